From an optimization exercise on the open Yosys and OpenROAD flow, aimed at small area and a short achievable clock period; shortcuts taken in it are not production practice.
At most, simulation tests tie the RTL to the original design; equivalence was not proved.
Order is by start time. A run may have started before the one above it ended, and the first run may already hold edits.
Not every run is shown, and edits may drop behaviour that the tests do not exercise.
Function not checked in runs 2 to 4, 9 to 14, 17, 18, 21 and 23: the RTL went through the layout flow alone.

==> flow/design.v <==
module DOUBLY_PIPELINE(clk,xi,yi,r,ang,xf,yf);
input signed[15:0] xi,yi;
input clk;
output reg signed [15:0] r,ang;
output reg signed [15:0] xf,yf;
 wire signed [15:0] ri,angi;
 wire  signed [15:0] xfi,yfi;
wire  signed [15:0] g1,g2,g3,g4,g5,g6,g7,g8;
ROTATING x1(clk,xi,yi,g1,g2,g3,g4,g5,g6,g7,g8,xfi,yfi);     
VECTORING x2(clk,xi,yi,g1,g2,g3,g4,g5,g6,g7,g8,ri,angi);  
always @(*)
begin 
xf<=xfi;
yf<=yfi;  
r<=ri;
ang<=angi;
end
endmodule
module ROTATING(clk,xi,yi,a1,a2,a3,a4,a5,a6,a7,a8,xf,yf);
input signed[15:0] xi,yi;
input   signed [15:0] a1,a2,a3,a4,a5,a6,a7,a8;
input clk;
output reg  signed [15:0] xf,yf;
reg  signed [15:0] x1,x2,x3,x4,x5,x6,x7,x8;
reg  signed [15:0] y1,y2,y3,y4,y5,y6,y7,y8;
wire signed [15:0] angle45,angle26,angle14,angle7,angle3_5,angle1_79,angle0_89,angle0_44;
reg  signed [15:0] angle_i [8:0];  
wire signed [15:0] s = 16'd607;
assign angle45 = 16'd4500;
assign angle26 = 16'd2657;
assign angle14 = 16'd1404;
assign angle7 = 16'd713;
assign angle3_5 = 16'd358;
assign angle1_79 = 16'd179;
assign angle0_89 = 16'd89;
assign angle0_44 = 16'd44;
always @(posedge clk)
begin  
    angle_i[0] <= angle45 ;
	    x1<= xi + yi;   
		y1<= yi - xi;
	   if (angle_i[0] > a2)
		begin 
		x2<= x1 - (y1>>>1);  
		y2<= y1 + (x1>>>1); 
		angle_i[1] <= angle_i[0] - angle26 ; 
		end 
	   else
		begin 
		x2<= x1+(y1>>>1); 
		y2<= y1-(x1>>>1);
	    angle_i[1] <= angle_i[0] + angle26 ;  
	   end
	 if (angle_i[1] > a3)
	    begin 
		 angle_i[2] <= angle_i[1] - angle14 ;  
		  x3<= x2 - (y2>>>2); 
		  y3<= y2 +(x2>>>2);
		end 
		else 
		begin 
	      angle_i[2] <= angle_i[1] + angle14 ;  
		  x3<= x2+(y2>>>2); 
		  y3<= y2-(x2>>>2);
		end 
	if (angle_i[2] > a4)
	    begin 
		  angle_i[3] <= angle_i[2] - angle7 ;  
		  x4<= x3 - (y3>>>3); 
		  y4<= y3 +(x3>>>3);
		 end 
		else 
		begin 
	     angle_i[3] <= angle_i[2] + angle7 ;  
		  x4<= x3+(y3>>>3); 
		  y4<= y3-(x3>>>3);
		end 
		if (angle_i[3] > a5)
	    begin 
			angle_i[4] <= angle_i[3] - angle3_5 ;  
			x5<= x4 - (y4>>>4); 
			y5<= y4 + (x4>>>4);
		 end 
		else 
		begin
			angle_i[4] <= angle_i[3] + angle3_5 ;  
			x5<= x4+(y4>>>4); 
			y5<= y4-(x4>>>4);
		end 
	   if (angle_i[4] > a6)
	    begin 
			angle_i[5] <= angle_i[4] - angle1_79 ;  
			x6<= x5 - (y5>>>5); 
			y6<= y5 +(x5>>>5);
		end
		else 
		begin 
	       angle_i[5] <= angle_i[4] + angle1_79 ;  
		   x6<= x5+(y5>>>5); 
		   y6<= y5-(x5>>>5);
		end 
		if (angle_i[5] > a7)
	    begin 
			angle_i[6] <= angle_i[5] - angle0_89 ;  
			x7<= x6 - (y6>>>6); 
			y7<= y6 +(x6>>>6);
		end
		else 
		begin 
			angle_i[6] <= angle_i[5] + angle0_89;  
			x7<= x6+(y6>>>6); 
			y7<= y6-(x6>>>6);
		end 
		if (angle_i[6] > a8)
	     begin 
			angle_i[7] <= angle_i[6] - angle0_44 ;  
			x8<= x7 - (y7>>>7); 
			y8<= y7 +(x7>>>7);
		 end 
		 else 
         begin 	     
			angle_i[7] <= angle_i[6] + angle0_44 ;  
			x8<= x7+(y7>>>7); 
			y8<= y7-(x7>>>7);
		 end  
      xf <=  (s*x8)/1000 ;
      yf <=  (s*y8)/1000 ;	  
end 
endmodule
module VECTORING(clk,a0,b0,ang1,ang2,ang3,ang4,ang5,ang6,ang7,ang8,r,ang);
input signed[15:0]a0,b0;
input clk;
  output reg signed [15:0]r,ang;  
  output reg signed[15:0] ang1,ang2,ang3,ang4,ang5,ang6,ang7,ang8;  
  reg signed [15:0] a1,a2,a3,a4,a5,a6,a7,a8;
  reg signed [15:0] b1,b2,b3,b4,b5,b6,b7,b8;
  reg signed[15:0] angle_x1,angle_x2,angle_x3,angle_x4,angle_x5,angle_x6,angle_x7,angle_x8;
wire signed [15:0] v = 16'd0607;
wire [15:0] angle_c0 = 16'd4500;
wire [15:0] angle_c1 = 16'd2657;
wire [15:0] angle_c2 = 16'd1404;
wire [15:0] angle_c3 = 16'd713;
wire [15:0] angle_c4 = 16'd358;
wire [15:0] angle_c5 = 16'd179;
wire [15:0] angle_c6 = 16'd089;
wire [15:0] angle_c7 = 16'd044; 
  always @ (posedge clk)
   begin
      a1<=a0+b0;
      b1<=b0-a0;
      angle_x1 <= angle_c0;
	  ang1 <= angle_x1;
    if(b1 < 0)  
   begin
      a2<= a1 - (b1>>>1);
      b2<= b1 + (a1>>>1);
     angle_x2<=angle_x1-angle_c1;
	   ang2<= angle_x2;
     end
    else
   begin
      a2<=a1+(b1>>>1);
      b2<=b1-(a1>>>1);
      angle_x2<=angle_x1+angle_c1;
	  ang2<= angle_x2;
    end
     if(b2<0)
	begin
     a3<=a2-(b2>>>2);
     b3<=b2+(a2>>>2);
     angle_x3<=angle_x2-angle_c2;
	  ang3<= angle_x3;
     end
  	else
  	begin
      a3<=a2+(b2>>>2);
      b3<=b2-(a2>>>2);
      angle_x3<=angle_x2+angle_c2;
	  ang3<= angle_x3;
	end
     if(b3<0)
	begin
     a4<=a3-(b3>>>3);
     b4<=b3+(a3>>>3);
     angle_x4<=angle_x3-angle_c3;
	 ang4<=angle_x4;
     end
  	else
  	begin
      a4<=a3+(b3>>>3);
      b4<=b3-(a3>>>3);
     angle_x4<=angle_x3+angle_c3;
	 ang4<=angle_x4;
	end
     if(b4<0)
	begin
     a5<=a4-(b4>>>4);
     b5<=b4+(a4>>>4);
      angle_x5<=angle_x4-angle_c4;
	   ang5<=angle_x5;
     end
  	else
  	begin
      a5<=a4+(b4>>>4);
      b5<=b4-(a4>>>4);
      angle_x5<=angle_x4+angle_c4;
	   ang5<=angle_x5;
	end
     if(b5<0)
	begin
     a6<=a5-(b5>>>5);
     b6<=b5+(a5>>>5);
    angle_x6<=angle_x5-angle_c5;
	 ang6<=angle_x6;
     end
  	else
  	begin
      a6<=a5+(b5>>>5);
      b6<=b5-(a5>>>5);
      angle_x6<=angle_x5+angle_c5;
	  ang6<=angle_x6;
	end
     if(b6<0)
	begin
     a7<=a6-(b6>>>6);
     b7<=b6+(a6>>>6);
     angle_x7<=angle_x6-angle_c6;
	 ang7<=angle_x7;
     end
  	else
  	begin
     a7<=a6+(b6>>>6);
     b7<=b6-(a6>>>6);
      angle_x7<=angle_x6+angle_c6;
	  ang7<=angle_x7;
 	 end
     if(b7<0)
	begin
      a8<=a7-(b7>>>7);
      b8<=b7+(a7>>>7);
      angle_x8<=angle_x7-angle_c7;
	  ang8<=angle_x8;
     end
  	else
      begin
      a8<=a7+(b7>>>7);
      b8<=b7-(a7>>>7);
       angle_x8<=angle_x7-angle_c7;
	   ang8<=angle_x8;
     end
r<=v*a8/1000;
ang<=angle_x8;
end
endmodule
==> flow/run.sh <==
#!/bin/bash
# synth_recipe.tcl (not shown) runs the flow's synth.tcl, then flattens the netlist and writes it again
# the make line also repeats each setting of config.mk as NAME=value (left out here)
make -C /OpenROAD-flow-scripts/flow DESIGN_CONFIG=/design/flow/config.mk WORK_HOME=/design/flow/orfs CLKGATE_MAP_FILE= SYNTH_SCRIPT=/design/flow/synth_recipe.tcl finish
==> flow/config.mk <==
export PLATFORM = sky130hd
export DESIGN_NAME = DOUBLY_PIPELINE
export DESIGN_NICKNAME = DOUBLY_PIPELINE
export VERILOG_FILES = /design/flow/design.v
export SDC_FILE = /design/flow/constraint.sdc
export NUM_CORES = 4
export LEC_CHECK = 0
export CAP_MARGIN = 20
export CORE_MARGIN = 2
export CORE_UTILIZATION = 40
export SLEW_MARGIN = 20
==> flow/constraint.sdc <==
create_clock -name core_clock -period 25.0 [get_ports {clk}]
set_input_delay 5.0000 -clock core_clock [delete_from_list [all_inputs] [get_ports {clk}]]
set_output_delay 5.0000 -clock core_clock [all_outputs]
set_load 0.01 [all_outputs]
==> results of run 1 <==
worst max path at each step:
stage / startpoint / endpoint / slack, ns / cells after the start
floorplan: x2.a8[15] / x2.r[14] / 7.63 / 66
global placement: x1.y8[5] / x1.yf[12] / 3.63 / 61
detailed placement: x1.y8[8] / x1.yf[12] / 3.36 / 61
CTS: x1.y8[5] / x1.yf[12] / 3.29 / 61
global route: x1.y8[2] / x1.yf[12] / 1.20 / 60
finish: x1.y8[5] / x1.yf[12] / 3.01 / 61
logic make-up (layout without fill, tap and decap cells):
group,after synthesis,count (layout),synth area share
AO/OA/AOI/OAI,2458,2458,0.224
AND/OR/NAND/NOR,2084,2084,0.138
buffers and inverters,1246,1325,0.0645
adder cells (fa/ha/maj),1181,1181,0.225
XOR/XNOR,1047,1047,0.124
flip-flops,750,750,0.202
multiplexers,155,155,0.0218
other,1,2,0.0000505
final cells by class:
class,instances,area (um^2)
fillers,18300,104000
clock inverters,45,548
clock buffers,117,2500
inverters,1020,3830
repair buffers,143,1310
diodes,1,2.50
flip-flops and latches,750,15000
multi-input cells,6926,54400
well taps,2480,3100
stage by stage:
| stage | hold slack, ns | setup slack, ns | util | area, um^2 | cells |
|---|---|---|---|---|---|
| final | 0.319 | 3.01 | 0.437 | 80800 | 11500 |
| after floorplan | 0.310 | 7.63 | - | 74200 | 8922 |
| after detailed placement | 0.312 | 3.36 | 0.420 | 77700 | 11300 |
| after global routing | 0.327 | 1.20 | 0.437 | 80800 | 11500 |
| after CTS | 0.323 | 3.29 | 0.437 | 80700 | 11500 |
| after global placement | 0.311 | 3.63 | 0.420 | 77700 | 11300 |
layout by cell type, fill, tap and decap left out, drive strengths merged, types with 35 or more instances in the layout:
cell	synthesis	routed
or3	48	48
nand2b	82	82
o21ai	446	446
o31ai	66	66
and3	64	64
a211o	40	40
nand3	172	172
fa	256	256
nand4	65	65
clkbuf	164	117
and2	64	64
o21a	65	65
mux2	35	35
nand2	426	426
o211ai	85	85
nor2	637	637
clkdlybuf4s50	0	95
mux2i	120	120
or2	38	38
a211oi	99	99
a21oi	751	751
ha	909	909
nor2b	55	55
a31oi	89	89
xnor2	665	665
a21o	198	198
nor4	73	73
buf	62	48
o21bai	191	191
xor2	382	382
inv	1018	1029
dfxtp	750	750
nor3	232	232
critical path: cells and delay by family (launching register included):
kind,cells,cell delay (ns)
buffers and inverters,5,0.53
adder cells (fa/ha/maj),7,2.88
multiplexers,7,2.43
flip-flops,1,0.51
XOR/XNOR,2,0.70
AO/OA/AOI/OAI,26,11.07
AND/OR/NAND/NOR,14,3.71
routing by layer:
| metal | wire length [um] | vias up | track usage |
|---|---|---|---|
| met5 | 0 | - | 0 |
| met3 | 6580 | 240 | 0.0196 |
| met1 | 81300 | 28800 | 0.239 |
| li1 | - | 31500 | - |
| met2 | 86400 | 1198 | 0.330 |
| met4 | 4650 | 0 | 0.0546 |
==> impl_metrics.toml, run 1 <==
[detailed_routing]
ant_nets = 0
vias_per_cell = 5.37
wl_per_cell_um = 15.6
drc_errors = 0
vias = 61700
routed_wl_um = 179000
drt_iter0_drc = 3457
drtPass1Iterations = 6

[synth]
synth_common_cells = "inv_1, ha_1, dfxtp_1, a21oi_1, xnor2_1"
yosys_warnings = 4
syn_area_um2 = 74200
ys_top_cells_by_area = "dfxtp_1, ha_1, xnor2_1"
synth_enable_flop_cells = 0
yosysSeqAreaShare = 0.202
synth.most_common_cell = "inv_1"
async_reset_ff_frac = 0
synthCells = 8922
ys_types = 146
synthFlopType = "dfxtp_1"
synth_seq_cells = 750
synth_top_area_cell = "dfxtp_1"
synth_area_per_cell_um2 = 8.32
synth_top_area_frac = 0.202

[sta]
rsz0062_at_grt = "no"
hold_violations = 0
report.final.slew_viol_count = 0
finalSetupTns_ns = 0
maxSlewHeadroom = 0.232
fin_skew_ns = 0.0310
period_minus_slack_ns = 21.99
fmax_ghz = 0.0455
finalSetupViolCount = 0
min_period_over_period = 0.880
worst_pin_slew_ns = 1.14

[clocking]
cts_tree = "done"
clk-insertion-delay-late_ns = 0.71
cts_buffer_depth = 3
cts_inserted_buffers = 89
hold_buffers = 0
cts_setup_buffers = 0
path_clk_slew_ns = 0.07
cts_sinks = 750
h-tree-depth = 3
cts_resized = 0
cts-root-buf = "clkbuf_16"

[die]
die_w_um = 435
fp.coreArea_um2 = 185000
initial_core_util = 0.401
rows = 158
fp.dieH_um = 435
pin_count = 97
die-area_um2 = 189000

[critical_path]
critical_path_required_ns = 25.56
r2r_setup_slack_ns = 3.01
r2r_cells = 61
cp-start-kind = "flip-flop"
worstPathArrival_ns = 22.55
r2r_end = "x1.yf[12]"
slowest_delay_ns = 1.06
cp_max_fo = 16
reg2reg_from = "x1.y8[5]"
crit_type = "flip-flop to flip-flop"
end_kind = "flip-flop"
cpMaxStageDelayCell = "a41oi_1"

[run_status]
status = "timing/DRC/antenna clean"

[min_path]
holdPathEnd = "x2.ang8[2]"
hold_path_class = "flip-flop to flip-flop"
min_from = "x2.angle_x8[2]"
whs_path_depth = 0

[grt]
antenna_found_initial = 2
grt_pass1_wl_um = 299000
grt_max_degree = 42
grtUsageTotal = 0.187
grt_pass1_vias = 60800
overflow = 0

[run]
maxCapViolCount = 0

[layout]
nets = 10100
regMostFlops = "x1.angle_i"
area_growth_pct = 8.86
drive_gt1_frac = 0.0479
largest_register_ffs = 74

[place]
numPortBuffers = 95
dp_hpwl_um = 145000
place.gp.congestion = 0.894
Power of run 1 is not shown: default switching activity piles up to over one toggle a cycle in this logic, so the estimate is an artifact.
==> run 2: changes to the inputs <==
==> flow/design.v (replaced) <==
module DOUBLY_PIPELINE(clk,xi,yi,r,ang,xf,yf);
input signed [15:0] xi,yi;
input clk;
output reg signed [15:0] r,ang;
output reg signed [15:0] xf,yf;
reg signed [15:0] a1,a2,a3,a4,a5,a6,a7,a8;
reg signed [15:0] b1,b2,b3,b4,b5,b6,b7;
reg [1:1] d2;
reg [2:1] d3;
reg [3:1] d4;
reg [4:1] d5;
reg [5:1] d6;
reg [6:1] d7;
reg [6:1] d8;
reg signed [15:0] x2,x3,x4,x5,x6,x7,x8;
reg signed [15:0] y2,y3,y4,y5,y6,y7,y8;
function signed [15:0] scale;
  input signed [15:0] v;
  reg signed [40:0] p;
  begin
    p = v * 41'sd5091885 + (v[15] ? 41'sd8384512 : 41'sd4096);
    scale = p[38:23];
  end
endfunction
function [15:0] angle;
  input [6:1] d;
  begin
    angle = 16'd4456 + (d[1] ? -16'd2657 : 16'd2657) + (d[2] ? -16'd1404 : 16'd1404)
          + (d[3] ? -16'd713 : 16'd713) + (d[4] ? -16'd358 : 16'd358)
          + (d[5] ? -16'd179 : 16'd179) + (d[6] ? -16'd89 : 16'd89);
  end
endfunction
always @(posedge clk) begin
  a1 <= xi + yi;
  b1 <= yi - xi;
  if (b1[15]) begin a2 <= a1 - (b1>>>1); b2 <= b1 + (a1>>>1); end
  else        begin a2 <= a1 + (b1>>>1); b2 <= b1 - (a1>>>1); end
  if (b2[15]) begin a3 <= a2 - (b2>>>2); b3 <= b2 + (a2>>>2); end
  else        begin a3 <= a2 + (b2>>>2); b3 <= b2 - (a2>>>2); end
  if (b3[15]) begin a4 <= a3 - (b3>>>3); b4 <= b3 + (a3>>>3); end
  else        begin a4 <= a3 + (b3>>>3); b4 <= b3 - (a3>>>3); end
  if (b4[15]) begin a5 <= a4 - (b4>>>4); b5 <= b4 + (a4>>>4); end
  else        begin a5 <= a4 + (b4>>>4); b5 <= b4 - (a4>>>4); end
  if (b5[15]) begin a6 <= a5 - (b5>>>5); b6 <= b5 + (a5>>>5); end
  else        begin a6 <= a5 + (b5>>>5); b6 <= b5 - (a5>>>5); end
  if (b6[15]) begin a7 <= a6 - (b6>>>6); b7 <= b6 + (a6>>>6); end
  else        begin a7 <= a6 + (b6>>>6); b7 <= b6 - (a6>>>6); end
  if (b7[15]) a8 <= a7 - (b7>>>7);
  else        a8 <= a7 + (b7>>>7);
  d2 <= b1[15];
  d3 <= {b2[15], d2};
  d4 <= {b3[15], d3};
  d5 <= {b4[15], d4};
  d6 <= {b5[15], d5};
  d7 <= {b6[15], d6};
  d8 <= d7;
  if (d3[1]) begin x2 <= a1 - (b1>>>1); y2 <= b1 + (a1>>>1); end
  else       begin x2 <= a1 + (b1>>>1); y2 <= b1 - (a1>>>1); end
  if (d4[2]) begin x3 <= x2 - (y2>>>2); y3 <= y2 + (x2>>>2); end
  else       begin x3 <= x2 + (y2>>>2); y3 <= y2 - (x2>>>2); end
  if (d5[3]) begin x4 <= x3 - (y3>>>3); y4 <= y3 + (x3>>>3); end
  else       begin x4 <= x3 + (y3>>>3); y4 <= y3 - (x3>>>3); end
  if (d6[4]) begin x5 <= x4 - (y4>>>4); y5 <= y4 + (x4>>>4); end
  else       begin x5 <= x4 + (y4>>>4); y5 <= y4 - (x4>>>4); end
  if (d7[5]) begin x6 <= x5 - (y5>>>5); y6 <= y5 + (x5>>>5); end
  else       begin x6 <= x5 + (y5>>>5); y6 <= y5 - (x5>>>5); end
  if (d8[6]) begin x7 <= x6 - (y6>>>6); y7 <= y6 + (x6>>>6); end
  else       begin x7 <= x6 + (y6>>>6); y7 <= y6 - (x6>>>6); end
  x8 <= x7 - (y7>>>7);
  y8 <= y7 + (x7>>>7);
  xf  <= scale(x8);
  yf  <= scale(y8);
  r   <= scale(a8);
  ang <= angle(d8);
end
endmodule
==> impl_metrics.toml, run 2 <==
[detailed_routing]
vias = 40200
ant_nets = 0
wl_per_cell_um = 15.3
drt_iter0_drc = 1442
vias_per_cell = 5.02
routed_wl_um = 123000
drc_errors = 0
drtPass1Iterations = 5

[critical_path]
critical_path_required_ns = 25.52
worstPathArrival_ns = 8.06
cp_max_fo = 3
cp-start-kind = "primary input"
end_kind = "flip-flop"
crit_type = "primary input to flip-flop"

[clocking]
cts-root-buf = "clkbuf_16"
h-tree-depth = 3
cts_tree = "done"
cts_inserted_buffers = 69
cts_setup_buffers = 0
cts_sinks = 544
clk-insertion-delay-late_ns = 0.67
path_clk_slew_ns = 0.06
hold_buffers = 0
cts_buffer_depth = 3
cts_resized = 0

[sta]
finalSetupViolCount = 0
hold_violations = 0
maxSlewHeadroom = 0.293
worst_pin_slew_ns = 1.06
report.final.slew_viol_count = 0
fin_skew_ns = 0.0340
finalSetupTns_ns = 0
fmax_ghz = 0.133
min_period_over_period = 0.302
period_minus_slack_ns = 7.54
rsz0062_at_grt = "no"

[layout]
nets = 7566
layout_commonest_cell = "inv_1"
mostFrequentLayoutCells = "inv_1, ha_1, dfxtp_1, nor2_1, fa_1"
diodes = 0
area_growth_pct = 9.93
drive_gt1_frac = 0.0315

[synth]
synthFlopType = "dfxtp_1"
synth_seq_cells = 544
synth_area_per_cell_um2 = 8.99
synth_common_cells = "inv_1, ha_1, dfxtp_1, nor2_1, fa_1"
synth.most_common_cell = "inv_1"
synthCells = 6062
yosysSeqAreaShare = 0.200
synth_top_area_cell = "ha_1"
async_reset_ff_frac = 0
syn_area_um2 = 54500
synth_enable_flop_cells = 0
synth_top_area_frac = 0.218
ys_top_cells_by_area = "ha_1, dfxtp_1, fa_1"
yosys_warnings = 1
ys_types = 89

[die]
die_w_um = 373
initial_core_util = 0.403
pin_count = 97
rows = 135
fp.coreArea_um2 = 135000
fp.dieH_um = 373
die-area_um2 = 139000

[grt]
overflow = 0
grt_max_degree = 43
grt_pass1_wl_um = 204000
antenna_found_initial = 1
grtUsageTotal = 0.178
grt_pass1_vias = 41000

[place]
place.gp.congestion = 0.929
dp_hpwl_um = 104000
numPortBuffers = 95

[run_status]
status = "timing/DRC/antenna clean"

[min_path]
hold_path_class = "flip-flop to flip-flop"

[run]
maxCapViolCount = 0
run 2: cells by family after synthesis:
kind of cell,share of synthesized area
compound gates,0.129
buf+inv,0.0712
xor+xnor,0.0975
flops,0.200
simple gates,0.123
mux,0.00838
other cells,0.0000688
fa+ha+maj,0.371
run 2: critical path: stages:
cell	delay (ns)
clkdlybuf4s50_1	0.54
inv_1	0.10
ha_1	0.31
o21bai_1	0.14
a21oi_1	0.12
o21ba_2	0.26
o31ai_1	0.40
a2111oi_0	0.29
o41ai_1	0.69
o211ai_1	0.20
run 2: path summary, 6_finish.rpt:
check | startpoint | to | slack (ns) | depth (start not counted)
worst max-delay path | xi[1] | a1[15] | 17.46 | 10
worst min register to register | d6[1] | d7[1] | 0.32 | 0
worst max register to register | a8[15] | r[13] | 18.81 | 22
worst min-delay path | d6[1] | d7[1] | 0.32 | 0
run 2: routing by layer:
layer / GRT usage / part of all wire / up-vias / wire length, um
met1: 0.213 / 0.45 / 18900 / 54700
met3: 0.0186 / 0.027 / 167 / 3340
met2: 0.330 / 0.50 / 508 / 61700
met4: 0.0522 / 0.025 / 0 / 3010
li1: - / - / 20600 / -
met5: 0 / 0 / - / 0
run 2: layout make-up:
type	instances	area [um^2]
Clock buffer	95	1970
Clock inverter	32	457
Fill cell	13200	75400
Inverter	959	3600
Multi-Input combinational cell	4487	39700
Sequential cell	544	10900
Tap cell	1781	2230
Timing Repair Buffer	105	1030
run 2: stage by stage:
stage,hold slack [ns],util,setup slack [ns],instance area (um^2),instances
global route,0.328,0.443,17.09,59900,8003
finish,0.317,0.443,17.46,59900,8003
CTS,0.317,0.443,17.47,59900,8003
floorplan,0.310,-,17.96,54500,6062
detailed placement,0.312,0.425,16.75,57400,7876
global placement,0.310,0.425,16.77,57400,7876
Power of run 2 is left out for the same reason.
==> run 3: changes to the inputs <==
==> flow/design.v (replaced) <==
module DOUBLY_PIPELINE(clk,xi,yi,r,ang,xf,yf);
input [15:0] xi,yi;
input clk;
output reg [15:0] r,ang;
output reg [15:0] xf,yf;
reg [15:0] a1,a2,a3,a4,a5,a6,a7,a8;
reg [15:0] b1,b2,b3,b4,b5,b6;
reg [15:7] b7;
reg [15:0] x2,x3,x4,x5,x6,x7,x8;
reg [15:0] y2,y3,y4,y5,y6,y7,y8;
reg [1:1] d2; reg [2:1] d3; reg [3:1] d4; reg [4:1] d5; reg [5:1] d6; reg [6:1] d7; reg [6:1] d8;
wire [15:0] s1a, s1b;
add16 u_s1a (.a(xi), .b(yi), .s(s1a));
sub16 u_s1b (.a(yi), .b(xi), .s(s1b));
always @(posedge clk) begin a1 <= s1a; b1 <= s1b; end
wire t_x1 = b1[1] ^ b1[15];
wire t_x2 = b1[2] ^ b1[15];
wire t_x3 = b1[3] ^ b1[15];
wire t_x4 = b1[4] ^ b1[15];
wire t_x5 = b1[5] ^ b1[15];
wire t_x6 = b1[6] ^ b1[15];
wire t_x7 = b1[7] ^ b1[15];
wire t_x8 = b1[8] ^ b1[15];
wire t_x9 = b1[9] ^ b1[15];
wire t_x10 = b1[10] ^ b1[15];
wire t_x11 = b1[11] ^ b1[15];
wire t_x12 = b1[12] ^ b1[15];
wire t_x13 = b1[13] ^ b1[15];
wire t_x14 = b1[14] ^ b1[15];
wire t_x15 = b1[15] ^ b1[15];
wire t_s16, t_c17; fa u_t_s16 (.a(a1[0]), .b(t_x1), .c(b1[15]), .s(t_s16), .co(t_c17));
wire t_s18, t_c19; fa u_t_s18 (.a(a1[1]), .b(t_x2), .c(t_c17), .s(t_s18), .co(t_c19));
wire t_s20, t_c21; fa u_t_s20 (.a(a1[2]), .b(t_x3), .c(t_c19), .s(t_s20), .co(t_c21));
wire t_s22, t_c23; fa u_t_s22 (.a(a1[3]), .b(t_x4), .c(t_c21), .s(t_s22), .co(t_c23));
wire t_s24, t_c25; fa u_t_s24 (.a(a1[4]), .b(t_x5), .c(t_c23), .s(t_s24), .co(t_c25));
wire t_s26, t_c27; fa u_t_s26 (.a(a1[5]), .b(t_x6), .c(t_c25), .s(t_s26), .co(t_c27));
wire t_s28, t_c29; fa u_t_s28 (.a(a1[6]), .b(t_x7), .c(t_c27), .s(t_s28), .co(t_c29));
wire t_s30, t_c31; fa u_t_s30 (.a(a1[7]), .b(t_x8), .c(t_c29), .s(t_s30), .co(t_c31));
wire t_s32, t_c33; fa u_t_s32 (.a(a1[8]), .b(t_x9), .c(t_c31), .s(t_s32), .co(t_c33));
wire t_s34, t_c35; fa u_t_s34 (.a(a1[9]), .b(t_x10), .c(t_c33), .s(t_s34), .co(t_c35));
wire t_s36, t_c37; fa u_t_s36 (.a(a1[10]), .b(t_x11), .c(t_c35), .s(t_s36), .co(t_c37));
wire t_s38, t_c39; fa u_t_s38 (.a(a1[11]), .b(t_x12), .c(t_c37), .s(t_s38), .co(t_c39));
wire t_s40, t_c41; fa u_t_s40 (.a(a1[12]), .b(t_x13), .c(t_c39), .s(t_s40), .co(t_c41));
wire t_s42, t_c43; fa u_t_s42 (.a(a1[13]), .b(t_x14), .c(t_c41), .s(t_s42), .co(t_c43));
wire t_s44, t_c45; fa u_t_s44 (.a(a1[14]), .b(t_x15), .c(t_c43), .s(t_s44), .co(t_c45));
wire t_s46, t_c47; fa u_t_s46 (.a(a1[15]), .b(t_x15), .c(t_c45), .s(t_s46), .co(t_c47));
wire [15:0] va2 = {t_s46, t_s44, t_s42, t_s40, t_s38, t_s36, t_s34, t_s32, t_s30, t_s28, t_s26, t_s24, t_s22, t_s20, t_s18, t_s16};
always @(posedge clk) a2 <= va2;
wire t_n48 = ~b1[15];
wire t_x49 = a1[1] ^ ~b1[15];
wire t_x50 = a1[2] ^ ~b1[15];
wire t_x51 = a1[3] ^ ~b1[15];
wire t_x52 = a1[4] ^ ~b1[15];
wire t_x53 = a1[5] ^ ~b1[15];
wire t_x54 = a1[6] ^ ~b1[15];
wire t_x55 = a1[7] ^ ~b1[15];
wire t_x56 = a1[8] ^ ~b1[15];
wire t_x57 = a1[9] ^ ~b1[15];
wire t_x58 = a1[10] ^ ~b1[15];
wire t_x59 = a1[11] ^ ~b1[15];
wire t_x60 = a1[12] ^ ~b1[15];
wire t_x61 = a1[13] ^ ~b1[15];
wire t_x62 = a1[14] ^ ~b1[15];
wire t_x63 = a1[15] ^ ~b1[15];
wire t_s64, t_c65; fa u_t_s64 (.a(b1[0]), .b(t_x49), .c(t_n48), .s(t_s64), .co(t_c65));
wire t_s66, t_c67; fa u_t_s66 (.a(b1[1]), .b(t_x50), .c(t_c65), .s(t_s66), .co(t_c67));
wire t_s68, t_c69; fa u_t_s68 (.a(b1[2]), .b(t_x51), .c(t_c67), .s(t_s68), .co(t_c69));
wire t_s70, t_c71; fa u_t_s70 (.a(b1[3]), .b(t_x52), .c(t_c69), .s(t_s70), .co(t_c71));
wire t_s72, t_c73; fa u_t_s72 (.a(b1[4]), .b(t_x53), .c(t_c71), .s(t_s72), .co(t_c73));
wire t_s74, t_c75; fa u_t_s74 (.a(b1[5]), .b(t_x54), .c(t_c73), .s(t_s74), .co(t_c75));
wire t_s76, t_c77; fa u_t_s76 (.a(b1[6]), .b(t_x55), .c(t_c75), .s(t_s76), .co(t_c77));
wire t_s78, t_c79; fa u_t_s78 (.a(b1[7]), .b(t_x56), .c(t_c77), .s(t_s78), .co(t_c79));
wire t_s80, t_c81; fa u_t_s80 (.a(b1[8]), .b(t_x57), .c(t_c79), .s(t_s80), .co(t_c81));
wire t_s82, t_c83; fa u_t_s82 (.a(b1[9]), .b(t_x58), .c(t_c81), .s(t_s82), .co(t_c83));
wire t_s84, t_c85; fa u_t_s84 (.a(b1[10]), .b(t_x59), .c(t_c83), .s(t_s84), .co(t_c85));
wire t_s86, t_c87; fa u_t_s86 (.a(b1[11]), .b(t_x60), .c(t_c85), .s(t_s86), .co(t_c87));
wire t_s88, t_c89; fa u_t_s88 (.a(b1[12]), .b(t_x61), .c(t_c87), .s(t_s88), .co(t_c89));
wire t_s90, t_c91; fa u_t_s90 (.a(b1[13]), .b(t_x62), .c(t_c89), .s(t_s90), .co(t_c91));
wire t_s92, t_c93; fa u_t_s92 (.a(b1[14]), .b(t_x63), .c(t_c91), .s(t_s92), .co(t_c93));
wire t_s94, t_c95; fa u_t_s94 (.a(b1[15]), .b(t_x63), .c(t_c93), .s(t_s94), .co(t_c95));
wire [15:0] vb2 = {t_s94, t_s92, t_s90, t_s88, t_s86, t_s84, t_s82, t_s80, t_s78, t_s76, t_s74, t_s72, t_s70, t_s68, t_s66, t_s64};
always @(posedge clk) b2 <= vb2;
wire t_x96 = b2[2] ^ b2[15];
wire t_x97 = b2[3] ^ b2[15];
wire t_x98 = b2[4] ^ b2[15];
wire t_x99 = b2[5] ^ b2[15];
wire t_x100 = b2[6] ^ b2[15];
wire t_x101 = b2[7] ^ b2[15];
wire t_x102 = b2[8] ^ b2[15];
wire t_x103 = b2[9] ^ b2[15];
wire t_x104 = b2[10] ^ b2[15];
wire t_x105 = b2[11] ^ b2[15];
wire t_x106 = b2[12] ^ b2[15];
wire t_x107 = b2[13] ^ b2[15];
wire t_x108 = b2[14] ^ b2[15];
wire t_x109 = b2[15] ^ b2[15];
wire t_s110, t_c111; fa u_t_s110 (.a(a2[0]), .b(t_x96), .c(b2[15]), .s(t_s110), .co(t_c111));
wire t_s112, t_c113; fa u_t_s112 (.a(a2[1]), .b(t_x97), .c(t_c111), .s(t_s112), .co(t_c113));
wire t_s114, t_c115; fa u_t_s114 (.a(a2[2]), .b(t_x98), .c(t_c113), .s(t_s114), .co(t_c115));
wire t_s116, t_c117; fa u_t_s116 (.a(a2[3]), .b(t_x99), .c(t_c115), .s(t_s116), .co(t_c117));
wire t_s118, t_c119; fa u_t_s118 (.a(a2[4]), .b(t_x100), .c(t_c117), .s(t_s118), .co(t_c119));
wire t_s120, t_c121; fa u_t_s120 (.a(a2[5]), .b(t_x101), .c(t_c119), .s(t_s120), .co(t_c121));
wire t_s122, t_c123; fa u_t_s122 (.a(a2[6]), .b(t_x102), .c(t_c121), .s(t_s122), .co(t_c123));
wire t_s124, t_c125; fa u_t_s124 (.a(a2[7]), .b(t_x103), .c(t_c123), .s(t_s124), .co(t_c125));
wire t_s126, t_c127; fa u_t_s126 (.a(a2[8]), .b(t_x104), .c(t_c125), .s(t_s126), .co(t_c127));
wire t_s128, t_c129; fa u_t_s128 (.a(a2[9]), .b(t_x105), .c(t_c127), .s(t_s128), .co(t_c129));
wire t_s130, t_c131; fa u_t_s130 (.a(a2[10]), .b(t_x106), .c(t_c129), .s(t_s130), .co(t_c131));
wire t_s132, t_c133; fa u_t_s132 (.a(a2[11]), .b(t_x107), .c(t_c131), .s(t_s132), .co(t_c133));
wire t_s134, t_c135; fa u_t_s134 (.a(a2[12]), .b(t_x108), .c(t_c133), .s(t_s134), .co(t_c135));
wire t_s136, t_c137; fa u_t_s136 (.a(a2[13]), .b(t_x109), .c(t_c135), .s(t_s136), .co(t_c137));
wire t_s138, t_c139; fa u_t_s138 (.a(a2[14]), .b(t_x109), .c(t_c137), .s(t_s138), .co(t_c139));
wire t_s140, t_c141; fa u_t_s140 (.a(a2[15]), .b(t_x109), .c(t_c139), .s(t_s140), .co(t_c141));
wire [15:0] va3 = {t_s140, t_s138, t_s136, t_s134, t_s132, t_s130, t_s128, t_s126, t_s124, t_s122, t_s120, t_s118, t_s116, t_s114, t_s112, t_s110};
always @(posedge clk) a3 <= va3;
wire t_n142 = ~b2[15];
wire t_x143 = a2[2] ^ ~b2[15];
wire t_x144 = a2[3] ^ ~b2[15];
wire t_x145 = a2[4] ^ ~b2[15];
wire t_x146 = a2[5] ^ ~b2[15];
wire t_x147 = a2[6] ^ ~b2[15];
wire t_x148 = a2[7] ^ ~b2[15];
wire t_x149 = a2[8] ^ ~b2[15];
wire t_x150 = a2[9] ^ ~b2[15];
wire t_x151 = a2[10] ^ ~b2[15];
wire t_x152 = a2[11] ^ ~b2[15];
wire t_x153 = a2[12] ^ ~b2[15];
wire t_x154 = a2[13] ^ ~b2[15];
wire t_x155 = a2[14] ^ ~b2[15];
wire t_x156 = a2[15] ^ ~b2[15];
wire t_s157, t_c158; fa u_t_s157 (.a(b2[0]), .b(t_x143), .c(t_n142), .s(t_s157), .co(t_c158));
wire t_s159, t_c160; fa u_t_s159 (.a(b2[1]), .b(t_x144), .c(t_c158), .s(t_s159), .co(t_c160));
wire t_s161, t_c162; fa u_t_s161 (.a(b2[2]), .b(t_x145), .c(t_c160), .s(t_s161), .co(t_c162));
wire t_s163, t_c164; fa u_t_s163 (.a(b2[3]), .b(t_x146), .c(t_c162), .s(t_s163), .co(t_c164));
wire t_s165, t_c166; fa u_t_s165 (.a(b2[4]), .b(t_x147), .c(t_c164), .s(t_s165), .co(t_c166));
wire t_s167, t_c168; fa u_t_s167 (.a(b2[5]), .b(t_x148), .c(t_c166), .s(t_s167), .co(t_c168));
wire t_s169, t_c170; fa u_t_s169 (.a(b2[6]), .b(t_x149), .c(t_c168), .s(t_s169), .co(t_c170));
wire t_s171, t_c172; fa u_t_s171 (.a(b2[7]), .b(t_x150), .c(t_c170), .s(t_s171), .co(t_c172));
wire t_s173, t_c174; fa u_t_s173 (.a(b2[8]), .b(t_x151), .c(t_c172), .s(t_s173), .co(t_c174));
wire t_s175, t_c176; fa u_t_s175 (.a(b2[9]), .b(t_x152), .c(t_c174), .s(t_s175), .co(t_c176));
wire t_s177, t_c178; fa u_t_s177 (.a(b2[10]), .b(t_x153), .c(t_c176), .s(t_s177), .co(t_c178));
wire t_s179, t_c180; fa u_t_s179 (.a(b2[11]), .b(t_x154), .c(t_c178), .s(t_s179), .co(t_c180));
wire t_s181, t_c182; fa u_t_s181 (.a(b2[12]), .b(t_x155), .c(t_c180), .s(t_s181), .co(t_c182));
wire t_s183, t_c184; fa u_t_s183 (.a(b2[13]), .b(t_x156), .c(t_c182), .s(t_s183), .co(t_c184));
wire t_s185, t_c186; fa u_t_s185 (.a(b2[14]), .b(t_x156), .c(t_c184), .s(t_s185), .co(t_c186));
wire t_s187, t_c188; fa u_t_s187 (.a(b2[15]), .b(t_x156), .c(t_c186), .s(t_s187), .co(t_c188));
wire [15:0] vb3 = {t_s187, t_s185, t_s183, t_s181, t_s179, t_s177, t_s175, t_s173, t_s171, t_s169, t_s167, t_s165, t_s163, t_s161, t_s159, t_s157};
always @(posedge clk) b3 <= vb3;
wire t_x189 = b3[3] ^ b3[15];
wire t_x190 = b3[4] ^ b3[15];
wire t_x191 = b3[5] ^ b3[15];
wire t_x192 = b3[6] ^ b3[15];
wire t_x193 = b3[7] ^ b3[15];
wire t_x194 = b3[8] ^ b3[15];
wire t_x195 = b3[9] ^ b3[15];
wire t_x196 = b3[10] ^ b3[15];
wire t_x197 = b3[11] ^ b3[15];
wire t_x198 = b3[12] ^ b3[15];
wire t_x199 = b3[13] ^ b3[15];
wire t_x200 = b3[14] ^ b3[15];
wire t_x201 = b3[15] ^ b3[15];
wire t_s202, t_c203; fa u_t_s202 (.a(a3[0]), .b(t_x189), .c(b3[15]), .s(t_s202), .co(t_c203));
wire t_s204, t_c205; fa u_t_s204 (.a(a3[1]), .b(t_x190), .c(t_c203), .s(t_s204), .co(t_c205));
wire t_s206, t_c207; fa u_t_s206 (.a(a3[2]), .b(t_x191), .c(t_c205), .s(t_s206), .co(t_c207));
wire t_s208, t_c209; fa u_t_s208 (.a(a3[3]), .b(t_x192), .c(t_c207), .s(t_s208), .co(t_c209));
wire t_s210, t_c211; fa u_t_s210 (.a(a3[4]), .b(t_x193), .c(t_c209), .s(t_s210), .co(t_c211));
wire t_s212, t_c213; fa u_t_s212 (.a(a3[5]), .b(t_x194), .c(t_c211), .s(t_s212), .co(t_c213));
wire t_s214, t_c215; fa u_t_s214 (.a(a3[6]), .b(t_x195), .c(t_c213), .s(t_s214), .co(t_c215));
wire t_s216, t_c217; fa u_t_s216 (.a(a3[7]), .b(t_x196), .c(t_c215), .s(t_s216), .co(t_c217));
wire t_s218, t_c219; fa u_t_s218 (.a(a3[8]), .b(t_x197), .c(t_c217), .s(t_s218), .co(t_c219));
wire t_s220, t_c221; fa u_t_s220 (.a(a3[9]), .b(t_x198), .c(t_c219), .s(t_s220), .co(t_c221));
wire t_s222, t_c223; fa u_t_s222 (.a(a3[10]), .b(t_x199), .c(t_c221), .s(t_s222), .co(t_c223));
wire t_s224, t_c225; fa u_t_s224 (.a(a3[11]), .b(t_x200), .c(t_c223), .s(t_s224), .co(t_c225));
wire t_s226, t_c227; fa u_t_s226 (.a(a3[12]), .b(t_x201), .c(t_c225), .s(t_s226), .co(t_c227));
wire t_s228, t_c229; fa u_t_s228 (.a(a3[13]), .b(t_x201), .c(t_c227), .s(t_s228), .co(t_c229));
wire t_s230, t_c231; fa u_t_s230 (.a(a3[14]), .b(t_x201), .c(t_c229), .s(t_s230), .co(t_c231));
wire t_s232, t_c233; fa u_t_s232 (.a(a3[15]), .b(t_x201), .c(t_c231), .s(t_s232), .co(t_c233));
wire [15:0] va4 = {t_s232, t_s230, t_s228, t_s226, t_s224, t_s222, t_s220, t_s218, t_s216, t_s214, t_s212, t_s210, t_s208, t_s206, t_s204, t_s202};
always @(posedge clk) a4 <= va4;
wire t_n234 = ~b3[15];
wire t_x235 = a3[3] ^ ~b3[15];
wire t_x236 = a3[4] ^ ~b3[15];
wire t_x237 = a3[5] ^ ~b3[15];
wire t_x238 = a3[6] ^ ~b3[15];
wire t_x239 = a3[7] ^ ~b3[15];
wire t_x240 = a3[8] ^ ~b3[15];
wire t_x241 = a3[9] ^ ~b3[15];
wire t_x242 = a3[10] ^ ~b3[15];
wire t_x243 = a3[11] ^ ~b3[15];
wire t_x244 = a3[12] ^ ~b3[15];
wire t_x245 = a3[13] ^ ~b3[15];
wire t_x246 = a3[14] ^ ~b3[15];
wire t_x247 = a3[15] ^ ~b3[15];
wire t_s248, t_c249; fa u_t_s248 (.a(b3[0]), .b(t_x235), .c(t_n234), .s(t_s248), .co(t_c249));
wire t_s250, t_c251; fa u_t_s250 (.a(b3[1]), .b(t_x236), .c(t_c249), .s(t_s250), .co(t_c251));
wire t_s252, t_c253; fa u_t_s252 (.a(b3[2]), .b(t_x237), .c(t_c251), .s(t_s252), .co(t_c253));
wire t_s254, t_c255; fa u_t_s254 (.a(b3[3]), .b(t_x238), .c(t_c253), .s(t_s254), .co(t_c255));
wire t_s256, t_c257; fa u_t_s256 (.a(b3[4]), .b(t_x239), .c(t_c255), .s(t_s256), .co(t_c257));
wire t_s258, t_c259; fa u_t_s258 (.a(b3[5]), .b(t_x240), .c(t_c257), .s(t_s258), .co(t_c259));
wire t_s260, t_c261; fa u_t_s260 (.a(b3[6]), .b(t_x241), .c(t_c259), .s(t_s260), .co(t_c261));
wire t_s262, t_c263; fa u_t_s262 (.a(b3[7]), .b(t_x242), .c(t_c261), .s(t_s262), .co(t_c263));
wire t_s264, t_c265; fa u_t_s264 (.a(b3[8]), .b(t_x243), .c(t_c263), .s(t_s264), .co(t_c265));
wire t_s266, t_c267; fa u_t_s266 (.a(b3[9]), .b(t_x244), .c(t_c265), .s(t_s266), .co(t_c267));
wire t_s268, t_c269; fa u_t_s268 (.a(b3[10]), .b(t_x245), .c(t_c267), .s(t_s268), .co(t_c269));
wire t_s270, t_c271; fa u_t_s270 (.a(b3[11]), .b(t_x246), .c(t_c269), .s(t_s270), .co(t_c271));
wire t_s272, t_c273; fa u_t_s272 (.a(b3[12]), .b(t_x247), .c(t_c271), .s(t_s272), .co(t_c273));
wire t_s274, t_c275; fa u_t_s274 (.a(b3[13]), .b(t_x247), .c(t_c273), .s(t_s274), .co(t_c275));
wire t_s276, t_c277; fa u_t_s276 (.a(b3[14]), .b(t_x247), .c(t_c275), .s(t_s276), .co(t_c277));
wire t_s278, t_c279; fa u_t_s278 (.a(b3[15]), .b(t_x247), .c(t_c277), .s(t_s278), .co(t_c279));
wire [15:0] vb4 = {t_s278, t_s276, t_s274, t_s272, t_s270, t_s268, t_s266, t_s264, t_s262, t_s260, t_s258, t_s256, t_s254, t_s252, t_s250, t_s248};
always @(posedge clk) b4 <= vb4;
wire t_x280 = b4[4] ^ b4[15];
wire t_x281 = b4[5] ^ b4[15];
wire t_x282 = b4[6] ^ b4[15];
wire t_x283 = b4[7] ^ b4[15];
wire t_x284 = b4[8] ^ b4[15];
wire t_x285 = b4[9] ^ b4[15];
wire t_x286 = b4[10] ^ b4[15];
wire t_x287 = b4[11] ^ b4[15];
wire t_x288 = b4[12] ^ b4[15];
wire t_x289 = b4[13] ^ b4[15];
wire t_x290 = b4[14] ^ b4[15];
wire t_x291 = b4[15] ^ b4[15];
wire t_s292, t_c293; fa u_t_s292 (.a(a4[0]), .b(t_x280), .c(b4[15]), .s(t_s292), .co(t_c293));
wire t_s294, t_c295; fa u_t_s294 (.a(a4[1]), .b(t_x281), .c(t_c293), .s(t_s294), .co(t_c295));
wire t_s296, t_c297; fa u_t_s296 (.a(a4[2]), .b(t_x282), .c(t_c295), .s(t_s296), .co(t_c297));
wire t_s298, t_c299; fa u_t_s298 (.a(a4[3]), .b(t_x283), .c(t_c297), .s(t_s298), .co(t_c299));
wire t_s300, t_c301; fa u_t_s300 (.a(a4[4]), .b(t_x284), .c(t_c299), .s(t_s300), .co(t_c301));
wire t_s302, t_c303; fa u_t_s302 (.a(a4[5]), .b(t_x285), .c(t_c301), .s(t_s302), .co(t_c303));
wire t_s304, t_c305; fa u_t_s304 (.a(a4[6]), .b(t_x286), .c(t_c303), .s(t_s304), .co(t_c305));
wire t_s306, t_c307; fa u_t_s306 (.a(a4[7]), .b(t_x287), .c(t_c305), .s(t_s306), .co(t_c307));
wire t_s308, t_c309; fa u_t_s308 (.a(a4[8]), .b(t_x288), .c(t_c307), .s(t_s308), .co(t_c309));
wire t_s310, t_c311; fa u_t_s310 (.a(a4[9]), .b(t_x289), .c(t_c309), .s(t_s310), .co(t_c311));
wire t_s312, t_c313; fa u_t_s312 (.a(a4[10]), .b(t_x290), .c(t_c311), .s(t_s312), .co(t_c313));
wire t_s314, t_c315; fa u_t_s314 (.a(a4[11]), .b(t_x291), .c(t_c313), .s(t_s314), .co(t_c315));
wire t_s316, t_c317; fa u_t_s316 (.a(a4[12]), .b(t_x291), .c(t_c315), .s(t_s316), .co(t_c317));
wire t_s318, t_c319; fa u_t_s318 (.a(a4[13]), .b(t_x291), .c(t_c317), .s(t_s318), .co(t_c319));
wire t_s320, t_c321; fa u_t_s320 (.a(a4[14]), .b(t_x291), .c(t_c319), .s(t_s320), .co(t_c321));
wire t_s322, t_c323; fa u_t_s322 (.a(a4[15]), .b(t_x291), .c(t_c321), .s(t_s322), .co(t_c323));
wire [15:0] va5 = {t_s322, t_s320, t_s318, t_s316, t_s314, t_s312, t_s310, t_s308, t_s306, t_s304, t_s302, t_s300, t_s298, t_s296, t_s294, t_s292};
always @(posedge clk) a5 <= va5;
wire t_n324 = ~b4[15];
wire t_x325 = a4[4] ^ ~b4[15];
wire t_x326 = a4[5] ^ ~b4[15];
wire t_x327 = a4[6] ^ ~b4[15];
wire t_x328 = a4[7] ^ ~b4[15];
wire t_x329 = a4[8] ^ ~b4[15];
wire t_x330 = a4[9] ^ ~b4[15];
wire t_x331 = a4[10] ^ ~b4[15];
wire t_x332 = a4[11] ^ ~b4[15];
wire t_x333 = a4[12] ^ ~b4[15];
wire t_x334 = a4[13] ^ ~b4[15];
wire t_x335 = a4[14] ^ ~b4[15];
wire t_x336 = a4[15] ^ ~b4[15];
wire t_s337, t_c338; fa u_t_s337 (.a(b4[0]), .b(t_x325), .c(t_n324), .s(t_s337), .co(t_c338));
wire t_s339, t_c340; fa u_t_s339 (.a(b4[1]), .b(t_x326), .c(t_c338), .s(t_s339), .co(t_c340));
wire t_s341, t_c342; fa u_t_s341 (.a(b4[2]), .b(t_x327), .c(t_c340), .s(t_s341), .co(t_c342));
wire t_s343, t_c344; fa u_t_s343 (.a(b4[3]), .b(t_x328), .c(t_c342), .s(t_s343), .co(t_c344));
wire t_s345, t_c346; fa u_t_s345 (.a(b4[4]), .b(t_x329), .c(t_c344), .s(t_s345), .co(t_c346));
wire t_s347, t_c348; fa u_t_s347 (.a(b4[5]), .b(t_x330), .c(t_c346), .s(t_s347), .co(t_c348));
wire t_s349, t_c350; fa u_t_s349 (.a(b4[6]), .b(t_x331), .c(t_c348), .s(t_s349), .co(t_c350));
wire t_s351, t_c352; fa u_t_s351 (.a(b4[7]), .b(t_x332), .c(t_c350), .s(t_s351), .co(t_c352));
wire t_s353, t_c354; fa u_t_s353 (.a(b4[8]), .b(t_x333), .c(t_c352), .s(t_s353), .co(t_c354));
wire t_s355, t_c356; fa u_t_s355 (.a(b4[9]), .b(t_x334), .c(t_c354), .s(t_s355), .co(t_c356));
wire t_s357, t_c358; fa u_t_s357 (.a(b4[10]), .b(t_x335), .c(t_c356), .s(t_s357), .co(t_c358));
wire t_s359, t_c360; fa u_t_s359 (.a(b4[11]), .b(t_x336), .c(t_c358), .s(t_s359), .co(t_c360));
wire t_s361, t_c362; fa u_t_s361 (.a(b4[12]), .b(t_x336), .c(t_c360), .s(t_s361), .co(t_c362));
wire t_s363, t_c364; fa u_t_s363 (.a(b4[13]), .b(t_x336), .c(t_c362), .s(t_s363), .co(t_c364));
wire t_s365, t_c366; fa u_t_s365 (.a(b4[14]), .b(t_x336), .c(t_c364), .s(t_s365), .co(t_c366));
wire t_s367, t_c368; fa u_t_s367 (.a(b4[15]), .b(t_x336), .c(t_c366), .s(t_s367), .co(t_c368));
wire [15:0] vb5 = {t_s367, t_s365, t_s363, t_s361, t_s359, t_s357, t_s355, t_s353, t_s351, t_s349, t_s347, t_s345, t_s343, t_s341, t_s339, t_s337};
always @(posedge clk) b5 <= vb5;
wire t_x369 = b5[5] ^ b5[15];
wire t_x370 = b5[6] ^ b5[15];
wire t_x371 = b5[7] ^ b5[15];
wire t_x372 = b5[8] ^ b5[15];
wire t_x373 = b5[9] ^ b5[15];
wire t_x374 = b5[10] ^ b5[15];
wire t_x375 = b5[11] ^ b5[15];
wire t_x376 = b5[12] ^ b5[15];
wire t_x377 = b5[13] ^ b5[15];
wire t_x378 = b5[14] ^ b5[15];
wire t_x379 = b5[15] ^ b5[15];
wire t_s380, t_c381; fa u_t_s380 (.a(a5[0]), .b(t_x369), .c(b5[15]), .s(t_s380), .co(t_c381));
wire t_s382, t_c383; fa u_t_s382 (.a(a5[1]), .b(t_x370), .c(t_c381), .s(t_s382), .co(t_c383));
wire t_s384, t_c385; fa u_t_s384 (.a(a5[2]), .b(t_x371), .c(t_c383), .s(t_s384), .co(t_c385));
wire t_s386, t_c387; fa u_t_s386 (.a(a5[3]), .b(t_x372), .c(t_c385), .s(t_s386), .co(t_c387));
wire t_s388, t_c389; fa u_t_s388 (.a(a5[4]), .b(t_x373), .c(t_c387), .s(t_s388), .co(t_c389));
wire t_s390, t_c391; fa u_t_s390 (.a(a5[5]), .b(t_x374), .c(t_c389), .s(t_s390), .co(t_c391));
wire t_s392, t_c393; fa u_t_s392 (.a(a5[6]), .b(t_x375), .c(t_c391), .s(t_s392), .co(t_c393));
wire t_s394, t_c395; fa u_t_s394 (.a(a5[7]), .b(t_x376), .c(t_c393), .s(t_s394), .co(t_c395));
wire t_s396, t_c397; fa u_t_s396 (.a(a5[8]), .b(t_x377), .c(t_c395), .s(t_s396), .co(t_c397));
wire t_s398, t_c399; fa u_t_s398 (.a(a5[9]), .b(t_x378), .c(t_c397), .s(t_s398), .co(t_c399));
wire t_s400, t_c401; fa u_t_s400 (.a(a5[10]), .b(t_x379), .c(t_c399), .s(t_s400), .co(t_c401));
wire t_s402, t_c403; fa u_t_s402 (.a(a5[11]), .b(t_x379), .c(t_c401), .s(t_s402), .co(t_c403));
wire t_s404, t_c405; fa u_t_s404 (.a(a5[12]), .b(t_x379), .c(t_c403), .s(t_s404), .co(t_c405));
wire t_s406, t_c407; fa u_t_s406 (.a(a5[13]), .b(t_x379), .c(t_c405), .s(t_s406), .co(t_c407));
wire t_s408, t_c409; fa u_t_s408 (.a(a5[14]), .b(t_x379), .c(t_c407), .s(t_s408), .co(t_c409));
wire t_s410, t_c411; fa u_t_s410 (.a(a5[15]), .b(t_x379), .c(t_c409), .s(t_s410), .co(t_c411));
wire [15:0] va6 = {t_s410, t_s408, t_s406, t_s404, t_s402, t_s400, t_s398, t_s396, t_s394, t_s392, t_s390, t_s388, t_s386, t_s384, t_s382, t_s380};
always @(posedge clk) a6 <= va6;
wire t_n412 = ~b5[15];
wire t_x413 = a5[5] ^ ~b5[15];
wire t_x414 = a5[6] ^ ~b5[15];
wire t_x415 = a5[7] ^ ~b5[15];
wire t_x416 = a5[8] ^ ~b5[15];
wire t_x417 = a5[9] ^ ~b5[15];
wire t_x418 = a5[10] ^ ~b5[15];
wire t_x419 = a5[11] ^ ~b5[15];
wire t_x420 = a5[12] ^ ~b5[15];
wire t_x421 = a5[13] ^ ~b5[15];
wire t_x422 = a5[14] ^ ~b5[15];
wire t_x423 = a5[15] ^ ~b5[15];
wire t_s424, t_c425; fa u_t_s424 (.a(b5[0]), .b(t_x413), .c(t_n412), .s(t_s424), .co(t_c425));
wire t_s426, t_c427; fa u_t_s426 (.a(b5[1]), .b(t_x414), .c(t_c425), .s(t_s426), .co(t_c427));
wire t_s428, t_c429; fa u_t_s428 (.a(b5[2]), .b(t_x415), .c(t_c427), .s(t_s428), .co(t_c429));
wire t_s430, t_c431; fa u_t_s430 (.a(b5[3]), .b(t_x416), .c(t_c429), .s(t_s430), .co(t_c431));
wire t_s432, t_c433; fa u_t_s432 (.a(b5[4]), .b(t_x417), .c(t_c431), .s(t_s432), .co(t_c433));
wire t_s434, t_c435; fa u_t_s434 (.a(b5[5]), .b(t_x418), .c(t_c433), .s(t_s434), .co(t_c435));
wire t_s436, t_c437; fa u_t_s436 (.a(b5[6]), .b(t_x419), .c(t_c435), .s(t_s436), .co(t_c437));
wire t_s438, t_c439; fa u_t_s438 (.a(b5[7]), .b(t_x420), .c(t_c437), .s(t_s438), .co(t_c439));
wire t_s440, t_c441; fa u_t_s440 (.a(b5[8]), .b(t_x421), .c(t_c439), .s(t_s440), .co(t_c441));
wire t_s442, t_c443; fa u_t_s442 (.a(b5[9]), .b(t_x422), .c(t_c441), .s(t_s442), .co(t_c443));
wire t_s444, t_c445; fa u_t_s444 (.a(b5[10]), .b(t_x423), .c(t_c443), .s(t_s444), .co(t_c445));
wire t_s446, t_c447; fa u_t_s446 (.a(b5[11]), .b(t_x423), .c(t_c445), .s(t_s446), .co(t_c447));
wire t_s448, t_c449; fa u_t_s448 (.a(b5[12]), .b(t_x423), .c(t_c447), .s(t_s448), .co(t_c449));
wire t_s450, t_c451; fa u_t_s450 (.a(b5[13]), .b(t_x423), .c(t_c449), .s(t_s450), .co(t_c451));
wire t_s452, t_c453; fa u_t_s452 (.a(b5[14]), .b(t_x423), .c(t_c451), .s(t_s452), .co(t_c453));
wire t_s454, t_c455; fa u_t_s454 (.a(b5[15]), .b(t_x423), .c(t_c453), .s(t_s454), .co(t_c455));
wire [15:0] vb6 = {t_s454, t_s452, t_s450, t_s448, t_s446, t_s444, t_s442, t_s440, t_s438, t_s436, t_s434, t_s432, t_s430, t_s428, t_s426, t_s424};
always @(posedge clk) b6 <= vb6;
wire t_x456 = b6[6] ^ b6[15];
wire t_x457 = b6[7] ^ b6[15];
wire t_x458 = b6[8] ^ b6[15];
wire t_x459 = b6[9] ^ b6[15];
wire t_x460 = b6[10] ^ b6[15];
wire t_x461 = b6[11] ^ b6[15];
wire t_x462 = b6[12] ^ b6[15];
wire t_x463 = b6[13] ^ b6[15];
wire t_x464 = b6[14] ^ b6[15];
wire t_x465 = b6[15] ^ b6[15];
wire t_s466, t_c467; fa u_t_s466 (.a(a6[0]), .b(t_x456), .c(b6[15]), .s(t_s466), .co(t_c467));
wire t_s468, t_c469; fa u_t_s468 (.a(a6[1]), .b(t_x457), .c(t_c467), .s(t_s468), .co(t_c469));
wire t_s470, t_c471; fa u_t_s470 (.a(a6[2]), .b(t_x458), .c(t_c469), .s(t_s470), .co(t_c471));
wire t_s472, t_c473; fa u_t_s472 (.a(a6[3]), .b(t_x459), .c(t_c471), .s(t_s472), .co(t_c473));
wire t_s474, t_c475; fa u_t_s474 (.a(a6[4]), .b(t_x460), .c(t_c473), .s(t_s474), .co(t_c475));
wire t_s476, t_c477; fa u_t_s476 (.a(a6[5]), .b(t_x461), .c(t_c475), .s(t_s476), .co(t_c477));
wire t_s478, t_c479; fa u_t_s478 (.a(a6[6]), .b(t_x462), .c(t_c477), .s(t_s478), .co(t_c479));
wire t_s480, t_c481; fa u_t_s480 (.a(a6[7]), .b(t_x463), .c(t_c479), .s(t_s480), .co(t_c481));
wire t_s482, t_c483; fa u_t_s482 (.a(a6[8]), .b(t_x464), .c(t_c481), .s(t_s482), .co(t_c483));
wire t_s484, t_c485; fa u_t_s484 (.a(a6[9]), .b(t_x465), .c(t_c483), .s(t_s484), .co(t_c485));
wire t_s486, t_c487; fa u_t_s486 (.a(a6[10]), .b(t_x465), .c(t_c485), .s(t_s486), .co(t_c487));
wire t_s488, t_c489; fa u_t_s488 (.a(a6[11]), .b(t_x465), .c(t_c487), .s(t_s488), .co(t_c489));
wire t_s490, t_c491; fa u_t_s490 (.a(a6[12]), .b(t_x465), .c(t_c489), .s(t_s490), .co(t_c491));
wire t_s492, t_c493; fa u_t_s492 (.a(a6[13]), .b(t_x465), .c(t_c491), .s(t_s492), .co(t_c493));
wire t_s494, t_c495; fa u_t_s494 (.a(a6[14]), .b(t_x465), .c(t_c493), .s(t_s494), .co(t_c495));
wire t_s496, t_c497; fa u_t_s496 (.a(a6[15]), .b(t_x465), .c(t_c495), .s(t_s496), .co(t_c497));
wire [15:0] va7 = {t_s496, t_s494, t_s492, t_s490, t_s488, t_s486, t_s484, t_s482, t_s480, t_s478, t_s476, t_s474, t_s472, t_s470, t_s468, t_s466};
always @(posedge clk) a7 <= va7;
wire t_n498 = ~b6[15];
wire t_x499 = a6[6] ^ ~b6[15];
wire t_x500 = a6[7] ^ ~b6[15];
wire t_x501 = a6[8] ^ ~b6[15];
wire t_x502 = a6[9] ^ ~b6[15];
wire t_x503 = a6[10] ^ ~b6[15];
wire t_x504 = a6[11] ^ ~b6[15];
wire t_x505 = a6[12] ^ ~b6[15];
wire t_x506 = a6[13] ^ ~b6[15];
wire t_x507 = a6[14] ^ ~b6[15];
wire t_x508 = a6[15] ^ ~b6[15];
wire t_c509; mj u_t_c509 (.a(b6[0]), .b(t_x499), .c(t_n498), .co(t_c509));
wire t_c510; mj u_t_c510 (.a(b6[1]), .b(t_x500), .c(t_c509), .co(t_c510));
wire t_c511; mj u_t_c511 (.a(b6[2]), .b(t_x501), .c(t_c510), .co(t_c511));
wire t_c512; mj u_t_c512 (.a(b6[3]), .b(t_x502), .c(t_c511), .co(t_c512));
wire t_c513; mj u_t_c513 (.a(b6[4]), .b(t_x503), .c(t_c512), .co(t_c513));
wire t_c514; mj u_t_c514 (.a(b6[5]), .b(t_x504), .c(t_c513), .co(t_c514));
wire t_c515; mj u_t_c515 (.a(b6[6]), .b(t_x505), .c(t_c514), .co(t_c515));
wire t_s516, t_c517; fa u_t_s516 (.a(b6[7]), .b(t_x506), .c(t_c515), .s(t_s516), .co(t_c517));
wire t_s518, t_c519; fa u_t_s518 (.a(b6[8]), .b(t_x507), .c(t_c517), .s(t_s518), .co(t_c519));
wire t_s520, t_c521; fa u_t_s520 (.a(b6[9]), .b(t_x508), .c(t_c519), .s(t_s520), .co(t_c521));
wire t_s522, t_c523; fa u_t_s522 (.a(b6[10]), .b(t_x508), .c(t_c521), .s(t_s522), .co(t_c523));
wire t_s524, t_c525; fa u_t_s524 (.a(b6[11]), .b(t_x508), .c(t_c523), .s(t_s524), .co(t_c525));
wire t_s526, t_c527; fa u_t_s526 (.a(b6[12]), .b(t_x508), .c(t_c525), .s(t_s526), .co(t_c527));
wire t_s528, t_c529; fa u_t_s528 (.a(b6[13]), .b(t_x508), .c(t_c527), .s(t_s528), .co(t_c529));
wire t_s530, t_c531; fa u_t_s530 (.a(b6[14]), .b(t_x508), .c(t_c529), .s(t_s530), .co(t_c531));
wire t_s532, t_c533; fa u_t_s532 (.a(b6[15]), .b(t_x508), .c(t_c531), .s(t_s532), .co(t_c533));
always @(posedge clk) b7 <= {t_s532, t_s530, t_s528, t_s526, t_s524, t_s522, t_s520, t_s518, t_s516};
wire t_x534 = b7[7] ^ b7[15];
wire t_x535 = b7[8] ^ b7[15];
wire t_x536 = b7[9] ^ b7[15];
wire t_x537 = b7[10] ^ b7[15];
wire t_x538 = b7[11] ^ b7[15];
wire t_x539 = b7[12] ^ b7[15];
wire t_x540 = b7[13] ^ b7[15];
wire t_x541 = b7[14] ^ b7[15];
wire t_x542 = b7[15] ^ b7[15];
wire t_s543, t_c544; fa u_t_s543 (.a(a7[0]), .b(t_x534), .c(b7[15]), .s(t_s543), .co(t_c544));
wire t_s545, t_c546; fa u_t_s545 (.a(a7[1]), .b(t_x535), .c(t_c544), .s(t_s545), .co(t_c546));
wire t_s547, t_c548; fa u_t_s547 (.a(a7[2]), .b(t_x536), .c(t_c546), .s(t_s547), .co(t_c548));
wire t_s549, t_c550; fa u_t_s549 (.a(a7[3]), .b(t_x537), .c(t_c548), .s(t_s549), .co(t_c550));
wire t_s551, t_c552; fa u_t_s551 (.a(a7[4]), .b(t_x538), .c(t_c550), .s(t_s551), .co(t_c552));
wire t_s553, t_c554; fa u_t_s553 (.a(a7[5]), .b(t_x539), .c(t_c552), .s(t_s553), .co(t_c554));
wire t_s555, t_c556; fa u_t_s555 (.a(a7[6]), .b(t_x540), .c(t_c554), .s(t_s555), .co(t_c556));
wire t_s557, t_c558; fa u_t_s557 (.a(a7[7]), .b(t_x541), .c(t_c556), .s(t_s557), .co(t_c558));
wire t_s559, t_c560; fa u_t_s559 (.a(a7[8]), .b(t_x542), .c(t_c558), .s(t_s559), .co(t_c560));
wire t_s561, t_c562; fa u_t_s561 (.a(a7[9]), .b(t_x542), .c(t_c560), .s(t_s561), .co(t_c562));
wire t_s563, t_c564; fa u_t_s563 (.a(a7[10]), .b(t_x542), .c(t_c562), .s(t_s563), .co(t_c564));
wire t_s565, t_c566; fa u_t_s565 (.a(a7[11]), .b(t_x542), .c(t_c564), .s(t_s565), .co(t_c566));
wire t_s567, t_c568; fa u_t_s567 (.a(a7[12]), .b(t_x542), .c(t_c566), .s(t_s567), .co(t_c568));
wire t_s569, t_c570; fa u_t_s569 (.a(a7[13]), .b(t_x542), .c(t_c568), .s(t_s569), .co(t_c570));
wire t_s571, t_c572; fa u_t_s571 (.a(a7[14]), .b(t_x542), .c(t_c570), .s(t_s571), .co(t_c572));
wire t_s573, t_c574; fa u_t_s573 (.a(a7[15]), .b(t_x542), .c(t_c572), .s(t_s573), .co(t_c574));
wire [15:0] va8 = {t_s573, t_s571, t_s569, t_s567, t_s565, t_s563, t_s561, t_s559, t_s557, t_s555, t_s553, t_s551, t_s549, t_s547, t_s545, t_s543};
always @(posedge clk) a8 <= va8;
always @(posedge clk) begin d2 <= b1[15]; d3 <= {b2[15], d2}; d4 <= {b3[15], d3}; d5 <= {b4[15], d4}; d6 <= {b5[15], d5}; d7 <= {b6[15], d6}; d8 <= d7; end
wire t_n575 = ~d3[1];
wire t_x576 = b1[1] ^ d3[1];
wire t_x577 = b1[2] ^ d3[1];
wire t_x578 = b1[3] ^ d3[1];
wire t_x579 = b1[4] ^ d3[1];
wire t_x580 = b1[5] ^ d3[1];
wire t_x581 = b1[6] ^ d3[1];
wire t_x582 = b1[7] ^ d3[1];
wire t_x583 = b1[8] ^ d3[1];
wire t_x584 = b1[9] ^ d3[1];
wire t_x585 = b1[10] ^ d3[1];
wire t_x586 = b1[11] ^ d3[1];
wire t_x587 = b1[12] ^ d3[1];
wire t_x588 = b1[13] ^ d3[1];
wire t_x589 = b1[14] ^ d3[1];
wire t_x590 = b1[15] ^ d3[1];
wire t_s591, t_c592; fa u_t_s591 (.a(a1[0]), .b(t_x576), .c(d3[1]), .s(t_s591), .co(t_c592));
wire t_s593, t_c594; fa u_t_s593 (.a(a1[1]), .b(t_x577), .c(t_c592), .s(t_s593), .co(t_c594));
wire t_s595, t_c596; fa u_t_s595 (.a(a1[2]), .b(t_x578), .c(t_c594), .s(t_s595), .co(t_c596));
wire t_s597, t_c598; fa u_t_s597 (.a(a1[3]), .b(t_x579), .c(t_c596), .s(t_s597), .co(t_c598));
wire t_s599, t_c600; fa u_t_s599 (.a(a1[4]), .b(t_x580), .c(t_c598), .s(t_s599), .co(t_c600));
wire t_s601, t_c602; fa u_t_s601 (.a(a1[5]), .b(t_x581), .c(t_c600), .s(t_s601), .co(t_c602));
wire t_s603, t_c604; fa u_t_s603 (.a(a1[6]), .b(t_x582), .c(t_c602), .s(t_s603), .co(t_c604));
wire t_s605, t_c606; fa u_t_s605 (.a(a1[7]), .b(t_x583), .c(t_c604), .s(t_s605), .co(t_c606));
wire t_s607, t_c608; fa u_t_s607 (.a(a1[8]), .b(t_x584), .c(t_c606), .s(t_s607), .co(t_c608));
wire t_s609, t_c610; fa u_t_s609 (.a(a1[9]), .b(t_x585), .c(t_c608), .s(t_s609), .co(t_c610));
wire t_s611, t_c612; fa u_t_s611 (.a(a1[10]), .b(t_x586), .c(t_c610), .s(t_s611), .co(t_c612));
wire t_s613, t_c614; fa u_t_s613 (.a(a1[11]), .b(t_x587), .c(t_c612), .s(t_s613), .co(t_c614));
wire t_s615, t_c616; fa u_t_s615 (.a(a1[12]), .b(t_x588), .c(t_c614), .s(t_s615), .co(t_c616));
wire t_s617, t_c618; fa u_t_s617 (.a(a1[13]), .b(t_x589), .c(t_c616), .s(t_s617), .co(t_c618));
wire t_s619, t_c620; fa u_t_s619 (.a(a1[14]), .b(t_x590), .c(t_c618), .s(t_s619), .co(t_c620));
wire t_s621, t_c622; fa u_t_s621 (.a(a1[15]), .b(t_x590), .c(t_c620), .s(t_s621), .co(t_c622));
wire [15:0] rx2 = {t_s621, t_s619, t_s617, t_s615, t_s613, t_s611, t_s609, t_s607, t_s605, t_s603, t_s601, t_s599, t_s597, t_s595, t_s593, t_s591};
wire t_x623 = a1[1] ^ ~d3[1];
wire t_x624 = a1[2] ^ ~d3[1];
wire t_x625 = a1[3] ^ ~d3[1];
wire t_x626 = a1[4] ^ ~d3[1];
wire t_x627 = a1[5] ^ ~d3[1];
wire t_x628 = a1[6] ^ ~d3[1];
wire t_x629 = a1[7] ^ ~d3[1];
wire t_x630 = a1[8] ^ ~d3[1];
wire t_x631 = a1[9] ^ ~d3[1];
wire t_x632 = a1[10] ^ ~d3[1];
wire t_x633 = a1[11] ^ ~d3[1];
wire t_x634 = a1[12] ^ ~d3[1];
wire t_x635 = a1[13] ^ ~d3[1];
wire t_x636 = a1[14] ^ ~d3[1];
wire t_x637 = a1[15] ^ ~d3[1];
wire t_s638, t_c639; fa u_t_s638 (.a(b1[0]), .b(t_x623), .c(t_n575), .s(t_s638), .co(t_c639));
wire t_s640, t_c641; fa u_t_s640 (.a(b1[1]), .b(t_x624), .c(t_c639), .s(t_s640), .co(t_c641));
wire t_s642, t_c643; fa u_t_s642 (.a(b1[2]), .b(t_x625), .c(t_c641), .s(t_s642), .co(t_c643));
wire t_s644, t_c645; fa u_t_s644 (.a(b1[3]), .b(t_x626), .c(t_c643), .s(t_s644), .co(t_c645));
wire t_s646, t_c647; fa u_t_s646 (.a(b1[4]), .b(t_x627), .c(t_c645), .s(t_s646), .co(t_c647));
wire t_s648, t_c649; fa u_t_s648 (.a(b1[5]), .b(t_x628), .c(t_c647), .s(t_s648), .co(t_c649));
wire t_s650, t_c651; fa u_t_s650 (.a(b1[6]), .b(t_x629), .c(t_c649), .s(t_s650), .co(t_c651));
wire t_s652, t_c653; fa u_t_s652 (.a(b1[7]), .b(t_x630), .c(t_c651), .s(t_s652), .co(t_c653));
wire t_s654, t_c655; fa u_t_s654 (.a(b1[8]), .b(t_x631), .c(t_c653), .s(t_s654), .co(t_c655));
wire t_s656, t_c657; fa u_t_s656 (.a(b1[9]), .b(t_x632), .c(t_c655), .s(t_s656), .co(t_c657));
wire t_s658, t_c659; fa u_t_s658 (.a(b1[10]), .b(t_x633), .c(t_c657), .s(t_s658), .co(t_c659));
wire t_s660, t_c661; fa u_t_s660 (.a(b1[11]), .b(t_x634), .c(t_c659), .s(t_s660), .co(t_c661));
wire t_s662, t_c663; fa u_t_s662 (.a(b1[12]), .b(t_x635), .c(t_c661), .s(t_s662), .co(t_c663));
wire t_s664, t_c665; fa u_t_s664 (.a(b1[13]), .b(t_x636), .c(t_c663), .s(t_s664), .co(t_c665));
wire t_s666, t_c667; fa u_t_s666 (.a(b1[14]), .b(t_x637), .c(t_c665), .s(t_s666), .co(t_c667));
wire t_s668, t_c669; fa u_t_s668 (.a(b1[15]), .b(t_x637), .c(t_c667), .s(t_s668), .co(t_c669));
wire [15:0] ry2 = {t_s668, t_s666, t_s664, t_s662, t_s660, t_s658, t_s656, t_s654, t_s652, t_s650, t_s648, t_s646, t_s644, t_s642, t_s640, t_s638};
always @(posedge clk) begin x2 <= rx2; y2 <= ry2; end
wire t_n670 = ~d4[2];
wire t_x671 = y2[2] ^ d4[2];
wire t_x672 = y2[3] ^ d4[2];
wire t_x673 = y2[4] ^ d4[2];
wire t_x674 = y2[5] ^ d4[2];
wire t_x675 = y2[6] ^ d4[2];
wire t_x676 = y2[7] ^ d4[2];
wire t_x677 = y2[8] ^ d4[2];
wire t_x678 = y2[9] ^ d4[2];
wire t_x679 = y2[10] ^ d4[2];
wire t_x680 = y2[11] ^ d4[2];
wire t_x681 = y2[12] ^ d4[2];
wire t_x682 = y2[13] ^ d4[2];
wire t_x683 = y2[14] ^ d4[2];
wire t_x684 = y2[15] ^ d4[2];
wire t_s685, t_c686; fa u_t_s685 (.a(x2[0]), .b(t_x671), .c(d4[2]), .s(t_s685), .co(t_c686));
wire t_s687, t_c688; fa u_t_s687 (.a(x2[1]), .b(t_x672), .c(t_c686), .s(t_s687), .co(t_c688));
wire t_s689, t_c690; fa u_t_s689 (.a(x2[2]), .b(t_x673), .c(t_c688), .s(t_s689), .co(t_c690));
wire t_s691, t_c692; fa u_t_s691 (.a(x2[3]), .b(t_x674), .c(t_c690), .s(t_s691), .co(t_c692));
wire t_s693, t_c694; fa u_t_s693 (.a(x2[4]), .b(t_x675), .c(t_c692), .s(t_s693), .co(t_c694));
wire t_s695, t_c696; fa u_t_s695 (.a(x2[5]), .b(t_x676), .c(t_c694), .s(t_s695), .co(t_c696));
wire t_s697, t_c698; fa u_t_s697 (.a(x2[6]), .b(t_x677), .c(t_c696), .s(t_s697), .co(t_c698));
wire t_s699, t_c700; fa u_t_s699 (.a(x2[7]), .b(t_x678), .c(t_c698), .s(t_s699), .co(t_c700));
wire t_s701, t_c702; fa u_t_s701 (.a(x2[8]), .b(t_x679), .c(t_c700), .s(t_s701), .co(t_c702));
wire t_s703, t_c704; fa u_t_s703 (.a(x2[9]), .b(t_x680), .c(t_c702), .s(t_s703), .co(t_c704));
wire t_s705, t_c706; fa u_t_s705 (.a(x2[10]), .b(t_x681), .c(t_c704), .s(t_s705), .co(t_c706));
wire t_s707, t_c708; fa u_t_s707 (.a(x2[11]), .b(t_x682), .c(t_c706), .s(t_s707), .co(t_c708));
wire t_s709, t_c710; fa u_t_s709 (.a(x2[12]), .b(t_x683), .c(t_c708), .s(t_s709), .co(t_c710));
wire t_s711, t_c712; fa u_t_s711 (.a(x2[13]), .b(t_x684), .c(t_c710), .s(t_s711), .co(t_c712));
wire t_s713, t_c714; fa u_t_s713 (.a(x2[14]), .b(t_x684), .c(t_c712), .s(t_s713), .co(t_c714));
wire t_s715, t_c716; fa u_t_s715 (.a(x2[15]), .b(t_x684), .c(t_c714), .s(t_s715), .co(t_c716));
wire [15:0] rx3 = {t_s715, t_s713, t_s711, t_s709, t_s707, t_s705, t_s703, t_s701, t_s699, t_s697, t_s695, t_s693, t_s691, t_s689, t_s687, t_s685};
wire t_x717 = x2[2] ^ ~d4[2];
wire t_x718 = x2[3] ^ ~d4[2];
wire t_x719 = x2[4] ^ ~d4[2];
wire t_x720 = x2[5] ^ ~d4[2];
wire t_x721 = x2[6] ^ ~d4[2];
wire t_x722 = x2[7] ^ ~d4[2];
wire t_x723 = x2[8] ^ ~d4[2];
wire t_x724 = x2[9] ^ ~d4[2];
wire t_x725 = x2[10] ^ ~d4[2];
wire t_x726 = x2[11] ^ ~d4[2];
wire t_x727 = x2[12] ^ ~d4[2];
wire t_x728 = x2[13] ^ ~d4[2];
wire t_x729 = x2[14] ^ ~d4[2];
wire t_x730 = x2[15] ^ ~d4[2];
wire t_s731, t_c732; fa u_t_s731 (.a(y2[0]), .b(t_x717), .c(t_n670), .s(t_s731), .co(t_c732));
wire t_s733, t_c734; fa u_t_s733 (.a(y2[1]), .b(t_x718), .c(t_c732), .s(t_s733), .co(t_c734));
wire t_s735, t_c736; fa u_t_s735 (.a(y2[2]), .b(t_x719), .c(t_c734), .s(t_s735), .co(t_c736));
wire t_s737, t_c738; fa u_t_s737 (.a(y2[3]), .b(t_x720), .c(t_c736), .s(t_s737), .co(t_c738));
wire t_s739, t_c740; fa u_t_s739 (.a(y2[4]), .b(t_x721), .c(t_c738), .s(t_s739), .co(t_c740));
wire t_s741, t_c742; fa u_t_s741 (.a(y2[5]), .b(t_x722), .c(t_c740), .s(t_s741), .co(t_c742));
wire t_s743, t_c744; fa u_t_s743 (.a(y2[6]), .b(t_x723), .c(t_c742), .s(t_s743), .co(t_c744));
wire t_s745, t_c746; fa u_t_s745 (.a(y2[7]), .b(t_x724), .c(t_c744), .s(t_s745), .co(t_c746));
wire t_s747, t_c748; fa u_t_s747 (.a(y2[8]), .b(t_x725), .c(t_c746), .s(t_s747), .co(t_c748));
wire t_s749, t_c750; fa u_t_s749 (.a(y2[9]), .b(t_x726), .c(t_c748), .s(t_s749), .co(t_c750));
wire t_s751, t_c752; fa u_t_s751 (.a(y2[10]), .b(t_x727), .c(t_c750), .s(t_s751), .co(t_c752));
wire t_s753, t_c754; fa u_t_s753 (.a(y2[11]), .b(t_x728), .c(t_c752), .s(t_s753), .co(t_c754));
wire t_s755, t_c756; fa u_t_s755 (.a(y2[12]), .b(t_x729), .c(t_c754), .s(t_s755), .co(t_c756));
wire t_s757, t_c758; fa u_t_s757 (.a(y2[13]), .b(t_x730), .c(t_c756), .s(t_s757), .co(t_c758));
wire t_s759, t_c760; fa u_t_s759 (.a(y2[14]), .b(t_x730), .c(t_c758), .s(t_s759), .co(t_c760));
wire t_s761, t_c762; fa u_t_s761 (.a(y2[15]), .b(t_x730), .c(t_c760), .s(t_s761), .co(t_c762));
wire [15:0] ry3 = {t_s761, t_s759, t_s757, t_s755, t_s753, t_s751, t_s749, t_s747, t_s745, t_s743, t_s741, t_s739, t_s737, t_s735, t_s733, t_s731};
always @(posedge clk) begin x3 <= rx3; y3 <= ry3; end
wire t_n763 = ~d5[3];
wire t_x764 = y3[3] ^ d5[3];
wire t_x765 = y3[4] ^ d5[3];
wire t_x766 = y3[5] ^ d5[3];
wire t_x767 = y3[6] ^ d5[3];
wire t_x768 = y3[7] ^ d5[3];
wire t_x769 = y3[8] ^ d5[3];
wire t_x770 = y3[9] ^ d5[3];
wire t_x771 = y3[10] ^ d5[3];
wire t_x772 = y3[11] ^ d5[3];
wire t_x773 = y3[12] ^ d5[3];
wire t_x774 = y3[13] ^ d5[3];
wire t_x775 = y3[14] ^ d5[3];
wire t_x776 = y3[15] ^ d5[3];
wire t_s777, t_c778; fa u_t_s777 (.a(x3[0]), .b(t_x764), .c(d5[3]), .s(t_s777), .co(t_c778));
wire t_s779, t_c780; fa u_t_s779 (.a(x3[1]), .b(t_x765), .c(t_c778), .s(t_s779), .co(t_c780));
wire t_s781, t_c782; fa u_t_s781 (.a(x3[2]), .b(t_x766), .c(t_c780), .s(t_s781), .co(t_c782));
wire t_s783, t_c784; fa u_t_s783 (.a(x3[3]), .b(t_x767), .c(t_c782), .s(t_s783), .co(t_c784));
wire t_s785, t_c786; fa u_t_s785 (.a(x3[4]), .b(t_x768), .c(t_c784), .s(t_s785), .co(t_c786));
wire t_s787, t_c788; fa u_t_s787 (.a(x3[5]), .b(t_x769), .c(t_c786), .s(t_s787), .co(t_c788));
wire t_s789, t_c790; fa u_t_s789 (.a(x3[6]), .b(t_x770), .c(t_c788), .s(t_s789), .co(t_c790));
wire t_s791, t_c792; fa u_t_s791 (.a(x3[7]), .b(t_x771), .c(t_c790), .s(t_s791), .co(t_c792));
wire t_s793, t_c794; fa u_t_s793 (.a(x3[8]), .b(t_x772), .c(t_c792), .s(t_s793), .co(t_c794));
wire t_s795, t_c796; fa u_t_s795 (.a(x3[9]), .b(t_x773), .c(t_c794), .s(t_s795), .co(t_c796));
wire t_s797, t_c798; fa u_t_s797 (.a(x3[10]), .b(t_x774), .c(t_c796), .s(t_s797), .co(t_c798));
wire t_s799, t_c800; fa u_t_s799 (.a(x3[11]), .b(t_x775), .c(t_c798), .s(t_s799), .co(t_c800));
wire t_s801, t_c802; fa u_t_s801 (.a(x3[12]), .b(t_x776), .c(t_c800), .s(t_s801), .co(t_c802));
wire t_s803, t_c804; fa u_t_s803 (.a(x3[13]), .b(t_x776), .c(t_c802), .s(t_s803), .co(t_c804));
wire t_s805, t_c806; fa u_t_s805 (.a(x3[14]), .b(t_x776), .c(t_c804), .s(t_s805), .co(t_c806));
wire t_s807, t_c808; fa u_t_s807 (.a(x3[15]), .b(t_x776), .c(t_c806), .s(t_s807), .co(t_c808));
wire [15:0] rx4 = {t_s807, t_s805, t_s803, t_s801, t_s799, t_s797, t_s795, t_s793, t_s791, t_s789, t_s787, t_s785, t_s783, t_s781, t_s779, t_s777};
wire t_x809 = x3[3] ^ ~d5[3];
wire t_x810 = x3[4] ^ ~d5[3];
wire t_x811 = x3[5] ^ ~d5[3];
wire t_x812 = x3[6] ^ ~d5[3];
wire t_x813 = x3[7] ^ ~d5[3];
wire t_x814 = x3[8] ^ ~d5[3];
wire t_x815 = x3[9] ^ ~d5[3];
wire t_x816 = x3[10] ^ ~d5[3];
wire t_x817 = x3[11] ^ ~d5[3];
wire t_x818 = x3[12] ^ ~d5[3];
wire t_x819 = x3[13] ^ ~d5[3];
wire t_x820 = x3[14] ^ ~d5[3];
wire t_x821 = x3[15] ^ ~d5[3];
wire t_s822, t_c823; fa u_t_s822 (.a(y3[0]), .b(t_x809), .c(t_n763), .s(t_s822), .co(t_c823));
wire t_s824, t_c825; fa u_t_s824 (.a(y3[1]), .b(t_x810), .c(t_c823), .s(t_s824), .co(t_c825));
wire t_s826, t_c827; fa u_t_s826 (.a(y3[2]), .b(t_x811), .c(t_c825), .s(t_s826), .co(t_c827));
wire t_s828, t_c829; fa u_t_s828 (.a(y3[3]), .b(t_x812), .c(t_c827), .s(t_s828), .co(t_c829));
wire t_s830, t_c831; fa u_t_s830 (.a(y3[4]), .b(t_x813), .c(t_c829), .s(t_s830), .co(t_c831));
wire t_s832, t_c833; fa u_t_s832 (.a(y3[5]), .b(t_x814), .c(t_c831), .s(t_s832), .co(t_c833));
wire t_s834, t_c835; fa u_t_s834 (.a(y3[6]), .b(t_x815), .c(t_c833), .s(t_s834), .co(t_c835));
wire t_s836, t_c837; fa u_t_s836 (.a(y3[7]), .b(t_x816), .c(t_c835), .s(t_s836), .co(t_c837));
wire t_s838, t_c839; fa u_t_s838 (.a(y3[8]), .b(t_x817), .c(t_c837), .s(t_s838), .co(t_c839));
wire t_s840, t_c841; fa u_t_s840 (.a(y3[9]), .b(t_x818), .c(t_c839), .s(t_s840), .co(t_c841));
wire t_s842, t_c843; fa u_t_s842 (.a(y3[10]), .b(t_x819), .c(t_c841), .s(t_s842), .co(t_c843));
wire t_s844, t_c845; fa u_t_s844 (.a(y3[11]), .b(t_x820), .c(t_c843), .s(t_s844), .co(t_c845));
wire t_s846, t_c847; fa u_t_s846 (.a(y3[12]), .b(t_x821), .c(t_c845), .s(t_s846), .co(t_c847));
wire t_s848, t_c849; fa u_t_s848 (.a(y3[13]), .b(t_x821), .c(t_c847), .s(t_s848), .co(t_c849));
wire t_s850, t_c851; fa u_t_s850 (.a(y3[14]), .b(t_x821), .c(t_c849), .s(t_s850), .co(t_c851));
wire t_s852, t_c853; fa u_t_s852 (.a(y3[15]), .b(t_x821), .c(t_c851), .s(t_s852), .co(t_c853));
wire [15:0] ry4 = {t_s852, t_s850, t_s848, t_s846, t_s844, t_s842, t_s840, t_s838, t_s836, t_s834, t_s832, t_s830, t_s828, t_s826, t_s824, t_s822};
always @(posedge clk) begin x4 <= rx4; y4 <= ry4; end
wire t_n854 = ~d6[4];
wire t_x855 = y4[4] ^ d6[4];
wire t_x856 = y4[5] ^ d6[4];
wire t_x857 = y4[6] ^ d6[4];
wire t_x858 = y4[7] ^ d6[4];
wire t_x859 = y4[8] ^ d6[4];
wire t_x860 = y4[9] ^ d6[4];
wire t_x861 = y4[10] ^ d6[4];
wire t_x862 = y4[11] ^ d6[4];
wire t_x863 = y4[12] ^ d6[4];
wire t_x864 = y4[13] ^ d6[4];
wire t_x865 = y4[14] ^ d6[4];
wire t_x866 = y4[15] ^ d6[4];
wire t_s867, t_c868; fa u_t_s867 (.a(x4[0]), .b(t_x855), .c(d6[4]), .s(t_s867), .co(t_c868));
wire t_s869, t_c870; fa u_t_s869 (.a(x4[1]), .b(t_x856), .c(t_c868), .s(t_s869), .co(t_c870));
wire t_s871, t_c872; fa u_t_s871 (.a(x4[2]), .b(t_x857), .c(t_c870), .s(t_s871), .co(t_c872));
wire t_s873, t_c874; fa u_t_s873 (.a(x4[3]), .b(t_x858), .c(t_c872), .s(t_s873), .co(t_c874));
wire t_s875, t_c876; fa u_t_s875 (.a(x4[4]), .b(t_x859), .c(t_c874), .s(t_s875), .co(t_c876));
wire t_s877, t_c878; fa u_t_s877 (.a(x4[5]), .b(t_x860), .c(t_c876), .s(t_s877), .co(t_c878));
wire t_s879, t_c880; fa u_t_s879 (.a(x4[6]), .b(t_x861), .c(t_c878), .s(t_s879), .co(t_c880));
wire t_s881, t_c882; fa u_t_s881 (.a(x4[7]), .b(t_x862), .c(t_c880), .s(t_s881), .co(t_c882));
wire t_s883, t_c884; fa u_t_s883 (.a(x4[8]), .b(t_x863), .c(t_c882), .s(t_s883), .co(t_c884));
wire t_s885, t_c886; fa u_t_s885 (.a(x4[9]), .b(t_x864), .c(t_c884), .s(t_s885), .co(t_c886));
wire t_s887, t_c888; fa u_t_s887 (.a(x4[10]), .b(t_x865), .c(t_c886), .s(t_s887), .co(t_c888));
wire t_s889, t_c890; fa u_t_s889 (.a(x4[11]), .b(t_x866), .c(t_c888), .s(t_s889), .co(t_c890));
wire t_s891, t_c892; fa u_t_s891 (.a(x4[12]), .b(t_x866), .c(t_c890), .s(t_s891), .co(t_c892));
wire t_s893, t_c894; fa u_t_s893 (.a(x4[13]), .b(t_x866), .c(t_c892), .s(t_s893), .co(t_c894));
wire t_s895, t_c896; fa u_t_s895 (.a(x4[14]), .b(t_x866), .c(t_c894), .s(t_s895), .co(t_c896));
wire t_s897, t_c898; fa u_t_s897 (.a(x4[15]), .b(t_x866), .c(t_c896), .s(t_s897), .co(t_c898));
wire [15:0] rx5 = {t_s897, t_s895, t_s893, t_s891, t_s889, t_s887, t_s885, t_s883, t_s881, t_s879, t_s877, t_s875, t_s873, t_s871, t_s869, t_s867};
wire t_x899 = x4[4] ^ ~d6[4];
wire t_x900 = x4[5] ^ ~d6[4];
wire t_x901 = x4[6] ^ ~d6[4];
wire t_x902 = x4[7] ^ ~d6[4];
wire t_x903 = x4[8] ^ ~d6[4];
wire t_x904 = x4[9] ^ ~d6[4];
wire t_x905 = x4[10] ^ ~d6[4];
wire t_x906 = x4[11] ^ ~d6[4];
wire t_x907 = x4[12] ^ ~d6[4];
wire t_x908 = x4[13] ^ ~d6[4];
wire t_x909 = x4[14] ^ ~d6[4];
wire t_x910 = x4[15] ^ ~d6[4];
wire t_s911, t_c912; fa u_t_s911 (.a(y4[0]), .b(t_x899), .c(t_n854), .s(t_s911), .co(t_c912));
wire t_s913, t_c914; fa u_t_s913 (.a(y4[1]), .b(t_x900), .c(t_c912), .s(t_s913), .co(t_c914));
wire t_s915, t_c916; fa u_t_s915 (.a(y4[2]), .b(t_x901), .c(t_c914), .s(t_s915), .co(t_c916));
wire t_s917, t_c918; fa u_t_s917 (.a(y4[3]), .b(t_x902), .c(t_c916), .s(t_s917), .co(t_c918));
wire t_s919, t_c920; fa u_t_s919 (.a(y4[4]), .b(t_x903), .c(t_c918), .s(t_s919), .co(t_c920));
wire t_s921, t_c922; fa u_t_s921 (.a(y4[5]), .b(t_x904), .c(t_c920), .s(t_s921), .co(t_c922));
wire t_s923, t_c924; fa u_t_s923 (.a(y4[6]), .b(t_x905), .c(t_c922), .s(t_s923), .co(t_c924));
wire t_s925, t_c926; fa u_t_s925 (.a(y4[7]), .b(t_x906), .c(t_c924), .s(t_s925), .co(t_c926));
wire t_s927, t_c928; fa u_t_s927 (.a(y4[8]), .b(t_x907), .c(t_c926), .s(t_s927), .co(t_c928));
wire t_s929, t_c930; fa u_t_s929 (.a(y4[9]), .b(t_x908), .c(t_c928), .s(t_s929), .co(t_c930));
wire t_s931, t_c932; fa u_t_s931 (.a(y4[10]), .b(t_x909), .c(t_c930), .s(t_s931), .co(t_c932));
wire t_s933, t_c934; fa u_t_s933 (.a(y4[11]), .b(t_x910), .c(t_c932), .s(t_s933), .co(t_c934));
wire t_s935, t_c936; fa u_t_s935 (.a(y4[12]), .b(t_x910), .c(t_c934), .s(t_s935), .co(t_c936));
wire t_s937, t_c938; fa u_t_s937 (.a(y4[13]), .b(t_x910), .c(t_c936), .s(t_s937), .co(t_c938));
wire t_s939, t_c940; fa u_t_s939 (.a(y4[14]), .b(t_x910), .c(t_c938), .s(t_s939), .co(t_c940));
wire t_s941, t_c942; fa u_t_s941 (.a(y4[15]), .b(t_x910), .c(t_c940), .s(t_s941), .co(t_c942));
wire [15:0] ry5 = {t_s941, t_s939, t_s937, t_s935, t_s933, t_s931, t_s929, t_s927, t_s925, t_s923, t_s921, t_s919, t_s917, t_s915, t_s913, t_s911};
always @(posedge clk) begin x5 <= rx5; y5 <= ry5; end
wire t_n943 = ~d7[5];
wire t_x944 = y5[5] ^ d7[5];
wire t_x945 = y5[6] ^ d7[5];
wire t_x946 = y5[7] ^ d7[5];
wire t_x947 = y5[8] ^ d7[5];
wire t_x948 = y5[9] ^ d7[5];
wire t_x949 = y5[10] ^ d7[5];
wire t_x950 = y5[11] ^ d7[5];
wire t_x951 = y5[12] ^ d7[5];
wire t_x952 = y5[13] ^ d7[5];
wire t_x953 = y5[14] ^ d7[5];
wire t_x954 = y5[15] ^ d7[5];
wire t_s955, t_c956; fa u_t_s955 (.a(x5[0]), .b(t_x944), .c(d7[5]), .s(t_s955), .co(t_c956));
wire t_s957, t_c958; fa u_t_s957 (.a(x5[1]), .b(t_x945), .c(t_c956), .s(t_s957), .co(t_c958));
wire t_s959, t_c960; fa u_t_s959 (.a(x5[2]), .b(t_x946), .c(t_c958), .s(t_s959), .co(t_c960));
wire t_s961, t_c962; fa u_t_s961 (.a(x5[3]), .b(t_x947), .c(t_c960), .s(t_s961), .co(t_c962));
wire t_s963, t_c964; fa u_t_s963 (.a(x5[4]), .b(t_x948), .c(t_c962), .s(t_s963), .co(t_c964));
wire t_s965, t_c966; fa u_t_s965 (.a(x5[5]), .b(t_x949), .c(t_c964), .s(t_s965), .co(t_c966));
wire t_s967, t_c968; fa u_t_s967 (.a(x5[6]), .b(t_x950), .c(t_c966), .s(t_s967), .co(t_c968));
wire t_s969, t_c970; fa u_t_s969 (.a(x5[7]), .b(t_x951), .c(t_c968), .s(t_s969), .co(t_c970));
wire t_s971, t_c972; fa u_t_s971 (.a(x5[8]), .b(t_x952), .c(t_c970), .s(t_s971), .co(t_c972));
wire t_s973, t_c974; fa u_t_s973 (.a(x5[9]), .b(t_x953), .c(t_c972), .s(t_s973), .co(t_c974));
wire t_s975, t_c976; fa u_t_s975 (.a(x5[10]), .b(t_x954), .c(t_c974), .s(t_s975), .co(t_c976));
wire t_s977, t_c978; fa u_t_s977 (.a(x5[11]), .b(t_x954), .c(t_c976), .s(t_s977), .co(t_c978));
wire t_s979, t_c980; fa u_t_s979 (.a(x5[12]), .b(t_x954), .c(t_c978), .s(t_s979), .co(t_c980));
wire t_s981, t_c982; fa u_t_s981 (.a(x5[13]), .b(t_x954), .c(t_c980), .s(t_s981), .co(t_c982));
wire t_s983, t_c984; fa u_t_s983 (.a(x5[14]), .b(t_x954), .c(t_c982), .s(t_s983), .co(t_c984));
wire t_s985, t_c986; fa u_t_s985 (.a(x5[15]), .b(t_x954), .c(t_c984), .s(t_s985), .co(t_c986));
wire [15:0] rx6 = {t_s985, t_s983, t_s981, t_s979, t_s977, t_s975, t_s973, t_s971, t_s969, t_s967, t_s965, t_s963, t_s961, t_s959, t_s957, t_s955};
wire t_x987 = x5[5] ^ ~d7[5];
wire t_x988 = x5[6] ^ ~d7[5];
wire t_x989 = x5[7] ^ ~d7[5];
wire t_x990 = x5[8] ^ ~d7[5];
wire t_x991 = x5[9] ^ ~d7[5];
wire t_x992 = x5[10] ^ ~d7[5];
wire t_x993 = x5[11] ^ ~d7[5];
wire t_x994 = x5[12] ^ ~d7[5];
wire t_x995 = x5[13] ^ ~d7[5];
wire t_x996 = x5[14] ^ ~d7[5];
wire t_x997 = x5[15] ^ ~d7[5];
wire t_s998, t_c999; fa u_t_s998 (.a(y5[0]), .b(t_x987), .c(t_n943), .s(t_s998), .co(t_c999));
wire t_s1000, t_c1001; fa u_t_s1000 (.a(y5[1]), .b(t_x988), .c(t_c999), .s(t_s1000), .co(t_c1001));
wire t_s1002, t_c1003; fa u_t_s1002 (.a(y5[2]), .b(t_x989), .c(t_c1001), .s(t_s1002), .co(t_c1003));
wire t_s1004, t_c1005; fa u_t_s1004 (.a(y5[3]), .b(t_x990), .c(t_c1003), .s(t_s1004), .co(t_c1005));
wire t_s1006, t_c1007; fa u_t_s1006 (.a(y5[4]), .b(t_x991), .c(t_c1005), .s(t_s1006), .co(t_c1007));
wire t_s1008, t_c1009; fa u_t_s1008 (.a(y5[5]), .b(t_x992), .c(t_c1007), .s(t_s1008), .co(t_c1009));
wire t_s1010, t_c1011; fa u_t_s1010 (.a(y5[6]), .b(t_x993), .c(t_c1009), .s(t_s1010), .co(t_c1011));
wire t_s1012, t_c1013; fa u_t_s1012 (.a(y5[7]), .b(t_x994), .c(t_c1011), .s(t_s1012), .co(t_c1013));
wire t_s1014, t_c1015; fa u_t_s1014 (.a(y5[8]), .b(t_x995), .c(t_c1013), .s(t_s1014), .co(t_c1015));
wire t_s1016, t_c1017; fa u_t_s1016 (.a(y5[9]), .b(t_x996), .c(t_c1015), .s(t_s1016), .co(t_c1017));
wire t_s1018, t_c1019; fa u_t_s1018 (.a(y5[10]), .b(t_x997), .c(t_c1017), .s(t_s1018), .co(t_c1019));
wire t_s1020, t_c1021; fa u_t_s1020 (.a(y5[11]), .b(t_x997), .c(t_c1019), .s(t_s1020), .co(t_c1021));
wire t_s1022, t_c1023; fa u_t_s1022 (.a(y5[12]), .b(t_x997), .c(t_c1021), .s(t_s1022), .co(t_c1023));
wire t_s1024, t_c1025; fa u_t_s1024 (.a(y5[13]), .b(t_x997), .c(t_c1023), .s(t_s1024), .co(t_c1025));
wire t_s1026, t_c1027; fa u_t_s1026 (.a(y5[14]), .b(t_x997), .c(t_c1025), .s(t_s1026), .co(t_c1027));
wire t_s1028, t_c1029; fa u_t_s1028 (.a(y5[15]), .b(t_x997), .c(t_c1027), .s(t_s1028), .co(t_c1029));
wire [15:0] ry6 = {t_s1028, t_s1026, t_s1024, t_s1022, t_s1020, t_s1018, t_s1016, t_s1014, t_s1012, t_s1010, t_s1008, t_s1006, t_s1004, t_s1002, t_s1000, t_s998};
always @(posedge clk) begin x6 <= rx6; y6 <= ry6; end
wire t_n1030 = ~d8[6];
wire t_x1031 = y6[6] ^ d8[6];
wire t_x1032 = y6[7] ^ d8[6];
wire t_x1033 = y6[8] ^ d8[6];
wire t_x1034 = y6[9] ^ d8[6];
wire t_x1035 = y6[10] ^ d8[6];
wire t_x1036 = y6[11] ^ d8[6];
wire t_x1037 = y6[12] ^ d8[6];
wire t_x1038 = y6[13] ^ d8[6];
wire t_x1039 = y6[14] ^ d8[6];
wire t_x1040 = y6[15] ^ d8[6];
wire t_s1041, t_c1042; fa u_t_s1041 (.a(x6[0]), .b(t_x1031), .c(d8[6]), .s(t_s1041), .co(t_c1042));
wire t_s1043, t_c1044; fa u_t_s1043 (.a(x6[1]), .b(t_x1032), .c(t_c1042), .s(t_s1043), .co(t_c1044));
wire t_s1045, t_c1046; fa u_t_s1045 (.a(x6[2]), .b(t_x1033), .c(t_c1044), .s(t_s1045), .co(t_c1046));
wire t_s1047, t_c1048; fa u_t_s1047 (.a(x6[3]), .b(t_x1034), .c(t_c1046), .s(t_s1047), .co(t_c1048));
wire t_s1049, t_c1050; fa u_t_s1049 (.a(x6[4]), .b(t_x1035), .c(t_c1048), .s(t_s1049), .co(t_c1050));
wire t_s1051, t_c1052; fa u_t_s1051 (.a(x6[5]), .b(t_x1036), .c(t_c1050), .s(t_s1051), .co(t_c1052));
wire t_s1053, t_c1054; fa u_t_s1053 (.a(x6[6]), .b(t_x1037), .c(t_c1052), .s(t_s1053), .co(t_c1054));
wire t_s1055, t_c1056; fa u_t_s1055 (.a(x6[7]), .b(t_x1038), .c(t_c1054), .s(t_s1055), .co(t_c1056));
wire t_s1057, t_c1058; fa u_t_s1057 (.a(x6[8]), .b(t_x1039), .c(t_c1056), .s(t_s1057), .co(t_c1058));
wire t_s1059, t_c1060; fa u_t_s1059 (.a(x6[9]), .b(t_x1040), .c(t_c1058), .s(t_s1059), .co(t_c1060));
wire t_s1061, t_c1062; fa u_t_s1061 (.a(x6[10]), .b(t_x1040), .c(t_c1060), .s(t_s1061), .co(t_c1062));
wire t_s1063, t_c1064; fa u_t_s1063 (.a(x6[11]), .b(t_x1040), .c(t_c1062), .s(t_s1063), .co(t_c1064));
wire t_s1065, t_c1066; fa u_t_s1065 (.a(x6[12]), .b(t_x1040), .c(t_c1064), .s(t_s1065), .co(t_c1066));
wire t_s1067, t_c1068; fa u_t_s1067 (.a(x6[13]), .b(t_x1040), .c(t_c1066), .s(t_s1067), .co(t_c1068));
wire t_s1069, t_c1070; fa u_t_s1069 (.a(x6[14]), .b(t_x1040), .c(t_c1068), .s(t_s1069), .co(t_c1070));
wire t_s1071, t_c1072; fa u_t_s1071 (.a(x6[15]), .b(t_x1040), .c(t_c1070), .s(t_s1071), .co(t_c1072));
wire [15:0] rx7 = {t_s1071, t_s1069, t_s1067, t_s1065, t_s1063, t_s1061, t_s1059, t_s1057, t_s1055, t_s1053, t_s1051, t_s1049, t_s1047, t_s1045, t_s1043, t_s1041};
wire t_x1073 = x6[6] ^ ~d8[6];
wire t_x1074 = x6[7] ^ ~d8[6];
wire t_x1075 = x6[8] ^ ~d8[6];
wire t_x1076 = x6[9] ^ ~d8[6];
wire t_x1077 = x6[10] ^ ~d8[6];
wire t_x1078 = x6[11] ^ ~d8[6];
wire t_x1079 = x6[12] ^ ~d8[6];
wire t_x1080 = x6[13] ^ ~d8[6];
wire t_x1081 = x6[14] ^ ~d8[6];
wire t_x1082 = x6[15] ^ ~d8[6];
wire t_s1083, t_c1084; fa u_t_s1083 (.a(y6[0]), .b(t_x1073), .c(t_n1030), .s(t_s1083), .co(t_c1084));
wire t_s1085, t_c1086; fa u_t_s1085 (.a(y6[1]), .b(t_x1074), .c(t_c1084), .s(t_s1085), .co(t_c1086));
wire t_s1087, t_c1088; fa u_t_s1087 (.a(y6[2]), .b(t_x1075), .c(t_c1086), .s(t_s1087), .co(t_c1088));
wire t_s1089, t_c1090; fa u_t_s1089 (.a(y6[3]), .b(t_x1076), .c(t_c1088), .s(t_s1089), .co(t_c1090));
wire t_s1091, t_c1092; fa u_t_s1091 (.a(y6[4]), .b(t_x1077), .c(t_c1090), .s(t_s1091), .co(t_c1092));
wire t_s1093, t_c1094; fa u_t_s1093 (.a(y6[5]), .b(t_x1078), .c(t_c1092), .s(t_s1093), .co(t_c1094));
wire t_s1095, t_c1096; fa u_t_s1095 (.a(y6[6]), .b(t_x1079), .c(t_c1094), .s(t_s1095), .co(t_c1096));
wire t_s1097, t_c1098; fa u_t_s1097 (.a(y6[7]), .b(t_x1080), .c(t_c1096), .s(t_s1097), .co(t_c1098));
wire t_s1099, t_c1100; fa u_t_s1099 (.a(y6[8]), .b(t_x1081), .c(t_c1098), .s(t_s1099), .co(t_c1100));
wire t_s1101, t_c1102; fa u_t_s1101 (.a(y6[9]), .b(t_x1082), .c(t_c1100), .s(t_s1101), .co(t_c1102));
wire t_s1103, t_c1104; fa u_t_s1103 (.a(y6[10]), .b(t_x1082), .c(t_c1102), .s(t_s1103), .co(t_c1104));
wire t_s1105, t_c1106; fa u_t_s1105 (.a(y6[11]), .b(t_x1082), .c(t_c1104), .s(t_s1105), .co(t_c1106));
wire t_s1107, t_c1108; fa u_t_s1107 (.a(y6[12]), .b(t_x1082), .c(t_c1106), .s(t_s1107), .co(t_c1108));
wire t_s1109, t_c1110; fa u_t_s1109 (.a(y6[13]), .b(t_x1082), .c(t_c1108), .s(t_s1109), .co(t_c1110));
wire t_s1111, t_c1112; fa u_t_s1111 (.a(y6[14]), .b(t_x1082), .c(t_c1110), .s(t_s1111), .co(t_c1112));
wire t_s1113, t_c1114; fa u_t_s1113 (.a(y6[15]), .b(t_x1082), .c(t_c1112), .s(t_s1113), .co(t_c1114));
wire [15:0] ry7 = {t_s1113, t_s1111, t_s1109, t_s1107, t_s1105, t_s1103, t_s1101, t_s1099, t_s1097, t_s1095, t_s1093, t_s1091, t_s1089, t_s1087, t_s1085, t_s1083};
always @(posedge clk) begin x7 <= rx7; y7 <= ry7; end
wire t_n1115 = ~y7[7];
wire t_n1116 = ~y7[8];
wire t_n1117 = ~y7[9];
wire t_n1118 = ~y7[10];
wire t_n1119 = ~y7[11];
wire t_n1120 = ~y7[12];
wire t_n1121 = ~y7[13];
wire t_n1122 = ~y7[14];
wire t_n1123 = ~y7[15];
wire t_n1124 = ~(x7[0] ^ t_n1115);
wire t_n1125 = x7[0] | t_n1115;
wire t_s1126, t_c1127; fa u_t_s1126 (.a(x7[1]), .b(t_n1116), .c(t_n1125), .s(t_s1126), .co(t_c1127));
wire t_s1128, t_c1129; fa u_t_s1128 (.a(x7[2]), .b(t_n1117), .c(t_c1127), .s(t_s1128), .co(t_c1129));
wire t_s1130, t_c1131; fa u_t_s1130 (.a(x7[3]), .b(t_n1118), .c(t_c1129), .s(t_s1130), .co(t_c1131));
wire t_s1132, t_c1133; fa u_t_s1132 (.a(x7[4]), .b(t_n1119), .c(t_c1131), .s(t_s1132), .co(t_c1133));
wire t_s1134, t_c1135; fa u_t_s1134 (.a(x7[5]), .b(t_n1120), .c(t_c1133), .s(t_s1134), .co(t_c1135));
wire t_s1136, t_c1137; fa u_t_s1136 (.a(x7[6]), .b(t_n1121), .c(t_c1135), .s(t_s1136), .co(t_c1137));
wire t_s1138, t_c1139; fa u_t_s1138 (.a(x7[7]), .b(t_n1122), .c(t_c1137), .s(t_s1138), .co(t_c1139));
wire t_s1140, t_c1141; fa u_t_s1140 (.a(x7[8]), .b(t_n1123), .c(t_c1139), .s(t_s1140), .co(t_c1141));
wire t_s1142, t_c1143; fa u_t_s1142 (.a(x7[9]), .b(t_n1123), .c(t_c1141), .s(t_s1142), .co(t_c1143));
wire t_s1144, t_c1145; fa u_t_s1144 (.a(x7[10]), .b(t_n1123), .c(t_c1143), .s(t_s1144), .co(t_c1145));
wire t_s1146, t_c1147; fa u_t_s1146 (.a(x7[11]), .b(t_n1123), .c(t_c1145), .s(t_s1146), .co(t_c1147));
wire t_s1148, t_c1149; fa u_t_s1148 (.a(x7[12]), .b(t_n1123), .c(t_c1147), .s(t_s1148), .co(t_c1149));
wire t_s1150, t_c1151; fa u_t_s1150 (.a(x7[13]), .b(t_n1123), .c(t_c1149), .s(t_s1150), .co(t_c1151));
wire t_s1152, t_c1153; fa u_t_s1152 (.a(x7[14]), .b(t_n1123), .c(t_c1151), .s(t_s1152), .co(t_c1153));
wire t_s1154, t_c1155; fa u_t_s1154 (.a(x7[15]), .b(t_n1123), .c(t_c1153), .s(t_s1154), .co(t_c1155));
wire [15:0] rx8 = {t_s1154, t_s1152, t_s1150, t_s1148, t_s1146, t_s1144, t_s1142, t_s1140, t_s1138, t_s1136, t_s1134, t_s1132, t_s1130, t_s1128, t_s1126, t_n1124};
wire t_s1156, t_c1157; ha u_t_s1156 (.a(y7[0]), .b(x7[7]), .s(t_s1156), .co(t_c1157));
wire t_s1158, t_c1159; fa u_t_s1158 (.a(y7[1]), .b(x7[8]), .c(t_c1157), .s(t_s1158), .co(t_c1159));
wire t_s1160, t_c1161; fa u_t_s1160 (.a(y7[2]), .b(x7[9]), .c(t_c1159), .s(t_s1160), .co(t_c1161));
wire t_s1162, t_c1163; fa u_t_s1162 (.a(y7[3]), .b(x7[10]), .c(t_c1161), .s(t_s1162), .co(t_c1163));
wire t_s1164, t_c1165; fa u_t_s1164 (.a(y7[4]), .b(x7[11]), .c(t_c1163), .s(t_s1164), .co(t_c1165));
wire t_s1166, t_c1167; fa u_t_s1166 (.a(y7[5]), .b(x7[12]), .c(t_c1165), .s(t_s1166), .co(t_c1167));
wire t_s1168, t_c1169; fa u_t_s1168 (.a(y7[6]), .b(x7[13]), .c(t_c1167), .s(t_s1168), .co(t_c1169));
wire t_s1170, t_c1171; fa u_t_s1170 (.a(y7[7]), .b(x7[14]), .c(t_c1169), .s(t_s1170), .co(t_c1171));
wire t_s1172, t_c1173; fa u_t_s1172 (.a(y7[8]), .b(x7[15]), .c(t_c1171), .s(t_s1172), .co(t_c1173));
wire t_s1174, t_c1175; fa u_t_s1174 (.a(y7[9]), .b(x7[15]), .c(t_c1173), .s(t_s1174), .co(t_c1175));
wire t_s1176, t_c1177; fa u_t_s1176 (.a(y7[10]), .b(x7[15]), .c(t_c1175), .s(t_s1176), .co(t_c1177));
wire t_s1178, t_c1179; fa u_t_s1178 (.a(y7[11]), .b(x7[15]), .c(t_c1177), .s(t_s1178), .co(t_c1179));
wire t_s1180, t_c1181; fa u_t_s1180 (.a(y7[12]), .b(x7[15]), .c(t_c1179), .s(t_s1180), .co(t_c1181));
wire t_s1182, t_c1183; fa u_t_s1182 (.a(y7[13]), .b(x7[15]), .c(t_c1181), .s(t_s1182), .co(t_c1183));
wire t_s1184, t_c1185; fa u_t_s1184 (.a(y7[14]), .b(x7[15]), .c(t_c1183), .s(t_s1184), .co(t_c1185));
wire t_s1186, t_c1187; fa u_t_s1186 (.a(y7[15]), .b(x7[15]), .c(t_c1185), .s(t_s1186), .co(t_c1187));
wire [15:0] ry8 = {t_s1186, t_s1184, t_s1182, t_s1180, t_s1178, t_s1176, t_s1174, t_s1172, t_s1170, t_s1168, t_s1166, t_s1164, t_s1162, t_s1160, t_s1158, t_s1156};
always @(posedge clk) begin x8 <= rx8; y8 <= ry8; end
function [15:0] angle;
  input [6:1] d;
  begin
    angle = 16'd4456 + (d[1] ? -16'd2657 : 16'd2657) + (d[2] ? -16'd1404 : 16'd1404)
          + (d[3] ? -16'd713 : 16'd713) + (d[4] ? -16'd358 : 16'd358)
          + (d[5] ? -16'd179 : 16'd179) + (d[6] ? -16'd89 : 16'd89);
  end
endfunction
wire [15:0] sx, sy, sr;
scale607 u_sx(.v(x8), .q(sx)); scale607 u_sy(.v(y8), .q(sy)); scale607 u_sr(.v(a8), .q(sr));
always @(posedge clk) begin xf <= sx; yf <= sy; r <= sr; ang <= angle(d8); end
endmodule
module scale607(v, q);
input [15:0] v;
output [15:0] q;
wire [15:0] nv = ~v;
wire t_s1, t_c2; ha u_t_s1 (.a(v[13]), .b(nv[11]), .s(t_s1), .co(t_c2));
wire t_s3, t_c4; fa u_t_s3 (.a(v[14]), .b(nv[12]), .c(nv[10]), .s(t_s3), .co(t_c4));
wire t_s5, t_c6; ha u_t_s5 (.a(v[8]), .b(v[5]), .s(t_s5), .co(t_c6));
wire t_s7, t_c8; fa u_t_s7 (.a(nv[15]), .b(nv[13]), .c(nv[11]), .s(t_s7), .co(t_c8));
wire t_s9, t_c10; fa u_t_s9 (.a(v[9]), .b(v[6]), .c(nv[3]), .s(t_s9), .co(t_c10));
wire t_s11, t_c12; fa u_t_s11 (.a(nv[14]), .b(nv[12]), .c(v[10]), .s(t_s11), .co(t_c12));
wire t_s13, t_c14; ha u_t_s13 (.a(v[7]), .b(nv[4]), .s(t_s13), .co(t_c14));
wire t_s15, t_c16; fa u_t_s15 (.a(v[15]), .b(nv[13]), .c(v[11]), .s(t_s15), .co(t_c16));
wire t_s17, t_c18; fa u_t_s17 (.a(v[8]), .b(nv[5]), .c(nv[3]), .s(t_s17), .co(t_c18));
wire t_s19, t_c20; fa u_t_s19 (.a(nv[14]), .b(v[12]), .c(v[9]), .s(t_s19), .co(t_c20));
wire t_s21, t_c22; ha u_t_s21 (.a(nv[6]), .b(nv[4]), .s(t_s21), .co(t_c22));
wire t_s23, t_c24; fa u_t_s23 (.a(v[15]), .b(v[13]), .c(v[10]), .s(t_s23), .co(t_c24));
wire t_s25, t_c26; fa u_t_s25 (.a(v[14]), .b(v[11]), .c(nv[8]), .s(t_s25), .co(t_c26));
wire t_s27, t_c28; ha u_t_s27 (.a(nv[15]), .b(v[12]), .s(t_s27), .co(t_c28));
wire t_s29, t_c30; fa u_t_s29 (.a(v[13]), .b(nv[10]), .c(nv[8]), .s(t_s29), .co(t_c30));
wire t_s31, t_c32; fa u_t_s31 (.a(v[14]), .b(nv[11]), .c(nv[9]), .s(t_s31), .co(t_c32));
wire t_s33, t_c34; ha u_t_s33 (.a(nv[6]), .b(v[3]), .s(t_s33), .co(t_c34));
wire t_s35, t_c36; fa u_t_s35 (.a(nv[15]), .b(nv[12]), .c(nv[10]), .s(t_s35), .co(t_c36));
wire t_s37, t_c38; ha u_t_s37 (.a(nv[13]), .b(nv[11]), .s(t_s37), .co(t_c38));
wire t_s39, t_c40; ha u_t_s39 (.a(nv[14]), .b(nv[12]), .s(t_s39), .co(t_c40));
wire t_s41, t_c42; fa u_t_s41 (.a(v[11]), .b(nv[9]), .c(nv[7]), .s(t_s41), .co(t_c42));
wire t_s43, t_c44; fa u_t_s43 (.a(v[12]), .b(nv[10]), .c(nv[8]), .s(t_s43), .co(t_c44));
wire t_s45, t_c46; ha u_t_s45 (.a(v[6]), .b(v[3]), .s(t_s45), .co(t_c46));
wire t_s47, t_c48; fa u_t_s47 (.a(t_s1), .b(nv[9]), .c(v[7]), .s(t_s47), .co(t_c48));
wire t_s49, t_c50; fa u_t_s49 (.a(v[4]), .b(nv[1]), .c(nv[15]), .s(t_s49), .co(t_c50));
wire t_s51, t_c52; fa u_t_s51 (.a(t_c2), .b(t_s3), .c(t_s5), .s(t_s51), .co(t_c52));
wire t_s53 = ~(nv[2] ^ nv[0]);
wire t_c54 = nv[2] | nv[0];
wire t_s55, t_c56; fa u_t_s55 (.a(t_c4), .b(t_c6), .c(t_s7), .s(t_s55), .co(t_c56));
wire t_s57 = ~(t_s9 ^ nv[1]);
wire t_c58 = t_s9 | nv[1];
wire t_s59, t_c60; fa u_t_s59 (.a(t_c8), .b(t_c10), .c(t_s11), .s(t_s59), .co(t_c60));
wire t_s61 = ~(t_s13 ^ nv[2]);
wire t_c62 = t_s13 | nv[2];
wire t_s63, t_c64; fa u_t_s63 (.a(t_c12), .b(t_c14), .c(t_s15), .s(t_s63), .co(t_c64));
wire t_s65 = ~(t_s17 ^ nv[0]);
wire t_c66 = t_s17 | nv[0];
wire t_s67, t_c68; fa u_t_s67 (.a(t_c16), .b(t_c18), .c(t_s19), .s(t_s67), .co(t_c68));
wire t_s69 = ~(t_s21 ^ nv[1]);
wire t_c70 = t_s21 | nv[1];
wire t_s71, t_c72; fa u_t_s71 (.a(t_c20), .b(t_c22), .c(t_s23), .s(t_s71), .co(t_c72));
wire t_s73, t_c74; fa u_t_s73 (.a(nv[7]), .b(nv[5]), .c(nv[2]), .s(t_s73), .co(t_c74));
wire t_s75, t_c76; fa u_t_s75 (.a(t_c24), .b(t_s25), .c(nv[6]), .s(t_s75), .co(t_c76));
wire t_s77 = ~(nv[3] ^ v[0]);
wire t_c78 = nv[3] | v[0];
wire t_s79, t_c80; fa u_t_s79 (.a(t_c26), .b(t_s27), .c(nv[9]), .s(t_s79), .co(t_c80));
wire t_s81, t_c82; fa u_t_s81 (.a(nv[7]), .b(nv[4]), .c(v[1]), .s(t_s81), .co(t_c82));
wire t_s83, t_c84; fa u_t_s83 (.a(t_c28), .b(t_s29), .c(nv[5]), .s(t_s83), .co(t_c84));
wire t_s85 = ~(v[2] ^ v[0]);
wire t_c86 = v[2] | v[0];
wire t_s87, t_c88; fa u_t_s87 (.a(t_c30), .b(t_s31), .c(t_s33), .s(t_s87), .co(t_c88));
wire t_s89 = ~(v[1] ^ v[15]);
wire t_c90 = v[1] | v[15];
wire t_s91, t_c92; fa u_t_s91 (.a(t_c32), .b(t_c34), .c(t_s35), .s(t_s91), .co(t_c92));
wire t_s93, t_c94; fa u_t_s93 (.a(nv[7]), .b(v[4]), .c(v[2]), .s(t_s93), .co(t_c94));
wire t_s95, t_c96; fa u_t_s95 (.a(t_c36), .b(t_s37), .c(nv[8]), .s(t_s95), .co(t_c96));
wire t_s97 = ~(v[5] ^ v[3]);
wire t_c98 = v[5] | v[3];
wire t_s99, t_c100; fa u_t_s99 (.a(t_c38), .b(t_s39), .c(nv[9]), .s(t_s99), .co(t_c100));
wire t_s101 = ~(v[6] ^ v[4]);
wire t_c102 = v[6] | v[4];
wire t_s103, t_c104; fa u_t_s103 (.a(t_c40), .b(v[15]), .c(nv[13]), .s(t_s103), .co(t_c104));
wire t_s105, t_c106; fa u_t_s105 (.a(nv[10]), .b(v[7]), .c(v[5]), .s(t_s105), .co(t_c106));
wire t_s107, t_c108; fa u_t_s107 (.a(nv[14]), .b(nv[11]), .c(v[8]), .s(t_s107), .co(t_c108));
wire t_s109 = ~v[6];
wire t_s110, t_c111; fa u_t_s110 (.a(v[15]), .b(nv[12]), .c(v[9]), .s(t_s110), .co(t_c111));
wire t_s112, t_c113; ha u_t_s112 (.a(nv[13]), .b(v[10]), .s(t_s112), .co(t_c113));
wire t_s114, t_c115; ha u_t_s114 (.a(nv[14]), .b(v[11]), .s(t_s114), .co(t_c115));
wire t_s116, t_c117; ha u_t_s116 (.a(t_s41), .b(v[5]), .s(t_s116), .co(t_c117));
wire t_s118, t_c119; fa u_t_s118 (.a(t_c42), .b(t_s43), .c(t_s45), .s(t_s118), .co(t_c119));
wire t_s120, t_c121; fa u_t_s120 (.a(t_c44), .b(t_c46), .c(t_s47), .s(t_s120), .co(t_c121));
wire t_s122, t_c123; fa u_t_s122 (.a(t_c48), .b(t_c50), .c(t_s51), .s(t_s122), .co(t_c123));
wire t_s124, t_c125; fa u_t_s124 (.a(t_c52), .b(t_c54), .c(t_s55), .s(t_s124), .co(t_c125));
wire t_s126, t_c127; fa u_t_s126 (.a(t_c56), .b(t_c58), .c(t_s59), .s(t_s126), .co(t_c127));
wire t_s128, t_c129; fa u_t_s128 (.a(t_c60), .b(t_c62), .c(t_s63), .s(t_s128), .co(t_c129));
wire t_s130, t_c131; fa u_t_s130 (.a(t_c64), .b(t_c66), .c(t_s67), .s(t_s130), .co(t_c131));
wire t_s132, t_c133; fa u_t_s132 (.a(t_c68), .b(t_c70), .c(t_s71), .s(t_s132), .co(t_c133));
wire t_s134, t_c135; fa u_t_s134 (.a(t_c72), .b(t_c74), .c(t_s75), .s(t_s134), .co(t_c135));
wire t_s136, t_c137; fa u_t_s136 (.a(t_c76), .b(t_c78), .c(t_s79), .s(t_s136), .co(t_c137));
wire t_s138, t_c139; fa u_t_s138 (.a(t_c80), .b(t_c82), .c(t_s83), .s(t_s138), .co(t_c139));
wire t_s140, t_c141; fa u_t_s140 (.a(t_c84), .b(t_c86), .c(t_s87), .s(t_s140), .co(t_c141));
wire t_s142, t_c143; fa u_t_s142 (.a(t_c88), .b(t_c90), .c(t_s91), .s(t_s142), .co(t_c143));
wire t_s144, t_c145; fa u_t_s144 (.a(t_c92), .b(t_c94), .c(t_s95), .s(t_s144), .co(t_c145));
wire t_s146, t_c147; fa u_t_s146 (.a(t_c96), .b(t_c98), .c(t_s99), .s(t_s146), .co(t_c147));
wire t_s148, t_c149; fa u_t_s148 (.a(t_c100), .b(t_c102), .c(t_s103), .s(t_s148), .co(t_c149));
wire t_s150, t_c151; fa u_t_s150 (.a(t_c104), .b(t_c106), .c(t_s107), .s(t_s150), .co(t_c151));
wire t_s152, t_c153; fa u_t_s152 (.a(t_c108), .b(v[6]), .c(t_s110), .s(t_s152), .co(t_c153));
wire t_s154, t_c155; fa u_t_s154 (.a(t_c111), .b(t_s112), .c(v[8]), .s(t_s154), .co(t_c155));
wire t_s156, t_c157; fa u_t_s156 (.a(t_c113), .b(t_s114), .c(v[9]), .s(t_s156), .co(t_c157));
wire t_s158, t_c159; fa u_t_s158 (.a(t_c115), .b(v[15]), .c(v[12]), .s(t_s158), .co(t_c159));
wire t_s160, t_c161; ha u_t_s160 (.a(v[13]), .b(v[11]), .s(t_s160), .co(t_c161));
wire t_s162, t_c163; ha u_t_s162 (.a(v[14]), .b(v[12]), .s(t_s162), .co(t_c163));
wire t_s164, t_c165; ha u_t_s164 (.a(t_s116), .b(v[2]), .s(t_s164), .co(t_c165));
wire t_s166, t_c167; fa u_t_s166 (.a(t_c117), .b(t_s118), .c(nv[0]), .s(t_s166), .co(t_c167));
wire t_s168, t_c169; fa u_t_s168 (.a(t_c119), .b(t_s120), .c(t_s49), .s(t_s168), .co(t_c169));
wire t_s170, t_c171; fa u_t_s170 (.a(t_c121), .b(t_s122), .c(t_s53), .s(t_s170), .co(t_c171));
wire t_s172, t_c173; fa u_t_s172 (.a(t_c123), .b(t_s124), .c(t_s57), .s(t_s172), .co(t_c173));
wire t_s174, t_c175; fa u_t_s174 (.a(t_c125), .b(t_s126), .c(t_s61), .s(t_s174), .co(t_c175));
wire t_s176, t_c177; fa u_t_s176 (.a(t_c127), .b(t_s128), .c(t_s65), .s(t_s176), .co(t_c177));
wire t_s178, t_c179; fa u_t_s178 (.a(t_c129), .b(t_s130), .c(t_s69), .s(t_s178), .co(t_c179));
wire t_s180, t_c181; fa u_t_s180 (.a(t_c131), .b(t_s132), .c(t_s73), .s(t_s180), .co(t_c181));
wire t_s182, t_c183; fa u_t_s182 (.a(t_c133), .b(t_s134), .c(t_s77), .s(t_s182), .co(t_c183));
wire t_s184, t_c185; fa u_t_s184 (.a(t_c135), .b(t_s136), .c(t_s81), .s(t_s184), .co(t_c185));
wire t_s186, t_c187; fa u_t_s186 (.a(t_c137), .b(t_s138), .c(t_s85), .s(t_s186), .co(t_c187));
wire t_s188, t_c189; fa u_t_s188 (.a(t_c139), .b(t_s140), .c(t_s89), .s(t_s188), .co(t_c189));
wire t_s190, t_c191; fa u_t_s190 (.a(t_c141), .b(t_s142), .c(t_s93), .s(t_s190), .co(t_c191));
wire t_s192, t_c193; fa u_t_s192 (.a(t_c143), .b(t_s144), .c(t_s97), .s(t_s192), .co(t_c193));
wire t_s194, t_c195; fa u_t_s194 (.a(t_c145), .b(t_s146), .c(t_s101), .s(t_s194), .co(t_c195));
wire t_s196, t_c197; fa u_t_s196 (.a(t_c147), .b(t_s148), .c(t_s105), .s(t_s196), .co(t_c197));
wire t_s198, t_c199; fa u_t_s198 (.a(t_c149), .b(t_s150), .c(t_s109), .s(t_s198), .co(t_c199));
wire t_s200, t_c201; fa u_t_s200 (.a(t_c151), .b(t_s152), .c(v[7]), .s(t_s200), .co(t_c201));
wire t_s202 = ~(t_c153 ^ t_s154);
wire t_c203 = t_c153 | t_s154;
wire t_s204 = ~(t_c155 ^ t_s156);
wire t_c205 = t_c155 | t_s156;
wire t_s206, t_c207; fa u_t_s206 (.a(t_c157), .b(t_s158), .c(v[10]), .s(t_s206), .co(t_c207));
wire t_s208 = ~(t_c159 ^ t_s160);
wire t_c209 = t_c159 | t_s160;
wire t_s210 = ~(t_c161 ^ t_s162);
wire t_c211 = t_c161 | t_s162;
wire t_s212, t_c213; fa u_t_s212 (.a(t_c163), .b(nv[15]), .c(v[13]), .s(t_s212), .co(t_c213));
wire t_s214 = ~v[14];
wire [27:0] ra = {1'b1, v[14], t_c213, t_c211, t_c209, t_c207, t_c205, t_c203, t_c201, t_c199, t_c197, t_c195, t_c193, t_c191, t_c189, t_c187, t_c185, t_c183, t_c181, t_c179, t_c177, t_c175, t_c173, t_c171, t_c169, t_c167, t_c165, t_s164};
wire [27:0] rb = {1'b0, nv[15], t_s214, t_s212, t_s210, t_s208, t_s206, t_s204, t_s202, t_s200, t_s198, t_s196, t_s194, t_s192, t_s190, t_s188, t_s186, t_s184, t_s182, t_s180, t_s178, t_s176, t_s174, t_s172, t_s170, t_s168, t_s166, 1'b1};
wire [27:0] sum;
cpa28 u_cpa (.a(ra), .b(rb), .s(sum));
assign q = sum[27:12];
endmodule
module cpa28(a, b, s);
input [27:0] a, b;
output [27:0] s;
assign s = a + b;
endmodule
module fa(a, b, c, s, co);
input a, b, c;
output s, co;
assign s = a ^ b ^ c;
assign co = (a & b) | (c & (a ^ b));
endmodule
module ha(a, b, s, co);
input a, b;
output s, co;
assign s = a ^ b;
assign co = a & b;
endmodule
module mj(a, b, c, co);
input a, b, c;
output co;
assign co = (a & b) | (c & (a | b));
endmodule
module add16(a, b, s);
input [15:0] a, b;
output [15:0] s;
assign s = a + b;
endmodule
module sub16(a, b, s);
input [15:0] a, b;
output [15:0] s;
assign s = a - b;
endmodule
--- a/flow/config.mk
+++ b/flow/config.mk
@@ -11 +11,3 @@
 export SLEW_MARGIN = 20
+export SYNTH_HIERARCHICAL = 1
+export SYNTH_MINIMUM_KEEP_SIZE = 0
==> impl_metrics.toml, run 3 <==
[run_status]
status = "timing/DRC/antenna clean"

[clocking]
cts_tree = "done"
cts_sinks = 547
cts_buffer_depth = 3
clk-insertion-delay-late_ns = 0.62
cts_resized = 0
path_clk_slew_ns = 0.06
cts-root-buf = "clkbuf_16"
h-tree-depth = 2
cts_setup_buffers = 0
hold_buffers = 0
cts_inserted_buffers = 61

[critical_path]
crit_type = "flip-flop to flip-flop"
crit_chain = "xnor2_1 > fa_1 > fa_1 > fa_1 > fa_1 > fa_1 > fa_1 > fa_1 > fa_1 > fa_1 > fa_1 > fa_1 > fa_1 > fa_1 > fa_1 > fa_1 > fa_1"
reg2reg_from = "d3[1]"
r2r_cells = 17
end_kind = "flip-flop"
slowest_delay_ns = 0.90
cp-start-kind = "flip-flop"
cpMaxStageDelayCell = "dfxtp_2"
cp_max_fo = 33
r2r_end = "y2[15]"
r2r_setup_slack_ns = 17.42
cpMostUsedCell = "fa_1"
crit_path_start = "d3[1]"
critical_path_required_ns = 25.49
worstPathArrival_ns = 8.07

[die]
initial_core_util = 0.403
rows = 110
pin_count = 97
die-area_um2 = 93200
die_w_um = 305
fp.coreArea_um2 = 90000
fp.dieH_um = 305

[layout]
drive_gt1_frac = 0.0601
area_growth_pct = 12.2
diodes = 0
nets = 3880
fill_cells = 8232
mostFrequentLayoutCells = "fa_1, dfxtp_1, inv_1, ha_1, xor2_1"
layout_commonest_cell = "fa_1"

[synth]
syn_area_um2 = 36300
yosys_warnings = 7
synth_area_per_cell_um2 = 13.1
synthCells = 2773

[place]
place.gp.congestion = 0.858
numPortBuffers = 95
dp_hpwl_um = 53300

[min_path]
min_from = "d6[2]"
hold_path_class = "flip-flop to flip-flop"
holdPathEnd = "d7[2]"
whs_path_depth = 0

[sta]
worst_pin_slew_ns = 0.903
hold_violations = 0
min_period_over_period = 0.303
finalSetupViolCount = 0
rsz0062_at_grt = "no"
report.final.slew_viol_count = 0
finalSetupTns_ns = 0
fin_skew_ns = 0.0249
period_minus_slack_ns = 7.58
fmax_ghz = 0.132
maxSlewHeadroom = 0.396

[detailed_routing]
wl_per_cell_um = 15.3
drc_errors = 0
drt_iter0_drc = 700
ant_nets = 0
vias_per_cell = 4.58
wl_met3_um = 1820
vias = 18900
dr_wl_met2_um = 30800
drtPass1Iterations = 4
highest_layer = "met4"
routed_wl_um = 63300
wl_met1_um = 29200

[run]
maxCapViolCount = 0

[grt]
grt_max_degree = 36
grtUsageTotal = 0.143
antenna_found_initial = 0
grt_pass1_wl_um = 108000
overflow = 0
grt_pass1_vias = 21200
## run 3: per-layer routing
metal  GRT usage  vias up
met5           0        -
met4      0.0393        0
met3      0.0173       98
met2       0.241      258
met1       0.194     9457
li1            -     9136
## run 3: worst max-delay path: cells and delay by family, from the launching register on
kind       cells  cell delay [ns]
fa+ha+maj     16             6.36
xor+xnor       1             0.20
flops          1             0.90
## run 3: cell type report
cell class	count	area, um^2	area share
clock buffers	86	1740	0.0427
clock inverters	24	338	0.00829
inverters	270	1010	0.0249
multi-input cells	1930	24200	0.594
flip-flops and latches	547	11000	0.269
well taps	1176	1470	0.0361
repair buffers	106	1030	0.0254
## run 3: how the worst max path moves through the flow
stage / end / slack [ns] / cells past startpoint
after floorplan: y7[15] / 17.61 / 19
after global placement: y2[15] / 17.51 / 17
after detailed placement: y2[15] / 17.42 / 17
after CTS: y2[15] / 17.41 / 17
after global routing: y2[15] / 17.12 / 17
final: y2[15] / 17.42 / 17
## run 3: through the flow
| stage | area (um^2) | hold slack (ns) | utilization | instances | worst slack [ns] |
|---|---|---|---|---|---|
| CTS | 40700 | 0.316 | 0.452 | 4139 | 17.41 |
| global placement | 38600 | 0.311 | 0.429 | 4029 | 17.51 |
| floorplan | 36400 | 0.310 | - | 2811 | 17.61 |
| finish | 40800 | 0.316 | 0.453 | 4139 | 17.42 |
| global route | 40800 | 0.323 | 0.453 | 4139 | 17.12 |
| detailed placement | 38600 | 0.313 | 0.429 | 4029 | 17.42 |
Power of run 3 is left out for the same reason.
==> run 4: changes to the inputs <==
==> flow/flow/run.sh (new file) <==
#!/bin/bash
# Standard layout, but buffer the ports with buf_4 instead of the default delay-cell buffer.
export BUFFER_PORTS_ARGS="-buffer_cell sky130_fd_sc_hd__buf_4"
bash standard.sh > standard.log 2>&1
==> flow/standard.sh (new file) <==
#!/bin/bash
# synth_recipe.tcl (not shown) runs the flow's synth.tcl, then flattens the netlist and writes it again
# the make line also repeats each setting of config.mk as NAME=value (left out here)
make -C /OpenROAD-flow-scripts/flow DESIGN_CONFIG=/design/flow/config.mk WORK_HOME=/design/flow/orfs CLKGATE_MAP_FILE= SYNTH_SCRIPT=/design/flow/synth_recipe.tcl "${@:-finish}"
removed: flow/run.sh
==> impl_metrics.toml, run 4 <==
[run_status]
status = "timing/DRC/antenna clean"

[critical_path]
r2r_setup_slack_ns = 17.37
cpMaxStageDelayCell = "dfxtp_2"
critical_path_buf_inv_count = 0
crit_chain = "xor2_1 > fa_1 > fa_1 > fa_1 > fa_1 > fa_1 > fa_1 > fa_1 > fa_1 > fa_1 > fa_1 > fa_1 > fa_1 > fa_1 > fa_1 > fa_1 > fa_1"
critical_path.top_delay_family = "adder cells"
crit_type = "flip-flop to flip-flop"
critical_path_required_ns = 25.51
r2r_end = "x2[15]"
cp_max_fo = 33
slowest_delay_ns = 0.93
reg2reg_from = "d3[1]"
end_kind = "flip-flop"
cp-start-kind = "flip-flop"
r2r_cells = 17
cpMostUsedCell = "fa_1"
worstPathArrival_ns = 8.13

[clocking]
cts_tree = "done"
cts-root-buf = "clkbuf_16"
cts_resized = 0
hold_buffers = 0
cts_buffer_depth = 3
cts_inserted_buffers = 59
clk-insertion-delay-late_ns = 0.63
path_clk_slew_ns = 0.06
cts_sinks = 547
cts_setup_buffers = 0
h-tree-depth = 2

[place]
dp_hpwl_um = 53400
pre_cts_slack_ns = 17.41
place.gp.congestion = 0.860
numPortBuffers = 95

[layout]
layout_commonest_cell = "fa_1"
drive_gt1_frac = 0.0934
layout.area.seq_um2 = 11000
mostFrequentLayoutCells = "fa_1, dfxtp_1, inv_1, ha_1, xor2_1"
multi_input_area_um2 = 24200
fill_cells = 8231
area_growth_pct = 11.4
diodes = 0
nets = 3879

[die]
pin_count = 97
die_w_um = 305
initial_core_util = 0.403
die-area_um2 = 93200
rows = 110
fp.dieH_um = 305
fp.coreArea_um2 = 90000

[grt]
antenna_found_initial = 0
grtUsageTotal = 0.142
grt_pass1_vias = 20900
grt_pass1_wl_um = 108000
grt_max_degree = 36
overflow = 0

[synth]
synthCells = 2773
syn_area_um2 = 36300
yosys_warnings = 7
synth_area_per_cell_um2 = 13.1

[detailed_routing]
vias_per_cell = 4.57
routed_wl_um = 63700
drtPass1Iterations = 5
ant_nets = 0
drc_errors = 0
vias = 18900
wl_per_cell_um = 15.4
drt_iter0_drc = 726

[sta]
finalSetupTns_ns = 0
period_minus_slack_ns = 7.63
finalSetupViolCount = 0
fin_ws_ns = 17.37
min_period_over_period = 0.305
maxSlewHeadroom = 0.321
rsz0062_at_grt = "no"
fmax_ghz = 0.131
worst_pin_slew_ns = 1.01
fin_skew_ns = 0.0312
hold_violations = 0
report.final.slew_viol_count = 0

[min_path]
whs_path_depth = 0
min_from = "d4[3]"
hold_path_class = "flip-flop to flip-flop"
holdPathEnd = "d5[3]"

[run]
maxCapViolCount = 0
[run 4: layout make-up]
cell class / instances / area share
clock buffers: 81 / 0.0410
clock inverters: 31 / 0.00863
inverters: 270 / 0.0251
multi-input cells: 1930 / 0.598
flip-flops and latches: 547 / 0.271
well taps: 1176 / 0.0364
repair buffers: 107 / 0.0199
[run 4: how the worst max path moves through the flow]
stage,from,end,cells after the start
final,d3[1],x2[15],17
after global routing,d3[1],y2[15],17
after CTS,d8[6],y7[15],18
after detailed placement,d3[1],x2[15],17
after global placement,d3[1],y2[15],17
after floorplan,d8[6],y7[15],19
[run 4: through the flow]
| step | instances | utilization | hold slack [ns] | area (um^2) |
|---|---|---|---|---|
| after CTS | 4141 | 0.449 | 0.326 | 40400 |
| after detailed placement | 4029 | 0.427 | 0.312 | 38400 |
| after global placement | 4029 | 0.427 | 0.311 | 38400 |
| after floorplan | 2811 | - | 0.310 | 36400 |
| after global routing | 4142 | 0.449 | 0.332 | 40400 |
| final | 4142 | 0.449 | 0.326 | 40400 |
[run 4: worst reg2reg max path: stages, from the launching register on]
cell and delay (ns):
dfxtp_2 0.93, xor2_1 0.22, fa_1 0.45, fa_1 0.39, fa_1 0.39, fa_1 0.39, fa_1 0.40, fa_1 0.39
fa_1 0.39, fa_1 0.39, fa_1 0.39, fa_1 0.41, fa_1 0.39, fa_1 0.39, fa_1 0.39, fa_1 0.39
fa_1 0.39, fa_1 0.43
[run 4: per-layer routing]
layer / vias to the layer above / track usage / wire length (um)
li1: 9120 / - / -
met1: 9481 / 0.191 / 29300
met2: 254 / 0.241 / 31000
met3: 89 / 0.0198 / 1980
met4: 0 / 0.0362 / 1360
met5: - / 0 / 0
Power of run 4 is left out for the same reason.
==> run 5: too many edits to list; what changed since run 4 <==
flow/design.v: 1001 -> 1422 lines; modules unchanged: 5
  DOUBLY_PIPELINE: edited, 837 -> 1185 lines, shown in part
  scale607: edited, 132 -> 210 lines, not shown
  removed: cpa28
==> module DOUBLY_PIPELINE, changes in run 5, first 41 of 1899 lines <==
@@ -11,2 +11,4 @@
 reg [1:1] d2; reg [2:1] d3; reg [3:1] d4; reg [4:1] d5; reg [5:1] d6; reg [6:1] d7; reg [6:1] d8;
+reg nb1, nb2, nb3, nb4, nb5, nb6;
+reg ne1, ne2, ne3, ne4, ne5, ne6;
 wire [15:0] s1a, s1b;
@@ -15,2 +17,3 @@
 always @(posedge clk) begin a1 <= s1a; b1 <= s1b; end
+always @(posedge clk) nb1 <= ~s1b[15];
 wire t_x1 = b1[1] ^ b1[15];
@@ -41,3 +44,3 @@
 wire t_s36, t_c37; fa u_t_s36 (.a(a1[10]), .b(t_x11), .c(t_c35), .s(t_s36), .co(t_c37));
-wire t_s38, t_c39; fa u_t_s38 (.a(a1[11]), .b(t_x12), .c(t_c37), .s(t_s38), .co(t_c39));
+wire t_s38, t_c39; ha u_t_s38 (.a(a1[11]), .b(t_x12), .s(t_s38), .co(t_c39));
 wire t_s40, t_c41; fa u_t_s40 (.a(a1[12]), .b(t_x13), .c(t_c39), .s(t_s40), .co(t_c41));
@@ -46,780 +49,1125 @@
 wire t_s46, t_c47; fa u_t_s46 (.a(a1[15]), .b(t_x15), .c(t_c45), .s(t_s46), .co(t_c47));
-wire [15:0] va2 = {t_s46, t_s44, t_s42, t_s40, t_s38, t_s36, t_s34, t_s32, t_s30, t_s28, t_s26, t_s24, t_s22, t_s20, t_s18, t_s16};
+wire t_n48 = t_s38 & t_s40;
+wire t_n49 = t_n48 & t_s42;
+wire t_n50 = t_n49 & t_s44;
+wire t_n51 = t_n50 & t_s46;
+wire t_n52 = t_s38 ^ t_c37;
+wire t_n53 = t_c37 & t_s38;
+wire t_n54 = t_s40 ^ t_n53;
+wire t_n55 = t_c37 & t_n48;
+wire t_n56 = t_s42 ^ t_n55;
+wire t_n57 = t_c37 & t_n49;
+wire t_n58 = t_s44 ^ t_n57;
+wire t_n59 = t_c37 & t_n50;
+wire t_n60 = t_s46 ^ t_n59;
+wire [15:0] va2 = {t_n60, t_n58, t_n56, t_n54, t_n52, t_s36, t_s34, t_s32, t_s30, t_s28, t_s26, t_s24, t_s22, t_s20, t_s18, t_s16};
 always @(posedge clk) a2 <= va2;
-wire t_n48 = ~b1[15];
-wire t_x49 = a1[1] ^ ~b1[15];
-wire t_x50 = a1[2] ^ ~b1[15];
-wire t_x51 = a1[3] ^ ~b1[15];
-wire t_x52 = a1[4] ^ ~b1[15];
-wire t_x53 = a1[5] ^ ~b1[15];
-wire t_x54 = a1[6] ^ ~b1[15];
-wire t_x55 = a1[7] ^ ~b1[15];
-wire t_x56 = a1[8] ^ ~b1[15];
--- a/flow/config.mk
+++ b/flow/config.mk
@@ -9,3 +9,5 @@
 export CORE_MARGIN = 2
-export CORE_UTILIZATION = 40
+export CORE_UTILIZATION = 60
+export CTS_BUF_LIST = sky130_fd_sc_hd__clkbuf_4
+export CTS_CLUSTER_SIZE = 20
 export SLEW_MARGIN = 20
==> impl_metrics.toml, run 5 <==
[run_status]
status = "timing/DRC/antenna clean"

[sta]
report.final.slew_viol_count = 0
rsz0062_at_grt = "no"
maxSlewHeadroom = 0.359
fin_skew_ns = 0.0442
finalSetupTns_ns = 0
finalSetupViolCount = 0
period_minus_slack_ns = 6.49
hold-worst-slack_ns = 0.305
hold_violations = 0
worst_pin_slew_ns = 0.958
min_period_over_period = 0.259
fmax_ghz = 0.154

[clocking]
path_clk_slew_ns = 0.07
cts_inserted_buffers = 147
cts_resized = 0
clk-insertion-delay-late_ns = 0.94
h-tree-depth = 4
hold_buffers = 0
cts_tree = "done"
cts_buffer_depth = 3
cts-root-buf = "clkbuf_4"
cts_setup_buffers = 0
cts_sinks = 559

[detailed_routing]
vias_per_cell = 4.97
wl_per_cell_um = 16.7
drc_errors = 0
routed_wl_um = 64700
drt_iter0_drc = 593
drtPass1Iterations = 4
ant_nets = 0
vias = 19200

[critical_path]
cpMaxStageDelayCell = "dfxtp_1"
critical_path_buf_inv_count = 1
worstPathArrival_ns = 1.49
crit_chain = "buf_4"
critical_path.top_delay_family = "flip-flops"
slowest_delay_ns = 0.40
cp_max_fo = 1
crit_type = "flip-flop to output port"
cp-start-kind = "flip-flop"
cp.depth = 1
critical_path_required_ns = 20.00
end_kind = "output port"
r2r_cells = 16

[layout]
finalInstanceArea_um2 = 40100
area_growth_pct = 8.51
nets = 3967
final_cells = 3870
multi_input_area_um2 = 24200
layout.area.seq_um2 = 11200
layout_commonest_cell = "fa_1"
drive_gt1_frac = 0.121
fill_cells = 4608
mostFrequentLayoutCells = "fa_1, dfxtp_1, xor2_1, inv_1, ha_1"

[grt]
antenna_found_initial = 3
grt_pass1_vias = 22200
grtUsageTotal = 0.219
grt_max_degree = 20
overflow = 0
grt_pass1_wl_um = 109000

[synth]
synth_enable_flop_cells = 0
ys_top_cells_by_area = "fa_1, dfxtp_1, xor2_1"
synth_area_per_cell_um2 = 13.2
async_reset_ff_frac = 0
synthCells = 2794
ys_types = 63
synth.most_common_cell = "fa_1"
synth_top_area_frac = 0.392
synthFlopType = "dfxtp_1"
yosys_warnings = 7
synth_top_area_cell = "fa_1"
syn_area_um2 = 37000
synth_seq_cells = 559
synth_common_cells = "fa_1, dfxtp_1, xor2_1, inv_1, ha_1"
yosysSeqAreaShare = 0.303

[place]
dpl.cell_count = 3617
numPortBuffers = 95
dpl_cell_area_um2 = 38200
dp_hpwl_um = 54400
place.gp.congestion = 0.926

[die]
pin_count = 97
initial_core_util = 0.610
fp.dieH_um = 252
die_w_um = 252
rows = 90
fp.coreArea_um2 = 60600
die-area_um2 = 63600

[run]
maxCapViolCount = 0

[min_path]
whs_path_depth = 0
hold_path_class = "flip-flop to flip-flop"
[run 5: changes by cell type in the layout (fill, tap and decap cells not counted), moves of 33 or more]
cell / delta
clkbuf_4: +193
xor2_1: +190
xnor2_1: -92
clkbuf_16: -59
a21oi_1: -45
nand4_1: +34
clkinv_1: +33
[run 5: cells by family (layout without fill, tap and decap cells)]
kind of cell / count (synthesis) / after routing / synth area share
AO/OA/AOI/OAI: 135 / 135 / 0.0249
adder cells (fa/ha/maj): 969 / 969 / 0.474
other: 1 / 37 / 0.000101
multiplexers: 4 / 4 / 0.00112
XOR/XNOR: 479 / 479 / 0.114
flip-flops: 559 / 559 / 0.303
AND/OR/NAND/NOR: 256 / 256 / 0.0370
buffers and inverters: 391 / 649 / 0.0461
[run 5: final cells by class]
cell class	count	share of cell area
Antenna cell	1	0.0000624
Sequential cell	559	0.279
Tap cell	782	0.0244
Multi-Input combinational cell	1879	0.603
Clock buffer	193	0.0361
Clock inverter	59	0.0103
Inverter	295	0.0276
Timing Repair Buffer	102	0.0191
[run 5: modules after synthesis, one instance, submodules excluded]
module           times used  cell area (um^2)
DOUBLY_PIPELINE           1             17800
scale607                  3               896
fa                      678              20.0
mj                       19              11.3
sub16                     1               793
ha                       88              12.5
add16                     1               810
[run 5: worst paths after layout]
check / startpoint / endpoint / slack, ns
max: xf[12] / xf[12] / 18.51
min: d7[2] / d8[2] / 0.31
max reg2reg: x8[15] / xf[9] / 18.65
min reg2reg: d7[2] / d8[2] / 0.31
[run 5: per-layer routing]
| layer | wire (um) | GRT usage | up-vias |
|---|---|---|---|
| met5 | 0 | 0 | - |
| met4 | 1740 | 0.0784 | 0 |
| met3 | 2320 | 0.0517 | 101 |
| met2 | 34400 | 0.395 | 338 |
| met1 | 26300 | 0.256 | 9636 |
| li1 | - | - | 9146 |
[run 5: metrics by stage]
| stage | worst slack, ns | utilization |
|---|---|---|
| after floorplan | 18.39 | - |
| after global placement | 18.03 | 0.631 |
| after detailed placement | 18.00 | 0.631 |
| after CTS | 18.33 | 0.662 |
| after global routing | 18.35 | 0.662 |
| final | 18.51 | 0.662 |
Power of run 5 is left out for the same reason.
==> run 6: changes to the inputs <==
--- a/flow/config.mk
+++ b/flow/config.mk
@@ -10,4 +10,2 @@
 export CORE_UTILIZATION = 60
-export CTS_BUF_LIST = sky130_fd_sc_hd__clkbuf_4
-export CTS_CLUSTER_SIZE = 20
 export SLEW_MARGIN = 20
==> impl_metrics.toml, run 6 <==
[die]
die-area_um2 = 63600
fp.coreArea_um2 = 60600
pin_count = 97
initial_core_util = 0.610
fp.dieH_um = 252
rows = 90
die_w_um = 252

[critical_path]
cp_max_fo = 3
r2r_cells = 16
reg2reg_from = "x8[15]"
worstPathArrival_ns = 6.88
critical_path.endpoint = "a1[12]"
crit_chain = "buf_4 > ha_1 > fa_1 > a21o_1 > a31oi_1 > o21ba_2 > o21ai_1 > xor2_1"
crit_type = "primary input to flip-flop"
critical_path_required_ns = 25.51
cp-start-kind = "primary input"
r2r_setup_slack_ns = 18.66
slowest_delay_ns = 0.41
cpMaxStageDelayCell = "fa_1"
r2r_end = "xf[9]"
end_kind = "flip-flop"
crit_path_start = "xi[0]"

[synth]
synth_top_area_cell = "fa_1"
synth_enable_flop_cells = 0
yosys_warnings = 7
synth.most_common_cell = "fa_1"
synthFlopType = "dfxtp_1"
yosysSeqAreaShare = 0.303
synth_seq_cells = 559
async_reset_ff_frac = 0
synthCells = 2794
syn_area_um2 = 37000
synth_common_cells = "fa_1, dfxtp_1, xor2_1, inv_1, ha_1"
synth_top_area_frac = 0.392
ys_types = 63
ys_top_cells_by_area = "fa_1, dfxtp_1, xor2_1"
synth_area_per_cell_um2 = 13.2

[detailed_routing]
ant_nets = 0
drt_iter0_drc = 629
vias = 18800
vias_per_cell = 5.04
drtPass1Iterations = 5
routed_wl_um = 64300
drc_errors = 0
wl_per_cell_um = 17.3

[layout]
diodes = 0
mostFrequentLayoutCells = "fa_1, dfxtp_1, xor2_1, inv_1, ha_1"
nets = 3879
area_growth_pct = 8.88
drive_gt1_frac = 0.0863
layout_commonest_cell = "fa_1"

[sta]
finalSetupViolCount = 0
fmax_ghz = 0.157
report.final.slew_viol_count = 0
period_minus_slack_ns = 6.37
hold_violations = 0
min_period_over_period = 0.255
finalSetupTns_ns = 0
rsz0062_at_grt = "no"
fin_skew_ns = 0.0225
maxSlewHeadroom = 0.348
worst_pin_slew_ns = 0.975

[clocking]
cts-root-buf = "clkbuf_16"
hold_buffers = 0
path_clk_slew_ns = 0.06
cts_buffer_depth = 3
cts_inserted_buffers = 59
cts_setup_buffers = 0
h-tree-depth = 2
cts_sinks = 559
cts_resized = 0
clk-insertion-delay-late_ns = 0.63
cts_tree = "done"

[grt]
grt_pass1_vias = 21500
grt_max_degree = 20
grt_pass1_wl_um = 108000
overflow = 0
grtUsageTotal = 0.214
antenna_found_initial = 2

[run]
maxCapViolCount = 0

[min_path]
whs_path_depth = 0
hold_path_class = "flip-flop to flip-flop"

[place]
dp_hpwl_um = 54400
place.gp.congestion = 0.926
numPortBuffers = 95

[run_status]
status = "timing/DRC/antenna clean"
==> run 6: changes by cell type in the layout (fill, tap and decap cells not counted), sizes merged <==
cell / delta
clkbuf: -109
diode: -1
inv: -2
clkinv: -30
bufinv: -3
==> run 6: how the worst min path moves through the flow <==
stage	from	endpoint	slack [ns]
6_report	d7[2]	d8[2]	0.32
4_1_cts	d7[2]	d8[2]	0.32
3_3_place_gp	d5[1]	d6[1]	0.31
5_1_grt	d7[2]	d8[2]	0.33
2_1_floorplan	d4[1]	d5[1]	0.31
3_5_place_dp	d6[2]	d7[2]	0.31
==> run 6: cells by family (layout without fill, tap and decap cells) <==
kind of cell    Yosys count  count (layout)  synth area share
fa+ha+maj               969             969             0.474
flops                   559             559             0.303
xor+xnor                479             479             0.114
buf+inv                 391             505            0.0461
simple gates            256             256            0.0370
compound gates          135             135            0.0249
mux                       4               4           0.00112
other cells               1              36          0.000101
==> run 6: routing by layer <==
metal / up-vias / part of all wire / global-route usage / wire length [um]
met5: - / 0 / 0 / 0
met4: 0 / 0.029 / 0.0661 / 1880
met3: 108 / 0.032 / 0.0281 / 2050
met2: 302 / 0.53 / 0.394 / 33900
met1: 9463 / 0.41 / 0.263 / 26500
li1: 8883 / - / - / -
==> run 6: per-module statistics from Yosys, one instance, submodules excluded <==
| module | flip-flops and latches | cells |
|---|---|---|
| mj | 0 | 1 |
| sub16 | 0 | 115 |
| fa | 0 | 1 |
| ha | 0 | 1 |
| scale607 | 0 | 144 |
| DOUBLY_PIPELINE | 559 | 1358 |
| add16 | 0 | 104 |
==> run 6: area by class of cell <==
| cell class | count | area (um^2) |
|---|---|---|
| Clock buffer | 84 | 1720 |
| Clock inverter | 24 | 283 |
| Fill cell | 4553 | 20300 |
| Inverter | 295 | 1110 |
| Multi-Input combinational cell | 1879 | 24200 |
| Sequential cell | 559 | 11200 |
| Tap cell | 782 | 978 |
| Timing Repair Buffer | 102 | 766 |
==> run 6: metrics by stage <==
step	hold WS [ns]	util	cells	worst slack, ns	instance area [um^2]
after floorplan	0.310	-	2829	18.39	37100
after global placement	0.312	0.631	3617	18.03	38200
after detailed placement	0.312	0.631	3617	18.00	38200
after CTS	0.318	0.664	3725	18.61	40200
after global routing	0.329	0.664	3725	18.33	40200
final	0.316	0.664	3725	18.63	40200
==> run 6: worst max-delay path, delay by kind of cell <==
kind,cells,cell delay [ns]
AOI/OAI and AO/OA,4,0.97
adders and majority gates,2,0.65
xor gates and xnor gates,1,0.14
buffers and inverters,1,0.12
Power of run 6 is left out for the same reason.
==> run 7: changes to the inputs <==
--- a/flow/config.mk
+++ b/flow/config.mk
@@ -9,3 +9,6 @@
 export CORE_MARGIN = 2
-export CORE_UTILIZATION = 60
+export CORE_UTILIZATION = 55
+export CTS_BUF_LIST = sky130_fd_sc_hd__clkbuf_16 sky130_fd_sc_hd__clkbuf_8
+export CTS_CLUSTER_DIAMETER = 80
+export CTS_CLUSTER_SIZE = 16
 export SLEW_MARGIN = 20
==> impl_metrics.toml, run 7 <==
[sta]
fmax_ghz = 0.155
worst_pin_slew_ns = 0.954
rsz0062_at_grt = "no"
finalSetupViolCount = 0
hold_violations = 0
maxSlewHeadroom = 0.362
min_period_over_period = 0.258
fin_skew_ns = 0.0173
period_minus_slack_ns = 6.45
report.final.slew_viol_count = 0
finalSetupTns_ns = 0

[synth]
synth_top_area_cell = "fa_1"
syn_area_um2 = 37000
synth_common_cells = "fa_1, dfxtp_1, xor2_1, inv_1, ha_1"
synthFlopType = "dfxtp_1"
synth_seq_cells = 559
synth_enable_flop_cells = 0
ys_types = 63
synth_top_area_frac = 0.392
async_reset_ff_frac = 0
synthCells = 2794
yosysSeqAreaShare = 0.303
synth.most_common_cell = "fa_1"
ys_top_cells_by_area = "fa_1, dfxtp_1, xor2_1"
yosys_warnings = 7
synth_area_per_cell_um2 = 13.2

[critical_path]
crit_type = "primary input to flip-flop"
end_kind = "flip-flop"
crit_chain = "buf_4 > ha_1 > fa_1 > a21o_1 > a31oi_1 > o21ba_2 > o21ai_1 > xor2_1"
r2r_setup_slack_ns = 18.74
cp-start-kind = "primary input"
critical_path_required_ns = 25.47
worstPathArrival_ns = 6.92
cpMaxStageDelayCell = "fa_1"
critical_path.top_delay_family = "compound AO/OA/AOI/OAI gates"
critical_path_buf_inv_count = 1
slowest_delay_ns = 0.43
cp_max_fo = 3

[detailed_routing]
drc_errors = 0
ant_nets = 0
vias_per_cell = 4.96
drt_iter0_drc = 579
drtPass1Iterations = 5
vias = 18700
routed_wl_um = 64300
wl_per_cell_um = 17.1

[clocking]
clk-insertion-delay-late_ns = 0.60
cts_inserted_buffers = 45
cts_tree = "done"
cts-root-buf = "clkbuf_16"
hold_buffers = 0
cts_resized = 0
cts_sinks = 559
cts_setup_buffers = 0
h-tree-depth = 2
cts_buffer_depth = 3
path_clk_slew_ns = 0.07

[grt]
grt_use_met1 = 0.233
grtUsageTotal = 0.196
gr-usage-met3 = 0.0250
antenna_found_initial = 0
grtUsageMet2 = 0.370
overflow = 0
busiest_layer = "met2"
grt_max_degree = 20
grt_pass1_vias = 21400
grt_pass1_wl_um = 108000

[layout]
layout_commonest_cell = "fa_1"
nets = 3867
area_growth_pct = 7.37
diodes = 0
mostFrequentLayoutCells = "fa_1, dfxtp_1, xor2_1, inv_1, ha_1"
drive_gt1_frac = 0.0749

[die]
die_w_um = 263
initial_core_util = 0.553
rows = 95
fp.coreArea_um2 = 66800
die-area_um2 = 69300
pin_count = 97
fp.dieH_um = 263

[place]
numPortBuffers = 95
place.gp.congestion = 0.921
dp_hpwl_um = 55000

[min_path]
hold_path_class = "flip-flop to flip-flop"

[run]
maxCapViolCount = 0

[run_status]
status = "timing/DRC/antenna clean"
## run 7: layout make-up
class	count	area [um^2]
well taps	873	1090
multi-input cells	1879	24200
flip-flops and latches	559	11200
clock inverters	15	189
fillers	5401	27100
inverters	295	1110
repair buffers	104	781
clock buffers	45	1130
## run 7: kinds of logic after synthesis
family | share of synthesized area
DFF | 0.303
buffers and inverters | 0.0461
other | 0.000101
adders and majority gates | 0.474
xor gates and xnor gates | 0.114
muxes | 0.00112
and+or+nand+nor | 0.0370
AOI/OAI and AO/OA | 0.0249
## run 7: worst reg2reg max path: stages (launching register included)
cell      delay, ns
dfxtp_1        0.60
inv_1          0.36
fa_1           0.53
fa_1           0.56
fa_1           0.44
fa_1           0.47
ha_1           0.20
fa_1           0.38
fa_1           0.42
fa_1           0.41
fa_1           0.49
nand4_1        0.13
nor3_2         0.37
o21bai_2       0.22
o31ai_1        0.27
ha_1           0.20
xor2_1         0.14
## run 7: modules after synthesis, one instance, submodules excluded
module           cells  flops+latches  times used
mj                   1              0          19
scale607           144              0           3
DOUBLY_PIPELINE   1358            559           1
add16              104              0           1
fa                   1              0         678
sub16              115              0           1
ha                   1              0          88
## run 7: through the flow
step           hold slack (ns)  utilization  std cells  setup WS, ns  instance area [um^2]
2_1_floorplan            0.310            -       2829         18.39                 37100
3_3_place_gp             0.312        0.574       3710         17.99                 38400
3_5_place_dp             0.314        0.574       3710         17.94                 38400
4_1_cts                  0.331        0.594       3770         18.59                 39700
5_1_grt                  0.333        0.594       3770         18.32                 39700
6_report                 0.327        0.594       3770         18.55                 39700
## run 7: layer usage
| layer | up-vias | routed length [um] |
|---|---|---|
| met5 | - | 0 |
| met4 | 0 | 1680 |
| met3 | 99 | 1870 |
| met2 | 261 | 34700 |
| met1 | 9496 | 26000 |
| li1 | 8828 | - |
## run 7: path summary, 6_finish.rpt
kind / cells past startpoint / startpoint / endpoint
worst min-delay path: 0 / d7[1] / d8[1]
worst min register to register: 0 / d7[1] / d8[1]
worst max-delay path: 8 / xi[0] / a1[10]
worst max register to register: 16 / y8[15] / yf[13]
Power of run 7 is left out for the same reason.
==> run 8: changes to the inputs <==
--- a/flow/config.mk
+++ b/flow/config.mk
@@ -9,6 +9,3 @@
 export CORE_MARGIN = 2
-export CORE_UTILIZATION = 55
-export CTS_BUF_LIST = sky130_fd_sc_hd__clkbuf_16 sky130_fd_sc_hd__clkbuf_8
-export CTS_CLUSTER_DIAMETER = 80
-export CTS_CLUSTER_SIZE = 16
+export CORE_UTILIZATION = 40
 export SLEW_MARGIN = 20
==> impl_metrics.toml, run 8 <==
[run_status]
status = "timing/DRC/antenna clean"

[clocking]
h-tree-depth = 2
cts_inserted_buffers = 61
cts_buffer_depth = 3
cts_resized = 0
path_clk_slew_ns = 0.06
clk-insertion-delay-late_ns = 0.65
hold_buffers = 0
cts-root-buf = "clkbuf_16"
cts_tree = "done"
cts_sinks = 559
cts_setup_buffers = 0

[critical_path]
worstPathArrival_ns = 6.83
end_kind = "flip-flop"
r2r_setup_slack_ns = 18.78
cp_max_fo = 4
r2r_end = "r[13]"
critical_path_required_ns = 25.55
reg2reg_from = "a8[15]"
cp-start-kind = "primary input"
r2r_cells = 16
crit_type = "primary input to flip-flop"

[layout]
nets = 3883
multi_input_area_um2 = 24200
fill_cells = 8396
drive_gt1_frac = 0.0918
diodes = 0
mostFrequentLayoutCells = "fa_1, dfxtp_1, xor2_1, inv_1, ha_1"
layout.area.seq_um2 = 11200
layout_commonest_cell = "fa_1"
area_growth_pct = 11.2

[die]
initial_core_util = 0.403
die_w_um = 308
die-area_um2 = 94800
rows = 111
pin_count = 97
fp.dieH_um = 308
fp.coreArea_um2 = 91700

[grt]
grt_max_degree = 20
antenna_found_initial = 0
grt_pass1_wl_um = 106000
grt_pass1_vias = 20700
grtUsageTotal = 0.137
overflow = 0

[sta]
min_period_over_period = 0.251
maxSlewHeadroom = 0.412
worst_pin_slew_ns = 0.879
hold_violations = 0
period_minus_slack_ns = 6.28
finalSetupViolCount = 0
fin_skew_ns = 0.0676
fmax_ghz = 0.159
finalSetupTns_ns = 0
rsz0062_at_grt = "no"
report.final.slew_viol_count = 0

[detailed_routing]
routed_wl_um = 61700
vias_per_cell = 4.45
drtPass1Iterations = 5
drt_iter0_drc = 612
drc_errors = 0
wl_per_cell_um = 14.9
ant_nets = 0
vias = 18400

[min_path]
holdPathEnd = "d8[2]"
whs_path_depth = 0
hold_path_class = "flip-flop to flip-flop"
min_from = "d7[2]"

[synth]
syn_area_um2 = 37000
synth_top_family_by_area = "adder cells"
yosys_warnings = 7
yosys.area_share.simple = 0.0370
synth_enable_flop_cells = 0
async_reset_ff_frac = 0
synthCells = 2794
synthXorXnorAreaFrac = 0.114
yosysSeqAreaShare = 0.303
synth.area.mux_share = 0.00112
synth_adder_area_share = 0.474
synthFlopType = "dfxtp_1"
synth_top_area_frac = 0.392
synth_top_area_cell = "fa_1"
synth.most_common_cell = "fa_1"
synth_area_per_cell_um2 = 13.2
synth_common_cells = "fa_1, dfxtp_1, xor2_1, inv_1, ha_1"
ys_types = 63
synth-compound-area-share = 0.0249
synth_seq_cells = 559
ys_top_cells_by_area = "fa_1, dfxtp_1, xor2_1"

[place]
numPortBuffers = 95
place.gp.congestion = 0.864
dp_hpwl_um = 52200

[run]
maxCapViolCount = 0
-- run 8: Yosys stat by module (local to each module, per instance) --
module | cells inside | flip-flops and latches | copies in the design | cell area (um^2)
DOUBLY_PIPELINE | 1358 | 559 | 1 | 17800
add16 | 104 | 0 | 1 | 810
fa | 1 | 0 | 678 | 20.0
ha | 1 | 0 | 88 | 12.5
mj | 1 | 0 | 19 | 11.3
scale607 | 144 | 0 | 3 | 896
sub16 | 115 | 0 | 1 | 793
-- run 8: metrics by stage --
step           cell area, um^2  setup slack [ns]  hold WS, ns   util  cells
3_5_place_dp             38800             18.08        0.312  0.423   4023
6_report                 41100             18.72        0.326  0.448   4139
2_1_floorplan            37100             18.39        0.310      -   2829
3_3_place_gp             38800             18.09        0.311  0.423   4023
4_1_cts                  41100             18.71        0.326  0.448   4139
5_1_grt                  41100             18.41        0.332  0.448   4139
-- run 8: routing by layer --
| layer | vias up | GRT usage | wire length [um] |
|---|---|---|---|
| met5 | - | 0 | 0 |
| met4 | 0 | 0.0425 | 1810 |
| met3 | 88 | 0.0177 | 1900 |
| met2 | 263 | 0.241 | 30800 |
| met1 | 9180 | 0.177 | 27200 |
| li1 | 8875 | - | - |
-- run 8: critical path: stages --
cell and delay, ns:
buf_4 0.08, inv_1 0.03, ha_1 0.22, fa_1 0.40
and2b_1 0.24, o211ai_1 0.15, a31oi_1 0.38, o22ai_1 0.17
xnor2_1 0.15
-- run 8: worst max-delay path by stage --
stage | end | cells after the start | start | slack [ns]
global placement | b1[8] | 9 | yi[0] | 18.09
CTS | yf[13] | 16 | y8[14] | 18.71
global route | xf[13] | 16 | x8[15] | 18.41
detailed placement | b1[8] | 9 | yi[0] | 18.08
finish | b1[8] | 9 | yi[0] | 18.72
floorplan | b1[8] | 8 | yi[0] | 18.39
-- run 8: logic make-up after synthesis --
kind of cell | Yosys count
AND/OR/NAND/NOR | 256
XOR/XNOR | 479
flip-flops | 559
AO/OA/AOI/OAI | 135
adder cells (fa/ha/maj) | 969
other | 1
buffers and inverters | 391
multiplexers | 4
-- run 8: layout make-up --
| cell class | count | area share |
|---|---|---|
| multi-input cells | 1879 | 0.589 |
| flip-flops and latches | 559 | 0.272 |
| clock buffers | 76 | 0.0414 |
| well taps | 1186 | 0.0361 |
| inverters | 295 | 0.0269 |
| repair buffers | 104 | 0.0190 |
| clock inverters | 40 | 0.0156 |
Power of run 8 is left out for the same reason.
## Run 9: large edit since run 8, in outline
flow/design.v: 1422 -> 1433 lines; modules unchanged: 5
  DOUBLY_PIPELINE: edited, 1185 -> 1168 lines, shown in part
  scale607: edited, 210 -> 196 lines, not shown
  angtab_a: new, 16 lines
  angtab_b: new, 16 lines
  xn2: new, 5 lines
  or2: new, 5 lines
==> module DOUBLY_PIPELINE as of run 9, first 40 of 1168 lines <==
module DOUBLY_PIPELINE(clk,xi,yi,r,ang,xf,yf);
input [15:0] xi,yi;
input clk;
output reg [15:0] r,ang;
output reg [15:0] xf,yf;
reg [15:0] a1,a2,a3,a4,a5,a6,a7,a8;
reg [15:0] b1,b2,b3,b4,b5,b6;
reg [15:7] b7;
reg [15:0] x2,x3,x4,x5,x6,x7,x8;
reg [15:0] y2,y3,y4,y5,y6,y7,y8;
reg [1:1] d2; reg [2:1] d3; reg [3:1] d4; reg [4:1] d5; reg [5:1] d6; reg [6:1] d7; reg [6:1] d8;
reg nb1, nb2, nb3, nb4, nb5, nb6;
reg ne1, ne2, ne3, ne4, ne5, ne6;
wire [15:0] s1a, s1b;
add16 u_s1a (.a(xi), .b(yi), .s(s1a));
sub16 u_s1b (.a(yi), .b(xi), .s(s1b));
always @(posedge clk) begin a1 <= s1a; b1 <= s1b; end
always @(posedge clk) nb1 <= ~s1b[15];
wire t_x1 = b1[1] ^ b1[15];
wire t_x2 = b1[2] ^ b1[15];
wire t_x3 = b1[3] ^ b1[15];
wire t_x4 = b1[4] ^ b1[15];
wire t_x5 = b1[5] ^ b1[15];
wire t_x6 = b1[6] ^ b1[15];
wire t_x7 = b1[7] ^ b1[15];
wire t_x8 = b1[8] ^ b1[15];
wire t_x9 = b1[9] ^ b1[15];
wire t_x10 = b1[10] ^ b1[15];
wire t_x11 = b1[11] ^ b1[15];
wire t_x12 = b1[12] ^ b1[15];
wire t_x13 = b1[13] ^ b1[15];
wire t_x14 = b1[14] ^ b1[15];
wire t_s15, t_c16; fa u_t_s15 (.a(a1[0]), .b(t_x1), .c(b1[15]), .s(t_s15), .co(t_c16));
wire t_s17, t_c18; fa u_t_s17 (.a(a1[1]), .b(t_x2), .c(t_c16), .s(t_s17), .co(t_c18));
wire t_s19, t_c20; fa u_t_s19 (.a(a1[2]), .b(t_x3), .c(t_c18), .s(t_s19), .co(t_c20));
wire t_s21, t_c22; fa u_t_s21 (.a(a1[3]), .b(t_x4), .c(t_c20), .s(t_s21), .co(t_c22));
wire t_s23, t_c24; fa u_t_s23 (.a(a1[4]), .b(t_x5), .c(t_c22), .s(t_s23), .co(t_c24));
wire t_s25, t_c26; fa u_t_s25 (.a(a1[5]), .b(t_x6), .c(t_c24), .s(t_s25), .co(t_c26));
wire t_s27, t_c28; fa u_t_s27 (.a(a1[6]), .b(t_x7), .c(t_c26), .s(t_s27), .co(t_c28));
wire t_s29, t_c30; fa u_t_s29 (.a(a1[7]), .b(t_x8), .c(t_c28), .s(t_s29), .co(t_c30));
==> module angtab_a as of run 9 <==
module angtab_a(d, q);
input [2:0] d;
output reg [14:0] q;
always @(*)
  case (d)
    3'd0: q = 15'd4302;
    3'd1: q = 15'd1645;
    3'd2: q = 15'd2898;
    3'd3: q = 15'd241;
    3'd4: q = 15'd3589;
    3'd5: q = 15'd932;
    3'd6: q = 15'd2185;
    3'd7: q = 15'd32296;
    default: q = 0;
  endcase
endmodule
==> module angtab_b as of run 9 <==
module angtab_b(d, q);
input [2:0] d;
output reg [9:0] q;
always @(*)
  case (d)
    3'd0: q = 10'd626;
    3'd1: q = 10'd268;
    3'd2: q = 10'd447;
    3'd3: q = 10'd89;
    3'd4: q = 10'd537;
    3'd5: q = 10'd179;
    3'd6: q = 10'd358;
    3'd7: q = 10'd0;
    default: q = 0;
  endcase
endmodule
==> module xn2 as of run 9 <==
module xn2(a, b, y);
input a, b;
output y;
assign y = ~(a ^ b);
endmodule
==> module or2 as of run 9 <==
module or2(a, b, y);
input a, b;
output y;
assign y = a | b;
endmodule
--- a/flow/config.mk
+++ b/flow/config.mk
@@ -9,3 +9,6 @@
 export CORE_MARGIN = 2
-export CORE_UTILIZATION = 40
+export CORE_UTILIZATION = 55
+export CTS_BUF_LIST = sky130_fd_sc_hd__clkbuf_16 sky130_fd_sc_hd__clkbuf_8
+export CTS_CLUSTER_DIAMETER = 80
+export CTS_CLUSTER_SIZE = 16
 export SLEW_MARGIN = 20
==> impl_metrics.toml, run 9 <==
[synth]
syn_area_um2 = 35100
synth_seq_cells = 559
yosys_warnings = 9
yosysSeqAreaShare = 0.319
ys_top_cells_by_area = "fa_1, dfxtp_1, xor2_1"
synthFlopType = "dfxtp_1"
synth_top_area_cell = "fa_1"
synth_area_per_cell_um2 = 13.7
synth_enable_flop_cells = 0
synth.most_common_cell = "fa_1"
synth_top_area_frac = 0.376
ys_types = 63
async_reset_ff_frac = 0
synthCells = 2567
synth_common_cells = "fa_1, dfxtp_1, xor2_1, ha_1, xnor2_1"

[clocking]
cts_inserted_buffers = 43
cts_sinks = 559
clk-insertion-delay-late_ns = 0.58
h-tree-depth = 2
cts-root-buf = "clkbuf_16"
hold_buffers = 0
path_clk_slew_ns = 0.07
cts_setup_buffers = 0
cts_buffer_depth = 3
cts_tree = "done"
cts_resized = 0

[critical_path]
cp_max_fo = 4
crit_type = "primary input to flip-flop"
worstPathArrival_ns = 6.87
cp-start-kind = "primary input"
end_kind = "flip-flop"
critical_path_required_ns = 25.48
r2r_setup_slack_ns = 18.73

[layout]
area_growth_pct = 6.80
finalInstanceArea_um2 = 37400
layout_commonest_cell = "fa_1"
drive_gt1_frac = 0.0830
nets = 3493
mostFrequentLayoutCells = "fa_1, dfxtp_1, xor2_1, ha_1, xnor2_1"
final_cells = 3473

[place]
dp_hpwl_um = 53100
place.gp.congestion = 0.935
dpl_cell_area_um2 = 36200
numPortBuffers = 95
dpl.cell_count = 3417
pre_cts_slack_ns = 18.04

[detailed_routing]
drtPass1Iterations = 4
ant_nets = 0
routed_wl_um = 62100
wl_per_cell_um = 17.9
vias = 17300
drt_iter0_drc = 484
drc_errors = 0
vias_per_cell = 4.99

[grt]
grtUsageTotal = 0.201
grt_use_met1 = 0.244
grt_pass1_vias = 20200
grt_pass1_wl_um = 105000
antenna_found_initial = 0
busiest_layer = "met2"
gr-usage-met3 = 0.0398
grt_max_degree = 22
grtUsageMet2 = 0.365
overflow = 0

[sta]
fin_ws_ns = 18.60
finalSetupViolCount = 0
worst_pin_slew_ns = 0.989
period_minus_slack_ns = 6.40
min_period_over_period = 0.256
hold_violations = 0
fin_skew_ns = 0.0164
finalSetupTns_ns = 0
rsz0062_at_grt = "no"
maxSlewHeadroom = 0.340
fmax_ghz = 0.156
report.final.slew_viol_count = 0

[die]
initial_core_util = 0.556
die_w_um = 256
rows = 92
die-area_um2 = 65800
fp.dieH_um = 256
fp.coreArea_um2 = 63100
pin_count = 97

[min_path]
hold_path_class = "flip-flop to flip-flop"

[run_status]
status = "timing/DRC/antenna clean"

[run]
maxCapViolCount = 0
[run 9: cell count changes in the layout (fill, tap and decap cells not counted), moves of 35 or more]
| cell | delta |
|---|---|
| or2_1 | +43 |
| fa_1 | -65 |
| inv_1 | -174 |
| ha_1 | -41 |
| xnor2_1 | +36 |
| conb_1 | -35 |
[run 9: kinds of logic after synthesis]
group	count (synthesis)	share of synthesized area
AOI/OAI and AO/OA	119	0.0229
xor gates and xnor gates	518	0.130
adders and majority gates	863	0.448
buffers and inverters	221	0.0333
DFF	559	0.319
muxes	6	0.00203
other	1	0.000107
and+or+nand+nor	280	0.0443
[run 9: path summary, 6_finish.rpt]
path          start      to  cells past startpoint
max           yi[0]   b1[8]                      9
min           d6[1]   d7[1]                      0
max reg2reg  x8[15]  xf[13]                     16
min reg2reg   d6[1]   d7[1]                      0
[run 9: stage by stage]
stage / hold slack (ns) / util
4_1_cts: 0.326 / 0.593
6_report: 0.323 / 0.594
3_3_place_gp: 0.311 / 0.574
2_1_floorplan: 0.310 / -
5_1_grt: 0.333 / 0.593
3_5_place_dp: 0.313 / 0.574
[run 9: area by class of cell]
class                   instances  area [um^2]
clock buffers                  45         1110
repair buffers                105          788
fillers                      5132        25600
diodes                          1         2.50
multi-input cells            1787        22700
inverters                     120          450
well taps                     846         1060
clock inverters                10          139
flip-flops and latches        559        11200
[run 9: critical path, stage by stage]
cell      delay [ns]
buf_4           0.09
inv_1           0.04
ha_1            0.21
fa_1            0.41
and2b_1         0.24
o211ai_1        0.15
a31oi_1         0.41
o22ai_1         0.17
xnor2_1         0.15
[run 9: routing by layer]
metal	vias up	wire (um)
li1	8190	-
met1	8765	25300
met2	284	32400
met3	102	2660
met4	0	1750
met5	-	0
[run 9: per-module statistics from Yosys (local to each module, per instance)]
module	cell area, um^2	times used	cells
xn2	8.76	43	1
sub16	793	1	115
mj	11.3	19	1
add16	810	1	104
angtab_a	241	1	28
DOUBLY_PIPELINE	16000	1	1160
or2	6.26	43	1
angtab_b	165	1	21
scale607	574	3	91
ha	12.5	105	1
fa	20.0	656	1
Power of run 9 is left out for the same reason.
==> run 10: changes to the inputs <==
--- a/flow/config.mk
+++ b/flow/config.mk
@@ -9,6 +9,3 @@
 export CORE_MARGIN = 2
-export CORE_UTILIZATION = 55
-export CTS_BUF_LIST = sky130_fd_sc_hd__clkbuf_16 sky130_fd_sc_hd__clkbuf_8
-export CTS_CLUSTER_DIAMETER = 80
-export CTS_CLUSTER_SIZE = 16
+export CORE_UTILIZATION = 40
 export SLEW_MARGIN = 20
==> impl_metrics.toml, run 10 <==
[layout]
nets = 3510
fill_cells = 7801
multi_input_area_um2 = 22700
layout_commonest_cell = "fa_1"
mostFrequentLayoutCells = "fa_1, dfxtp_1, xor2_1, ha_1, xnor2_1"
drive_gt1_frac = 0.0967
layout.area.seq_um2 = 11200
area_growth_pct = 10.1

[critical_path]
critical_path_buf_inv_count = 1
cp-start-kind = "flip-flop"
end_kind = "flip-flop"
crit_chain = "inv_1 > fa_1 > fa_1 > fa_1 > fa_1 > ha_1 > fa_1 > fa_1 > fa_1 > fa_1 > nand4_1 > nor3_2 > o21bai_2 > o31ai_1 > ha_1 > xor2_1"
cpMaxStageDelayCell = "dfxtp_1"
cpMostUsedCell = "fa_1"
crit_type = "flip-flop to flip-flop"
critical_path_required_ns = 25.56
worstPathArrival_ns = 6.93
slowest_delay_ns = 0.65
critical_path.top_delay_family = "adder cells"
cp_max_fo = 8

[detailed_routing]
routed_wl_um = 62300
ant_nets = 0
drc_errors = 0
drtPass1Iterations = 4
drt_iter0_drc = 540
vias_per_cell = 4.52
wl_per_cell_um = 16.2
vias = 17300

[synth]
synth_common_cells = "fa_1, dfxtp_1, xor2_1, ha_1, xnor2_1"
ys_types = 63
synthCells = 2567
async_reset_ff_frac = 0
synth.most_common_cell = "fa_1"
synth_top_area_frac = 0.376
yosysSeqAreaShare = 0.319
synth_enable_flop_cells = 0
yosys_warnings = 9
synth_top_area_cell = "fa_1"
synth_seq_cells = 559
synthFlopType = "dfxtp_1"
syn_area_um2 = 35100
ys_top_cells_by_area = "fa_1, dfxtp_1, xor2_1"
synth_area_per_cell_um2 = 13.7

[clocking]
cts_tree = "done"
cts_inserted_buffers = 61
h-tree-depth = 2
cts_buffer_depth = 3
path_clk_slew_ns = 0.06
clk-insertion-delay-late_ns = 0.63
cts_resized = 0
cts_sinks = 559
cts-root-buf = "clkbuf_16"
cts_setup_buffers = 0
hold_buffers = 0

[die]
die_w_um = 300
die-area_um2 = 90000
fp.dieH_um = 300
pin_count = 97
initial_core_util = 0.404
rows = 108
fp.coreArea_um2 = 86800

[sta]
period_minus_slack_ns = 6.37
maxSlewHeadroom = 0.280
finalSetupViolCount = 0
report.final.slew_viol_count = 0
min_period_over_period = 0.255
fmax_ghz = 0.157
finalSetupTns_ns = 0
rsz0062_at_grt = "no"
hold_violations = 0
fin_skew_ns = 0.0318
hold-worst-slack_ns = 0.325
worst_pin_slew_ns = 1.08

[grt]
grt_pass1_wl_um = 105000
grt_pass1_vias = 20300
grt_max_degree = 22
antenna_found_initial = 1
overflow = 0
grtUsageTotal = 0.144

[place]
place.gp.congestion = 0.874
numPortBuffers = 95
dp_hpwl_um = 52800

[run]
maxCapViolCount = 0

[min_path]
hold_path_class = "flip-flop to flip-flop"

[run_status]
status = "timing/DRC/antenna clean"
run 10: cell counts after synthesis:
Identical to the previous run, type by type.
run 10: layer usage:
layer	wire length, um	up-vias	part of all wire	track usage
li1	-	8248	-	-
met1	26600	8700	0.43	0.180
met2	32100	288	0.52	0.261
met3	1920	101	0.031	0.0175
met4	1640	0	0.026	0.0436
met5	0	-	0	0
run 10: final timing paths:
check	start	endpoint	slack [ns]	cells after the start
setup / recovery	x8[15]	xf[13]	18.63	16
hold / removal	d6[1]	d7[1]	0.33	0
setup reg to reg	x8[15]	xf[13]	18.63	16
hold reg to reg	d6[1]	d7[1]	0.33	0
run 10: final cells by class:
type | instances | share of cell area
clock inverters | 23 | 0.00726
multi-input cells | 1787 | 0.588
repair buffers | 104 | 0.0202
inverters | 120 | 0.0117
diodes | 1 | 0.0000649
flip-flops and latches | 559 | 0.290
clock buffers | 86 | 0.0451
well taps | 1155 | 0.0375
run 10: Yosys stat by module, one instance, submodules excluded:
module,cell area (um^2),flip-flops and latches,cells,copies in the design
sub16,793,0,115,1
or2,6.26,0,1,43
angtab_b,165,0,21,1
xn2,8.76,0,1,43
fa,20.0,0,1,656
mj,11.3,0,1,19
ha,12.5,0,1,105
DOUBLY_PIPELINE,16000,559,1160,1
angtab_a,241,0,28,1
add16,810,0,104,1
scale607,574,0,91,3
run 10: kinds of logic after synthesis:
family,after synthesis,synth area share
adder cells (fa/ha/maj),863,0.448
flip-flops,559,0.319
XOR/XNOR,518,0.130
AND/OR/NAND/NOR,280,0.0443
buffers and inverters,221,0.0333
AO/OA/AOI/OAI,119,0.0229
multiplexers,6,0.00203
other,1,0.000107
run 10: stage by stage:
stage                     setup WS [ns]  std cells  cell area, um^2  utilization
after floorplan                   18.39       2567            35100            -
after CTS                         18.56       3834            38600        0.445
after global placement            18.10       3725            36600        0.421
after global routing              18.29       3834            38600        0.445
after detailed placement          18.06       3725            36600        0.421
final                             18.63       3835            38600        0.445
Power of run 10 is left out for the same reason.
==> run 11: changes to the inputs <==
--- a/flow/design.v
+++ b/flow/design.v
@@ -1156,3 +1156,3 @@
 wire t_s1494, t_c1495; fa u_t_s1494 (.a(angA[7]), .b(angB[7]), .c(t_c1493), .s(t_s1494), .co(t_c1495));
-wire t_s1496, t_c1497; fa u_t_s1496 (.a(angA[8]), .b(angB[8]), .c(t_c1495), .s(t_s1496), .co(t_c1497));
+wire t_s1496, t_c1497; ha u_t_s1496 (.a(angA[8]), .b(angB[8]), .s(t_s1496), .co(t_c1497));
 wire t_s1498, t_c1499; fa u_t_s1498 (.a(angA[9]), .b(angB[9]), .c(t_c1497), .s(t_s1498), .co(t_c1499));
@@ -1163,3 +1163,22 @@
 wire t_s1508, t_c1509; ha u_t_s1508 (.a(angA[14]), .b(t_c1507), .s(t_s1508), .co(t_c1509));
-wire [15:0] angv = {t_s1508, t_s1506, t_s1504, t_s1502, t_s1500, t_s1498, t_s1496, t_s1494, t_s1492, t_s1490, t_s1488, t_s1486, t_s1484, t_s1482, t_s1480, 1'b0};
+wire t_n1510 = t_s1496 & t_s1498;
+wire t_n1511 = t_n1510 & t_s1500;
+wire t_n1512 = t_n1511 & t_s1502;
+wire t_n1513 = t_n1512 & t_s1504;
+wire t_n1514 = t_n1513 & t_s1506;
+wire t_n1515 = t_n1514 & t_s1508;
+wire t_n1516 = t_s1496 ^ t_c1495;
+wire t_n1517 = t_c1495 & t_s1496;
+wire t_n1518 = t_s1498 ^ t_n1517;
+wire t_n1519 = t_c1495 & t_n1510;
+wire t_n1520 = t_s1500 ^ t_n1519;
+wire t_n1521 = t_c1495 & t_n1511;
+wire t_n1522 = t_s1502 ^ t_n1521;
+wire t_n1523 = t_c1495 & t_n1512;
+wire t_n1524 = t_s1504 ^ t_n1523;
+wire t_n1525 = t_c1495 & t_n1513;
+wire t_n1526 = t_s1506 ^ t_n1525;
+wire t_n1527 = t_c1495 & t_n1514;
+wire t_n1528 = t_s1508 ^ t_n1527;
+wire [15:0] angv = {t_n1528, t_n1526, t_n1524, t_n1522, t_n1520, t_n1518, t_n1516, t_s1494, t_s1492, t_s1490, t_s1488, t_s1486, t_s1484, t_s1482, t_s1480, 1'b0};
 wire [15:0] sx, sy, sr;
--- a/flow/config.mk
+++ b/flow/config.mk
@@ -9,3 +9,6 @@
 export CORE_MARGIN = 2
-export CORE_UTILIZATION = 40
+export CORE_UTILIZATION = 55
+export CTS_BUF_LIST = sky130_fd_sc_hd__clkbuf_16 sky130_fd_sc_hd__clkbuf_8
+export CTS_CLUSTER_DIAMETER = 80
+export CTS_CLUSTER_SIZE = 16
 export SLEW_MARGIN = 20
==> impl_metrics.toml, run 11 <==
[synth]
synth_top_area_cell = "fa_1"
ys_top_cells_by_area = "fa_1, dfxtp_1, xor2_1"
async_reset_ff_frac = 0
synth_top_area_frac = 0.374
synth_area_per_cell_um2 = 13.6
ys_types = 62
synth.most_common_cell = "fa_1"
syn_area_um2 = 35100
synth.area.mux_share = 0.00203
synth_common_cells = "fa_1, dfxtp_1, xor2_1, ha_1, xnor2_1"
synth_enable_flop_cells = 0
synth_adder_area_share = 0.447
synth_top_family_by_area = "adder cells"
synth-compound-area-share = 0.0228
synthCells = 2582
synthXorXnorAreaFrac = 0.131
yosys_warnings = 9
synth_seq_cells = 559
yosys.area_share.simple = 0.0448
yosysSeqAreaShare = 0.318
synthFlopType = "dfxtp_1"

[grt]
antenna_found_initial = 1
grt_pass1_wl_um = 105000
grt_use_met1 = 0.242
grt_pass1_vias = 20200
grtUsageTotal = 0.201
overflow = 0
busiest_layer = "met2"
gr-usage-met3 = 0.0369
grtUsageMet2 = 0.364
grt_max_degree = 22

[clocking]
cts_sinks = 559
clk-insertion-delay-late_ns = 0.58
cts_inserted_buffers = 45
cts_setup_buffers = 0
cts_buffer_depth = 3
hold_buffers = 0
path_clk_slew_ns = 0.07
cts_tree = "done"
h-tree-depth = 2
cts-root-buf = "clkbuf_16"
cts_resized = 0

[detailed_routing]
routed_wl_um = 62300
drc_errors = 0
drt_iter0_drc = 560
drtPass1Iterations = 4
ant_nets = 0
vias_per_cell = 4.99
vias = 17400
wl_per_cell_um = 17.8

[critical_path]
crit_chain = "buf_4 > inv_1 > ha_1 > fa_1 > and2b_1 > o211ai_1 > a31oi_1 > o22ai_1 > xnor2_1"
cp_max_fo = 4
worstPathArrival_ns = 6.86
crit_type = "primary input to flip-flop"
slowest_delay_ns = 0.42
critical_path_required_ns = 25.48
cp-start-kind = "primary input"
cpMaxStageDelayCell = "fa_1"
end_kind = "flip-flop"

[place]
dp_hpwl_um = 53500
place.gp.congestion = 0.928
numPortBuffers = 95
pre_cts_slack_ns = 18.02

[sta]
maxSlewHeadroom = 0.353
finalSetupViolCount = 0
worst_pin_slew_ns = 0.970
report.final.slew_viol_count = 0
fin_skew_ns = 0.0152
min_period_over_period = 0.256
fmax_ghz = 0.157
hold_violations = 0
finalSetupTns_ns = 0
period_minus_slack_ns = 6.39
rsz0062_at_grt = "no"
fin_ws_ns = 18.61

[layout]
layout_commonest_cell = "fa_1"
drive_gt1_frac = 0.0838
mostFrequentLayoutCells = "fa_1, dfxtp_1, xor2_1, ha_1, xnor2_1"
diodes = 0
fill_cells = 5137
nets = 3511
area_growth_pct = 7.06

[die]
initial_core_util = 0.557
die_w_um = 257
pin_count = 97
fp.dieH_um = 257
die-area_um2 = 65900
rows = 92
fp.coreArea_um2 = 63100

[run]
maxCapViolCount = 0

[min_path]
hold_path_class = "flip-flop to flip-flop"

[run_status]
status = "timing/DRC/antenna clean"
run 11: changes by cell type in the layout (fill, tap and decap cells not counted), sizes merged, moves of 2 or more:
cell,before,now
xor2,385,389
nor2,33,36
clkinvlp,4,1
clkinv,13,1
nand3,54,57
clkbuf,86,51
ha,186,188
bufinv,5,1
inv,121,129
xnor2,133,135
run 11: layer usage:
| layer | share of wire | wire [um] | vias up |
|---|---|---|---|
| met2 | 0.52 | 32400 | 283 |
| met4 | 0.032 | 2020 | 0 |
| met5 | 0 | 0 | - |
| li1 | - | - | 8252 |
| met1 | 0.40 | 25200 | 8812 |
| met3 | 0.044 | 2720 | 98 |
run 11: cell type report:
type                       instances  area (um^2)  area share
clock inverter                    11          129     0.00343
tap                              846         1060      0.0281
inverter                         121          454      0.0121
timing repair buffer             105          788      0.0210
clock buffer                      51         1230      0.0327
multi-input combinational       1801        22800       0.605
sequential                       559        11200       0.297
run 11: cells by family after synthesis:
family          Yosys count
compound gates          119
simple gates            287
fa+ha+maj               864
other cells               1
xor+xnor                524
buf+inv                 222
flops                   559
mux                       6
run 11: path summary, 6_finish.rpt:
| path | startpoint | slack (ns) | end | cells past startpoint |
|---|---|---|---|---|
| setup / recovery | yi[0] | 18.61 | b1[8] | 9 |
| hold / removal | d7[3] | 0.33 | d8[3] | 0 |
| setup reg to reg | a8[15] | 18.76 | r[13] | 16 |
| hold reg to reg | d7[3] | 0.33 | d8[3] | 0 |
run 11: modules after synthesis, one instance, submodules excluded:
module	area [um^2]	flip-flops and latches
sub16	793	0
scale607	574	0
add16	810	0
mj	11.3	0
angtab_b	165	0
angtab_a	241	0
or2	6.26	0
xn2	8.76	0
fa	20.0	0
DOUBLY_PIPELINE	16100	559
ha	12.5	0
run 11: critical path: cells and delay by family:
| family | cells | cell delay (ns) |
|---|---|---|
| fa+ha+maj | 2 | 0.63 |
| compound gates | 3 | 0.71 |
| buf+inv | 2 | 0.12 |
| simple gates | 1 | 0.24 |
| xor+xnor | 1 | 0.15 |
run 11: metrics by stage:
stage	instances	utilization	instance area, um^2	hold slack, ns
2_1_floorplan	2582	-	35100	0.310
3_3_place_gp	3432	0.575	36300	0.311
3_5_place_dp	3432	0.575	36300	0.313
4_1_cts	3494	0.596	37600	0.329
5_1_grt	3494	0.596	37600	0.333
6_report	3494	0.596	37600	0.327
Power of run 11 is left out for the same reason.
==> run 12: changes to the inputs <==
--- a/flow/config.mk
+++ b/flow/config.mk
@@ -10,5 +10,5 @@
 export CORE_UTILIZATION = 55
-export CTS_BUF_LIST = sky130_fd_sc_hd__clkbuf_16 sky130_fd_sc_hd__clkbuf_8
-export CTS_CLUSTER_DIAMETER = 80
-export CTS_CLUSTER_SIZE = 16
+export CTS_BUF_LIST = sky130_fd_sc_hd__clkbuf_16
+export CTS_CLUSTER_DIAMETER = 120
+export CTS_CLUSTER_SIZE = 30
 export SLEW_MARGIN = 20
==> impl_metrics.toml, run 12 <==
[run_status]
status = "timing/DRC/antenna clean"

[sta]
fmax_ghz = 0.157
finalSetupViolCount = 0
maxSlewHeadroom = 0.343
period_minus_slack_ns = 6.38
hold_violations = 0
fin_skew_ns = 0.0157
report.final.slew_viol_count = 0
worst_pin_slew_ns = 0.985
finalSetupTns_ns = 0
min_period_over_period = 0.255
fin_ws_ns = 18.62
rsz0062_at_grt = "no"

[min_path]
whs_path_depth = 0
min_from = "d7[2]"
hold_path_class = "flip-flop to flip-flop"
holdPathEnd = "d8[2]"

[synth]
synthCells = 2582
yosys.area_share.simple = 0.0448
synthFlopType = "dfxtp_1"
synth-compound-area-share = 0.0228
synth_common_cells = "fa_1, dfxtp_1, xor2_1, ha_1, xnor2_1"
synth.most_common_cell = "fa_1"
syn_area_um2 = 35100
synth_top_area_frac = 0.374
synth_seq_cells = 559
async_reset_ff_frac = 0
yosys_warnings = 9
synth_top_area_cell = "fa_1"
synth_top_family_by_area = "adder cells"
synthXorXnorAreaFrac = 0.131
synth.area.mux_share = 0.00203
ys_top_cells_by_area = "fa_1, dfxtp_1, xor2_1"
synth_adder_area_share = 0.447
synth_enable_flop_cells = 0
ys_types = 62
yosysSeqAreaShare = 0.318
synth_area_per_cell_um2 = 13.6

[detailed_routing]
ant_nets = 0
drtPass1Iterations = 5
vias_per_cell = 4.99
routed_wl_um = 61800
drc_errors = 0
wl_per_cell_um = 17.9
drt_iter0_drc = 617
vias = 17300

[critical_path]
slowest_delay_ns = 0.42
worstPathArrival_ns = 6.86
r2r_end = "xf[13]"
cp-start-kind = "primary input"
r2r_setup_slack_ns = 18.74
critical_path_required_ns = 25.48
cpMaxStageDelayCell = "fa_1"
crit_type = "primary input to flip-flop"
cp_max_fo = 4
reg2reg_from = "x8[15]"
crit_chain = "buf_4 > inv_1 > ha_1 > fa_1 > and2b_1 > o211ai_1 > a31oi_1 > o22ai_1 > xnor2_1"
r2r_cells = 16
end_kind = "flip-flop"

[grt]
grt_pass1_vias = 20000
grt_max_degree = 31
antenna_found_initial = 1
overflow = 0
grtUsageTotal = 0.198
grt_pass1_wl_um = 104000

[clocking]
cts_tree = "done"
cts_inserted_buffers = 23
cts_sinks = 559
clk-insertion-delay-late_ns = 0.60
hold_buffers = 0
cts_resized = 0
cts-root-buf = "clkbuf_16"
cts_buffer_depth = 3
cts_setup_buffers = 0
h-tree-depth = 1
path_clk_slew_ns = 0.10

[die]
fp.dieH_um = 257
die_w_um = 257
fp.coreArea_um2 = 63100
rows = 92
pin_count = 97
die-area_um2 = 65900
initial_core_util = 0.557

[layout]
drive_gt1_frac = 0.0730
nets = 3489
final_core_util = 0.585
diodes = 0
layout_commonest_cell = "fa_1"
mostFrequentLayoutCells = "fa_1, dfxtp_1, xor2_1, ha_1, xnor2_1"
fill_cells = 5196
finalInstanceArea_um2 = 36900
area_growth_pct = 5.03

[place]
numPortBuffers = 95
place.gp.congestion = 0.928
pre_cts_slack_ns = 18.02
dpl_cell_area_um2 = 36300
dp_hpwl_um = 53500

[run]
maxCapViolCount = 0
run 12: cell count changes in the layout (fill, tap and decap cells not counted):
cell        previous run  this run
inv_8                  3         1
clkbuf_8               4         0
bufinv_16              1         0
clkinv_4               0         1
inv_6                  2         0
inv_1                123       121
clkinv_8               1         0
clkinvlp_4             1         2
clkbuf_16             47        23
inv_16                 0         1
run 12: worst max path at each step:
stage	startpoint	end	slack (ns)	cells past startpoint
global route	a8[15]	r[13]	18.35	16
finish	yi[0]	b1[8]	18.62	9
global placement	xi[0]	a1[12]	18.04	8
detailed placement	xi[0]	a1[12]	18.02	8
CTS	xi[0]	a1[12]	18.67	8
floorplan	yi[0]	b1[8]	18.39	8
run 12: final cells by class:
| cell class | instances | area, um^2 | share of cell area |
|---|---|---|---|
| repair buffers | 105 | 788 | 0.0214 |
| multi-input cells | 1801 | 22800 | 0.617 |
| flip-flops and latches | 559 | 11200 | 0.303 |
| well taps | 846 | 1060 | 0.0287 |
| inverters | 121 | 454 | 0.0123 |
| clock inverters | 6 | 71.3 | 0.00193 |
| clock buffers | 23 | 576 | 0.0156 |
run 12: Yosys stat by module, one instance, submodules excluded, a selection:
module,copies in the design,cells,cell area [um^2]
sub16,1,115,793
scale607,3,91,574
angtab_b,1,21,165
mj,19,1,11.3
xn2,43,1,8.76
or2,43,1,6.26
run 12: through the flow:
| stage | hold slack, ns | std cells |
|---|---|---|
| 6_report | 0.336 | 3461 |
| 4_1_cts | 0.337 | 3461 |
| 3_3_place_gp | 0.311 | 3432 |
| 5_1_grt | 0.343 | 3461 |
| 2_1_floorplan | 0.310 | 2582 |
| 3_5_place_dp | 0.313 | 3432 |
run 12: kinds of logic after synthesis:
group	after synthesis
simple gates	287
xor+xnor	524
flops	559
buf+inv	222
compound gates	119
fa+ha+maj	864
other cells	1
mux	6
run 12: per-layer routing:
layer / track usage / wire, um / up-vias
li1: - / - / 8189
met1: 0.242 / 25200 / 8792
met2: 0.365 / 32500 / 227
met3: 0.0317 / 2310 / 71
met4: 0.0510 / 1830 / 0
met5: 0 / 0 / -
run 12: critical path, delay by kind of cell:
family / cells / cell delay, ns
AO/OA/AOI/OAI: 3 / 0.70
AND/OR/NAND/NOR: 1 / 0.24
buffers and inverters: 2 / 0.12
XOR/XNOR: 1 / 0.15
adder cells (fa/ha/maj): 2 / 0.63
Power of run 12 is left out for the same reason.
--- run 13: outline of the changes from run 12 ---
flow/design.v: 1452 -> 1357 lines; modules unchanged: 10
  DOUBLY_PIPELINE: edited, 1187 -> 1092 lines, shown in part
==> module DOUBLY_PIPELINE, changes in run 13, first 42 of 2155 lines <==
@@ -43,4 +43,4 @@
 wire t_s35, t_c36; fa u_t_s35 (.a(a1[10]), .b(t_x11), .c(t_c34), .s(t_s35), .co(t_c36));
-wire t_s37, t_c38; ha u_t_s37 (.a(a1[11]), .b(t_x12), .s(t_s37), .co(t_c38));
-wire t_s39, t_c40; fa u_t_s39 (.a(a1[12]), .b(t_x13), .c(t_c38), .s(t_s39), .co(t_c40));
+wire t_s37, t_c38; fa u_t_s37 (.a(a1[11]), .b(t_x12), .c(t_c36), .s(t_s37), .co(t_c38));
+wire t_s39, t_c40; ha u_t_s39 (.a(a1[12]), .b(t_x13), .s(t_s39), .co(t_c40));
 wire t_s41, t_c42; fa u_t_s41 (.a(a1[13]), .b(t_x14), .c(t_c40), .s(t_s41), .co(t_c42));
@@ -48,510 +48,457 @@
 wire t_s45, t_c46; ha u_t_s45 (.a(a1[15]), .b(t_c44), .s(t_s45), .co(t_c46));
-wire t_n47 = t_s37 & t_s39;
-wire t_n48 = t_n47 & t_s41;
-wire t_n49 = t_n48 & t_s43;
-wire t_n50 = t_n49 & t_s45;
-wire t_n51 = t_s37 ^ t_c36;
-wire t_n52 = t_c36 & t_s37;
-wire t_n53 = t_s39 ^ t_n52;
-wire t_n54 = t_c36 & t_n47;
-wire t_n55 = t_s41 ^ t_n54;
-wire t_n56 = t_c36 & t_n48;
-wire t_n57 = t_s43 ^ t_n56;
-wire t_n58 = t_c36 & t_n49;
-wire t_n59 = t_s45 ^ t_n58;
-wire [15:0] va2 = {t_n59, t_n57, t_n55, t_n53, t_n51, t_s35, t_s33, t_s31, t_s29, t_s27, t_s25, t_s23, t_s21, t_s19, t_s17, t_s15};
+wire t_n47 = t_s39 & t_s41;
+wire t_n48 = t_n47 & t_s43;
+wire t_n49 = t_n48 & t_s45;
+wire t_n50 = t_s39 ^ t_c38;
+wire t_n51 = t_c38 & t_s39;
+wire t_n52 = t_s41 ^ t_n51;
+wire t_n53 = t_c38 & t_n47;
+wire t_n54 = t_s43 ^ t_n53;
+wire t_n55 = t_c38 & t_n48;
+wire t_n56 = t_s45 ^ t_n55;
+wire [15:0] va2 = {t_n56, t_n54, t_n52, t_n50, t_s37, t_s35, t_s33, t_s31, t_s29, t_s27, t_s25, t_s23, t_s21, t_s19, t_s17, t_s15};
 always @(posedge clk) a2 <= va2;
-wire t_x60 = a1[1] ^ nb1;
-wire t_x61 = a1[2] ^ nb1;
-wire t_x62 = a1[3] ^ nb1;
-wire t_x63 = a1[4] ^ nb1;
-wire t_x64 = a1[5] ^ nb1;
-wire t_x65 = a1[6] ^ nb1;
-wire t_x66 = a1[7] ^ nb1;
==> impl_metrics.toml, run 13 <==
[clocking]
hold_buffers = 0
clk-insertion-delay-late_ns = 0.60
cts_resized = 0
h-tree-depth = 1
path_clk_slew_ns = 0.12
cts_tree = "done"
cts_inserted_buffers = 23
cts-root-buf = "clkbuf_16"
cts_sinks = 559
cts_setup_buffers = 0
cts_buffer_depth = 3

[layout]
layout.area.seq_um2 = 11200
diodes = 0
fill_cells = 5160
layout_commonest_cell = "fa_1"
area_growth_pct = 4.81
finalInstanceArea_um2 = 36500
drive_gt1_frac = 0.0733
multi_input_area_um2 = 22500
mostFrequentLayoutCells = "fa_1, dfxtp_1, xor2_1, ha_1, xnor2_1"
nets = 3422

[die]
die-area_um2 = 65400
fp.dieH_um = 256
die_w_um = 256
pin_count = 97
fp.coreArea_um2 = 62900
rows = 92
initial_core_util = 0.555

[detailed_routing]
drtPass1Iterations = 6
vias = 17100
vias_per_cell = 5.04
ant_nets = 0
drt_iter0_drc = 585
drc_errors = 0
wl_per_cell_um = 18.2
routed_wl_um = 61500

[critical_path]
worstPathArrival_ns = 6.99
crit_chain = "xor2_1 > fa_1 > fa_1 > fa_1 > fa_1 > fa_1 > fa_1 > fa_1 > fa_1 > fa_1 > fa_1 > fa_1 > fa_1 > ha_1 > xor2_1"
cp_max_fo = 16
cp-start-kind = "flip-flop"
critical_path_required_ns = 25.50
cpMostUsedCell = "fa_1"
slowest_delay_ns = 0.93
crit_path_start = "ne1"
crit_type = "flip-flop to flip-flop"
cpMaxStageDelayCell = "dfxtp_1"
end_kind = "flip-flop"
reg2reg_from = "ne1"

[synth]
synth_top_area_frac = 0.378
yosys_warnings = 9
async_reset_ff_frac = 0
synth.most_common_cell = "fa_1"
synthFlopType = "dfxtp_1"
synth_area_per_cell_um2 = 13.9
synth_top_family_by_area = "adder cells"
synth_adder_area_share = 0.454
yosysSeqAreaShare = 0.321
synth_common_cells = "fa_1, dfxtp_1, xor2_1, ha_1, xnor2_1"
synth_seq_cells = 559
synth.area.mux_share = 0.00201
syn_area_um2 = 34900
synthCells = 2513
yosys.area_share.simple = 0.0423
synthXorXnorAreaFrac = 0.122
synth_top_area_cell = "fa_1"
ys_top_cells_by_area = "fa_1, dfxtp_1, xor2_1"
synth_enable_flop_cells = 0
synth-compound-area-share = 0.0250
ys_types = 63

[grt]
busiest_layer = "met2"
grt_pass1_vias = 19600
grt_max_degree = 31
grtUsageTotal = 0.197
overflow = 0
grt_use_met1 = 0.243
antenna_found_initial = 0
grt_pass1_wl_um = 103000
grtUsageMet2 = 0.367
gr-usage-met3 = 0.0215

[sta]
worst_pin_slew_ns = 0.954
finalSetupTns_ns = 0
finalSetupViolCount = 0
rsz0062_at_grt = "no"
period_minus_slack_ns = 6.49
fmax_ghz = 0.154
fin_skew_ns = 0.0268
maxSlewHeadroom = 0.363
report.final.slew_viol_count = 0
hold_violations = 0
min_period_over_period = 0.260

[min_path]
min_from = "d5[2]"
hold_path_class = "flip-flop to flip-flop"

[place]
place.gp.congestion = 0.882
dp_hpwl_um = 53100
numPortBuffers = 95
dpl_cell_area_um2 = 35900

[run]
maxCapViolCount = 0

[run_status]
status = "timing/DRC/antenna clean"
[run 13: cell types whose count changed after synthesis, moves of 4 or more]
cell     before  now
a21o_1        7   11
buf_4        83   75
buf_6         2   14
nor2_1       36   19
xor2_1      389  359
and3_1        9    3
inv_1       121  103
a21oi_1      36   29
xnor2_1     133  126
ha_1        188  194
[run 13: kinds of logic (layout without fill, tap and decap cells)]
logic type / after synthesis / in the layout
adders and majority gates: 871 / 871
and+or+nand+nor: 261 / 261
DFF: 559 / 559
other: 1 / 1
AOI/OAI and AO/OA: 123 / 123
muxes: 6 / 6
xor gates and xnor gates: 485 / 485
buffers and inverters: 207 / 233
[run 13: per-layer routing]
layer,share of wire,up-vias
li1,-,7972
met5,0,-
met1,0.41,8775
met4,0.030,0
met2,0.53,231
met3,0.027,78
[run 13: final cells by class]
| class | instances | share of cell area |
|---|---|---|
| clock buffer | 23 | 0.0158 |
| clock inverter | 4 | 0.00178 |
| inverter | 103 | 0.0106 |
| multi-input combinational | 1747 | 0.615 |
| sequential | 559 | 0.306 |
| tap | 846 | 0.0290 |
| timing repair buffer | 103 | 0.0212 |
[run 13: path summary, 6_finish.rpt]
check,endpoint,slack [ns],cells past startpoint
worst max register to register,y2[13],18.51,15
worst min-delay path,d6[2],0.33,0
worst min register to register,d6[2],0.33,0
worst max-delay path,y2[13],18.51,15
[run 13: per-module statistics from Yosys, one instance, submodules excluded]
module / cell area (um^2) / flops+latches
mj: 11.3 / 0
add16: 810 / 0
fa: 20.0 / 0
scale607: 574 / 0
ha: 12.5 / 0
DOUBLY_PIPELINE: 15600 / 559
angtab_b: 165 / 0
sub16: 933 / 0
angtab_a: 241 / 0
xn2: 8.76 / 0
or2: 6.26 / 0
[run 13: worst max-delay path: cells and delay by family (launching register included)]
kind / cells / cell delay (ns)
adders and majority gates: 13 / 5.11
DFF: 1 / 0.93
xor gates and xnor gates: 2 / 0.34
[run 13: per-stage QoR]
stage | worst slack (ns) | hold slack (ns) | utilization | instances
floorplan | 18.46 | 0.310 | - | 2513
global placement | 18.01 | 0.311 | 0.571 | 3358
detailed placement | 18.00 | 0.313 | 0.571 | 3358
CTS | 18.48 | 0.332 | 0.581 | 3385
global route | 18.26 | 0.335 | 0.581 | 3385
finish | 18.51 | 0.330 | 0.581 | 3385
Power of run 13 is left out for the same reason.
==> run 14: changes to the inputs <==
--- a/flow/design.v
+++ b/flow/design.v
@@ -1350,3 +1350,118 @@
 output [15:0] s;
-assign s = a + b;
+wire [15:0] g0, p0;
+kg u_g0 (.a(a[0]), .b(b[0]), .y(g0[0])); kp u_p0 (.a(a[0]), .b(b[0]), .y(p0[0]));
+kg u_g1 (.a(a[1]), .b(b[1]), .y(g0[1])); kp u_p1 (.a(a[1]), .b(b[1]), .y(p0[1]));
+kg u_g2 (.a(a[2]), .b(b[2]), .y(g0[2])); kp u_p2 (.a(a[2]), .b(b[2]), .y(p0[2]));
+kg u_g3 (.a(a[3]), .b(b[3]), .y(g0[3])); kp u_p3 (.a(a[3]), .b(b[3]), .y(p0[3]));
+kg u_g4 (.a(a[4]), .b(b[4]), .y(g0[4])); kp u_p4 (.a(a[4]), .b(b[4]), .y(p0[4]));
+kg u_g5 (.a(a[5]), .b(b[5]), .y(g0[5])); kp u_p5 (.a(a[5]), .b(b[5]), .y(p0[5]));
+kg u_g6 (.a(a[6]), .b(b[6]), .y(g0[6])); kp u_p6 (.a(a[6]), .b(b[6]), .y(p0[6]));
+kg u_g7 (.a(a[7]), .b(b[7]), .y(g0[7])); kp u_p7 (.a(a[7]), .b(b[7]), .y(p0[7]));
+kg u_g8 (.a(a[8]), .b(b[8]), .y(g0[8])); kp u_p8 (.a(a[8]), .b(b[8]), .y(p0[8]));
+kg u_g9 (.a(a[9]), .b(b[9]), .y(g0[9])); kp u_p9 (.a(a[9]), .b(b[9]), .y(p0[9]));
+kg u_g10 (.a(a[10]), .b(b[10]), .y(g0[10])); kp u_p10 (.a(a[10]), .b(b[10]), .y(p0[10]));
+kg u_g11 (.a(a[11]), .b(b[11]), .y(g0[11])); kp u_p11 (.a(a[11]), .b(b[11]), .y(p0[11]));
+kg u_g12 (.a(a[12]), .b(b[12]), .y(g0[12])); kp u_p12 (.a(a[12]), .b(b[12]), .y(p0[12]));
+kg u_g13 (.a(a[13]), .b(b[13]), .y(g0[13])); kp u_p13 (.a(a[13]), .b(b[13]), .y(p0[13]));
+kg u_g14 (.a(a[14]), .b(b[14]), .y(g0[14])); kp u_p14 (.a(a[14]), .b(b[14]), .y(p0[14]));
+kg u_g15 (.a(a[15]), .b(b[15]), .y(g0[15])); kp u_p15 (.a(a[15]), .b(b[15]), .y(p0[15]));
+wire G1_1; kao u_G1_1 (.g1(g0[1]), .p1(p0[1]), .g0(g0[0]), .y(G1_1));
+wire G1_2; kao u_G1_2 (.g1(g0[2]), .p1(p0[2]), .g0(g0[1]), .y(G1_2));
+wire P1_2; kan u_P1_2 (.a(p0[2]), .b(p0[1]), .y(P1_2));
+wire G1_3; kao u_G1_3 (.g1(g0[3]), .p1(p0[3]), .g0(g0[2]), .y(G1_3));
+wire P1_3; kan u_P1_3 (.a(p0[3]), .b(p0[2]), .y(P1_3));
+wire G1_4; kao u_G1_4 (.g1(g0[4]), .p1(p0[4]), .g0(g0[3]), .y(G1_4));
+wire P1_4; kan u_P1_4 (.a(p0[4]), .b(p0[3]), .y(P1_4));
+wire G1_5; kao u_G1_5 (.g1(g0[5]), .p1(p0[5]), .g0(g0[4]), .y(G1_5));
+wire P1_5; kan u_P1_5 (.a(p0[5]), .b(p0[4]), .y(P1_5));
+wire G1_6; kao u_G1_6 (.g1(g0[6]), .p1(p0[6]), .g0(g0[5]), .y(G1_6));
+wire P1_6; kan u_P1_6 (.a(p0[6]), .b(p0[5]), .y(P1_6));
+wire G1_7; kao u_G1_7 (.g1(g0[7]), .p1(p0[7]), .g0(g0[6]), .y(G1_7));
+wire P1_7; kan u_P1_7 (.a(p0[7]), .b(p0[6]), .y(P1_7));
+wire G1_8; kao u_G1_8 (.g1(g0[8]), .p1(p0[8]), .g0(g0[7]), .y(G1_8));
+wire P1_8; kan u_P1_8 (.a(p0[8]), .b(p0[7]), .y(P1_8));
+wire G1_9; kao u_G1_9 (.g1(g0[9]), .p1(p0[9]), .g0(g0[8]), .y(G1_9));
+wire P1_9; kan u_P1_9 (.a(p0[9]), .b(p0[8]), .y(P1_9));
+wire G1_10; kao u_G1_10 (.g1(g0[10]), .p1(p0[10]), .g0(g0[9]), .y(G1_10));
+wire P1_10; kan u_P1_10 (.a(p0[10]), .b(p0[9]), .y(P1_10));
+wire G1_11; kao u_G1_11 (.g1(g0[11]), .p1(p0[11]), .g0(g0[10]), .y(G1_11));
+wire P1_11; kan u_P1_11 (.a(p0[11]), .b(p0[10]), .y(P1_11));
+wire G1_12; kao u_G1_12 (.g1(g0[12]), .p1(p0[12]), .g0(g0[11]), .y(G1_12));
+wire P1_12; kan u_P1_12 (.a(p0[12]), .b(p0[11]), .y(P1_12));
+wire G1_13; kao u_G1_13 (.g1(g0[13]), .p1(p0[13]), .g0(g0[12]), .y(G1_13));
+wire P1_13; kan u_P1_13 (.a(p0[13]), .b(p0[12]), .y(P1_13));
+wire G1_14; kao u_G1_14 (.g1(g0[14]), .p1(p0[14]), .g0(g0[13]), .y(G1_14));
+wire P1_14; kan u_P1_14 (.a(p0[14]), .b(p0[13]), .y(P1_14));
+wire G1_15; kao u_G1_15 (.g1(g0[15]), .p1(p0[15]), .g0(g0[14]), .y(G1_15));
+wire P1_15; kan u_P1_15 (.a(p0[15]), .b(p0[14]), .y(P1_15));
+wire G2_2; kao u_G2_2 (.g1(G1_2), .p1(P1_2), .g0(g0[0]), .y(G2_2));
+wire G2_3; kao u_G2_3 (.g1(G1_3), .p1(P1_3), .g0(G1_1), .y(G2_3));
+wire G2_4; kao u_G2_4 (.g1(G1_4), .p1(P1_4), .g0(G1_2), .y(G2_4));
+wire P2_4; kan u_P2_4 (.a(P1_4), .b(P1_2), .y(P2_4));
+wire G2_5; kao u_G2_5 (.g1(G1_5), .p1(P1_5), .g0(G1_3), .y(G2_5));
+wire P2_5; kan u_P2_5 (.a(P1_5), .b(P1_3), .y(P2_5));
+wire G2_6; kao u_G2_6 (.g1(G1_6), .p1(P1_6), .g0(G1_4), .y(G2_6));
+wire P2_6; kan u_P2_6 (.a(P1_6), .b(P1_4), .y(P2_6));
+wire G2_7; kao u_G2_7 (.g1(G1_7), .p1(P1_7), .g0(G1_5), .y(G2_7));
+wire P2_7; kan u_P2_7 (.a(P1_7), .b(P1_5), .y(P2_7));
+wire G2_8; kao u_G2_8 (.g1(G1_8), .p1(P1_8), .g0(G1_6), .y(G2_8));
+wire P2_8; kan u_P2_8 (.a(P1_8), .b(P1_6), .y(P2_8));
+wire G2_9; kao u_G2_9 (.g1(G1_9), .p1(P1_9), .g0(G1_7), .y(G2_9));
+wire P2_9; kan u_P2_9 (.a(P1_9), .b(P1_7), .y(P2_9));
+wire G2_10; kao u_G2_10 (.g1(G1_10), .p1(P1_10), .g0(G1_8), .y(G2_10));
+wire P2_10; kan u_P2_10 (.a(P1_10), .b(P1_8), .y(P2_10));
+wire G2_11; kao u_G2_11 (.g1(G1_11), .p1(P1_11), .g0(G1_9), .y(G2_11));
+wire P2_11; kan u_P2_11 (.a(P1_11), .b(P1_9), .y(P2_11));
+wire G2_12; kao u_G2_12 (.g1(G1_12), .p1(P1_12), .g0(G1_10), .y(G2_12));
+wire P2_12; kan u_P2_12 (.a(P1_12), .b(P1_10), .y(P2_12));
+wire G2_13; kao u_G2_13 (.g1(G1_13), .p1(P1_13), .g0(G1_11), .y(G2_13));
+wire P2_13; kan u_P2_13 (.a(P1_13), .b(P1_11), .y(P2_13));
+wire G2_14; kao u_G2_14 (.g1(G1_14), .p1(P1_14), .g0(G1_12), .y(G2_14));
+wire P2_14; kan u_P2_14 (.a(P1_14), .b(P1_12), .y(P2_14));
+wire G2_15; kao u_G2_15 (.g1(G1_15), .p1(P1_15), .g0(G1_13), .y(G2_15));
+wire P2_15; kan u_P2_15 (.a(P1_15), .b(P1_13), .y(P2_15));
+wire G4_4; kao u_G4_4 (.g1(G2_4), .p1(P2_4), .g0(g0[0]), .y(G4_4));
+wire G4_5; kao u_G4_5 (.g1(G2_5), .p1(P2_5), .g0(G1_1), .y(G4_5));
+wire G4_6; kao u_G4_6 (.g1(G2_6), .p1(P2_6), .g0(G2_2), .y(G4_6));
+wire G4_7; kao u_G4_7 (.g1(G2_7), .p1(P2_7), .g0(G2_3), .y(G4_7));
+wire G4_8; kao u_G4_8 (.g1(G2_8), .p1(P2_8), .g0(G2_4), .y(G4_8));
+wire P4_8; kan u_P4_8 (.a(P2_8), .b(P2_4), .y(P4_8));
+wire G4_9; kao u_G4_9 (.g1(G2_9), .p1(P2_9), .g0(G2_5), .y(G4_9));
+wire P4_9; kan u_P4_9 (.a(P2_9), .b(P2_5), .y(P4_9));
+wire G4_10; kao u_G4_10 (.g1(G2_10), .p1(P2_10), .g0(G2_6), .y(G4_10));
+wire P4_10; kan u_P4_10 (.a(P2_10), .b(P2_6), .y(P4_10));
+wire G4_11; kao u_G4_11 (.g1(G2_11), .p1(P2_11), .g0(G2_7), .y(G4_11));
+wire P4_11; kan u_P4_11 (.a(P2_11), .b(P2_7), .y(P4_11));
+wire G4_12; kao u_G4_12 (.g1(G2_12), .p1(P2_12), .g0(G2_8), .y(G4_12));
+wire P4_12; kan u_P4_12 (.a(P2_12), .b(P2_8), .y(P4_12));
+wire G4_13; kao u_G4_13 (.g1(G2_13), .p1(P2_13), .g0(G2_9), .y(G4_13));
+wire P4_13; kan u_P4_13 (.a(P2_13), .b(P2_9), .y(P4_13));
+wire G4_14; kao u_G4_14 (.g1(G2_14), .p1(P2_14), .g0(G2_10), .y(G4_14));
+wire P4_14; kan u_P4_14 (.a(P2_14), .b(P2_10), .y(P4_14));
+wire G4_15; kao u_G4_15 (.g1(G2_15), .p1(P2_15), .g0(G2_11), .y(G4_15));
+wire P4_15; kan u_P4_15 (.a(P2_15), .b(P2_11), .y(P4_15));
+wire G8_8; kao u_G8_8 (.g1(G4_8), .p1(P4_8), .g0(g0[0]), .y(G8_8));
+wire G8_9; kao u_G8_9 (.g1(G4_9), .p1(P4_9), .g0(G1_1), .y(G8_9));
+wire G8_10; kao u_G8_10 (.g1(G4_10), .p1(P4_10), .g0(G2_2), .y(G8_10));
+wire G8_11; kao u_G8_11 (.g1(G4_11), .p1(P4_11), .g0(G2_3), .y(G8_11));
+wire G8_12; kao u_G8_12 (.g1(G4_12), .p1(P4_12), .g0(G4_4), .y(G8_12));
+wire G8_13; kao u_G8_13 (.g1(G4_13), .p1(P4_13), .g0(G4_5), .y(G8_13));
+wire G8_14; kao u_G8_14 (.g1(G4_14), .p1(P4_14), .g0(G4_6), .y(G8_14));
+wire G8_15; kao u_G8_15 (.g1(G4_15), .p1(P4_15), .g0(G4_7), .y(G8_15));
+assign s[0] = p0[0];
+kx u_s1 (.a(p0[1]), .b(g0[0]), .y(s[1]));
+kx u_s2 (.a(p0[2]), .b(G1_1), .y(s[2]));
+kx u_s3 (.a(p0[3]), .b(G2_2), .y(s[3]));
+kx u_s4 (.a(p0[4]), .b(G2_3), .y(s[4]));
+kx u_s5 (.a(p0[5]), .b(G4_4), .y(s[5]));
+kx u_s6 (.a(p0[6]), .b(G4_5), .y(s[6]));
+kx u_s7 (.a(p0[7]), .b(G4_6), .y(s[7]));
+kx u_s8 (.a(p0[8]), .b(G4_7), .y(s[8]));
+kx u_s9 (.a(p0[9]), .b(G8_8), .y(s[9]));
+kx u_s10 (.a(p0[10]), .b(G8_9), .y(s[10]));
+kx u_s11 (.a(p0[11]), .b(G8_10), .y(s[11]));
+kx u_s12 (.a(p0[12]), .b(G8_11), .y(s[12]));
+kx u_s13 (.a(p0[13]), .b(G8_12), .y(s[13]));
+kx u_s14 (.a(p0[14]), .b(G8_13), .y(s[14]));
+kx u_s15 (.a(p0[15]), .b(G8_14), .y(s[15]));
 endmodule
@@ -1355,3 +1470,127 @@
 output [15:0] s;
-assign s = a - b;
+wire [15:0] g0, p0;
+kgn u_g0 (.a(a[0]), .b(b[0]), .y(g0[0])); kpn u_p0 (.a(a[0]), .b(b[0]), .y(p0[0]));
+kgn u_g1 (.a(a[1]), .b(b[1]), .y(g0[1])); kpn u_p1 (.a(a[1]), .b(b[1]), .y(p0[1]));
+kgn u_g2 (.a(a[2]), .b(b[2]), .y(g0[2])); kpn u_p2 (.a(a[2]), .b(b[2]), .y(p0[2]));
+kgn u_g3 (.a(a[3]), .b(b[3]), .y(g0[3])); kpn u_p3 (.a(a[3]), .b(b[3]), .y(p0[3]));
+kgn u_g4 (.a(a[4]), .b(b[4]), .y(g0[4])); kpn u_p4 (.a(a[4]), .b(b[4]), .y(p0[4]));
+kgn u_g5 (.a(a[5]), .b(b[5]), .y(g0[5])); kpn u_p5 (.a(a[5]), .b(b[5]), .y(p0[5]));
+kgn u_g6 (.a(a[6]), .b(b[6]), .y(g0[6])); kpn u_p6 (.a(a[6]), .b(b[6]), .y(p0[6]));
+kgn u_g7 (.a(a[7]), .b(b[7]), .y(g0[7])); kpn u_p7 (.a(a[7]), .b(b[7]), .y(p0[7]));
+kgn u_g8 (.a(a[8]), .b(b[8]), .y(g0[8])); kpn u_p8 (.a(a[8]), .b(b[8]), .y(p0[8]));
+kgn u_g9 (.a(a[9]), .b(b[9]), .y(g0[9])); kpn u_p9 (.a(a[9]), .b(b[9]), .y(p0[9]));
+kgn u_g10 (.a(a[10]), .b(b[10]), .y(g0[10])); kpn u_p10 (.a(a[10]), .b(b[10]), .y(p0[10]));
+kgn u_g11 (.a(a[11]), .b(b[11]), .y(g0[11])); kpn u_p11 (.a(a[11]), .b(b[11]), .y(p0[11]));
+kgn u_g12 (.a(a[12]), .b(b[12]), .y(g0[12])); kpn u_p12 (.a(a[12]), .b(b[12]), .y(p0[12]));
+kgn u_g13 (.a(a[13]), .b(b[13]), .y(g0[13])); kpn u_p13 (.a(a[13]), .b(b[13]), .y(p0[13]));
+kgn u_g14 (.a(a[14]), .b(b[14]), .y(g0[14])); kpn u_p14 (.a(a[14]), .b(b[14]), .y(p0[14]));
+kgn u_g15 (.a(a[15]), .b(b[15]), .y(g0[15])); kpn u_p15 (.a(a[15]), .b(b[15]), .y(p0[15]));
+wire c0g; kor u_c0 (.a(g0[0]), .b(p0[0]), .y(c0g));
+wire G1_1; kao u_G1_1 (.g1(g0[1]), .p1(p0[1]), .g0(c0g), .y(G1_1));
+wire G1_2; kao u_G1_2 (.g1(g0[2]), .p1(p0[2]), .g0(g0[1]), .y(G1_2));
+wire P1_2; kan u_P1_2 (.a(p0[2]), .b(p0[1]), .y(P1_2));
+wire G1_3; kao u_G1_3 (.g1(g0[3]), .p1(p0[3]), .g0(g0[2]), .y(G1_3));
+wire P1_3; kan u_P1_3 (.a(p0[3]), .b(p0[2]), .y(P1_3));
+wire G1_4; kao u_G1_4 (.g1(g0[4]), .p1(p0[4]), .g0(g0[3]), .y(G1_4));
+wire P1_4; kan u_P1_4 (.a(p0[4]), .b(p0[3]), .y(P1_4));
+wire G1_5; kao u_G1_5 (.g1(g0[5]), .p1(p0[5]), .g0(g0[4]), .y(G1_5));
+wire P1_5; kan u_P1_5 (.a(p0[5]), .b(p0[4]), .y(P1_5));
+wire G1_6; kao u_G1_6 (.g1(g0[6]), .p1(p0[6]), .g0(g0[5]), .y(G1_6));
+wire P1_6; kan u_P1_6 (.a(p0[6]), .b(p0[5]), .y(P1_6));
+wire G1_7; kao u_G1_7 (.g1(g0[7]), .p1(p0[7]), .g0(g0[6]), .y(G1_7));
+wire P1_7; kan u_P1_7 (.a(p0[7]), .b(p0[6]), .y(P1_7));
+wire G1_8; kao u_G1_8 (.g1(g0[8]), .p1(p0[8]), .g0(g0[7]), .y(G1_8));
+wire P1_8; kan u_P1_8 (.a(p0[8]), .b(p0[7]), .y(P1_8));
+wire G1_9; kao u_G1_9 (.g1(g0[9]), .p1(p0[9]), .g0(g0[8]), .y(G1_9));
+wire P1_9; kan u_P1_9 (.a(p0[9]), .b(p0[8]), .y(P1_9));
+wire G1_10; kao u_G1_10 (.g1(g0[10]), .p1(p0[10]), .g0(g0[9]), .y(G1_10));
+wire P1_10; kan u_P1_10 (.a(p0[10]), .b(p0[9]), .y(P1_10));
+wire G1_11; kao u_G1_11 (.g1(g0[11]), .p1(p0[11]), .g0(g0[10]), .y(G1_11));
+wire P1_11; kan u_P1_11 (.a(p0[11]), .b(p0[10]), .y(P1_11));
+wire G1_12; kao u_G1_12 (.g1(g0[12]), .p1(p0[12]), .g0(g0[11]), .y(G1_12));
+wire P1_12; kan u_P1_12 (.a(p0[12]), .b(p0[11]), .y(P1_12));
+wire G1_13; kao u_G1_13 (.g1(g0[13]), .p1(p0[13]), .g0(g0[12]), .y(G1_13));
+wire P1_13; kan u_P1_13 (.a(p0[13]), .b(p0[12]), .y(P1_13));
+wire G1_14; kao u_G1_14 (.g1(g0[14]), .p1(p0[14]), .g0(g0[13]), .y(G1_14));
+wire P1_14; kan u_P1_14 (.a(p0[14]), .b(p0[13]), .y(P1_14));
+wire G1_15; kao u_G1_15 (.g1(g0[15]), .p1(p0[15]), .g0(g0[14]), .y(G1_15));
+wire P1_15; kan u_P1_15 (.a(p0[15]), .b(p0[14]), .y(P1_15));
+wire G2_2; kao u_G2_2 (.g1(G1_2), .p1(P1_2), .g0(c0g), .y(G2_2));
+wire G2_3; kao u_G2_3 (.g1(G1_3), .p1(P1_3), .g0(G1_1), .y(G2_3));
+wire G2_4; kao u_G2_4 (.g1(G1_4), .p1(P1_4), .g0(G1_2), .y(G2_4));
+wire P2_4; kan u_P2_4 (.a(P1_4), .b(P1_2), .y(P2_4));
+wire G2_5; kao u_G2_5 (.g1(G1_5), .p1(P1_5), .g0(G1_3), .y(G2_5));
+wire P2_5; kan u_P2_5 (.a(P1_5), .b(P1_3), .y(P2_5));
+wire G2_6; kao u_G2_6 (.g1(G1_6), .p1(P1_6), .g0(G1_4), .y(G2_6));
+wire P2_6; kan u_P2_6 (.a(P1_6), .b(P1_4), .y(P2_6));
+wire G2_7; kao u_G2_7 (.g1(G1_7), .p1(P1_7), .g0(G1_5), .y(G2_7));
+wire P2_7; kan u_P2_7 (.a(P1_7), .b(P1_5), .y(P2_7));
+wire G2_8; kao u_G2_8 (.g1(G1_8), .p1(P1_8), .g0(G1_6), .y(G2_8));
+wire P2_8; kan u_P2_8 (.a(P1_8), .b(P1_6), .y(P2_8));
+wire G2_9; kao u_G2_9 (.g1(G1_9), .p1(P1_9), .g0(G1_7), .y(G2_9));
+wire P2_9; kan u_P2_9 (.a(P1_9), .b(P1_7), .y(P2_9));
+wire G2_10; kao u_G2_10 (.g1(G1_10), .p1(P1_10), .g0(G1_8), .y(G2_10));
+wire P2_10; kan u_P2_10 (.a(P1_10), .b(P1_8), .y(P2_10));
+wire G2_11; kao u_G2_11 (.g1(G1_11), .p1(P1_11), .g0(G1_9), .y(G2_11));
+wire P2_11; kan u_P2_11 (.a(P1_11), .b(P1_9), .y(P2_11));
+wire G2_12; kao u_G2_12 (.g1(G1_12), .p1(P1_12), .g0(G1_10), .y(G2_12));
+wire P2_12; kan u_P2_12 (.a(P1_12), .b(P1_10), .y(P2_12));
+wire G2_13; kao u_G2_13 (.g1(G1_13), .p1(P1_13), .g0(G1_11), .y(G2_13));
+wire P2_13; kan u_P2_13 (.a(P1_13), .b(P1_11), .y(P2_13));
+wire G2_14; kao u_G2_14 (.g1(G1_14), .p1(P1_14), .g0(G1_12), .y(G2_14));
+wire P2_14; kan u_P2_14 (.a(P1_14), .b(P1_12), .y(P2_14));
+wire G2_15; kao u_G2_15 (.g1(G1_15), .p1(P1_15), .g0(G1_13), .y(G2_15));
+wire P2_15; kan u_P2_15 (.a(P1_15), .b(P1_13), .y(P2_15));
+wire G4_4; kao u_G4_4 (.g1(G2_4), .p1(P2_4), .g0(c0g), .y(G4_4));
+wire G4_5; kao u_G4_5 (.g1(G2_5), .p1(P2_5), .g0(G1_1), .y(G4_5));
+wire G4_6; kao u_G4_6 (.g1(G2_6), .p1(P2_6), .g0(G2_2), .y(G4_6));
+wire G4_7; kao u_G4_7 (.g1(G2_7), .p1(P2_7), .g0(G2_3), .y(G4_7));
+wire G4_8; kao u_G4_8 (.g1(G2_8), .p1(P2_8), .g0(G2_4), .y(G4_8));
+wire P4_8; kan u_P4_8 (.a(P2_8), .b(P2_4), .y(P4_8));
+wire G4_9; kao u_G4_9 (.g1(G2_9), .p1(P2_9), .g0(G2_5), .y(G4_9));
+wire P4_9; kan u_P4_9 (.a(P2_9), .b(P2_5), .y(P4_9));
+wire G4_10; kao u_G4_10 (.g1(G2_10), .p1(P2_10), .g0(G2_6), .y(G4_10));
+wire P4_10; kan u_P4_10 (.a(P2_10), .b(P2_6), .y(P4_10));
+wire G4_11; kao u_G4_11 (.g1(G2_11), .p1(P2_11), .g0(G2_7), .y(G4_11));
+wire P4_11; kan u_P4_11 (.a(P2_11), .b(P2_7), .y(P4_11));
+wire G4_12; kao u_G4_12 (.g1(G2_12), .p1(P2_12), .g0(G2_8), .y(G4_12));
+wire P4_12; kan u_P4_12 (.a(P2_12), .b(P2_8), .y(P4_12));
+wire G4_13; kao u_G4_13 (.g1(G2_13), .p1(P2_13), .g0(G2_9), .y(G4_13));
+wire P4_13; kan u_P4_13 (.a(P2_13), .b(P2_9), .y(P4_13));
+wire G4_14; kao u_G4_14 (.g1(G2_14), .p1(P2_14), .g0(G2_10), .y(G4_14));
+wire P4_14; kan u_P4_14 (.a(P2_14), .b(P2_10), .y(P4_14));
+wire G4_15; kao u_G4_15 (.g1(G2_15), .p1(P2_15), .g0(G2_11), .y(G4_15));
+wire P4_15; kan u_P4_15 (.a(P2_15), .b(P2_11), .y(P4_15));
+wire G8_8; kao u_G8_8 (.g1(G4_8), .p1(P4_8), .g0(c0g), .y(G8_8));
+wire G8_9; kao u_G8_9 (.g1(G4_9), .p1(P4_9), .g0(G1_1), .y(G8_9));
+wire G8_10; kao u_G8_10 (.g1(G4_10), .p1(P4_10), .g0(G2_2), .y(G8_10));
+wire G8_11; kao u_G8_11 (.g1(G4_11), .p1(P4_11), .g0(G2_3), .y(G8_11));
+wire G8_12; kao u_G8_12 (.g1(G4_12), .p1(P4_12), .g0(G4_4), .y(G8_12));
+wire G8_13; kao u_G8_13 (.g1(G4_13), .p1(P4_13), .g0(G4_5), .y(G8_13));
+wire G8_14; kao u_G8_14 (.g1(G4_14), .p1(P4_14), .g0(G4_6), .y(G8_14));
+wire G8_15; kao u_G8_15 (.g1(G4_15), .p1(P4_15), .g0(G4_7), .y(G8_15));
+assign s[0] = ~p0[0];
+kx u_s1 (.a(p0[1]), .b(c0g), .y(s[1]));
+kx u_s2 (.a(p0[2]), .b(G1_1), .y(s[2]));
+kx u_s3 (.a(p0[3]), .b(G2_2), .y(s[3]));
+kx u_s4 (.a(p0[4]), .b(G2_3), .y(s[4]));
+kx u_s5 (.a(p0[5]), .b(G4_4), .y(s[5]));
+kx u_s6 (.a(p0[6]), .b(G4_5), .y(s[6]));
+kx u_s7 (.a(p0[7]), .b(G4_6), .y(s[7]));
+kx u_s8 (.a(p0[8]), .b(G4_7), .y(s[8]));
+kx u_s9 (.a(p0[9]), .b(G8_8), .y(s[9]));
+kx u_s10 (.a(p0[10]), .b(G8_9), .y(s[10]));
+kx u_s11 (.a(p0[11]), .b(G8_10), .y(s[11]));
+kx u_s12 (.a(p0[12]), .b(G8_11), .y(s[12]));
+kx u_s13 (.a(p0[13]), .b(G8_12), .y(s[13]));
+kx u_s14 (.a(p0[14]), .b(G8_13), .y(s[14]));
+kx u_s15 (.a(p0[15]), .b(G8_14), .y(s[15]));
 endmodule
+module kg(a, b, y); input a, b; output y; assign y = a & b; endmodule
+module kp(a, b, y); input a, b; output y; assign y = a ^ b; endmodule
+module kgn(a, b, y); input a, b; output y; assign y = a & ~b; endmodule
+module kpn(a, b, y); input a, b; output y; assign y = ~(a ^ b); endmodule
+module kor(a, b, y); input a, b; output y; assign y = a | b; endmodule
+module kao(g1, p1, g0, y); input g1, p1, g0; output y; assign y = g1 | (p1 & g0); endmodule
+module kan(a, b, y); input a, b; output y; assign y = a & b; endmodule
+module kx(a, b, y); input a, b; output y; assign y = a ^ b; endmodule
==> impl_metrics.toml, run 14 <==
[layout]
finalInstanceArea_um2 = 36700
nets = 3416
fill_cells = 5181
drive_gt1_frac = 0.0706
area_growth_pct = 4.85
final_core_util = 0.582
mostFrequentLayoutCells = "fa_1, dfxtp_1, xor2_1, ha_1, xnor2_1"
layout_commonest_cell = "fa_1"
diodes = 0

[synth]
synth.most_common_cell = "fa_1"
synthFlopType = "dfxtp_1"
syn_area_um2 = 35000
synth_top_area_frac = 0.375
async_reset_ff_frac = 0
synth_seq_cells = 559
yosys_warnings = 9
yosysSeqAreaShare = 0.319
ys_top_cells_by_area = "fa_1, dfxtp_1, xor2_1"
synth_enable_flop_cells = 0
synthCells = 2528
synth_common_cells = "fa_1, dfxtp_1, xor2_1, ha_1, xnor2_1"
synth_top_area_cell = "fa_1"
synth_area_per_cell_um2 = 13.9
ys_types = 39

[detailed_routing]
drc_errors = 0
vias_per_cell = 4.96
wl_per_cell_um = 18.5
vias = 16900
drtPass1Iterations = 4
drt_iter0_drc = 668
ant_nets = 0
routed_wl_um = 62900

[die]
fp.dieH_um = 256
pin_count = 97
die-area_um2 = 65700
initial_core_util = 0.555
fp.coreArea_um2 = 63100
rows = 92
die_w_um = 256

[grt]
antenna_found_initial = 0
grt_max_degree = 31
grtUsageTotal = 0.203
grt_pass1_vias = 19400
overflow = 0
grt_pass1_wl_um = 105000

[sta]
fin_skew_ns = 0.0302
worst_pin_slew_ns = 0.983
fmax_ghz = 0.156
fin_ws_ns = 18.59
finalSetupViolCount = 0
finalSetupTns_ns = 0
report.final.slew_viol_count = 0
hold_violations = 0
period_minus_slack_ns = 6.41
rsz0062_at_grt = "no"
maxSlewHeadroom = 0.342
min_period_over_period = 0.256

[clocking]
cts_setup_buffers = 0
cts-root-buf = "clkbuf_16"
cts_inserted_buffers = 22
cts_buffer_depth = 3
cts_sinks = 559
cts_resized = 0
clk-insertion-delay-late_ns = 0.59
path_clk_slew_ns = 0.11
hold_buffers = 0
h-tree-depth = 1
cts_tree = "done"

[critical_path]
cpMostUsedCell = "fa_1"
cpMaxStageDelayCell = "dfxtp_1"
crit_chain = "xor2_1 > fa_1 > fa_1 > fa_1 > fa_1 > fa_1 > fa_1 > fa_1 > fa_1 > fa_1 > fa_1 > fa_1 > fa_1 > ha_1 > xor2_1"
cp-start-kind = "flip-flop"
crit_type = "flip-flop to flip-flop"
end_kind = "flip-flop"
slowest_delay_ns = 0.82
worstPathArrival_ns = 6.87
critical_path_required_ns = 25.46
cp_max_fo = 14

[place]
pre_cts_slack_ns = 18.42
place.gp.congestion = 0.837
dpl_cell_area_um2 = 36100
dp_hpwl_um = 55200
numPortBuffers = 95

[run]
maxCapViolCount = 0

[run_status]
status = "timing/DRC/antenna clean"

[min_path]
hold_path_class = "flip-flop to flip-flop"
## run 14: cell count changes after synthesis, moves of 10 or more
cell	delta
nor2_1	-12
inv_1	-19
xor2_1	+34
nor2b_4	+14
nand3_1	-10
a21o_1	+80
and2_1	+77
ha_1	-30
a21oi_1	-22
nand2_1	-17
## run 14: per-stage QoR
stage,hold WS [ns],std cells
6_report,0.332,3411
5_1_grt,0.340,3411
4_1_cts,0.339,3411
3_5_place_dp,0.315,3385
3_3_place_gp,0.310,3385
2_1_floorplan,0.310,2528
## run 14: cell families after synthesis
family | synth area share
other | 0.000107
DFF | 0.319
AOI/OAI and AO/OA | 0.0281
muxes | 0.000714
and+or+nand+nor | 0.0515
buffers and inverters | 0.0301
xor gates and xnor gates | 0.130
adders and majority gates | 0.440
## run 14: layout make-up
cell class	count	area (um^2)	area share
Clock buffer	22	551	0.0150
Clock inverter	4	32.5	0.000886
Timing Repair Buffer	106	796	0.0217
Inverter	84	315	0.00858
Multi-Input combinational cell	1790	22800	0.620
Sequential cell	559	11200	0.305
Tap cell	846	1060	0.0288
## run 14: path summary, 6_finish.rpt
| path | to | cells past startpoint | start | slack (ns) |
|---|---|---|---|---|
| min | d8[3] | 0 | d7[3] | 0.33 |
| max | x5[13] | 15 | d6[4] | 18.59 |
| max reg2reg | x5[13] | 15 | d6[4] | 18.59 |
| min reg2reg | d8[3] | 0 | d7[3] | 0.33 |
## run 14: worst max-delay path: cells and delay by family, from the launching register on
family                   cells  cell delay, ns
XOR/XNOR                     2            0.36
flip-flops                   1            0.82
adder cells (fa/ha/maj)     13            5.11
## run 14: per-module statistics from Yosys (local to each module, per instance), excerpt
module | area [um^2] | times used | cells
kor | 6.26 | 1 | 1
kx | 8.76 | 30 | 1
kgn | 13.8 | 15 | 1
ha | 12.5 | 114 | 1
kp | 8.76 | 16 | 1
kan | 6.26 | 62 | 1
kpn | 8.76 | 16 | 1
scale607 | 574 | 3 | 91
angtab_a | 239 | 1 | 29
kao | 7.51 | 90 | 1
## run 14: metal layers
layer  global-route usage  up-vias  routed length (um)  part of all wire
li1                     -     7986                   -                 -
met1                0.271     8709               27700              0.44
met2                0.365      178               32800              0.52
met3               0.0192       49                1610             0.025
met4               0.0344        0                 854             0.014
met5                    0        -                   0                 0
Power of run 14 is left out for the same reason.
==> run 15: too many edits to list; what changed since run 14 <==
flow/design.v: 1596 -> 1686 lines; modules unchanged: 17
  DOUBLY_PIPELINE: edited, 1092 -> 1181 lines, shown in part
  scale607: edited, 196 -> 197 lines, not shown
==> module DOUBLY_PIPELINE, changes in run 15, first 42 of 2148 lines <==
@@ -43,4 +43,4 @@
 wire t_s35, t_c36; fa u_t_s35 (.a(a1[10]), .b(t_x11), .c(t_c34), .s(t_s35), .co(t_c36));
-wire t_s37, t_c38; fa u_t_s37 (.a(a1[11]), .b(t_x12), .c(t_c36), .s(t_s37), .co(t_c38));
-wire t_s39, t_c40; ha u_t_s39 (.a(a1[12]), .b(t_x13), .s(t_s39), .co(t_c40));
+wire t_s37, t_c38; ha u_t_s37 (.a(a1[11]), .b(t_x12), .s(t_s37), .co(t_c38));
+wire t_s39, t_c40; fa u_t_s39 (.a(a1[12]), .b(t_x13), .c(t_c38), .s(t_s39), .co(t_c40));
 wire t_s41, t_c42; fa u_t_s41 (.a(a1[13]), .b(t_x14), .c(t_c40), .s(t_s41), .co(t_c42));
@@ -48,457 +48,504 @@
 wire t_s45, t_c46; ha u_t_s45 (.a(a1[15]), .b(t_c44), .s(t_s45), .co(t_c46));
-wire t_n47 = t_s39 & t_s41;
-wire t_n48 = t_n47 & t_s43;
-wire t_n49 = t_n48 & t_s45;
-wire t_n50 = t_s39 ^ t_c38;
-wire t_n51 = t_c38 & t_s39;
-wire t_n52 = t_s41 ^ t_n51;
-wire t_n53 = t_c38 & t_n47;
-wire t_n54 = t_s43 ^ t_n53;
-wire t_n55 = t_c38 & t_n48;
-wire t_n56 = t_s45 ^ t_n55;
-wire [15:0] va2 = {t_n56, t_n54, t_n52, t_n50, t_s37, t_s35, t_s33, t_s31, t_s29, t_s27, t_s25, t_s23, t_s21, t_s19, t_s17, t_s15};
+wire t_n47 = t_s37 & t_s39;
+wire t_n48 = t_n47 & t_s41;
+wire t_n49 = t_n48 & t_s43;
+wire t_n50 = t_n49 & t_s45;
+wire t_n51 = t_s37 ^ t_c36;
+wire t_n52 = t_c36 & t_s37;
+wire t_n53 = t_s39 ^ t_n52;
+wire t_n54 = t_c36 & t_n47;
+wire t_n55 = t_s41 ^ t_n54;
+wire t_n56 = t_c36 & t_n48;
+wire t_n57 = t_s43 ^ t_n56;
+wire t_n58 = t_c36 & t_n49;
+wire t_n59 = t_s45 ^ t_n58;
+wire [15:0] va2 = {t_n59, t_n57, t_n55, t_n53, t_n51, t_s35, t_s33, t_s31, t_s29, t_s27, t_s25, t_s23, t_s21, t_s19, t_s17, t_s15};
 always @(posedge clk) a2 <= va2;
-wire t_x57 = a1[1] ^ nb1;
-wire t_x58 = a1[2] ^ nb1;
-wire t_x59 = a1[3] ^ nb1;
-wire t_x60 = a1[4] ^ nb1;
-wire t_x61 = a1[5] ^ nb1;
-wire t_x62 = a1[6] ^ nb1;
-wire t_x63 = a1[7] ^ nb1;
==> impl_metrics.toml, run 15 <==
[clocking]
cts_tree = "done"
cts_setup_buffers = 0
clk-insertion-delay-late_ns = 0.61
cts-root-buf = "clkbuf_16"
cts_inserted_buffers = 23
cts_sinks = 559
cts_resized = 0
path_clk_slew_ns = 0.11
h-tree-depth = 1
hold_buffers = 0
cts_buffer_depth = 3

[detailed_routing]
wl_per_cell_um = 18.2
drc_errors = 0
routed_wl_um = 63300
vias = 17000
drtPass1Iterations = 4
drt_iter0_drc = 602
ant_nets = 0
vias_per_cell = 4.91

[critical_path]
end_kind = "output port"
crit_path_start = "ang[1]"
cp_max_fo = 1
r2r_setup_slack_ns = 18.97
reg2reg_from = "nb5"
critical_path.endpoint = "ang[1]"
critical_path_required_ns = 20.00
cpMaxStageDelayCell = "dfxtp_1"
cp.depth = 1
r2r_end = "b6[15]"
cp-start-kind = "flip-flop"
crit_chain = "buf_4"
r2r_cells = 15
slowest_delay_ns = 0.43
worstPathArrival_ns = 1.18
critical_path_buf_inv_count = 1
critical_path.top_delay_family = "flip-flops"
crit_type = "flip-flop to output port"

[place]
dpl.cell_count = 3445
numPortBuffers = 95
dpl_cell_area_um2 = 36500
place.gp.congestion = 0.872
dp_hpwl_um = 55400

[synth]
synthFlopType = "dfxtp_1"
yosys_warnings = 9
synth_area_per_cell_um2 = 13.7
synth_adder_area_share = 0.435
synthCells = 2585
synth_top_area_frac = 0.371
synthXorXnorAreaFrac = 0.139
syn_area_um2 = 35300
synth.area.mux_share = 0.000708
synth_top_area_cell = "fa_1"
synth-compound-area-share = 0.0270
synth_enable_flop_cells = 0
ys_types = 37
synth.most_common_cell = "fa_1"
yosys.area_share.simple = 0.0502
yosysSeqAreaShare = 0.317
synth_seq_cells = 559
synth_top_family_by_area = "adder cells"
synth_common_cells = "fa_1, dfxtp_1, xor2_1, ha_1, xnor2_1"
async_reset_ff_frac = 0
ys_top_cells_by_area = "fa_1, dfxtp_1, xor2_1"

[die]
fp.dieH_um = 257
initial_core_util = 0.558
rows = 92
die-area_um2 = 66300
pin_count = 97
fp.coreArea_um2 = 63300
die_w_um = 257

[sta]
finalSetupTns_ns = 0
worst_pin_slew_ns = 0.955
finalSetupViolCount = 0
fin_skew_ns = 0.0231
fmax_ghz = 0.162
maxSlewHeadroom = 0.361
rsz0062_at_grt = "no"
min_period_over_period = 0.247
period_minus_slack_ns = 6.18
hold_violations = 0
report.final.slew_viol_count = 0

[layout]
diodes = 0
finalInstanceArea_um2 = 37200
nets = 3479
final_core_util = 0.587
layout_commonest_cell = "fa_1"
area_growth_pct = 5.18
final_cells = 3474
mostFrequentLayoutCells = "fa_1, dfxtp_1, xor2_1, ha_1, xnor2_1"
drive_gt1_frac = 0.0700

[grt]
overflow = 0
antenna_found_initial = 0
grt_pass1_wl_um = 105000
grt_pass1_vias = 19800
grtUsageTotal = 0.201
grt_max_degree = 31

[run]
maxCapViolCount = 0

[min_path]
hold_path_class = "flip-flop to flip-flop"

[run_status]
status = "timing/DRC/antenna clean"
==> run 15: changes by cell type in the layout (fill, tap and decap cells not counted), moves of 9 or more <==
cell and change:
inv_1 +22, nand4_1 -11, nor2_1 +23, xor2_1 +39, a21oi_1 +9
==> run 15: logic make-up after synthesis <==
kind of cell / count (synthesis)
mux: 2
flops: 559
other cells: 1
compound gates: 131
buf+inv: 199
xor+xnor: 561
fa+ha+maj: 838
simple gates: 294
==> run 15: per-layer routing <==
layer / share of wire / GRT usage / routed length (um)
met5: 0 / 0 / 0
met4: 0.016 / 0.0326 / 981
met3: 0.024 / 0.0184 / 1540
met2: 0.53 / 0.376 / 33700
met1: 0.43 / 0.258 / 27000
==> run 15: how the worst min path moves through the flow <==
| stage | depth (start not counted) | to | slack (ns) | from |
|---|---|---|---|---|
| after floorplan | 0 | d5[1] | 0.31 | d4[1] |
| after global placement | 0 | d6[1] | 0.31 | d5[1] |
| after detailed placement | 0 | d6[2] | 0.31 | d5[2] |
| after CTS | 0 | d6[1] | 0.34 | d5[1] |
| after global routing | 0 | d6[2] | 0.34 | d5[2] |
| final | 0 | d8[3] | 0.33 | d7[3] |
==> run 15: metrics by stage <==
| stage | setup slack, ns | hold slack [ns] |
|---|---|---|
| 3_5_place_dp | 18.41 | 0.313 |
| 6_report | 18.82 | 0.334 |
| 5_1_grt | 18.73 | 0.345 |
| 4_1_cts | 18.80 | 0.338 |
| 2_1_floorplan | 18.76 | 0.310 |
| 3_3_place_gp | 18.34 | 0.311 |
==> run 15: per-module statistics from Yosys (local to each module, per instance), a selection <==
| module | cells inside | flops+latches | copies in the design | cell area, um^2 |
|---|---|---|---|---|
| angtab_b | 21 | 0 | 1 | 165 |
| fa | 1 | 0 | 655 | 20.0 |
| kao | 1 | 0 | 90 | 7.51 |
| kg | 1 | 0 | 15 | 6.26 |
| kor | 1 | 0 | 1 | 6.26 |
| kpn | 1 | 0 | 16 | 8.76 |
| mj | 1 | 0 | 16 | 11.3 |
| scale607 | 84 | 0 | 3 | 533 |
| sub16 | 1 | 0 | 1 | 3.75 |
| xn2 | 1 | 0 | 43 | 8.76 |
==> run 15: worst register-to-register path, stage by stage (launching register included) <==
cell and delay (ns):
dfxtp_1 0.76, xor2_1 0.19, fa_1 0.44, fa_1 0.40, fa_1 0.39, fa_1 0.41
fa_1 0.46, fa_1 0.42, fa_1 0.40, fa_1 0.39, fa_1 0.39, fa_1 0.39
fa_1 0.42, and3_1 0.24, nand3_1 0.14, xnor2_1 0.13
==> run 15: cell type report <==
class | count | area, um^2
fillers | 5136 | 26100
inverters | 107 | 402
multi-input cells | 1827 | 23100
clock inverters | 6 | 73.8
clock buffers | 23 | 576
flip-flops and latches | 559 | 11200
well taps | 846 | 1060
repair buffers | 106 | 796
Power of run 15 is left out for the same reason.
==> run 16: changes to the inputs <==
==> flow/flow/run.sh (replaced) <==
#!/bin/bash
# The standard layout, with two changes: the ports are buffered with buf_4
# instead of the default delay-cell buffer, and after placement the flip-flops
# that drive an output port or many loads get a stronger drive (same cell type).
set -euo pipefail
export BUFFER_PORTS_ARGS="-buffer_cell sky130_fd_sc_hd__buf_4"
bash standard.sh synth floorplan place > standard_place.log 2>&1
openroad -no_init -exit flow/upsize.tcl > upsize.log 2>&1
bash standard.sh > standard.log 2>&1
==> flow/flow/upsize.tcl (new file) <==
# Give a stronger drive to flip-flops that drive an output port buffer or a
# high-fanout net, then legalize the placement again.
set res $::env(FLOW_OUT)/../orfs/results/$::env(FLOW_PLATFORM)/DOUBLY_PIPELINE/base
read_db $res/3_place.odb
read_liberty $::env(FLOW_HOME)/platforms/$::env(FLOW_PLATFORM)/lib/sky130_fd_sc_hd__tt_025C_1v80.lib
set n 0
foreach inst [get_cells *] {
  set master [get_property $inst ref_name]
  if {$master ne "sky130_fd_sc_hd__dfxtp_1"} { continue }
  set q [get_pins -of_objects $inst -filter "direction == output"]
  set net [get_nets -of_objects $q]
  set loads [get_pins -of_objects $net -filter "direction == input"]
  set nl [llength $loads]
  set to_port 0
  foreach l $loads {
    set lc [get_cells -of_objects $l]
    set onet [get_nets -of_objects [get_pins -of_objects $lc -filter "direction == output"]]
    if {[llength [get_ports -quiet -of_objects $onet]] > 0} { set to_port 1 }
  }
  if {$to_port || $nl >= 8} {
    set new [expr {$nl >= 12 ? "sky130_fd_sc_hd__dfxtp_4" : "sky130_fd_sc_hd__dfxtp_2"}]
    if {$to_port} { set new "sky130_fd_sc_hd__dfxtp_2" }
    replace_cell $inst $new
    incr n
  }
}
puts "upsized $n flip-flops"
detailed_placement
check_placement -verbose
write_db $res/3_place.odb
==> impl_metrics.toml, run 16 <==
[detailed_routing]
vias = 17100
routed_wl_um = 63500
drtPass1Iterations = 6
drt_iter0_drc = 571
drc_errors = 0
ant_nets = 0
wl_per_cell_um = 18.2
vias_per_cell = 4.92

[synth]
syn_area_um2 = 35300
synth_top_area_frac = 0.371
synth_enable_flop_cells = 0
synth_seq_cells = 559
ys_top_cells_by_area = "fa_1, dfxtp_1, xor2_1"
synth.most_common_cell = "fa_1"
yosysSeqAreaShare = 0.317
synthXorXnorAreaFrac = 0.139
synthFlopType = "dfxtp_1"
synth_top_family_by_area = "adder cells"
synth_area_per_cell_um2 = 13.7
synthCells = 2585
synth.area.mux_share = 0.000708
synth-compound-area-share = 0.0270
async_reset_ff_frac = 0
ys_types = 37
synth_adder_area_share = 0.435
yosys_warnings = 9
yosys.area_share.simple = 0.0502
synth_top_area_cell = "fa_1"
synth_common_cells = "fa_1, dfxtp_1, xor2_1, ha_1, xnor2_1"

[grt]
gr-usage-met3 = 0.0184
antenna_found_initial = 0
overflow = 0
grt_pass1_wl_um = 105000
grt_pass1_vias = 19800
busiest_layer = "met2"
grtUsageTotal = 0.202
grtUsageMet2 = 0.377
grt_use_met1 = 0.257
grt_max_degree = 32

[die]
pin_count = 97
die-area_um2 = 66300
initial_core_util = 0.558
fp.dieH_um = 257
fp.coreArea_um2 = 63300
rows = 92
die_w_um = 257

[min_path]
min_from = "d7[1]"
hold_path_class = "flip-flop to flip-flop"
holdPathEnd = "d8[1]"
whs_path_depth = 0

[critical_path]
cp-start-kind = "flip-flop"
crit_chain = "buf_4"
slowest_delay_ns = 0.39
r2r_end = "xf[13]"
r2r_cells = 15
critical_path.top_delay_family = "flip-flops"
crit_type = "flip-flop to output port"
reg2reg_from = "x8[14]"
r2r_setup_slack_ns = 19.26
cpMaxStageDelayCell = "dfxtp_2"
worstPathArrival_ns = 1.12
cp_max_fo = 1
critical_path_required_ns = 20.00
critical_path_buf_inv_count = 1
end_kind = "output port"

[clocking]
cts_inserted_buffers = 23
cts-root-buf = "clkbuf_16"
clk-insertion-delay-late_ns = 0.61
path_clk_slew_ns = 0.11
cts_sinks = 559
cts_tree = "done"
hold_buffers = 0
cts_setup_buffers = 0
cts_buffer_depth = 3
cts_resized = 0
h-tree-depth = 1

[place]
dpl_cell_area_um2 = 36500
place.gp.congestion = 0.872
dpl.cell_count = 3445
numPortBuffers = 95
dp_hpwl_um = 55400

[sta]
finalSetupTns_ns = 0
hold_violations = 0
fmax_ghz = 0.163
min_period_over_period = 0.245
maxSlewHeadroom = 0.365
finalSetupViolCount = 0
rsz0062_at_grt = "no"
fin_skew_ns = 0.0207
worst_pin_slew_ns = 0.950
period_minus_slack_ns = 6.12
report.final.slew_viol_count = 0

[layout]
finalInstanceArea_um2 = 37300
area_growth_pct = 5.59
drive_gt1_frac = 0.101
mostFrequentLayoutCells = "fa_1, dfxtp_1, xor2_1, ha_1, xnor2_1"
final_cells = 3478
nets = 3479
diodes = 0
layout_commonest_cell = "fa_1"
fill_cells = 5138

[run_status]
status = "timing/DRC/antenna clean"

[run]
maxCapViolCount = 0
## run 16: how the worst max path moves through the flow
stage	from	to	slack, ns	cells after the start
3_5_place_dp	xi[3]	nb1	18.41	8
4_1_cts	ang[9]	ang[9]	18.86	1
2_1_floorplan	yi[0]	nb1	18.76	7
3_3_place_gp	xi[3]	nb1	18.34	8
6_report	ang[1]	ang[1]	18.88	1
5_1_grt	ang[1]	ang[1]	18.85	1
## run 16: cell families after synthesis
logic type,after synthesis
AOI/OAI and AO/OA,131
xor gates and xnor gates,561
adders and majority gates,838
buffers and inverters,199
DFF,559
muxes,2
other,1
and+or+nand+nor,294
## run 16: per-module statistics from Yosys (local to each module, per instance), excerpt
| module | flops+latches | cells inside |
|---|---|---|
| kao | 0 | 1 |
| kpn | 0 | 1 |
| DOUBLY_PIPELINE | 559 | 1167 |
| angtab_a | 0 | 29 |
| kor | 0 | 1 |
| kp | 0 | 1 |
| kan | 0 | 1 |
| ha | 0 | 1 |
| add16 | 0 | 1 |
| scale607 | 0 | 84 |
## run 16: worst reg2reg max path, stage by stage (launching register included)
cell and delay (ns):
dfxtp_1 0.61, inv_1 0.32, fa_1 0.53, fa_1 0.57
fa_1 0.43, fa_1 0.49, ha_1 0.22, fa_1 0.39
fa_1 0.40, fa_1 0.50, nand4_1 0.12, a21oi_1 0.46
nand4_1 0.25, nand2_1 0.13, ha_1 0.16, xor2_1 0.12
## run 16: layout make-up
class                   count  area, um^2  share of cell area
flip-flops and latches    559       11300               0.303
repair buffers            106         796              0.0213
clock inverters            10        88.8             0.00238
well taps                 846        1060              0.0284
inverters                 107         402              0.0108
multi-input cells        1827       23100               0.618
clock buffers              23         576              0.0154
## run 16: through the flow
stage | worst slack (ns) | hold WS, ns | util
global placement | 18.34 | 0.311 | 0.577
global route | 18.85 | 0.341 | 0.589
finish | 18.88 | 0.335 | 0.589
detailed placement | 18.41 | 0.313 | 0.577
floorplan | 18.76 | 0.310 | -
CTS | 18.86 | 0.337 | 0.589
## run 16: metal layers
| layer | up-vias | part of all wire |
|---|---|---|
| li1 | 8126 | - |
| met1 | 8760 | 0.43 |
| met2 | 164 | 0.53 |
| met3 | 49 | 0.022 |
| met4 | 0 | 0.016 |
| met5 | - | 0 |
Power of run 16 is left out for the same reason.
==> run 17: too many edits to list; what changed since run 16 <==
flow/design.v: 1686 -> 1689 lines; modules unchanged: 18
  DOUBLY_PIPELINE: edited, 1181 -> 1184 lines, shown in part
==> module DOUBLY_PIPELINE as of run 17, first 39 of 1184 lines <==
module DOUBLY_PIPELINE(clk,xi,yi,r,ang,xf,yf);
input [15:0] xi,yi;
input clk;
output reg [15:0] r,ang;
output reg [15:0] xf,yf;
reg [15:0] a1,a2,a3,a4,a5,a6,a7,a8;
reg [15:0] b1,b2,b3,b4,b5,b6;
reg [15:7] b7;
reg [15:0] x2,x3,x4,x5,x6,x7,x8;
reg [15:0] y2,y3,y4,y5,y6,y7,y8;
reg [1:1] d2; reg [2:1] d3; reg [3:1] d4; reg [4:1] d5; reg [5:1] d6; reg [6:1] d7; reg [6:1] d8;
wire [15:0] s1a, s1b;
add16 u_s1a (.a(xi), .b(yi), .s(s1a));
sub16 u_s1b (.a(yi), .b(xi), .s(s1b));
always @(posedge clk) begin a1 <= s1a; b1 <= s1b; end
wire t_n1 = ~b1[15];
wire t_x2 = b1[1] ^ b1[15];
wire t_x3 = b1[2] ^ b1[15];
wire t_x4 = b1[3] ^ b1[15];
wire t_x5 = b1[4] ^ b1[15];
wire t_x6 = b1[5] ^ b1[15];
wire t_x7 = b1[6] ^ b1[15];
wire t_x8 = b1[7] ^ b1[15];
wire t_x9 = b1[8] ^ b1[15];
wire t_x10 = b1[9] ^ b1[15];
wire t_x11 = b1[10] ^ b1[15];
wire t_x12 = b1[11] ^ b1[15];
wire t_x13 = b1[12] ^ b1[15];
wire t_x14 = b1[13] ^ b1[15];
wire t_x15 = b1[14] ^ b1[15];
wire t_s16, t_c17; fa u_t_s16 (.a(a1[0]), .b(t_x2), .c(b1[15]), .s(t_s16), .co(t_c17));
wire t_s18, t_c19; fa u_t_s18 (.a(a1[1]), .b(t_x3), .c(t_c17), .s(t_s18), .co(t_c19));
wire t_s20, t_c21; fa u_t_s20 (.a(a1[2]), .b(t_x4), .c(t_c19), .s(t_s20), .co(t_c21));
wire t_s22, t_c23; fa u_t_s22 (.a(a1[3]), .b(t_x5), .c(t_c21), .s(t_s22), .co(t_c23));
wire t_s24, t_c25; fa u_t_s24 (.a(a1[4]), .b(t_x6), .c(t_c23), .s(t_s24), .co(t_c25));
wire t_s26, t_c27; fa u_t_s26 (.a(a1[5]), .b(t_x7), .c(t_c25), .s(t_s26), .co(t_c27));
wire t_s28, t_c29; fa u_t_s28 (.a(a1[6]), .b(t_x8), .c(t_c27), .s(t_s28), .co(t_c29));
wire t_s30, t_c31; fa u_t_s30 (.a(a1[7]), .b(t_x9), .c(t_c29), .s(t_s30), .co(t_c31));
wire t_s32, t_c33; fa u_t_s32 (.a(a1[8]), .b(t_x10), .c(t_c31), .s(t_s32), .co(t_c33));
==> impl_metrics.toml, run 17 <==
[run_status]
status = "timing/DRC/antenna clean"

[critical_path]
slowest_delay_ns = 0.97
cp-start-kind = "flip-flop"
critical_path_required_ns = 25.47
end_kind = "flip-flop"
crit_type = "flip-flop to flip-flop"
r2r_end = "y7[12]"
reg2reg_from = "d8[6]"
crit_chain = "xnor2_1 > fa_1 > fa_1 > fa_1 > fa_1 > fa_1 > fa_1 > fa_1 > fa_1 > fa_1 > fa_1 > fa_1 > ha_1 > xor2_1"
cpMostUsedCell = "fa_1"
worstPathArrival_ns = 6.65
r2r_setup_slack_ns = 18.82
cp_max_fo = 32
cpMaxStageDelayCell = "dfxtp_2"
r2r_cells = 14

[sta]
fin_skew_ns = 0.0243
hold_violations = 0
finalSetupTns_ns = 0
report.final.slew_viol_count = 0
worst_pin_slew_ns = 1.03
fmax_ghz = 0.162
rsz0062_at_grt = "no"
maxSlewHeadroom = 0.314
min_period_over_period = 0.247
period_minus_slack_ns = 6.18
finalSetupViolCount = 0

[clocking]
path_clk_slew_ns = 0.11
cts_sinks = 547
cts_buffer_depth = 3
h-tree-depth = 1
cts_resized = 0
cts_inserted_buffers = 23
hold_buffers = 0
cts_tree = "done"
cts_setup_buffers = 0
clk-insertion-delay-late_ns = 0.59
cts-root-buf = "clkbuf_16"

[grt]
grt_pass1_vias = 19700
grt_max_degree = 34
overflow = 0
antenna_found_initial = 3
grtUsageTotal = 0.200
grt_pass1_wl_um = 104000

[detailed_routing]
wl_per_cell_um = 18.0
vias = 17000
drt_iter0_drc = 657
ant_nets = 0
routed_wl_um = 62300
vias_per_cell = 4.90
drc_errors = 0
drtPass1Iterations = 4

[synth]
syn_area_um2 = 35200
yosys_warnings = 9
synth_top_area_cell = "fa_1"
async_reset_ff_frac = 0
synthCells = 2577
synth_common_cells = "fa_1, dfxtp_1, xor2_1, xnor2_1, ha_1"
ys_types = 37
synth_enable_flop_cells = 0
yosysSeqAreaShare = 0.311
synthFlopType = "dfxtp_1"
synth.most_common_cell = "fa_1"
synth_top_area_frac = 0.373
ys_top_cells_by_area = "fa_1, dfxtp_1, xor2_1"
synth_seq_cells = 547
synth_area_per_cell_um2 = 13.6

[place]
place.gp.congestion = 0.904
numPortBuffers = 95
dp_hpwl_um = 54100
dpl_cell_area_um2 = 36200

[layout]
area_growth_pct = 5.17
finalInstanceArea_um2 = 37000
diodes = 0
layout_commonest_cell = "fa_1"
mostFrequentLayoutCells = "fa_1, dfxtp_1, xor2_1, xnor2_1, ha_1"
drive_gt1_frac = 0.0977
nets = 3468

[min_path]
min_from = "d7[6]"
holdPathEnd = "d8[6]"
hold_path_class = "flip-flop to flip-flop"
whs_path_depth = 0

[die]
rows = 92
fp.dieH_um = 257
initial_core_util = 0.557
die-area_um2 = 66000
fp.coreArea_um2 = 63100
die_w_um = 257
pin_count = 97

[run]
maxCapViolCount = 0
[run 17: cell count changes in the layout (fill, tap and decap cells not counted), moves of 2 or more]
| cell | before | now |
|---|---|---|
| dfxtp_1 | 477 | 474 |
| xnor2_2 | 2 | 0 |
| dfxtp_4 | 11 | 0 |
| dfxtp_2 | 71 | 73 |
| inv_6 | 0 | 4 |
| xor2_1 | 432 | 279 |
| xnor2_1 | 127 | 277 |
| and3_1 | 6 | 4 |
| nand2_1 | 33 | 31 |
| inv_16 | 2 | 0 |
| nor2_1 | 30 | 34 |
| or2_4 | 2 | 0 |
| inv_1 | 111 | 114 |
[run 17: cell type report]
class	instances	area, um^2
clock buffer	23	576
clock inverter	8	81.3
fill	5137	26100
inverter	114	428
multi-input combinational	1822	23000
sequential	547	11000
tap	846	1060
timing repair buffer	105	788
[run 17: logic make-up after synthesis]
| kind of cell | after synthesis | share of synthesized area |
|---|---|---|
| simple gates | 294 | 0.0503 |
| mux | 2 | 0.000712 |
| other cells | 1 | 0.000107 |
| fa+ha+maj | 838 | 0.438 |
| xor+xnor | 556 | 0.139 |
| buf+inv | 208 | 0.0342 |
| flops | 547 | 0.311 |
| compound gates | 131 | 0.0272 |
[run 17: per-stage QoR]
| stage | setup WS, ns | util | hold WS (ns) | std cells |
|---|---|---|---|---|
| finish | 18.82 | 0.586 | 0.333 | 3465 |
| global route | 18.54 | 0.586 | 0.342 | 3465 |
| CTS | 18.77 | 0.586 | 0.335 | 3465 |
| detailed placement | 18.47 | 0.574 | 0.313 | 3434 |
| global placement | 18.49 | 0.574 | 0.312 | 3434 |
| floorplan | 18.78 | - | 0.310 | 2577 |
[run 17: critical path: cells and delay by family, from the launching register on]
family                   cells  cell delay [ns]
XOR/XNOR                     2             0.34
adder cells (fa/ha/maj)     12             4.76
flip-flops                   1             0.97
[run 17: worst max-delay path by stage]
stage | startpoint | endpoint | slack [ns] | cells past startpoint
4_1_cts | d4[2] | y3[12] | 18.77 | 14
3_3_place_gp | xi[10] | b1[11] | 18.49 | 7
3_5_place_dp | xi[0] | b1[12] | 18.47 | 7
5_1_grt | d3[1] | y2[15] | 18.54 | 15
6_report | d8[6] | y7[12] | 18.82 | 14
2_1_floorplan | yi[0] | b1[12] | 18.78 | 6
[run 17: per-module statistics from Yosys, one instance, submodules excluded, a selection]
module / flops+latches / area [um^2]
scale607: 0 / 533
kp: 0 / 8.76
kg: 0 / 6.26
DOUBLY_PIPELINE: 547 / 15900
angtab_b: 0 / 165
ha: 0 / 12.5
kao: 0 / 7.51
[run 17: layer usage]
metal | GRT usage | wire length [um] | up-vias
li1 | - | - | 8083
met1 | 0.245 | 25500 | 8607
met4 | 0.0473 | 1660 | 0
met2 | 0.372 | 33000 | 221
met5 | 0 | 0 | -
met3 | 0.0260 | 2140 | 64
Power of run 17 is left out for the same reason.
## Run 18: large edit since run 17, in outline
flow/design.v: 1689 -> 1597 lines; modules unchanged: 18
  DOUBLY_PIPELINE: edited, 1184 -> 1092 lines, shown in part
==> module DOUBLY_PIPELINE as of run 18, first 40 of 1092 lines <==
module DOUBLY_PIPELINE(clk,xi,yi,r,ang,xf,yf);
input [15:0] xi,yi;
input clk;
output reg [15:0] r,ang;
output reg [15:0] xf,yf;
reg [15:0] a1,a2,a3,a4,a5,a6,a7,a8;
reg [15:0] b1,b2,b3,b4,b5,b6;
reg [15:7] b7;
reg [15:0] x2,x3,x4,x5,x6,x7,x8;
reg [15:0] y2,y3,y4,y5,y6,y7,y8;
reg [1:1] d2; reg [2:1] d3; reg [3:1] d4; reg [4:1] d5; reg [5:1] d6; reg [6:1] d7; reg [6:1] d8;
reg nb1, nb2, nb3, nb4, nb5, nb6;
reg ne1, ne2, ne3, ne4, ne5, ne6;
wire [15:0] s1a, s1b;
add16 u_s1a (.a(xi), .b(yi), .s(s1a));
sub16 u_s1b (.a(yi), .b(xi), .s(s1b));
always @(posedge clk) begin a1 <= s1a; b1 <= s1b; end
always @(posedge clk) nb1 <= ~s1b[15];
wire t_x1 = b1[1] ^ b1[15];
wire t_x2 = b1[2] ^ b1[15];
wire t_x3 = b1[3] ^ b1[15];
wire t_x4 = b1[4] ^ b1[15];
wire t_x5 = b1[5] ^ b1[15];
wire t_x6 = b1[6] ^ b1[15];
wire t_x7 = b1[7] ^ b1[15];
wire t_x8 = b1[8] ^ b1[15];
wire t_x9 = b1[9] ^ b1[15];
wire t_x10 = b1[10] ^ b1[15];
wire t_x11 = b1[11] ^ b1[15];
wire t_x12 = b1[12] ^ b1[15];
wire t_x13 = b1[13] ^ b1[15];
wire t_x14 = b1[14] ^ b1[15];
wire t_s15, t_c16; fa u_t_s15 (.a(a1[0]), .b(t_x1), .c(b1[15]), .s(t_s15), .co(t_c16));
wire t_s17, t_c18; fa u_t_s17 (.a(a1[1]), .b(t_x2), .c(t_c16), .s(t_s17), .co(t_c18));
wire t_s19, t_c20; fa u_t_s19 (.a(a1[2]), .b(t_x3), .c(t_c18), .s(t_s19), .co(t_c20));
wire t_s21, t_c22; fa u_t_s21 (.a(a1[3]), .b(t_x4), .c(t_c20), .s(t_s21), .co(t_c22));
wire t_s23, t_c24; fa u_t_s23 (.a(a1[4]), .b(t_x5), .c(t_c22), .s(t_s23), .co(t_c24));
wire t_s25, t_c26; fa u_t_s25 (.a(a1[5]), .b(t_x6), .c(t_c24), .s(t_s25), .co(t_c26));
wire t_s27, t_c28; fa u_t_s27 (.a(a1[6]), .b(t_x7), .c(t_c26), .s(t_s27), .co(t_c28));
wire t_s29, t_c30; fa u_t_s29 (.a(a1[7]), .b(t_x8), .c(t_c28), .s(t_s29), .co(t_c30));
==> impl_metrics.toml, run 18 <==
[synth]
synth_common_cells = "fa_1, dfxtp_1, xor2_1, ha_1, xnor2_1"
yosys_warnings = 9
synth_area_per_cell_um2 = 13.9
synth_top_area_cell = "fa_1"
ys_types = 35
synth_top_area_frac = 0.376
synth_enable_flop_cells = 0
ys_top_cells_by_area = "fa_1, dfxtp_1, xor2_1"
synth_seq_cells = 559
synthFlopType = "dfxtp_1"
syn_area_um2 = 34900
synth.most_common_cell = "fa_1"
synthCells = 2507
yosysSeqAreaShare = 0.321
async_reset_ff_frac = 0

[sta]
fmax_ghz = 0.162
hold_violations = 0
fin_ws_ns = 18.83
period_minus_slack_ns = 6.17
maxSlewHeadroom = 0.341
fin_skew_ns = 0.0222
finalSetupViolCount = 0
worst_pin_slew_ns = 0.985
min_period_over_period = 0.247
finalSetupTns_ns = 0
report.final.slew_viol_count = 0
rsz0062_at_grt = "no"

[layout]
drive_gt1_frac = 0.102
diodes = 0
fill_cells = 5125
mostFrequentLayoutCells = "fa_1, dfxtp_1, xor2_1, ha_1, xnor2_1"
area_growth_pct = 5.53
layout_commonest_cell = "fa_1"
nets = 3405
final_cells = 3402

[die]
fp.coreArea_um2 = 63000
die-area_um2 = 65500
pin_count = 97
die_w_um = 256
rows = 92
initial_core_util = 0.555
fp.dieH_um = 256

[place]
dp_hpwl_um = 55200
numPortBuffers = 95
dpl.cell_count = 3367
place.gp.congestion = 0.879
pre_cts_slack_ns = 18.43

[detailed_routing]
wl_per_cell_um = 18.6
vias_per_cell = 4.92
vias = 16700
drtPass1Iterations = 5
ant_nets = 0
drt_iter0_drc = 630
drc_errors = 0
routed_wl_um = 63200

[critical_path]
cpMostUsedCell = "fa_1"
worstPathArrival_ns = 6.67
crit_type = "flip-flop to flip-flop"
critical_path_buf_inv_count = 1
critical_path.top_delay_family = "adder cells"
cpMaxStageDelayCell = "fa_1"
crit_chain = "buf_4 > xor2_1 > fa_1 > fa_1 > fa_1 > fa_1 > fa_1 > fa_1 > fa_1 > fa_1 > fa_1 > fa_1 > fa_1 > fa_1 > ha_1 > xor2_1"
critical_path_required_ns = 25.50
cp_max_fo = 21
cp-start-kind = "flip-flop"
end_kind = "flip-flop"
slowest_delay_ns = 0.46

[min_path]
hold_path_class = "flip-flop to flip-flop"

[clocking]
cts_sinks = 559
cts_setup_buffers = 0
clk-insertion-delay-late_ns = 0.60
hold_buffers = 0
cts-root-buf = "clkbuf_16"
cts_inserted_buffers = 23
cts_tree = "done"
path_clk_slew_ns = 0.11
h-tree-depth = 1
cts_resized = 0
cts_buffer_depth = 3

[grt]
grtUsageTotal = 0.204
grt_pass1_vias = 19400
overflow = 0
antenna_found_initial = 0
grt_max_degree = 32
grt_pass1_wl_um = 105000

[run_status]
status = "timing/DRC/antenna clean"

[run]
maxCapViolCount = 0
## run 18: cell type report
type | count | area, um^2 | area share
sequential | 559 | 11300 | 0.307
timing repair buffer | 106 | 796 | 0.0216
clock inverter | 12 | 93.8 | 0.00255
inverter | 90 | 338 | 0.00917
clock buffer | 23 | 576 | 0.0156
multi-input combinational | 1766 | 22700 | 0.615
tap | 846 | 1060 | 0.0287
## run 18: logic make-up (layout without fill, tap and decap cells)
kind of cell | Yosys count | count (layout) | synth area share
compound gates | 131 | 131 | 0.0273
xor+xnor | 525 | 525 | 0.132
fa+ha+maj | 842 | 842 | 0.442
buf+inv | 182 | 231 | 0.0304
flops | 559 | 559 | 0.321
mux | 2 | 2 | 0.000717
other cells | 1 | 1 | 0.000107
simple gates | 265 | 265 | 0.0470
## run 18: final timing paths
| kind | startpoint | end | slack, ns | cells after the start |
|---|---|---|---|---|
| setup reg to reg | d8[6] | x7[13] | 18.83 | 16 |
| setup / recovery | d8[6] | x7[13] | 18.83 | 16 |
| hold reg to reg | d7[3] | d8[3] | 0.33 | 0 |
| hold / removal | d7[3] | d8[3] | 0.33 | 0 |
## run 18: metrics by stage
| step | hold slack, ns | area [um^2] | util |
|---|---|---|---|
| global placement | 0.310 | 36000 | 0.572 |
| floorplan | 0.310 | 34900 | - |
| detailed placement | 0.312 | 36000 | 0.572 |
| global route | 0.339 | 36800 | 0.585 |
| finish | 0.332 | 36800 | 0.585 |
| CTS | 0.334 | 36800 | 0.585 |
## run 18: layer usage
metal	track usage	up-vias	wire length [um]	part of all wire
met5	0	-	0	0
met4	0.0365	0	1160	0.018
met3	0.0194	67	1490	0.024
met2	0.368	164	32900	0.52
met1	0.270	8618	27600	0.44
li1	-	7898	-	-
## run 18: per-module statistics from Yosys (local to each module, per instance), excerpt
| module | area, um^2 | times used |
|---|---|---|
| DOUBLY_PIPELINE | 15600 | 1 |
| add16 | 7.51 | 1 |
| angtab_a | 239 | 1 |
| ha | 12.5 | 117 |
| kan | 6.26 | 62 |
| kao | 7.51 | 90 |
| kor | 6.26 | 1 |
| kp | 8.76 | 16 |
| kpn | 8.76 | 16 |
| kx | 8.76 | 30 |
| mj | 11.3 | 16 |
| or2 | 6.26 | 43 |
| sub16 | 3.75 | 1 |
| xn2 | 8.76 | 43 |
Power of run 18 is left out for the same reason.
==> run 19: changes to the inputs <==
==> flow/design.v: back to that of run 15 <==
--- a/flow/flow/upsize.tcl
+++ b/flow/flow/upsize.tcl
@@ -27,2 +27,23 @@
 puts "upsized $n flip-flops"
+# cells fed straight from an input port buffer that drive several loads
+set m 0
+foreach port [all_inputs] {
+  if {[get_name $port] eq "clk"} { continue }
+  set pnet [get_nets -quiet [get_name $port]]
+  foreach bpin [get_pins -of_objects $pnet -filter "direction == input"] {
+    set buf [get_cells -of_objects $bpin]
+    set bnet [get_nets -of_objects [get_pins -of_objects $buf -filter "direction == output"]]
+    foreach lpin [get_pins -of_objects $bnet -filter "direction == input"] {
+      set lc [get_cells -of_objects $lpin]
+      set ref [get_property $lc ref_name]
+      if {![regexp {^(sky130_fd_sc_hd__\w+)_1$} $ref -> base]} { continue }
+      set onet [get_nets -of_objects [get_pins -of_objects $lc -filter "direction == output"]]
+      if {[llength [get_pins -of_objects $onet -filter "direction == input"]] < 3} { continue }
+      if {[llength [get_lib_cells -quiet */${base}_2]] == 0} { continue }
+      replace_cell $lc ${base}_2
+      incr m
+    }
+  }
+}
+puts "upsized $m input-side cells"
 detailed_placement
==> impl_metrics.toml, run 19 <==
[run_status]
status = "timing/DRC/antenna clean"

[synth]
yosysSeqAreaShare = 0.317
synth_area_per_cell_um2 = 13.7
synth.area.mux_share = 0.000708
synth_enable_flop_cells = 0
synth_top_family_by_area = "adder cells"
synth_top_area_frac = 0.371
syn_area_um2 = 35300
yosys.area_share.simple = 0.0502
synthCells = 2585
synth_common_cells = "fa_1, dfxtp_1, xor2_1, ha_1, xnor2_1"
async_reset_ff_frac = 0
synth_seq_cells = 559
ys_types = 37
synth-compound-area-share = 0.0270
ys_top_cells_by_area = "fa_1, dfxtp_1, xor2_1"
synthXorXnorAreaFrac = 0.139
synth_top_area_cell = "fa_1"
synth_adder_area_share = 0.435
yosys_warnings = 9
synthFlopType = "dfxtp_1"
synth.most_common_cell = "fa_1"

[grt]
grt_pass1_vias = 19900
grt_max_degree = 32
overflow = 0
antenna_found_initial = 0
grt_pass1_wl_um = 106000
grtUsageTotal = 0.202

[clocking]
path_clk_slew_ns = 0.11
cts_tree = "done"
cts_sinks = 559
clk-insertion-delay-late_ns = 0.60
hold_buffers = 0
cts_setup_buffers = 0
cts_inserted_buffers = 23
cts_resized = 0
cts-root-buf = "clkbuf_16"
h-tree-depth = 1
cts_buffer_depth = 3

[critical_path]
crit_type = "flip-flop to output port"
slowest_delay_ns = 0.39
critical_path_buf_inv_count = 1
end_kind = "output port"
cp_max_fo = 1
cpMaxStageDelayCell = "dfxtp_2"
critical_path.top_delay_family = "flip-flops"
crit_chain = "buf_4"
critical_path_required_ns = 20.00
worstPathArrival_ns = 1.12
cp-start-kind = "flip-flop"

[place]
dp_hpwl_um = 55400
dpl_cell_area_um2 = 36500
dpl.cell_count = 3445
place.gp.congestion = 0.872
numPortBuffers = 95

[sta]
finalSetupViolCount = 0
fmax_ghz = 0.163
period_minus_slack_ns = 6.12
fin_skew_ns = 0.0184
rsz0062_at_grt = "no"
hold-worst-slack_ns = 0.335
min_period_over_period = 0.245
hold_violations = 0
worst_pin_slew_ns = 0.964
maxSlewHeadroom = 0.355
finalSetupTns_ns = 0
report.final.slew_viol_count = 0

[die]
fp.dieH_um = 257
die_w_um = 257
rows = 92
die-area_um2 = 66300
initial_core_util = 0.558
fp.coreArea_um2 = 63300
pin_count = 97

[layout]
finalInstanceArea_um2 = 37500
drive_gt1_frac = 0.112
area_growth_pct = 6.19
nets = 3479
final_cells = 3478
diodes = 0
layout_commonest_cell = "fa_1"
mostFrequentLayoutCells = "fa_1, dfxtp_1, xor2_1, ha_1, xnor2_1"

[detailed_routing]
ant_nets = 0
wl_per_cell_um = 18.2
vias = 17100
vias_per_cell = 4.91
routed_wl_um = 63400
drtPass1Iterations = 4
drc_errors = 0
drt_iter0_drc = 530

[run]
maxCapViolCount = 0

[min_path]
hold_path_class = "flip-flop to flip-flop"
[run 19: per-module statistics from Yosys, one instance, submodules excluded, a selection]
module / cells inside / flops+latches / area (um^2) / copies in the design
fa: 1 / 0 / 20.0 / 655
kpn: 1 / 0 / 8.76 / 16
ha: 1 / 0 / 12.5 / 112
add16: 1 / 0 / 7.51 / 1
DOUBLY_PIPELINE: 1167 / 559 / 16100 / 1
kg: 1 / 0 / 6.26 / 15
mj: 1 / 0 / 11.3 / 16
kor: 1 / 0 / 6.26 / 1
angtab_a: 29 / 0 / 239 / 1
kp: 1 / 0 / 8.76 / 16
scale607: 84 / 0 / 533 / 3
[run 19: area by class of cell]
class,instances,area [um^2]
Clock buffer,23,576
Clock inverter,10,88.8
Fill cell,5120,25800
Inverter,107,402
Multi-Input combinational cell,1827,23300
Sequential cell,559,11300
Tap cell,846,1060
Timing Repair Buffer,106,796
[run 19: logic make-up after synthesis]
family,after synthesis
xor+xnor,561
simple gates,294
fa+ha+maj,838
other cells,1
mux,2
flops,559
compound gates,131
buf+inv,199
[run 19: metrics by stage]
step | worst slack (ns) | util
after detailed placement | 18.41 | 0.577
final | 18.88 | 0.593
after CTS | 18.86 | 0.593
after floorplan | 18.76 | -
after global placement | 18.34 | 0.577
after global routing | 18.85 | 0.593
[run 19: worst paths after layout]
path,slack (ns),end,startpoint,depth (start not counted)
worst min-delay path,0.34,d8[1],d7[1],0
worst max-delay path,18.88,ang[1],ang[1],1
worst max register to register,19.26,xf[13],x8[14],15
worst min register to register,0.34,d8[1],d7[1],0
[run 19: metal layers]
| layer | share of wire | vias up | GRT usage | wire length [um] |
|---|---|---|---|---|
| li1 | - | 8117 | - | - |
| met1 | 0.43 | 8741 | 0.258 | 27000 |
| met2 | 0.53 | 167 | 0.378 | 33900 |
| met3 | 0.025 | 47 | 0.0184 | 1580 |
| met4 | 0.015 | 0 | 0.0323 | 941 |
| met5 | 0 | - | 0 | 0 |
Power of run 19 is left out for the same reason.
==> run 20: changes to the inputs <==
--- a/flow/flow/upsize.tcl
+++ b/flow/flow/upsize.tcl
@@ -27,23 +27,3 @@
 puts "upsized $n flip-flops"
-# cells fed straight from an input port buffer that drive several loads
-set m 0
-foreach port [all_inputs] {
-  if {[get_name $port] eq "clk"} { continue }
-  set pnet [get_nets -quiet [get_name $port]]
-  foreach bpin [get_pins -of_objects $pnet -filter "direction == input"] {
-    set buf [get_cells -of_objects $bpin]
-    set bnet [get_nets -of_objects [get_pins -of_objects $buf -filter "direction == output"]]
-    foreach lpin [get_pins -of_objects $bnet -filter "direction == input"] {
-      set lc [get_cells -of_objects $lpin]
-      set ref [get_property $lc ref_name]
-      if {![regexp {^(sky130_fd_sc_hd__\w+)_1$} $ref -> base]} { continue }
-      set onet [get_nets -of_objects [get_pins -of_objects $lc -filter "direction == output"]]
-      if {[llength [get_pins -of_objects $onet -filter "direction == input"]] < 3} { continue }
-      if {[llength [get_lib_cells -quiet */${base}_2]] == 0} { continue }
-      replace_cell $lc ${base}_2
-      incr m
-    }
-  }
-}
-puts "upsized $m input-side cells"
+
 detailed_placement
==> impl_metrics.toml, run 20 <==
[detailed_routing]
ant_nets = 0
wl_per_cell_um = 18.2
routed_wl_um = 63500
vias = 17100
drtPass1Iterations = 6
drt_iter0_drc = 571
drc_errors = 0
vias_per_cell = 4.92

[die]
fp.dieH_um = 257
fp.coreArea_um2 = 63300
pin_count = 97
die-area_um2 = 66300
rows = 92
initial_core_util = 0.558
die_w_um = 257

[clocking]
cts_setup_buffers = 0
cts_buffer_depth = 3
cts_inserted_buffers = 23
cts_resized = 0
clk-insertion-delay-late_ns = 0.61
cts_sinks = 559
cts_tree = "done"
cts-root-buf = "clkbuf_16"
hold_buffers = 0
path_clk_slew_ns = 0.11
h-tree-depth = 1

[critical_path]
reg2reg_from = "x8[14]"
r2r_cells = 15
cpMaxStageDelayCell = "dfxtp_2"
r2r_setup_slack_ns = 19.26
critical_path.top_delay_family = "flip-flops"
crit_type = "flip-flop to output port"
cp.depth = 1
critical_path_buf_inv_count = 1
end_kind = "output port"
critical_path.endpoint = "ang[1]"
crit_chain = "buf_4"
r2r_end = "xf[13]"
cp_max_fo = 1
cp-start-kind = "flip-flop"
critical_path_required_ns = 20.00
crit_path_start = "ang[1]"
slowest_delay_ns = 0.39
worstPathArrival_ns = 1.12

[layout]
mostFrequentLayoutCells = "fa_1, dfxtp_1, xor2_1, ha_1, xnor2_1"
finalInstanceArea_um2 = 37300
nets = 3479
area_growth_pct = 5.59
drive_gt1_frac = 0.101
diodes = 0
layout_commonest_cell = "fa_1"
final_cells = 3478

[sta]
fmax_ghz = 0.163
hold-worst-slack_ns = 0.335
fin_skew_ns = 0.0207
report.final.slew_viol_count = 0
period_minus_slack_ns = 6.12
rsz0062_at_grt = "no"
hold_violations = 0
worst_pin_slew_ns = 0.950
finalSetupViolCount = 0
min_period_over_period = 0.245
maxSlewHeadroom = 0.365
finalSetupTns_ns = 0

[grt]
antenna_found_initial = 0
grt_max_degree = 32
grt_pass1_vias = 19800
overflow = 0
grt_pass1_wl_um = 105000
grtUsageTotal = 0.202

[place]
place.gp.congestion = 0.872
dp_hpwl_um = 55400
numPortBuffers = 95
dpl_cell_area_um2 = 36500
dpl.cell_count = 3445

[synth]
synth_common_cells = "fa_1, dfxtp_1, xor2_1, ha_1, xnor2_1"
ys_top_cells_by_area = "fa_1, dfxtp_1, xor2_1"
synth_top_area_frac = 0.371
synth_area_per_cell_um2 = 13.7
async_reset_ff_frac = 0
yosys_warnings = 9
yosysSeqAreaShare = 0.317
syn_area_um2 = 35300
synth.most_common_cell = "fa_1"
synthFlopType = "dfxtp_1"
ys_types = 37
synth_seq_cells = 559
synth_enable_flop_cells = 0
synth_top_area_cell = "fa_1"
synthCells = 2585

[run]
maxCapViolCount = 0

[run_status]
status = "timing/DRC/antenna clean"

[min_path]
hold_path_class = "flip-flop to flip-flop"
run 20: worst min-delay path by stage:
stage | from | to | slack (ns) | cells past startpoint
after floorplan | d4[1] | d5[1] | 0.31 | 0
after global placement | d5[1] | d6[1] | 0.31 | 0
after detailed placement | d5[2] | d6[2] | 0.31 | 0
after CTS | d5[1] | d6[1] | 0.34 | 0
after global routing | d7[3] | d8[3] | 0.34 | 0
final | d7[1] | d8[1] | 0.34 | 0
run 20: cells by family (layout without fill, tap and decap cells):
family,after synthesis,after routing,synth area share
compound gates,131,131,0.0270
fa+ha+maj,838,838,0.435
other cells,1,1,0.000106
buf+inv,199,246,0.0304
xor+xnor,561,561,0.139
mux,2,2,0.000708
simple gates,294,294,0.0502
flops,559,559,0.317
run 20: stage by stage:
step	util	setup slack [ns]
2_1_floorplan	-	18.76
3_3_place_gp	0.577	18.34
3_5_place_dp	0.577	18.41
4_1_cts	0.589	18.86
5_1_grt	0.589	18.85
6_report	0.589	18.88
run 20: Yosys stat by module (local to each module, per instance), a selection:
module / cells / copies in the design / area (um^2)
DOUBLY_PIPELINE: 1167 / 1 / 16100
scale607: 84 / 3 / 533
angtab_b: 21 / 1 / 165
fa: 1 / 655 / 20.0
kgn: 1 / 15 / 13.8
ha: 1 / 112 / 12.5
mj: 1 / 16 / 11.3
kx: 1 / 30 / 8.76
xn2: 1 / 43 / 8.76
kpn: 1 / 16 / 8.76
kp: 1 / 16 / 8.76
add16: 1 / 1 / 7.51
kan: 1 / 62 / 6.26
kg: 1 / 15 / 6.26
or2: 1 / 43 / 6.26
sub16: 1 / 1 / 3.75
run 20: cell type report:
class / instances / area [um^2]
Fill cell: 5138 / 26000
Clock buffer: 23 / 576
Timing Repair Buffer: 106 / 796
Multi-Input combinational cell: 1827 / 23100
Clock inverter: 10 / 88.8
Sequential cell: 559 / 11300
Inverter: 107 / 402
Tap cell: 846 / 1060
run 20: layer usage:
metal | vias up | track usage | share of wire
met1 | 8760 | 0.257 | 0.43
met2 | 164 | 0.377 | 0.53
met4 | 0 | 0.0328 | 0.016
li1 | 8126 | - | -
met5 | - | 0 | 0
met3 | 49 | 0.0184 | 0.022
Power of run 20 is left out for the same reason.
--- run 21: outline of the changes from run 20 ---
flow/design.v: 1686 -> 1666 lines; modules unchanged: 18
  DOUBLY_PIPELINE: edited, 1181 -> 1161 lines, shown in part
==> module DOUBLY_PIPELINE as of run 21, first 41 of 1161 lines <==
module DOUBLY_PIPELINE(clk,xi,yi,r,ang,xf,yf);
input [15:0] xi,yi;
input clk;
output reg [15:0] r,ang;
output reg [15:0] xf,yf;
reg [15:0] a1,a2,a3,a4,a5,a6,a7,a8;
reg [15:0] b1,b2,b3,b4,b5,b6;
reg [15:7] b7;
reg [15:0] x2,x3,x4,x5,x6,x7,x8;
reg [15:0] y2,y3,y4,y5,y6,y7,y8;
reg [1:1] d2; reg [2:1] d3; reg [3:1] d4; reg [4:1] d5; reg [5:1] d6; reg [6:1] d7; reg [6:1] d8;
reg nb1, nb2, nb3, nb4, nb5, nb6;
reg ne1;
wire [15:0] s1a, s1b;
add16 u_s1a (.a(xi), .b(yi), .s(s1a));
sub16 u_s1b (.a(yi), .b(xi), .s(s1b));
always @(posedge clk) begin a1 <= s1a; b1 <= s1b; end
always @(posedge clk) nb1 <= ~s1b[15];
wire t_x1 = b1[1] ^ b1[15];
wire t_x2 = b1[2] ^ b1[15];
wire t_x3 = b1[3] ^ b1[15];
wire t_x4 = b1[4] ^ b1[15];
wire t_x5 = b1[5] ^ b1[15];
wire t_x6 = b1[6] ^ b1[15];
wire t_x7 = b1[7] ^ b1[15];
wire t_x8 = b1[8] ^ b1[15];
wire t_x9 = b1[9] ^ b1[15];
wire t_x10 = b1[10] ^ b1[15];
wire t_x11 = b1[11] ^ b1[15];
wire t_x12 = b1[12] ^ b1[15];
wire t_x13 = b1[13] ^ b1[15];
wire t_x14 = b1[14] ^ b1[15];
wire t_s15, t_c16; fa u_t_s15 (.a(a1[0]), .b(t_x1), .c(b1[15]), .s(t_s15), .co(t_c16));
wire t_s17, t_c18; fa u_t_s17 (.a(a1[1]), .b(t_x2), .c(t_c16), .s(t_s17), .co(t_c18));
wire t_s19, t_c20; fa u_t_s19 (.a(a1[2]), .b(t_x3), .c(t_c18), .s(t_s19), .co(t_c20));
wire t_s21, t_c22; fa u_t_s21 (.a(a1[3]), .b(t_x4), .c(t_c20), .s(t_s21), .co(t_c22));
wire t_s23, t_c24; fa u_t_s23 (.a(a1[4]), .b(t_x5), .c(t_c22), .s(t_s23), .co(t_c24));
wire t_s25, t_c26; fa u_t_s25 (.a(a1[5]), .b(t_x6), .c(t_c24), .s(t_s25), .co(t_c26));
wire t_s27, t_c28; fa u_t_s27 (.a(a1[6]), .b(t_x7), .c(t_c26), .s(t_s27), .co(t_c28));
wire t_s29, t_c30; fa u_t_s29 (.a(a1[7]), .b(t_x8), .c(t_c28), .s(t_s29), .co(t_c30));
wire t_s31, t_c32; fa u_t_s31 (.a(a1[8]), .b(t_x9), .c(t_c30), .s(t_s31), .co(t_c32));
==> impl_metrics.toml, run 21 <==
[run_status]
status = "timing/DRC/antenna clean"

[min_path]
min_from = "d7[3]"
holdPathEnd = "d8[3]"
whs_path_depth = 0
hold_path_class = "flip-flop to flip-flop"

[die]
initial_core_util = 0.555
die_w_um = 256
fp.dieH_um = 256
fp.coreArea_um2 = 62900
rows = 92
die-area_um2 = 65500
pin_count = 97

[synth]
async_reset_ff_frac = 0
syn_area_um2 = 34900
yosys_warnings = 9
synth_area_per_cell_um2 = 13.6
synth_top_area_frac = 0.373
synth_seq_cells = 554
synth_top_area_cell = "fa_1"
ys_top_cells_by_area = "fa_1, dfxtp_1, xor2_1"
ys_types = 36
synth_common_cells = "fa_1, dfxtp_1, xor2_1, xnor2_1, ha_1"
synth_enable_flop_cells = 0
synth.most_common_cell = "fa_1"
yosysSeqAreaShare = 0.318
synthFlopType = "dfxtp_1"
synthCells = 2569

[place]
dp_hpwl_um = 55100
pre_cts_slack_ns = 18.40
numPortBuffers = 95
place.gp.congestion = 0.859

[grt]
grt_max_degree = 32
busiest_layer = "met2"
grt_use_met1 = 0.257
grtUsageTotal = 0.202
gr-usage-met3 = 0.0289
grt_pass1_vias = 19600
grtUsageMet2 = 0.367
overflow = 0
grt_pass1_wl_um = 105000
antenna_found_initial = 0

[sta]
fin_skew_ns = 0.0220
fmax_ghz = 0.158
fin_ws_ns = 18.69
worst_pin_slew_ns = 0.898
min_period_over_period = 0.253
report.final.slew_viol_count = 0
finalSetupTns_ns = 0
maxSlewHeadroom = 0.399
hold_violations = 0
rsz0062_at_grt = "no"
finalSetupViolCount = 0
period_minus_slack_ns = 6.31

[clocking]
cts_sinks = 554
cts_buffer_depth = 3
cts_inserted_buffers = 23
h-tree-depth = 1
cts_setup_buffers = 0
cts_resized = 0
clk-insertion-delay-late_ns = 0.59
hold_buffers = 0
cts-root-buf = "clkbuf_16"
path_clk_slew_ns = 0.11
cts_tree = "done"

[critical_path]
cp-start-kind = "flip-flop"
crit_chain = "buf_4 > fa_1 > fa_1 > fa_1 > fa_1 > fa_1 > fa_1 > fa_1 > fa_1 > fa_1 > fa_1 > fa_1 > fa_1 > fa_1 > ha_1 > xor2_1"
critical_path_buf_inv_count = 1
cpMaxStageDelayCell = "fa_1"
critical_path.top_delay_family = "adder cells"
reg2reg_from = "d8[6]"
cpMostUsedCell = "fa_1"
r2r_end = "x7[14]"
slowest_delay_ns = 0.43
end_kind = "flip-flop"
worstPathArrival_ns = 6.80
cp_max_fo = 27
r2r_cells = 16
critical_path_required_ns = 25.48
crit_type = "flip-flop to flip-flop"
r2r_setup_slack_ns = 18.69

[detailed_routing]
vias = 16900
drtPass1Iterations = 4
routed_wl_um = 62900
drt_iter0_drc = 541
ant_nets = 0
vias_per_cell = 4.87
wl_per_cell_um = 18.1
drc_errors = 0

[layout]
fill_cells = 5136
area_growth_pct = 5.80
diodes = 0
mostFrequentLayoutCells = "fa_1, dfxtp_1, xor2_1, xnor2_1, ha_1"
layout_commonest_cell = "fa_1"
nets = 3458
drive_gt1_frac = 0.0987

[run]
maxCapViolCount = 0
==> run 21: cell count changes after synthesis, moves of 5 or more <==
cell	delta
buf_2	+11
nor2_1	-10
nand2_1	+7
ha_1	-6
xnor2_1	+72
buf_4	-23
fa_1	-5
nand4_1	-9
xor2_1	-103
inv_1	+44
dfxtp_1	-5
or2_1	+5
==> run 21: metrics by stage <==
step                      area [um^2]  hold WS, ns  std cells  utilization
after CTS                       36900        0.335       3469        0.587
after floorplan                 34900        0.310       2569            -
after global routing            36900        0.345       3469        0.587
final                           36900        0.333       3469        0.587
after global placement          36100        0.311       3435        0.575
after detailed placement        36100        0.312       3435        0.575
==> run 21: logic make-up after synthesis <==
family,count (synthesis),synth area share
xor gates and xnor gates,532,0.136
AOI/OAI and AO/OA,131,0.0274
muxes,2,0.000717
adders and majority gates,827,0.436
other,1,0.000107
buffers and inverters,237,0.0337
and+or+nand+nor,285,0.0489
DFF,554,0.318
==> run 21: how the worst max path moves through the flow <==
stage | from | to | slack [ns] | cells after the start
after detailed placement | xi[0] | nb1 | 18.40 | 8
after CTS | d8[6] | x7[14] | 18.71 | 16
final | d8[6] | x7[14] | 18.69 | 16
after global placement | xi[9] | nb1 | 18.39 | 8
after floorplan | yi[0] | nb1 | 18.76 | 7
after global routing | d8[6] | x7[14] | 18.49 | 16
==> run 21: layer usage <==
layer,vias up,part of all wire
met5,-,0
met4,0,0.021
met3,66,0.035
met2,185,0.52
met1,8659,0.42
li1,7992,-
==> run 21: area by class of cell <==
cell class	count	area (um^2)	share of cell area
Clock buffer	23	576	0.0156
Clock inverter	11	95.1	0.00258
Inverter	151	567	0.0154
Multi-Input combinational cell	1778	22600	0.613
Sequential cell	554	11200	0.303
Tap cell	846	1060	0.0287
Timing Repair Buffer	106	796	0.0216
==> run 21: worst reg2reg max path, cell delays in order (launching register included) <==
cell,delay [ns]
dfxtp_1,0.31
buf_4,0.24
fa_1,0.43
fa_1,0.40
fa_1,0.39
fa_1,0.40
fa_1,0.40
fa_1,0.39
fa_1,0.41
fa_1,0.40
fa_1,0.41
fa_1,0.40
fa_1,0.39
fa_1,0.39
fa_1,0.43
ha_1,0.24
xor2_1,0.17
==> run 21: per-module statistics from Yosys, one instance, submodules excluded, a selection <==
module | copies in the design | area (um^2)
kao | 90 | 7.51
kor | 1 | 6.26
angtab_b | 1 | 165
xn2 | 48 | 8.76
kx | 30 | 8.76
kan | 62 | 6.26
mj | 16 | 11.3
Power of run 21 is left out for the same reason.
==> run 22: changes to the inputs <==
--- a/flow/design.v
+++ b/flow/design.v
@@ -673,447 +673,477 @@
 wire t_s847, t_c848; fa u_t_s847 (.a(x2[11]), .b(y2[13]), .c(t_c846), .s(t_s847), .co(t_c848));
-wire t_s849, t_c850; fa u_t_s849 (.a(x2[12]), .b(y2[14]), .c(t_c848), .s(t_s849), .co(t_c850));
-wire t_s851, t_c852; ha u_t_s851 (.a(x2[13]), .b(y2[15]), .s(t_s851), .co(t_c852));
+wire t_s849, t_c850; ha u_t_s849 (.a(x2[12]), .b(y2[14]), .s(t_s849), .co(t_c850));
+wire t_s851, t_c852; fa u_t_s851 (.a(x2[13]), .b(y2[15]), .c(t_c850), .s(t_s851), .co(t_c852));
 wire t_s853, t_c854; fa u_t_s853 (.a(x2[14]), .b(y2[15]), .c(t_c852), .s(t_s853), .co(t_c854));
 wire t_s855, t_c856; fa u_t_s855 (.a(x2[15]), .b(y2[15]), .c(t_c854), .s(t_s855), .co(t_c856));
-wire t_n857 = t_s851 & t_s853;
-wire t_n858 = t_n857 & t_s855;
-wire t_n859 = t_s851 ^ t_c850;
-wire t_n860 = t_c850 & t_s851;
-wire t_n861 = t_s853 ^ t_n860;
-wire t_n862 = t_c850 & t_n857;
-wire t_n863 = t_s855 ^ t_n862;
-wire [15:0] rx3 = {t_n863, t_n861, t_n859, t_s849, t_s847, t_s845, t_s843, t_s841, t_s839, t_s837, t_s835, t_s833, t_s831, t_s829, t_s827, t_s825};
-wire t_n864 = ~x2[2];
-wire t_n865 = ~x2[3];
-wire t_n866 = ~x2[4];
-wire t_n867 = ~x2[5];
-wire t_n868 = ~x2[6];
-wire t_n869 = ~x2[7];
-wire t_n870 = ~x2[8];
-wire t_n871 = ~x2[9];
-wire t_n872 = ~x2[10];
-wire t_n873 = ~x2[11];
-wire t_n874 = ~x2[12];
-wire t_n875 = ~x2[13];
-wire t_n876 = ~x2[14];
-wire t_n877 = ~x2[15];
-wire t_s878, t_c879; xn2 u_t_s878 (.a(y2[0]), .b(t_n864), .y(t_s878)); or2 u_t_c879 (.a(y2[0]), .b(t_n864), .y(t_c879));
-wire t_n880 = t_s878 ^ t_f824;
-wire t_s881, t_c882; fa u_t_s881 (.a(y2[1]), .b(t_n865), .c(t_c879), .s(t_s881), .co(t_c882));
+wire t_n857 = t_s849 & t_s851;
+wire t_n858 = t_n857 & t_s853;
+wire t_n859 = t_n858 & t_s855;
+wire t_n860 = t_s849 ^ t_c848;
+wire t_n861 = t_c848 & t_s849;
+wire t_n862 = t_s851 ^ t_n861;
+wire t_n863 = t_c848 & t_n857;
+wire t_n864 = t_s853 ^ t_n863;
+wire t_n865 = t_c848 & t_n858;
+wire t_n866 = t_s855 ^ t_n865;
+wire [15:0] rx3 = {t_n866, t_n864, t_n862, t_n860, t_s847, t_s845, t_s843, t_s841, t_s839, t_s837, t_s835, t_s833, t_s831, t_s829, t_s827, t_s825};
+wire t_n867 = ~x2[2];
+wire t_n868 = ~x2[3];
+wire t_n869 = ~x2[4];
+wire t_n870 = ~x2[5];
+wire t_n871 = ~x2[6];
+wire t_n872 = ~x2[7];
+wire t_n873 = ~x2[8];
+wire t_n874 = ~x2[9];
+wire t_n875 = ~x2[10];
+wire t_n876 = ~x2[11];
+wire t_n877 = ~x2[12];
+wire t_n878 = ~x2[13];
+wire t_n879 = ~x2[14];
+wire t_n880 = ~x2[15];
+wire t_s881, t_c882; xn2 u_t_s881 (.a(y2[0]), .b(t_n867), .y(t_s881)); or2 u_t_c882 (.a(y2[0]), .b(t_n867), .y(t_c882));
 wire t_n883 = t_s881 ^ t_f824;
-wire t_s884, t_c885; fa u_t_s884 (.a(y2[2]), .b(t_n866), .c(t_c882), .s(t_s884), .co(t_c885));
+wire t_s884, t_c885; fa u_t_s884 (.a(y2[1]), .b(t_n868), .c(t_c882), .s(t_s884), .co(t_c885));
 wire t_n886 = t_s884 ^ t_f824;
-wire t_s887, t_c888; fa u_t_s887 (.a(y2[3]), .b(t_n867), .c(t_c885), .s(t_s887), .co(t_c888));
+wire t_s887, t_c888; fa u_t_s887 (.a(y2[2]), .b(t_n869), .c(t_c885), .s(t_s887), .co(t_c888));
 wire t_n889 = t_s887 ^ t_f824;
-wire t_s890, t_c891; fa u_t_s890 (.a(y2[4]), .b(t_n868), .c(t_c888), .s(t_s890), .co(t_c891));
+wire t_s890, t_c891; fa u_t_s890 (.a(y2[3]), .b(t_n870), .c(t_c888), .s(t_s890), .co(t_c891));
 wire t_n892 = t_s890 ^ t_f824;
-wire t_s893, t_c894; fa u_t_s893 (.a(y2[5]), .b(t_n869), .c(t_c891), .s(t_s893), .co(t_c894));
+wire t_s893, t_c894; fa u_t_s893 (.a(y2[4]), .b(t_n871), .c(t_c891), .s(t_s893), .co(t_c894));
 wire t_n895 = t_s893 ^ t_f824;
-wire t_s896, t_c897; fa u_t_s896 (.a(y2[6]), .b(t_n870), .c(t_c894), .s(t_s896), .co(t_c897));
+wire t_s896, t_c897; fa u_t_s896 (.a(y2[5]), .b(t_n872), .c(t_c894), .s(t_s896), .co(t_c897));
 wire t_n898 = t_s896 ^ t_f824;
-wire t_s899, t_c900; fa u_t_s899 (.a(y2[7]), .b(t_n871), .c(t_c897), .s(t_s899), .co(t_c900));
+wire t_s899, t_c900; fa u_t_s899 (.a(y2[6]), .b(t_n873), .c(t_c897), .s(t_s899), .co(t_c900));
 wire t_n901 = t_s899 ^ t_f824;
-wire t_s902, t_c903; fa u_t_s902 (.a(y2[8]), .b(t_n872), .c(t_c900), .s(t_s902), .co(t_c903));
+wire t_s902, t_c903; fa u_t_s902 (.a(y2[7]), .b(t_n874), .c(t_c900), .s(t_s902), .co(t_c903));
 wire t_n904 = t_s902 ^ t_f824;
-wire t_s905, t_c906; fa u_t_s905 (.a(y2[9]), .b(t_n873), .c(t_c903), .s(t_s905), .co(t_c906));
+wire t_s905, t_c906; fa u_t_s905 (.a(y2[8]), .b(t_n875), .c(t_c903), .s(t_s905), .co(t_c906));
 wire t_n907 = t_s905 ^ t_f824;
-wire t_s908, t_c909; fa u_t_s908 (.a(y2[10]), .b(t_n874), .c(t_c906), .s(t_s908), .co(t_c909));
+wire t_s908, t_c909; fa u_t_s908 (.a(y2[9]), .b(t_n876), .c(t_c906), .s(t_s908), .co(t_c909));
 wire t_n910 = t_s908 ^ t_f824;
-wire t_s911, t_c912; fa u_t_s911 (.a(y2[11]), .b(t_n875), .c(t_c909), .s(t_s911), .co(t_c912));
+wire t_s911, t_c912; fa u_t_s911 (.a(y2[10]), .b(t_n877), .c(t_c909), .s(t_s911), .co(t_c912));
 wire t_n913 = t_s911 ^ t_f824;
-wire t_s914, t_c915; fa u_t_s914 (.a(y2[12]), .b(t_n876), .c(t_c912), .s(t_s914), .co(t_c915));
+wire t_s914, t_c915; fa u_t_s914 (.a(y2[11]), .b(t_n878), .c(t_c912), .s(t_s914), .co(t_c915));
 wire t_n916 = t_s914 ^ t_f824;
-wire t_s917, t_c918; ha u_t_s917 (.a(y2[13]), .b(t_n877), .s(t_s917), .co(t_c918));
-wire t_s919, t_c920; fa u_t_s919 (.a(y2[14]), .b(t_n877), .c(t_c918), .s(t_s919), .co(t_c920));
-wire t_s921, t_c922; fa u_t_s921 (.a(y2[15]), .b(t_n877), .c(t_c920), .s(t_s921), .co(t_c922));
-wire t_n923 = t_s917 & t_s919;
-wire t_n924 = t_n923 & t_s921;
-wire t_n925 = t_s917 ^ t_f824;
-wire t_n926 = t_n925 ^ t_c915;
-wire t_n927 = t_s919 ^ t_f824;
-wire t_n928 = t_c915 & t_s917;
-wire t_n929 = t_n927 ^ t_n928;
-wire t_n930 = t_s921 ^ t_f824;
-wire t_n931 = t_c915 & t_n923;
+wire t_s917, t_c918; ha u_t_s917 (.a(y2[12]), .b(t_n879), .s(t_s917), .co(t_c918));
+wire t_s919, t_c920; fa u_t_s919 (.a(y2[13]), .b(t_n880), .c(t_c918), .s(t_s919), .co(t_c920));
+wire t_s921, t_c922; fa u_t_s921 (.a(y2[14]), .b(t_n880), .c(t_c920), .s(t_s921), .co(t_c922));
+wire t_s923, t_c924; fa u_t_s923 (.a(y2[15]), .b(t_n880), .c(t_c922), .s(t_s923), .co(t_c924));
+wire t_n925 = t_s917 & t_s919;
+wire t_n926 = t_n925 & t_s921;
+wire t_n927 = t_n926 & t_s923;
+wire t_n928 = t_s917 ^ t_f824;
+wire t_n929 = t_n928 ^ t_c915;
+wire t_n930 = t_s919 ^ t_f824;
+wire t_n931 = t_c915 & t_s917;
 wire t_n932 = t_n930 ^ t_n931;
-wire [15:0] ry3 = {t_n932, t_n929, t_n926, t_n916, t_n913, t_n910, t_n907, t_n904, t_n901, t_n898, t_n895, t_n892, t_n889, t_n886, t_n883, t_n880};
+wire t_n933 = t_s921 ^ t_f824;
+wire t_n934 = t_c915 & t_n925;
+wire t_n935 = t_n933 ^ t_n934;
+wire t_n936 = t_s923 ^ t_f824;
+wire t_n937 = t_c915 & t_n926;
+wire t_n938 = t_n936 ^ t_n937;
+wire [15:0] ry3 = {t_n938, t_n935, t_n932, t_n929, t_n916, t_n913, t_n910, t_n907, t_n904, t_n901, t_n898, t_n895, t_n892, t_n889, t_n886, t_n883};
 always @(posedge clk) begin x3 <= rx3; y3 <= ry3; end
-wire t_f933 = d5[3] ^ d5[4];
-wire t_s934, t_c935; fa u_t_s934 (.a(x3[0]), .b(y3[3]), .c(d5[3]), .s(t_s934), .co(t_c935));
-wire t_s936, t_c937; fa u_t_s936 (.a(x3[1]), .b(y3[4]), .c(t_c935), .s(t_s936), .co(t_c937));
-wire t_s938, t_c939; fa u_t_s938 (.a(x3[2]), .b(y3[5]), .c(t_c937), .s(t_s938), .co(t_c939));
-wire t_s940, t_c941; fa u_t_s940 (.a(x3[3]), .b(y3[6]), .c(t_c939), .s(t_s940), .co(t_c941));
-wire t_s942, t_c943; fa u_t_s942 (.a(x3[4]), .b(y3[7]), .c(t_c941), .s(t_s942), .co(t_c943));
-wire t_s944, t_c945; fa u_t_s944 (.a(x3[5]), .b(y3[8]), .c(t_c943), .s(t_s944), .co(t_c945));
-wire t_s946, t_c947; fa u_t_s946 (.a(x3[6]), .b(y3[9]), .c(t_c945), .s(t_s946), .co(t_c947));
-wire t_s948, t_c949; fa u_t_s948 (.a(x3[7]), .b(y3[10]), .c(t_c947), .s(t_s948), .co(t_c949));
-wire t_s950, t_c951; fa u_t_s950 (.a(x3[8]), .b(y3[11]), .c(t_c949), .s(t_s950), .co(t_c951));
-wire t_s952, t_c953; fa u_t_s952 (.a(x3[9]), .b(y3[12]), .c(t_c951), .s(t_s952), .co(t_c953));
-wire t_s954, t_c955; fa u_t_s954 (.a(x3[10]), .b(y3[13]), .c(t_c953), .s(t_s954), .co(t_c955));
-wire t_s956, t_c957; fa u_t_s956 (.a(x3[11]), .b(y3[14]), .c(t_c955), .s(t_s956), .co(t_c957));
-wire t_s958, t_c959; fa u_t_s958 (.a(x3[12]), .b(y3[15]), .c(t_c957), .s(t_s958), .co(t_c959));
-wire t_s960, t_c961; ha u_t_s960 (.a(x3[13]), .b(y3[15]), .s(t_s960), .co(t_c961));
-wire t_s962, t_c963; fa u_t_s962 (.a(x3[14]), .b(y3[15]), .c(t_c961), .s(t_s962), .co(t_c963));
-wire t_s964, t_c965; fa u_t_s964 (.a(x3[15]), .b(y3[15]), .c(t_c963), .s(t_s964), .co(t_c965));
-wire t_n966 = t_s960 & t_s962;
-wire t_n967 = t_n966 & t_s964;
-wire t_n968 = t_s960 ^ t_c959;
-wire t_n969 = t_c959 & t_s960;
-wire t_n970 = t_s962 ^ t_n969;
-wire t_n971 = t_c959 & t_n966;
-wire t_n972 = t_s964 ^ t_n971;
-wire [15:0] rx4 = {t_n972, t_n970, t_n968, t_s958, t_s956, t_s954, t_s952, t_s950, t_s948, t_s946, t_s944, t_s942, t_s940, t_s938, t_s936, t_s934};
-wire t_n973 = ~x3[3];
-wire t_n974 = ~x3[4];
-wire t_n975 = ~x3[5];
-wire t_n976 = ~x3[6];
-wire t_n977 = ~x3[7];
-wire t_n978 = ~x3[8];
-wire t_n979 = ~x3[9];
-wire t_n980 = ~x3[10];
-wire t_n981 = ~x3[11];
-wire t_n982 = ~x3[12];
-wire t_n983 = ~x3[13];
-wire t_n984 = ~x3[14];
-wire t_n985 = ~x3[15];
-wire t_s986, t_c987; xn2 u_t_s986 (.a(y3[0]), .b(t_n973), .y(t_s986)); or2 u_t_c987 (.a(y3[0]), .b(t_n973), .y(t_c987));
-wire t_n988 = t_s986 ^ t_f933;
-wire t_s989, t_c990; fa u_t_s989 (.a(y3[1]), .b(t_n974), .c(t_c987), .s(t_s989), .co(t_c990));
-wire t_n991 = t_s989 ^ t_f933;
-wire t_s992, t_c993; fa u_t_s992 (.a(y3[2]), .b(t_n975), .c(t_c990), .s(t_s992), .co(t_c993));
-wire t_n994 = t_s992 ^ t_f933;
-wire t_s995, t_c996; fa u_t_s995 (.a(y3[3]), .b(t_n976), .c(t_c993), .s(t_s995), .co(t_c996));
-wire t_n997 = t_s995 ^ t_f933;
-wire t_s998, t_c999; fa u_t_s998 (.a(y3[4]), .b(t_n977), .c(t_c996), .s(t_s998), .co(t_c999));
-wire t_n1000 = t_s998 ^ t_f933;
-wire t_s1001, t_c1002; fa u_t_s1001 (.a(y3[5]), .b(t_n978), .c(t_c999), .s(t_s1001), .co(t_c1002));
-wire t_n1003 = t_s1001 ^ t_f933;
-wire t_s1004, t_c1005; fa u_t_s1004 (.a(y3[6]), .b(t_n979), .c(t_c1002), .s(t_s1004), .co(t_c1005));
-wire t_n1006 = t_s1004 ^ t_f933;
-wire t_s1007, t_c1008; fa u_t_s1007 (.a(y3[7]), .b(t_n980), .c(t_c1005), .s(t_s1007), .co(t_c1008));
-wire t_n1009 = t_s1007 ^ t_f933;
-wire t_s1010, t_c1011; fa u_t_s1010 (.a(y3[8]), .b(t_n981), .c(t_c1008), .s(t_s1010), .co(t_c1011));
-wire t_n1012 = t_s1010 ^ t_f933;
-wire t_s1013, t_c1014; fa u_t_s1013 (.a(y3[9]), .b(t_n982), .c(t_c1011), .s(t_s1013), .co(t_c1014));
-wire t_n1015 = t_s1013 ^ t_f933;
-wire t_s1016, t_c1017; fa u_t_s1016 (.a(y3[10]), .b(t_n983), .c(t_c1014), .s(t_s1016), .co(t_c1017));
-wire t_n1018 = t_s1016 ^ t_f933;
-wire t_s1019, t_c1020; fa u_t_s1019 (.a(y3[11]), .b(t_n984), .c(t_c1017), .s(t_s1019), .co(t_c1020));
-wire t_n1021 = t_s1019 ^ t_f933;
-wire t_s1022, t_c1023; fa u_t_s1022 (.a(y3[12]), .b(t_n985), .c(t_c1020), .s(t_s1022), .co(t_c1023));
-wire t_n1024 = t_s1022 ^ t_f933;
-wire t_s1025, t_c1026; ha u_t_s1025 (.a(y3[13]), .b(t_n985), .s(t_s1025), .co(t_c1026));
-wire t_s1027, t_c1028; fa u_t_s1027 (.a(y3[14]), .b(t_n985), .c(t_c1026), .s(t_s1027), .co(t_c1028));
-wire t_s1029, t_c1030; fa u_t_s1029 (.a(y3[15]), .b(t_n985), .c(t_c1028), .s(t_s1029), .co(t_c1030));
-wire t_n1031 = t_s1025 & t_s1027;
-wire t_n1032 = t_n1031 & t_s1029;
-wire t_n1033 = t_s1025 ^ t_f933;
-wire t_n1034 = t_n1033 ^ t_c1023;
-wire t_n1035 = t_s1027 ^ t_f933;
-wire t_n1036 = t_c1023 & t_s1025;
-wire t_n1037 = t_n1035 ^ t_n1036;
-wire t_n1038 = t_s1029 ^ t_f933;
-wire t_n1039 = t_c1023 & t_n1031;
-wire t_n1040 = t_n1038 ^ t_n1039;
-wire [15:0] ry4 = {t_n1040, t_n1037, t_n1034, t_n1024, t_n1021, t_n1018, t_n1015, t_n1012, t_n1009, t_n1006, t_n1003, t_n1000, t_n997, t_n994, t_n991, t_n988};
+wire t_f939 = d5[3] ^ d5[4];
+wire t_s940, t_c941; fa u_t_s940 (.a(x3[0]), .b(y3[3]), .c(d5[3]), .s(t_s940), .co(t_c941));
+wire t_s942, t_c943; fa u_t_s942 (.a(x3[1]), .b(y3[4]), .c(t_c941), .s(t_s942), .co(t_c943));
+wire t_s944, t_c945; fa u_t_s944 (.a(x3[2]), .b(y3[5]), .c(t_c943), .s(t_s944), .co(t_c945));
+wire t_s946, t_c947; fa u_t_s946 (.a(x3[3]), .b(y3[6]), .c(t_c945), .s(t_s946), .co(t_c947));
+wire t_s948, t_c949; fa u_t_s948 (.a(x3[4]), .b(y3[7]), .c(t_c947), .s(t_s948), .co(t_c949));
+wire t_s950, t_c951; fa u_t_s950 (.a(x3[5]), .b(y3[8]), .c(t_c949), .s(t_s950), .co(t_c951));
+wire t_s952, t_c953; fa u_t_s952 (.a(x3[6]), .b(y3[9]), .c(t_c951), .s(t_s952), .co(t_c953));
+wire t_s954, t_c955; fa u_t_s954 (.a(x3[7]), .b(y3[10]), .c(t_c953), .s(t_s954), .co(t_c955));
+wire t_s956, t_c957; fa u_t_s956 (.a(x3[8]), .b(y3[11]), .c(t_c955), .s(t_s956), .co(t_c957));
+wire t_s958, t_c959; fa u_t_s958 (.a(x3[9]), .b(y3[12]), .c(t_c957), .s(t_s958), .co(t_c959));
+wire t_s960, t_c961; fa u_t_s960 (.a(x3[10]), .b(y3[13]), .c(t_c959), .s(t_s960), .co(t_c961));
+wire t_s962, t_c963; fa u_t_s962 (.a(x3[11]), .b(y3[14]), .c(t_c961), .s(t_s962), .co(t_c963));
+wire t_s964, t_c965; ha u_t_s964 (.a(x3[12]), .b(y3[15]), .s(t_s964), .co(t_c965));
+wire t_s966, t_c967; fa u_t_s966 (.a(x3[13]), .b(y3[15]), .c(t_c965), .s(t_s966), .co(t_c967));
+wire t_s968, t_c969; fa u_t_s968 (.a(x3[14]), .b(y3[15]), .c(t_c967), .s(t_s968), .co(t_c969));
+wire t_s970, t_c971; fa u_t_s970 (.a(x3[15]), .b(y3[15]), .c(t_c969), .s(t_s970), .co(t_c971));
+wire t_n972 = t_s964 & t_s966;
+wire t_n973 = t_n972 & t_s968;
+wire t_n974 = t_n973 & t_s970;
+wire t_n975 = t_s964 ^ t_c963;
+wire t_n976 = t_c963 & t_s964;
+wire t_n977 = t_s966 ^ t_n976;
+wire t_n978 = t_c963 & t_n972;
+wire t_n979 = t_s968 ^ t_n978;
+wire t_n980 = t_c963 & t_n973;
+wire t_n981 = t_s970 ^ t_n980;
+wire [15:0] rx4 = {t_n981, t_n979, t_n977, t_n975, t_s962, t_s960, t_s958, t_s956, t_s954, t_s952, t_s950, t_s948, t_s946, t_s944, t_s942, t_s940};
+wire t_n982 = ~x3[3];
+wire t_n983 = ~x3[4];
+wire t_n984 = ~x3[5];
+wire t_n985 = ~x3[6];
+wire t_n986 = ~x3[7];
+wire t_n987 = ~x3[8];
+wire t_n988 = ~x3[9];
+wire t_n989 = ~x3[10];
+wire t_n990 = ~x3[11];
+wire t_n991 = ~x3[12];
+wire t_n992 = ~x3[13];
+wire t_n993 = ~x3[14];
+wire t_n994 = ~x3[15];
+wire t_s995, t_c996; xn2 u_t_s995 (.a(y3[0]), .b(t_n982), .y(t_s995)); or2 u_t_c996 (.a(y3[0]), .b(t_n982), .y(t_c996));
+wire t_n997 = t_s995 ^ t_f939;
+wire t_s998, t_c999; fa u_t_s998 (.a(y3[1]), .b(t_n983), .c(t_c996), .s(t_s998), .co(t_c999));
+wire t_n1000 = t_s998 ^ t_f939;
+wire t_s1001, t_c1002; fa u_t_s1001 (.a(y3[2]), .b(t_n984), .c(t_c999), .s(t_s1001), .co(t_c1002));
+wire t_n1003 = t_s1001 ^ t_f939;
+wire t_s1004, t_c1005; fa u_t_s1004 (.a(y3[3]), .b(t_n985), .c(t_c1002), .s(t_s1004), .co(t_c1005));
+wire t_n1006 = t_s1004 ^ t_f939;
+wire t_s1007, t_c1008; fa u_t_s1007 (.a(y3[4]), .b(t_n986), .c(t_c1005), .s(t_s1007), .co(t_c1008));
+wire t_n1009 = t_s1007 ^ t_f939;
+wire t_s1010, t_c1011; fa u_t_s1010 (.a(y3[5]), .b(t_n987), .c(t_c1008), .s(t_s1010), .co(t_c1011));
+wire t_n1012 = t_s1010 ^ t_f939;
+wire t_s1013, t_c1014; fa u_t_s1013 (.a(y3[6]), .b(t_n988), .c(t_c1011), .s(t_s1013), .co(t_c1014));
+wire t_n1015 = t_s1013 ^ t_f939;
+wire t_s1016, t_c1017; fa u_t_s1016 (.a(y3[7]), .b(t_n989), .c(t_c1014), .s(t_s1016), .co(t_c1017));
+wire t_n1018 = t_s1016 ^ t_f939;
+wire t_s1019, t_c1020; fa u_t_s1019 (.a(y3[8]), .b(t_n990), .c(t_c1017), .s(t_s1019), .co(t_c1020));
+wire t_n1021 = t_s1019 ^ t_f939;
+wire t_s1022, t_c1023; fa u_t_s1022 (.a(y3[9]), .b(t_n991), .c(t_c1020), .s(t_s1022), .co(t_c1023));
+wire t_n1024 = t_s1022 ^ t_f939;
+wire t_s1025, t_c1026; fa u_t_s1025 (.a(y3[10]), .b(t_n992), .c(t_c1023), .s(t_s1025), .co(t_c1026));
+wire t_n1027 = t_s1025 ^ t_f939;
+wire t_s1028, t_c1029; fa u_t_s1028 (.a(y3[11]), .b(t_n993), .c(t_c1026), .s(t_s1028), .co(t_c1029));
+wire t_n1030 = t_s1028 ^ t_f939;
+wire t_s1031, t_c1032; ha u_t_s1031 (.a(y3[12]), .b(t_n994), .s(t_s1031), .co(t_c1032));
+wire t_s1033, t_c1034; fa u_t_s1033 (.a(y3[13]), .b(t_n994), .c(t_c1032), .s(t_s1033), .co(t_c1034));
+wire t_s1035, t_c1036; fa u_t_s1035 (.a(y3[14]), .b(t_n994), .c(t_c1034), .s(t_s1035), .co(t_c1036));
+wire t_s1037, t_c1038; fa u_t_s1037 (.a(y3[15]), .b(t_n994), .c(t_c1036), .s(t_s1037), .co(t_c1038));
+wire t_n1039 = t_s1031 & t_s1033;
+wire t_n1040 = t_n1039 & t_s1035;
+wire t_n1041 = t_n1040 & t_s1037;
+wire t_n1042 = t_s1031 ^ t_f939;
+wire t_n1043 = t_n1042 ^ t_c1029;
+wire t_n1044 = t_s1033 ^ t_f939;
+wire t_n1045 = t_c1029 & t_s1031;
+wire t_n1046 = t_n1044 ^ t_n1045;
+wire t_n1047 = t_s1035 ^ t_f939;
+wire t_n1048 = t_c1029 & t_n1039;
+wire t_n1049 = t_n1047 ^ t_n1048;
+wire t_n1050 = t_s1037 ^ t_f939;
+wire t_n1051 = t_c1029 & t_n1040;
+wire t_n1052 = t_n1050 ^ t_n1051;
+wire [15:0] ry4 = {t_n1052, t_n1049, t_n1046, t_n1043, t_n1030, t_n1027, t_n1024, t_n1021, t_n1018, t_n1015, t_n1012, t_n1009, t_n1006, t_n1003, t_n1000, t_n997};
 always @(posedge clk) begin x4 <= rx4; y4 <= ry4; end
-wire t_f1041 = d6[4] ^ d6[5];
-wire t_s1042, t_c1043; fa u_t_s1042 (.a(x4[0]), .b(y4[4]), .c(d6[4]), .s(t_s1042), .co(t_c1043));
-wire t_s1044, t_c1045; fa u_t_s1044 (.a(x4[1]), .b(y4[5]), .c(t_c1043), .s(t_s1044), .co(t_c1045));
-wire t_s1046, t_c1047; fa u_t_s1046 (.a(x4[2]), .b(y4[6]), .c(t_c1045), .s(t_s1046), .co(t_c1047));
-wire t_s1048, t_c1049; fa u_t_s1048 (.a(x4[3]), .b(y4[7]), .c(t_c1047), .s(t_s1048), .co(t_c1049));
-wire t_s1050, t_c1051; fa u_t_s1050 (.a(x4[4]), .b(y4[8]), .c(t_c1049), .s(t_s1050), .co(t_c1051));
-wire t_s1052, t_c1053; fa u_t_s1052 (.a(x4[5]), .b(y4[9]), .c(t_c1051), .s(t_s1052), .co(t_c1053));
-wire t_s1054, t_c1055; fa u_t_s1054 (.a(x4[6]), .b(y4[10]), .c(t_c1053), .s(t_s1054), .co(t_c1055));
-wire t_s1056, t_c1057; fa u_t_s1056 (.a(x4[7]), .b(y4[11]), .c(t_c1055), .s(t_s1056), .co(t_c1057));
-wire t_s1058, t_c1059; fa u_t_s1058 (.a(x4[8]), .b(y4[12]), .c(t_c1057), .s(t_s1058), .co(t_c1059));
-wire t_s1060, t_c1061; fa u_t_s1060 (.a(x4[9]), .b(y4[13]), .c(t_c1059), .s(t_s1060), .co(t_c1061));
-wire t_s1062, t_c1063; fa u_t_s1062 (.a(x4[10]), .b(y4[14]), .c(t_c1061), .s(t_s1062), .co(t_c1063));
-wire t_s1064, t_c1065; fa u_t_s1064 (.a(x4[11]), .b(y4[15]), .c(t_c1063), .s(t_s1064), .co(t_c1065));
-wire t_s1066, t_c1067; fa u_t_s1066 (.a(x4[12]), .b(y4[15]), .c(t_c1065), .s(t_s1066), .co(t_c1067));
-wire t_s1068, t_c1069; ha u_t_s1068 (.a(x4[13]), .b(y4[15]), .s(t_s1068), .co(t_c1069));
-wire t_s1070, t_c1071; fa u_t_s1070 (.a(x4[14]), .b(y4[15]), .c(t_c1069), .s(t_s1070), .co(t_c1071));
-wire t_s1072, t_c1073; fa u_t_s1072 (.a(x4[15]), .b(y4[15]), .c(t_c1071), .s(t_s1072), .co(t_c1073));
-wire t_n1074 = t_s1068 & t_s1070;
-wire t_n1075 = t_n1074 & t_s1072;
-wire t_n1076 = t_s1068 ^ t_c1067;
-wire t_n1077 = t_c1067 & t_s1068;
-wire t_n1078 = t_s1070 ^ t_n1077;
-wire t_n1079 = t_c1067 & t_n1074;
-wire t_n1080 = t_s1072 ^ t_n1079;
-wire [15:0] rx5 = {t_n1080, t_n1078, t_n1076, t_s1066, t_s1064, t_s1062, t_s1060, t_s1058, t_s1056, t_s1054, t_s1052, t_s1050, t_s1048, t_s1046, t_s1044, t_s1042};
-wire t_n1081 = ~x4[4];
-wire t_n1082 = ~x4[5];
-wire t_n1083 = ~x4[6];
-wire t_n1084 = ~x4[7];
-wire t_n1085 = ~x4[8];
-wire t_n1086 = ~x4[9];
-wire t_n1087 = ~x4[10];
-wire t_n1088 = ~x4[11];
-wire t_n1089 = ~x4[12];
-wire t_n1090 = ~x4[13];
-wire t_n1091 = ~x4[14];
-wire t_n1092 = ~x4[15];
-wire t_s1093, t_c1094; xn2 u_t_s1093 (.a(y4[0]), .b(t_n1081), .y(t_s1093)); or2 u_t_c1094 (.a(y4[0]), .b(t_n1081), .y(t_c1094));
-wire t_n1095 = t_s1093 ^ t_f1041;
-wire t_s1096, t_c1097; fa u_t_s1096 (.a(y4[1]), .b(t_n1082), .c(t_c1094), .s(t_s1096), .co(t_c1097));
-wire t_n1098 = t_s1096 ^ t_f1041;
-wire t_s1099, t_c1100; fa u_t_s1099 (.a(y4[2]), .b(t_n1083), .c(t_c1097), .s(t_s1099), .co(t_c1100));
-wire t_n1101 = t_s1099 ^ t_f1041;
-wire t_s1102, t_c1103; fa u_t_s1102 (.a(y4[3]), .b(t_n1084), .c(t_c1100), .s(t_s1102), .co(t_c1103));
-wire t_n1104 = t_s1102 ^ t_f1041;
-wire t_s1105, t_c1106; fa u_t_s1105 (.a(y4[4]), .b(t_n1085), .c(t_c1103), .s(t_s1105), .co(t_c1106));
-wire t_n1107 = t_s1105 ^ t_f1041;
-wire t_s1108, t_c1109; fa u_t_s1108 (.a(y4[5]), .b(t_n1086), .c(t_c1106), .s(t_s1108), .co(t_c1109));
-wire t_n1110 = t_s1108 ^ t_f1041;
-wire t_s1111, t_c1112; fa u_t_s1111 (.a(y4[6]), .b(t_n1087), .c(t_c1109), .s(t_s1111), .co(t_c1112));
-wire t_n1113 = t_s1111 ^ t_f1041;
-wire t_s1114, t_c1115; fa u_t_s1114 (.a(y4[7]), .b(t_n1088), .c(t_c1112), .s(t_s1114), .co(t_c1115));
-wire t_n1116 = t_s1114 ^ t_f1041;
-wire t_s1117, t_c1118; fa u_t_s1117 (.a(y4[8]), .b(t_n1089), .c(t_c1115), .s(t_s1117), .co(t_c1118));
-wire t_n1119 = t_s1117 ^ t_f1041;
-wire t_s1120, t_c1121; fa u_t_s1120 (.a(y4[9]), .b(t_n1090), .c(t_c1118), .s(t_s1120), .co(t_c1121));
-wire t_n1122 = t_s1120 ^ t_f1041;
-wire t_s1123, t_c1124; fa u_t_s1123 (.a(y4[10]), .b(t_n1091), .c(t_c1121), .s(t_s1123), .co(t_c1124));
-wire t_n1125 = t_s1123 ^ t_f1041;
-wire t_s1126, t_c1127; fa u_t_s1126 (.a(y4[11]), .b(t_n1092), .c(t_c1124), .s(t_s1126), .co(t_c1127));
-wire t_n1128 = t_s1126 ^ t_f1041;
-wire t_s1129, t_c1130; fa u_t_s1129 (.a(y4[12]), .b(t_n1092), .c(t_c1127), .s(t_s1129), .co(t_c1130));
-wire t_n1131 = t_s1129 ^ t_f1041;
-wire t_s1132, t_c1133; ha u_t_s1132 (.a(y4[13]), .b(t_n1092), .s(t_s1132), .co(t_c1133));
-wire t_s1134, t_c1135; fa u_t_s1134 (.a(y4[14]), .b(t_n1092), .c(t_c1133), .s(t_s1134), .co(t_c1135));
-wire t_s1136, t_c1137; fa u_t_s1136 (.a(y4[15]), .b(t_n1092), .c(t_c1135), .s(t_s1136), .co(t_c1137));
-wire t_n1138 = t_s1132 & t_s1134;
-wire t_n1139 = t_n1138 & t_s1136;
-wire t_n1140 = t_s1132 ^ t_f1041;
-wire t_n1141 = t_n1140 ^ t_c1130;
-wire t_n1142 = t_s1134 ^ t_f1041;
-wire t_n1143 = t_c1130 & t_s1132;
-wire t_n1144 = t_n1142 ^ t_n1143;
-wire t_n1145 = t_s1136 ^ t_f1041;
-wire t_n1146 = t_c1130 & t_n1138;
-wire t_n1147 = t_n1145 ^ t_n1146;
-wire [15:0] ry5 = {t_n1147, t_n1144, t_n1141, t_n1131, t_n1128, t_n1125, t_n1122, t_n1119, t_n1116, t_n1113, t_n1110, t_n1107, t_n1104, t_n1101, t_n1098, t_n1095};
+wire t_f1053 = d6[4] ^ d6[5];
+wire t_s1054, t_c1055; fa u_t_s1054 (.a(x4[0]), .b(y4[4]), .c(d6[4]), .s(t_s1054), .co(t_c1055));
+wire t_s1056, t_c1057; fa u_t_s1056 (.a(x4[1]), .b(y4[5]), .c(t_c1055), .s(t_s1056), .co(t_c1057));
+wire t_s1058, t_c1059; fa u_t_s1058 (.a(x4[2]), .b(y4[6]), .c(t_c1057), .s(t_s1058), .co(t_c1059));
+wire t_s1060, t_c1061; fa u_t_s1060 (.a(x4[3]), .b(y4[7]), .c(t_c1059), .s(t_s1060), .co(t_c1061));
+wire t_s1062, t_c1063; fa u_t_s1062 (.a(x4[4]), .b(y4[8]), .c(t_c1061), .s(t_s1062), .co(t_c1063));
+wire t_s1064, t_c1065; fa u_t_s1064 (.a(x4[5]), .b(y4[9]), .c(t_c1063), .s(t_s1064), .co(t_c1065));
+wire t_s1066, t_c1067; fa u_t_s1066 (.a(x4[6]), .b(y4[10]), .c(t_c1065), .s(t_s1066), .co(t_c1067));
+wire t_s1068, t_c1069; fa u_t_s1068 (.a(x4[7]), .b(y4[11]), .c(t_c1067), .s(t_s1068), .co(t_c1069));
+wire t_s1070, t_c1071; fa u_t_s1070 (.a(x4[8]), .b(y4[12]), .c(t_c1069), .s(t_s1070), .co(t_c1071));
+wire t_s1072, t_c1073; fa u_t_s1072 (.a(x4[9]), .b(y4[13]), .c(t_c1071), .s(t_s1072), .co(t_c1073));
+wire t_s1074, t_c1075; fa u_t_s1074 (.a(x4[10]), .b(y4[14]), .c(t_c1073), .s(t_s1074), .co(t_c1075));
+wire t_s1076, t_c1077; fa u_t_s1076 (.a(x4[11]), .b(y4[15]), .c(t_c1075), .s(t_s1076), .co(t_c1077));
+wire t_s1078, t_c1079; ha u_t_s1078 (.a(x4[12]), .b(y4[15]), .s(t_s1078), .co(t_c1079));
+wire t_s1080, t_c1081; fa u_t_s1080 (.a(x4[13]), .b(y4[15]), .c(t_c1079), .s(t_s1080), .co(t_c1081));
+wire t_s1082, t_c1083; fa u_t_s1082 (.a(x4[14]), .b(y4[15]), .c(t_c1081), .s(t_s1082), .co(t_c1083));
+wire t_s1084, t_c1085; fa u_t_s1084 (.a(x4[15]), .b(y4[15]), .c(t_c1083), .s(t_s1084), .co(t_c1085));
+wire t_n1086 = t_s1078 & t_s1080;
+wire t_n1087 = t_n1086 & t_s1082;
+wire t_n1088 = t_n1087 & t_s1084;
+wire t_n1089 = t_s1078 ^ t_c1077;
+wire t_n1090 = t_c1077 & t_s1078;
+wire t_n1091 = t_s1080 ^ t_n1090;
+wire t_n1092 = t_c1077 & t_n1086;
+wire t_n1093 = t_s1082 ^ t_n1092;
+wire t_n1094 = t_c1077 & t_n1087;
+wire t_n1095 = t_s1084 ^ t_n1094;
+wire [15:0] rx5 = {t_n1095, t_n1093, t_n1091, t_n1089, t_s1076, t_s1074, t_s1072, t_s1070, t_s1068, t_s1066, t_s1064, t_s1062, t_s1060, t_s1058, t_s1056, t_s1054};
+wire t_n1096 = ~x4[4];
+wire t_n1097 = ~x4[5];
+wire t_n1098 = ~x4[6];
+wire t_n1099 = ~x4[7];
+wire t_n1100 = ~x4[8];
+wire t_n1101 = ~x4[9];
+wire t_n1102 = ~x4[10];
+wire t_n1103 = ~x4[11];
+wire t_n1104 = ~x4[12];
+wire t_n1105 = ~x4[13];
+wire t_n1106 = ~x4[14];
+wire t_n1107 = ~x4[15];
+wire t_s1108, t_c1109; xn2 u_t_s1108 (.a(y4[0]), .b(t_n1096), .y(t_s1108)); or2 u_t_c1109 (.a(y4[0]), .b(t_n1096), .y(t_c1109));
+wire t_n1110 = t_s1108 ^ t_f1053;
+wire t_s1111, t_c1112; fa u_t_s1111 (.a(y4[1]), .b(t_n1097), .c(t_c1109), .s(t_s1111), .co(t_c1112));
+wire t_n1113 = t_s1111 ^ t_f1053;
+wire t_s1114, t_c1115; fa u_t_s1114 (.a(y4[2]), .b(t_n1098), .c(t_c1112), .s(t_s1114), .co(t_c1115));
+wire t_n1116 = t_s1114 ^ t_f1053;
+wire t_s1117, t_c1118; fa u_t_s1117 (.a(y4[3]), .b(t_n1099), .c(t_c1115), .s(t_s1117), .co(t_c1118));
+wire t_n1119 = t_s1117 ^ t_f1053;
+wire t_s1120, t_c1121; fa u_t_s1120 (.a(y4[4]), .b(t_n1100), .c(t_c1118), .s(t_s1120), .co(t_c1121));
+wire t_n1122 = t_s1120 ^ t_f1053;
+wire t_s1123, t_c1124; fa u_t_s1123 (.a(y4[5]), .b(t_n1101), .c(t_c1121), .s(t_s1123), .co(t_c1124));
+wire t_n1125 = t_s1123 ^ t_f1053;
+wire t_s1126, t_c1127; fa u_t_s1126 (.a(y4[6]), .b(t_n1102), .c(t_c1124), .s(t_s1126), .co(t_c1127));
+wire t_n1128 = t_s1126 ^ t_f1053;
+wire t_s1129, t_c1130; fa u_t_s1129 (.a(y4[7]), .b(t_n1103), .c(t_c1127), .s(t_s1129), .co(t_c1130));
+wire t_n1131 = t_s1129 ^ t_f1053;
+wire t_s1132, t_c1133; fa u_t_s1132 (.a(y4[8]), .b(t_n1104), .c(t_c1130), .s(t_s1132), .co(t_c1133));
+wire t_n1134 = t_s1132 ^ t_f1053;
+wire t_s1135, t_c1136; fa u_t_s1135 (.a(y4[9]), .b(t_n1105), .c(t_c1133), .s(t_s1135), .co(t_c1136));
+wire t_n1137 = t_s1135 ^ t_f1053;
+wire t_s1138, t_c1139; fa u_t_s1138 (.a(y4[10]), .b(t_n1106), .c(t_c1136), .s(t_s1138), .co(t_c1139));
+wire t_n1140 = t_s1138 ^ t_f1053;
+wire t_s1141, t_c1142; fa u_t_s1141 (.a(y4[11]), .b(t_n1107), .c(t_c1139), .s(t_s1141), .co(t_c1142));
+wire t_n1143 = t_s1141 ^ t_f1053;
+wire t_s1144, t_c1145; ha u_t_s1144 (.a(y4[12]), .b(t_n1107), .s(t_s1144), .co(t_c1145));
+wire t_s1146, t_c1147; fa u_t_s1146 (.a(y4[13]), .b(t_n1107), .c(t_c1145), .s(t_s1146), .co(t_c1147));
+wire t_s1148, t_c1149; fa u_t_s1148 (.a(y4[14]), .b(t_n1107), .c(t_c1147), .s(t_s1148), .co(t_c1149));
+wire t_s1150, t_c1151; fa u_t_s1150 (.a(y4[15]), .b(t_n1107), .c(t_c1149), .s(t_s1150), .co(t_c1151));
+wire t_n1152 = t_s1144 & t_s1146;
+wire t_n1153 = t_n1152 & t_s1148;
+wire t_n1154 = t_n1153 & t_s1150;
+wire t_n1155 = t_s1144 ^ t_f1053;
+wire t_n1156 = t_n1155 ^ t_c1142;
+wire t_n1157 = t_s1146 ^ t_f1053;
+wire t_n1158 = t_c1142 & t_s1144;
+wire t_n1159 = t_n1157 ^ t_n1158;
+wire t_n1160 = t_s1148 ^ t_f1053;
+wire t_n1161 = t_c1142 & t_n1152;
+wire t_n1162 = t_n1160 ^ t_n1161;
+wire t_n1163 = t_s1150 ^ t_f1053;
+wire t_n1164 = t_c1142 & t_n1153;
+wire t_n1165 = t_n1163 ^ t_n1164;
+wire [15:0] ry5 = {t_n1165, t_n1162, t_n1159, t_n1156, t_n1143, t_n1140, t_n1137, t_n1134, t_n1131, t_n1128, t_n1125, t_n1122, t_n1119, t_n1116, t_n1113, t_n1110};
 always @(posedge clk) begin x5 <= rx5; y5 <= ry5; end
-wire t_f1148 = d7[5] ^ d7[6];
-wire t_s1149, t_c1150; fa u_t_s1149 (.a(x5[0]), .b(y5[5]), .c(d7[5]), .s(t_s1149), .co(t_c1150));
-wire t_s1151, t_c1152; fa u_t_s1151 (.a(x5[1]), .b(y5[6]), .c(t_c1150), .s(t_s1151), .co(t_c1152));
-wire t_s1153, t_c1154; fa u_t_s1153 (.a(x5[2]), .b(y5[7]), .c(t_c1152), .s(t_s1153), .co(t_c1154));
-wire t_s1155, t_c1156; fa u_t_s1155 (.a(x5[3]), .b(y5[8]), .c(t_c1154), .s(t_s1155), .co(t_c1156));
-wire t_s1157, t_c1158; fa u_t_s1157 (.a(x5[4]), .b(y5[9]), .c(t_c1156), .s(t_s1157), .co(t_c1158));
-wire t_s1159, t_c1160; fa u_t_s1159 (.a(x5[5]), .b(y5[10]), .c(t_c1158), .s(t_s1159), .co(t_c1160));
-wire t_s1161, t_c1162; fa u_t_s1161 (.a(x5[6]), .b(y5[11]), .c(t_c1160), .s(t_s1161), .co(t_c1162));
-wire t_s1163, t_c1164; fa u_t_s1163 (.a(x5[7]), .b(y5[12]), .c(t_c1162), .s(t_s1163), .co(t_c1164));
-wire t_s1165, t_c1166; fa u_t_s1165 (.a(x5[8]), .b(y5[13]), .c(t_c1164), .s(t_s1165), .co(t_c1166));
-wire t_s1167, t_c1168; fa u_t_s1167 (.a(x5[9]), .b(y5[14]), .c(t_c1166), .s(t_s1167), .co(t_c1168));
-wire t_s1169, t_c1170; fa u_t_s1169 (.a(x5[10]), .b(y5[15]), .c(t_c1168), .s(t_s1169), .co(t_c1170));
-wire t_s1171, t_c1172; fa u_t_s1171 (.a(x5[11]), .b(y5[15]), .c(t_c1170), .s(t_s1171), .co(t_c1172));
-wire t_s1173, t_c1174; fa u_t_s1173 (.a(x5[12]), .b(y5[15]), .c(t_c1172), .s(t_s1173), .co(t_c1174));
-wire t_s1175, t_c1176; ha u_t_s1175 (.a(x5[13]), .b(y5[15]), .s(t_s1175), .co(t_c1176));
-wire t_s1177, t_c1178; fa u_t_s1177 (.a(x5[14]), .b(y5[15]), .c(t_c1176), .s(t_s1177), .co(t_c1178));
-wire t_s1179, t_c1180; fa u_t_s1179 (.a(x5[15]), .b(y5[15]), .c(t_c1178), .s(t_s1179), .co(t_c1180));
-wire t_n1181 = t_s1175 & t_s1177;
-wire t_n1182 = t_n1181 & t_s1179;
-wire t_n1183 = t_s1175 ^ t_c1174;
-wire t_n1184 = t_c1174 & t_s1175;
-wire t_n1185 = t_s1177 ^ t_n1184;
-wire t_n1186 = t_c1174 & t_n1181;
-wire t_n1187 = t_s1179 ^ t_n1186;
-wire [15:0] rx6 = {t_n1187, t_n1185, t_n1183, t_s1173, t_s1171, t_s1169, t_s1167, t_s1165, t_s1163, t_s1161, t_s1159, t_s1157, t_s1155, t_s1153, t_s1151, t_s1149};
-wire t_n1188 = ~x5[5];
-wire t_n1189 = ~x5[6];
-wire t_n1190 = ~x5[7];
-wire t_n1191 = ~x5[8];
-wire t_n1192 = ~x5[9];
-wire t_n1193 = ~x5[10];
-wire t_n1194 = ~x5[11];
-wire t_n1195 = ~x5[12];
-wire t_n1196 = ~x5[13];
-wire t_n1197 = ~x5[14];
-wire t_n1198 = ~x5[15];
-wire t_s1199, t_c1200; xn2 u_t_s1199 (.a(y5[0]), .b(t_n1188), .y(t_s1199)); or2 u_t_c1200 (.a(y5[0]), .b(t_n1188), .y(t_c1200));
-wire t_n1201 = t_s1199 ^ t_f1148;
-wire t_s1202, t_c1203; fa u_t_s1202 (.a(y5[1]), .b(t_n1189), .c(t_c1200), .s(t_s1202), .co(t_c1203));
-wire t_n1204 = t_s1202 ^ t_f1148;
-wire t_s1205, t_c1206; fa u_t_s1205 (.a(y5[2]), .b(t_n1190), .c(t_c1203), .s(t_s1205), .co(t_c1206));
-wire t_n1207 = t_s1205 ^ t_f1148;
-wire t_s1208, t_c1209; fa u_t_s1208 (.a(y5[3]), .b(t_n1191), .c(t_c1206), .s(t_s1208), .co(t_c1209));
-wire t_n1210 = t_s1208 ^ t_f1148;
-wire t_s1211, t_c1212; fa u_t_s1211 (.a(y5[4]), .b(t_n1192), .c(t_c1209), .s(t_s1211), .co(t_c1212));
-wire t_n1213 = t_s1211 ^ t_f1148;
-wire t_s1214, t_c1215; fa u_t_s1214 (.a(y5[5]), .b(t_n1193), .c(t_c1212), .s(t_s1214), .co(t_c1215));
-wire t_n1216 = t_s1214 ^ t_f1148;
-wire t_s1217, t_c1218; fa u_t_s1217 (.a(y5[6]), .b(t_n1194), .c(t_c1215), .s(t_s1217), .co(t_c1218));
-wire t_n1219 = t_s1217 ^ t_f1148;
-wire t_s1220, t_c1221; fa u_t_s1220 (.a(y5[7]), .b(t_n1195), .c(t_c1218), .s(t_s1220), .co(t_c1221));
-wire t_n1222 = t_s1220 ^ t_f1148;
-wire t_s1223, t_c1224; fa u_t_s1223 (.a(y5[8]), .b(t_n1196), .c(t_c1221), .s(t_s1223), .co(t_c1224));
-wire t_n1225 = t_s1223 ^ t_f1148;
-wire t_s1226, t_c1227; fa u_t_s1226 (.a(y5[9]), .b(t_n1197), .c(t_c1224), .s(t_s1226), .co(t_c1227));
-wire t_n1228 = t_s1226 ^ t_f1148;
-wire t_s1229, t_c1230; fa u_t_s1229 (.a(y5[10]), .b(t_n1198), .c(t_c1227), .s(t_s1229), .co(t_c1230));
-wire t_n1231 = t_s1229 ^ t_f1148;
-wire t_s1232, t_c1233; fa u_t_s1232 (.a(y5[11]), .b(t_n1198), .c(t_c1230), .s(t_s1232), .co(t_c1233));
-wire t_n1234 = t_s1232 ^ t_f1148;
-wire t_s1235, t_c1236; fa u_t_s1235 (.a(y5[12]), .b(t_n1198), .c(t_c1233), .s(t_s1235), .co(t_c1236));
-wire t_n1237 = t_s1235 ^ t_f1148;
-wire t_s1238, t_c1239; ha u_t_s1238 (.a(y5[13]), .b(t_n1198), .s(t_s1238), .co(t_c1239));
-wire t_s1240, t_c1241; fa u_t_s1240 (.a(y5[14]), .b(t_n1198), .c(t_c1239), .s(t_s1240), .co(t_c1241));
-wire t_s1242, t_c1243; fa u_t_s1242 (.a(y5[15]), .b(t_n1198), .c(t_c1241), .s(t_s1242), .co(t_c1243));
-wire t_n1244 = t_s1238 & t_s1240;
-wire t_n1245 = t_n1244 & t_s1242;
-wire t_n1246 = t_s1238 ^ t_f1148;
-wire t_n1247 = t_n1246 ^ t_c1236;
-wire t_n1248 = t_s1240 ^ t_f1148;
-wire t_n1249 = t_c1236 & t_s1238;
-wire t_n1250 = t_n1248 ^ t_n1249;
-wire t_n1251 = t_s1242 ^ t_f1148;
-wire t_n1252 = t_c1236 & t_n1244;
-wire t_n1253 = t_n1251 ^ t_n1252;
-wire [15:0] ry6 = {t_n1253, t_n1250, t_n1247, t_n1237, t_n1234, t_n1231, t_n1228, t_n1225, t_n1222, t_n1219, t_n1216, t_n1213, t_n1210, t_n1207, t_n1204, t_n1201};
+wire t_f1166 = d7[5] ^ d7[6];
+wire t_s1167, t_c1168; fa u_t_s1167 (.a(x5[0]), .b(y5[5]), .c(d7[5]), .s(t_s1167), .co(t_c1168));
+wire t_s1169, t_c1170; fa u_t_s1169 (.a(x5[1]), .b(y5[6]), .c(t_c1168), .s(t_s1169), .co(t_c1170));
+wire t_s1171, t_c1172; fa u_t_s1171 (.a(x5[2]), .b(y5[7]), .c(t_c1170), .s(t_s1171), .co(t_c1172));
+wire t_s1173, t_c1174; fa u_t_s1173 (.a(x5[3]), .b(y5[8]), .c(t_c1172), .s(t_s1173), .co(t_c1174));
+wire t_s1175, t_c1176; fa u_t_s1175 (.a(x5[4]), .b(y5[9]), .c(t_c1174), .s(t_s1175), .co(t_c1176));
+wire t_s1177, t_c1178; fa u_t_s1177 (.a(x5[5]), .b(y5[10]), .c(t_c1176), .s(t_s1177), .co(t_c1178));
+wire t_s1179, t_c1180; fa u_t_s1179 (.a(x5[6]), .b(y5[11]), .c(t_c1178), .s(t_s1179), .co(t_c1180));
+wire t_s1181, t_c1182; fa u_t_s1181 (.a(x5[7]), .b(y5[12]), .c(t_c1180), .s(t_s1181), .co(t_c1182));
+wire t_s1183, t_c1184; fa u_t_s1183 (.a(x5[8]), .b(y5[13]), .c(t_c1182), .s(t_s1183), .co(t_c1184));
+wire t_s1185, t_c1186; fa u_t_s1185 (.a(x5[9]), .b(y5[14]), .c(t_c1184), .s(t_s1185), .co(t_c1186));
+wire t_s1187, t_c1188; fa u_t_s1187 (.a(x5[10]), .b(y5[15]), .c(t_c1186), .s(t_s1187), .co(t_c1188));
+wire t_s1189, t_c1190; fa u_t_s1189 (.a(x5[11]), .b(y5[15]), .c(t_c1188), .s(t_s1189), .co(t_c1190));
+wire t_s1191, t_c1192; ha u_t_s1191 (.a(x5[12]), .b(y5[15]), .s(t_s1191), .co(t_c1192));
+wire t_s1193, t_c1194; fa u_t_s1193 (.a(x5[13]), .b(y5[15]), .c(t_c1192), .s(t_s1193), .co(t_c1194));
+wire t_s1195, t_c1196; fa u_t_s1195 (.a(x5[14]), .b(y5[15]), .c(t_c1194), .s(t_s1195), .co(t_c1196));
+wire t_s1197, t_c1198; fa u_t_s1197 (.a(x5[15]), .b(y5[15]), .c(t_c1196), .s(t_s1197), .co(t_c1198));
+wire t_n1199 = t_s1191 & t_s1193;
+wire t_n1200 = t_n1199 & t_s1195;
+wire t_n1201 = t_n1200 & t_s1197;
+wire t_n1202 = t_s1191 ^ t_c1190;
+wire t_n1203 = t_c1190 & t_s1191;
+wire t_n1204 = t_s1193 ^ t_n1203;
+wire t_n1205 = t_c1190 & t_n1199;
+wire t_n1206 = t_s1195 ^ t_n1205;
+wire t_n1207 = t_c1190 & t_n1200;
+wire t_n1208 = t_s1197 ^ t_n1207;
+wire [15:0] rx6 = {t_n1208, t_n1206, t_n1204, t_n1202, t_s1189, t_s1187, t_s1185, t_s1183, t_s1181, t_s1179, t_s1177, t_s1175, t_s1173, t_s1171, t_s1169, t_s1167};
+wire t_n1209 = ~x5[5];
+wire t_n1210 = ~x5[6];
+wire t_n1211 = ~x5[7];
+wire t_n1212 = ~x5[8];
+wire t_n1213 = ~x5[9];
+wire t_n1214 = ~x5[10];
+wire t_n1215 = ~x5[11];
+wire t_n1216 = ~x5[12];
+wire t_n1217 = ~x5[13];
+wire t_n1218 = ~x5[14];
+wire t_n1219 = ~x5[15];
+wire t_s1220, t_c1221; xn2 u_t_s1220 (.a(y5[0]), .b(t_n1209), .y(t_s1220)); or2 u_t_c1221 (.a(y5[0]), .b(t_n1209), .y(t_c1221));
+wire t_n1222 = t_s1220 ^ t_f1166;
+wire t_s1223, t_c1224; fa u_t_s1223 (.a(y5[1]), .b(t_n1210), .c(t_c1221), .s(t_s1223), .co(t_c1224));
+wire t_n1225 = t_s1223 ^ t_f1166;
+wire t_s1226, t_c1227; fa u_t_s1226 (.a(y5[2]), .b(t_n1211), .c(t_c1224), .s(t_s1226), .co(t_c1227));
+wire t_n1228 = t_s1226 ^ t_f1166;
+wire t_s1229, t_c1230; fa u_t_s1229 (.a(y5[3]), .b(t_n1212), .c(t_c1227), .s(t_s1229), .co(t_c1230));
+wire t_n1231 = t_s1229 ^ t_f1166;
+wire t_s1232, t_c1233; fa u_t_s1232 (.a(y5[4]), .b(t_n1213), .c(t_c1230), .s(t_s1232), .co(t_c1233));
+wire t_n1234 = t_s1232 ^ t_f1166;
+wire t_s1235, t_c1236; fa u_t_s1235 (.a(y5[5]), .b(t_n1214), .c(t_c1233), .s(t_s1235), .co(t_c1236));
+wire t_n1237 = t_s1235 ^ t_f1166;
+wire t_s1238, t_c1239; fa u_t_s1238 (.a(y5[6]), .b(t_n1215), .c(t_c1236), .s(t_s1238), .co(t_c1239));
+wire t_n1240 = t_s1238 ^ t_f1166;
+wire t_s1241, t_c1242; fa u_t_s1241 (.a(y5[7]), .b(t_n1216), .c(t_c1239), .s(t_s1241), .co(t_c1242));
+wire t_n1243 = t_s1241 ^ t_f1166;
+wire t_s1244, t_c1245; fa u_t_s1244 (.a(y5[8]), .b(t_n1217), .c(t_c1242), .s(t_s1244), .co(t_c1245));
+wire t_n1246 = t_s1244 ^ t_f1166;
+wire t_s1247, t_c1248; fa u_t_s1247 (.a(y5[9]), .b(t_n1218), .c(t_c1245), .s(t_s1247), .co(t_c1248));
+wire t_n1249 = t_s1247 ^ t_f1166;
+wire t_s1250, t_c1251; fa u_t_s1250 (.a(y5[10]), .b(t_n1219), .c(t_c1248), .s(t_s1250), .co(t_c1251));
+wire t_n1252 = t_s1250 ^ t_f1166;
+wire t_s1253, t_c1254; fa u_t_s1253 (.a(y5[11]), .b(t_n1219), .c(t_c1251), .s(t_s1253), .co(t_c1254));
+wire t_n1255 = t_s1253 ^ t_f1166;
+wire t_s1256, t_c1257; ha u_t_s1256 (.a(y5[12]), .b(t_n1219), .s(t_s1256), .co(t_c1257));
+wire t_s1258, t_c1259; fa u_t_s1258 (.a(y5[13]), .b(t_n1219), .c(t_c1257), .s(t_s1258), .co(t_c1259));
+wire t_s1260, t_c1261; fa u_t_s1260 (.a(y5[14]), .b(t_n1219), .c(t_c1259), .s(t_s1260), .co(t_c1261));
+wire t_s1262, t_c1263; fa u_t_s1262 (.a(y5[15]), .b(t_n1219), .c(t_c1261), .s(t_s1262), .co(t_c1263));
+wire t_n1264 = t_s1256 & t_s1258;
+wire t_n1265 = t_n1264 & t_s1260;
+wire t_n1266 = t_n1265 & t_s1262;
+wire t_n1267 = t_s1256 ^ t_f1166;
+wire t_n1268 = t_n1267 ^ t_c1254;
+wire t_n1269 = t_s1258 ^ t_f1166;
+wire t_n1270 = t_c1254 & t_s1256;
+wire t_n1271 = t_n1269 ^ t_n1270;
+wire t_n1272 = t_s1260 ^ t_f1166;
+wire t_n1273 = t_c1254 & t_n1264;
+wire t_n1274 = t_n1272 ^ t_n1273;
+wire t_n1275 = t_s1262 ^ t_f1166;
+wire t_n1276 = t_c1254 & t_n1265;
+wire t_n1277 = t_n1275 ^ t_n1276;
+wire [15:0] ry6 = {t_n1277, t_n1274, t_n1271, t_n1268, t_n1255, t_n1252, t_n1249, t_n1246, t_n1243, t_n1240, t_n1237, t_n1234, t_n1231, t_n1228, t_n1225, t_n1222};
 always @(posedge clk) begin x6 <= rx6; y6 <= ry6; end
-wire t_s1254, t_c1255; fa u_t_s1254 (.a(x6[0]), .b(y6[6]), .c(d8[6]), .s(t_s1254), .co(t_c1255));
-wire t_s1256, t_c1257; fa u_t_s1256 (.a(x6[1]), .b(y6[7]), .c(t_c1255), .s(t_s1256), .co(t_c1257));
-wire t_s1258, t_c1259; fa u_t_s1258 (.a(x6[2]), .b(y6[8]), .c(t_c1257), .s(t_s1258), .co(t_c1259));
-wire t_s1260, t_c1261; fa u_t_s1260 (.a(x6[3]), .b(y6[9]), .c(t_c1259), .s(t_s1260), .co(t_c1261));
-wire t_s1262, t_c1263; fa u_t_s1262 (.a(x6[4]), .b(y6[10]), .c(t_c1261), .s(t_s1262), .co(t_c1263));
-wire t_s1264, t_c1265; fa u_t_s1264 (.a(x6[5]), .b(y6[11]), .c(t_c1263), .s(t_s1264), .co(t_c1265));
-wire t_s1266, t_c1267; fa u_t_s1266 (.a(x6[6]), .b(y6[12]), .c(t_c1265), .s(t_s1266), .co(t_c1267));
-wire t_s1268, t_c1269; fa u_t_s1268 (.a(x6[7]), .b(y6[13]), .c(t_c1267), .s(t_s1268), .co(t_c1269));
-wire t_s1270, t_c1271; fa u_t_s1270 (.a(x6[8]), .b(y6[14]), .c(t_c1269), .s(t_s1270), .co(t_c1271));
-wire t_s1272, t_c1273; fa u_t_s1272 (.a(x6[9]), .b(y6[15]), .c(t_c1271), .s(t_s1272), .co(t_c1273));
-wire t_s1274, t_c1275; fa u_t_s1274 (.a(x6[10]), .b(y6[15]), .c(t_c1273), .s(t_s1274), .co(t_c1275));
-wire t_s1276, t_c1277; fa u_t_s1276 (.a(x6[11]), .b(y6[15]), .c(t_c1275), .s(t_s1276), .co(t_c1277));
-wire t_s1278, t_c1279; fa u_t_s1278 (.a(x6[12]), .b(y6[15]), .c(t_c1277), .s(t_s1278), .co(t_c1279));
-wire t_s1280, t_c1281; ha u_t_s1280 (.a(x6[13]), .b(y6[15]), .s(t_s1280), .co(t_c1281));
-wire t_s1282, t_c1283; fa u_t_s1282 (.a(x6[14]), .b(y6[15]), .c(t_c1281), .s(t_s1282), .co(t_c1283));
-wire t_s1284, t_c1285; fa u_t_s1284 (.a(x6[15]), .b(y6[15]), .c(t_c1283), .s(t_s1284), .co(t_c1285));
-wire t_n1286 = t_s1280 & t_s1282;
-wire t_n1287 = t_n1286 & t_s1284;
-wire t_n1288 = t_s1280 ^ t_c1279;
-wire t_n1289 = t_c1279 & t_s1280;
-wire t_n1290 = t_s1282 ^ t_n1289;
-wire t_n1291 = t_c1279 & t_n1286;
-wire t_n1292 = t_s1284 ^ t_n1291;
-wire [15:0] rx7 = {t_n1292, t_n1290, t_n1288, t_s1278, t_s1276, t_s1274, t_s1272, t_s1270, t_s1268, t_s1266, t_s1264, t_s1262, t_s1260, t_s1258, t_s1256, t_s1254};
-wire t_n1293 = ~x6[6];
-wire t_n1294 = ~x6[7];
-wire t_n1295 = ~x6[8];
-wire t_n1296 = ~x6[9];
-wire t_n1297 = ~x6[10];
-wire t_n1298 = ~x6[11];
-wire t_n1299 = ~x6[12];
-wire t_n1300 = ~x6[13];
-wire t_n1301 = ~x6[14];
-wire t_n1302 = ~x6[15];
-wire t_s1303, t_c1304; xn2 u_t_s1303 (.a(y6[0]), .b(t_n1293), .y(t_s1303)); or2 u_t_c1304 (.a(y6[0]), .b(t_n1293), .y(t_c1304));
-wire t_n1305 = t_s1303 ^ d8[6];
-wire t_s1306, t_c1307; fa u_t_s1306 (.a(y6[1]), .b(t_n1294), .c(t_c1304), .s(t_s1306), .co(t_c1307));
-wire t_n1308 = t_s1306 ^ d8[6];
-wire t_s1309, t_c1310; fa u_t_s1309 (.a(y6[2]), .b(t_n1295), .c(t_c1307), .s(t_s1309), .co(t_c1310));
-wire t_n1311 = t_s1309 ^ d8[6];
-wire t_s1312, t_c1313; fa u_t_s1312 (.a(y6[3]), .b(t_n1296), .c(t_c1310), .s(t_s1312), .co(t_c1313));
-wire t_n1314 = t_s1312 ^ d8[6];
-wire t_s1315, t_c1316; fa u_t_s1315 (.a(y6[4]), .b(t_n1297), .c(t_c1313), .s(t_s1315), .co(t_c1316));
-wire t_n1317 = t_s1315 ^ d8[6];
-wire t_s1318, t_c1319; fa u_t_s1318 (.a(y6[5]), .b(t_n1298), .c(t_c1316), .s(t_s1318), .co(t_c1319));
-wire t_n1320 = t_s1318 ^ d8[6];
-wire t_s1321, t_c1322; fa u_t_s1321 (.a(y6[6]), .b(t_n1299), .c(t_c1319), .s(t_s1321), .co(t_c1322));
-wire t_n1323 = t_s1321 ^ d8[6];
-wire t_s1324, t_c1325; fa u_t_s1324 (.a(y6[7]), .b(t_n1300), .c(t_c1322), .s(t_s1324), .co(t_c1325));
-wire t_n1326 = t_s1324 ^ d8[6];
-wire t_s1327, t_c1328; fa u_t_s1327 (.a(y6[8]), .b(t_n1301), .c(t_c1325), .s(t_s1327), .co(t_c1328));
-wire t_n1329 = t_s1327 ^ d8[6];
-wire t_s1330, t_c1331; fa u_t_s1330 (.a(y6[9]), .b(t_n1302), .c(t_c1328), .s(t_s1330), .co(t_c1331));
+wire t_s1278, t_c1279; fa u_t_s1278 (.a(x6[0]), .b(y6[6]), .c(d8[6]), .s(t_s1278), .co(t_c1279));
+wire t_s1280, t_c1281; fa u_t_s1280 (.a(x6[1]), .b(y6[7]), .c(t_c1279), .s(t_s1280), .co(t_c1281));
+wire t_s1282, t_c1283; fa u_t_s1282 (.a(x6[2]), .b(y6[8]), .c(t_c1281), .s(t_s1282), .co(t_c1283));
+wire t_s1284, t_c1285; fa u_t_s1284 (.a(x6[3]), .b(y6[9]), .c(t_c1283), .s(t_s1284), .co(t_c1285));
+wire t_s1286, t_c1287; fa u_t_s1286 (.a(x6[4]), .b(y6[10]), .c(t_c1285), .s(t_s1286), .co(t_c1287));
+wire t_s1288, t_c1289; fa u_t_s1288 (.a(x6[5]), .b(y6[11]), .c(t_c1287), .s(t_s1288), .co(t_c1289));
+wire t_s1290, t_c1291; fa u_t_s1290 (.a(x6[6]), .b(y6[12]), .c(t_c1289), .s(t_s1290), .co(t_c1291));
+wire t_s1292, t_c1293; fa u_t_s1292 (.a(x6[7]), .b(y6[13]), .c(t_c1291), .s(t_s1292), .co(t_c1293));
+wire t_s1294, t_c1295; fa u_t_s1294 (.a(x6[8]), .b(y6[14]), .c(t_c1293), .s(t_s1294), .co(t_c1295));
+wire t_s1296, t_c1297; fa u_t_s1296 (.a(x6[9]), .b(y6[15]), .c(t_c1295), .s(t_s1296), .co(t_c1297));
+wire t_s1298, t_c1299; fa u_t_s1298 (.a(x6[10]), .b(y6[15]), .c(t_c1297), .s(t_s1298), .co(t_c1299));
+wire t_s1300, t_c1301; fa u_t_s1300 (.a(x6[11]), .b(y6[15]), .c(t_c1299), .s(t_s1300), .co(t_c1301));
+wire t_s1302, t_c1303; ha u_t_s1302 (.a(x6[12]), .b(y6[15]), .s(t_s1302), .co(t_c1303));
+wire t_s1304, t_c1305; fa u_t_s1304 (.a(x6[13]), .b(y6[15]), .c(t_c1303), .s(t_s1304), .co(t_c1305));
+wire t_s1306, t_c1307; fa u_t_s1306 (.a(x6[14]), .b(y6[15]), .c(t_c1305), .s(t_s1306), .co(t_c1307));
+wire t_s1308, t_c1309; fa u_t_s1308 (.a(x6[15]), .b(y6[15]), .c(t_c1307), .s(t_s1308), .co(t_c1309));
+wire t_n1310 = t_s1302 & t_s1304;
+wire t_n1311 = t_n1310 & t_s1306;
+wire t_n1312 = t_n1311 & t_s1308;
+wire t_n1313 = t_s1302 ^ t_c1301;
+wire t_n1314 = t_c1301 & t_s1302;
+wire t_n1315 = t_s1304 ^ t_n1314;
+wire t_n1316 = t_c1301 & t_n1310;
+wire t_n1317 = t_s1306 ^ t_n1316;
+wire t_n1318 = t_c1301 & t_n1311;
+wire t_n1319 = t_s1308 ^ t_n1318;
+wire [15:0] rx7 = {t_n1319, t_n1317, t_n1315, t_n1313, t_s1300, t_s1298, t_s1296, t_s1294, t_s1292, t_s1290, t_s1288, t_s1286, t_s1284, t_s1282, t_s1280, t_s1278};
+wire t_n1320 = ~x6[6];
+wire t_n1321 = ~x6[7];
+wire t_n1322 = ~x6[8];
+wire t_n1323 = ~x6[9];
+wire t_n1324 = ~x6[10];
+wire t_n1325 = ~x6[11];
+wire t_n1326 = ~x6[12];
+wire t_n1327 = ~x6[13];
+wire t_n1328 = ~x6[14];
+wire t_n1329 = ~x6[15];
+wire t_s1330, t_c1331; xn2 u_t_s1330 (.a(y6[0]), .b(t_n1320), .y(t_s1330)); or2 u_t_c1331 (.a(y6[0]), .b(t_n1320), .y(t_c1331));
 wire t_n1332 = t_s1330 ^ d8[6];
-wire t_s1333, t_c1334; fa u_t_s1333 (.a(y6[10]), .b(t_n1302), .c(t_c1331), .s(t_s1333), .co(t_c1334));
+wire t_s1333, t_c1334; fa u_t_s1333 (.a(y6[1]), .b(t_n1321), .c(t_c1331), .s(t_s1333), .co(t_c1334));
 wire t_n1335 = t_s1333 ^ d8[6];
-wire t_s1336, t_c1337; fa u_t_s1336 (.a(y6[11]), .b(t_n1302), .c(t_c1334), .s(t_s1336), .co(t_c1337));
+wire t_s1336, t_c1337; fa u_t_s1336 (.a(y6[2]), .b(t_n1322), .c(t_c1334), .s(t_s1336), .co(t_c1337));
 wire t_n1338 = t_s1336 ^ d8[6];
-wire t_s1339, t_c1340; fa u_t_s1339 (.a(y6[12]), .b(t_n1302), .c(t_c1337), .s(t_s1339), .co(t_c1340));
+wire t_s1339, t_c1340; fa u_t_s1339 (.a(y6[3]), .b(t_n1323), .c(t_c1337), .s(t_s1339), .co(t_c1340));
 wire t_n1341 = t_s1339 ^ d8[6];
-wire t_s1342, t_c1343; ha u_t_s1342 (.a(y6[13]), .b(t_n1302), .s(t_s1342), .co(t_c1343));
-wire t_s1344, t_c1345; fa u_t_s1344 (.a(y6[14]), .b(t_n1302), .c(t_c1343), .s(t_s1344), .co(t_c1345));
-wire t_s1346, t_c1347; fa u_t_s1346 (.a(y6[15]), .b(t_n1302), .c(t_c1345), .s(t_s1346), .co(t_c1347));
-wire t_n1348 = t_s1342 & t_s1344;
-wire t_n1349 = t_n1348 & t_s1346;
-wire t_n1350 = t_s1342 ^ d8[6];
-wire t_n1351 = t_n1350 ^ t_c1340;
-wire t_n1352 = t_s1344 ^ d8[6];
-wire t_n1353 = t_c1340 & t_s1342;
-wire t_n1354 = t_n1352 ^ t_n1353;
-wire t_n1355 = t_s1346 ^ d8[6];
-wire t_n1356 = t_c1340 & t_n1348;
-wire t_n1357 = t_n1355 ^ t_n1356;
-wire [15:0] ry7 = {t_n1357, t_n1354, t_n1351, t_n1341, t_n1338, t_n1335, t_n1332, t_n1329, t_n1326, t_n1323, t_n1320, t_n1317, t_n1314, t_n1311, t_n1308, t_n1305};
+wire t_s1342, t_c1343; fa u_t_s1342 (.a(y6[4]), .b(t_n1324), .c(t_c1340), .s(t_s1342), .co(t_c1343));
+wire t_n1344 = t_s1342 ^ d8[6];
+wire t_s1345, t_c1346; fa u_t_s1345 (.a(y6[5]), .b(t_n1325), .c(t_c1343), .s(t_s1345), .co(t_c1346));
+wire t_n1347 = t_s1345 ^ d8[6];
+wire t_s1348, t_c1349; fa u_t_s1348 (.a(y6[6]), .b(t_n1326), .c(t_c1346), .s(t_s1348), .co(t_c1349));
+wire t_n1350 = t_s1348 ^ d8[6];
+wire t_s1351, t_c1352; fa u_t_s1351 (.a(y6[7]), .b(t_n1327), .c(t_c1349), .s(t_s1351), .co(t_c1352));
+wire t_n1353 = t_s1351 ^ d8[6];
+wire t_s1354, t_c1355; fa u_t_s1354 (.a(y6[8]), .b(t_n1328), .c(t_c1352), .s(t_s1354), .co(t_c1355));
+wire t_n1356 = t_s1354 ^ d8[6];
+wire t_s1357, t_c1358; fa u_t_s1357 (.a(y6[9]), .b(t_n1329), .c(t_c1355), .s(t_s1357), .co(t_c1358));
+wire t_n1359 = t_s1357 ^ d8[6];
+wire t_s1360, t_c1361; fa u_t_s1360 (.a(y6[10]), .b(t_n1329), .c(t_c1358), .s(t_s1360), .co(t_c1361));
+wire t_n1362 = t_s1360 ^ d8[6];
+wire t_s1363, t_c1364; fa u_t_s1363 (.a(y6[11]), .b(t_n1329), .c(t_c1361), .s(t_s1363), .co(t_c1364));
+wire t_n1365 = t_s1363 ^ d8[6];
+wire t_s1366, t_c1367; ha u_t_s1366 (.a(y6[12]), .b(t_n1329), .s(t_s1366), .co(t_c1367));
+wire t_s1368, t_c1369; fa u_t_s1368 (.a(y6[13]), .b(t_n1329), .c(t_c1367), .s(t_s1368), .co(t_c1369));
+wire t_s1370, t_c1371; fa u_t_s1370 (.a(y6[14]), .b(t_n1329), .c(t_c1369), .s(t_s1370), .co(t_c1371));
+wire t_s1372, t_c1373; fa u_t_s1372 (.a(y6[15]), .b(t_n1329), .c(t_c1371), .s(t_s1372), .co(t_c1373));
+wire t_n1374 = t_s1366 & t_s1368;
+wire t_n1375 = t_n1374 & t_s1370;
+wire t_n1376 = t_n1375 & t_s1372;
+wire t_n1377 = t_s1366 ^ d8[6];
+wire t_n1378 = t_n1377 ^ t_c1364;
+wire t_n1379 = t_s1368 ^ d8[6];
+wire t_n1380 = t_c1364 & t_s1366;
+wire t_n1381 = t_n1379 ^ t_n1380;
+wire t_n1382 = t_s1370 ^ d8[6];
+wire t_n1383 = t_c1364 & t_n1374;
+wire t_n1384 = t_n1382 ^ t_n1383;
+wire t_n1385 = t_s1372 ^ d8[6];
+wire t_n1386 = t_c1364 & t_n1375;
+wire t_n1387 = t_n1385 ^ t_n1386;
+wire [15:0] ry7 = {t_n1387, t_n1384, t_n1381, t_n1378, t_n1365, t_n1362, t_n1359, t_n1356, t_n1353, t_n1350, t_n1347, t_n1344, t_n1341, t_n1338, t_n1335, t_n1332};
 always @(posedge clk) begin x7 <= rx7; y7 <= ry7; end
-wire t_n1358 = ~y7[7];
-wire t_n1359 = ~y7[8];
-wire t_n1360 = ~y7[9];
-wire t_n1361 = ~y7[10];
-wire t_n1362 = ~y7[11];
-wire t_n1363 = ~y7[12];
-wire t_n1364 = ~y7[13];
-wire t_n1365 = ~y7[14];
-wire t_n1366 = ~y7[15];
-wire t_s1367, t_c1368; xn2 u_t_s1367 (.a(x7[0]), .b(t_n1358), .y(t_s1367)); or2 u_t_c1368 (.a(x7[0]), .b(t_n1358), .y(t_c1368));
-wire t_s1369, t_c1370; fa u_t_s1369 (.a(x7[1]), .b(t_n1359), .c(t_c1368), .s(t_s1369), .co(t_c1370));
-wire t_s1371, t_c1372; fa u_t_s1371 (.a(x7[2]), .b(t_n1360), .c(t_c1370), .s(t_s1371), .co(t_c1372));
-wire t_s1373, t_c1374; fa u_t_s1373 (.a(x7[3]), .b(t_n1361), .c(t_c1372), .s(t_s1373), .co(t_c1374));
-wire t_s1375, t_c1376; fa u_t_s1375 (.a(x7[4]), .b(t_n1362), .c(t_c1374), .s(t_s1375), .co(t_c1376));
-wire t_s1377, t_c1378; fa u_t_s1377 (.a(x7[5]), .b(t_n1363), .c(t_c1376), .s(t_s1377), .co(t_c1378));
-wire t_s1379, t_c1380; fa u_t_s1379 (.a(x7[6]), .b(t_n1364), .c(t_c1378), .s(t_s1379), .co(t_c1380));
-wire t_s1381, t_c1382; fa u_t_s1381 (.a(x7[7]), .b(t_n1365), .c(t_c1380), .s(t_s1381), .co(t_c1382));
-wire t_s1383, t_c1384; fa u_t_s1383 (.a(x7[8]), .b(t_n1366), .c(t_c1382), .s(t_s1383), .co(t_c1384));
-wire t_s1385, t_c1386; fa u_t_s1385 (.a(x7[9]), .b(t_n1366), .c(t_c1384), .s(t_s1385), .co(t_c1386));
-wire t_s1387, t_c1388; fa u_t_s1387 (.a(x7[10]), .b(t_n1366), .c(t_c1386), .s(t_s1387), .co(t_c1388));
-wire t_s1389, t_c1390; ha u_t_s1389 (.a(x7[11]), .b(t_n1366), .s(t_s1389), .co(t_c1390));
-wire t_s1391, t_c1392; fa u_t_s1391 (.a(x7[12]), .b(t_n1366), .c(t_c1390), .s(t_s1391), .co(t_c1392));
-wire t_s1393, t_c1394; fa u_t_s1393 (.a(x7[13]), .b(t_n1366), .c(t_c1392), .s(t_s1393), .co(t_c1394));
-wire t_s1395, t_c1396; fa u_t_s1395 (.a(x7[14]), .b(t_n1366), .c(t_c1394), .s(t_s1395), .co(t_c1396));
-wire t_s1397, t_c1398; fa u_t_s1397 (.a(x7[15]), .b(t_n1366), .c(t_c1396), .s(t_s1397), .co(t_c1398));
-wire t_n1399 = t_s1389 & t_s1391;
-wire t_n1400 = t_n1399 & t_s1393;
-wire t_n1401 = t_n1400 & t_s1395;
-wire t_n1402 = t_n1401 & t_s1397;
-wire t_n1403 = t_s1389 ^ t_c1388;
-wire t_n1404 = t_c1388 & t_s1389;
-wire t_n1405 = t_s1391 ^ t_n1404;
-wire t_n1406 = t_c1388 & t_n1399;
-wire t_n1407 = t_s1393 ^ t_n1406;
-wire t_n1408 = t_c1388 & t_n1400;
-wire t_n1409 = t_s1395 ^ t_n1408;
-wire t_n1410 = t_c1388 & t_n1401;
-wire t_n1411 = t_s1397 ^ t_n1410;
-wire [15:0] rx8 = {t_n1411, t_n1409, t_n1407, t_n1405, t_n1403, t_s1387, t_s1385, t_s1383, t_s1381, t_s1379, t_s1377, t_s1375, t_s1373, t_s1371, t_s1369, t_s1367};
-wire t_s1412, t_c1413; ha u_t_s1412 (.a(y7[0]), .b(x7[7]), .s(t_s1412), .co(t_c1413));
-wire t_s1414, t_c1415; fa u_t_s1414 (.a(y7[1]), .b(x7[8]), .c(t_c1413), .s(t_s1414), .co(t_c1415));
-wire t_s1416, t_c1417; fa u_t_s1416 (.a(y7[2]), .b(x7[9]), .c(t_c1415), .s(t_s1416), .co(t_c1417));
-wire t_s1418, t_c1419; fa u_t_s1418 (.a(y7[3]), .b(x7[10]), .c(t_c1417), .s(t_s1418), .co(t_c1419));
-wire t_s1420, t_c1421; fa u_t_s1420 (.a(y7[4]), .b(x7[11]), .c(t_c1419), .s(t_s1420), .co(t_c1421));
-wire t_s1422, t_c1423; fa u_t_s1422 (.a(y7[5]), .b(x7[12]), .c(t_c1421), .s(t_s1422), .co(t_c1423));
-wire t_s1424, t_c1425; fa u_t_s1424 (.a(y7[6]), .b(x7[13]), .c(t_c1423), .s(t_s1424), .co(t_c1425));
-wire t_s1426, t_c1427; fa u_t_s1426 (.a(y7[7]), .b(x7[14]), .c(t_c1425), .s(t_s1426), .co(t_c1427));
-wire t_s1428, t_c1429; fa u_t_s1428 (.a(y7[8]), .b(x7[15]), .c(t_c1427), .s(t_s1428), .co(t_c1429));
-wire t_s1430, t_c1431; fa u_t_s1430 (.a(y7[9]), .b(x7[15]), .c(t_c1429), .s(t_s1430), .co(t_c1431));
-wire t_s1432, t_c1433; fa u_t_s1432 (.a(y7[10]), .b(x7[15]), .c(t_c1431), .s(t_s1432), .co(t_c1433));
-wire t_s1434, t_c1435; ha u_t_s1434 (.a(y7[11]), .b(x7[15]), .s(t_s1434), .co(t_c1435));
-wire t_s1436, t_c1437; fa u_t_s1436 (.a(y7[12]), .b(x7[15]), .c(t_c1435), .s(t_s1436), .co(t_c1437));
-wire t_s1438, t_c1439; fa u_t_s1438 (.a(y7[13]), .b(x7[15]), .c(t_c1437), .s(t_s1438), .co(t_c1439));
-wire t_s1440, t_c1441; fa u_t_s1440 (.a(y7[14]), .b(x7[15]), .c(t_c1439), .s(t_s1440), .co(t_c1441));
-wire t_s1442, t_c1443; fa u_t_s1442 (.a(y7[15]), .b(x7[15]), .c(t_c1441), .s(t_s1442), .co(t_c1443));
-wire t_n1444 = t_s1434 & t_s1436;
-wire t_n1445 = t_n1444 & t_s1438;
-wire t_n1446 = t_n1445 & t_s1440;
-wire t_n1447 = t_n1446 & t_s1442;
-wire t_n1448 = t_s1434 ^ t_c1433;
-wire t_n1449 = t_c1433 & t_s1434;
-wire t_n1450 = t_s1436 ^ t_n1449;
-wire t_n1451 = t_c1433 & t_n1444;
-wire t_n1452 = t_s1438 ^ t_n1451;
-wire t_n1453 = t_c1433 & t_n1445;
-wire t_n1454 = t_s1440 ^ t_n1453;
-wire t_n1455 = t_c1433 & t_n1446;
-wire t_n1456 = t_s1442 ^ t_n1455;
-wire [15:0] ry8 = {t_n1456, t_n1454, t_n1452, t_n1450, t_n1448, t_s1432, t_s1430, t_s1428, t_s1426, t_s1424, t_s1422, t_s1420, t_s1418, t_s1416, t_s1414, t_s1412};
+wire t_n1388 = ~y7[7];
+wire t_n1389 = ~y7[8];
+wire t_n1390 = ~y7[9];
+wire t_n1391 = ~y7[10];
+wire t_n1392 = ~y7[11];
+wire t_n1393 = ~y7[12];
+wire t_n1394 = ~y7[13];
+wire t_n1395 = ~y7[14];
+wire t_n1396 = ~y7[15];
+wire t_s1397, t_c1398; xn2 u_t_s1397 (.a(x7[0]), .b(t_n1388), .y(t_s1397)); or2 u_t_c1398 (.a(x7[0]), .b(t_n1388), .y(t_c1398));
+wire t_s1399, t_c1400; fa u_t_s1399 (.a(x7[1]), .b(t_n1389), .c(t_c1398), .s(t_s1399), .co(t_c1400));
+wire t_s1401, t_c1402; fa u_t_s1401 (.a(x7[2]), .b(t_n1390), .c(t_c1400), .s(t_s1401), .co(t_c1402));
+wire t_s1403, t_c1404; fa u_t_s1403 (.a(x7[3]), .b(t_n1391), .c(t_c1402), .s(t_s1403), .co(t_c1404));
+wire t_s1405, t_c1406; fa u_t_s1405 (.a(x7[4]), .b(t_n1392), .c(t_c1404), .s(t_s1405), .co(t_c1406));
+wire t_s1407, t_c1408; fa u_t_s1407 (.a(x7[5]), .b(t_n1393), .c(t_c1406), .s(t_s1407), .co(t_c1408));
+wire t_s1409, t_c1410; fa u_t_s1409 (.a(x7[6]), .b(t_n1394), .c(t_c1408), .s(t_s1409), .co(t_c1410));
+wire t_s1411, t_c1412; fa u_t_s1411 (.a(x7[7]), .b(t_n1395), .c(t_c1410), .s(t_s1411), .co(t_c1412));
+wire t_s1413, t_c1414; fa u_t_s1413 (.a(x7[8]), .b(t_n1396), .c(t_c1412), .s(t_s1413), .co(t_c1414));
+wire t_s1415, t_c1416; fa u_t_s1415 (.a(x7[9]), .b(t_n1396), .c(t_c1414), .s(t_s1415), .co(t_c1416));
+wire t_s1417, t_c1418; fa u_t_s1417 (.a(x7[10]), .b(t_n1396), .c(t_c1416), .s(t_s1417), .co(t_c1418));
+wire t_s1419, t_c1420; ha u_t_s1419 (.a(x7[11]), .b(t_n1396), .s(t_s1419), .co(t_c1420));
+wire t_s1421, t_c1422; fa u_t_s1421 (.a(x7[12]), .b(t_n1396), .c(t_c1420), .s(t_s1421), .co(t_c1422));
+wire t_s1423, t_c1424; fa u_t_s1423 (.a(x7[13]), .b(t_n1396), .c(t_c1422), .s(t_s1423), .co(t_c1424));
+wire t_s1425, t_c1426; fa u_t_s1425 (.a(x7[14]), .b(t_n1396), .c(t_c1424), .s(t_s1425), .co(t_c1426));
+wire t_s1427, t_c1428; fa u_t_s1427 (.a(x7[15]), .b(t_n1396), .c(t_c1426), .s(t_s1427), .co(t_c1428));
+wire t_n1429 = t_s1419 & t_s1421;
+wire t_n1430 = t_n1429 & t_s1423;
+wire t_n1431 = t_n1430 & t_s1425;
+wire t_n1432 = t_n1431 & t_s1427;
+wire t_n1433 = t_s1419 ^ t_c1418;
+wire t_n1434 = t_c1418 & t_s1419;
+wire t_n1435 = t_s1421 ^ t_n1434;
+wire t_n1436 = t_c1418 & t_n1429;
+wire t_n1437 = t_s1423 ^ t_n1436;
+wire t_n1438 = t_c1418 & t_n1430;
+wire t_n1439 = t_s1425 ^ t_n1438;
+wire t_n1440 = t_c1418 & t_n1431;
+wire t_n1441 = t_s1427 ^ t_n1440;
+wire [15:0] rx8 = {t_n1441, t_n1439, t_n1437, t_n1435, t_n1433, t_s1417, t_s1415, t_s1413, t_s1411, t_s1409, t_s1407, t_s1405, t_s1403, t_s1401, t_s1399, t_s1397};
+wire t_s1442, t_c1443; ha u_t_s1442 (.a(y7[0]), .b(x7[7]), .s(t_s1442), .co(t_c1443));
+wire t_s1444, t_c1445; fa u_t_s1444 (.a(y7[1]), .b(x7[8]), .c(t_c1443), .s(t_s1444), .co(t_c1445));
+wire t_s1446, t_c1447; fa u_t_s1446 (.a(y7[2]), .b(x7[9]), .c(t_c1445), .s(t_s1446), .co(t_c1447));
+wire t_s1448, t_c1449; fa u_t_s1448 (.a(y7[3]), .b(x7[10]), .c(t_c1447), .s(t_s1448), .co(t_c1449));
+wire t_s1450, t_c1451; fa u_t_s1450 (.a(y7[4]), .b(x7[11]), .c(t_c1449), .s(t_s1450), .co(t_c1451));
+wire t_s1452, t_c1453; fa u_t_s1452 (.a(y7[5]), .b(x7[12]), .c(t_c1451), .s(t_s1452), .co(t_c1453));
+wire t_s1454, t_c1455; fa u_t_s1454 (.a(y7[6]), .b(x7[13]), .c(t_c1453), .s(t_s1454), .co(t_c1455));
+wire t_s1456, t_c1457; fa u_t_s1456 (.a(y7[7]), .b(x7[14]), .c(t_c1455), .s(t_s1456), .co(t_c1457));
+wire t_s1458, t_c1459; fa u_t_s1458 (.a(y7[8]), .b(x7[15]), .c(t_c1457), .s(t_s1458), .co(t_c1459));
+wire t_s1460, t_c1461; fa u_t_s1460 (.a(y7[9]), .b(x7[15]), .c(t_c1459), .s(t_s1460), .co(t_c1461));
+wire t_s1462, t_c1463; fa u_t_s1462 (.a(y7[10]), .b(x7[15]), .c(t_c1461), .s(t_s1462), .co(t_c1463));
+wire t_s1464, t_c1465; ha u_t_s1464 (.a(y7[11]), .b(x7[15]), .s(t_s1464), .co(t_c1465));
+wire t_s1466, t_c1467; fa u_t_s1466 (.a(y7[12]), .b(x7[15]), .c(t_c1465), .s(t_s1466), .co(t_c1467));
+wire t_s1468, t_c1469; fa u_t_s1468 (.a(y7[13]), .b(x7[15]), .c(t_c1467), .s(t_s1468), .co(t_c1469));
+wire t_s1470, t_c1471; fa u_t_s1470 (.a(y7[14]), .b(x7[15]), .c(t_c1469), .s(t_s1470), .co(t_c1471));
+wire t_s1472, t_c1473; fa u_t_s1472 (.a(y7[15]), .b(x7[15]), .c(t_c1471), .s(t_s1472), .co(t_c1473));
+wire t_n1474 = t_s1464 & t_s1466;
+wire t_n1475 = t_n1474 & t_s1468;
+wire t_n1476 = t_n1475 & t_s1470;
+wire t_n1477 = t_n1476 & t_s1472;
+wire t_n1478 = t_s1464 ^ t_c1463;
+wire t_n1479 = t_c1463 & t_s1464;
+wire t_n1480 = t_s1466 ^ t_n1479;
+wire t_n1481 = t_c1463 & t_n1474;
+wire t_n1482 = t_s1468 ^ t_n1481;
+wire t_n1483 = t_c1463 & t_n1475;
+wire t_n1484 = t_s1470 ^ t_n1483;
+wire t_n1485 = t_c1463 & t_n1476;
+wire t_n1486 = t_s1472 ^ t_n1485;
+wire [15:0] ry8 = {t_n1486, t_n1484, t_n1482, t_n1480, t_n1478, t_s1462, t_s1460, t_s1458, t_s1456, t_s1454, t_s1452, t_s1450, t_s1448, t_s1446, t_s1444, t_s1442};
 always @(posedge clk) begin x8 <= rx8; y8 <= ry8; end
@@ -1122,37 +1152,37 @@
 angtab_b u_angb (.d(d8[6:4]), .q(angB));
-wire t_s1457, t_c1458; ha u_t_s1457 (.a(angA[0]), .b(angB[0]), .s(t_s1457), .co(t_c1458));
-wire t_s1459, t_c1460; fa u_t_s1459 (.a(angA[1]), .b(angB[1]), .c(t_c1458), .s(t_s1459), .co(t_c1460));
-wire t_s1461, t_c1462; fa u_t_s1461 (.a(angA[2]), .b(angB[2]), .c(t_c1460), .s(t_s1461), .co(t_c1462));
-wire t_s1463, t_c1464; fa u_t_s1463 (.a(angA[3]), .b(angB[3]), .c(t_c1462), .s(t_s1463), .co(t_c1464));
-wire t_s1465, t_c1466; fa u_t_s1465 (.a(angA[4]), .b(angB[4]), .c(t_c1464), .s(t_s1465), .co(t_c1466));
-wire t_s1467, t_c1468; fa u_t_s1467 (.a(angA[5]), .b(angB[5]), .c(t_c1466), .s(t_s1467), .co(t_c1468));
-wire t_s1469, t_c1470; fa u_t_s1469 (.a(angA[6]), .b(angB[6]), .c(t_c1468), .s(t_s1469), .co(t_c1470));
-wire t_s1471, t_c1472; fa u_t_s1471 (.a(angA[7]), .b(angB[7]), .c(t_c1470), .s(t_s1471), .co(t_c1472));
-wire t_s1473, t_c1474; ha u_t_s1473 (.a(angA[8]), .b(angB[8]), .s(t_s1473), .co(t_c1474));
-wire t_s1475, t_c1476; fa u_t_s1475 (.a(angA[9]), .b(angB[9]), .c(t_c1474), .s(t_s1475), .co(t_c1476));
-wire t_s1477, t_c1478; ha u_t_s1477 (.a(angA[10]), .b(t_c1476), .s(t_s1477), .co(t_c1478));
-wire t_s1479, t_c1480; ha u_t_s1479 (.a(angA[11]), .b(t_c1478), .s(t_s1479), .co(t_c1480));
-wire t_s1481, t_c1482; ha u_t_s1481 (.a(angA[12]), .b(t_c1480), .s(t_s1481), .co(t_c1482));
-wire t_s1483, t_c1484; ha u_t_s1483 (.a(angA[13]), .b(t_c1482), .s(t_s1483), .co(t_c1484));
-wire t_s1485, t_c1486; ha u_t_s1485 (.a(angA[14]), .b(t_c1484), .s(t_s1485), .co(t_c1486));
-wire t_n1487 = t_s1473 & t_s1475;
-wire t_n1488 = t_n1487 & t_s1477;
-wire t_n1489 = t_n1488 & t_s1479;
-wire t_n1490 = t_n1489 & t_s1481;
-wire t_n1491 = t_n1490 & t_s1483;
-wire t_n1492 = t_n1491 & t_s1485;
-wire t_n1493 = t_s1473 ^ t_c1472;
-wire t_n1494 = t_c1472 & t_s1473;
-wire t_n1495 = t_s1475 ^ t_n1494;
-wire t_n1496 = t_c1472 & t_n1487;
-wire t_n1497 = t_s1477 ^ t_n1496;
-wire t_n1498 = t_c1472 & t_n1488;
-wire t_n1499 = t_s1479 ^ t_n1498;
-wire t_n1500 = t_c1472 & t_n1489;
-wire t_n1501 = t_s1481 ^ t_n1500;
-wire t_n1502 = t_c1472 & t_n1490;
-wire t_n1503 = t_s1483 ^ t_n1502;
-wire t_n1504 = t_c1472 & t_n1491;
-wire t_n1505 = t_s1485 ^ t_n1504;
-wire [15:0] angv = {t_n1505, t_n1503, t_n1501, t_n1499, t_n1497, t_n1495, t_n1493, t_s1471, t_s1469, t_s1467, t_s1465, t_s1463, t_s1461, t_s1459, t_s1457, 1'b0};
+wire t_s1487, t_c1488; ha u_t_s1487 (.a(angA[0]), .b(angB[0]), .s(t_s1487), .co(t_c1488));
+wire t_s1489, t_c1490; fa u_t_s1489 (.a(angA[1]), .b(angB[1]), .c(t_c1488), .s(t_s1489), .co(t_c1490));
+wire t_s1491, t_c1492; fa u_t_s1491 (.a(angA[2]), .b(angB[2]), .c(t_c1490), .s(t_s1491), .co(t_c1492));
+wire t_s1493, t_c1494; fa u_t_s1493 (.a(angA[3]), .b(angB[3]), .c(t_c1492), .s(t_s1493), .co(t_c1494));
+wire t_s1495, t_c1496; fa u_t_s1495 (.a(angA[4]), .b(angB[4]), .c(t_c1494), .s(t_s1495), .co(t_c1496));
+wire t_s1497, t_c1498; fa u_t_s1497 (.a(angA[5]), .b(angB[5]), .c(t_c1496), .s(t_s1497), .co(t_c1498));
+wire t_s1499, t_c1500; fa u_t_s1499 (.a(angA[6]), .b(angB[6]), .c(t_c1498), .s(t_s1499), .co(t_c1500));
+wire t_s1501, t_c1502; fa u_t_s1501 (.a(angA[7]), .b(angB[7]), .c(t_c1500), .s(t_s1501), .co(t_c1502));
+wire t_s1503, t_c1504; ha u_t_s1503 (.a(angA[8]), .b(angB[8]), .s(t_s1503), .co(t_c1504));
+wire t_s1505, t_c1506; fa u_t_s1505 (.a(angA[9]), .b(angB[9]), .c(t_c1504), .s(t_s1505), .co(t_c1506));
+wire t_s1507, t_c1508; ha u_t_s1507 (.a(angA[10]), .b(t_c1506), .s(t_s1507), .co(t_c1508));
+wire t_s1509, t_c1510; ha u_t_s1509 (.a(angA[11]), .b(t_c1508), .s(t_s1509), .co(t_c1510));
+wire t_s1511, t_c1512; ha u_t_s1511 (.a(angA[12]), .b(t_c1510), .s(t_s1511), .co(t_c1512));
+wire t_s1513, t_c1514; ha u_t_s1513 (.a(angA[13]), .b(t_c1512), .s(t_s1513), .co(t_c1514));
+wire t_s1515, t_c1516; ha u_t_s1515 (.a(angA[14]), .b(t_c1514), .s(t_s1515), .co(t_c1516));
+wire t_n1517 = t_s1503 & t_s1505;
+wire t_n1518 = t_n1517 & t_s1507;
+wire t_n1519 = t_n1518 & t_s1509;
+wire t_n1520 = t_n1519 & t_s1511;
+wire t_n1521 = t_n1520 & t_s1513;
+wire t_n1522 = t_n1521 & t_s1515;
+wire t_n1523 = t_s1503 ^ t_c1502;
+wire t_n1524 = t_c1502 & t_s1503;
+wire t_n1525 = t_s1505 ^ t_n1524;
+wire t_n1526 = t_c1502 & t_n1517;
+wire t_n1527 = t_s1507 ^ t_n1526;
+wire t_n1528 = t_c1502 & t_n1518;
+wire t_n1529 = t_s1509 ^ t_n1528;
+wire t_n1530 = t_c1502 & t_n1519;
+wire t_n1531 = t_s1511 ^ t_n1530;
+wire t_n1532 = t_c1502 & t_n1520;
+wire t_n1533 = t_s1513 ^ t_n1532;
+wire t_n1534 = t_c1502 & t_n1521;
+wire t_n1535 = t_s1515 ^ t_n1534;
+wire [15:0] angv = {t_n1535, t_n1533, t_n1531, t_n1529, t_n1527, t_n1525, t_n1523, t_s1501, t_s1499, t_s1497, t_s1495, t_s1493, t_s1491, t_s1489, t_s1487, 1'b0};
 wire [15:0] sx, sy, sr;
==> impl_metrics.toml, run 22 <==
[run_status]
status = "timing/DRC/antenna clean"

[layout]
area_growth_pct = 5.72
nets = 3473
final_core_util = 0.587
layout_commonest_cell = "fa_1"
drive_gt1_frac = 0.0979
fill_cells = 5132
final_cells = 3481
diodes = 0
mostFrequentLayoutCells = "fa_1, dfxtp_1, xor2_1, xnor2_1, ha_1"

[synth]
synth_common_cells = "fa_1, dfxtp_1, xor2_1, xnor2_1, ha_1"
synth_enable_flop_cells = 0
synth_top_area_frac = 0.371
synth_adder_area_share = 0.434
yosysSeqAreaShare = 0.317
ys_top_cells_by_area = "fa_1, dfxtp_1, xor2_1"
yosys_warnings = 9
synthXorXnorAreaFrac = 0.138
synth_top_family_by_area = "adder cells"
synthFlopType = "dfxtp_1"
synth_area_per_cell_um2 = 13.6
syn_area_um2 = 35000
synth_top_area_cell = "fa_1"
synth-compound-area-share = 0.0273
synth.area.mux_share = 0.000714
ys_types = 37
synth_seq_cells = 554
yosys.area_share.simple = 0.0504
synth.most_common_cell = "fa_1"
synthCells = 2585
async_reset_ff_frac = 0

[clocking]
cts_resized = 0
cts-root-buf = "clkbuf_16"
cts_buffer_depth = 3
cts_setup_buffers = 0
clk-insertion-delay-late_ns = 0.59
hold_buffers = 0
h-tree-depth = 1
cts_tree = "done"
cts_sinks = 554
cts_inserted_buffers = 23
path_clk_slew_ns = 0.11

[critical_path]
slowest_delay_ns = 0.38
crit_type = "flip-flop to output port"
cpMaxStageDelayCell = "dfxtp_2"
r2r_end = "x7[13]"
cp_max_fo = 1
reg2reg_from = "d8[6]"
critical_path.top_delay_family = "flip-flops"
critical_path.endpoint = "ang[6]"
worstPathArrival_ns = 1.10
cp-start-kind = "flip-flop"
critical_path_buf_inv_count = 1
end_kind = "output port"
critical_path_required_ns = 20.00
cp.depth = 1
r2r_cells = 15
crit_chain = "buf_4"
r2r_setup_slack_ns = 19.05
crit_path_start = "ang[6]"

[detailed_routing]
vias_per_cell = 4.94
wl_per_cell_um = 18.2
drc_errors = 0
drtPass1Iterations = 5
routed_wl_um = 63400
drt_iter0_drc = 453
vias = 17200
ant_nets = 0

[place]
dp_hpwl_um = 55300
dpl.cell_count = 3450
numPortBuffers = 95
place.gp.congestion = 0.927

[die]
fp.dieH_um = 256
initial_core_util = 0.555
die_w_um = 256
die-area_um2 = 65700
rows = 92
fp.coreArea_um2 = 63100
pin_count = 97

[sta]
period_minus_slack_ns = 6.10
finalSetupTns_ns = 0
rsz0062_at_grt = "no"
finalSetupViolCount = 0
report.final.slew_viol_count = 0
maxSlewHeadroom = 0.385
hold-worst-slack_ns = 0.333
worst_pin_slew_ns = 0.919
fmax_ghz = 0.164
hold_violations = 0
min_period_over_period = 0.244
fin_skew_ns = 0.0302

[run]
maxCapViolCount = 0

[grt]
grt_pass1_wl_um = 105000
grt_max_degree = 32
grtUsageTotal = 0.203
overflow = 0
antenna_found_initial = 0
grt_pass1_vias = 19900

[min_path]
min_from = "d7[3]"
hold_path_class = "flip-flop to flip-flop"
==> run 22: changes by cell type after synthesis <==
cell	delta
and3_1	+1
and4_1	+1
buf_2	+1
buf_4	-1
inv_1	-2
nand2_1	+1
nand4_1	+9
nor2_1	-3
or2_2	-1
xnor2_1	+11
xor2_1	-1
==> run 22: layer usage <==
metal / track usage / share of wire
met1: 0.237 / 0.40
met2: 0.402 / 0.57
met3: 0.0200 / 0.023
met4: 0.0373 / 0.016
met5: 0 / 0
==> run 22: kinds of logic (layout without fill, tap and decap cells) <==
family	Yosys count	after routing
buf+inv	235	285
xor+xnor	542	542
flops	554	554
mux	2	2
compound gates	131	131
fa+ha+maj	827	827
other cells	1	1
simple gates	293	293
==> run 22: layout make-up <==
| cell class | instances | area [um^2] | share of cell area |
|---|---|---|---|
| clock inverter | 8 | 78.8 | 0.00213 |
| inverter | 149 | 559 | 0.0151 |
| multi-input combinational | 1796 | 22800 | 0.615 |
| tap | 846 | 1060 | 0.0286 |
| clock buffer | 23 | 576 | 0.0155 |
| timing repair buffer | 105 | 788 | 0.0213 |
| sequential | 554 | 11200 | 0.302 |
==> run 22: worst min path at each step <==
stage | endpoint | slack (ns) | cells after the start
global placement | d7[2] | 0.31 | 0
detailed placement | d7[1] | 0.31 | 0
floorplan | d5[1] | 0.31 | 0
global route | d6[1] | 0.34 | 0
CTS | d6[1] | 0.33 | 0
finish | d8[3] | 0.33 | 0
==> run 22: metrics by stage <==
stage | setup WS (ns) | instance area (um^2)
floorplan | 18.76 | 35000
global placement | 18.36 | 36300
detailed placement | 18.36 | 36300
CTS | 18.87 | 37000
global route | 18.84 | 37000
finish | 18.90 | 37000
==> run 22: modules after synthesis, one instance, submodules excluded, excerpt <==
module	flops+latches	times used	cell area [um^2]	cells
angtab_a	0	1	239	29
or2	0	48	6.26	1
kor	0	1	6.26	1
kpn	0	16	8.76	1
ha	0	112	12.5	1
fa	0	650	20.0	1
angtab_b	0	1	165	21
DOUBLY_PIPELINE	554	1	15800	1162
kan	0	62	6.26	1
xn2	0	48	8.76	1
add16	0	1	7.51	1
kp	0	16	8.76	1
kgn	0	15	13.8	1
Power of run 22 is left out for the same reason.
==> run 23: changes to the inputs <==
--- a/flow/design.v
+++ b/flow/design.v
@@ -15,5 +15,6 @@
 add16 u_s1a (.a(xi), .b(yi), .s(s1a));
-sub16 u_s1b (.a(yi), .b(xi), .s(s1b));
+wire s1bn15;
+sub16 u_s1b (.a(yi), .b(xi), .s(s1b), .sn15(s1bn15));
 always @(posedge clk) begin a1 <= s1a; b1 <= s1b; end
-always @(posedge clk) nb1 <= ~s1b[15];
+always @(posedge clk) nb1 <= s1bn15;
 wire t_x1 = b1[1] ^ b1[15];
@@ -1567,22 +1568,23 @@
 endmodule
-module sub16(a, b, s);
+module sub16(a, b, s, sn15);
 input [15:0] a, b;
 output [15:0] s;
+output sn15;
 wire [15:0] g0, p0;
-kgn u_g0 (.a(a[0]), .b(b[0]), .y(g0[0])); kpn u_p0 (.a(a[0]), .b(b[0]), .y(p0[0]));
-kgn u_g1 (.a(a[1]), .b(b[1]), .y(g0[1])); kpn u_p1 (.a(a[1]), .b(b[1]), .y(p0[1]));
-kgn u_g2 (.a(a[2]), .b(b[2]), .y(g0[2])); kpn u_p2 (.a(a[2]), .b(b[2]), .y(p0[2]));
-kgn u_g3 (.a(a[3]), .b(b[3]), .y(g0[3])); kpn u_p3 (.a(a[3]), .b(b[3]), .y(p0[3]));
-kgn u_g4 (.a(a[4]), .b(b[4]), .y(g0[4])); kpn u_p4 (.a(a[4]), .b(b[4]), .y(p0[4]));
-kgn u_g5 (.a(a[5]), .b(b[5]), .y(g0[5])); kpn u_p5 (.a(a[5]), .b(b[5]), .y(p0[5]));
-kgn u_g6 (.a(a[6]), .b(b[6]), .y(g0[6])); kpn u_p6 (.a(a[6]), .b(b[6]), .y(p0[6]));
-kgn u_g7 (.a(a[7]), .b(b[7]), .y(g0[7])); kpn u_p7 (.a(a[7]), .b(b[7]), .y(p0[7]));
-kgn u_g8 (.a(a[8]), .b(b[8]), .y(g0[8])); kpn u_p8 (.a(a[8]), .b(b[8]), .y(p0[8]));
-kgn u_g9 (.a(a[9]), .b(b[9]), .y(g0[9])); kpn u_p9 (.a(a[9]), .b(b[9]), .y(p0[9]));
-kgn u_g10 (.a(a[10]), .b(b[10]), .y(g0[10])); kpn u_p10 (.a(a[10]), .b(b[10]), .y(p0[10]));
-kgn u_g11 (.a(a[11]), .b(b[11]), .y(g0[11])); kpn u_p11 (.a(a[11]), .b(b[11]), .y(p0[11]));
-kgn u_g12 (.a(a[12]), .b(b[12]), .y(g0[12])); kpn u_p12 (.a(a[12]), .b(b[12]), .y(p0[12]));
-kgn u_g13 (.a(a[13]), .b(b[13]), .y(g0[13])); kpn u_p13 (.a(a[13]), .b(b[13]), .y(p0[13]));
-kgn u_g14 (.a(a[14]), .b(b[14]), .y(g0[14])); kpn u_p14 (.a(a[14]), .b(b[14]), .y(p0[14]));
-kgn u_g15 (.a(a[15]), .b(b[15]), .y(g0[15])); kpn u_p15 (.a(a[15]), .b(b[15]), .y(p0[15]));
+wire nb0; kinv u_n0 (.a(b[0]), .y(nb0)); kg u_g0 (.a(a[0]), .b(nb0), .y(g0[0])); kpn u_p0 (.a(a[0]), .b(b[0]), .y(p0[0]));
+wire nb1; kinv u_n1 (.a(b[1]), .y(nb1)); kg u_g1 (.a(a[1]), .b(nb1), .y(g0[1])); kpn u_p1 (.a(a[1]), .b(b[1]), .y(p0[1]));
+wire nb2; kinv u_n2 (.a(b[2]), .y(nb2)); kg u_g2 (.a(a[2]), .b(nb2), .y(g0[2])); kpn u_p2 (.a(a[2]), .b(b[2]), .y(p0[2]));
+wire nb3; kinv u_n3 (.a(b[3]), .y(nb3)); kg u_g3 (.a(a[3]), .b(nb3), .y(g0[3])); kpn u_p3 (.a(a[3]), .b(b[3]), .y(p0[3]));
+wire nb4; kinv u_n4 (.a(b[4]), .y(nb4)); kg u_g4 (.a(a[4]), .b(nb4), .y(g0[4])); kpn u_p4 (.a(a[4]), .b(b[4]), .y(p0[4]));
+wire nb5; kinv u_n5 (.a(b[5]), .y(nb5)); kg u_g5 (.a(a[5]), .b(nb5), .y(g0[5])); kpn u_p5 (.a(a[5]), .b(b[5]), .y(p0[5]));
+wire nb6; kinv u_n6 (.a(b[6]), .y(nb6)); kg u_g6 (.a(a[6]), .b(nb6), .y(g0[6])); kpn u_p6 (.a(a[6]), .b(b[6]), .y(p0[6]));
+wire nb7; kinv u_n7 (.a(b[7]), .y(nb7)); kg u_g7 (.a(a[7]), .b(nb7), .y(g0[7])); kpn u_p7 (.a(a[7]), .b(b[7]), .y(p0[7]));
+wire nb8; kinv u_n8 (.a(b[8]), .y(nb8)); kg u_g8 (.a(a[8]), .b(nb8), .y(g0[8])); kpn u_p8 (.a(a[8]), .b(b[8]), .y(p0[8]));
+wire nb9; kinv u_n9 (.a(b[9]), .y(nb9)); kg u_g9 (.a(a[9]), .b(nb9), .y(g0[9])); kpn u_p9 (.a(a[9]), .b(b[9]), .y(p0[9]));
+wire nb10; kinv u_n10 (.a(b[10]), .y(nb10)); kg u_g10 (.a(a[10]), .b(nb10), .y(g0[10])); kpn u_p10 (.a(a[10]), .b(b[10]), .y(p0[10]));
+wire nb11; kinv u_n11 (.a(b[11]), .y(nb11)); kg u_g11 (.a(a[11]), .b(nb11), .y(g0[11])); kpn u_p11 (.a(a[11]), .b(b[11]), .y(p0[11]));
+wire nb12; kinv u_n12 (.a(b[12]), .y(nb12)); kg u_g12 (.a(a[12]), .b(nb12), .y(g0[12])); kpn u_p12 (.a(a[12]), .b(b[12]), .y(p0[12]));
+wire nb13; kinv u_n13 (.a(b[13]), .y(nb13)); kg u_g13 (.a(a[13]), .b(nb13), .y(g0[13])); kpn u_p13 (.a(a[13]), .b(b[13]), .y(p0[13]));
+wire nb14; kinv u_n14 (.a(b[14]), .y(nb14)); kg u_g14 (.a(a[14]), .b(nb14), .y(g0[14])); kpn u_p14 (.a(a[14]), .b(b[14]), .y(p0[14]));
+wire nb15; kinv u_n15 (.a(b[15]), .y(nb15)); kg u_g15 (.a(a[15]), .b(nb15), .y(g0[15])); kpn u_p15 (.a(a[15]), .b(b[15]), .y(p0[15]));
 wire c0g; kor u_c0 (.a(g0[0]), .b(p0[0]), .y(c0g));
@@ -1687,2 +1689,3 @@
 kx u_s15 (.a(p0[15]), .b(G8_14), .y(s[15]));
+kxn u_sn15 (.a(p0[15]), .b(G8_14), .y(sn15));
 endmodule
@@ -1696 +1699,3 @@
 module kx(a, b, y); input a, b; output y; assign y = a ^ b; endmodule
+module kxn(a, b, y); input a, b; output y; assign y = ~(a ^ b); endmodule
+module kinv(a, y); input a; output y; assign y = ~a; endmodule
==> impl_metrics.toml, run 23 <==
[run_status]
status = "timing/DRC/antenna clean"

[synth]
async_reset_ff_frac = 0
ys_top_cells_by_area = "fa_1, dfxtp_1, xor2_1"
yosysSeqAreaShare = 0.317
synth-compound-area-share = 0.0273
synth_area_per_cell_um2 = 13.5
synthCells = 2600
syn_area_um2 = 35000
synthXorXnorAreaFrac = 0.138
synth_top_area_frac = 0.372
yosys.area_share.simple = 0.0472
ys_types = 36
synth_enable_flop_cells = 0
synth_top_family_by_area = "adder cells"
synth_adder_area_share = 0.435
synth_top_area_cell = "fa_1"
synth_common_cells = "fa_1, dfxtp_1, xor2_1, xnor2_1, inv_1"
synth.area.mux_share = 0.000715
yosys_warnings = 9
synthFlopType = "dfxtp_1"
synth_seq_cells = 554
synth.most_common_cell = "fa_1"

[grt]
grtUsageTotal = 0.201
antenna_found_initial = 0
grt_max_degree = 32
overflow = 0
grt_pass1_wl_um = 104000
grt_pass1_vias = 19700

[run]
maxCapViolCount = 0

[sta]
rsz0062_at_grt = "no"
min_period_over_period = 0.245
report.final.slew_viol_count = 0
fin_skew_ns = 0.0394
period_minus_slack_ns = 6.13
worst_pin_slew_ns = 0.908
maxSlewHeadroom = 0.393
finalSetupTns_ns = 0
finalSetupViolCount = 0
hold_violations = 0
fmax_ghz = 0.163

[detailed_routing]
drtPass1Iterations = 6
vias_per_cell = 4.92
wl_per_cell_um = 18.0
ant_nets = 0
drc_errors = 0
routed_wl_um = 62800
drt_iter0_drc = 544
vias = 17200

[critical_path]
critical_path_buf_inv_count = 1
critical_path_required_ns = 20.00
cp_max_fo = 1
crit_type = "flip-flop to output port"
cp-start-kind = "flip-flop"
crit_chain = "buf_4"
slowest_delay_ns = 0.39
critical_path.top_delay_family = "flip-flops"
end_kind = "output port"
worstPathArrival_ns = 1.13
cpMaxStageDelayCell = "dfxtp_2"

[die]
fp.coreArea_um2 = 63000
die-area_um2 = 65600
initial_core_util = 0.556
fp.dieH_um = 256
rows = 92
die_w_um = 256
pin_count = 97

[place]
dp_hpwl_um = 55000
dpl_cell_area_um2 = 36200
numPortBuffers = 95
dpl.cell_count = 3462
place.gp.congestion = 0.877

[clocking]
cts_resized = 0
cts_setup_buffers = 0
cts_inserted_buffers = 23
cts_buffer_depth = 3
clk-insertion-delay-late_ns = 0.61
path_clk_slew_ns = 0.11
hold_buffers = 0
h-tree-depth = 1
cts_sinks = 554
cts-root-buf = "clkbuf_16"
cts_tree = "done"

[layout]
diodes = 0
area_growth_pct = 5.74
finalInstanceArea_um2 = 37000
multi_input_area_um2 = 22700
fill_cells = 5135
mostFrequentLayoutCells = "fa_1, dfxtp_1, xor2_1, xnor2_1, inv_1"
nets = 3485
drive_gt1_frac = 0.0917
layout.area.seq_um2 = 11200
final_cells = 3496
layout_commonest_cell = "fa_1"

[min_path]
hold_path_class = "flip-flop to flip-flop"
-- run 23: kinds of logic after synthesis --
group           after synthesis
compound gates              131
xor+xnor                    543
fa+ha+maj                   827
buf+inv                     249
flops                       554
mux                           2
other cells                   1
simple gates                293
-- run 23: path summary, 6_finish.rpt --
| check | cells past startpoint | from | to | slack [ns] |
|---|---|---|---|---|
| worst min-delay path | 0 | d7[4] | d8[4] | 0.33 |
| worst max-delay path | 1 | ang[7] | ang[7] | 18.87 |
| worst max register to register | 15 | d8[6] | x7[13] | 19.06 |
| worst min register to register | 0 | d7[4] | d8[4] | 0.33 |
-- run 23: cell type report --
type                    count  area share
inverters                 163      0.0165
clock inverters            11     0.00260
well taps                 846      0.0286
clock buffers              23      0.0156
multi-input cells        1797       0.613
repair buffers            102      0.0207
flip-flops and latches    554       0.303
-- run 23: routing by layer --
layer  track usage  share of wire  up-vias
met3        0.0196          0.025       68
met2         0.379           0.55      185
met5             0              0        -
met4        0.0442          0.020        0
met1         0.248           0.41     8835
li1              -              -     8107
-- run 23: Yosys stat by module, one instance, submodules excluded, a selection --
| module | copies in the design | cell area, um^2 |
|---|---|---|
| DOUBLY_PIPELINE | 1 | 15800 |
| scale607 | 3 | 533 |
| angtab_b | 1 | 165 |
| fa | 650 | 20.0 |
| ha | 112 | 12.5 |
| kxn | 1 | 8.76 |
| kp | 16 | 8.76 |
| kx | 30 | 8.76 |
| xn2 | 48 | 8.76 |
| kao | 90 | 7.51 |
| add16 | 1 | 7.51 |
| or2 | 48 | 6.26 |
| kg | 30 | 6.26 |
| kinv | 15 | 3.75 |
-- run 23: per-stage QoR --
step	worst slack [ns]	util	hold slack (ns)
final	18.87	0.587	0.332
after global routing	18.83	0.587	0.338
after CTS	18.84	0.587	0.332
after detailed placement	18.48	0.575	0.312
after global placement	18.50	0.575	0.310
after floorplan	18.78	-	0.310
Power of run 23 is left out for the same reason.
==> run 24: changes to the inputs <==
==> flow/design.v: back to that of run 22 <==
--- a/flow/flow/upsize.tcl
+++ b/flow/flow/upsize.tcl
@@ -21,3 +21,3 @@
     set new [expr {$nl >= 12 ? "sky130_fd_sc_hd__dfxtp_4" : "sky130_fd_sc_hd__dfxtp_2"}]
-    if {$to_port} { set new "sky130_fd_sc_hd__dfxtp_2" }
+    if {$to_port} { set new "sky130_fd_sc_hd__dfxtp_4" }
     replace_cell $inst $new
==> impl_metrics.toml, run 24 <==
[synth]
ys_types = 37
yosys_warnings = 9
synth_common_cells = "fa_1, dfxtp_1, xor2_1, xnor2_1, ha_1"
synth_top_area_frac = 0.371
synth.most_common_cell = "fa_1"
synth_area_per_cell_um2 = 13.6
ys_top_cells_by_area = "fa_1, dfxtp_1, xor2_1"
syn_area_um2 = 35000
synth_top_area_cell = "fa_1"
synth_seq_cells = 554
synthFlopType = "dfxtp_1"
async_reset_ff_frac = 0
synthCells = 2585
synth_enable_flop_cells = 0
yosysSeqAreaShare = 0.317

[critical_path]
critical_path_required_ns = 20.00
end_kind = "output port"
slowest_delay_ns = 0.37
reg2reg_from = "d8[6]"
cp_max_fo = 1
cp-start-kind = "flip-flop"
r2r_cells = 15
crit_chain = "buf_4"
worstPathArrival_ns = 1.10
crit_type = "flip-flop to output port"
cpMaxStageDelayCell = "dfxtp_4"
cp.depth = 1
crit_path_start = "ang[8]"
critical_path.top_delay_family = "flip-flops"
critical_path_buf_inv_count = 1

[clocking]
cts_buffer_depth = 3
cts_resized = 0
cts-root-buf = "clkbuf_16"
h-tree-depth = 1
cts_tree = "done"
cts_sinks = 554
hold_buffers = 0
clk-insertion-delay-late_ns = 0.59
cts_inserted_buffers = 23
cts_setup_buffers = 0
path_clk_slew_ns = 0.11

[die]
fp.coreArea_um2 = 63100
die_w_um = 256
initial_core_util = 0.555
die-area_um2 = 65700
pin_count = 97
fp.dieH_um = 256
rows = 92

[sta]
finalSetupViolCount = 0
min_period_over_period = 0.244
rsz0062_at_grt = "no"
period_minus_slack_ns = 6.10
report.final.slew_viol_count = 0
fin_skew_ns = 0.0284
worst_pin_slew_ns = 0.925
finalSetupTns_ns = 0
maxSlewHeadroom = 0.381
fmax_ghz = 0.164
hold_violations = 0

[min_path]
min_from = "d7[3]"
whs_path_depth = 0
hold_path_class = "flip-flop to flip-flop"

[grt]
grt_max_degree = 32
antenna_found_initial = 0
grt_pass1_wl_um = 105000
overflow = 0
grt_pass1_vias = 19900
grtUsageTotal = 0.204

[layout]
drive_gt1_frac = 0.0978
diodes = 0
finalInstanceArea_um2 = 37200
layout_commonest_cell = "fa_1"
multi_input_area_um2 = 22800
layout.area.seq_um2 = 11400
nets = 3473
mostFrequentLayoutCells = "fa_1, dfxtp_1, xor2_1, xnor2_1, ha_1"
final_cells = 3484
fill_cells = 5117
area_growth_pct = 6.20

[place]
numPortBuffers = 95
dp_hpwl_um = 55300
dpl.cell_count = 3450
dpl_cell_area_um2 = 36300
place.gp.congestion = 0.927

[detailed_routing]
wl_per_cell_um = 18.2
vias = 17200
ant_nets = 0
drtPass1Iterations = 4
routed_wl_um = 63600
drt_iter0_drc = 495
drc_errors = 0
vias_per_cell = 4.93

[run]
maxCapViolCount = 0

[run_status]
status = "timing/DRC/antenna clean"
[run 24: cell families after synthesis]
logic type / count (synthesis) / synth area share
AO/OA/AOI/OAI: 131 / 0.0273
XOR/XNOR: 542 / 0.138
adder cells (fa/ha/maj): 827 / 0.434
buffers and inverters: 235 / 0.0333
flip-flops: 554 / 0.317
multiplexers: 2 / 0.000714
other: 1 / 0.000107
AND/OR/NAND/NOR: 293 / 0.0504
[run 24: per-stage QoR]
stage                     hold slack [ns]  worst slack [ns]  utilization
after floorplan                     0.310             18.76            -
after global placement              0.310             18.36        0.575
after detailed placement            0.312             18.36        0.575
after CTS                           0.332             18.85        0.590
after global routing                0.338             18.85        0.590
final                               0.333             18.90        0.590
[run 24: modules after synthesis (local to each module, per instance), excerpt]
module	times used	flops+latches
angtab_a	1	0
fa	650	0
ha	112	0
kp	16	0
kg	15	0
or2	48	0
[run 24: layout make-up]
class / instances / area share
Clock buffer: 23 / 0.0155
Clock inverter: 11 / 0.00239
Inverter: 149 / 0.0150
Multi-Input combinational cell: 1796 / 0.612
Timing Repair Buffer: 105 / 0.0212
Sequential cell: 554 / 0.305
Tap cell: 846 / 0.0285
[run 24: worst paths after layout]
path / to / slack, ns
worst min register to register: d8[3] / 0.33
worst max register to register: x7[13] / 19.05
worst max-delay path: ang[8] / 18.90
worst min-delay path: d8[3] / 0.33
[run 24: layer usage]
metal	GRT usage	routed length (um)	up-vias
met3	0.0207	1600	63
met5	0	0	-
li1	-	-	8083
met4	0.0367	972	0
met2	0.402	36000	180
met1	0.239	25100	8847
Power of run 24 is left out for the same reason.
==> run 25: changes to the inputs <==
--- a/flow/config.mk
+++ b/flow/config.mk
@@ -9,3 +9,3 @@
 export CORE_MARGIN = 2
-export CORE_UTILIZATION = 55
+export CORE_UTILIZATION = 65
 export CTS_BUF_LIST = sky130_fd_sc_hd__clkbuf_16
==> impl_metrics.toml, run 25 <==
[run_status]
status = "timing/DRC/antenna clean"

[synth]
ys_types = 37
synth_area_per_cell_um2 = 13.6
synth_common_cells = "fa_1, dfxtp_1, xor2_1, xnor2_1, ha_1"
synth_seq_cells = 554
ys_top_cells_by_area = "fa_1, dfxtp_1, xor2_1"
synth.most_common_cell = "fa_1"
synthFlopType = "dfxtp_1"
synth_enable_flop_cells = 0
synth_top_area_cell = "fa_1"
yosysSeqAreaShare = 0.317
synth_top_area_frac = 0.371
synthCells = 2585
async_reset_ff_frac = 0
syn_area_um2 = 35000
yosys_warnings = 9

[layout]
nets = 3472
mostFrequentLayoutCells = "fa_1, dfxtp_1, xor2_1, xnor2_1, ha_1"
diodes = 0
layout_commonest_cell = "fa_1"
area_growth_pct = 5.56
drive_gt1_frac = 0.0966
final_cells = 3335
final_core_util = 0.690
finalInstanceArea_um2 = 37000
fill_cells = 3817

[sta]
fmax_ghz = 0.164
worst_pin_slew_ns = 0.982
fin_skew_ns = 0.0231
maxSlewHeadroom = 0.343
finalSetupTns_ns = 0
finalSetupViolCount = 0
rsz0062_at_grt = "no"
min_period_over_period = 0.244
hold_violations = 0
period_minus_slack_ns = 6.10
report.final.slew_viol_count = 0

[grt]
grt_pass1_wl_um = 103000
antenna_found_initial = 0
grt_max_degree = 32
overflow = 0
grt_pass1_vias = 20100
grtUsageTotal = 0.235

[place]
dpl.cell_count = 3300
dpl_cell_area_um2 = 36100
dp_hpwl_um = 53700
place.gp.congestion = 0.936
numPortBuffers = 95

[clocking]
cts_inserted_buffers = 22
cts-root-buf = "clkbuf_16"
h-tree-depth = 1
cts_buffer_depth = 3
cts_setup_buffers = 0
cts_tree = "done"
clk-insertion-delay-late_ns = 0.58
cts_sinks = 554
path_clk_slew_ns = 0.11
hold_buffers = 0
cts_resized = 0

[detailed_routing]
highest_layer = "met4"
vias_per_cell = 5.19
dr_wl_met2_um = 32800
drc_errors = 0
vias = 17300
routed_wl_um = 61700
wl_per_cell_um = 18.5
drt_iter0_drc = 589
ant_nets = 0
wl_met1_um = 24100
drtPass1Iterations = 4
wl_met3_um = 2130

[critical_path]
critical_path_required_ns = 25.46
cp-start-kind = "primary input"
worstPathArrival_ns = 6.56
crit_type = "primary input to flip-flop"
cp_max_fo = 4
end_kind = "flip-flop"

[die]
pin_count = 97
fp.dieH_um = 236
initial_core_util = 0.654
rows = 85
fp.coreArea_um2 = 53600
die-area_um2 = 55800
die_w_um = 236

[min_path]
hold_path_class = "flip-flop to flip-flop"

[run]
maxCapViolCount = 0
[run 25: path summary, 6_finish.rpt]
kind         startpoint  slack (ns)  depth (start not counted)     end
min               d7[3]        0.33                          0   d8[3]
max reg2reg       d8[6]       19.11                         15  x7[13]
max              xi[10]       18.90                          8     nb1
min reg2reg       d7[3]        0.33                          0   d8[3]
[run 25: metrics by stage]
step | hold slack, ns | setup slack, ns
after floorplan | 0.310 | 18.76
after global placement | 0.310 | 18.25
after detailed placement | 0.312 | 18.29
after CTS | 0.334 | 18.87
after global routing | 0.342 | 18.78
final | 0.334 | 18.90
[run 25: area by class of cell]
type | instances | area (um^2) | area share
clock buffers | 23 | 576 | 0.0156
well taps | 696 | 871 | 0.0235
multi-input cells | 1796 | 22800 | 0.616
repair buffers | 105 | 788 | 0.0213
clock inverters | 12 | 55.1 | 0.00149
inverters | 149 | 559 | 0.0151
flip-flops and latches | 554 | 11400 | 0.307
[run 25: Yosys stat by module (local to each module, per instance), excerpt]
module | cell area, um^2 | times used
angtab_a | 239 | 1
mj | 11.3 | 16
kx | 8.76 | 30
xn2 | 8.76 | 48
add16 | 7.51 | 1
or2 | 6.26 | 48
kan | 6.26 | 62
sub16 | 3.75 | 1
[run 25: kinds of logic (layout without fill, tap and decap cells)]
kind of cell | after synthesis | count (layout) | synth area share
mux | 2 | 2 | 0.000714
flops | 554 | 554 | 0.317
other cells | 1 | 1 | 0.000107
fa+ha+maj | 827 | 827 | 0.434
buf+inv | 235 | 289 | 0.0333
xor+xnor | 542 | 542 | 0.138
simple gates | 293 | 293 | 0.0504
compound gates | 131 | 131 | 0.0273
[run 25: layer usage]
| metal | GRT usage | vias up |
|---|---|---|
| met5 | 0 | - |
| met4 | 0.0951 | 0 |
| met3 | 0.0277 | 107 |
| met2 | 0.436 | 309 |
| met1 | 0.279 | 8814 |
| li1 | - | 8077 |
[run 25: worst max-delay path, cell delays in order]
cell	delay (ns)
buf_4	0.14
xnor2_1	0.52
and2_1	0.25
and2_1	0.17
and2_1	0.13
a21o_1	0.12
xor2_1	0.17
inv_1	0.05
Power of run 25 is left out for the same reason.

what the ideal ports hide:
The results above use ideal ports. As a check the final layouts listed here were re-extracted and re-timed, cells and wires unchanged. Step 1, drivers: a clkbuf_16 drives clk and a buf_2 each remaining input, both assumed. Step 2 times the ports against the registers' clock, not the clock port: input delays grow and output delays shrink by t, the midpoint of the rising clock arrivals with the driver on. Slacks: ideal / step 1 / step 2; pairs: ideal / step 1.
run | t (ns) | slack for setup (ns) | hold slack, ns
run 1 | 0.768 | 3.009 / 3.009 / 3.009 | 0.319 / 0.319 / 0.319
run 2 | 0.728 | 17.460 / 17.514 / 16.786 | 0.317 / 0.317 / 0.317
run 3 | 0.667 | 17.417 / 17.417 / 17.417 | 0.316 / 0.316 / 0.316
run 4 | 0.671 | 17.372 / 17.372 / 17.372 | 0.326 / 0.326 / 0.326
run 5 | 0.978 | 18.514 / 18.459 / 17.960 | 0.305 / 0.305 / 0.305
run 6 | 0.680 | 18.631 / 18.660 / 17.988 | 0.316 / 0.316 / 0.316
run 7 | 0.652 | 18.548 / 18.591 / 17.939 | 0.327 / 0.327 / 0.327
run 8 | 0.675 | 18.720 / 18.752 / 18.077 | 0.326 / 0.326 / 0.326
run 9 | 0.646 | 18.602 / 18.646 / 18.000 | 0.323 / 0.323 / 0.323
run 10 | 0.678 | 18.634 / 18.634 / 18.029 | 0.325 / 0.325 / 0.325
run 11 | 0.643 | 18.612 / 18.650 / 18.007 | 0.327 / 0.327 / 0.327
run 12 | 0.659 | 18.618 / 18.660 / 18.001 | 0.336 / 0.336 / 0.336
run 13 | 0.656 | 18.508 / 18.508 / 18.002 | 0.330 / 0.330 / 0.330
run 14 | 0.636 | 18.591 / 18.591 / 18.422 | 0.332 / 0.332 / 0.332
run 15 | 0.658 | 18.817 / 18.752 / 18.395 | 0.334 / 0.334 / 0.334
run 16 | 0.661 | 18.881 / 18.816 / 18.408 | 0.335 / 0.335 / 0.335
run 17 | 0.641 | 18.820 / 18.820 / 18.477 | 0.333 / 0.333 / 0.333
run 18 | 0.659 | 18.835 / 18.805 / 18.427 | 0.332 / 0.332 / 0.332
run 19 | 0.659 | 18.879 / 18.814 / 18.440 | 0.335 / 0.335 / 0.335
run 20 | 0.661 | 18.881 / 18.816 / 18.408 | 0.335 / 0.335 / 0.335
run 21 | 0.649 | 18.687 / 18.687 / 18.422 | 0.333 / 0.333 / 0.333
run 22 | 0.645 | 18.901 / 18.834 / 18.379 | 0.333 / 0.333 / 0.333
run 23 | 0.654 | 18.871 / 18.807 / 18.433 | 0.332 / 0.332 / 0.332
run 24 | 0.645 | 18.898 / 18.831 / 18.387 | 0.333 / 0.333 / 0.333
run 25 | 0.628 | 18.903 / 18.844 / 18.314 | 0.334 / 0.334 / 0.334
After both steps setup and hold are still met in every run listed. For run 2, which loses most, drivers alone change the setup slack by +0.054 ns; drivers and shift together by -0.674 ns.
